What follows belongs to an exercise in optimizing a design on an open flow for small area, a short achievable clock period and few clock cycles per item; a production flow would make more cautious choices. RTL that was checked went through simulation tests only; none was proved equivalent to the original. Order is by start time. A run may have started before the one above it ended, and the first run may already hold edits. Not every run is shown, and edits may drop behaviour that the tests do not exercise. For runs 2, 5, 10 to 12, 16, 18, 21, 22, 26, 27, 31, 32, 36 and 37, only the layout was checked, not whether the RTL still works. No activity file was given, so power comes from the tool's default toggle rates.

File: flow/config.mk
export PLATFORM = sky130hd
export DESIGN_NAME = xillybus_wrapper
export DESIGN_NICKNAME = xillybus_wrapper
export VERILOG_FILES = /design/flow/design.v
export SDC_FILE = /design/flow/constraint.sdc
export NUM_CORES = 4
export LEC_CHECK = 0
export CAP_MARGIN = 20
export CORE_MARGIN = 2
export CORE_UTILIZATION = 40
export SLEW_MARGIN = 20
File: flow/constraint.sdc
create_clock -name core_clock -period 7.0 [get_ports {ap_clk}]
set_input_delay 1.4000 -clock core_clock [delete_from_list [all_inputs] [get_ports {ap_clk}]]
set_output_delay 1.4000 -clock core_clock [all_outputs]
set_load 0.01 [all_outputs]
File: flow/design.v
`timescale 1 ns / 1 ps 
(* CORE_GENERATION_INFO="xillybus_wrapper,hls_ip_2014_4,{HLS_INPUT_TYPE=c,HLS_INPUT_FLOAT=0,HLS_INPUT_FIXED=0,HLS_INPUT_PART=xc7z020clg400-1,HLS_INPUT_CLOCK=10.000000,HLS_INPUT_ARCH=others,HLS_SYN_CLOCK=6.380000,HLS_SYN_LAT=2,HLS_SYN_TPT=none,HLS_SYN_MEM=0,HLS_SYN_DSP=1,HLS_SYN_FF=30,HLS_SYN_LUT=10}" *)
module xillybus_wrapper (
        ap_clk,
        ap_rst,
        in_r_dout,
        in_r_empty_n,
        in_r_read,
        out_r_din,
        out_r_full_n,
        out_r_write
);
parameter    ap_const_logic_1 = 1'b1;
parameter    ap_const_logic_0 = 1'b0;
parameter    ap_ST_st1_fsm_0 = 3'b1;
parameter    ap_ST_st2_fsm_1 = 3'b10;
parameter    ap_ST_st3_fsm_2 = 3'b100;
parameter    ap_const_lv32_0 = 32'b00000000000000000000000000000000;
parameter    ap_const_lv1_1 = 1'b1;
parameter    ap_const_lv32_1 = 32'b1;
parameter    ap_const_lv32_2 = 32'b10;
parameter    ap_const_lv32_10 = 32'b10000;
parameter    ap_const_lv32_17 = 32'b10111;
parameter    ap_const_lv32_8 = 32'b1000;
parameter    ap_const_lv32_F = 32'b1111;
parameter    ap_const_lv22_556 = 22'b10101010110;
parameter    ap_const_lv32_C = 32'b1100;
parameter    ap_const_lv32_15 = 32'b10101;
parameter    ap_true = 1'b1;
input   ap_clk;
input   ap_rst;
input  [31:0] in_r_dout;
input   in_r_empty_n;
output   in_r_read;
output  [31:0] out_r_din;
input   out_r_full_n;
output   out_r_write;
reg in_r_read;
reg out_r_write;
reg   [7:0] r_reg_130;
(* fsm_encoding = "none" *) reg   [2:0] ap_CS_fsm;
reg    ap_sig_cseq_ST_st1_fsm_0;
reg    ap_sig_bdd_26;
wire   [8:0] tmp1_fu_88_p2;
reg   [8:0] tmp1_reg_135;
reg   [9:0] y_reg_140;
reg    ap_sig_cseq_ST_st2_fsm_1;
reg    ap_sig_bdd_41;
reg    ap_sig_cseq_ST_st3_fsm_2;
reg    ap_sig_bdd_51;
wire   [7:0] g_fu_70_p4;
wire   [7:0] b_fu_56_p1;
wire   [8:0] b_cast_fu_84_p1;
wire   [8:0] g_cast_fu_80_p1;
wire   [9:0] tmp1_cast_fu_97_p1;
wire   [9:0] r_cast_fu_94_p1;
wire   [9:0] tmp_3_fu_100_p2;
wire   [9:0] mul_fu_110_p0;
wire   [21:0] mul_fu_110_p2;
reg   [2:0] ap_NS_fsm;
wire   [21:0] mul_fu_110_p00;
always @ (posedge ap_clk)
begin : ap_ret_ap_CS_fsm
    if (ap_rst == 1'b1) begin
        ap_CS_fsm <= ap_ST_st1_fsm_0;
    end else begin
        ap_CS_fsm <= ap_NS_fsm;
    end
end
always @(posedge ap_clk)
begin
    if (((ap_const_logic_1 == ap_sig_cseq_ST_st1_fsm_0) & ~(in_r_empty_n == ap_const_logic_0))) begin
        r_reg_130 <= {{in_r_dout[ap_const_lv32_17 : ap_const_lv32_10]}};
        tmp1_reg_135 <= tmp1_fu_88_p2;
    end
end
always @(posedge ap_clk)
begin
    if ((ap_const_logic_1 == ap_sig_cseq_ST_st2_fsm_1)) begin
        y_reg_140 <= {{mul_fu_110_p2[ap_const_lv32_15 : ap_const_lv32_C]}};
    end
end
always @ (ap_sig_bdd_26)
begin
    if (ap_sig_bdd_26) begin
        ap_sig_cseq_ST_st1_fsm_0 = ap_const_logic_1;
    end else begin
        ap_sig_cseq_ST_st1_fsm_0 = ap_const_logic_0;
    end
end
always @ (ap_sig_bdd_41)
begin
    if (ap_sig_bdd_41) begin
        ap_sig_cseq_ST_st2_fsm_1 = ap_const_logic_1;
    end else begin
        ap_sig_cseq_ST_st2_fsm_1 = ap_const_logic_0;
    end
end
always @ (ap_sig_bdd_51)
begin
    if (ap_sig_bdd_51) begin
        ap_sig_cseq_ST_st3_fsm_2 = ap_const_logic_1;
    end else begin
        ap_sig_cseq_ST_st3_fsm_2 = ap_const_logic_0;
    end
end
always @ (in_r_empty_n or ap_sig_cseq_ST_st1_fsm_0)
begin
    if (((ap_const_logic_1 == ap_sig_cseq_ST_st1_fsm_0) & ~(in_r_empty_n == ap_const_logic_0))) begin
        in_r_read = ap_const_logic_1;
    end else begin
        in_r_read = ap_const_logic_0;
    end
end
always @ (out_r_full_n or ap_sig_cseq_ST_st3_fsm_2)
begin
    if (((ap_const_logic_1 == ap_sig_cseq_ST_st3_fsm_2) & ~(out_r_full_n == ap_const_logic_0))) begin
        out_r_write = ap_const_logic_1;
    end else begin
        out_r_write = ap_const_logic_0;
    end
end
always @ (in_r_empty_n or out_r_full_n or ap_CS_fsm)
begin
    case (ap_CS_fsm)
        ap_ST_st1_fsm_0 : 
        begin
            if (~(in_r_empty_n == ap_const_logic_0)) begin
                ap_NS_fsm = ap_ST_st2_fsm_1;
            end else begin
                ap_NS_fsm = ap_ST_st1_fsm_0;
            end
        end
        ap_ST_st2_fsm_1 : 
        begin
            ap_NS_fsm = ap_ST_st3_fsm_2;
        end
        ap_ST_st3_fsm_2 : 
        begin
            if (~(out_r_full_n == ap_const_logic_0)) begin
                ap_NS_fsm = ap_ST_st1_fsm_0;
            end else begin
                ap_NS_fsm = ap_ST_st3_fsm_2;
            end
        end
        default : 
        begin
            ap_NS_fsm = 'bx;
        end
    endcase
end
always @ (ap_CS_fsm)
begin
    ap_sig_bdd_26 = (ap_CS_fsm[ap_const_lv32_0] == ap_const_lv1_1);
end
always @ (ap_CS_fsm)
begin
    ap_sig_bdd_41 = (ap_const_lv1_1 == ap_CS_fsm[ap_const_lv32_1]);
end
always @ (ap_CS_fsm)
begin
    ap_sig_bdd_51 = (ap_const_lv1_1 == ap_CS_fsm[ap_const_lv32_2]);
end
assign b_cast_fu_84_p1 = b_fu_56_p1;
assign b_fu_56_p1 = in_r_dout[7:0];
assign g_cast_fu_80_p1 = g_fu_70_p4;
assign g_fu_70_p4 = {{in_r_dout[ap_const_lv32_F : ap_const_lv32_8]}};
assign mul_fu_110_p0 = mul_fu_110_p00;
assign mul_fu_110_p00 = tmp_3_fu_100_p2;
assign mul_fu_110_p2 = (mul_fu_110_p0 * $signed('h556));
assign out_r_din = y_reg_140;
assign r_cast_fu_94_p1 = r_reg_130;
assign tmp1_cast_fu_97_p1 = tmp1_reg_135;
assign tmp1_fu_88_p2 = (b_cast_fu_84_p1 + g_cast_fu_80_p1);
assign tmp_3_fu_100_p2 = (tmp1_cast_fu_97_p1 + r_cast_fu_94_p1);
endmodule  
File: flow/run.sh
#!/bin/bash
# synth_recipe.tcl (not shown) runs the flow's synth.tcl, then flattens the netlist and writes it again
# the make line also repeats each setting of config.mk as NAME=value (left out here)
make -C /OpenROAD-flow-scripts/flow DESIGN_CONFIG=/design/flow/config.mk WORK_HOME=/design/flow/orfs CLKGATE_MAP_FILE= SYNTH_SCRIPT=/design/flow/synth_recipe.tcl finish
==> impl_metrics.csv, run 1 <==
group,metric,value,unit
final_layout,drive_above_1_share,3.88,%
worst_setup_path,crit_required,7.03,ns
placement,io_buffers,38,
final_layout,antenna-diode-count,0,
cts,worst_skew_pair.late_latency,0.27,ns
timing,worstMarginPinSlew,0.783,ns
global_routing,grt_max_degree,19,
timing,min_period,6.03,ns
floorplanning,die_h,98.1,µm
timing,fmax,0.166,GHz
global_routing,grt_pass1_wl,10600,µm
synthesis,yosysWarnings,1,
final_layout,final_util,46.8,%
route,dr.pass1.iters,4,
synthesis,seq_area_frac_synth,23.7,%
timing,worst_slack,0.971,ns
timing,fin_hold_ws,0.499,ns
worst_setup_path,cp-end-kind,"register",
worst_setup_path,r2r-end,"y_reg_140[7]$_DFFE_PP_",
global_routing,grt_overflow,0,
floorplanning,die_x,98.1,µm
floorplanning,core,8640,µm²
route,wl_per_cell,12.0,µm
timing,rsz0062_at_grt,"false",
route,drt_iter0_drc,55,
cts,cts_hold_buf,0,
synthesis,ys_types,42,
timing,max_slew_margin,47.8,%
cts,htreeDepth,2,
timing,report.final.slew_viol_count,0,
job,drv_cap,0,
worst_setup_path,cp.arrival,6.05,ns
cts,postCtsSetupRepairBufs,0,
cts,ctsResizeCount,0,
worst_setup_path,endpoint,"y_reg_140[7]$_DFFE_PP_",
worst_setup_path,critPathLaunch,"tmp1_reg_135[0]$_DFFE_PP_",
synthesis,ys_ff_latch,29,
placement,pre_cts_ws,0.972,ns
worst_setup_path,path_class,"register to register",
timing,setup_viol,0,
cts,cts_sinks,29,
worst_hold_path,hp-class,"register to register",
cts,cts-buffers-inserted,5,
timing,fin_setup_tns,0,ns
cts,root_buffer,"clkbuf_8",
global_routing,grt_usage,13.5,%
final_layout,synthToLayoutAreaGrowth,14.1,%
route,via_count,2376,
floorplanning,start_util,41.0,%
route,wl,5940,µm
timing,finClkSkew,0.00540,ns
worst_setup_path,critPathMaxFanout,3,
floorplanning,std_cell_rows,34,
timing,hold_viol_final,0,
route,remaining_drc_errors,0,
placement,routabilityCongestion,0.812,
synthesis,synth_edf_count,26,
final_layout,nets,520,
synthesis,syn_inst,344,
floorplanning,dieArea,9630,µm²
placement,dpl.hpwl,5190,µm
floorplanning,io_pins,70,
synthesis,synth_flop_cell,"edfxtp_1",
route,viasPerCell,4.80,
worst_setup_path,r2r-start,"tmp1_reg_135[0]$_DFFE_PP_",
outcome,status,"finished clean",
timing,min_period_over_period,86.1,%
global_routing,grt_pass1_vias,2440,
worst_setup_path,r2r_slack,0.97,ns
synthesis,syn_avg_cell_area,10.3,µm²
final_layout,fill_cells,826,
worst_setup_path,reg2reg_depth,22,
route,postRouteAntennaNets,0,
cts,cts_max_path_buffers,2,
synthesis,synth_area,3540,µm²
cts,cts_tree,"done",
worst_setup_path,cp-start-kind,"register",
cts,clkTransAtPathRegs,0.06,ns
synthesis,async_reset_ff_share,0,%
global_routing,antenna_found_initial,0,
registers in the layout (all words and copies together), names as in the netlist:
signal        flops
r_reg_130         8
ap_CS_fsm         3
y_reg_140         9
tmp1_reg_135      9
logic make-up (layout without fill, tap and decap cells):
| logic type | count (synthesis) | count (layout) | synth area share, % |
|---|---|---|---|
| AO/OA/AOI/OAI | 65 | 65 | 12.2 |
| XOR/XNOR | 30 | 30 | 7.62 |
| adder cells (fa/ha/maj) | 98 | 98 | 39.3 |
| buffers and inverters | 71 | 92 | 9.95 |
| flip-flops | 29 | 29 | 23.7 |
| other | 1 | 23 | 0.106 |
| AND/OR/NAND/NOR | 50 | 50 | 7.10 |
how the worst min path moves through the flow:
stage,startpoint,end,cells past startpoint
floorplan,ap_CS_fsm[0]$_SDFF_PP1_,ap_CS_fsm[2]$_SDFF_PP0_,1
global placement,ap_CS_fsm[0]$_SDFF_PP1_,ap_CS_fsm[2]$_SDFF_PP0_,1
detailed placement,ap_CS_fsm[0]$_SDFF_PP1_,ap_CS_fsm[2]$_SDFF_PP0_,1
CTS,ap_CS_fsm[0]$_SDFF_PP1_,ap_CS_fsm[2]$_SDFF_PP0_,1
global route,ap_CS_fsm[0]$_SDFF_PP1_,ap_CS_fsm[2]$_SDFF_PP0_,1
finish,ap_CS_fsm[0]$_SDFF_PP1_,ap_CS_fsm[2]$_SDFF_PP0_,1
worst max-delay path: stages, from the launching register on:
cell and delay, ns:
edfxtp_1 0.36, ha_1 0.24, fa_1 0.41, a21o_1 0.21, a21oi_2 0.17, nor2_1 0.06
o21a_1 0.20, o41ai_4 0.28, xnor2_1 0.20, ha_1 0.27, ha_1 0.33, fa_1 0.52
fa_1 0.53, inv_1 0.05, fa_1 0.49, inv_1 0.04, ha_1 0.31, a21oi_1 0.25
o211ai_1 0.17, o211ai_2 0.23, and4bb_1 0.24, nor3_2 0.05, xor2_1 0.14
synthesized netlist by cell type, types with 4 or more instances:
cell	n	area (µm²)
o211ai_1	4	30.0
buf_4	23	173
nand2_1	13	48.8
nor2_1	13	48.8
fa_1	22	440
xnor2_1	15	131
inv_1	46	173
xor2_1	14	123
nor3_1	5	25.0
edfxtp_1	26	781
ha_1	76	951
o21ai_0	14	70.1
a21o_1	8	60.1
a21oi_1	22	110
metrics by stage:
stage	std cells	instance area, µm²
finish	495	4050
global route	495	4050
CTS	495	4050
detailed placement	487	3960
global placement	487	3960
floorplan	366	3630
cell type report:
type / count / area [µm²] / share of cell area [%]
Sequential cell: 29 / 841 / 20.8
Clock inverter: 2 / 10.0 / 0.247
Timing Repair Buffer: 38 / 380 / 9.40
Tap cell: 108 / 135 / 3.34
Inverter: 46 / 173 / 4.27
Clock buffer: 6 / 72.6 / 1.79
Multi-Input combinational cell: 266 / 2430 / 60.2
layout by cell type (no fill, tap or decap), types with 2 or more instances in the layout:
master	n
nor2_1	13
xor2_1	14
conb_1	23
nand2b_1	3
o21ai_1	2
dfxtp_1	3
xnor2_1	15
edfxtp_1	26
nand2_1	13
a21o_1	8
nor3_1	5
o21ai_0	14
a21oi_2	2
ha_1	76
clkbuf_8	5
nor2b_1	2
o21a_1	3
clkdlybuf4s50_1	38
o211ai_1	4
a21oi_1	22
fa_1	22
and3_1	2
inv_1	46
and2_1	3
clkinv_2	2
nand4_1	3
layer usage:
layer / track usage [%] / routed length, µm / up-vias
met5: 0 / 0 / -
met2: 22.9 / 2940 / 51
met1: 17.7 / 2730 / 1091
li1: - / - / 1232
met4: 3.48 / 52 / 0
met3: 2.58 / 216 / 2
Testbench counts, summed over its fixed seeds: cycles 24,000, items 8,000.
Power of run 1 is left out: the tool's default activity adds up to more than one toggle a clock period on the data nets, which glitch-free logic cannot reach.
==> run 2, diff against run 1 <==
==> flow/design.v (replaced) <==
module xillybus_wrapper (
    input         ap_clk,
    input         ap_rst,
    input  [31:0] in_r_dout,
    input         in_r_empty_n,
    output        in_r_read,
    output [31:0] out_r_din,
    input         out_r_full_n,
    output        out_r_write
);
    wire [9:0]  sum  = in_r_dout[23:16] + in_r_dout[15:8] + in_r_dout[7:0];
    wire [20:0] prod = sum * 11'd683;    
    reg        vld;
    reg  [7:0] y;
    wire ready = ~vld | out_r_full_n;
    assign in_r_read   = in_r_empty_n & ready;
    assign out_r_write = vld & out_r_full_n;
    assign out_r_din   = {24'd0, y};
    always @(posedge ap_clk) begin
        if (ap_rst) vld <= 1'b0;
        else if (ready) vld <= in_r_empty_n;
        if (ready) y <= prod[18:11];
    end
endmodule
==> impl_metrics.csv, run 2 <==
group,metric,value,unit
outcome,status,"finished clean",
synthesis,synth_area,2710,µm²
final_layout,synthToLayoutAreaGrowth,46.9,%
floorplanning,core,6460,µm²
final_layout,final_common_cell,"buf_4",
cts,cts_tree,"done",
worst_setup_path,crit_family,"adder cells",
worst_setup_path,slowest_stage,"fa_1",
floorplanning,start_util,41.9,%
synthesis,syn_inst,274,
synthesis,synth.area.top_cells,"ha_1 (30%), fa_1 (22%), edfxtp_1 (8.9%)",
synthesis,synth_top_area_share,30.0,%
worst_setup_path,cp-end-kind,"register",
synthesis,synth_flop_cell,"edfxtp_1",
final_layout,multi_input_area,2540,µm²
final_layout,antenna-diode-count,0,
global_routing,grt_pass1_wl,9320,µm
timing,min_period_over_period,97.2,%
global_routing,grt_overflow,0,
synthesis,ys_ff_latch,9,
route,dr.pass1.iters,5,
route,drt-met1-wl,2650,µm
final_layout,largestRegisters,"y (8), vld (1)",
worst_setup_path,crit_required,7.09,ns
route,postRouteAntennaNets,0,
final_layout,final_cell_mix,"buf_4 (65), ha_1 (44), inv_1 (42)",
route,wl_met2,2620,µm
route,highest_layer,"met4",
worst_setup_path,worst_path_largest_cell_delay,0.52,ns
timing,hold_viol_final,0,
floorplanning,io_pins,70,
cts,cts-buffers-inserted,3,
route,wl_met3,133,µm
worst_setup_path,endpoint,"y[4]$_DFFE_PN_",
route,wl_per_cell,12.0,µm
worst_setup_path,cp-start-kind,"primary input",
cts,clkTransAtPathRegs,0.04,ns
timing,min_period,6.80,ns
route,wl,5480,µm
floorplanning,std_cell_rows,29,
worst_setup_path,r2r_slack,6.04,ns
cts,cts_sinks,9,
synthesis,ys_types,40,
timing,finClkSkew,0.00123,ns
global_routing,grt_pass1_vias,2153,
final_layout,drive_above_1_share,31.6,%
global_routing,grt_max_degree,11,
timing,setup_viol,0,
cts,root_buffer,"clkbuf_8",
synthesis,synth_edf_count,8,
timing,worst_slack,0.196,ns
placement,pre_cts_ws,-0.615,ns
final_layout,final_area,3980,µm²
placement,post_dp_cell_area,3500,µm²
final_layout,fill_cells,530,
synthesis,yosysWarnings,1,
global_routing,antenna_found_initial,0,
worst_setup_path,reg2reg_depth,1,
worst_setup_path,critPathLaunch,"in_r_dout[1]",
route,drt_iter0_drc,71,
final_layout,final-seq-area,260,µm²
synthesis,yosysMostFrequentCell,"ha_1",
worst_setup_path,path_cells,"clkdlybuf4s50_1 > inv_1 > fa_1 > inv_2 > ha_4 > fa_2 > a21oi_4 > o21ai_2 > o21a_1 > nor2_4 > xnor2_2 > ha_4 > ha_4 > fa_1 > fa_1 > inv_1 > fa_1 > inv_2 > ha_4 > o21a_1 > o211ai_2 > o2bb2ai_2 > or4_1 > nand4_1",
final_layout,stdcell_count,457,
synthesis,ys_top_cells_by_count,"ha_1 (65), inv_1 (45), fa_1 (30), buf_4 (24)",
worst_setup_path,path_depth,24,
worst_setup_path,cp_num_buf_inv,5,
placement,io_buffers,37,
final_layout,largest_register_ffs,8,
worst_setup_path,critPathMaxFanout,3,
synthesis,async_reset_ff_share,0,%
worst_setup_path,r2r-end,"y[0]$_DFFE_PN_",
worst_hold_path,hold_depth,2,
worst_setup_path,r2r-start,"vld$_SDFFE_PP0N_",
route,via_count,2178,
route,remaining_drc_errors,0,
timing,fmax,0.147,GHz
floorplanning,die_h,86.3,µm
placement,dp_cells,442,
synthesis,synth_largest_area_cell,"ha_1",
synthesis,syn_avg_cell_area,9.88,µm²
cts,cts_hold_buf,0,
placement,dpl.hpwl,4490,µm
cts,htreeDepth,1,
synthesis,seq_area_frac_synth,9.61,%
floorplanning,dieArea,7440,µm²
route,viasPerCell,4.77,
job,drv_cap,0,
timing,report.final.slew_viol_count,0,
cts,worst_skew_pair.late_latency,0.23,ns
worst_setup_path,path_class,"primary input to register",
final_layout,nets,512,
worst_setup_path,cp.arrival,6.89,ns
cts,cts_max_path_buffers,2,
global_routing,grt_usage,15.2,%
final_layout,largest_register,"y",
floorplanning,die_x,86.3,µm
placement,routabilityCongestion,0.838,
worst_hold_path,hp-class,"register to register",
## run 2: changes by cell type in the layout (fill, tap and decap cells not counted), sizes merged, moves of 4 or more
cell / delta
nor2: -6
xor2: -8
ha: -11
fa: +8
o21ai: -7
a21oi: -10
a21o: -7
edfxtp: -18
buf: +66
nand2: -6
xnor2: -4
nor3: -4
## run 2: final cells by class
cell class | instances | share of cell area, %
timing repair buffer | 103 | 21.9
tap | 77 | 2.42
inverter | 45 | 4.25
sequential | 9 | 6.54
multi-input combinational | 219 | 63.8
clock buffer | 4 | 1.13
## run 2: kinds of logic after synthesis
logic type	synth area share [%]
XOR/XNOR	5.82
AO/OA/AOI/OAI	11.6
AND/OR/NAND/NOR	7.72
flip-flops	9.61
other	0.138
buffers and inverters	12.9
adder cells (fa/ha/maj)	52.2
## run 2: tightest hold or removal path, cell delays in order, from the launching register on
cell,delay (ns)
dfxtp_1,0.30
nand2b_1,0.31
a21oi_1,0.12
## run 2: metal layers
metal | global-route usage (%) | vias to the layer above
met1 | 23.2 | 1019
met3 | 0.857 | 6
met5 | 0 | -
met2 | 24.3 | 43
met4 | 2.56 | 0
li1 | - | 1110
## run 2: worst min-delay path by stage
stage                          start               end  slack (ns)
floorplan           vld$_SDFFE_PP0N_  vld$_SDFFE_PP0N_        0.68
global placement    vld$_SDFFE_PP0N_  vld$_SDFFE_PP0N_        0.78
detailed placement  vld$_SDFFE_PP0N_  vld$_SDFFE_PP0N_        0.79
CTS                 vld$_SDFFE_PP0N_  vld$_SDFFE_PP0N_        0.79
global route        vld$_SDFFE_PP0N_  vld$_SDFFE_PP0N_        0.87
finish              vld$_SDFFE_PP0N_  vld$_SDFFE_PP0N_        0.77
## run 2: through the flow
stage | setup TNS, ns | hold WS (ns) | util, %
after global routing | -0.105 | 0.870 | 61.6
final | 0 | 0.775 | 61.6
after CTS | 0 | 0.794 | 58.8
after detailed placement | -3.92 | 0.786 | 54.1
after global placement | -3.74 | 0.778 | 54.1
after floorplan | 0 | 0.684 | -
## run 2: timing repair
action / 4_1_cts / 5_1_grt
resized for setup: 36 / 21
pin swaps: 38 / 34
setup buffers: 7 / 4
endpoints found under the setup margin: 8 / 8
Power of run 2 is left out for the same reason.
==> run 3, diff against run 2 <==
==> flow/design.v (replaced) <==
module xillybus_wrapper (
    input         ap_clk,
    input         ap_rst,
    input  [31:0] in_r_dout,
    input         in_r_empty_n,
    output        in_r_read,
    output [31:0] out_r_din,
    input         out_r_full_n,
    output        out_r_write
);
    function [1:0] step3(input [1:0] m, input b);
        case ({m, b})
            3'b000: step3 = 2'd0;
            3'b001: step3 = 2'd1;
            3'b010: step3 = 2'd2;
            3'b011: step3 = 2'd0;
            3'b100: step3 = 2'd1;
            3'b101: step3 = 2'd2;
            default: step3 = 2'bxx;
        endcase
    endfunction
    wire [7:0] R = in_r_dout[23:16];
    wire [7:0] G = in_r_dout[15:8];
    wire [7:0] B = in_r_dout[7:0];
    reg        vld;
    reg  [9:0] s;
    wire ready = ~vld | out_r_full_n;
    assign in_r_read   = in_r_empty_n & ready;
    assign out_r_write = vld & out_r_full_n;
    always @(posedge ap_clk) begin
        if (ap_rst) vld <= 1'b0;
        else if (ready) vld <= in_r_empty_n;
        if (ready) s <= R + G + B;
    end
    reg [1:0] m [0:10];
    reg [7:0] q;
    integer i;
    always @* begin
        m[10] = 2'd0;
        for (i = 9; i >= 0; i = i - 1) m[i] = step3(m[i+1], s[i]);
        for (i = 0; i < 8; i = i + 1) q[i] = m[i+1][1] | (m[i+1][0] & s[i]);
    end
    assign out_r_din = {24'd0, q};
endmodule
--- a/flow/config.mk
+++ b/flow/config.mk
@@ -6,6 +6,8 @@
 export NUM_CORES = 4
 export LEC_CHECK = 0
+export ABC_CLOCK_PERIOD_IN_PS = 3400
 export CAP_MARGIN = 20
 export CORE_MARGIN = 2
 export CORE_UTILIZATION = 40
+export SETUP_SLACK_MARGIN = 3.6
 export SLEW_MARGIN = 20
==> impl_metrics.csv, run 3 <==
group,metric,value,unit
global_routing,grt_pass1_wl,6710,µm
final_layout,final_common_cell,"buf_4",
timing,fin_setup_tns,0,ns
synthesis,synth_area,1690,µm²
synthesis,ys_types,49,
worst_setup_path,r2r_slack,6.07,ns
power,powerDensity,379,nW/µm²
route,postRouteAntennaNets,0,
global_routing,grt_max_degree,12,
worst_setup_path,critPathLaunch,"s[6]$_DFFE_PN_",
timing,rsz0062_at_grt,"true",
worst_setup_path,r2r-start,"vld$_SDFFE_PP0N_",
synthesis,synth_largest_area_cell,"edfxtp_1",
floorplanning,start_util,42.0,%
cts,cts_max_path_buffers,2,
floorplanning,core,4030,µm²
timing,report.final.slew_viol_count,0,
power,vdd_ir_drop_max,120,µV
cts,cts_hold_buf,0,
worst_setup_path,crit_required,5.60,ns
cts,cts-buffers-inserted,3,
worst_setup_path,cp-start-kind,"register",
synthesis,yosysWarnings,2,
timing,setup_viol,0,
worst_setup_path,endpoint,"out_r_din[0]",
final_layout,stdcell_count,323,
synthesis,synth_top_area_share,17.7,%
synthesis,ys_top_cells_by_count,"buf_4 (26), inv_1 (18), a21oi_1 (14), nor2_1 (12), o21ai_0 (12)",
placement,dp_cells,276,
synthesis,ys_ff_latch,11,
final_layout,final_cell_mix,"buf_4 (37), conb_1 (24), clkdlybuf4s50_1 (14)",
worst_setup_path,cp.arrival,2.47,ns
route,wl,4240,µm
global_routing,grt_overflow,0,
route,remaining_drc_errors,0,
synthesis,seq_area_frac_synth,18.9,%
cts,cts_sinks,11,
cts,htreeDepth,1,
timing,min_period,3.87,ns
power,p_leak,1.11,nW
synthesis,synth_flop_cell,"edfxtp_1",
worst_setup_path,r2r-end,"s[9]$_DFFE_PN_",
worst_hold_path,hp-class,"register to register",
final_layout,final_util,61.1,%
floorplanning,std_cell_rows,23,
timing,fin_hold_ws,0.745,ns
route,wl_per_cell,13.1,µm
final_layout,largest_register_ffs,10,
synthesis,synth.area.top_cells,"edfxtp_1 (18%), buf_4 (12%), fa_1 (11%)",
global_routing,grt_usage,16.7,%
final_layout,synthToLayoutAreaGrowth,45.3,%
floorplanning,die_h,69.1,µm
worst_setup_path,path_class,"register to primary output",
timing,fmax,0.259,GHz
global_routing,antenna_found_initial,0,
route,drt_iter0_drc,141,
worst_setup_path,critPathMaxFanout,5,
outcome,status,"finished clean",
final_layout,drive_above_1_share,33.0,%
final_layout,largest_register,"s",
timing,min_period_over_period,55.2,%
synthesis,synth_edf_count,10,
synthesis,syn_avg_cell_area,8.38,µm²
cts,cts_tree,"done",
route,viasPerCell,5.15,
cts,clkTransAtPathRegs,0.05,ns
synthesis,syn_inst,202,
cts,worst_skew_pair.late_latency,0.23,ns
placement,routabilityCongestion,0.833,
timing,finClkSkew,0.00804,ns
placement,dpl.hpwl,2480,µm
synthesis,async_reset_ff_share,0,%
final_layout,largestRegisters,"s (10), vld (1)",
global_routing,grt_pass1_vias,1541,
floorplanning,io_pins,70,
job,drv_cap,0,
route,via_count,1664,
timing,hold_viol_final,0,
route,dr.pass1.iters,4,
worst_setup_path,cp-end-kind,"primary output",
floorplanning,die_x,69.1,µm
worst_setup_path,reg2reg_depth,2,
final_layout,nets,326,
final_layout,antenna-diode-count,0,
floorplanning,dieArea,4770,µm²
synthesis,yosysMostFrequentCell,"buf_4",
placement,io_buffers,37,
cts,root_buffer,"clkbuf_8",
==> run 3: per-stage QoR <==
step / power [mW] / instance area (µm²) / setup WS [ns]
after global routing: 1.01 / 2460 / 3.02
final: 0.931 / 2460 / 3.13
after CTS: 0.855 / 2360 / 3.17
after floorplan: 0.504 / 1790 / 3.60
after global placement: 0.631 / 1970 / 2.54
after detailed placement: 0.632 / 1970 / 2.53
==> run 3: worst min path at each step <==
stage | from | end | slack (ns) | cells after the start
CTS | vld$_SDFFE_PP0N_ | vld$_SDFFE_PP0N_ | 0.74 | 3
global route | vld$_SDFFE_PP0N_ | s[0]$_DFFE_PN_ | 0.79 | 2
global placement | vld$_SDFFE_PP0N_ | vld$_SDFFE_PP0N_ | 0.89 | 2
detailed placement | vld$_SDFFE_PP0N_ | vld$_SDFFE_PP0N_ | 0.89 | 2
finish | vld$_SDFFE_PP0N_ | vld$_SDFFE_PP0N_ | 0.75 | 3
floorplan | vld$_SDFFE_PP0N_ | vld$_SDFFE_PP0N_ | 0.73 | 2
==> run 3: cell families (layout without fill, tap and decap cells) <==
kind of cell,Yosys count,in the layout,synth area share (%)
XOR/XNOR,9,9,4.66
AND/OR/NAND/NOR,52,52,17.7
flip-flops,11,11,18.9
buffers and inverters,54,102,18.8
AO/OA/AOI/OAI,59,59,23.9
adder cells (fa/ha/maj),16,16,15.8
other,1,24,0.222
==> run 3: critical path, cell delays in order, from the launching register on <==
cell	delay (ns)
edfxtp_1	0.39
buf_6	0.15
nor3b_4	0.15
or3_1	0.36
a32oi_2	0.24
nand2_2	0.13
buf_6	0.14
a211o_1	0.24
o211a_1	0.14
a32oi_2	0.15
buf_2	0.15
==> run 3: layout make-up <==
type / count / area (µm²)
Timing Repair Buffer: 80 / 664
Tap cell: 50 / 62.6
Fill cell: 373 / 1570
Clock buffer: 4 / 45.0
Multi-Input combinational cell: 160 / 1300
Sequential cell: 11 / 320
Inverter: 18 / 71.3
==> run 3: power breakdown <==
group | leakage, nW | internal (mW) | switching, mW
combinational | 0.977 | 0.383 | 0.358
clock | 0.0228 | 0.0398 | 0.0219
sequential | 0.113 | 0.0989 | 0.0303
==> run 3: per-layer routing <==
| metal | global-route usage [%] | up-vias | share of wire [%] |
|---|---|---|---|
| met3 | 1.02 | 6 | 4.6 |
| met5 | 0 | - | 0 |
| li1 | - | 799 | - |
| met2 | 29.4 | 69 | 53 |
| met1 | 21.4 | 790 | 41 |
| met4 | 5.88 | 0 | 1.3 |
==> run 3: what timing repair did <==
action,4_1_cts,5_1_grt
resized for setup,79,26
setup buffers,37,6
pin swaps,21,20
endpoints found under the setup margin,14,13
cloned,0,0
Testbench counts for the RTL of run 3, summed over its fixed seeds: cycles 8,008, items 8,000.
==> run 4, diff against run 3 <==
==> flow/flow/run.sh (new file) <==
#!/bin/bash
# Standard ORFS layout with two changes: every port buffer starts as a
# sky130_fd_sc_hd__buf_1 (the resizer may still resize it), and the constant
# outputs share the one tie cell synthesis made instead of one tie cell each.
set -euo pipefail
bash standard.sh SKIP_REPAIR_TIE_FANOUT=1 \
  "BUFFER_PORTS_ARGS=-buffer_cell sky130_fd_sc_hd__buf_1" finish > standard_flow.log 2>&1
==> flow/standard.sh (new file) <==
#!/bin/bash
# synth_recipe.tcl (not shown) runs the flow's synth.tcl, then flattens the netlist and writes it again
# the make line also repeats each setting of config.mk as NAME=value (left out here)
make -C /OpenROAD-flow-scripts/flow DESIGN_CONFIG=/design/flow/config.mk WORK_HOME=/design/flow/orfs CLKGATE_MAP_FILE= SYNTH_SCRIPT=/design/flow/synth_recipe.tcl "${@:-finish}"
--- a/flow/config.mk
+++ b/flow/config.mk
@@ -6,8 +6,7 @@
 export NUM_CORES = 4
 export LEC_CHECK = 0
-export ABC_CLOCK_PERIOD_IN_PS = 3400
 export CAP_MARGIN = 20
 export CORE_MARGIN = 2
-export CORE_UTILIZATION = 40
+export CORE_UTILIZATION = 60
 export SETUP_SLACK_MARGIN = 3.6
 export SLEW_MARGIN = 20
removed: flow/run.sh
==> impl_metrics.csv, run 4 <==
group,metric,value,unit
outcome,status,"finished clean",
cts,cts-buffers-inserted,3,
floorplanning,die_h,57.1,µm
worst_setup_path,cp-end-kind,"primary output",
route,viasPerCell,5.94,
route,wl_per_cell,15.3,µm
synthesis,ys_types,49,
worst_setup_path,critPathMaxFanout,7,
worst_setup_path,cp.arrival,2.54,ns
timing,rsz0062_at_grt,"true",
power,vdd_ir_drop_max,344,µV
final_layout,antenna-diode-count,0,
cts,htreeDepth,1,
worst_setup_path,crit_required,5.60,ns
worst_setup_path,cp-start-kind,"register",
global_routing,grt_max_degree,25,
synthesis,syn_inst,202,
final_layout,synthToLayoutAreaGrowth,18.4,%
global_routing,grt_pass1_wl,6530,µm
floorplanning,start_util,62.5,%
cts,clkTransAtPathRegs,0.06,ns
job,drv_cap,0,
final_layout,nets,290,
route,highest_layer,"met4",
synthesis,synth_edf_count,10,
floorplanning,std_cell_rows,19,
placement,dpl.hpwl,2500,µm
synthesis,syn_avg_cell_area,8.38,µm²
final_layout,largest_register,"s",
timing,fmax,0.254,GHz
cts,cts_sinks,11,
synthesis,seq_area_frac_synth,18.9,%
synthesis,yosysWarnings,2,
timing,hold_viol_final,0,
final_layout,largestRegisters,"s (10), vld (1)",
power,powerDensity,405,nW/µm²
route,wl,4100,µm
global_routing,grt_overflow,0,
worst_hold_path,hp-class,"register to register",
cts,cts_max_path_buffers,2,
timing,setup_viol,0,
final_layout,final_cell_mix,"buf_1 (33), buf_4 (25), inv_1 (17)",
synthesis,yosysMostFrequentCell,"buf_4",
final_layout,largest_register_ffs,10,
timing,finClkSkew,0.000672,ns
placement,routabilityCongestion,0.779,
power,p_leak,0.854,nW
cts,cts_hold_buf,0,
floorplanning,dieArea,3260,µm²
global_routing,grt_pass1_vias,1586,
synthesis,ys_top_cells_by_count,"buf_4 (26), inv_1 (18), a21oi_1 (14), nor2_1 (12), o21ai_0 (12)",
synthesis,async_reset_ff_share,0,%
route,remaining_drc_errors,0,
synthesis,synth.area.top_cells,"edfxtp_1 (18%), buf_4 (12%), fa_1 (11%)",
floorplanning,die_x,57.1,µm
route,wl_met2,2200,µm
cts,cts_tree,"done",
synthesis,synth_flop_cell,"edfxtp_1",
timing,fin_hold_ws,0.705,ns
worst_setup_path,path_class,"register to primary output",
route,wl_met3,286,µm
synthesis,synth_largest_area_cell,"edfxtp_1",
global_routing,antenna_found_initial,0,
timing,fin_setup_tns,0,ns
global_routing,grt_usage,25.6,%
route,via_count,1591,
placement,io_buffers,37,
cts,worst_skew_pair.late_latency,0.26,ns
synthesis,ys_ff_latch,11,
route,drt_iter0_drc,219,
final_layout,drive_above_1_share,26.6,%
floorplanning,io_pins,70,
final_layout,final_common_cell,"buf_1",
timing,min_period,3.94,ns
route,drt-met1-wl,1540,µm
cts,root_buffer,"clkbuf_4",
floorplanning,core,2710,µm²
timing,min_period_over_period,56.3,%
route,dr.pass1.iters,5,
timing,report.final.slew_viol_count,0,
synthesis,synth_top_area_share,17.7,%
route,postRouteAntennaNets,0,
synthesis,synth_area,1690,µm²
-- run 4: changes by cell type in the layout (fill, tap and decap cells not counted), sizes merged --
cell	before	now
conb	24	1
buf	49	65
clkdlybuf4s50	14	0
dlygate4sd2	9	0
clkbuf	8	5
clkdlybuf4s15	3	0
dlymetal6s2s	1	0
o21bai	1	2
-- run 4: what timing repair did --
action / CTS / global route
hold endpoints to repair: 0 / 0
gates cloned: 1 / 0
pin swaps: 10 / 5
gates resized for setup: 18 / 18
endpoints found under the setup margin: 7 / 9
setup buffers: 26 / 3
-- run 4: stage by stage --
step / utilization (%) / power, mW / instances / area, µm² / setup slack [ns]
floorplan: - / 0.504 / 202 / 1700 / 3.60
global placement: 60.0 / 0.547 / 234 / 1630 / 3.02
detailed placement: 60.0 / 0.567 / 234 / 1630 / 2.84
CTS: 71.0 / 0.745 / 265 / 1920 / 3.15
global route: 74.0 / 0.865 / 268 / 2000 / 2.96
finish: 74.0 / 0.812 / 268 / 2000 / 3.06
-- run 4: final timing paths --
check	start	endpoint	slack [ns]	cells after the start
setup reg to reg	vld$_SDFFE_PP0N_	s[9]$_DFFE_PN_	6.13	2
setup / recovery	s[7]$_DFFE_PN_	out_r_din[1]	3.06	9
hold / removal	vld$_SDFFE_PP0N_	vld$_SDFFE_PP0N_	0.70	3
hold reg to reg	vld$_SDFFE_PP0N_	vld$_SDFFE_PP0N_	0.70	3
-- run 4: report_power, final --
part / internal, mW / switching (mW) / total (mW) / leakage (nW)
clock network: 0.0220 / 0.0197 / 0.0418 / 0.0150
registers: 0.0987 / 0.0303 / 0.129 / 0.113
logic: 0.300 / 0.341 / 0.641 / 0.726
total: 0.421 / 0.391 / 0.812 / 0.854
-- run 4: layout make-up --
type	instances	area, µm²
inverters	18	71.3
repair buffers	66	370
fillers	202	706
flip-flops and latches	11	320
well taps	31	38.8
multi-input cells	138	1180
clock buffers	4	26.3
-- run 4: logic make-up (layout without fill, tap and decap cells) --
family,Yosys count,count (layout),synth area share [%]
DFF,11,11,18.9
buffers and inverters,54,88,18.8
AOI/OAI and AO/OA,59,60,23.9
xor gates and xnor gates,9,9,4.66
and+or+nand+nor,52,52,17.7
adders and majority gates,16,16,15.8
other,1,1,0.222
-- run 4: worst max-delay path, stage by stage, from the launching register on --
cell      delay [ns]
edfxtp_1        0.51
and3b_1         0.27
or3_1           0.32
a32oi_2         0.28
nand2_2         0.17
buf_6           0.16
nor2_2          0.07
o31ai_1         0.06
a221o_1         0.29
buf_2           0.14
-- run 4: metal layers --
layer | up-vias | track usage [%]
met3 | 12 | 3.63
met4 | 0 | 15.0
met1 | 740 | 26.8
li1 | 757 | -
met5 | - | 0
met2 | 82 | 48.1
==> run 5, diff against run 4 <==
--- a/flow/design.v
+++ b/flow/design.v
@@ -23,14 +23,11 @@
     wire [7:0] G = in_r_dout[15:8];
     wire [7:0] B = in_r_dout[7:0];
-    reg        vld;
+    reg        vld1, vld2;
     reg  [9:0] s;
-    wire ready = ~vld | out_r_full_n;
+    reg  [7:0] y;
+    wire ready = ~vld2 | out_r_full_n;
     assign in_r_read   = in_r_empty_n & ready;
-    assign out_r_write = vld & out_r_full_n;
-    always @(posedge ap_clk) begin
-        if (ap_rst) vld <= 1'b0;
-        else if (ready) vld <= in_r_empty_n;
-        if (ready) s <= R + G + B;
-    end
+    assign out_r_write = vld2 & out_r_full_n;
+    assign out_r_din   = {24'd0, y};
     reg [1:0] m [0:10];
     reg [7:0] q;
@@ -41,4 +38,16 @@
         for (i = 0; i < 8; i = i + 1) q[i] = m[i+1][1] | (m[i+1][0] & s[i]);
     end
-    assign out_r_din = {24'd0, q};
+    always @(posedge ap_clk) begin
+        if (ap_rst) begin
+            vld1 <= 1'b0;
+            vld2 <= 1'b0;
+        end else if (ready) begin
+            vld1 <= in_r_empty_n;
+            vld2 <= vld1;
+        end
+        if (ready) begin
+            s <= R + G + B;
+            y <= q;
+        end
+    end
 endmodule
--- a/flow/config.mk
+++ b/flow/config.mk
@@ -6,7 +6,8 @@
 export NUM_CORES = 4
 export LEC_CHECK = 0
+export ABC_AREA = 1
 export CAP_MARGIN = 20
 export CORE_MARGIN = 2
 export CORE_UTILIZATION = 60
-export SETUP_SLACK_MARGIN = 3.6
+export SETUP_SLACK_MARGIN = 3.7
 export SLEW_MARGIN = 20
==> impl_metrics.csv, run 5 <==
group,metric,value,unit
synthesis,syn_avg_cell_area,9.46,µm²
cts,cts-buffers-inserted,3,
floorplanning,die_x,55.9,µm
cts,cts_tree,"done",
cts,worst_skew_pair.late_latency,0.30,ns
timing,fin_setup_tns,0,ns
global_routing,antenna_found_initial,0,
final_layout,antenna-diode-count,0,
route,dr.pass1.iters,6,
timing,worst_slack,3.70,ns
route,wl_per_cell,11.5,µm
synthesis,synth_top_area_share,33.4,%
final_layout,final_util,68.9,%
worst_setup_path,path_class,"primary input to primary output",
worst_setup_path,r2r-start,"s[8]$_DFFE_PN_",
floorplanning,io_pins,70,
synthesis,synthAdderAreaFrac,16.6,%
worst_setup_path,crit_required,5.60,ns
synthesis,ys_top_cells_by_count,"inv_1 (27), nand2_1 (25), buf_4 (24), edfxtp_1 (18), nand3_1 (18)",
synthesis,synth.area.top_cells,"edfxtp_1 (33%), fa_1 (11%), buf_4 (11%)",
synthesis,yosys.area_share.simple,22.5,%
worst_setup_path,path_cells,"buf_6 > nor2_4 > inv_8 > nand2_4 > inv_2 > buf_6",
worst_setup_path,cp-start-kind,"primary input",
worst_setup_path,critPathMaxFanout,2,
placement,io_buffers,37,
global_routing,grt_usage,17.5,%
route,drt_iter0_drc,14,
final_layout,largest_register,"s",
cts,cts_max_path_buffers,2,
worst_hold_path,worstHoldStart,"vld1$_SDFFE_PP0N_",
cts,htreeDepth,1,
final_layout,final_common_cell,"buf_1",
route,wl,2540,µm
cts,clkTransAtPathRegs,0.11,ns
final_layout,largestRegisters,"s (10), y (8)",
route,via_count,1134,
global_routing,grt_max_degree,25,
synthesis,synth_flop_cell,"edfxtp_1",
synthesis,synth_top_family_by_area,"simple AND/OR/NAND/NOR gates",
global_routing,grt_busiest_layer,"met2",
timing,min_period_over_period,47.2,%
cts,root_buffer,"clkbuf_4",
global_routing,grt_pass1_vias,1102,
synthesis,ys_types,22,
worst_setup_path,slowest_stage,"nor2_4",
global_routing,use_met2,34.7,%
synthesis,synthXorXnorAreaFrac,3.25,%
worst_setup_path,critPathMostFrequentCell,"buf_6",
timing,min_period,3.30,ns
worst_setup_path,critPathLaunch,"out_r_full_n",
route,remaining_drc_errors,0,
synthesis,synth_largest_area_cell,"edfxtp_1",
power,vdd_ir_drop_max,274,µV
final_layout,drive_above_1_share,16.3,%
placement,pre_cts_ws,3.33,ns
power,p_leak,0.820,nW
route,viasPerCell,5.15,
floorplanning,start_util,64.1,%
floorplanning,die_h,55.9,µm
final_layout,final_cell_mix,"buf_1 (35), inv_1 (25), nand2_1 (24)",
worst_setup_path,cp.arrival,1.90,ns
route,postRouteAntennaNets,0,
timing,fmax,0.303,GHz
timing,hold_viol_final,0,
global_routing,met1_usage,17.6,%
final_layout,synthToLayoutAreaGrowth,7.50,%
synthesis,synth_edf_count,18,
placement,dpl.hpwl,2100,µm
job,drv_cap,0,
floorplanning,core,2520,µm²
power,powerDensity,400,nW/µm²
synthesis,synth_compound_area_share,4.18,%
worst_setup_path,cp-end-kind,"primary output",
worst_hold_path,hp-class,"register to register",
power,total_power,696,µW
synthesis,ys_ff_latch,20,
floorplanning,dieArea,3130,µm²
cts,cts_hold_buf,0,
cts,cts_sinks,20,
timing,finClkSkew,0.00612,ns
synthesis,synth_area,1620,µm²
worst_setup_path,worst_path_largest_cell_delay,0.17,ns
synthesis,async_reset_ff_share,0,%
synthesis,seq_area_frac_synth,35.9,%
global_routing,grt_overflow,0,
final_layout,largest_register_ffs,10,
global_routing,grt_pass1_wl,4330,µm
global_routing,grt_util_met3,3.26,%
final_layout,nets,243,
timing,setup_viol,0,
placement,routabilityCongestion,0.755,
outcome,status,"finished clean",
timing,rsz0062_at_grt,"true",
timing,report.final.slew_viol_count,0,
floorplanning,std_cell_rows,18,
synthesis,yosysMostFrequentCell,"inv_1",
synthesis,synthMuxAreaShare,0,%
synthesis,syn_inst,171,
synthesis,yosysWarnings,2,
[run 5: critical path, delay by kind of cell]
kind / cells / cell delay, ns
buf+inv: 4 / 0.28
simple gates: 2 / 0.22
[run 5: report_power, final]
part           leakage, nW  internal, mW  switching, mW  total, mW
clock network       0.0279        0.0578         0.0360     0.0939
registers            0.208         0.201         0.0259      0.227
logic                0.584         0.139          0.237      0.375
total                0.820         0.397          0.299      0.696
[run 5: layout make-up]
cell class	instances	area (µm²)
Timing Repair Buffer	39	169
Tap cell	30	37.5
Clock buffer	3	22.5
Multi-Input combinational cell	100	791
Inverter	27	109
Clock inverter	1	30.0
Fill cell	203	783
Sequential cell	20	581
[run 5: worst paths after layout]
path	to	slack [ns]	cells after the start
hold reg to reg	vld1$_SDFFE_PP0N_	0.49	2
hold / removal	vld1$_SDFFE_PP0N_	0.49	2
setup / recovery	in_r_read	3.70	6
setup reg to reg	y[0]$_DFFE_PN_	4.98	14
[run 5: cells by family after synthesis]
family / Yosys count
xor+xnor: 6
flops: 20
compound gates: 12
fa+ha+maj: 16
buf+inv: 51
other cells: 1
simple gates: 65
[run 5: what timing repair did]
action / in CTS / in global routing
endpoints found under the setup margin: 1 / 2
pin swaps: 1 / 1
resized for setup: 9 / 3
buffers inserted: 2 / 0
[run 5: per-stage QoR]
stage	cell area, µm²	hold WS [ns]	std cells
after global routing	1740	0.531	220
after CTS	1730	0.480	220
after global placement	1640	0.449	214
after floorplan	1640	0.438	171
final	1740	0.485	220
after detailed placement	1640	0.464	214
[run 5: metal layers]
metal  wire (µm)  part of all wire [%]  vias to the layer above
met5           0                     0                        -
met4          29                   1.1                        0
met3         156                   6.2                        4
met2        1340                    53                       39
met1        1000                    40                      522
li1            -                     -                      569
==> run 6, diff against run 5 <==
--- a/flow/design.v
+++ b/flow/design.v
@@ -23,11 +23,14 @@
     wire [7:0] G = in_r_dout[15:8];
     wire [7:0] B = in_r_dout[7:0];
-    reg        vld1, vld2;
+    reg        vld;
     reg  [9:0] s;
-    reg  [7:0] y;
-    wire ready = ~vld2 | out_r_full_n;
+    wire ready = ~vld | out_r_full_n;
     assign in_r_read   = in_r_empty_n & ready;
-    assign out_r_write = vld2 & out_r_full_n;
-    assign out_r_din   = {24'd0, y};
+    assign out_r_write = vld & out_r_full_n;
+    always @(posedge ap_clk) begin
+        if (ap_rst) vld <= 1'b0;
+        else if (ready) vld <= in_r_empty_n;
+        if (ready) s <= R + G + B;
+    end
     reg [1:0] m [0:10];
     reg [7:0] q;
@@ -38,16 +41,4 @@
         for (i = 0; i < 8; i = i + 1) q[i] = m[i+1][1] | (m[i+1][0] & s[i]);
     end
-    always @(posedge ap_clk) begin
-        if (ap_rst) begin
-            vld1 <= 1'b0;
-            vld2 <= 1'b0;
-        end else if (ready) begin
-            vld1 <= in_r_empty_n;
-            vld2 <= vld1;
-        end
-        if (ready) begin
-            s <= R + G + B;
-            y <= q;
-        end
-    end
+    assign out_r_din = {24'd0, q};
 endmodule
==> impl_metrics.csv, run 6 <==
group,metric,value,unit
synthesis,syn_inst,158,
synthesis,ys_types,22,
floorplanning,io_pins,70,
global_routing,grt_max_degree,25,
worst_setup_path,r2r-start,"vld$_SDFFE_PP0N_",
cts,clkTransAtPathRegs,0.07,ns
placement,post_dp_cell_area,1360,µm²
cts,cts-buffers-inserted,3,
floorplanning,std_cell_rows,17,
synthesis,synth_area,1340,µm²
synthesis,synth_flop_cell,"edfxtp_1",
power,power.switching,354,µW
final_layout,largest_register_ffs,10,
synthesis,async_reset_ff_share,0,%
global_routing,antenna_found_initial,0,
timing,hold_viol_final,0,
route,wl_per_cell,10.3,µm
timing,fin_setup_tns,0,ns
final_layout,drive_above_1_share,29.1,%
worst_hold_path,worstHoldStart,"vld$_SDFFE_PP0N_",
floorplanning,dieArea,2630,µm²
worst_setup_path,critPathLaunch,"s[9]$_DFFE_PN_",
route,remaining_drc_errors,0,
power,seqPwrFrac,18.5,%
final_layout,final_area,1560,µm²
route,via_count,1050,
synthesis,synth.area.top_cells,"edfxtp_1 (22%), fa_1 (13%), buf_4 (13%)",
worst_hold_path,hp-class,"register to register",
global_routing,grt_pass1_vias,937,
placement,routabilityCongestion,0.703,
cts,worst_skew_pair.late_latency,0.27,ns
final_layout,final_common_cell,"buf_1",
worst_setup_path,path_class,"register to primary output",
worst_setup_path,cp.arrival,2.15,ns
synthesis,seq_area_frac_synth,23.8,%
power,vdd_ir_drop_max,224,µV
power,pwr-share-comb,75.3,%
power,powerDensity,435,nW/µm²
placement,dpl.hpwl,1770,µm
synthesis,yosysWarnings,2,
worst_setup_path,critPathMaxFanout,5,
final_layout,largest_register,"s",
placement,io_buffers,37,
route,drt_iter0_drc,16,
synthesis,ys_top_cells_by_count,"inv_1 (26), buf_4 (24), nand2_1 (24), nand3_1 (18), edfxtp_1 (10)",
final_layout,nets,232,
timing,finClkSkew,0.00532,ns
floorplanning,die_h,51.3,µm
final_layout,synthToLayoutAreaGrowth,16.2,%
cts,cts_tree,"done",
cts,cts_sinks,11,
timing,min_period_over_period,50.7,%
cts,htreeDepth,1,
worst_setup_path,cp-end-kind,"primary output",
cts,cts_max_path_buffers,2,
job,drv_cap,0,
timing,fmax,0.282,GHz
final_layout,antenna-diode-count,0,
timing,setup_viol,0,
synthesis,syn_avg_cell_area,8.50,µm²
final_layout,final_cell_mix,"buf_1 (34), inv_1 (24), nand2_1 (16)",
timing,rsz0062_at_grt,"true",
route,wl,2140,µm
global_routing,grt_overflow,0,
power,p_leak,0.750,nW
synthesis,synth_largest_area_cell,"edfxtp_1",
final_layout,stdcell_count,207,
floorplanning,core,2170,µm²
synthesis,synth_edf_count,10,
final_layout,largestRegisters,"s (10), vld (1)",
synthesis,yosysMostFrequentCell,"inv_1",
outcome,status,"finished clean",
route,dr.pass1.iters,4,
placement,dp_cells,199,
worst_setup_path,crit_required,5.60,ns
power,intPower,325,µW
timing,min_period,3.55,ns
power,pwr-share-clk,6.2,%
synthesis,ys_ff_latch,11,
floorplanning,start_util,61.9,%
worst_setup_path,cp-start-kind,"register",
route,postRouteAntennaNets,0,
floorplanning,die_x,51.3,µm
cts,cts_hold_buf,0,
synthesis,synth_top_area_share,22.3,%
cts,root_buffer,"clkbuf_4",
route,viasPerCell,5.07,
global_routing,grt_pass1_wl,3460,µm
global_routing,grt_usage,17.2,%
power,switching_share,52.2,%
timing,report.final.slew_viol_count,0,
==> run 6: cell count changes in the layout (fill, tap and decap cells not counted), moves of 8 or more <==
cell / before / now
nand3_2: 3 / 11
edfxtp_1: 18 / 10
nand3_1: 18 / 8
nand2_1: 24 / 16
==> run 6: final timing paths <==
check | endpoint | slack [ns] | cells after the start
worst max-delay path | out_r_din[0] | 3.45 | 16
worst min-delay path | vld$_SDFFE_PP0N_ | 0.80 | 2
worst max register to register | s[1]$_DFFE_PN_ | 6.01 | 1
worst min register to register | vld$_SDFFE_PP0N_ | 0.80 | 2
==> run 6: logic make-up after synthesis <==
kind of cell / after synthesis / share of synthesized area [%]
XOR/XNOR: 6 / 3.91
AO/OA/AOI/OAI: 13 / 5.40
other: 1 / 0.279
AND/OR/NAND/NOR: 61 / 26.0
adder cells (fa/ha/maj): 16 / 19.9
flip-flops: 11 / 23.8
buffers and inverters: 50 / 20.7
==> run 6: layout make-up <==
cell class | count | area [µm²]
clock inverter | 1 | 5.00
fill | 171 | 608
sequential | 11 | 320
inverter | 26 | 97.6
tap | 28 | 35.0
timing repair buffer | 41 | 173
clock buffer | 3 | 22.5
multi-input combinational | 97 | 908
==> run 6: stage by stage <==
stage	hold slack, ns	setup slack (ns)	power (mW)	util [%]
3_3_place_gp	0.778	3.46	0.495	62.6
2_1_floorplan	0.708	3.70	0.433	-
4_1_cts	0.808	3.46	0.639	69.4
3_5_place_dp	0.799	3.44	0.510	62.6
5_1_grt	0.844	3.29	0.735	72.0
6_report	0.797	3.45	0.679	72.0
==> run 6: routing by layer <==
layer / track usage [%] / up-vias / wire length [µm]
met5: 0 / - / 0
met4: 10.5 / 0 / 27
met3: 0.877 / 2 / 108
met2: 31.8 / 36 / 1060
met1: 19.2 / 483 / 946
li1: - / 529 / -
==> run 6: power groups by stage <==
| stage | clock, mW | combinational (mW) | sequential, mW |
|---|---|---|---|
| final | 0.0420 | 0.511 | 0.126 |
| after global routing | 0.0456 | 0.560 | 0.129 |
| after CTS | 0.0436 | 0.472 | 0.124 |
| after detailed placement | 0 | 0.390 | 0.120 |
| after global placement | 0 | 0.376 | 0.118 |
| after floorplan | 0 | 0.318 | 0.115 |
==> run 6: timing repair <==
item / CTS / global route
gates resized for setup: 27 / 9
setup endpoints to repair: 3 / 6
pin swaps: 5 / 10
buffers inserted: 1 / 3
==> run 6: worst max-delay path: stages (launching register included) <==
cell	delay, ns
edfxtp_1	0.42
inv_1	0.09
nand2_2	0.07
nand2_2	0.11
nand3_4	0.14
nand2_4	0.13
nand2_8	0.07
nand2_4	0.07
nand2_4	0.07
nand2_4	0.07
nand3b_4	0.09
nand2_2	0.09
nand2_4	0.06
buf_4	0.14
nand4_1	0.07
nand2_1	0.05
buf_2	0.13
Testbench counts for the RTL of run 6, summed over its fixed seeds: cycles 8,008, items 8,000.
==> run 7, diff against run 6 <==
--- a/flow/config.mk
+++ b/flow/config.mk
@@ -8,6 +8,6 @@
 export ABC_AREA = 1
 export CAP_MARGIN = 20
-export CORE_MARGIN = 2
-export CORE_UTILIZATION = 60
-export SETUP_SLACK_MARGIN = 3.7
+export CORE_AREA = 2.3 2.72 61.64 61.2
+export DIE_AREA = 0 0 64 64
+export SETUP_SLACK_MARGIN = 3.4
 export SLEW_MARGIN = 20
==> impl_metrics.csv, run 7 <==
group,metric,value,unit
worst_setup_path,critPathMaxFanout,5,
global_routing,grt_pass1_wl,3300,µm
final_layout,synthToLayoutAreaGrowth,15.9,%
timing,fmax,0.284,GHz
placement,pre_cts_ws,3.33,ns
final_layout,final_common_cell,"buf_1",
timing,worst_slack,3.48,ns
power,powerDensity,429,nW/µm²
timing,fin_hold_ws,0.780,ns
timing,min_period,3.52,ns
route,via_count,999,
timing,fin_setup_tns,0,ns
route,dr.pass1.iters,4,
cts,worst_skew_pair.late_latency,0.26,ns
global_routing,grt_overflow,0,
final_layout,fill_cells,323,
final_layout,antenna-diode-count,0,
synthesis,ys_types,22,
cts,cts_hold_buf,0,
floorplanning,start_util,39.6,%
synthesis,synth_area,1340,µm²
synthesis,synth_flop_cell,"edfxtp_1",
timing,min_period_over_period,50.3,%
final_layout,largest_register,"s",
final_layout,final_cell_mix,"buf_1 (36), inv_1 (25), nand2_1 (14)",
power,total_power,668,µW
cts,cts_sinks,11,
placement,dpl.hpwl,1660,µm
cts,clkTransAtPathRegs,0.06,ns
cts,cts_max_path_buffers,2,
worst_setup_path,path_class,"register to primary output",
timing,setup_viol,0,
timing,report.final.slew_viol_count,0,
floorplanning,io_pins,70,
cts,root_buffer,"clkbuf_4",
synthesis,ys_ff_latch,11,
worst_setup_path,crit_required,5.60,ns
floorplanning,core,3390,µm²
placement,io_buffers,37,
final_layout,nets,231,
final_layout,drive_above_1_share,25.8,%
route,wl,1990,µm
synthesis,yosysWarnings,2,
route,drt_iter0_drc,18,
worst_setup_path,cp-end-kind,"primary output",
synthesis,syn_avg_cell_area,8.50,µm²
synthesis,seq_area_frac_synth,23.8,%
synthesis,synth_top_area_share,22.3,%
cts,cts_tree,"done",
global_routing,antenna_found_initial,0,
job,drv_cap,0,
floorplanning,std_cell_rows,21,
timing,hold_viol_final,0,
cts,cts-buffers-inserted,3,
worst_setup_path,cp-start-kind,"register",
cts,htreeDepth,1,
final_layout,largestRegisters,"s (10), vld (1)",
worst_setup_path,cp.arrival,2.12,ns
floorplanning,die_h,64,µm
timing,finClkSkew,0.00251,ns
floorplanning,die_x,64,µm
route,viasPerCell,4.46,
worst_setup_path,reg2reg_depth,1,
final_layout,largest_register_ffs,10,
synthesis,syn_inst,158,
global_routing,grt_usage,9.87,%
synthesis,synth.area.top_cells,"edfxtp_1 (22%), fa_1 (13%), buf_4 (13%)",
route,remaining_drc_errors,0,
floorplanning,dieArea,4100,µm²
synthesis,yosysMostFrequentCell,"inv_1",
outcome,status,"finished clean",
synthesis,async_reset_ff_share,0,%
global_routing,grt_max_degree,25,
placement,routabilityCongestion,0.735,
synthesis,synth_largest_area_cell,"edfxtp_1",
route,wl_per_cell,8.88,µm
synthesis,ys_top_cells_by_count,"inv_1 (26), buf_4 (24), nand2_1 (24), nand3_1 (18), edfxtp_1 (10)",
synthesis,synth_edf_count,10,
route,postRouteAntennaNets,0,
worst_hold_path,hp-class,"register to register",
global_routing,grt_pass1_vias,885,
worst_hold_path,hold_depth,2,
power,vdd_ir_drop_max,127,µV
power,p_leak,0.742,nW
timing,rsz0062_at_grt,"true",
## run 7: changes by cell type in the layout (fill, tap and decap cells not counted), sizes merged
cell,previous run,this run
buf,41,40
## run 7: worst max-delay path, stage by stage (launching register included)
cell	delay, ns
edfxtp_1	0.42
inv_1	0.09
nand2_2	0.07
nand2_2	0.11
nand3_4	0.13
nand2_4	0.12
nand2_8	0.07
nand2_4	0.07
nand2_4	0.08
nand2_4	0.08
nand3b_4	0.09
nand2_2	0.08
nand2_4	0.07
nand2_2	0.07
nand2_2	0.05
nand2_2	0.07
nand2_2	0.04
nand2_1	0.04
buf_2	0.12
## run 7: cell type report
class                           count  area [µm²]  share of cell area (%)
Clock inverter                      1        5.00                   0.321
Inverter                           26        97.6                    6.27
Sequential cell                    11         320                    20.6
Timing Repair Buffer               40         163                    10.4
Clock buffer                        3        22.5                    1.45
Multi-Input combinational cell     97         892                    57.3
Tap cell                           46        57.6                    3.69
## run 7: metrics by stage
stage	instance area (µm²)	util (%)	cells
CTS	1390	40.9	221
global route	1560	46.0	224
finish	1560	46.0	224
global placement	1360	40.1	217
detailed placement	1360	40.1	217
floorplan	1340	-	158
## run 7: path summary, 6_finish.rpt
path	start	end	slack, ns
min reg2reg	vld$_SDFFE_PP0N_	vld$_SDFFE_PP0N_	0.78
max reg2reg	vld$_SDFFE_PP0N_	s[4]$_DFFE_PN_	6.03
max	s[9]$_DFFE_PN_	out_r_din[0]	3.48
min	vld$_SDFFE_PP0N_	vld$_SDFFE_PP0N_	0.78
## run 7: what timing repair did
item                       in CTS  in global routing
resized for setup               0                 35
setup buffers                   0                  3
setup endpoints to repair       0                  3
## run 7: logic make-up after synthesis
kind of cell	count (synthesis)	share of synthesized area, %
AO/OA/AOI/OAI	13	5.40
buffers and inverters	50	20.7
XOR/XNOR	6	3.91
adder cells (fa/ha/maj)	16	19.9
AND/OR/NAND/NOR	61	26.0
other	1	0.279
flip-flops	11	23.8
## run 7: report_power, final
| part | switching (mW) | leakage [nW] | internal, mW | total (mW) |
|---|---|---|---|---|
| Sequential | 0.0261 | 0.113 | 0.0995 | 0.126 |
| Combinational | 0.306 | 0.611 | 0.196 | 0.502 |
| Clock | 0.0195 | 0.0177 | 0.0211 | 0.0406 |
| Total | 0.352 | 0.742 | 0.316 | 0.668 |
## run 7: layer usage
layer	GRT usage (%)	share of wire, %	up-vias
met4	5.71	2.4	0
met2	17.4	51	24
met1	11.5	42	442
li1	-	-	529
met3	1.06	5.0	4
met5	0	0	-
==> run 8, diff against run 7 <==
--- a/flow/config.mk
+++ b/flow/config.mk
@@ -10,4 +10,4 @@
 export CORE_AREA = 2.3 2.72 61.64 61.2
 export DIE_AREA = 0 0 64 64
-export SETUP_SLACK_MARGIN = 3.4
+export SETUP_SLACK_MARGIN = 3.6
 export SLEW_MARGIN = 20
==> impl_metrics.csv, run 8 <==
group,metric,value,unit
outcome,status,"finished clean",
global_routing,grt_max_degree,25,
final_layout,final_cell_mix,"buf_1 (34), inv_1 (25), nand2_1 (17)",
timing,fin_setup_tns,0,ns
final_layout,drive_above_1_share,23.7,%
placement,dpl.hpwl,1660,µm
global_routing,grt_usage,10.5,%
cts,clkTransAtPathRegs,0.06,ns
global_routing,grt_overflow,0,
timing,min_period,3.50,ns
cts,cts_sinks,11,
route,viasPerCell,4.51,
synthesis,synth_edf_count,10,
synthesis,async_reset_ff_share,0,%
cts,root_buffer,"clkbuf_4",
worst_setup_path,cp-start-kind,"register",
timing,hold_viol_final,0,
worst_hold_path,hold_depth,2,
route,wl,2020,µm
global_routing,antenna_found_initial,0,
final_layout,antenna-diode-count,0,
route,remaining_drc_errors,0,
placement,io_buffers,37,
timing,setup_viol,0,
floorplanning,std_cell_rows,21,
final_layout,largest_register,"s",
worst_setup_path,cp-end-kind,"primary output",
final_layout,nets,230,
route,drt_iter0_drc,14,
floorplanning,dieArea,4100,µm²
synthesis,ys_types,22,
final_layout,largestRegisters,"s (10), vld (1)",
power,vdd_ir_drop_max,117,µV
synthesis,seq_area_frac_synth,23.8,%
global_routing,grt_pass1_wl,3490,µm
power,p_leak,0.720,nW
route,dr.pass1.iters,2,
final_layout,final_common_cell,"buf_1",
floorplanning,io_pins,70,
timing,finClkSkew,0.00130,ns
synthesis,yosysMostFrequentCell,"inv_1",
synthesis,syn_avg_cell_area,8.50,µm²
global_routing,grt_pass1_vias,920,
synthesis,synth_largest_area_cell,"edfxtp_1",
timing,fmax,0.286,GHz
route,postRouteAntennaNets,0,
cts,cts_tree,"done",
floorplanning,die_x,64,µm
worst_setup_path,r2r-start,"vld$_SDFFE_PP0N_",
route,wl_per_cell,9.04,µm
worst_setup_path,cp.arrival,2.10,ns
route,via_count,1006,
timing,rsz0062_at_grt,"true",
cts,cts_hold_buf,0,
floorplanning,die_h,64,µm
synthesis,syn_inst,158,
worst_hold_path,worstHoldStart,"vld$_SDFFE_PP0N_",
final_layout,final_area,1520,µm²
timing,min_period_over_period,50.0,%
worst_setup_path,r2r-end,"s[4]$_DFFE_PN_",
cts,htreeDepth,1,
cts,cts_max_path_buffers,2,
synthesis,synth_flop_cell,"edfxtp_1",
floorplanning,core,3390,µm²
synthesis,ys_ff_latch,11,
cts,worst_skew_pair.late_latency,0.26,ns
final_layout,synthToLayoutAreaGrowth,12.8,%
synthesis,synth_area,1340,µm²
worst_setup_path,r2r_slack,6.03,ns
worst_setup_path,critPathMaxFanout,5,
synthesis,ys_top_cells_by_count,"inv_1 (26), buf_4 (24), nand2_1 (24), nand3_1 (18), edfxtp_1 (10)",
final_layout,largest_register_ffs,10,
power,powerDensity,413,nW/µm²
timing,report.final.slew_viol_count,0,
worst_hold_path,hp-class,"register to register",
cts,cts-buffers-inserted,3,
synthesis,synth_top_area_share,22.3,%
job,drv_cap,0,
worst_setup_path,path_class,"register to primary output",
worst_setup_path,crit_required,5.60,ns
worst_setup_path,reg2reg_depth,1,
placement,post_dp_cell_area,1360,µm²
placement,routabilityCongestion,0.735,
synthesis,synth.area.top_cells,"edfxtp_1 (22%), fa_1 (13%), buf_4 (13%)",
synthesis,yosysWarnings,2,
worst_hold_path,holdPathEnd,"vld$_SDFFE_PP0N_",
floorplanning,start_util,39.6,%
-- run 8: how the worst max path moves through the flow --
stage | startpoint | end | slack, ns
3_3_place_gp | in_r_dout[1] | s[9]$_DFFE_PN_ | 3.35
5_1_grt | s[9]$_DFFE_PN_ | out_r_din[0] | 3.29
4_1_cts | s[9]$_DFFE_PN_ | out_r_din[0] | 3.50
6_report | s[8]$_DFFE_PN_ | out_r_din[0] | 3.50
3_5_place_dp | in_r_dout[1] | s[9]$_DFFE_PN_ | 3.33
2_1_floorplan | in_r_dout[3] | s[8]$_DFFE_PN_ | 3.61
-- run 8: critical path: stages, from the launching register on --
cell      delay (ns)
edfxtp_1        0.41
inv_2           0.08
nand2_2         0.07
nand2_2         0.11
nand3_4         0.13
nand2_4         0.10
nand2_4         0.07
nand2_2         0.08
nand2_4         0.07
nand2_4         0.07
nand3b_4        0.08
nand2_2         0.07
nand2_2         0.07
nand2_1         0.08
nand2_1         0.05
nand2_1         0.06
nand2_1         0.05
nand2_1         0.05
buf_2           0.12
-- run 8: timing repair --
| action | 4_1_cts | 5_1_grt |
|---|---|---|
| endpoints found under the setup margin | 2 | 6 |
| resized for setup | 18 | 11 |
| pin swaps | 10 | 6 |
| setup buffers | 2 | 0 |
-- run 8: metal layers --
| layer | track usage, % | vias up | routed length, µm |
|---|---|---|---|
| li1 | - | 523 | - |
| met4 | 5.71 | 0 | 48 |
| met2 | 18.8 | 24 | 1040 |
| met3 | 1.06 | 4 | 101 |
| met1 | 12.1 | 455 | 824 |
| met5 | 0 | - | 0 |
-- run 8: cell families after synthesis --
kind of cell,count (synthesis),share of synthesized area (%)
xor+xnor,6,3.91
buf+inv,50,20.7
compound gates,13,5.40
flops,11,23.8
fa+ha+maj,16,19.9
other cells,1,0.279
simple gates,61,26.0
-- run 8: report_power, final --
group	internal, mW	switching, mW
logic	0.180	0.283
registers	0.0994	0.0231
clock network	0.0211	0.0198
total	0.301	0.326
-- run 8: area by class of cell --
class	count	area, µm²
clock buffers	3	22.5
clock inverters	1	5.00
fillers	333	1870
inverters	26	97.6
multi-input cells	97	855
flip-flops and latches	11	320
well taps	46	57.6
repair buffers	39	158
-- run 8: metrics by stage --
stage | setup WS, ns | power [mW] | util, % | hold slack, ns | cells
after floorplan | 3.61 | 0.428 | - | 0.708 | 158
after global placement | 3.35 | 0.499 | 40.1 | 0.795 | 217
after detailed placement | 3.33 | 0.505 | 40.1 | 0.791 | 217
after CTS | 3.50 | 0.611 | 43.7 | 0.800 | 223
after global routing | 3.29 | 0.690 | 44.7 | 0.882 | 223
final | 3.50 | 0.627 | 44.7 | 0.780 | 223
==> run 9, diff against run 8 <==
--- a/flow/config.mk
+++ b/flow/config.mk
@@ -9,4 +9,6 @@
 export CAP_MARGIN = 20
 export CORE_AREA = 2.3 2.72 61.64 61.2
+export CTS_CLUSTER_DIAMETER = 100
+export CTS_CLUSTER_SIZE = 30
 export DIE_AREA = 0 0 64 64
 export SETUP_SLACK_MARGIN = 3.6
==> impl_metrics.csv, run 9 <==
group,metric,value,unit
final_layout,antenna-diode-count,0,
global_routing,grt_pass1_wl,3490,µm
placement,dpl.hpwl,1660,µm
synthesis,synth_largest_area_cell,"edfxtp_1",
placement,post_dp_cell_area,1360,µm²
worst_hold_path,worstHoldStart,"vld$_SDFFE_PP0N_",
cts,clkTransAtPathRegs,0.06,ns
timing,worst_slack,3.50,ns
synthesis,async_reset_ff_share,0,%
synthesis,yosysMostFrequentCell,"inv_1",
synthesis,ys_top_cells_by_count,"inv_1 (26), buf_4 (24), nand2_1 (24), nand3_1 (18), edfxtp_1 (10)",
route,remaining_drc_errors,0,
route,wl,2020,µm
cts,cts-buffers-inserted,3,
worst_setup_path,critPathLaunch,"s[8]$_DFFE_PN_",
synthesis,synth_flop_cell,"edfxtp_1",
timing,rsz0062_at_grt,"true",
power,pwr-share-comb,73.9,%
synthesis,ys_ff_latch,11,
power,power.switching,326,µW
synthesis,synth_edf_count,10,
final_layout,largestRegisters,"s (10), vld (1)",
placement,io_buffers,37,
global_routing,grt_usage,10.5,%
cts,worst_skew_pair.late_latency,0.26,ns
route,wl_per_cell,9.04,µm
worst_setup_path,cp-start-kind,"register",
floorplanning,die_h,64,µm
route,viasPerCell,4.51,
timing,min_period,3.50,ns
synthesis,syn_avg_cell_area,8.50,µm²
final_layout,nets,230,
worst_setup_path,cp.arrival,2.10,ns
synthesis,synth_area,1340,µm²
timing,hold_viol_final,0,
cts,htreeDepth,1,
cts,cts_tree,"done",
timing,fin_setup_tns,0,ns
global_routing,grt_overflow,0,
floorplanning,start_util,39.6,%
final_layout,largest_register,"s",
synthesis,yosysWarnings,2,
power,pwr-share-clk,6.5,%
worst_setup_path,r2r_slack,6.03,ns
synthesis,synth.area.top_cells,"edfxtp_1 (22%), fa_1 (13%), buf_4 (13%)",
placement,pre_cts_ws,3.33,ns
power,vdd_ir_drop_max,117,µV
floorplanning,io_pins,70,
worst_setup_path,crit_required,5.60,ns
power,powerDensity,413,nW/µm²
floorplanning,dieArea,4100,µm²
power,intPower,301,µW
cts,cts_max_path_buffers,2,
floorplanning,core,3390,µm²
global_routing,antenna_found_initial,0,
timing,fmax,0.286,GHz
route,via_count,1006,
timing,min_period_over_period,50.0,%
cts,cts_sinks,11,
power,total_power,627,µW
synthesis,seq_area_frac_synth,23.8,%
cts,cts_hold_buf,0,
synthesis,ys_types,22,
final_layout,synthToLayoutAreaGrowth,12.8,%
final_layout,largest_register_ffs,10,
outcome,status,"finished clean",
placement,routabilityCongestion,0.735,
timing,setup_viol,0,
job,drv_cap,0,
synthesis,syn_inst,158,
global_routing,grt_pass1_vias,920,
timing,report.final.slew_viol_count,0,
route,drt_iter0_drc,14,
final_layout,final_util,44.7,%
worst_setup_path,cp-end-kind,"primary output",
route,dr.pass1.iters,2,
power,switching_share,52.0,%
final_layout,final_area,1520,µm²
cts,root_buffer,"clkbuf_4",
power,seqPwrFrac,19.5,%
worst_setup_path,r2r-start,"vld$_SDFFE_PP0N_",
floorplanning,die_x,64,µm
final_layout,final_cell_mix,"buf_1 (34), inv_1 (25), nand2_1 (17)",
power,p_leak,0.720,nW
timing,finClkSkew,0.00130,ns
global_routing,grt_max_degree,25,
worst_hold_path,hp-class,"register to register",
synthesis,synth_top_area_share,22.3,%
final_layout,final_common_cell,"buf_1",
worst_setup_path,reg2reg_depth,1,
floorplanning,std_cell_rows,21,
final_layout,drive_above_1_share,23.7,%
worst_setup_path,path_class,"register to primary output",
worst_setup_path,critPathMaxFanout,5,
worst_hold_path,hold_depth,2,
route,postRouteAntennaNets,0,
[run 9: routing by layer]
| metal | routed length (µm) | global-route usage, % |
|---|---|---|
| met3 | 101 | 1.06 |
| met4 | 48 | 5.71 |
| met1 | 824 | 12.1 |
| met5 | 0 | 0 |
| met2 | 1040 | 18.8 |
[run 9: cells by family after synthesis]
logic type                 synth area share [%]
AOI/OAI and AO/OA                          5.40
xor gates and xnor gates                   3.91
adders and majority gates                  19.9
buffers and inverters                      20.7
DFF                                        23.8
other                                     0.279
and+or+nand+nor                            26.0
[run 9: through the flow]
step,hold slack [ns],instances
floorplan,0.708,158
global placement,0.795,217
detailed placement,0.791,217
CTS,0.800,223
global route,0.882,223
finish,0.780,223
[run 9: repair_timing]
action / 4_1_cts / 5_1_grt
setup endpoints to repair: 2 / 6
pin swaps: 10 / 6
resized for setup: 18 / 11
setup buffers: 2 / 0
[run 9: worst paths after layout]
| check | to |
|---|---|
| worst max-delay path | out_r_din[0] |
| worst min-delay path | vld$_SDFFE_PP0N_ |
| worst max register to register | s[4]$_DFFE_PN_ |
| worst min register to register | vld$_SDFFE_PP0N_ |
[run 9: worst max-delay path, cell delays in order (launching register included)]
cell      delay, ns
edfxtp_1       0.41
inv_2          0.08
nand2_2        0.07
nand2_2        0.11
nand3_4        0.13
nand2_4        0.10
nand2_4        0.07
nand2_2        0.08
nand2_4        0.07
nand2_4        0.07
nand3b_4       0.08
nand2_2        0.07
nand2_2        0.07
nand2_1        0.08
nand2_1        0.05
nand2_1        0.06
nand2_1        0.05
nand2_1        0.05
buf_2          0.12
[run 9: final cells by class]
type	count	area, µm²
inverter	26	97.6
clock buffer	3	22.5
clock inverter	1	5.00
sequential	11	320
multi-input combinational	97	855
tap	46	57.6
timing repair buffer	39	158
fill	333	1870
[run 9: power by group through the flow]
stage | registers, mW | clock network, mW | logic (mW)
2_1_floorplan | 0.115 | 0 | 0.313
3_3_place_gp | 0.119 | 0 | 0.381
3_5_place_dp | 0.120 | 0 | 0.385
4_1_cts | 0.122 | 0.0422 | 0.447
5_1_grt | 0.125 | 0.0451 | 0.519
6_report | 0.122 | 0.0409 | 0.463
==> run 10, diff against run 9 <==
--- a/flow/design.v
+++ b/flow/design.v
@@ -9,4 +9,5 @@
     output        out_r_write
 );
+    localparam K = 7;
     function [1:0] step3(input [1:0] m, input b);
         case ({m, b})
@@ -23,6 +24,17 @@
     wire [7:0] G = in_r_dout[15:8];
     wire [7:0] B = in_r_dout[7:0];
-    reg        vld;
-    reg  [9:0] s;
+    wire [9:0] sum = R + G + B;
+    reg [1:0] mt [K:10];
+    reg [7:K] qt;
+    integer i;
+    always @* begin
+        mt[10] = 2'd0;
+        for (i = 9; i >= K; i = i - 1) mt[i] = step3(mt[i+1], sum[i]);
+        for (i = K; i < 8; i = i + 1) qt[i] = mt[i+1][1] | (mt[i+1][0] & sum[i]);
+    end
+    reg          vld;
+    reg  [7:K]   qh;      
+    reg  [1:0]   mh;      
+    reg  [K-1:0] sl;      
     wire ready = ~vld | out_r_full_n;
     assign in_r_read   = in_r_empty_n & ready;
@@ -31,14 +43,17 @@
         if (ap_rst) vld <= 1'b0;
         else if (ready) vld <= in_r_empty_n;
-        if (ready) s <= R + G + B;
+        if (ready) begin
+            qh <= qt;
+            mh <= mt[K];
+            sl <= sum[K-1:0];
+        end
     end
-    reg [1:0] m [0:10];
-    reg [7:0] q;
-    integer i;
+    reg [1:0] m [0:K];
+    reg [K-1:0] ql;
     always @* begin
-        m[10] = 2'd0;
-        for (i = 9; i >= 0; i = i - 1) m[i] = step3(m[i+1], s[i]);
-        for (i = 0; i < 8; i = i + 1) q[i] = m[i+1][1] | (m[i+1][0] & s[i]);
+        m[K] = mh;
+        for (i = K - 1; i >= 0; i = i - 1) m[i] = step3(m[i+1], sl[i]);
+        for (i = 0; i < K; i = i + 1) ql[i] = m[i+1][1] | (m[i+1][0] & sl[i]);
     end
-    assign out_r_din = {24'd0, q};
+    assign out_r_din = {24'd0, qh, ql};
 endmodule
--- a/flow/config.mk
+++ b/flow/config.mk
@@ -9,6 +9,4 @@
 export CAP_MARGIN = 20
 export CORE_AREA = 2.3 2.72 61.64 61.2
-export CTS_CLUSTER_DIAMETER = 100
-export CTS_CLUSTER_SIZE = 30
 export DIE_AREA = 0 0 64 64
 export SETUP_SLACK_MARGIN = 3.6
==> impl_metrics.csv, run 10 <==
group,metric,value,unit
worst_setup_path,path_depth,13,
worst_setup_path,cp-start-kind,"primary input",
synthesis,synth_largest_area_cell,"edfxtp_1",
floorplanning,die_x,64,µm
floorplanning,io_pins,70,
synthesis,syn_avg_cell_area,8.20,µm²
synthesis,yosysMostFrequentCell,"nand2_1",
worst_setup_path,cp_num_buf_inv,3,
global_routing,grt_usage,9.76,%
global_routing,grt_max_degree,25,
worst_setup_path,cp.arrival,3.46,ns
outcome,status,"finished clean",
route,viasPerCell,4.41,
placement,io_buffers,37,
worst_setup_path,critPathLaunch,"in_r_dout[1]",
global_routing,grt_pass1_vias,875,
synthesis,ys_types,25,
final_layout,synthToLayoutAreaGrowth,16.7,%
cts,cts-buffers-inserted,3,
global_routing,grt_overflow,0,
job,drv_cap,0,
final_layout,largestRegisters,"sl (7), mh (2)",
route,drt_iter0_drc,24,
synthesis,syn_inst,163,
worst_setup_path,crit_family,"adder cells",
global_routing,grt_pass1_wl,3300,µm
floorplanning,core,3390,µm²
synthesis,synth.area.top_cells,"edfxtp_1 (22%), buf_4 (14%), fa_1 (13%)",
synthesis,async_reset_ff_share,0,%
worst_setup_path,slowest_stage,"fa_1",
timing,min_period,3.44,ns
worst_hold_path,hp-class,"register to register",
worst_setup_path,worst_path_largest_cell_delay,0.53,ns
cts,clkTransAtPathRegs,0.07,ns
floorplanning,die_h,64,µm
final_layout,drive_above_1_share,28.3,%
synthesis,ys_top_cells_by_count,"nand2_1 (26), buf_4 (25), inv_1 (25), nand3_1 (14), a21oi_1 (11)",
final_layout,final_cell_mix,"buf_1 (34), inv_1 (21), nand2_1 (18)",
timing,setup_viol,0,
route,via_count,1027,
timing,fmax,0.291,GHz
floorplanning,dieArea,4100,µm²
timing,min_period_over_period,49.1,%
worst_setup_path,path_cells,"buf_6 > fa_1 > ha_2 > inv_2 > fa_2 > o21ai_2 > a21oi_1 > o21bai_1 > buf_4 > xnor2_4 > nor2_2 > nand2_1 > nand2_1",
route,wl,2050,µm
route,postRouteAntennaNets,0,
worst_setup_path,r2r_slack,6.00,ns
worst_setup_path,critPathMostFrequentCell,"nand2_1",
route,wl_per_cell,8.81,µm
cts,cts_tree,"done",
synthesis,synth_top_area_share,22.5,%
synthesis,synth_area,1340,µm²
placement,routabilityCongestion,0.787,
final_layout,nets,240,
placement,dpl.hpwl,1620,µm
timing,fin_setup_tns,0,ns
worst_setup_path,crit_required,7.02,ns
worst_setup_path,path_class,"primary input to register",
timing,hold_viol_final,0,
worst_setup_path,r2r-start,"vld$_SDFFE_PP0N_",
floorplanning,std_cell_rows,21,
synthesis,yosysWarnings,3,
worst_setup_path,cp-end-kind,"register",
cts,root_buffer,"clkbuf_4",
final_layout,antenna-diode-count,0,
synthesis,synth_edf_count,10,
synthesis,seq_area_frac_synth,24.0,%
power,total_power,628,µW
power,vdd_ir_drop_max,97.3,µV
cts,cts_max_path_buffers,2,
worst_setup_path,endpoint,"mh[0]$_DFFE_PN_",
final_layout,largest_register_ffs,7,
cts,worst_skew_pair.late_latency,0.26,ns
timing,report.final.slew_viol_count,0,
synthesis,synth_flop_cell,"edfxtp_1",
cts,cts_sinks,11,
route,remaining_drc_errors,0,
worst_setup_path,reg2reg_depth,1,
route,dr.pass1.iters,4,
cts,htreeDepth,1,
floorplanning,start_util,39.4,%
power,powerDensity,403,nW/µm²
global_routing,antenna_found_initial,0,
synthesis,ys_ff_latch,11,
cts,cts_hold_buf,0,
final_layout,largest_register,"sl",
power,p_leak,0.723,nW
worst_setup_path,r2r-end,"sl[1]$_DFFE_PN_",
timing,finClkSkew,0.00460,ns
worst_setup_path,critPathMaxFanout,4,
worst_hold_path,hold_depth,2,
final_layout,final_common_cell,"buf_1",
timing,rsz0062_at_grt,"true",
## run 10: power breakdown
part           switching [mW]  internal, mW  total [mW]
Combinational           0.275         0.189       0.463
Clock                  0.0188        0.0211      0.0399
Sequential             0.0211         0.103       0.124
Total                   0.315         0.313       0.628
## run 10: cell families after synthesis
group | share of synthesized area, %
other | 0.281
buffers and inverters | 21.3
adders and majority gates | 20.0
xor gates and xnor gates | 3.93
DFF | 24.0
AOI/OAI and AO/OA | 7.02
and+or+nand+nor | 23.4
## run 10: repair_timing
action / in CTS / in global routing
pin swaps: 5 / 13
setup endpoints to repair: 3 / 6
buffers inserted: 3 / 5
gates resized for setup: 5 / 31
## run 10: final cells by class
cell class,instances,area [µm²]
multi-input cells,101,847
repair buffers,45,209
clock buffers,3,22.5
fillers,340,1830
well taps,46,57.6
clock inverters,1,5.00
inverters,26,97.6
flip-flops and latches,11,320
## run 10: metal layers
metal	wire length, µm	vias to the layer above	GRT usage (%)
met5	0	-	0
met1	937	446	13.8
met3	117	2	0.704
met2	969	30	14.5
met4	27	0	5.98
li1	-	549	-
## run 10: how the worst min path moves through the flow
stage | startpoint | to | slack, ns
2_1_floorplan | vld$_SDFFE_PP0N_ | vld$_SDFFE_PP0N_ | 0.71
3_3_place_gp | vld$_SDFFE_PP0N_ | vld$_SDFFE_PP0N_ | 0.80
3_5_place_dp | vld$_SDFFE_PP0N_ | vld$_SDFFE_PP0N_ | 0.80
4_1_cts | vld$_SDFFE_PP0N_ | vld$_SDFFE_PP0N_ | 0.81
5_1_grt | vld$_SDFFE_PP0N_ | vld$_SDFFE_PP0N_ | 0.90
6_report | vld$_SDFFE_PP0N_ | vld$_SDFFE_PP0N_ | 0.80
## run 10: through the flow
step	setup WS [ns]	hold WS [ns]	util (%)	cell area (µm²)	std cells
global placement	3.22	0.804	39.8	1350	221
finish	3.56	0.797	46.0	1560	233
detailed placement	3.19	0.804	39.8	1350	221
CTS	3.53	0.814	41.6	1410	228
floorplan	3.45	0.708	-	1340	163
global route	3.43	0.902	46.0	1560	233
==> run 11, diff against run 10 <==
--- a/flow/config.mk
+++ b/flow/config.mk
@@ -10,4 +10,4 @@
 export CORE_AREA = 2.3 2.72 61.64 61.2
 export DIE_AREA = 0 0 64 64
-export SETUP_SLACK_MARGIN = 3.6
+export SETUP_SLACK_MARGIN = 3.3
 export SLEW_MARGIN = 20
==> impl_metrics.csv, run 11 <==
group,metric,value,unit
outcome,status,"finished clean",
placement,routabilityCongestion,0.771,
power,switching_share,49.9,%
global_routing,grt_usage,9.72,%
final_layout,drive_above_1_share,12.8,%
global_routing,grt_pass1_wl,3260,µm
cts,cts_tree,"done",
synthesis,ys_top_cells_by_count,"nand2_1 (26), buf_4 (25), inv_1 (25), nand3_1 (14), a21oi_1 (11)",
global_routing,grt_max_degree,25,
timing,fmax,0.287,GHz
worst_setup_path,crit_required,7.02,ns
worst_hold_path,hp-class,"register to register",
cts,root_buffer,"clkbuf_4",
synthesis,synth_top_area_share,22.5,%
final_layout,synthToLayoutAreaGrowth,4.68,%
timing,min_period_over_period,49.9,%
global_routing,grt_pass1_vias,829,
synthesis,synthXorXnorAreaFrac,3.93,%
global_routing,grt_overflow,0,
final_layout,stdcell_count,226,
route,remaining_drc_errors,0,
route,wl_met2,755,µm
floorplanning,dieArea,4100,µm²
final_layout,largestRegisters,"sl (7), mh (2)",
final_layout,nets,233,
placement,dp_cells,221,
cts,htreeDepth,1,
power,pwr-share-clk,7.8,%
final_layout,final_common_cell,"buf_1",
floorplanning,die_x,64,µm
synthesis,yosys.area_share.simple,23.4,%
timing,fin_setup_tns,0,ns
synthesis,synth_area,1340,µm²
route,drt-met1-wl,927,µm
synthesis,yosysMostFrequentCell,"nand2_1",
synthesis,synthAdderAreaFrac,20.0,%
final_layout,largest_register_ffs,7,
power,powerDensity,372,nW/µm²
timing,fin_hold_ws,0.792,ns
route,viasPerCell,4.41,
worst_setup_path,cp-end-kind,"register",
synthesis,seq_area_frac_synth,24.0,%
cts,cts-buffers-inserted,3,
synthesis,syn_inst,163,
route,wl_met3,119,µm
timing,hold_viol_final,0,
route,wl_per_cell,8.12,µm
placement,io_buffers,37,
floorplanning,io_pins,70,
placement,pre_cts_ws,3.13,ns
worst_setup_path,cp-start-kind,"primary input",
power,pwr-share-comb,68.9,%
synthesis,synth_compound_area_share,7.02,%
cts,cts_max_path_buffers,2,
route,highest_layer,"met4",
timing,rsz0062_at_grt,"false",
placement,dpl.hpwl,1590,µm
final_layout,final_cell_mix,"buf_1 (37), inv_1 (25), nand2_1 (25)",
cts,clkTransAtPathRegs,0.06,ns
synthesis,synth.area.top_cells,"edfxtp_1 (22%), buf_4 (14%), fa_1 (13%)",
timing,setup_viol,0,
synthesis,synth_largest_area_cell,"edfxtp_1",
route,wl,1840,µm
synthesis,syn_avg_cell_area,8.20,µm²
synthesis,yosysWarnings,3,
worst_setup_path,critPathMaxFanout,2,
power,p_leak,0.654,nW
route,dr.pass1.iters,4,
worst_setup_path,path_class,"primary input to register",
route,drt_iter0_drc,39,
cts,worst_skew_pair.late_latency,0.26,ns
floorplanning,std_cell_rows,21,
timing,worst_slack,3.51,ns
cts,cts_sinks,11,
synthesis,synth_top_family_by_area,"simple AND/OR/NAND/NOR gates",
power,seqPwrFrac,23.3,%
synthesis,synth_edf_count,10,
final_layout,largest_register,"sl",
synthesis,ys_ff_latch,11,
power,intPower,261,µW
worst_setup_path,cp.arrival,3.51,ns
route,via_count,996,
timing,finClkSkew,0.00204,ns
timing,min_period,3.49,ns
synthesis,synth_flop_cell,"edfxtp_1",
final_layout,antenna-diode-count,0,
floorplanning,die_h,64,µm
job,drv_cap,0,
global_routing,antenna_found_initial,0,
timing,report.final.slew_viol_count,0,
power,vdd_ir_drop_max,82.3,µV
power,power.switching,260,µW
synthesis,ys_types,25,
floorplanning,core,3390,µm²
floorplanning,start_util,39.4,%
synthesis,async_reset_ff_share,0,%
synthesis,synthMuxAreaShare,0,%
route,postRouteAntennaNets,0,
-- run 11: changes by cell type in the layout (fill, tap and decap cells not counted), moves of 2 or more --
cell / previous run / this run
inv_1: 21 / 25
nand3_4: 3 / 1
buf_4: 8 / 1
nand2_2: 10 / 6
nand3_2: 7 / 4
nand2_4: 3 / 0
inv_2: 5 / 1
nor2_1: 2 / 4
nor2_2: 2 / 0
nand3_1: 8 / 13
nand2_1: 18 / 25
buf_1: 34 / 37
-- run 11: cell families after synthesis --
logic type / count (synthesis)
AO/OA/AOI/OAI: 17
XOR/XNOR: 6
adder cells (fa/ha/maj): 16
buffers and inverters: 51
flip-flops: 11
other: 1
AND/OR/NAND/NOR: 61
-- run 11: worst max-delay path, stage by stage --
cell,delay (ns)
buf_1,0.09
fa_1,0.54
ha_2,0.17
inv_1,0.05
fa_2,0.36
o21ai_2,0.17
a21oi_2,0.08
o21bai_2,0.17
nand2_1,0.08
nand2_2,0.08
nand3_2,0.06
inv_1,0.08
nor2_1,0.05
nand2_1,0.06
nand2_1,0.05
-- run 11: final cells by class --
type / count / area, µm²
clock buffer: 4 / 26.3
fill: 357 / 1990
inverter: 26 / 97.6
multi-input combinational: 101 / 751
sequential: 11 / 320
tap: 46 / 57.6
timing repair buffer: 38 / 146
-- run 11: metal layers --
layer	vias up	GRT usage [%]
met5	-	0
met1	427	13.8
li1	535	-
met2	32	13.7
met3	2	1.23
met4	0	6.52
-- run 11: power by group through the flow --
| stage | combinational, mW | clock (mW) | sequential [mW] |
|---|---|---|---|
| 6_report | 0.358 | 0.0404 | 0.121 |
| 5_1_grt | 0.417 | 0.0471 | 0.125 |
| 4_1_cts | 0.356 | 0.0421 | 0.121 |
| 3_5_place_dp | 0.355 | 0 | 0.123 |
| 3_3_place_gp | 0.352 | 0 | 0.123 |
| 2_1_floorplan | 0.291 | 0 | 0.119 |
-- run 11: timing repair --
action | CTS | global route
buffers inserted | 0 | 1
setup endpoints to repair | 0 | 2
hold buffers | 0 | 0
gates resized for setup | 0 | 6
-- run 11: worst paths after layout --
kind | slack (ns) | endpoint | depth (start not counted) | startpoint
min | 0.79 | vld$_SDFFE_PP0N_ | 2 | vld$_SDFFE_PP0N_
max | 3.51 | mh[0]$_DFFE_PN_ | 15 | in_r_dout[1]
min reg2reg | 0.79 | vld$_SDFFE_PP0N_ | 2 | vld$_SDFFE_PP0N_
max reg2reg | 6.01 | sl[5]$_DFFE_PN_ | 1 | vld$_SDFFE_PP0N_
-- run 11: per-stage QoR --
step	cell area, µm²	total power [mW]	utilization (%)
5_1_grt	1400	0.589	41.3
6_report	1400	0.520	41.3
2_1_floorplan	1340	0.410	-
3_3_place_gp	1350	0.474	39.7
4_1_cts	1370	0.519	40.5
3_5_place_dp	1350	0.478	39.7
==> run 12, diff against run 11 <==
--- a/flow/config.mk
+++ b/flow/config.mk
@@ -10,4 +10,4 @@
 export CORE_AREA = 2.3 2.72 61.64 61.2
 export DIE_AREA = 0 0 64 64
-export SETUP_SLACK_MARGIN = 3.3
+export SETUP_SLACK_MARGIN = 2.5
 export SLEW_MARGIN = 20
==> impl_metrics.csv, run 12 <==
group,metric,value,unit
worst_setup_path,r2r_slack,6.01,ns
placement,pre_cts_ws,3.13,ns
synthesis,synth.area.top_cells,"edfxtp_1 (22%), buf_4 (14%), fa_1 (13%)",
final_layout,antenna-diode-count,0,
timing,min_period,3.57,ns
route,drt_iter0_drc,42,
timing,hold_viol_final,0,
power,vdd_ir_drop_max,82.4,µV
synthesis,ys_types,25,
synthesis,seq_area_frac_synth,24.0,%
cts,htreeDepth,1,
synthesis,synth_edf_count,10,
global_routing,antenna_found_initial,0,
final_layout,final_common_cell,"buf_1",
floorplanning,std_cell_rows,21,
global_routing,grt_max_degree,25,
cts,cts-buffers-inserted,3,
global_routing,use_met2,13.7,%
global_routing,grt_pass1_wl,3260,µm
final_layout,drive_above_1_share,8.94,%
synthesis,synth_top_area_share,22.5,%
timing,finClkSkew,0.00245,ns
route,wl_per_cell,7.97,µm
power,p_leak,0.647,nW
placement,routabilityCongestion,0.771,
floorplanning,io_pins,70,
timing,min_period_over_period,51.0,%
job,drv_cap,0,
cts,ctsResizeCount,0,
floorplanning,die_h,64,µm
final_layout,fill_cells,357,
cts,postCtsSetupRepairBufs,0,
final_layout,largest_register,"sl",
cts,worst_skew_pair.late_latency,0.26,ns
floorplanning,dieArea,4100,µm²
worst_hold_path,worstHoldStart,"vld$_SDFFE_PP0N_",
synthesis,yosysMostFrequentCell,"nand2_1",
worst_hold_path,hp-class,"register to register",
worst_setup_path,r2r-start,"vld$_SDFFE_PP0N_",
worst_setup_path,cp.arrival,3.59,ns
cts,cts_hold_buf,0,
route,viasPerCell,4.38,
global_routing,grt_usage,9.72,%
final_layout,synthToLayoutAreaGrowth,2.62,%
route,dr.pass1.iters,4,
outcome,status,"finished clean",
cts,cts_sinks,11,
global_routing,met1_usage,13.8,%
floorplanning,die_x,64,µm
synthesis,synth_area,1340,µm²
global_routing,grt_util_met3,1.23,%
timing,setup_viol,0,
global_routing,grt_busiest_layer,"met1",
synthesis,syn_inst,163,
route,remaining_drc_errors,0,
floorplanning,start_util,39.4,%
cts,root_buffer,"clkbuf_4",
final_layout,final_util,40.5,%
synthesis,synth_largest_area_cell,"edfxtp_1",
synthesis,ys_ff_latch,11,
final_layout,multi_input_area,731,µm²
synthesis,synth_flop_cell,"edfxtp_1",
global_routing,grt_overflow,0,
worst_setup_path,r2r-end,"sl[5]$_DFFE_PN_",
power,powerDensity,375,nW/µm²
route,via_count,985,
worst_hold_path,holdPathEnd,"vld$_SDFFE_PP0N_",
synthesis,ys_top_cells_by_count,"nand2_1 (26), buf_4 (25), inv_1 (25), nand3_1 (14), a21oi_1 (11)",
placement,io_buffers,37,
cts,cts_tree,"done",
synthesis,async_reset_ff_share,0,%
cts,clkTransAtPathRegs,0.06,ns
worst_setup_path,cp-start-kind,"primary input",
timing,report.final.slew_viol_count,0,
worst_setup_path,critPathMaxFanout,2,
cts,cts_max_path_buffers,2,
final_layout,final-seq-area,320,µm²
placement,dpl.hpwl,1590,µm
floorplanning,core,3390,µm²
worst_setup_path,reg2reg_depth,1,
worst_setup_path,path_class,"primary input to register",
final_layout,nets,232,
route,wl,1790,µm
global_routing,grt_pass1_vias,829,
synthesis,yosysWarnings,3,
final_layout,largest_register_ffs,7,
timing,worst_slack,3.43,ns
route,postRouteAntennaNets,0,
final_layout,largestRegisters,"sl (7), mh (2)",
worst_setup_path,cp-end-kind,"register",
timing,rsz0062_at_grt,"false",
synthesis,syn_avg_cell_area,8.20,µm²
worst_setup_path,crit_required,7.02,ns
timing,fin_setup_tns,0,ns
timing,fmax,0.280,GHz
final_layout,final_cell_mix,"buf_1 (37), nand2_1 (26), inv_1 (25)",
worst_hold_path,hold_depth,2,
-- run 12: cell counts after synthesis --
Identical to the previous run, type by type.
-- run 12: cells by family (layout without fill, tap and decap cells) --
family	after synthesis	after routing	share of synthesized area [%]
buffers and inverters	51	67	21.3
other	1	1	0.281
DFF	11	11	24.0
and+or+nand+nor	61	61	23.4
AOI/OAI and AO/OA	17	17	7.02
xor gates and xnor gates	6	6	3.93
adders and majority gates	16	16	20.0
-- run 12: cell type report --
| type | instances | area share (%) |
|---|---|---|
| Tap cell | 46 | 4.20 |
| Clock buffer | 4 | 1.92 |
| Multi-Input combinational cell | 101 | 53.3 |
| Sequential cell | 11 | 23.4 |
| Timing Repair Buffer | 37 | 10.1 |
| Inverter | 26 | 7.12 |
-- run 12: per-stage QoR --
step / hold WS [ns] / power [mW] / instances / instance area, µm²
floorplan: 0.708 / 0.410 / 163 / 1340
global placement: 0.797 / 0.474 / 221 / 1350
detailed placement: 0.803 / 0.478 / 221 / 1350
CTS: 0.811 / 0.519 / 225 / 1370
global route: 0.874 / 0.584 / 225 / 1370
finish: 0.792 / 0.515 / 225 / 1370
-- run 12: worst max-delay path by stage --
stage | cells after the start | end | from
3_5_place_dp | 15 | mh[0]$_DFFE_PN_ | in_r_dout[1]
3_3_place_gp | 15 | mh[0]$_DFFE_PN_ | in_r_dout[1]
5_1_grt | 15 | mh[0]$_DFFE_PN_ | in_r_dout[1]
4_1_cts | 15 | mh[0]$_DFFE_PN_ | in_r_dout[1]
6_report | 15 | mh[0]$_DFFE_PN_ | in_r_dout[1]
2_1_floorplan | 14 | mh[0]$_DFFE_PN_ | in_r_dout[1]
-- run 12: metal layers --
layer | wire, µm | share of wire [%] | vias to the layer above
met5 | 0 | 0 | -
met4 | 33 | 1.8 | 0
met3 | 113 | 6.3 | 2
met2 | 730 | 41 | 30
met1 | 917 | 51 | 419
li1 | - | - | 534
-- run 12: worst max-delay path, stage by stage --
cell and delay, ns:
buf_1 0.09, fa_1 0.53, ha_1 0.16, inv_1 0.05
fa_1 0.41, o21ai_2 0.19, a21oi_1 0.08, o21bai_1 0.19
nand2_1 0.07, nand2_1 0.08, nand3_1 0.09, inv_1 0.09
nor2_1 0.05, nand2_1 0.06, nand2_1 0.05
-- run 12: power breakdown --
part	internal, mW	switching, mW	leakage, nW
registers	0.103	0.0183	0.114
clock network	0.0220	0.0185	0.0150
logic	0.132	0.221	0.518
==> run 13, diff against run 12 <==
--- a/flow/design.v
+++ b/flow/design.v
@@ -9,5 +9,5 @@
     output        out_r_write
 );
-    localparam K = 7;
+    localparam K = 6;
     function [1:0] step3(input [1:0] m, input b);
         case ({m, b})
--- a/flow/config.mk
+++ b/flow/config.mk
@@ -10,4 +10,4 @@
 export CORE_AREA = 2.3 2.72 61.64 61.2
 export DIE_AREA = 0 0 64 64
-export SETUP_SLACK_MARGIN = 2.5
+export SETUP_SLACK_MARGIN = 3.6
 export SLEW_MARGIN = 20
==> impl_metrics.csv, run 13 <==
group,metric,value,unit
power,p_leak,0.739,nW
final_layout,synthToLayoutAreaGrowth,8.49,%
global_routing,grt_pass1_vias,948,
route,dr.pass1.iters,4,
floorplanning,core,3390,µm²
timing,finClkSkew,0.00397,ns
synthesis,async_reset_ff_share,0,%
floorplanning,dieArea,4100,µm²
worst_setup_path,path_cells,"buf_6 > fa_1 > ha_2 > fa_2 > nand3_2 > nand2_2 > nand2_1 > o211ai_1 > inv_1 > nand3_2 > nand2_2 > inv_2 > nand3_2 > nand2_1",
floorplanning,io_pins,70,
synthesis,ys_types,22,
final_layout,antenna-diode-count,0,
synthesis,yosysWarnings,3,
power,powerDensity,338,nW/µm²
timing,report.final.slew_viol_count,0,
synthesis,seq_area_frac_synth,23.4,%
final_layout,final_cell_mix,"nand2_1 (43), buf_1 (36), inv_1 (26)",
synthesis,yosysMostFrequentCell,"nand2_1",
placement,io_buffers,37,
final_layout,final_common_cell,"nand2_1",
cts,worst_skew_pair.late_latency,0.26,ns
global_routing,grt_pass1_wl,3550,µm
synthesis,ys_top_cells_by_count,"nand2_1 (45), inv_1 (27), buf_4 (24), nand3_1 (19), edfxtp_1 (10)",
worst_hold_path,hp-class,"register to register",
worst_setup_path,cp.arrival,3.35,ns
timing,rsz0062_at_grt,"true",
cts,cts_tree,"done",
worst_setup_path,critPathMostFrequentCell,"nand3_2",
power,vdd_ir_drop_max,89.3,µV
route,via_count,1086,
global_routing,grt_max_degree,25,
global_routing,antenna_found_initial,0,
worst_setup_path,critPathMaxFanout,3,
synthesis,synth.area.top_cells,"edfxtp_1 (22%), fa_1 (13%), buf_4 (13%)",
placement,pre_cts_ws,3.36,ns
final_layout,final_util,43.9,%
timing,worst_slack,3.67,ns
worst_setup_path,path_class,"primary input to register",
synthesis,synth_top_area_share,21.9,%
synthesis,synth_edf_count,10,
synthesis,syn_inst,178,
final_layout,largest_register_ffs,6,
timing,min_period,3.33,ns
synthesis,synth_area,1370,µm²
synthesis,ys_ff_latch,11,
cts,cts-buffers-inserted,3,
cts,root_buffer,"clkbuf_4",
final_layout,nets,251,
outcome,status,"finished clean",
job,drv_cap,0,
floorplanning,std_cell_rows,21,
cts,cts_sinks,11,
timing,setup_viol,0,
timing,fin_setup_tns,0,ns
synthesis,syn_avg_cell_area,7.70,µm²
placement,dpl.hpwl,1730,µm
cts,cts_max_path_buffers,2,
worst_setup_path,worst_path_largest_cell_delay,0.48,ns
final_layout,drive_above_1_share,15.7,%
final_layout,largestRegisters,"sl (6), mh (2), qh (2)",
synthesis,synth_largest_area_cell,"edfxtp_1",
placement,routabilityCongestion,0.758,
timing,hold_viol_final,0,
route,viasPerCell,4.45,
floorplanning,die_h,64,µm
floorplanning,start_util,40.5,%
cts,htreeDepth,1,
route,wl,2040,µm
cts,clkTransAtPathRegs,0.06,ns
route,drt_iter0_drc,27,
floorplanning,die_x,64,µm
worst_setup_path,cp-end-kind,"register",
route,remaining_drc_errors,0,
timing,fmax,0.300,GHz
worst_setup_path,slowest_stage,"fa_1",
synthesis,synth_flop_cell,"edfxtp_1",
global_routing,grt_overflow,0,
timing,min_period_over_period,47.6,%
route,wl_per_cell,8.36,µm
route,postRouteAntennaNets,0,
worst_setup_path,cp-start-kind,"primary input",
global_routing,grt_usage,10.6,%
worst_setup_path,crit_required,7.02,ns
final_layout,largest_register,"sl",
power,total_power,502,µW
run 13: cell count changes in the layout (fill, tap and decap cells not counted), sizes merged, moves of 3 or more:
cell   previous run  this run
buf              37        40
a21oi            11         6
inv              26        29
nand2            31        53
nor2              4         1
nand3            18        21
run 13: path summary, 6_finish.rpt:
kind,from,end,slack [ns],cells after the start
setup / recovery,in_r_dout[17],mh[0]$_DFFE_PN_,3.67,14
hold / removal,vld$_SDFFE_PP0N_,vld$_SDFFE_PP0N_,0.80,2
setup reg to reg,vld$_SDFFE_PP0N_,mh[0]$_DFFE_PN_,6.02,1
hold reg to reg,vld$_SDFFE_PP0N_,vld$_SDFFE_PP0N_,0.80,2
run 13: cells by family (layout without fill, tap and decap cells):
logic type	Yosys count	after routing	synth area share (%)
compound gates	12	12	4.56
xor+xnor	4	4	2.55
fa+ha+maj	16	16	19.5
buf+inv	53	73	21.1
flops	11	11	23.4
other cells	1	1	0.273
simple gates	81	81	28.6
run 13: power breakdown:
part           internal [mW]  switching [mW]  total [mW]
logic                  0.127           0.216       0.343
registers              0.103          0.0161       0.119
clock network         0.0211          0.0195      0.0407
run 13: metrics by stage:
| stage | hold WS, ns | cells | cell area, µm² |
|---|---|---|---|
| floorplan | 0.709 | 178 | 1380 |
| global placement | 0.804 | 237 | 1390 |
| detailed placement | 0.808 | 237 | 1390 |
| CTS | 0.822 | 241 | 1420 |
| global route | 0.899 | 244 | 1490 |
| finish | 0.797 | 244 | 1490 |
run 13: cell type report:
class                           instances  area, µm²
Clock buffer                            3       22.5
Inverter                               29        109
Tap cell                               46       57.6
Fill cell                             346       1900
Sequential cell                        11        320
Timing Repair Buffer                   40        169
Clock inverter                          1       5.00
Multi-Input combinational cell        114        805
run 13: critical path: cells and delay by family:
kind | cells | cell delay, ns
fa+ha+maj | 3 | 1.08
simple gates | 7 | 0.47
buf+inv | 3 | 0.25
compound gates | 1 | 0.14
run 13: metal layers:
| metal | global-route usage, % | up-vias | wire (µm) |
|---|---|---|---|
| met4 | 6.52 | 0 | 37 |
| met1 | 13.2 | 468 | 871 |
| li1 | - | 586 | - |
| met5 | 0 | - | 0 |
| met2 | 17.2 | 28 | 1000 |
| met3 | 1.58 | 4 | 129 |
run 13: what timing repair did:
item,4_1_cts,5_1_grt
setup buffers,0,3
endpoints found under the setup margin,0,3
hold buffers,0,0
gates resized for setup,0,10
Testbench counts for the RTL of run 13, summed over its fixed seeds: cycles 8,008, items 8,000.
==> run 14, diff against run 13 <==
--- a/flow/config.mk
+++ b/flow/config.mk
@@ -10,4 +10,4 @@
 export CORE_AREA = 2.3 2.72 61.64 61.2
 export DIE_AREA = 0 0 64 64
-export SETUP_SLACK_MARGIN = 3.6
+export SETUP_SLACK_MARGIN = 3.0
 export SLEW_MARGIN = 20
==> impl_metrics.csv, run 14 <==
group,metric,value,unit
outcome,status,"finished clean",
worst_setup_path,path_class,"primary input to register",
synthesis,yosysMostFrequentCell,"nand2_1",
floorplanning,core,3390,µm²
cts,cts_max_path_buffers,2,
worst_setup_path,critPathMaxFanout,3,
final_layout,final_area,1410,µm²
job,drv_cap,0,
cts,ctsResizeCount,0,
synthesis,async_reset_ff_share,0,%
global_routing,grt_overflow,0,
floorplanning,io_pins,70,
timing,min_period,3.46,ns
global_routing,grt_usage,10.4,%
synthesis,ys_ff_latch,11,
final_layout,final_util,41.7,%
cts,cts_hold_buf,0,
route,postRouteAntennaNets,0,
power,powerDensity,341,nW/µm²
route,remaining_drc_errors,0,
power,p_leak,0.715,nW
global_routing,grt_max_degree,25,
global_routing,antenna_found_initial,0,
floorplanning,dieArea,4100,µm²
final_layout,antenna-diode-count,0,
timing,min_period_over_period,49.4,%
final_layout,final_cell_mix,"nand2_1 (45), buf_1 (37), inv_1 (27)",
synthesis,syn_inst,178,
route,wl,1910,µm
placement,post_dp_cell_area,1390,µm²
final_layout,largest_register,"sl",
cts,clkTransAtPathRegs,0.06,ns
global_routing,grt_pass1_wl,3450,µm
cts,root_buffer,"clkbuf_4",
timing,worst_slack,3.54,ns
synthesis,ys_top_cells_by_count,"nand2_1 (45), inv_1 (27), buf_4 (24), nand3_1 (19), edfxtp_1 (10)",
timing,fmax,0.289,GHz
floorplanning,std_cell_rows,21,
final_layout,final_common_cell,"nand2_1",
synthesis,seq_area_frac_synth,23.4,%
timing,fin_setup_tns,0,ns
worst_hold_path,hp-class,"register to register",
floorplanning,die_h,64,µm
worst_setup_path,crit_required,7.02,ns
timing,rsz0062_at_grt,"false",
synthesis,syn_avg_cell_area,7.70,µm²
route,dr.pass1.iters,4,
timing,setup_viol,0,
final_layout,largestRegisters,"sl (6), mh (2), qh (2)",
synthesis,synth_flop_cell,"edfxtp_1",
placement,routabilityCongestion,0.806,
timing,finClkSkew,0.00266,ns
worst_setup_path,cp-end-kind,"register",
floorplanning,die_x,64,µm
final_layout,fill_cells,362,
cts,htreeDepth,1,
floorplanning,start_util,40.5,%
final_layout,nets,248,
cts,cts_sinks,11,
final_layout,drive_above_1_share,8.21,%
placement,pre_cts_ws,3.25,ns
cts,worst_skew_pair.late_latency,0.26,ns
global_routing,grt_pass1_vias,909,
final_layout,largest_register_ffs,6,
route,via_count,1062,
synthesis,ys_types,22,
route,viasPerCell,4.41,
cts,postCtsSetupRepairBufs,0,
timing,hold_viol_final,0,
worst_setup_path,cp.arrival,3.48,ns
synthesis,synth.area.top_cells,"edfxtp_1 (22%), fa_1 (13%), buf_4 (13%)",
synthesis,synth_area,1370,µm²
synthesis,synth_top_area_share,21.9,%
timing,report.final.slew_viol_count,0,
final_layout,synthToLayoutAreaGrowth,3.10,%
synthesis,synth_edf_count,10,
cts,cts_tree,"done",
synthesis,yosysWarnings,3,
placement,io_buffers,37,
route,wl_per_cell,7.92,µm
power,vdd_ir_drop_max,84.1,µV
route,drt_iter0_drc,49,
synthesis,synth_largest_area_cell,"edfxtp_1",
worst_setup_path,cp-start-kind,"primary input",
placement,dpl.hpwl,1740,µm
cts,cts-buffers-inserted,3,
==> run 14: cell types whose count changed in the layout (fill, tap and decap cells not counted), sizes merged <==
cell and delta:
clkinv -1, buf -3, clkbuf +1
==> run 14: metrics by stage <==
stage               hold WS (ns)  total power, mW  std cells
floorplan                  0.709            0.384        178
global placement           0.804            0.446        237
detailed placement         0.808            0.448        237
CTS                        0.818            0.489        241
global route               0.890            0.542        241
finish                     0.797            0.482        241
==> run 14: cell type report <==
type,instances,area [µm²],share of cell area (%)
repair buffers,37,139,9.82
inverters,29,109,7.70
well taps,46,57.6,4.07
multi-input cells,114,762,53.9
flip-flops and latches,11,320,22.7
clock buffers,4,26.3,1.86
==> run 14: power breakdown <==
| part | leakage, nW | total, mW | switching, mW | internal (mW) |
|---|---|---|---|---|
| Sequential | 0.115 | 0.119 | 0.0158 | 0.103 |
| Clock | 0.0150 | 0.0405 | 0.0185 | 0.0220 |
| Combinational | 0.585 | 0.322 | 0.207 | 0.115 |
==> run 14: routing by layer <==
metal | vias to the layer above | track usage [%] | share of wire (%)
li1 | 581 | - | -
met1 | 451 | 12.7 | 45
met2 | 26 | 17.3 | 48
met3 | 4 | 1.23 | 5.5
met4 | 0 | 6.52 | 1.7
met5 | - | 0 | 0
==> run 14: cells by family (layout without fill, tap and decap cells) <==
group,count (synthesis),after routing,synth area share [%]
other,1,1,0.273
DFF,11,11,23.4
adders and majority gates,16,16,19.5
AOI/OAI and AO/OA,12,12,4.56
and+or+nand+nor,81,81,28.6
buffers and inverters,53,70,21.1
xor gates and xnor gates,4,4,2.55
==> run 14: worst max-delay path, cell delays in order <==
cell and delay, ns:
buf_1 0.09, fa_1 0.49, ha_1 0.25, fa_1 0.40
nand3_1 0.11, nand2_2 0.08, nand2_1 0.08, nand2_1 0.05
nand2_1 0.06, nand2_1 0.06, inv_1 0.08, nand3_1 0.09
nand2_2 0.09, inv_2 0.04, nand3_1 0.05, nand2_1 0.05
==> run 14: path summary, 6_finish.rpt <==
check                                        end  slack, ns  depth (start not counted)              from
worst min register to register  vld$_SDFFE_PP0N_       0.80                          2  vld$_SDFFE_PP0N_
worst max-delay path             mh[0]$_DFFE_PN_       3.54                         16      in_r_dout[1]
worst min-delay path            vld$_SDFFE_PP0N_       0.80                          2  vld$_SDFFE_PP0N_
worst max register to register   sl[2]$_DFFE_PN_       6.01                          1  vld$_SDFFE_PP0N_
==> run 15, diff against run 14 <==
--- a/flow/config.mk
+++ b/flow/config.mk
@@ -10,4 +10,4 @@
 export CORE_AREA = 2.3 2.72 61.64 61.2
 export DIE_AREA = 0 0 64 64
-export SETUP_SLACK_MARGIN = 3.0
+export SETUP_SLACK_MARGIN = 3.3
 export SLEW_MARGIN = 20
==> impl_metrics.csv, run 15 <==
group,metric,value,unit
synthesis,syn_avg_cell_area,7.70,µm²
cts,cts_sinks,11,
cts,cts_tree,"done",
timing,hold_viol_final,0,
synthesis,yosysMostFrequentCell,"nand2_1",
worst_hold_path,worstHoldStart,"vld$_SDFFE_PP0N_",
synthesis,synth_top_area_share,21.9,%
cts,worst_skew_pair.late_latency,0.26,ns
route,drt_iter0_drc,49,
worst_hold_path,hp-class,"register to register",
worst_setup_path,r2r_slack,6.01,ns
power,power.switching,241,µW
synthesis,synth.area.top_cells,"edfxtp_1 (22%), fa_1 (13%), buf_4 (13%)",
worst_setup_path,critPathMaxFanout,3,
worst_setup_path,cp-end-kind,"register",
power,switching_share,50.1,%
route,wl_per_cell,7.92,µm
synthesis,async_reset_ff_share,0,%
power,vdd_ir_drop_max,84.1,µV
cts,postCtsSetupRepairBufs,0,
cts,clkTransAtPathRegs,0.06,ns
synthesis,yosysWarnings,3,
worst_setup_path,r2r-start,"vld$_SDFFE_PP0N_",
power,pwr-share-clk,8.4,%
placement,io_buffers,37,
job,drv_cap,0,
timing,fin_hold_ws,0.797,ns
worst_setup_path,path_class,"primary input to register",
cts,ctsResizeCount,0,
final_layout,stdcell_count,241,
synthesis,synth_largest_area_cell,"edfxtp_1",
timing,min_period_over_period,49.4,%
cts,htreeDepth,1,
timing,rsz0062_at_grt,"false",
floorplanning,io_pins,70,
final_layout,drive_above_1_share,8.21,%
power,intPower,240,µW
worst_setup_path,cp-start-kind,"primary input",
route,postRouteAntennaNets,0,
cts,cts_max_path_buffers,2,
power,seqPwrFrac,24.7,%
route,viasPerCell,4.41,
synthesis,seq_area_frac_synth,23.4,%
final_layout,synthToLayoutAreaGrowth,3.10,%
floorplanning,die_x,64,µm
final_layout,largest_register,"sl",
cts,cts-buffers-inserted,3,
floorplanning,dieArea,4100,µm²
route,dr.pass1.iters,4,
route,wl,1910,µm
timing,report.final.slew_viol_count,0,
global_routing,grt_pass1_vias,909,
final_layout,final_util,41.7,%
global_routing,grt_usage,10.4,%
synthesis,synth_area,1370,µm²
timing,min_period,3.46,ns
outcome,status,"finished clean",
synthesis,syn_inst,178,
timing,finClkSkew,0.00266,ns
placement,dpl.hpwl,1740,µm
synthesis,synth_edf_count,10,
route,remaining_drc_errors,0,
worst_setup_path,reg2reg_depth,1,
final_layout,final_cell_mix,"nand2_1 (45), buf_1 (37), inv_1 (27)",
placement,routabilityCongestion,0.806,
final_layout,largest_register_ffs,6,
power,p_leak,0.715,nW
power,powerDensity,341,nW/µm²
floorplanning,core,3390,µm²
power,pwr-share-comb,66.9,%
placement,pre_cts_ws,3.25,ns
synthesis,ys_top_cells_by_count,"nand2_1 (45), inv_1 (27), buf_4 (24), nand3_1 (19), edfxtp_1 (10)",
timing,fin_setup_tns,0,ns
synthesis,synth_flop_cell,"edfxtp_1",
final_layout,final_area,1410,µm²
worst_setup_path,crit_required,7.02,ns
final_layout,largestRegisters,"sl (6), mh (2), qh (2)",
global_routing,grt_max_degree,25,
placement,post_dp_cell_area,1390,µm²
timing,fmax,0.289,GHz
final_layout,antenna-diode-count,0,
final_layout,nets,248,
timing,worst_slack,3.54,ns
worst_hold_path,holdPathEnd,"vld$_SDFFE_PP0N_",
global_routing,grt_overflow,0,
route,via_count,1062,
synthesis,ys_types,22,
final_layout,fill_cells,362,
final_layout,final_common_cell,"nand2_1",
floorplanning,std_cell_rows,21,
synthesis,ys_ff_latch,11,
floorplanning,start_util,40.5,%
cts,cts_hold_buf,0,
floorplanning,die_h,64,µm
global_routing,antenna_found_initial,0,
placement,dp_cells,237,
worst_hold_path,hold_depth,2,
timing,setup_viol,0,
worst_setup_path,cp.arrival,3.48,ns
power,total_power,482,µW
cts,root_buffer,"clkbuf_4",
global_routing,grt_pass1_wl,3450,µm
worst_setup_path,r2r-end,"sl[2]$_DFFE_PN_",
run 15: power by group through the flow:
stage	sequential, mW	combinational [mW]	clock [mW]
2_1_floorplan	0.121	0.263	0
3_3_place_gp	0.121	0.325	0
3_5_place_dp	0.121	0.327	0
4_1_cts	0.119	0.328	0.0425
5_1_grt	0.122	0.375	0.0454
6_report	0.119	0.322	0.0405
run 15: worst max-delay path: stages:
cell	delay, ns
buf_1	0.09
fa_1	0.49
ha_1	0.25
fa_1	0.40
nand3_1	0.11
nand2_2	0.08
nand2_1	0.08
nand2_1	0.05
nand2_1	0.06
nand2_1	0.06
inv_1	0.08
nand3_1	0.09
nand2_2	0.09
inv_2	0.04
nand3_1	0.05
nand2_1	0.05
run 15: cell type report:
cell class,instances,area (µm²),share of cell area [%]
Multi-Input combinational cell,114,762,53.9
Sequential cell,11,320,22.7
Timing Repair Buffer,37,139,9.82
Inverter,29,109,7.70
Tap cell,46,57.6,4.07
Clock buffer,4,26.3,1.86
run 15: routing by layer:
layer / GRT usage [%] / vias up / share of wire [%]
met5: 0 / - / 0
met4: 6.52 / 0 / 1.7
met3: 1.23 / 4 / 5.5
met2: 17.3 / 26 / 48
met1: 12.7 / 451 / 45
li1: - / 581 / -
run 15: how the worst max path moves through the flow:
stage	startpoint	end	slack [ns]	depth (start not counted)
finish	in_r_dout[1]	mh[0]$_DFFE_PN_	3.54	16
global route	in_r_dout[1]	mh[0]$_DFFE_PN_	3.33	14
CTS	in_r_dout[1]	mh[0]$_DFFE_PN_	3.52	16
detailed placement	in_r_dout[1]	mh[0]$_DFFE_PN_	3.25	16
global placement	in_r_dout[1]	mh[0]$_DFFE_PN_	3.28	16
floorplan	in_r_dout[1]	mh[0]$_DFFE_PN_	3.52	15
run 15: kinds of logic after synthesis:
logic type | share of synthesized area [%]
buf+inv | 21.1
xor+xnor | 2.55
flops | 23.4
simple gates | 28.6
fa+ha+maj | 19.5
other cells | 0.273
compound gates | 4.56
==> run 16, diff against run 15 <==
--- a/flow/design.v
+++ b/flow/design.v
@@ -9,5 +9,5 @@
     output        out_r_write
 );
-    localparam K = 6;
+    localparam K = 7;
     function [1:0] step3(input [1:0] m, input b);
         case ({m, b})
@@ -21,16 +21,28 @@
         endcase
     endfunction
+    function [9-K:0] divtop(input [9-K:0] x);
+        reg [1:0] m;
+        reg [7:K] q;
+        integer j;
+        begin
+            m = 2'd0;
+            for (j = 9 - K; j >= 0; j = j - 1) begin
+                if (j + K <= 7) q[j + K] = m[1] | (m[0] & x[j]);
+                m = step3(m, x[j]);
+            end
+            divtop = {q, m};
+        end
+    endfunction
     wire [7:0] R = in_r_dout[23:16];
     wire [7:0] G = in_r_dout[15:8];
     wire [7:0] B = in_r_dout[7:0];
-    wire [9:0] sum = R + G + B;
-    reg [1:0] mt [K:10];
-    reg [7:K] qt;
-    integer i;
-    always @* begin
-        mt[10] = 2'd0;
-        for (i = 9; i >= K; i = i - 1) mt[i] = step3(mt[i+1], sum[i]);
-        for (i = K; i < 8; i = i + 1) qt[i] = mt[i+1][1] | (mt[i+1][0] & sum[i]);
-    end
+    wire [7:0] a = R ^ G ^ B;
+    wire [7:0] c = (R & G) | (R & B) | (G & B);
+    wire [K:0]   lo = {1'b0, a[K-1:0]} + {1'b0, c[K-2:0], 1'b0};
+    wire [9-K:0] hi0 = {2'b00, a[7:K]} + {1'b0, c[7:K-1]};
+    wire [9-K:0] hi1 = {2'b00, a[7:K]} + {1'b0, c[7:K-1]} + 1'b1;
+    wire [9-K:0] d0 = divtop(hi0);
+    wire [9-K:0] d1 = divtop(hi1);
+    wire [9-K:0] dt = lo[K] ? d1 : d0;
     reg          vld;
     reg  [7:K]   qh;      
@@ -44,11 +56,12 @@
         else if (ready) vld <= in_r_empty_n;
         if (ready) begin
-            qh <= qt;
-            mh <= mt[K];
-            sl <= sum[K-1:0];
+            qh <= dt[9-K:2];
+            mh <= dt[1:0];
+            sl <= lo[K-1:0];
         end
     end
     reg [1:0] m [0:K];
     reg [K-1:0] ql;
+    integer i;
     always @* begin
         m[K] = mh;
==> impl_metrics.csv, run 16 <==
group,metric,value,unit
cts,cts_tree,"done",
synthesis,synth_flop_cell,"edfxtp_1",
placement,dpl.hpwl,1600,µm
route,viasPerCell,4.32,
timing,hold_viol_final,0,
worst_setup_path,path_class,"primary input to register",
worst_hold_path,holdPathEnd,"vld$_SDFFE_PP0N_",
floorplanning,die_x,64,µm
cts,cts_max_path_buffers,2,
final_layout,final_cell_mix,"buf_1 (37), inv_1 (27), nand2_1 (22)",
cts,htreeDepth,1,
floorplanning,die_h,64,µm
global_routing,grt_usage,10.3,%
synthesis,synth_top_family_by_area,"simple AND/OR/NAND/NOR gates",
final_layout,largest_register,"sl",
final_layout,multi_input_area,783,µm²
synthesis,synth_edf_count,10,
placement,pre_cts_ws,3.26,ns
cts,postCtsSetupRepairBufs,0,
global_routing,grt_overflow,0,
synthesis,synth_compound_area_share,6.99,%
synthesis,synthAdderAreaFrac,22.9,%
timing,worst_slack,3.56,ns
final_layout,nets,238,
floorplanning,io_pins,70,
final_layout,fill_cells,353,
route,wl_per_cell,7.69,µm
power,p_leak,0.678,nW
final_layout,antenna-diode-count,0,
worst_setup_path,cp-start-kind,"primary input",
cts,clkTransAtPathRegs,0.06,ns
route,remaining_drc_errors,0,
timing,min_period_over_period,49.2,%
route,drt_iter0_drc,31,
timing,min_period,3.44,ns
worst_setup_path,cp-end-kind,"register",
timing,rsz0062_at_grt,"false",
route,via_count,986,
floorplanning,core,3390,µm²
worst_setup_path,r2r-start,"vld$_SDFFE_PP0N_",
power,total_power,501,µW
worst_hold_path,worstHoldStart,"vld$_SDFFE_PP0N_",
route,wl,1750,µm
route,dr.pass1.iters,5,
cts,cts-buffers-inserted,3,
final_layout,largest_register_ffs,7,
synthesis,yosys.area_share.simple,23.4,%
synthesis,synth_area,1400,µm²
worst_hold_path,hold_depth,2,
floorplanning,dieArea,4100,µm²
final_layout,final-seq-area,320,µm²
job,drv_cap,0,
synthesis,synth_largest_area_cell,"edfxtp_1",
route,postRouteAntennaNets,0,
final_layout,final_common_cell,"buf_1",
synthesis,async_reset_ff_share,0,%
timing,report.final.slew_viol_count,0,
synthesis,synthXorXnorAreaFrac,2.51,%
placement,io_buffers,37,
global_routing,grt_pass1_vias,948,
power,powerDensity,350,nW/µm²
floorplanning,start_util,41.2,%
outcome,status,"finished clean",
synthesis,synth_top_area_share,21.5,%
worst_setup_path,critPathMaxFanout,6,
cts,worst_skew_pair.late_latency,0.25,ns
placement,routabilityCongestion,0.752,
cts,cts_sinks,11,
worst_hold_path,hp-class,"register to register",
global_routing,grt_max_degree,25,
cts,root_buffer,"clkbuf_4",
power,vdd_ir_drop_max,84.4,µV
synthesis,syn_avg_cell_area,8.41,µm²
final_layout,synthToLayoutAreaGrowth,2.51,%
timing,fmax,0.291,GHz
worst_setup_path,r2r_slack,6.01,ns
final_layout,drive_above_1_share,10.4,%
timing,finClkSkew,0.000108,ns
final_layout,largestRegisters,"sl (7), mh (2)",
synthesis,synthMuxAreaShare,0,%
synthesis,ys_top_cells_by_count,"inv_1 (27), buf_4 (25), nand2_1 (22), nand3_1 (12), fa_1 (11)",
synthesis,syn_inst,166,
worst_setup_path,reg2reg_depth,1,
synthesis,seq_area_frac_synth,22.9,%
floorplanning,std_cell_rows,21,
worst_setup_path,r2r-end,"sl[0]$_DFFE_PN_",
synthesis,synth.area.top_cells,"edfxtp_1 (22%), fa_1 (16%), buf_4 (13%)",
synthesis,yosysMostFrequentCell,"inv_1",
worst_setup_path,crit_required,7.01,ns
timing,fin_setup_tns,0,ns
synthesis,ys_ff_latch,11,
worst_setup_path,cp.arrival,3.45,ns
cts,cts_hold_buf,0,
timing,setup_viol,0,
synthesis,yosysWarnings,2,
global_routing,antenna_found_initial,0,
global_routing,grt_pass1_wl,3480,µm
synthesis,ys_types,29,
cts,ctsResizeCount,0,
run 16: changes by cell type after synthesis, sizes merged, moves of 2 or more:
cell / before / now
nor2: 1 / 8
fa: 9 / 11
nand2: 53 / 29
a211oi: 0 / 2
nand3: 21 / 17
or2: 0 / 2
run 16: cell type report:
cell class / instances / share of cell area [%]
Tap cell: 46 / 4.02
Inverter: 28 / 7.34
Multi-Input combinational cell: 102 / 54.7
Sequential cell: 11 / 22.4
Timing Repair Buffer: 37 / 9.70
Clock buffer: 4 / 1.84
run 16: kinds of logic (layout without fill, tap and decap cells):
kind of cell / after synthesis / count (layout)
buffers and inverters: 53 / 69
adders and majority gates: 19 / 19
and+or+nand+nor: 61 / 61
xor gates and xnor gates: 4 / 4
DFF: 11 / 11
other: 1 / 1
AOI/OAI and AO/OA: 17 / 17
run 16: power by group:
part           switching, mW  leakage [nW]  internal, mW
logic                  0.212         0.550         0.131
clock network         0.0177        0.0150        0.0219
registers             0.0176         0.113         0.101
run 16: worst max path at each step:
stage	startpoint	to	slack, ns	cells past startpoint
global placement	in_r_dout[7]	mh[0]$_DFFE_PN_	3.30	11
floorplan	in_r_dout[7]	mh[0]$_DFFE_PN_	3.49	10
detailed placement	in_r_dout[7]	mh[0]$_DFFE_PN_	3.26	11
global route	in_r_dout[7]	mh[0]$_DFFE_PN_	3.33	11
CTS	in_r_dout[7]	mh[0]$_DFFE_PN_	3.55	11
finish	in_r_dout[7]	mh[0]$_DFFE_PN_	3.56	11
run 16: worst max-delay path: stages:
cell and delay, ns:
buf_1 0.09, fa_1 0.47, ha_1 0.41, fa_1 0.56, inv_1 0.05, nor2_1 0.16, nor2_1 0.06, inv_1 0.07
o22ai_1 0.06, nand2_1 0.07, o31ai_1 0.06
run 16: routing by layer:
layer / vias up / GRT usage (%) / wire length, µm
met5: - / 0 / 0
met4: 0 / 5.71 / 27
met3: 2 / 0.704 / 130
met2: 28 / 17.3 / 775
met1: 413 / 13.0 / 819
li1: 543 / - / -
run 16: metrics by stage:
stage                     cell area (µm²)  instances  hold slack (ns)  util (%)
after floorplan                      1400        166            0.709         -
after global placement               1410        224            0.812      41.5
after detailed placement             1410        224            0.811      41.5
after CTS                            1430        228            0.821      42.2
after global routing                 1430        228            0.907      42.2
final                                1430        228            0.796      42.2
==> run 17, diff against run 16 <==
==> flow/design.v (replaced) <==
module xillybus_wrapper (
    input         ap_clk,
    input         ap_rst,
    input  [31:0] in_r_dout,
    input         in_r_empty_n,
    output        in_r_read,
    output [31:0] out_r_din,
    input         out_r_full_n,
    output        out_r_write
);
    function [1:0] step3(input [1:0] m, input b);
        case ({m, b})
            3'b000: step3 = 2'd0;
            3'b001: step3 = 2'd1;
            3'b010: step3 = 2'd2;
            3'b011: step3 = 2'd0;
            3'b100: step3 = 2'd1;
            3'b101: step3 = 2'd2;
            default: step3 = 2'bxx;
        endcase
    endfunction
    wire [7:0] R = in_r_dout[23:16];
    wire [7:0] G = in_r_dout[15:8];
    wire [7:0] B = in_r_dout[7:0];
    reg        vld;
    reg  [9:0] s;
    wire ready = ~vld | out_r_full_n;
    assign in_r_read   = in_r_empty_n & ready;
    assign out_r_write = vld & out_r_full_n;
    always @(posedge ap_clk) begin
        if (ap_rst) vld <= 1'b0;
        else if (ready) vld <= in_r_empty_n;
        if (ready) s <= R + G + B;
    end
    reg [1:0] m [0:10];
    reg [7:0] q;
    integer i;
    always @* begin
        m[10] = 2'd0;
        for (i = 9; i >= 0; i = i - 1) m[i] = step3(m[i+1], s[i]);
        for (i = 0; i < 8; i = i + 1) q[i] = m[i+1][1] | (m[i+1][0] & s[i]);
    end
    assign out_r_din = {24'd0, q};
endmodule
--- a/flow/config.mk
+++ b/flow/config.mk
@@ -10,4 +10,4 @@
 export CORE_AREA = 2.3 2.72 61.64 61.2
 export DIE_AREA = 0 0 64 64
-export SETUP_SLACK_MARGIN = 3.3
+export SETUP_SLACK_MARGIN = 3.0
 export SLEW_MARGIN = 20
==> impl_metrics.csv, run 17 <==
group,metric,value,unit
outcome,status,"finished clean",
worst_setup_path,worst_path_largest_cell_delay,0.38,ns
synthesis,syn_avg_cell_area,8.50,µm²
final_layout,drive_above_1_share,11.4,%
worst_setup_path,r2r-start,"vld$_SDFFE_PP0N_",
floorplanning,die_h,64,µm
worst_setup_path,cp-start-kind,"register",
job,drv_cap,0,
worst_setup_path,r2r_slack,6.03,ns
cts,cts_max_path_buffers,2,
final_layout,synthToLayoutAreaGrowth,3.26,%
final_layout,final_area,1390,µm²
final_layout,final_common_cell,"buf_1",
synthesis,synthAdderAreaFrac,19.9,%
worst_setup_path,path_cells,"inv_1 > nand2_1 > nand2_1 > nand3_2 > nand2_4 > nand2_4 > nand2_2 > nand2_4 > nand2_2 > nand3b_4 > nand2_2 > nand2_2 > nand2_1 > nand2_1 > nand2_1 > nand2_1 > nand2_1 > buf_1",
synthesis,synth_top_family_by_area,"simple AND/OR/NAND/NOR gates",
cts,postCtsSetupRepairBufs,0,
cts,worst_skew_pair.late_latency,0.26,ns
cts,ctsResizeCount,0,
synthesis,synth_flop_cell,"edfxtp_1",
final_layout,largest_register,"s",
route,wl,1820,µm
worst_setup_path,critPathLaunch,"s[8]$_DFFE_PN_",
synthesis,synth_compound_area_share,5.40,%
timing,finClkSkew,0.00247,ns
timing,fmax,0.283,GHz
final_layout,antenna-diode-count,0,
timing,setup_viol,0,
synthesis,synth_largest_area_cell,"edfxtp_1",
synthesis,yosysMostFrequentCell,"inv_1",
synthesis,yosysWarnings,2,
worst_setup_path,critPathMostFrequentCell,"nand2_1",
worst_setup_path,endpoint,"out_r_din[0]",
floorplanning,io_pins,70,
synthesis,yosys.area_share.simple,26.0,%
synthesis,ys_top_cells_by_count,"inv_1 (26), buf_4 (24), nand2_1 (24), nand3_1 (18), edfxtp_1 (10)",
power,vdd_ir_drop_max,107,µV
placement,io_buffers,37,
global_routing,antenna_found_initial,0,
worst_setup_path,crit_required,5.60,ns
route,viasPerCell,4.36,
cts,clkTransAtPathRegs,0.06,ns
timing,fin_setup_tns,0,ns
placement,post_dp_cell_area,1360,µm²
route,postRouteAntennaNets,0,
worst_setup_path,cp.arrival,2.13,ns
route,via_count,964,
synthesis,synthXorXnorAreaFrac,3.91,%
synthesis,synthMuxAreaShare,0,%
global_routing,grt_pass1_vias,885,
final_layout,largest_register_ffs,10,
synthesis,synth_edf_count,10,
cts,cts_tree,"done",
worst_setup_path,critPathMaxFanout,5,
floorplanning,std_cell_rows,21,
floorplanning,start_util,39.6,%
synthesis,synth.area.top_cells,"edfxtp_1 (22%), fa_1 (13%), buf_4 (13%)",
global_routing,grt_overflow,0,
cts,cts_sinks,11,
cts,cts-buffers-inserted,3,
timing,report.final.slew_viol_count,0,
worst_setup_path,cp-end-kind,"primary output",
placement,routabilityCongestion,0.735,
placement,dpl.hpwl,1660,µm
global_routing,grt_max_degree,25,
synthesis,ys_ff_latch,11,
worst_setup_path,reg2reg_depth,1,
floorplanning,core,3390,µm²
route,remaining_drc_errors,0,
final_layout,nets,228,
worst_hold_path,hp-class,"register to register",
route,dr.pass1.iters,4,
timing,min_period,3.53,ns
synthesis,syn_inst,158,
timing,rsz0062_at_grt,"false",
synthesis,ys_types,22,
synthesis,synth_top_area_share,22.3,%
global_routing,grt_pass1_wl,3300,µm
worst_setup_path,path_class,"register to primary output",
synthesis,async_reset_ff_share,0,%
floorplanning,die_x,64,µm
global_routing,grt_usage,9.87,%
worst_setup_path,r2r-end,"s[4]$_DFFE_PN_",
cts,cts_hold_buf,0,
final_layout,final_cell_mix,"buf_1 (37), inv_1 (26), nand2_1 (24)",
final_layout,fill_cells,342,
cts,root_buffer,"clkbuf_4",
power,powerDensity,390,nW/µm²
timing,hold_viol_final,0,
route,wl_per_cell,8.25,µm
placement,dp_cells,217,
timing,min_period_over_period,50.4,%
power,p_leak,0.685,nW
final_layout,stdcell_count,221,
final_layout,largestRegisters,"s (10), vld (1)",
worst_setup_path,slowest_stage,"edfxtp_1",
synthesis,synth_area,1340,µm²
route,drt_iter0_drc,11,
cts,htreeDepth,1,
floorplanning,dieArea,4100,µm²
synthesis,seq_area_frac_synth,23.8,%
==> run 17: cells by family (layout without fill, tap and decap cells) <==
kind of cell    count (synthesis)  count (layout)
simple gates                   61              61
buf+inv                        50              67
fa+ha+maj                      16              16
compound gates                 13              13
flops                          11              11
xor+xnor                        6               6
other cells                     1               1
==> run 17: worst min-delay path by stage <==
stage	from	endpoint	slack, ns	depth (start not counted)
after floorplan	vld$_SDFFE_PP0N_	vld$_SDFFE_PP0N_	0.71	2
after global placement	vld$_SDFFE_PP0N_	vld$_SDFFE_PP0N_	0.80	2
after detailed placement	vld$_SDFFE_PP0N_	vld$_SDFFE_PP0N_	0.79	2
after CTS	vld$_SDFFE_PP0N_	vld$_SDFFE_PP0N_	0.80	2
after global routing	vld$_SDFFE_PP0N_	vld$_SDFFE_PP0N_	0.88	2
final	vld$_SDFFE_PP0N_	vld$_SDFFE_PP0N_	0.78	2
==> run 17: critical path, delay by kind of cell (launching register included) <==
kind	cells	cell delay [ns]
buf+inv	2	0.23
flops	1	0.38
simple gates	16	1.27
==> run 17: per-stage QoR <==
stage | setup slack (ns) | hold WS (ns) | utilization, % | power (mW)
6_report | 3.47 | 0.780 | 40.9 | 0.541
3_3_place_gp | 3.35 | 0.795 | 40.1 | 0.499
2_1_floorplan | 3.61 | 0.708 | - | 0.428
4_1_cts | 3.45 | 0.800 | 40.9 | 0.547
3_5_place_dp | 3.33 | 0.791 | 40.1 | 0.505
5_1_grt | 3.18 | 0.882 | 40.9 | 0.604
==> run 17: cell type report <==
type / count / area, µm² / share of cell area [%]
clock buffer: 3 / 22.5 / 1.62
clock inverter: 1 / 5.00 / 0.361
inverter: 26 / 97.6 / 7.03
multi-input combinational: 97 / 746 / 53.7
sequential: 11 / 320 / 23.1
tap: 46 / 57.6 / 4.15
timing repair buffer: 37 / 139 / 10.0
==> run 17: metal layers <==
metal  global-route usage (%)  routed length [µm]  vias to the layer above  part of all wire (%)
met1                     11.5                 793                      415                    43
met4                     5.71                  47                        0                   2.6
met3                     1.06                 100                        4                   5.5
li1                         -                   -                      521                     -
met5                        0                   0                        -                     0
met2                     17.4                 881                       24                    48
==> run 17: where the power goes <==
part	switching, mW	total [mW]	internal, mW
registers	0.0189	0.118	0.0992
clock network	0.0195	0.0406	0.0211
logic	0.242	0.382	0.140
Testbench counts for the RTL of run 17, summed over its fixed seeds: cycles 8,008, items 8,000.
==> run 18, diff against run 17 <==
--- a/flow/design.v
+++ b/flow/design.v
@@ -9,4 +9,5 @@
     output        out_r_write
 );
+    localparam K = 7;
     function [1:0] step3(input [1:0] m, input b);
         case ({m, b})
@@ -23,6 +24,17 @@
     wire [7:0] G = in_r_dout[15:8];
     wire [7:0] B = in_r_dout[7:0];
-    reg        vld;
-    reg  [9:0] s;
+    wire [9:0] sum = R + G + B;
+    reg [1:0] mt [K:10];
+    reg [7:K] qt;
+    integer i;
+    always @* begin
+        mt[10] = 2'd0;
+        for (i = 9; i >= K; i = i - 1) mt[i] = step3(mt[i+1], sum[i]);
+        for (i = K; i < 8; i = i + 1) qt[i] = mt[i+1][1] | (mt[i+1][0] & sum[i]);
+    end
+    reg          vld;
+    reg  [7:K]   qh;      
+    reg  [1:0]   mh;      
+    reg  [K-1:0] sl;      
     wire ready = ~vld | out_r_full_n;
     assign in_r_read   = in_r_empty_n & ready;
@@ -31,14 +43,17 @@
         if (ap_rst) vld <= 1'b0;
         else if (ready) vld <= in_r_empty_n;
-        if (ready) s <= R + G + B;
+        if (ready) begin
+            qh <= qt;
+            mh <= mt[K];
+            sl <= sum[K-1:0];
+        end
     end
-    reg [1:0] m [0:10];
-    reg [7:0] q;
-    integer i;
+    reg [1:0] m [0:K];
+    reg [K-1:0] ql;
     always @* begin
-        m[10] = 2'd0;
-        for (i = 9; i >= 0; i = i - 1) m[i] = step3(m[i+1], s[i]);
-        for (i = 0; i < 8; i = i + 1) q[i] = m[i+1][1] | (m[i+1][0] & s[i]);
+        m[K] = mh;
+        for (i = K - 1; i >= 0; i = i - 1) m[i] = step3(m[i+1], sl[i]);
+        for (i = 0; i < K; i = i + 1) ql[i] = m[i+1][1] | (m[i+1][0] & sl[i]);
     end
-    assign out_r_din = {24'd0, q};
+    assign out_r_din = {24'd0, qh, ql};
 endmodule
==> impl_metrics.csv, run 18 <==
group,metric,value,unit
outcome,status,"finished clean",
timing,min_period_over_period,51.0,%
synthesis,ys_top_cells_by_count,"nand2_1 (26), buf_4 (25), inv_1 (25), nand3_1 (14), a21oi_1 (11)",
worst_setup_path,path_class,"primary input to register",
route,wl,1790,µm
synthesis,ys_ff_latch,11,
worst_setup_path,critPathMaxFanout,2,
power,p_leak,0.647,nW
timing,fmax,0.280,GHz
final_layout,synthToLayoutAreaGrowth,2.62,%
floorplanning,core,3390,µm²
worst_hold_path,hp-class,"register to register",
synthesis,yosysMostFrequentCell,"nand2_1",
route,wl_per_cell,7.97,µm
route,via_count,985,
global_routing,antenna_found_initial,0,
global_routing,grt_max_degree,25,
worst_setup_path,r2r-end,"sl[5]$_DFFE_PN_",
worst_hold_path,holdPathEnd,"vld$_SDFFE_PP0N_",
timing,report.final.slew_viol_count,0,
synthesis,synthXorXnorAreaFrac,3.93,%
cts,cts_max_path_buffers,2,
worst_setup_path,crit_required,7.02,ns
synthesis,synth_largest_area_cell,"edfxtp_1",
timing,finClkSkew,0.00245,ns
synthesis,synth.area.top_cells,"edfxtp_1 (22%), buf_4 (14%), fa_1 (13%)",
timing,hold_viol_final,0,
timing,rsz0062_at_grt,"false",
worst_setup_path,cp-start-kind,"primary input",
floorplanning,dieArea,4100,µm²
placement,dpl.hpwl,1590,µm
synthesis,synth_area,1340,µm²
placement,io_buffers,37,
cts,cts_sinks,11,
global_routing,grt_usage,9.72,%
synthesis,synth_edf_count,10,
final_layout,largest_register,"sl",
synthesis,yosys.area_share.simple,23.4,%
cts,clkTransAtPathRegs,0.06,ns
global_routing,grt_pass1_wl,3260,µm
power,total_power,515,µW
final_layout,antenna-diode-count,0,
final_layout,drive_above_1_share,8.94,%
worst_setup_path,critPathMostFrequentCell,"nand2_1",
cts,postCtsSetupRepairBufs,0,
synthesis,synth_top_family_by_area,"simple AND/OR/NAND/NOR gates",
synthesis,synth_top_area_share,22.5,%
timing,min_period,3.57,ns
synthesis,synthAdderAreaFrac,20.0,%
timing,fin_hold_ws,0.792,ns
worst_setup_path,cp_num_buf_inv,3,
synthesis,seq_area_frac_synth,24.0,%
synthesis,syn_inst,163,
final_layout,nets,232,
cts,root_buffer,"clkbuf_4",
synthesis,syn_avg_cell_area,8.20,µm²
worst_setup_path,cp.arrival,3.59,ns
worst_setup_path,path_cells,"buf_1 > fa_1 > ha_1 > inv_1 > fa_1 > o21ai_2 > a21oi_1 > o21bai_1 > nand2_1 > nand2_1 > nand3_1 > inv_1 > nor2_1 > nand2_1 > nand2_1",
final_layout,largest_register_ffs,7,
worst_hold_path,hold_depth,2,
worst_setup_path,r2r-start,"vld$_SDFFE_PP0N_",
global_routing,grt_pass1_vias,829,
global_routing,grt_overflow,0,
synthesis,synthMuxAreaShare,0,%
floorplanning,io_pins,70,
route,remaining_drc_errors,0,
cts,ctsResizeCount,0,
worst_setup_path,r2r_slack,6.01,ns
worst_setup_path,reg2reg_depth,1,
synthesis,ys_types,25,
route,drt_iter0_drc,42,
cts,cts-buffers-inserted,3,
floorplanning,die_h,64,µm
worst_setup_path,crit_family,"adder cells",
final_layout,final_common_cell,"buf_1",
synthesis,synth_compound_area_share,7.02,%
cts,worst_skew_pair.late_latency,0.26,ns
route,dr.pass1.iters,4,
cts,htreeDepth,1,
worst_setup_path,cp-end-kind,"register",
route,postRouteAntennaNets,0,
job,drv_cap,0,
worst_setup_path,slowest_stage,"fa_1",
synthesis,yosysWarnings,3,
power,powerDensity,375,nW/µm²
final_layout,final_cell_mix,"buf_1 (37), nand2_1 (26), inv_1 (25)",
cts,cts_tree,"done",
worst_hold_path,worstHoldStart,"vld$_SDFFE_PP0N_",
power,vdd_ir_drop_max,82.4,µV
floorplanning,die_x,64,µm
floorplanning,start_util,39.4,%
cts,cts_hold_buf,0,
route,viasPerCell,4.38,
floorplanning,std_cell_rows,21,
worst_setup_path,worst_path_largest_cell_delay,0.53,ns
timing,setup_viol,0,
synthesis,synth_flop_cell,"edfxtp_1",
final_layout,largestRegisters,"sl (7), mh (2)",
timing,fin_setup_tns,0,ns
synthesis,async_reset_ff_share,0,%
placement,routabilityCongestion,0.771,
[run 18: cell type report]
| cell class | instances | area (µm²) |
|---|---|---|
| inverters | 26 | 97.6 |
| fillers | 357 | 2020 |
| well taps | 46 | 57.6 |
| clock buffers | 4 | 26.3 |
| multi-input cells | 101 | 731 |
| repair buffers | 37 | 139 |
| flip-flops and latches | 11 | 320 |
[run 18: power breakdown]
part	total, mW	leakage [nW]	switching (mW)	internal (mW)
Sequential	0.122	0.114	0.0183	0.103
Clock	0.0405	0.0150	0.0185	0.0220
Combinational	0.353	0.518	0.221	0.132
Total	0.515	0.647	0.258	0.257
[run 18: through the flow]
| stage | utilization, % | cells | area, µm² | setup WS (ns) |
|---|---|---|---|---|
| after floorplan | - | 163 | 1340 | 3.38 |
| after global placement | 39.7 | 221 | 1350 | 3.15 |
| after detailed placement | 39.7 | 221 | 1350 | 3.13 |
| after CTS | 40.5 | 225 | 1370 | 3.41 |
| after global routing | 40.5 | 225 | 1370 | 3.21 |
| final | 40.5 | 225 | 1370 | 3.43 |
[run 18: metal layers]
metal | up-vias | routed length (µm) | track usage (%) | share of wire [%]
met2 | 30 | 730 | 13.7 | 41
met3 | 2 | 113 | 1.23 | 6.3
met5 | - | 0 | 0 | 0
met4 | 0 | 33 | 6.52 | 1.8
li1 | 534 | - | - | -
met1 | 419 | 917 | 13.8 | 51
[run 18: kinds of logic (layout without fill, tap and decap cells)]
logic type / count (synthesis) / count (layout)
compound gates: 17 / 17
other cells: 1 / 1
flops: 11 / 11
fa+ha+maj: 16 / 16
buf+inv: 51 / 67
simple gates: 61 / 61
xor+xnor: 6 / 6
[run 18: how the worst max path moves through the flow]
stage / startpoint / end / slack (ns) / cells after the start
finish: in_r_dout[1] / mh[0]$_DFFE_PN_ / 3.43 / 15
detailed placement: in_r_dout[1] / mh[0]$_DFFE_PN_ / 3.13 / 15
CTS: in_r_dout[1] / mh[0]$_DFFE_PN_ / 3.41 / 15
floorplan: in_r_dout[1] / mh[0]$_DFFE_PN_ / 3.38 / 14
global placement: in_r_dout[1] / mh[0]$_DFFE_PN_ / 3.15 / 15
global route: in_r_dout[1] / mh[0]$_DFFE_PN_ / 3.21 / 15
==> run 19, diff against run 18 <==
--- a/flow/design.v
+++ b/flow/design.v
@@ -9,5 +9,5 @@
     output        out_r_write
 );
-    localparam K = 7;
+    localparam K = 6;
     function [1:0] step3(input [1:0] m, input b);
         case ({m, b})
--- a/flow/config.mk
+++ b/flow/config.mk
@@ -6,8 +6,8 @@
 export NUM_CORES = 4
 export LEC_CHECK = 0
-export ABC_AREA = 1
+export ABC_AREA = 0
 export CAP_MARGIN = 20
 export CORE_AREA = 2.3 2.72 61.64 61.2
 export DIE_AREA = 0 0 64 64
-export SETUP_SLACK_MARGIN = 3.0
+export SETUP_SLACK_MARGIN = 2.5
 export SLEW_MARGIN = 20
==> impl_metrics.csv, run 19 <==
group,metric,value,unit
outcome,status,"finished clean",
global_routing,grt_pass1_vias,1371,
synthesis,synth_area,1780,µm²
worst_setup_path,cp-start-kind,"primary input",
floorplanning,dieArea,4100,µm²
cts,htreeDepth,1,
timing,worst_slack,3.05,ns
placement,pre_cts_ws,2.76,ns
final_layout,drive_above_1_share,8.74,%
synthesis,ys_top_cells_by_count,"buf_4 (26), inv_1 (13), nand2_1 (13), a21oi_1 (12), edfxtp_1 (10)",
placement,dpl.hpwl,2550,µm
synthesis,ys_ff_latch,11,
floorplanning,die_x,64,µm
route,drt_iter0_drc,125,
timing,min_period_over_period,56.5,%
placement,io_buffers,37,
global_routing,grt_usage,16.6,%
global_routing,grt_pass1_wl,5600,µm
route,dr.pass1.iters,5,
timing,min_period,3.95,ns
worst_setup_path,critPathMostFrequentCell,"fa_1",
final_layout,largest_register,"sl",
placement,post_dp_cell_area,1720,µm²
floorplanning,std_cell_rows,21,
worst_hold_path,worstHoldStart,"vld$_SDFFE_PP0N_",
power,total_power,606,µW
worst_setup_path,reg2reg_depth,1,
worst_setup_path,cp-end-kind,"register",
cts,ctsResizeCount,0,
route,wl_per_cell,12.3,µm
worst_setup_path,slowest_stage,"fa_1",
synthesis,synth_edf_count,10,
placement,dp_cells,248,
worst_setup_path,r2r-start,"vld$_SDFFE_PP0N_",
worst_setup_path,worst_path_largest_cell_delay,0.47,ns
route,wl,3110,µm
cts,postCtsSetupRepairBufs,0,
placement,routabilityCongestion,0.869,
synthesis,yosysWarnings,3,
final_layout,final_area,1740,µm²
final_layout,antenna-diode-count,0,
synthesis,synth.area.top_cells,"edfxtp_1 (17%), buf_4 (11%), fa_1 (10%)",
worst_setup_path,r2r_slack,5.98,ns
timing,report.final.slew_viol_count,0,
global_routing,antenna_found_initial,0,
floorplanning,die_h,64,µm
synthesis,syn_inst,200,
cts,cts_hold_buf,0,
route,remaining_drc_errors,0,
cts,cts_sinks,11,
final_layout,final_util,51.4,%
final_layout,final_cell_mix,"buf_1 (37), inv_1 (13), nand2_1 (13)",
synthesis,synth_largest_area_cell,"edfxtp_1",
global_routing,grt_max_degree,25,
final_layout,final_common_cell,"buf_1",
power,vdd_ir_drop_max,152,µV
worst_setup_path,path_class,"primary input to register",
cts,clkTransAtPathRegs,0.06,ns
worst_hold_path,hp-class,"register to register",
synthesis,syn_avg_cell_area,8.88,µm²
power,powerDensity,348,nW/µm²
worst_hold_path,hold_depth,2,
final_layout,synthToLayoutAreaGrowth,-1.90,%
timing,max_slew_margin,62.8,%
floorplanning,start_util,52.4,%
floorplanning,core,3390,µm²
timing,fin_setup_tns,0,ns
synthesis,ys_types,62,
timing,setup_viol,0,
synthesis,synth_top_area_share,16.9,%
timing,worstMarginPinSlew,0.558,ns
worst_setup_path,crit_required,7.01,ns
final_layout,largestRegisters,"sl (6), mh (2), qh (2)",
final_layout,stdcell_count,252,
route,via_count,1388,
final_layout,largest_register_ffs,6,
worst_hold_path,holdPathEnd,"vld$_SDFFE_PP0N_",
power,p_leak,0.664,nW
timing,fmax,0.253,GHz
timing,fin_hold_ws,0.829,ns
timing,hold_viol_final,0,
cts,cts_tree,"done",
synthesis,yosysMostFrequentCell,"buf_4",
job,drv_cap,0,
cts,cts_max_path_buffers,2,
timing,finClkSkew,0.00219,ns
cts,cts-buffers-inserted,3,
final_layout,nets,259,
global_routing,grt_overflow,0,
synthesis,seq_area_frac_synth,18.0,%
synthesis,async_reset_ff_share,0,%
cts,worst_skew_pair.late_latency,0.26,ns
route,viasPerCell,5.51,
timing,rsz0062_at_grt,"false",
route,postRouteAntennaNets,0,
worst_setup_path,critPathMaxFanout,3,
cts,root_buffer,"clkbuf_4",
worst_setup_path,path_cells,"buf_1 > fa_1 > ha_1 > fa_1 > a211o_1 > a21o_1 > a21oi_4 > xor2_1 > o22ai_1 > a221o_1",
floorplanning,io_pins,70,
worst_setup_path,r2r-end,"sl[2]$_DFFE_PN_",
synthesis,synth_flop_cell,"edfxtp_1",
worst_setup_path,cp.arrival,3.97,ns
[run 19: area by class of cell]
| class | count | area (µm²) |
|---|---|---|
| Fill cell | 329 | 1650 |
| Tap cell | 46 | 57.6 |
| Clock buffer | 4 | 26.3 |
| Multi-Input combinational cell | 140 | 1150 |
| Timing Repair Buffer | 37 | 139 |
| Sequential cell | 11 | 320 |
| Inverter | 14 | 52.6 |
[run 19: power breakdown]
group,switching [mW],internal (mW)
registers,0.0610,0.103
clock network,0.0187,0.0220
logic,0.216,0.185
total,0.296,0.310
[run 19: how the worst max path moves through the flow]
stage,slack (ns),start,cells past startpoint,to
after CTS,3.04,in_r_dout[1],10,mh[0]$_DFFE_PN_
after detailed placement,2.76,in_r_dout[1],10,mh[0]$_DFFE_PN_
final,3.05,in_r_dout[1],10,mh[0]$_DFFE_PN_
after global placement,2.79,in_r_dout[1],10,mh[0]$_DFFE_PN_
after floorplan,2.99,in_r_dout[1],9,mh[0]$_DFFE_PN_
after global routing,2.89,in_r_dout[1],10,mh[1]$_DFFE_PN_
[run 19: logic make-up (layout without fill, tap and decap cells)]
kind of cell	Yosys count	count (layout)	share of synthesized area (%)
buffers and inverters	49	55	17.4
other	1	1	0.211
DFF	11	11	18.0
muxes	3	3	1.76
AOI/OAI and AO/OA	61	61	26.8
adders and majority gates	17	17	15.7
and+or+nand+nor	46	46	13.1
xor gates and xnor gates	12	12	6.98
[run 19: per-layer routing]
metal  share of wire, %  vias to the layer above  wire [µm]  GRT usage [%]
met5                  0                        -          0              0
met4               0.87                        0         27           7.61
met3                5.8                        2        181           1.23
met2                 51                       41       1580           29.7
met1                 42                      640       1310           20.2
li1                   -                      705          -              -
[run 19: worst max-delay path, delay by kind of cell]
| family | cells | cell delay (ns) |
|---|---|---|
| buffers and inverters | 1 | 0.09 |
| adders and majority gates | 3 | 1.16 |
| xor gates and xnor gates | 1 | 0.16 |
| AOI/OAI and AO/OA | 5 | 1.17 |
Testbench counts for the RTL of run 19, summed over its fixed seeds: cycles 8,008, items 8,000.
==> run 20, diff against run 19 <==
--- a/flow/config.mk
+++ b/flow/config.mk
@@ -10,4 +10,4 @@
 export CORE_AREA = 2.3 2.72 61.64 61.2
 export DIE_AREA = 0 0 64 64
-export SETUP_SLACK_MARGIN = 2.5
+export SETUP_SLACK_MARGIN = 3.2
 export SLEW_MARGIN = 20
==> impl_metrics.csv, run 20 <==
group,metric,value,unit
floorplanning,die_x,64,µm
timing,setup_viol,0,
final_layout,nets,269,
worst_setup_path,cp-start-kind,"primary input",
final_layout,largestRegisters,"sl (6), mh (2), qh (2)",
synthesis,synth_flop_cell,"edfxtp_1",
timing,fin_hold_ws,0.677,ns
synthesis,ys_top_cells_by_count,"buf_4 (26), inv_1 (13), nand2_1 (13), a21oi_1 (12), edfxtp_1 (10)",
timing,min_period,3.81,ns
cts,htreeDepth,1,
timing,rsz0062_at_grt,"true",
power,powerDensity,356,nW/µm²
outcome,status,"finished clean",
synthesis,ys_ff_latch,11,
route,dr.pass1.iters,4,
power,p_leak,0.711,nW
global_routing,antenna_found_initial,0,
worst_setup_path,cp.arrival,3.91,ns
worst_setup_path,cp_num_buf_inv,1,
global_routing,grt_overflow,0,
worst_setup_path,slowest_stage,"fa_1",
synthesis,synth_largest_area_cell,"edfxtp_1",
final_layout,antenna-diode-count,0,
route,wl,3310,µm
route,wl_per_cell,12.6,µm
timing,report.final.slew_viol_count,0,
global_routing,grt_pass1_wl,5350,µm
worst_setup_path,path_class,"primary input to register",
synthesis,ys_types,62,
cts,root_buffer,"clkbuf_4",
synthesis,synth_compound_area_share,26.8,%
job,drv_cap,0,
final_layout,largest_register,"sl",
worst_setup_path,critPathMostFrequentCell,"a211o_1",
timing,fmax,0.263,GHz
final_layout,final_common_cell,"buf_1",
cts,cts_hold_buf,0,
final_layout,largest_register_ffs,6,
cts,cts_tree,"done",
synthesis,yosysWarnings,3,
synthesis,synth_top_family_by_area,"compound AO/OA/AOI/OAI gates",
worst_hold_path,hp-class,"register to register",
worst_setup_path,crit_family,"adder cells",
route,via_count,1449,
floorplanning,core,3390,µm²
cts,clkTransAtPathRegs,0.06,ns
route,drt_iter0_drc,84,
floorplanning,die_h,64,µm
synthesis,synthAdderAreaFrac,15.7,%
final_layout,fill_cells,327,
placement,dpl.hpwl,2560,µm
route,viasPerCell,5.53,
synthesis,syn_inst,200,
route,postRouteAntennaNets,0,
final_layout,drive_above_1_share,14.8,%
floorplanning,dieArea,4100,µm²
synthesis,yosysMostFrequentCell,"buf_4",
synthesis,synth_top_area_share,16.9,%
global_routing,grt_pass1_vias,1287,
cts,cts_max_path_buffers,2,
timing,min_period_over_period,54.4,%
floorplanning,start_util,52.4,%
cts,worst_skew_pair.late_latency,0.26,ns
synthesis,seq_area_frac_synth,18.0,%
synthesis,synth_area,1780,µm²
synthesis,synthXorXnorAreaFrac,6.98,%
timing,fin_setup_tns,0,ns
worst_setup_path,critPathMaxFanout,3,
floorplanning,std_cell_rows,21,
route,remaining_drc_errors,0,
cts,cts_sinks,11,
worst_setup_path,cp-end-kind,"register",
final_layout,final_cell_mix,"buf_1 (37), inv_1 (13), nand2_1 (13)",
cts,cts-buffers-inserted,3,
synthesis,synth_edf_count,10,
timing,finClkSkew,0.00195,ns
synthesis,synth.area.top_cells,"edfxtp_1 (17%), buf_4 (11%), fa_1 (10%)",
synthesis,synthMuxAreaShare,1.76,%
final_layout,synthToLayoutAreaGrowth,3.03,%
worst_setup_path,worst_path_largest_cell_delay,0.48,ns
placement,routabilityCongestion,0.865,
power,vdd_ir_drop_max,146,µV
floorplanning,io_pins,70,
worst_setup_path,crit_required,7.10,ns
timing,hold_viol_final,0,
synthesis,syn_avg_cell_area,8.88,µm²
power,total_power,651,µW
synthesis,yosys.area_share.simple,13.1,%
synthesis,async_reset_ff_share,0,%
worst_setup_path,path_cells,"buf_1 > fa_1 > ha_2 > fa_2 > a211o_1 > a211o_1 > xnor2_1 > a22oi_2 > or2_0 > a32oi_1",
global_routing,grt_usage,15.8,%
global_routing,grt_max_degree,25,
placement,io_buffers,37,
[run 20: changes by cell type in the layout (fill, tap and decap cells not counted), sizes merged]
cell  previous run  this run
buf             37        47
[run 20: path summary, 6_finish.rpt]
check | cells past startpoint | slack [ns] | endpoint | startpoint
worst max-delay path | 10 | 3.19 | mh[1]$_DFFE_PN_ | in_r_dout[1]
worst min-delay path | 2 | 0.68 | vld$_SDFFE_PP0N_ | vld$_SDFFE_PP0N_
worst max register to register | 1 | 6.16 | qh[6]$_DFFE_PN_ | vld$_SDFFE_PP0N_
worst min register to register | 2 | 0.68 | vld$_SDFFE_PP0N_ | vld$_SDFFE_PP0N_
[run 20: cells by family after synthesis]
logic type | after synthesis
other | 1
AOI/OAI and AO/OA | 61
and+or+nand+nor | 46
muxes | 3
buffers and inverters | 49
DFF | 11
adders and majority gates | 17
xor gates and xnor gates | 12
[run 20: what timing repair did]
item | CTS | global route
endpoints found under the setup margin | 3 | 5
gates cloned | 0 | 0
pin swaps | 2 | 0
resized for setup | 0 | 2
setup buffers | 0 | 10
[run 20: report_power, final]
group          total (mW)  internal, mW  switching (mW)  leakage [nW]
sequential          0.150         0.103          0.0473         0.114
combinational       0.460         0.217           0.244         0.582
clock              0.0400        0.0220          0.0180        0.0150
total               0.651         0.342           0.309         0.711
[run 20: per-layer routing]
layer	track usage [%]	part of all wire, %	vias to the layer above
li1	-	-	727
met2	27.3	50	58
met5	0	0	-
met1	20.0	43	660
met4	6.52	1.2	0
met3	1.76	6.1	4
[run 20: layout make-up]
class / count / area, µm² / share of cell area (%)
well taps: 46 / 57.6 / 3.15
clock buffers: 4 / 26.3 / 1.44
repair buffers: 47 / 214 / 11.7
inverters: 14 / 52.6 / 2.87
multi-input cells: 140 / 1160 / 63.3
flip-flops and latches: 11 / 320 / 17.5
[run 20: stage by stage]
step	cell area [µm²]	util (%)	std cells	worst slack [ns]
2_1_floorplan	1780	-	200	3.14
3_3_place_gp	1720	50.8	248	2.94
3_5_place_dp	1720	50.8	248	2.90
4_1_cts	1750	51.5	252	3.20
5_1_grt	1830	54.0	262	3.11
6_report	1830	54.0	262	3.19
==> run 21, diff against run 20 <==
--- a/flow/design.v
+++ b/flow/design.v
@@ -9,5 +9,5 @@
     output        out_r_write
 );
-    localparam K = 6;
+    localparam K = 7;
     function [1:0] step3(input [1:0] m, input b);
         case ({m, b})
--- a/flow/config.mk
+++ b/flow/config.mk
@@ -6,8 +6,8 @@
 export NUM_CORES = 4
 export LEC_CHECK = 0
-export ABC_AREA = 0
+export ABC_AREA = 1
 export CAP_MARGIN = 20
-export CORE_AREA = 2.3 2.72 61.64 61.2
-export DIE_AREA = 0 0 64 64
-export SETUP_SLACK_MARGIN = 3.2
+export CORE_AREA = 2.3 2.72 58.42 59.84
+export DIE_AREA = 0 0 60.5 62.2
+export SETUP_SLACK_MARGIN = 3.3
 export SLEW_MARGIN = 20
==> impl_metrics.csv, run 21 <==
group,metric,value,unit
global_routing,grt_pass1_wl,3930,µm
power,intPower,258,µW
worst_setup_path,cp-start-kind,"primary input",
global_routing,grt_busiest_layer,"met2",
floorplanning,start_util,41.7,%
final_layout,nets,232,
final_layout,final-seq-area,320,µm²
timing,finClkSkew,0.00571,ns
worst_setup_path,r2r-end,"sl[6]$_DFFE_PN_",
worst_setup_path,r2r-start,"vld$_SDFFE_PP0N_",
timing,min_period,3.54,ns
placement,dpl.hpwl,1930,µm
global_routing,grt_max_degree,25,
synthesis,synth_top_family_by_area,"simple AND/OR/NAND/NOR gates",
floorplanning,io_pins,70,
worst_setup_path,reg2reg_depth,1,
final_layout,drive_above_1_share,10.1,%
final_layout,largest_register_ffs,7,
cts,clkTransAtPathRegs,0.07,ns
synthesis,ys_types,25,
power,powerDensity,386,nW/µm²
final_layout,synthToLayoutAreaGrowth,3.18,%
timing,hold_viol_final,0,
power,switching_share,51.5,%
global_routing,grt_usage,13.2,%
cts,root_buffer,"clkbuf_4",
power,p_leak,0.647,nW
placement,routabilityCongestion,0.771,
global_routing,grt_pass1_vias,1024,
outcome,status,"finished clean",
final_layout,final_area,1380,µm²
global_routing,use_met2,23.8,%
cts,cts_tree,"done",
final_layout,final_common_cell,"buf_1",
cts,worst_skew_pair.late_latency,0.26,ns
floorplanning,die_x,60.5,µm
worst_setup_path,path_class,"primary input to register",
floorplanning,dieArea,3760,µm²
timing,fin_setup_tns,0,ns
global_routing,grt_overflow,0,
synthesis,ys_ff_latch,11,
cts,cts-buffers-inserted,3,
global_routing,antenna_found_initial,0,
route,viasPerCell,4.66,
synthesis,yosysMostFrequentCell,"nand2_1",
power,pwr-share-comb,69.0,%
synthesis,synth_flop_cell,"edfxtp_1",
timing,fmax,0.282,GHz
worst_setup_path,critPathMaxFanout,2,
power,pwr-share-clk,8.0,%
job,drv_cap,0,
final_layout,largest_register,"sl",
worst_setup_path,endpoint,"mh[0]$_DFFE_PN_",
synthesis,yosysWarnings,3,
synthesis,async_reset_ff_share,0,%
power,total_power,533,µW
worst_setup_path,crit_required,7.02,ns
timing,rsz0062_at_grt,"false",
final_layout,largestRegisters,"sl (7), mh (2)",
placement,post_dp_cell_area,1350,µm²
placement,io_buffers,37,
synthesis,synth_area,1340,µm²
worst_setup_path,critPathLaunch,"in_r_dout[1]",
global_routing,grt_util_met3,1.25,%
route,wl,2240,µm
power,seqPwrFrac,23.0,%
synthesis,syn_avg_cell_area,8.20,µm²
synthesis,synthXorXnorAreaFrac,3.93,%
route,wl_per_cell,9.94,µm
worst_hold_path,hp-class,"register to register",
cts,htreeDepth,1,
cts,cts_max_path_buffers,2,
synthesis,syn_inst,163,
synthesis,ys_top_cells_by_count,"nand2_1 (26), buf_4 (25), inv_1 (25), nand3_1 (14), a21oi_1 (11)",
synthesis,synth_top_area_share,22.5,%
route,postRouteAntennaNets,0,
floorplanning,die_h,62.2,µm
final_layout,fill_cells,349,
final_layout,multi_input_area,738,µm²
cts,postCtsSetupRepairBufs,0,
final_layout,final_cell_mix,"buf_1 (37), nand2_1 (26), inv_1 (25)",
synthesis,yosys.area_share.simple,23.4,%
floorplanning,std_cell_rows,21,
route,dr.pass1.iters,4,
power,vdd_ir_drop_max,92.6,µV
synthesis,synthAdderAreaFrac,20.0,%
synthesis,synth_edf_count,10,
floorplanning,core,3210,µm²
final_layout,antenna-diode-count,0,
timing,setup_viol,0,
route,drt_iter0_drc,49,
route,via_count,1048,
worst_setup_path,cp-end-kind,"register",
worst_setup_path,cp.arrival,3.56,ns
synthesis,synth_largest_area_cell,"edfxtp_1",
synthesis,synth.area.top_cells,"edfxtp_1 (22%), buf_4 (14%), fa_1 (13%)",
worst_setup_path,r2r_slack,5.98,ns
global_routing,met1_usage,14.7,%
synthesis,synthMuxAreaShare,0,%
route,remaining_drc_errors,0,
synthesis,seq_area_frac_synth,24.0,%
cts,cts_sinks,11,
power,power.switching,274,µW
synthesis,synth_compound_area_share,7.02,%
timing,report.final.slew_viol_count,0,
timing,min_period_over_period,50.6,%
final_layout,final_util,43.0,%
## run 21: cell types whose count changed after synthesis, sizes merged, moves of 4 or more
cell / before / now
nand2: 13 / 31
nand3: 4 / 18
o21ai: 9 / 4
buf: 33 / 25
nand4: 0 / 5
nand2b: 4 / 0
a21o: 5 / 0
inv: 13 / 26
nor3: 7 / 0
xnor2: 9 / 2
nor2: 9 / 4
## run 21: worst min path at each step
stage	from	endpoint	slack, ns	cells after the start
final	vld$_SDFFE_PP0N_	vld$_SDFFE_PP0N_	0.82	2
after global routing	vld$_SDFFE_PP0N_	vld$_SDFFE_PP0N_	0.93	2
after CTS	vld$_SDFFE_PP0N_	vld$_SDFFE_PP0N_	0.84	2
after detailed placement	vld$_SDFFE_PP0N_	vld$_SDFFE_PP0N_	0.83	2
after global placement	vld$_SDFFE_PP0N_	vld$_SDFFE_PP0N_	0.79	2
after floorplan	vld$_SDFFE_PP0N_	vld$_SDFFE_PP0N_	0.71	2
## run 21: repair_timing
item	in CTS	in global routing
endpoints found under the setup margin	0	1
gates resized for setup	0	2
hold buffers	0	0
## run 21: critical path, cell delays in order
cell      delay [ns]
buf_1           0.09
fa_1            0.54
ha_1            0.17
inv_1           0.06
fa_2            0.36
o21ai_2         0.15
a21oi_1         0.08
o21bai_1        0.22
nand2_1         0.08
nand2_1         0.10
nand3_2         0.07
inv_1           0.08
nor2_1          0.05
nand2_1         0.07
nand2_1         0.05
## run 21: cells by family after synthesis
kind of cell	Yosys count
AO/OA/AOI/OAI	17
XOR/XNOR	6
adder cells (fa/ha/maj)	16
buffers and inverters	51
flip-flops	11
other	1
AND/OR/NAND/NOR	61
## run 21: through the flow
stage | hold WS (ns) | instances | setup WS [ns]
global placement | 0.793 | 221 | 3.16
floorplan | 0.708 | 163 | 3.38
global route | 0.929 | 225 | 3.30
detailed placement | 0.833 | 221 | 3.10
finish | 0.822 | 225 | 3.46
CTS | 0.841 | 225 | 3.38
## run 21: layout make-up
cell class | count | area share (%)
Clock buffer | 4 | 1.91
Multi-Input combinational cell | 101 | 53.5
Timing Repair Buffer | 37 | 10.1
Sequential cell | 11 | 23.2
Tap cell | 46 | 4.17
Inverter | 26 | 7.08
## run 21: per-layer routing
metal	up-vias	share of wire [%]
met1	482	40
met5	-	0
met3	2	5.5
met4	0	1.2
met2	31	53
li1	533	-
## run 21: power by group through the flow
stage / clock [mW] / sequential, mW / combinational [mW]
2_1_floorplan: 0 / 0.119 / 0.291
3_3_place_gp: 0 / 0.122 / 0.344
3_5_place_dp: 0 / 0.124 / 0.364
4_1_cts: 0.0430 / 0.122 / 0.365
5_1_grt: 0.0479 / 0.125 / 0.422
6_report: 0.0426 / 0.122 / 0.368
==> run 22, diff against run 21 <==
--- a/flow/design.v
+++ b/flow/design.v
@@ -21,16 +21,28 @@
         endcase
     endfunction
+    function [9-K:0] divtop(input [9-K:0] x);
+        reg [1:0] m;
+        reg [7:K] q;
+        integer j;
+        begin
+            m = 2'd0;
+            for (j = 9 - K; j >= 0; j = j - 1) begin
+                if (j + K <= 7) q[j + K] = m[1] | (m[0] & x[j]);
+                m = step3(m, x[j]);
+            end
+            divtop = {q, m};
+        end
+    endfunction
     wire [7:0] R = in_r_dout[23:16];
     wire [7:0] G = in_r_dout[15:8];
     wire [7:0] B = in_r_dout[7:0];
-    wire [9:0] sum = R + G + B;
-    reg [1:0] mt [K:10];
-    reg [7:K] qt;
-    integer i;
-    always @* begin
-        mt[10] = 2'd0;
-        for (i = 9; i >= K; i = i - 1) mt[i] = step3(mt[i+1], sum[i]);
-        for (i = K; i < 8; i = i + 1) qt[i] = mt[i+1][1] | (mt[i+1][0] & sum[i]);
-    end
+    wire [7:0] a = R ^ G ^ B;
+    wire [7:0] c = (R & G) | (R & B) | (G & B);
+    wire [K:0]   lo = {1'b0, a[K-1:0]} + {1'b0, c[K-2:0], 1'b0};
+    wire [9-K:0] hi0 = {2'b00, a[7:K]} + {1'b0, c[7:K-1]};
+    wire [9-K:0] hi1 = {2'b00, a[7:K]} + {1'b0, c[7:K-1]} + 1'b1;
+    wire [9-K:0] d0 = divtop(hi0);
+    wire [9-K:0] d1 = divtop(hi1);
+    wire [9-K:0] dt = lo[K] ? d1 : d0;
     reg          vld;
     reg  [7:K]   qh;      
@@ -44,11 +56,12 @@
         else if (ready) vld <= in_r_empty_n;
         if (ready) begin
-            qh <= qt;
-            mh <= mt[K];
-            sl <= sum[K-1:0];
+            qh <= dt[9-K:2];
+            mh <= dt[1:0];
+            sl <= lo[K-1:0];
         end
     end
     reg [1:0] m [0:K];
     reg [K-1:0] ql;
+    integer i;
     always @* begin
         m[K] = mh;
==> impl_metrics.csv, run 22 <==
group,metric,value,unit
outcome,status,"finished clean",
synthesis,ys_ff_latch,11,
route,dr.pass1.iters,4,
timing,min_period,3.45,ns
timing,hold_viol_final,0,
floorplanning,std_cell_rows,21,
worst_setup_path,cp-end-kind,"register",
timing,min_period_over_period,49.2,%
synthesis,synth.area.top_cells,"edfxtp_1 (22%), fa_1 (16%), buf_4 (13%)",
floorplanning,die_x,60.5,µm
synthesis,seq_area_frac_synth,22.9,%
job,drv_cap,0,
placement,routabilityCongestion,0.749,
power,p_leak,0.678,nW
placement,io_buffers,37,
synthesis,syn_avg_cell_area,8.41,µm²
final_layout,largestRegisters,"sl (7), mh (2)",
final_layout,final_common_cell,"buf_1",
final_layout,antenna-diode-count,0,
timing,fin_setup_tns,0,ns
route,remaining_drc_errors,0,
route,wl_per_cell,8.99,µm
synthesis,async_reset_ff_share,0,%
cts,postCtsSetupRepairBufs,0,
worst_setup_path,path_class,"primary input to register",
timing,report.final.slew_viol_count,0,
cts,clkTransAtPathRegs,0.06,ns
cts,ctsResizeCount,0,
worst_setup_path,critPathLaunch,"in_r_dout[7]",
timing,setup_viol,0,
final_layout,largest_register_ffs,7,
worst_setup_path,endpoint,"mh[0]$_DFFE_PN_",
final_layout,final_cell_mix,"buf_1 (37), inv_1 (27), nand2_1 (22)",
worst_setup_path,crit_required,7.01,ns
cts,root_buffer,"clkbuf_4",
synthesis,synth_largest_area_cell,"edfxtp_1",
cts,cts_sinks,11,
floorplanning,dieArea,3760,µm²
final_layout,final_area,1430,µm²
route,wl,2050,µm
worst_setup_path,r2r-start,"vld$_SDFFE_PP0N_",
synthesis,yosysWarnings,2,
floorplanning,core,3210,µm²
floorplanning,io_pins,70,
cts,cts_tree,"done",
synthesis,synth_area,1400,µm²
route,via_count,1010,
cts,cts_hold_buf,0,
cts,htreeDepth,1,
worst_setup_path,cp.arrival,3.45,ns
route,postRouteAntennaNets,0,
global_routing,grt_usage,12.0,%
final_layout,fill_cells,343,
global_routing,grt_max_degree,25,
cts,worst_skew_pair.late_latency,0.25,ns
timing,fmax,0.290,GHz
final_layout,nets,238,
route,drt_iter0_drc,64,
final_layout,largest_register,"sl",
timing,finClkSkew,0.000667,ns
route,viasPerCell,4.43,
worst_setup_path,cp-start-kind,"primary input",
synthesis,syn_inst,166,
floorplanning,die_h,62.2,µm
final_layout,drive_above_1_share,10.4,%
timing,rsz0062_at_grt,"false",
worst_hold_path,hp-class,"register to register",
final_layout,multi_input_area,783,µm²
global_routing,antenna_found_initial,0,
worst_setup_path,r2r_slack,6.02,ns
final_layout,synthToLayoutAreaGrowth,2.51,%
global_routing,grt_overflow,0,
global_routing,grt_pass1_vias,953,
power,vdd_ir_drop_max,101,µV
synthesis,synth_top_area_share,21.5,%
cts,cts-buffers-inserted,3,
cts,cts_max_path_buffers,2,
worst_setup_path,reg2reg_depth,1,
power,powerDensity,354,nW/µm²
placement,dpl.hpwl,1850,µm
synthesis,synth_edf_count,10,
worst_setup_path,r2r-end,"qh$_DFFE_PN_",
global_routing,grt_pass1_wl,3550,µm
placement,post_dp_cell_area,1410,µm²
synthesis,yosysMostFrequentCell,"inv_1",
synthesis,synth_flop_cell,"edfxtp_1",
worst_setup_path,critPathMaxFanout,6,
floorplanning,start_util,43.6,%
synthesis,ys_types,29,
synthesis,ys_top_cells_by_count,"inv_1 (27), buf_4 (25), nand2_1 (22), nand3_1 (12), fa_1 (11)",
final_layout,final-seq-area,320,µm²
run 22: changes by cell type in the layout (fill, tap and decap cells not counted), sizes merged, moves of 2 or more:
| cell | previous run | this run |
|---|---|---|
| a211oi | 0 | 2 |
| nand2 | 31 | 29 |
| o21ai | 4 | 6 |
| fa | 9 | 11 |
| nor2 | 4 | 8 |
| a21oi | 11 | 5 |
| inv | 26 | 28 |
run 22: layer usage:
metal	vias to the layer above	track usage [%]	share of wire, %
li1	546	-	-
met1	436	13.7	43
met2	26	21.2	50
met3	2	0.833	5.5
met4	0	6.52	1.3
met5	-	0	0
run 22: how the worst min path moves through the flow:
stage,from,to,slack (ns),depth (start not counted)
2_1_floorplan,vld$_SDFFE_PP0N_,vld$_SDFFE_PP0N_,0.71,2
3_3_place_gp,vld$_SDFFE_PP0N_,vld$_SDFFE_PP0N_,0.78,2
3_5_place_dp,vld$_SDFFE_PP0N_,vld$_SDFFE_PP0N_,0.80,2
4_1_cts,vld$_SDFFE_PP0N_,vld$_SDFFE_PP0N_,0.81,2
5_1_grt,vld$_SDFFE_PP0N_,vld$_SDFFE_PP0N_,0.85,2
6_report,vld$_SDFFE_PP0N_,vld$_SDFFE_PP0N_,0.80,2
run 22: kinds of logic (layout without fill, tap and decap cells):
group | after synthesis | count (layout) | share of synthesized area (%)
xor+xnor | 4 | 4 | 2.51
buf+inv | 53 | 69 | 21.0
compound gates | 17 | 17 | 6.99
flops | 11 | 11 | 22.9
other cells | 1 | 1 | 0.269
simple gates | 61 | 61 | 23.4
fa+ha+maj | 19 | 19 | 22.9
run 22: power breakdown:
group / leakage, nW / internal [mW] / switching (mW)
sequential: 0.113 / 0.101 / 0.0185
clock: 0.0150 / 0.0220 / 0.0178
combinational: 0.550 / 0.131 / 0.216
run 22: through the flow:
step	instances	util, %	setup slack [ns]	hold WS, ns	power [mW]
floorplan	166	-	3.49	0.709	0.404
global placement	224	43.8	3.31	0.776	0.460
detailed placement	224	43.8	3.26	0.800	0.472
CTS	228	44.7	3.55	0.810	0.513
global route	228	44.7	3.36	0.853	0.562
finish	228	44.7	3.55	0.799	0.507
run 22: final cells by class:
cell class,instances,share of cell area [%]
Clock buffer,4,1.84
Multi-Input combinational cell,102,54.7
Inverter,28,7.34
Tap cell,46,4.02
Sequential cell,11,22.4
Timing Repair Buffer,37,9.70
run 22: critical path, cell delays in order:
cell	delay [ns]
buf_1	0.09
fa_1	0.47
ha_1	0.42
fa_1	0.56
inv_1	0.05
nor2_1	0.15
nor2_1	0.06
inv_1	0.07
o22ai_1	0.06
nand2_1	0.07
o31ai_1	0.06
==> run 23, diff against run 22 <==
==> flow/design.v (replaced) <==
module xillybus_wrapper (
    input         ap_clk,
    input         ap_rst,
    input  [31:0] in_r_dout,
    input         in_r_empty_n,
    output        in_r_read,
    output [31:0] out_r_din,
    input         out_r_full_n,
    output        out_r_write
);
    localparam K = 6;
    function [1:0] step3(input [1:0] m, input b);
        case ({m, b})
            3'b000: step3 = 2'd0;
            3'b001: step3 = 2'd1;
            3'b010: step3 = 2'd2;
            3'b011: step3 = 2'd0;
            3'b100: step3 = 2'd1;
            3'b101: step3 = 2'd2;
            default: step3 = 2'bxx;
        endcase
    endfunction
    wire [7:0] R = in_r_dout[23:16];
    wire [7:0] G = in_r_dout[15:8];
    wire [7:0] B = in_r_dout[7:0];
    wire [9:0] sum = R + G + B;
    reg [1:0] mt [K:10];
    reg [7:K] qt;
    integer i;
    always @* begin
        mt[10] = 2'd0;
        for (i = 9; i >= K; i = i - 1) mt[i] = step3(mt[i+1], sum[i]);
        for (i = K; i < 8; i = i + 1) qt[i] = mt[i+1][1] | (mt[i+1][0] & sum[i]);
    end
    reg          vld;
    reg  [7:K]   qh;      
    reg  [1:0]   mh;      
    reg  [K-1:0] sl;      
    wire ready = ~vld | out_r_full_n;
    assign in_r_read   = in_r_empty_n & ready;
    assign out_r_write = vld & out_r_full_n;
    always @(posedge ap_clk) begin
        if (ap_rst) vld <= 1'b0;
        else if (ready) vld <= in_r_empty_n;
        if (ready) begin
            qh <= qt;
            mh <= mt[K];
            sl <= sum[K-1:0];
        end
    end
    reg [1:0] m [0:K];
    reg [K-1:0] ql;
    always @* begin
        m[K] = mh;
        for (i = K - 1; i >= 0; i = i - 1) m[i] = step3(m[i+1], sl[i]);
        for (i = 0; i < K; i = i + 1) ql[i] = m[i+1][1] | (m[i+1][0] & sl[i]);
    end
    assign out_r_din = {24'd0, qh, ql};
endmodule
==> impl_metrics.csv, run 23 <==
group,metric,value,unit
placement,dp_cells,237,
timing,min_period_over_period,48.8,%
worst_setup_path,r2r_slack,6.01,ns
worst_hold_path,worstHoldStart,"vld$_SDFFE_PP0N_",
final_layout,antenna-diode-count,0,
global_routing,grt_max_degree,25,
placement,routabilityCongestion,0.792,
timing,finClkSkew,0.000645,ns
cts,ctsResizeCount,0,
cts,postCtsSetupRepairBufs,0,
route,viasPerCell,4.45,
worst_setup_path,cp-start-kind,"primary input",
worst_setup_path,reg2reg_depth,1,
power,vdd_ir_drop_max,93.4,µV
cts,cts-buffers-inserted,3,
cts,cts_sinks,11,
global_routing,grt_pass1_wl,3380,µm
route,remaining_drc_errors,0,
timing,min_period,3.42,ns
global_routing,grt_pass1_vias,925,
route,via_count,1072,
cts,htreeDepth,1,
timing,hold_viol_final,0,
power,powerDensity,340,nW/µm²
final_layout,largestRegisters,"sl (6), mh (2), qh (2)",
cts,clkTransAtPathRegs,0.06,ns
synthesis,ys_ff_latch,11,
global_routing,antenna_found_initial,0,
worst_setup_path,r2r-start,"vld$_SDFFE_PP0N_",
final_layout,nets,248,
cts,root_buffer,"clkbuf_4",
global_routing,grt_util_met3,1.67,%
synthesis,seq_area_frac_synth,23.4,%
final_layout,largest_register,"sl",
final_layout,stdcell_count,241,
outcome,status,"finished clean",
placement,pre_cts_ws,3.28,ns
worst_setup_path,r2r-end,"sl[0]$_DFFE_PN_",
route,wl_per_cell,7.61,µm
route,postRouteAntennaNets,0,
timing,fin_hold_ws,0.802,ns
worst_hold_path,hp-class,"register to register",
timing,worst_slack,3.58,ns
synthesis,syn_avg_cell_area,7.70,µm²
placement,io_buffers,37,
synthesis,syn_inst,178,
timing,fmax,0.293,GHz
timing,fin_setup_tns,0,ns
synthesis,yosysMostFrequentCell,"nand2_1",
global_routing,met1_usage,13.5,%
final_layout,final_cell_mix,"nand2_1 (45), buf_1 (37), inv_1 (27)",
cts,worst_skew_pair.late_latency,0.26,ns
route,dr.pass1.iters,4,
timing,setup_viol,0,
floorplanning,std_cell_rows,21,
timing,rsz0062_at_grt,"false",
synthesis,synth_area,1370,µm²
cts,cts_max_path_buffers,2,
placement,dpl.hpwl,1660,µm
timing,report.final.slew_viol_count,0,
floorplanning,die_x,60.5,µm
final_layout,drive_above_1_share,8.21,%
worst_hold_path,hold_depth,2,
final_layout,final_common_cell,"nand2_1",
synthesis,synth.area.top_cells,"edfxtp_1 (22%), fa_1 (13%), buf_4 (13%)",
synthesis,synth_top_area_share,21.9,%
synthesis,ys_types,22,
final_layout,synthToLayoutAreaGrowth,3.10,%
worst_setup_path,crit_required,7.02,ns
floorplanning,core,3210,µm²
worst_setup_path,critPathMaxFanout,3,
floorplanning,io_pins,70,
floorplanning,dieArea,3760,µm²
floorplanning,die_h,62.2,µm
cts,cts_hold_buf,0,
synthesis,yosysWarnings,3,
worst_setup_path,cp.arrival,3.44,ns
route,drt_iter0_drc,40,
synthesis,synth_largest_area_cell,"edfxtp_1",
route,wl,1840,µm
synthesis,async_reset_ff_share,0,%
worst_setup_path,path_class,"primary input to register",
global_routing,use_met2,18.6,%
global_routing,grt_busiest_layer,"met2",
synthesis,synth_edf_count,10,
synthesis,ys_top_cells_by_count,"nand2_1 (45), inv_1 (27), buf_4 (24), nand3_1 (19), edfxtp_1 (10)",
cts,cts_tree,"done",
final_layout,largest_register_ffs,6,
power,p_leak,0.715,nW
global_routing,grt_usage,11.3,%
synthesis,synth_flop_cell,"edfxtp_1",
floorplanning,start_util,42.8,%
global_routing,grt_overflow,0,
worst_setup_path,cp-end-kind,"register",
job,drv_cap,0,
worst_hold_path,holdPathEnd,"vld$_SDFFE_PP0N_",
run 23: how the worst max path moves through the flow:
stage	from	to	slack (ns)	depth (start not counted)
final	in_r_dout[1]	mh[0]$_DFFE_PN_	3.58	16
after global routing	in_r_dout[1]	mh[0]$_DFFE_PN_	3.35	16
after CTS	in_r_dout[1]	mh[0]$_DFFE_PN_	3.57	16
after detailed placement	in_r_dout[1]	mh[0]$_DFFE_PN_	3.28	16
after global placement	in_r_dout[1]	mh[0]$_DFFE_PN_	3.28	14
after floorplan	in_r_dout[1]	mh[0]$_DFFE_PN_	3.52	15
run 23: cell families (layout without fill, tap and decap cells):
family,after synthesis,count (layout),share of synthesized area [%]
buf+inv,53,70,21.1
fa+ha+maj,16,16,19.5
xor+xnor,4,4,2.55
other cells,1,1,0.273
flops,11,11,23.4
compound gates,12,12,4.56
simple gates,81,81,28.6
run 23: where the power goes:
group	leakage (nW)	switching [mW]	internal [mW]	total, mW
clock network	0.0150	0.0191	0.0220	0.0412
logic	0.585	0.206	0.115	0.321
registers	0.115	0.0158	0.103	0.119
run 23: per-stage QoR:
step                util (%)  instance area, µm²  total power, mW
finish                  44.1                1410            0.481
global route            44.1                1410            0.546
CTS                     44.1                1410            0.489
detailed placement      43.3                1390            0.446
global placement        43.3                1390            0.446
floorplan                  -                1370            0.384
run 23: worst max-delay path, stage by stage:
cell and delay (ns):
buf_1 0.09, fa_1 0.47, ha_1 0.24, fa_1 0.40, nand3_1 0.11, nand2_2 0.08, nand2_1 0.08, nand2_1 0.05
nand2_1 0.06, nand2_1 0.06, inv_1 0.08, nand3_1 0.09, nand2_2 0.09, inv_2 0.04, nand3_1 0.06, nand2_1 0.05
run 23: cell type report:
class	count	area, µm²
Inverter	29	109
Fill cell	332	1790
Sequential cell	11	320
Multi-Input combinational cell	114	762
Clock buffer	4	26.3
Tap cell	46	57.6
Timing Repair Buffer	37	139
run 23: metal layers:
layer	vias to the layer above	part of all wire, %
met1	463	45
li1	579	-
met2	26	45
met4	0	2.4
met5	-	0
met3	4	8.0
Testbench counts for the RTL of run 23, summed over its fixed seeds: cycles 8,008, items 8,000.
==> run 24, diff against run 23 <==
==> flow/design.v (replaced) <==
module xillybus_wrapper (
    input         ap_clk,
    input         ap_rst,
    input  [31:0] in_r_dout,
    input         in_r_empty_n,
    output        in_r_read,
    output [31:0] out_r_din,
    input         out_r_full_n,
    output        out_r_write
);
    function [1:0] step3(input [1:0] m, input b);
        case ({m, b})
            3'b000: step3 = 2'd0;
            3'b001: step3 = 2'd1;
            3'b010: step3 = 2'd2;
            3'b011: step3 = 2'd0;
            3'b100: step3 = 2'd1;
            3'b101: step3 = 2'd2;
            default: step3 = 2'bxx;
        endcase
    endfunction
    wire [7:0] R = in_r_dout[23:16];
    wire [7:0] G = in_r_dout[15:8];
    wire [7:0] B = in_r_dout[7:0];
    reg        vld;
    reg  [9:0] s;
    wire ready = ~vld | out_r_full_n;
    assign in_r_read   = in_r_empty_n & ready;
    assign out_r_write = vld & out_r_full_n;
    always @(posedge ap_clk) begin
        if (ap_rst) vld <= 1'b0;
        else if (ready) vld <= in_r_empty_n;
        if (ready) s <= R + G + B;
    end
    reg [1:0] m [0:10];
    reg [7:0] q;
    integer i;
    always @* begin
        m[10] = 2'd0;
        for (i = 9; i >= 0; i = i - 1) m[i] = step3(m[i+1], s[i]);
        for (i = 0; i < 8; i = i + 1) q[i] = m[i+1][1] | (m[i+1][0] & s[i]);
    end
    assign out_r_din = {24'd0, q};
endmodule
==> impl_metrics.csv, run 24 <==
group,metric,value,unit
synthesis,syn_avg_cell_area,8.50,µm²
power,pwr-share-clk,6.1,%
final_layout,largestRegisters,"s (10), vld (1)",
synthesis,ys_ff_latch,11,
floorplanning,std_cell_rows,21,
power,seqPwrFrac,19.3,%
synthesis,synth_edf_count,10,
route,postRouteAntennaNets,0,
timing,finClkSkew,0.000588,ns
synthesis,ys_types,22,
synthesis,synth_flop_cell,"edfxtp_1",
cts,cts_sinks,11,
worst_setup_path,reg2reg_depth,1,
route,wl_per_cell,9.92,µm
timing,hold_viol_final,0,
worst_setup_path,cp-start-kind,"register",
timing,min_period_over_period,50.8,%
route,viasPerCell,4.61,
route,wl,2200,µm
timing,rsz0062_at_grt,"true",
final_layout,drive_above_1_share,21.0,%
timing,fin_hold_ws,0.785,ns
global_routing,grt_pass1_wl,3710,µm
worst_setup_path,cp-end-kind,"primary output",
timing,fmax,0.281,GHz
cts,cts_hold_buf,0,
floorplanning,core,3210,µm²
job,drv_cap,0,
worst_setup_path,cp.arrival,2.15,ns
synthesis,synth_top_area_share,22.3,%
timing,fin_setup_tns,0,ns
timing,worst_slack,3.45,ns
placement,routabilityCongestion,0.770,
synthesis,synth.area.top_cells,"edfxtp_1 (22%), fa_1 (13%), buf_4 (13%)",
global_routing,antenna_found_initial,0,
final_layout,antenna-diode-count,0,
final_layout,largest_register_ffs,10,
final_layout,final_cell_mix,"buf_1 (36), inv_1 (25), nand2_1 (17)",
cts,cts-buffers-inserted,3,
final_layout,synthToLayoutAreaGrowth,14.0,%
cts,htreeDepth,1,
synthesis,syn_inst,158,
power,power.switching,353,µW
final_layout,final_util,47.8,%
synthesis,ys_top_cells_by_count,"inv_1 (26), buf_4 (24), nand2_1 (24), nand3_1 (18), edfxtp_1 (10)",
final_layout,nets,229,
synthesis,yosysWarnings,2,
final_layout,stdcell_count,222,
timing,min_period,3.55,ns
floorplanning,die_x,60.5,µm
final_layout,final_common_cell,"buf_1",
cts,worst_skew_pair.late_latency,0.25,ns
cts,clkTransAtPathRegs,0.06,ns
global_routing,grt_max_degree,25,
floorplanning,io_pins,70,
route,drt_iter0_drc,26,
synthesis,synth_largest_area_cell,"edfxtp_1",
floorplanning,dieArea,3760,µm²
floorplanning,start_util,41.9,%
cts,cts_tree,"done",
placement,dp_cells,217,
cts,root_buffer,"clkbuf_4",
route,remaining_drc_errors,0,
final_layout,largest_register,"s",
power,vdd_ir_drop_max,107,µV
worst_setup_path,crit_required,5.60,ns
cts,cts_max_path_buffers,2,
worst_setup_path,path_class,"register to primary output",
synthesis,yosysMostFrequentCell,"inv_1",
outcome,status,"finished clean",
power,switching_share,54.0,%
placement,dpl.hpwl,1770,µm
route,via_count,1024,
placement,pre_cts_ws,3.33,ns
synthesis,async_reset_ff_share,0,%
global_routing,grt_pass1_vias,1006,
worst_setup_path,critPathMaxFanout,3,
power,intPower,301,µW
route,dr.pass1.iters,4,
floorplanning,die_h,62.2,µm
synthesis,synth_area,1340,µm²
worst_hold_path,hold_depth,2,
global_routing,grt_overflow,0,
timing,report.final.slew_viol_count,0,
worst_hold_path,hp-class,"register to register",
placement,io_buffers,37,
timing,setup_viol,0,
power,powerDensity,427,nW/µm²
power,p_leak,0.726,nW
power,pwr-share-comb,74.6,%
global_routing,grt_usage,12.1,%
synthesis,seq_area_frac_synth,23.8,%
[run 24: per-stage QoR]
stage                     instance area [µm²]  total power [mW]
after global placement                   1360             0.492
after CTS                                1390             0.549
after floorplan                          1340             0.428
after global routing                     1530             0.712
after detailed placement                 1360             0.508
final                                    1530             0.654
[run 24: worst max-delay path, stage by stage, from the launching register on]
cell	delay, ns
edfxtp_1	0.38
inv_1	0.14
nand3_1	0.14
nand3_2	0.12
nand2_4	0.08
nand2_1	0.07
nand2_1	0.10
nand3_2	0.12
nand3_1	0.12
nand2_2	0.12
nand3_2	0.10
nand3_2	0.09
nand2_1	0.05
inv_1	0.05
nand2_1	0.04
nand2_1	0.05
clkbuf_2	0.12
[run 24: final cells by class]
| class | count | area (µm²) |
|---|---|---|
| inverters | 26 | 97.6 |
| flip-flops and latches | 11 | 320 |
| repair buffers | 38 | 148 |
| clock buffers | 4 | 26.3 |
| fillers | 324 | 1670 |
| multi-input cells | 97 | 882 |
| well taps | 46 | 57.6 |
[run 24: power groups by stage]
stage	sequential, mW	clock, mW	combinational, mW
after CTS	0.119	0.0416	0.389
after global routing	0.131	0.0436	0.538
after global placement	0.119	0	0.373
after floorplan	0.115	0	0.313
after detailed placement	0.120	0	0.388
final	0.126	0.0399	0.487
[run 24: timing repair]
| action | in CTS | in global routing |
|---|---|---|
| setup buffers | 0 | 1 |
| resized for setup | 0 | 29 |
| endpoints found under the setup margin | 0 | 2 |
[run 24: worst paths after layout]
| path | from | endpoint | slack [ns] |
|---|---|---|---|
| worst min register to register | vld$_SDFFE_PP0N_ | vld$_SDFFE_PP0N_ | 0.78 |
| worst max register to register | vld$_SDFFE_PP0N_ | s[6]$_DFFE_PN_ | 6.03 |
| worst max-delay path | s[7]$_DFFE_PN_ | out_r_din[0] | 3.45 |
| worst min-delay path | vld$_SDFFE_PP0N_ | vld$_SDFFE_PP0N_ | 0.78 |
[run 24: logic make-up (layout without fill, tap and decap cells)]
| group | count (synthesis) | count (layout) | share of synthesized area (%) |
|---|---|---|---|
| and+or+nand+nor | 61 | 61 | 26.0 |
| buffers and inverters | 50 | 68 | 20.7 |
| adders and majority gates | 16 | 16 | 19.9 |
| AOI/OAI and AO/OA | 13 | 13 | 5.40 |
| DFF | 11 | 11 | 23.8 |
| xor gates and xnor gates | 6 | 6 | 3.91 |
| other | 1 | 1 | 0.279 |
[run 24: per-layer routing]
metal	vias up	global-route usage, %	wire length, µm
met4	0	5.71	45
li1	519	-	-
met3	4	0.208	117
met5	-	0	0
met2	37	23.8	1230
met1	464	12.5	812
Testbench counts for the RTL of run 24, summed over its fixed seeds: cycles 8,008, items 8,000.
==> run 25, diff against run 24 <==
--- a/flow/design.v
+++ b/flow/design.v
@@ -9,4 +9,5 @@
     output        out_r_write
 );
+    localparam K = 6;
     function [1:0] step3(input [1:0] m, input b);
         case ({m, b})
@@ -23,6 +24,17 @@
     wire [7:0] G = in_r_dout[15:8];
     wire [7:0] B = in_r_dout[7:0];
-    reg        vld;
-    reg  [9:0] s;
+    wire [9:0] sum = R + G + B;
+    reg [1:0] mt [K:10];
+    reg [7:K] qt;
+    integer i;
+    always @* begin
+        mt[10] = 2'd0;
+        for (i = 9; i >= K; i = i - 1) mt[i] = step3(mt[i+1], sum[i]);
+        for (i = K; i < 8; i = i + 1) qt[i] = mt[i+1][1] | (mt[i+1][0] & sum[i]);
+    end
+    reg          vld;
+    reg  [7:K]   qh;      
+    reg  [1:0]   mh;      
+    reg  [K-1:0] sl;      
     wire ready = ~vld | out_r_full_n;
     assign in_r_read   = in_r_empty_n & ready;
@@ -31,14 +43,17 @@
         if (ap_rst) vld <= 1'b0;
         else if (ready) vld <= in_r_empty_n;
-        if (ready) s <= R + G + B;
+        if (ready) begin
+            qh <= qt;
+            mh <= mt[K];
+            sl <= sum[K-1:0];
+        end
     end
-    reg [1:0] m [0:10];
-    reg [7:0] q;
-    integer i;
+    reg [1:0] m [0:K];
+    reg [K-1:0] ql;
     always @* begin
-        m[10] = 2'd0;
-        for (i = 9; i >= 0; i = i - 1) m[i] = step3(m[i+1], s[i]);
-        for (i = 0; i < 8; i = i + 1) q[i] = m[i+1][1] | (m[i+1][0] & s[i]);
+        m[K] = mh;
+        for (i = K - 1; i >= 0; i = i - 1) m[i] = step3(m[i+1], sl[i]);
+        for (i = 0; i < K; i = i + 1) ql[i] = m[i+1][1] | (m[i+1][0] & sl[i]);
     end
-    assign out_r_din = {24'd0, q};
+    assign out_r_din = {24'd0, qh, ql};
 endmodule
--- a/flow/config.mk
+++ b/flow/config.mk
@@ -10,4 +10,5 @@
 export CORE_AREA = 2.3 2.72 58.42 59.84
 export DIE_AREA = 0 0 60.5 62.2
+export PLACE_DENSITY = 0.8
 export SETUP_SLACK_MARGIN = 3.3
 export SLEW_MARGIN = 20
==> impl_metrics.csv, run 25 <==
group,metric,value,unit
final_layout,final_util,44.1,%
final_layout,final_cell_mix,"nand2_1 (45), buf_1 (37), inv_1 (27)",
synthesis,syn_inst,178,
synthesis,synth_flop_cell,"edfxtp_1",
global_routing,grt_pass1_vias,1017,
final_layout,stdcell_count,241,
synthesis,synth_largest_area_cell,"edfxtp_1",
cts,cts_max_path_buffers,2,
final_layout,largest_register,"sl",
final_layout,antenna-diode-count,0,
timing,min_period_over_period,49.1,%
floorplanning,core,3210,µm²
placement,pre_cts_ws,3.27,ns
floorplanning,die_x,60.5,µm
global_routing,grt_pass1_wl,3800,µm
timing,report.final.slew_viol_count,0,
route,viasPerCell,4.47,
synthesis,synth_area,1370,µm²
cts,ctsResizeCount,0,
route,drt_iter0_drc,25,
cts,cts-buffers-inserted,3,
placement,post_dp_cell_area,1390,µm²
route,postRouteAntennaNets,0,
worst_setup_path,critPathMaxFanout,3,
final_layout,largest_register_ffs,6,
job,drv_cap,0,
final_layout,final_area,1410,µm²
route,via_count,1078,
worst_setup_path,path_cells,"buf_1 > fa_1 > ha_1 > fa_1 > nand3_1 > nand2_2 > nand2_1 > nand2_1 > nand2_1 > nand2_1 > inv_1 > nand3_1 > nand2_2 > inv_2 > nand3_1 > nand2_1",
cts,cts_sinks,11,
synthesis,synth.area.top_cells,"edfxtp_1 (22%), fa_1 (13%), buf_4 (13%)",
synthesis,ys_ff_latch,11,
floorplanning,die_h,62.2,µm
worst_setup_path,slowest_stage,"fa_1",
worst_setup_path,reg2reg_depth,1,
cts,postCtsSetupRepairBufs,0,
synthesis,seq_area_frac_synth,23.4,%
global_routing,antenna_found_initial,0,
outcome,status,"finished clean",
global_routing,grt_overflow,0,
final_layout,final_common_cell,"nand2_1",
route,wl_per_cell,8.70,µm
cts,cts_hold_buf,0,
synthesis,async_reset_ff_share,0,%
synthesis,ys_types,22,
worst_setup_path,cp-start-kind,"primary input",
final_layout,drive_above_1_share,8.21,%
power,powerDensity,344,nW/µm²
worst_setup_path,cp.arrival,3.46,ns
placement,dpl.hpwl,1890,µm
floorplanning,io_pins,70,
timing,hold_viol_final,0,
worst_hold_path,hp-class,"register to register",
cts,clkTransAtPathRegs,0.06,ns
timing,rsz0062_at_grt,"false",
timing,setup_viol,0,
worst_setup_path,critPathMostFrequentCell,"nand2_1",
synthesis,synth_top_area_share,21.9,%
worst_setup_path,path_class,"primary input to register",
synthesis,ys_top_cells_by_count,"nand2_1 (45), inv_1 (27), buf_4 (24), nand3_1 (19), edfxtp_1 (10)",
route,dr.pass1.iters,4,
synthesis,synth_edf_count,10,
power,p_leak,0.715,nW
timing,fin_hold_ws,0.814,ns
timing,fin_setup_tns,0,ns
floorplanning,std_cell_rows,21,
floorplanning,dieArea,3760,µm²
floorplanning,start_util,42.8,%
final_layout,fill_cells,356,
worst_hold_path,hold_depth,2,
cts,root_buffer,"clkbuf_4",
final_layout,nets,248,
placement,routabilityCongestion,0.814,
timing,fmax,0.291,GHz
cts,worst_skew_pair.late_latency,0.26,ns
final_layout,synthToLayoutAreaGrowth,3.10,%
route,remaining_drc_errors,0,
timing,finClkSkew,0.00307,ns
route,wl,2100,µm
timing,min_period,3.44,ns
cts,htreeDepth,1,
cts,cts_tree,"done",
synthesis,yosysMostFrequentCell,"nand2_1",
final_layout,largestRegisters,"sl (6), mh (2), qh (2)",
worst_setup_path,worst_path_largest_cell_delay,0.47,ns
power,total_power,486,µW
worst_setup_path,cp-end-kind,"register",
placement,io_buffers,37,
worst_setup_path,crit_required,7.02,ns
synthesis,yosysWarnings,3,
synthesis,syn_avg_cell_area,7.70,µm²
placement,dp_cells,237,
timing,worst_slack,3.56,ns
global_routing,grt_max_degree,25,
power,vdd_ir_drop_max,88.5,µV
global_routing,grt_usage,12.7,%
-- run 25: layer usage --
metal,wire [µm],share of wire [%],track usage (%)
met1,879,42,14.9
met2,1130,54,22.0
met3,83,4.0,1.25
met4,0,0,6.52
met5,0,0,0
-- run 25: worst paths after layout --
path | start | endpoint | slack, ns
worst min-delay path | vld$_SDFFE_PP0N_ | vld$_SDFFE_PP0N_ | 0.81
worst max-delay path | in_r_dout[1] | mh[0]$_DFFE_PN_ | 3.56
worst min register to register | vld$_SDFFE_PP0N_ | vld$_SDFFE_PP0N_ | 0.81
worst max register to register | vld$_SDFFE_PP0N_ | sl[0]$_DFFE_PN_ | 5.99
-- run 25: where the power goes --
| part | switching (mW) | internal (mW) |
|---|---|---|
| Clock | 0.0189 | 0.0220 |
| Sequential | 0.0167 | 0.103 |
| Combinational | 0.209 | 0.116 |
-- run 25: area by class of cell --
| cell class | instances | area [µm²] | area share (%) |
|---|---|---|---|
| Multi-Input combinational cell | 114 | 762 | 53.9 |
| Sequential cell | 11 | 320 | 22.7 |
| Timing Repair Buffer | 37 | 139 | 9.82 |
| Inverter | 29 | 109 | 7.70 |
| Tap cell | 46 | 57.6 | 4.07 |
| Clock buffer | 4 | 26.3 | 1.86 |
-- run 25: kinds of logic (layout without fill, tap and decap cells) --
| logic type | Yosys count | count (layout) | share of synthesized area [%] |
|---|---|---|---|
| XOR/XNOR | 4 | 4 | 2.55 |
| buffers and inverters | 53 | 70 | 21.1 |
| AND/OR/NAND/NOR | 81 | 81 | 28.6 |
| flip-flops | 11 | 11 | 23.4 |
| other | 1 | 1 | 0.273 |
| adder cells (fa/ha/maj) | 16 | 16 | 19.5 |
| AO/OA/AOI/OAI | 12 | 12 | 4.56 |
-- run 25: critical path: cells and delay by family --
kind                       cells  cell delay [ns]
adders and majority gates      3             1.12
buffers and inverters          3             0.21
and+or+nand+nor               10             0.72
Testbench counts for the RTL of run 25, summed over its fixed seeds: cycles 8,008, items 8,000.
==> run 26, diff against run 25 <==
--- a/flow/design.v
+++ b/flow/design.v
@@ -9,5 +9,5 @@
     output        out_r_write
 );
-    localparam K = 6;
+    localparam K = 5;
     function [1:0] step3(input [1:0] m, input b);
         case ({m, b})
--- a/flow/config.mk
+++ b/flow/config.mk
@@ -10,5 +10,4 @@
 export CORE_AREA = 2.3 2.72 58.42 59.84
 export DIE_AREA = 0 0 60.5 62.2
-export PLACE_DENSITY = 0.8
 export SETUP_SLACK_MARGIN = 3.3
 export SLEW_MARGIN = 20
==> impl_metrics.csv, run 26 <==
group,metric,value,unit
outcome,status,"finished clean",
synthesis,ys_ff_latch,11,
synthesis,synth.area.top_cells,"edfxtp_1 (22%), fa_1 (13%), buf_4 (13%)",
global_routing,grt_pass1_wl,3510,µm
worst_hold_path,holdPathEnd,"vld$_SDFFE_PP0N_",
timing,finClkSkew,0.00290,ns
power,vdd_ir_drop_max,77.9,µV
floorplanning,core,3210,µm²
timing,setup_viol,0,
worst_hold_path,worstHoldStart,"vld$_SDFFE_PP0N_",
timing,report.final.slew_viol_count,0,
power,switching_share,47.9,%
synthesis,ys_top_cells_by_count,"nand2_1 (47), inv_1 (26), buf_4 (24), nand3_1 (12)",
worst_setup_path,cp.arrival,3.55,ns
power,p_leak,0.728,nW
power,power.switching,210,µW
synthesis,synth_top_area_share,21.5,%
synthesis,synth_flop_cell,"edfxtp_1",
power,pwr-share-comb,64.5,%
final_layout,nets,256,
synthesis,seq_area_frac_synth,23.0,%
cts,cts_hold_buf,0,
floorplanning,std_cell_rows,21,
route,remaining_drc_errors,0,
worst_hold_path,hold_depth,2,
route,postRouteAntennaNets,0,
cts,htreeDepth,1,
placement,io_buffers,37,
final_layout,final_cell_mix,"nand2_1 (45), buf_1 (37), inv_1 (26)",
power,pwr-share-clk,9.2,%
route,viasPerCell,4.48,
final_layout,drive_above_1_share,13.8,%
worst_setup_path,crit_required,7.01,ns
job,drv_cap,0,
global_routing,grt_pass1_vias,932,
cts,clkTransAtPathRegs,0.06,ns
timing,hold_viol_final,0,
final_layout,largestRegisters,"sl (5), qh (3), mh (2)",
timing,rsz0062_at_grt,"false",
final_layout,final_common_cell,"nand2_1",
route,wl_per_cell,8.28,µm
cts,root_buffer,"clkbuf_4",
timing,min_period_over_period,50.4,%
floorplanning,die_x,60.5,µm
synthesis,async_reset_ff_share,0,%
route,via_count,1116,
synthesis,synth_largest_area_cell,"edfxtp_1",
final_layout,antenna-diode-count,0,
floorplanning,start_util,43.5,%
final_layout,fill_cells,347,
worst_setup_path,cp-start-kind,"primary input",
cts,cts-buffers-inserted,3,
global_routing,grt_max_degree,25,
synthesis,ys_types,24,
global_routing,grt_usage,11.9,%
timing,fmax,0.283,GHz
placement,routabilityCongestion,0.752,
floorplanning,dieArea,3760,µm²
synthesis,syn_avg_cell_area,7.54,µm²
route,wl,2060,µm
synthesis,synth_area,1400,µm²
final_layout,largest_register,"sl",
power,powerDensity,300,nW/µm²
worst_hold_path,hp-class,"register to register",
power,total_power,438,µW
timing,fin_setup_tns,0,ns
floorplanning,io_pins,70,
cts,cts_sinks,11,
global_routing,antenna_found_initial,0,
cts,cts_max_path_buffers,2,
final_layout,largest_register_ffs,5,
final_layout,synthToLayoutAreaGrowth,4.75,%
worst_setup_path,critPathMaxFanout,4,
power,seqPwrFrac,26.2,%
final_layout,final-seq-area,320,µm²
synthesis,synth_edf_count,10,
worst_setup_path,reg2reg_depth,1,
floorplanning,die_h,62.2,µm
timing,min_period,3.53,ns
cts,cts_tree,"done",
global_routing,grt_overflow,0,
worst_setup_path,path_class,"primary input to register",
final_layout,multi_input_area,802,µm²
synthesis,syn_inst,185,
worst_setup_path,r2r_slack,5.99,ns
power,intPower,228,µW
synthesis,yosysMostFrequentCell,"nand2_1",
worst_setup_path,r2r-end,"sl[4]$_DFFE_PN_",
route,drt_iter0_drc,19,
route,dr.pass1.iters,4,
cts,worst_skew_pair.late_latency,0.26,ns
worst_setup_path,r2r-start,"vld$_SDFFE_PP0N_",
placement,dpl.hpwl,1790,µm
synthesis,yosysWarnings,3,
worst_setup_path,cp-end-kind,"register",
run 26: cell count changes after synthesis, moves of 2 or more:
cell	previous run	this run
a21oi_1	6	4
nand2_4	2	0
nand2_1	45	47
nor2_1	1	9
o21ai_1	2	4
nand3_1	19	12
or2_1	0	2
nand2_2	6	10
run 26: how the worst max path moves through the flow:
stage / cells past startpoint / endpoint / slack [ns] / start
after floorplan: 13 / mh[1]$_DFFE_PN_ / 3.35 / in_r_dout[1]
after global placement: 14 / qh[5]$_DFFE_PN_ / 3.05 / in_r_dout[1]
after detailed placement: 14 / mh[1]$_DFFE_PN_ / 3.07 / in_r_dout[1]
after CTS: 14 / mh[1]$_DFFE_PN_ / 3.34 / in_r_dout[1]
after global routing: 16 / mh[0]$_DFFE_PN_ / 3.30 / in_r_dout[1]
final: 16 / mh[1]$_DFFE_PN_ / 3.47 / in_r_dout[1]
run 26: cell families after synthesis:
family / after synthesis / synth area share, %
adders and majority gates: 16 / 19.2
other: 1 / 0.269
xor gates and xnor gates: 3 / 1.88
buffers and inverters: 53 / 20.7
AOI/OAI and AO/OA: 12 / 4.66
and+or+nand+nor: 89 / 30.3
DFF: 11 / 23.0
run 26: worst max-delay path: stages:
cell and delay (ns):
buf_1 0.09, fa_1 0.47, ha_1 0.24, fa_2 0.35, nand3_1 0.10, nand3_2 0.12, nand2_2 0.10, nand2_1 0.07
nand2_1 0.06, nand2_1 0.10, nand3_4 0.09, nand2_2 0.07, nand2_2 0.09, nand2_1 0.07, nand2_1 0.06, nand2_1 0.04
run 26: layout make-up:
cell class	count	share of cell area, %
Clock buffer	4	1.80
Tap cell	46	3.94
Sequential cell	11	21.9
Timing Repair Buffer	38	10.0
Inverter	29	7.45
Multi-Input combinational cell	121	54.9
run 26: per-stage QoR:
| step | setup slack, ns | util, % | std cells | hold WS, ns | instance area, µm² |
|---|---|---|---|---|---|
| 6_report | 3.47 | 45.6 | 249 | 0.812 | 1460 |
| 5_1_grt | 3.30 | 45.6 | 249 | 0.932 | 1460 |
| 4_1_cts | 3.34 | 44.8 | 248 | 0.840 | 1440 |
| 3_5_place_dp | 3.07 | 44.0 | 244 | 0.833 | 1410 |
| 3_3_place_gp | 3.05 | 44.0 | 244 | 0.811 | 1410 |
| 2_1_floorplan | 3.35 | - | 185 | 0.709 | 1400 |
run 26: per-layer routing:
layer | wire length, µm | GRT usage (%)
met1 | 893 | 13.6
met2 | 1020 | 21.2
met3 | 124 | 1.88
met4 | 23 | 4.89
met5 | 0 | 0
run 26: repair_timing:
item | in CTS | in global routing
gates resized for setup | 0 | 5
setup buffers | 0 | 1
endpoints found under the setup margin | 0 | 3
run 26: power groups by stage:
| stage | sequential (mW) | clock (mW) | combinational (mW) |
|---|---|---|---|
| final | 0.115 | 0.0405 | 0.282 |
| after global routing | 0.118 | 0.0457 | 0.329 |
| after CTS | 0.115 | 0.0426 | 0.280 |
| after detailed placement | 0.116 | 0 | 0.279 |
| after global placement | 0.116 | 0 | 0.276 |
| after floorplan | 0.119 | 0 | 0.222 |
==> run 27, diff against run 26 <==
--- a/flow/design.v
+++ b/flow/design.v
@@ -9,5 +9,5 @@
     output        out_r_write
 );
-    localparam K = 5;
+    localparam K = 7;
     function [1:0] step3(input [1:0] m, input b);
         case ({m, b})
--- a/flow/config.mk
+++ b/flow/config.mk
@@ -10,4 +10,5 @@
 export CORE_AREA = 2.3 2.72 58.42 59.84
 export DIE_AREA = 0 0 60.5 62.2
+export PLACE_DENSITY = 0.8
 export SETUP_SLACK_MARGIN = 3.3
 export SLEW_MARGIN = 20
==> impl_metrics.csv, run 27 <==
group,metric,value,unit
floorplanning,start_util,41.7,%
floorplanning,io_pins,70,
cts,cts-buffers-inserted,3,
timing,finClkSkew,0.00444,ns
global_routing,grt_busiest_layer,"met2",
route,remaining_drc_errors,0,
timing,min_period_over_period,50.7,%
synthesis,yosysWarnings,3,
synthesis,yosysMostFrequentCell,"nand2_1",
worst_setup_path,path_class,"primary input to register",
final_layout,final_common_cell,"buf_1",
synthesis,syn_avg_cell_area,8.20,µm²
timing,hold_viol_final,0,
route,wl_per_cell,8.55,µm
worst_setup_path,cp-start-kind,"primary input",
final_layout,final_cell_mix,"buf_1 (37), nand2_1 (26), inv_1 (25)",
global_routing,grt_max_degree,25,
cts,worst_skew_pair.late_latency,0.26,ns
final_layout,antenna-diode-count,0,
cts,cts_sinks,11,
synthesis,ys_top_cells_by_count,"nand2_1 (26), buf_4 (25), inv_1 (25), nand3_1 (14), a21oi_1 (11)",
final_layout,fill_cells,342,
outcome,status,"finished clean",
cts,clkTransAtPathRegs,0.06,ns
synthesis,ys_ff_latch,11,
floorplanning,die_x,60.5,µm
timing,setup_viol,0,
power,vdd_ir_drop_max,108,µV
synthesis,syn_inst,163,
route,drt_iter0_drc,15,
final_layout,largest_register,"sl",
synthesis,synth.area.top_cells,"edfxtp_1 (22%), buf_4 (14%), fa_1 (13%)",
route,postRouteAntennaNets,0,
synthesis,seq_area_frac_synth,24.0,%
final_layout,final_util,42.9,%
synthesis,synth_largest_area_cell,"edfxtp_1",
cts,postCtsSetupRepairBufs,0,
global_routing,antenna_found_initial,0,
synthesis,ys_types,25,
job,drv_cap,0,
floorplanning,core,3210,µm²
global_routing,grt_util_met3,1.25,%
cts,cts_tree,"done",
global_routing,grt_pass1_vias,960,
synthesis,synth_flop_cell,"edfxtp_1",
global_routing,grt_usage,11.5,%
global_routing,use_met2,20.7,%
timing,rsz0062_at_grt,"false",
timing,report.final.slew_viol_count,0,
global_routing,grt_overflow,0,
power,powerDensity,379,nW/µm²
global_routing,grt_pass1_wl,3440,µm
final_layout,largestRegisters,"sl (7), mh (2)",
route,dr.pass1.iters,4,
worst_hold_path,hp-class,"register to register",
floorplanning,dieArea,3760,µm²
synthesis,async_reset_ff_share,0,%
cts,htreeDepth,1,
synthesis,synth_top_area_share,22.5,%
timing,fin_setup_tns,0,ns
global_routing,met1_usage,12.1,%
final_layout,synthToLayoutAreaGrowth,2.81,%
final_layout,largest_register_ffs,7,
floorplanning,std_cell_rows,21,
timing,min_period,3.55,ns
power,p_leak,0.647,nW
route,viasPerCell,4.66,
floorplanning,die_h,62.2,µm
worst_setup_path,critPathMaxFanout,2,
placement,dpl.hpwl,1720,µm
cts,root_buffer,"clkbuf_4",
route,via_count,1048,
route,wl,1920,µm
placement,io_buffers,37,
synthesis,synth_edf_count,10,
placement,routabilityCongestion,0.710,
cts,cts_max_path_buffers,2,
timing,fmax,0.282,GHz
final_layout,nets,232,
worst_setup_path,crit_required,7.02,ns
worst_setup_path,cp-end-kind,"register",
final_layout,drive_above_1_share,9.50,%
worst_setup_path,cp.arrival,3.57,ns
synthesis,synth_area,1340,µm²
## run 27: changes by cell type after synthesis, moves of 2 or more
| cell | before | now |
|---|---|---|
| o21ai_1 | 4 | 0 |
| nand2_2 | 10 | 5 |
| a21oi_1 | 4 | 11 |
| nand3_1 | 12 | 14 |
| nor2_1 | 9 | 4 |
| nand2_1 | 47 | 26 |
| inv_2 | 3 | 1 |
| xnor2_1 | 0 | 2 |
## run 27: worst paths after layout
kind	from	end	slack (ns)	cells past startpoint
worst min-delay path	vld$_SDFFE_PP0N_	vld$_SDFFE_PP0N_	0.78	2
worst min register to register	vld$_SDFFE_PP0N_	vld$_SDFFE_PP0N_	0.78	2
worst max-delay path	in_r_dout[1]	mh[0]$_DFFE_PN_	3.45	15
worst max register to register	vld$_SDFFE_PP0N_	sl[6]$_DFFE_PN_	6.03	1
## run 27: layout make-up
class                           count  area (µm²)  area share (%)
Tap cell                           46        57.6            4.19
Clock buffer                        4        26.3            1.91
Multi-Input combinational cell    101         733            53.4
Timing Repair Buffer               37         139            10.1
Inverter                           26        97.6            7.10
Sequential cell                    11         320            23.3
## run 27: repair_timing
item,in CTS,in global routing
resized for setup,0,1
hold endpoints to repair,0,0
hold buffers,0,0
setup endpoints to repair,0,2
## run 27: stage by stage
| stage | total power, mW | worst slack [ns] | std cells | instance area [µm²] | hold slack, ns |
|---|---|---|---|---|---|
| final | 0.520 | 3.45 | 225 | 1370 | 0.783 |
| after global routing | 0.577 | 3.31 | 225 | 1370 | 0.870 |
| after CTS | 0.524 | 3.39 | 225 | 1370 | 0.796 |
| after detailed placement | 0.482 | 3.11 | 221 | 1350 | 0.788 |
| after global placement | 0.471 | 3.17 | 221 | 1350 | 0.777 |
| after floorplan | 0.410 | 3.38 | 163 | 1340 | 0.708 |
## run 27: cells by family (layout without fill, tap and decap cells)
group | after synthesis | after routing | share of synthesized area (%)
flops | 11 | 11 | 24.0
compound gates | 17 | 17 | 7.02
xor+xnor | 6 | 6 | 3.93
simple gates | 61 | 61 | 23.4
other cells | 1 | 1 | 0.281
fa+ha+maj | 16 | 16 | 20.0
buf+inv | 51 | 67 | 21.3
## run 27: report_power, final
group | internal [mW] | switching (mW) | leakage (nW) | total (mW)
logic | 0.133 | 0.225 | 0.518 | 0.357
registers | 0.103 | 0.0186 | 0.114 | 0.122
clock network | 0.0220 | 0.0187 | 0.0150 | 0.0407
## run 27: per-layer routing
| layer | share of wire (%) | vias to the layer above |
|---|---|---|
| met3 | 7.0 | 4 |
| met5 | 0 | - |
| met2 | 53 | 46 |
| met4 | 2.9 | 0 |
| li1 | - | 537 |
| met1 | 37 | 461 |
## run 27: critical path, stage by stage
cell	delay [ns]
buf_1	0.09
fa_1	0.54
ha_1	0.17
inv_1	0.06
fa_2	0.36
o21ai_2	0.16
a21oi_1	0.08
o21bai_1	0.21
nand2_1	0.08
nand2_1	0.08
nand3_1	0.09
inv_1	0.09
nor2_1	0.05
nand2_1	0.07
nand2_1	0.04
==> run 28, diff against run 27 <==
--- a/flow/design.v
+++ b/flow/design.v
@@ -9,5 +9,5 @@
     output        out_r_write
 );
-    localparam K = 7;
+    localparam K = 6;
     function [1:0] step3(input [1:0] m, input b);
         case ({m, b})
--- a/flow/config.mk
+++ b/flow/config.mk
@@ -10,5 +10,4 @@
 export CORE_AREA = 2.3 2.72 58.42 59.84
 export DIE_AREA = 0 0 60.5 62.2
-export PLACE_DENSITY = 0.8
-export SETUP_SLACK_MARGIN = 3.3
+export SETUP_SLACK_MARGIN = 3.5
 export SLEW_MARGIN = 20
==> impl_metrics.csv, run 28 <==
group,metric,value,unit
worst_setup_path,path_cells,"buf_1 > fa_1 > ha_2 > fa_2 > nand3_1 > nand2_2 > nand2_1 > o211ai_1 > inv_1 > nand3_1 > nand2_2 > inv_2 > nand3_1 > nand2_1",
global_routing,grt_max_degree,25,
synthesis,yosysMostFrequentCell,"nand2_1",
synthesis,yosysWarnings,3,
power,pwr-share-comb,67.1,%
cts,cts_sinks,11,
cts,worst_skew_pair.late_latency,0.26,ns
worst_hold_path,hp-class,"register to register",
timing,min_period,3.30,ns
floorplanning,die_x,60.5,µm
placement,post_dp_cell_area,1390,µm²
final_layout,largest_register_ffs,6,
final_layout,final_util,44.8,%
worst_setup_path,crit_family,"adder cells",
route,remaining_drc_errors,0,
final_layout,largestRegisters,"sl (6), mh (2), qh (2)",
power,total_power,486,µW
global_routing,grt_pass1_vias,925,
outcome,status,"finished clean",
final_layout,synthToLayoutAreaGrowth,4.74,%
global_routing,antenna_found_initial,0,
cts,cts_max_path_buffers,2,
power,seqPwrFrac,24.5,%
final_layout,drive_above_1_share,11.7,%
route,dr.pass1.iters,4,
synthesis,ys_types,22,
synthesis,async_reset_ff_share,0,%
synthesis,synth_edf_count,10,
floorplanning,die_h,62.2,µm
route,wl,1860,µm
synthesis,syn_avg_cell_area,7.70,µm²
synthesis,ys_ff_latch,11,
final_layout,final_common_cell,"nand2_1",
placement,routabilityCongestion,0.792,
placement,dpl.hpwl,1660,µm
timing,report.final.slew_viol_count,0,
worst_setup_path,cp-end-kind,"register",
worst_setup_path,worst_path_largest_cell_delay,0.47,ns
worst_setup_path,slowest_stage,"fa_1",
synthesis,synth_area,1370,µm²
timing,fin_setup_tns,0,ns
power,intPower,243,µW
cts,root_buffer,"clkbuf_4",
timing,setup_viol,0,
power,pwr-share-clk,8.4,%
floorplanning,start_util,42.8,%
floorplanning,dieArea,3760,µm²
timing,fmax,0.303,GHz
synthesis,synth_largest_area_cell,"edfxtp_1",
worst_setup_path,crit_required,7.02,ns
worst_setup_path,path_class,"primary input to register",
route,viasPerCell,4.45,
worst_setup_path,r2r_slack,6.01,ns
synthesis,synth.area.top_cells,"edfxtp_1 (22%), fa_1 (13%), buf_4 (13%)",
synthesis,seq_area_frac_synth,23.4,%
worst_setup_path,cp.arrival,3.33,ns
synthesis,synth_top_area_share,21.9,%
cts,clkTransAtPathRegs,0.06,ns
final_layout,antenna-diode-count,0,
floorplanning,std_cell_rows,21,
final_layout,nets,249,
cts,htreeDepth,1,
power,p_leak,0.717,nW
route,drt_iter0_drc,54,
worst_setup_path,critPathMaxFanout,3,
cts,cts-buffers-inserted,3,
power,switching_share,50.1,%
power,vdd_ir_drop_max,93.4,µV
worst_setup_path,critPathMostFrequentCell,"nand3_1",
global_routing,grt_pass1_wl,3380,µm
job,drv_cap,0,
final_layout,final-seq-area,320,µm²
route,postRouteAntennaNets,0,
synthesis,synth_flop_cell,"edfxtp_1",
timing,hold_viol_final,0,
global_routing,grt_overflow,0,
cts,cts_tree,"done",
route,wl_per_cell,7.69,µm
worst_setup_path,cp_num_buf_inv,3,
global_routing,grt_usage,11.3,%
power,powerDensity,339,nW/µm²
synthesis,syn_inst,178,
final_layout,largest_register,"sl",
route,via_count,1076,
final_layout,final_area,1440,µm²
final_layout,multi_input_area,777,µm²
timing,rsz0062_at_grt,"false",
placement,io_buffers,37,
power,power.switching,244,µW
floorplanning,core,3210,µm²
timing,finClkSkew,0.00118,ns
floorplanning,io_pins,70,
timing,min_period_over_period,47.2,%
final_layout,final_cell_mix,"nand2_1 (43), buf_1 (37), inv_1 (26)",
synthesis,ys_top_cells_by_count,"nand2_1 (45), inv_1 (27), buf_4 (24), nand3_1 (19), edfxtp_1 (10)",
worst_setup_path,cp-start-kind,"primary input",
final_layout,fill_cells,329,
==> run 28: layer usage <==
layer	GRT usage [%]	vias up	routed length (µm)
met1	13.5	464	836
met5	0	-	0
met2	18.6	26	833
met3	1.67	4	146
li1	-	582	-
met4	6.52	0	44
==> run 28: area by class of cell <==
cell class | instances | share of cell area (%)
Tap cell | 46 | 4.01
Inverter | 29 | 7.58
Clock buffer | 4 | 1.83
Multi-Input combinational cell | 114 | 54.1
Sequential cell | 11 | 22.3
Timing Repair Buffer | 38 | 10.2
==> run 28: worst paths after layout <==
path,start,to,depth (start not counted)
setup reg to reg,vld$_SDFFE_PP0N_,sl[0]$_DFFE_PN_,1
hold reg to reg,vld$_SDFFE_PP0N_,vld$_SDFFE_PP0N_,2
hold / removal,vld$_SDFFE_PP0N_,vld$_SDFFE_PP0N_,2
setup / recovery,in_r_dout[1],mh[0]$_DFFE_PN_,14
==> run 28: per-stage QoR <==
stage | hold WS, ns | cells | setup slack [ns]
final | 0.800 | 242 | 3.70
after global routing | 0.898 | 242 | 3.50
after CTS | 0.822 | 241 | 3.57
after detailed placement | 0.817 | 237 | 3.28
after global placement | 0.802 | 237 | 3.28
after floorplan | 0.709 | 178 | 3.52
==> run 28: repair_timing <==
item | CTS | global route
buffers inserted | 0 | 1
hold buffers | 0 | 0
setup endpoints to repair | 0 | 3
gates resized for setup | 0 | 6
==> run 28: logic make-up after synthesis <==
logic type                 count (synthesis)  share of synthesized area [%]
DFF                                       11                           23.4
other                                      1                          0.273
xor gates and xnor gates                   4                           2.55
buffers and inverters                     53                           21.1
and+or+nand+nor                           81                           28.6
adders and majority gates                 16                           19.5
AOI/OAI and AO/OA                         12                           4.56
==> run 28: power groups by stage <==
| stage | clock (mW) | combinational (mW) | sequential, mW |
|---|---|---|---|
| 2_1_floorplan | 0 | 0.263 | 0.121 |
| 3_5_place_dp | 0 | 0.325 | 0.121 |
| 3_3_place_gp | 0 | 0.325 | 0.121 |
| 5_1_grt | 0.0448 | 0.383 | 0.123 |
| 6_report | 0.0411 | 0.326 | 0.119 |
| 4_1_cts | 0.0431 | 0.326 | 0.119 |
==> run 28: tightest hold or removal path, stage by stage, from the launching register on <==
cell	delay [ns]
dfxtp_1	0.32
nand2_1	0.33
a21oi_1	0.11
Testbench counts for the RTL of run 28, summed over its fixed seeds: cycles 8,008, items 8,000.
==> run 29, diff against run 28 <==
--- a/flow/config.mk
+++ b/flow/config.mk
@@ -10,4 +10,4 @@
 export CORE_AREA = 2.3 2.72 58.42 59.84
 export DIE_AREA = 0 0 60.5 62.2
-export SETUP_SLACK_MARGIN = 3.5
+export SETUP_SLACK_MARGIN = 3.4
 export SLEW_MARGIN = 20
==> impl_metrics.csv, run 29 <==
group,metric,value,unit
synthesis,synth_edf_count,10,
route,wl_per_cell,7.63,µm
cts,root_buffer,"clkbuf_4",
floorplanning,std_cell_rows,21,
outcome,status,"finished clean",
timing,report.final.slew_viol_count,0,
synthesis,ys_types,22,
synthesis,synthAdderAreaFrac,19.5,%
placement,routabilityCongestion,0.792,
synthesis,yosysWarnings,3,
final_layout,fill_cells,333,
cts,htreeDepth,1,
worst_setup_path,crit_required,7.02,ns
floorplanning,start_util,42.8,%
final_layout,final_cell_mix,"nand2_1 (45), buf_1 (37), inv_1 (27)",
route,remaining_drc_errors,0,
global_routing,grt_overflow,0,
cts,cts-buffers-inserted,3,
timing,hold_viol_final,0,
global_routing,grt_max_degree,25,
cts,postCtsSetupRepairBufs,0,
floorplanning,dieArea,3760,µm²
power,powerDensity,340,nW/µm²
power,p_leak,0.714,nW
route,drt_iter0_drc,40,
route,wl,1840,µm
worst_setup_path,path_cells,"buf_1 > fa_1 > ha_1 > fa_2 > nand3_1 > nand2_2 > nand2_1 > nand2_1 > nand2_1 > nand2_1 > inv_1 > nand3_1 > nand2_2 > inv_2 > nand3_1 > nand2_1",
synthesis,synthMuxAreaShare,0,%
floorplanning,die_h,62.2,µm
final_layout,drive_above_1_share,8.72,%
timing,fin_hold_ws,0.802,ns
route,postRouteAntennaNets,0,
final_layout,final_common_cell,"nand2_1",
synthesis,synth.area.top_cells,"edfxtp_1 (22%), fa_1 (13%), buf_4 (13%)",
final_layout,antenna-diode-count,0,
global_routing,grt_usage,11.3,%
timing,fmax,0.297,GHz
final_layout,largestRegisters,"sl (6), mh (2), qh (2)",
placement,io_buffers,37,
final_layout,synthToLayoutAreaGrowth,3.28,%
synthesis,syn_avg_cell_area,7.70,µm²
synthesis,synth_flop_cell,"edfxtp_1",
worst_setup_path,cp-end-kind,"register",
synthesis,syn_inst,178,
floorplanning,io_pins,70,
route,viasPerCell,4.45,
synthesis,seq_area_frac_synth,23.4,%
synthesis,synth_top_family_by_area,"simple AND/OR/NAND/NOR gates",
cts,clkTransAtPathRegs,0.06,ns
cts,cts_max_path_buffers,2,
cts,worst_skew_pair.late_latency,0.26,ns
global_routing,grt_pass1_wl,3380,µm
timing,fin_setup_tns,0,ns
cts,cts_sinks,11,
synthesis,yosys.area_share.simple,28.6,%
power,vdd_ir_drop_max,93.4,µV
route,dr.pass1.iters,4,
synthesis,synth_compound_area_share,4.56,%
worst_setup_path,path_class,"primary input to register",
cts,cts_tree,"done",
worst_setup_path,slowest_stage,"fa_1",
timing,min_period_over_period,48.1,%
power,total_power,481,µW
route,via_count,1073,
synthesis,ys_ff_latch,11,
global_routing,grt_pass1_vias,925,
global_routing,antenna_found_initial,0,
final_layout,largest_register,"sl",
worst_setup_path,worst_path_largest_cell_delay,0.47,ns
synthesis,synth_top_area_share,21.9,%
timing,finClkSkew,0.000645,ns
worst_setup_path,cp-start-kind,"primary input",
synthesis,yosysMostFrequentCell,"nand2_1",
worst_hold_path,hp-class,"register to register",
placement,dpl.hpwl,1660,µm
synthesis,ys_top_cells_by_count,"nand2_1 (45), inv_1 (27), buf_4 (24), nand3_1 (19), edfxtp_1 (10)",
floorplanning,die_x,60.5,µm
job,drv_cap,0,
timing,setup_viol,0,
timing,rsz0062_at_grt,"false",
worst_setup_path,cp.arrival,3.39,ns
synthesis,synth_largest_area_cell,"edfxtp_1",
worst_setup_path,critPathMostFrequentCell,"nand2_1",
worst_setup_path,critPathMaxFanout,3,
final_layout,largest_register_ffs,6,
synthesis,synth_area,1370,µm²
timing,min_period,3.37,ns
final_layout,nets,248,
floorplanning,core,3210,µm²
synthesis,async_reset_ff_share,0,%
synthesis,synthXorXnorAreaFrac,2.55,%
[run 29: worst paths after layout]
kind / startpoint / endpoint / slack, ns / depth (start not counted)
worst min register to register: vld$_SDFFE_PP0N_ / vld$_SDFFE_PP0N_ / 0.80 / 2
worst max register to register: vld$_SDFFE_PP0N_ / sl[0]$_DFFE_PN_ / 6.01 / 1
worst max-delay path: in_r_dout[1] / mh[0]$_DFFE_PN_ / 3.63 / 16
worst min-delay path: vld$_SDFFE_PP0N_ / vld$_SDFFE_PP0N_ / 0.80 / 2
[run 29: area by class of cell]
class / count / area [µm²] / area share, %
Inverter: 29 / 109 / 7.69
Tap cell: 46 / 57.6 / 4.06
Clock buffer: 4 / 26.3 / 1.86
Multi-Input combinational cell: 114 / 764 / 54.0
Timing Repair Buffer: 37 / 139 / 9.81
Sequential cell: 11 / 320 / 22.6
[run 29: repair_timing]
| action | CTS | global route |
|---|---|---|
| resized for setup | 0 | 1 |
| hold buffers | 0 | 0 |
| endpoints found under the setup margin | 0 | 1 |
[run 29: kinds of logic after synthesis]
family,count (synthesis)
simple gates,81
compound gates,12
flops,11
xor+xnor,4
fa+ha+maj,16
buf+inv,53
other cells,1
[run 29: stage by stage]
step	utilization (%)	instance area (µm²)	std cells	setup slack, ns
floorplan	-	1370	178	3.52
global placement	43.3	1390	237	3.28
detailed placement	43.3	1390	237	3.28
CTS	44.1	1410	241	3.57
global route	44.2	1420	241	3.41
finish	44.2	1420	241	3.63
[run 29: worst max-delay path: cells and delay by family]
kind | cells | cell delay [ns]
fa+ha+maj | 3 | 1.06
buf+inv | 3 | 0.21
simple gates | 10 | 0.72
[run 29: layer usage]
layer,global-route usage (%),up-vias,share of wire [%]
met4,6.52,0,2.4
met3,1.67,4,7.9
li1,-,579,-
met2,18.6,26,45
met1,13.5,464,45
met5,0,-,0
[run 29: power breakdown]
part	leakage, nW	internal (mW)	switching (mW)
combinational	0.584	0.115	0.206
clock	0.0150	0.0220	0.0191
sequential	0.115	0.103	0.0158
==> run 30, diff against run 29 <==
--- a/flow/config.mk
+++ b/flow/config.mk
@@ -10,4 +10,4 @@
 export CORE_AREA = 2.3 2.72 58.42 59.84
 export DIE_AREA = 0 0 60.5 62.2
-export SETUP_SLACK_MARGIN = 3.4
+export SETUP_SLACK_MARGIN = 3.55
 export SLEW_MARGIN = 20
==> impl_metrics.csv, run 30 <==
group,metric,value,unit
outcome,status,"finished clean",
worst_setup_path,cp.arrival,3.31,ns
final_layout,largest_register_ffs,6,
synthesis,synth_largest_area_cell,"edfxtp_1",
route,wl,2010,µm
worst_setup_path,worst_path_largest_cell_delay,0.48,ns
timing,setup_viol,0,
final_layout,largestRegisters,"sl (6), mh (2), qh (2)",
global_routing,grt_pass1_wl,3390,µm
job,drv_cap,0,
synthesis,synth.area.top_cells,"edfxtp_1 (22%), fa_1 (13%), buf_4 (13%)",
final_layout,final_common_cell,"nand2_1",
worst_setup_path,cp-end-kind,"register",
route,postRouteAntennaNets,0,
floorplanning,start_util,42.8,%
synthesis,synth_area,1370,µm²
worst_setup_path,r2r_slack,6.01,ns
cts,cts_max_path_buffers,2,
power,p_leak,0.726,nW
worst_hold_path,worstHoldStart,"vld$_SDFFE_PP0N_",
route,remaining_drc_errors,0,
global_routing,grt_usage,11.3,%
synthesis,syn_inst,178,
worst_setup_path,crit_required,7.02,ns
synthesis,ys_top_cells_by_count,"nand2_1 (45), inv_1 (27), buf_4 (24), nand3_1 (19), edfxtp_1 (10)",
final_layout,final_util,45.3,%
floorplanning,std_cell_rows,21,
power,vdd_ir_drop_max,95.6,µV
synthesis,synth_top_area_share,21.9,%
route,wl_per_cell,8.27,µm
synthesis,ys_ff_latch,11,
timing,fmax,0.304,GHz
worst_hold_path,holdPathEnd,"vld$_SDFFE_PP0N_",
worst_setup_path,slowest_stage,"fa_1",
cts,worst_skew_pair.late_latency,0.26,ns
worst_setup_path,cp-start-kind,"primary input",
final_layout,synthToLayoutAreaGrowth,5.93,%
route,via_count,1082,
worst_setup_path,critPathMostFrequentCell,"nand2_2",
timing,min_period_over_period,47.0,%
final_layout,largest_register,"sl",
synthesis,ys_types,22,
final_layout,antenna-diode-count,0,
worst_setup_path,path_class,"primary input to register",
global_routing,grt_max_degree,25,
placement,routabilityCongestion,0.791,
power,powerDensity,339,nW/µm²
global_routing,grt_pass1_vias,914,
timing,report.final.slew_viol_count,0,
placement,pre_cts_ws,3.33,ns
synthesis,yosysWarnings,3,
synthesis,yosysMostFrequentCell,"nand2_1",
placement,io_buffers,37,
final_layout,drive_above_1_share,13.7,%
synthesis,synth_edf_count,10,
route,drt_iter0_drc,36,
synthesis,seq_area_frac_synth,23.4,%
floorplanning,io_pins,70,
synthesis,syn_avg_cell_area,7.70,µm²
worst_setup_path,path_cells,"buf_1 > fa_1 > ha_2 > fa_2 > nand3_2 > nand2_2 > nand2_2 > o211ai_1 > inv_1 > nand3_1 > nand2_2 > inv_2 > nand3_1 > nand2_1",
cts,cts_sinks,11,
worst_setup_path,critPathMaxFanout,3,
timing,rsz0062_at_grt,"false",
cts,htreeDepth,1,
floorplanning,core,3210,µm²
placement,post_dp_cell_area,1390,µm²
cts,cts_hold_buf,0,
route,dr.pass1.iters,4,
worst_hold_path,hold_depth,2,
worst_setup_path,r2r-start,"vld$_SDFFE_PP0N_",
final_layout,final_area,1450,µm²
timing,worst_slack,3.71,ns
timing,finClkSkew,0.00236,ns
timing,hold_viol_final,0,
timing,min_period,3.29,ns
route,viasPerCell,4.45,
synthesis,async_reset_ff_share,0,%
worst_setup_path,r2r-end,"mh[1]$_DFFE_PN_",
floorplanning,dieArea,3760,µm²
worst_setup_path,cp_num_buf_inv,3,
cts,cts_tree,"done",
floorplanning,die_h,62.2,µm
final_layout,final_cell_mix,"nand2_1 (42), buf_1 (37), inv_1 (26)",
worst_setup_path,crit_family,"adder cells",
timing,fin_setup_tns,0,ns
global_routing,grt_overflow,0,
cts,clkTransAtPathRegs,0.07,ns
worst_hold_path,hp-class,"register to register",
worst_setup_path,reg2reg_depth,1,
cts,cts-buffers-inserted,3,
synthesis,synth_flop_cell,"edfxtp_1",
final_layout,nets,250,
floorplanning,die_x,60.5,µm
placement,dpl.hpwl,1760,µm
cts,root_buffer,"clkbuf_4",
power,total_power,493,µW
global_routing,antenna_found_initial,0,
run 30: cell counts after synthesis:
No cell type changed its count.
run 30: cell type report:
cell class              instances  area, µm²
flip-flops and latches         11        320
clock inverters                 1       5.00
multi-input cells             114        785
well taps                      46       57.6
clock buffers                   3       22.5
inverters                      29        109
repair buffers                 39        154
fillers                       352       1750
run 30: per-stage QoR:
| stage | hold WS (ns) | cells |
|---|---|---|
| 2_1_floorplan | 0.709 | 178 |
| 3_3_place_gp | 0.805 | 237 |
| 3_5_place_dp | 0.812 | 237 |
| 4_1_cts | 0.822 | 241 |
| 5_1_grt | 0.894 | 243 |
| 6_report | 0.802 | 243 |
run 30: tightest hold or removal path, cell delays in order, from the launching register on:
cell and delay [ns]:
dfxtp_1 0.32, nand2_1 0.33, a21oi_1 0.11
run 30: kinds of logic (layout without fill, tap and decap cells):
family	after synthesis	in the layout	share of synthesized area (%)
buf+inv	53	72	21.1
simple gates	81	81	28.6
xor+xnor	4	4	2.55
flops	11	11	23.4
compound gates	12	12	4.56
fa+ha+maj	16	16	19.5
other cells	1	1	0.273
run 30: layer usage:
metal  up-vias  routed length, µm  track usage (%)
met5         -                  0                0
met4         0                 27             4.89
met3         2                 93             1.25
met2        26               1020             19.7
met1       472                869             13.5
li1        582                  -                -
run 30: power breakdown:
part           switching [mW]  total, mW  leakage, nW  internal, mW
Sequential             0.0165      0.120        0.115         0.103
Combinational           0.213      0.332        0.594         0.120
Clock                  0.0198     0.0409       0.0177        0.0211
run 30: worst max path at each step:
| stage | from | end | cells after the start | slack (ns) |
|---|---|---|---|---|
| 6_report | in_r_dout[1] | mh[0]$_DFFE_PN_ | 14 | 3.71 |
| 3_3_place_gp | in_r_dout[1] | mh[0]$_DFFE_PN_ | 14 | 3.34 |
| 3_5_place_dp | in_r_dout[1] | mh[0]$_DFFE_PN_ | 16 | 3.33 |
| 2_1_floorplan | in_r_dout[1] | mh[0]$_DFFE_PN_ | 15 | 3.57 |
| 5_1_grt | in_r_dout[1] | mh[0]$_DFFE_PN_ | 14 | 3.56 |
| 4_1_cts | in_r_dout[1] | mh[0]$_DFFE_PN_ | 14 | 3.61 |
run 30: what timing repair did:
action	CTS	global route
gates resized for setup	0	7
endpoints found under the setup margin	0	3
buffers inserted	0	2
==> run 31, diff against run 30 <==
--- a/flow/design.v
+++ b/flow/design.v
@@ -9,5 +9,5 @@
     output        out_r_write
 );
-    localparam K = 6;
+    localparam K = 7;
     function [1:0] step3(input [1:0] m, input b);
         case ({m, b})
@@ -21,16 +21,28 @@
         endcase
     endfunction
+    function [9-K:0] divtop(input [9-K:0] x);
+        reg [1:0] m;
+        reg [7:K] q;
+        integer j;
+        begin
+            m = 2'd0;
+            for (j = 9 - K; j >= 0; j = j - 1) begin
+                if (j + K <= 7) q[j + K] = m[1] | (m[0] & x[j]);
+                m = step3(m, x[j]);
+            end
+            divtop = {q, m};
+        end
+    endfunction
     wire [7:0] R = in_r_dout[23:16];
     wire [7:0] G = in_r_dout[15:8];
     wire [7:0] B = in_r_dout[7:0];
-    wire [9:0] sum = R + G + B;
-    reg [1:0] mt [K:10];
-    reg [7:K] qt;
-    integer i;
-    always @* begin
-        mt[10] = 2'd0;
-        for (i = 9; i >= K; i = i - 1) mt[i] = step3(mt[i+1], sum[i]);
-        for (i = K; i < 8; i = i + 1) qt[i] = mt[i+1][1] | (mt[i+1][0] & sum[i]);
-    end
+    wire [7:0] a = R ^ G ^ B;
+    wire [7:0] c = (R & G) | (R & B) | (G & B);
+    wire [K:0]   lo = {1'b0, a[K-1:0]} + {1'b0, c[K-2:0], 1'b0};
+    wire [9-K:0] hi0 = {2'b00, a[7:K]} + {1'b0, c[7:K-1]};
+    wire [9-K:0] hi1 = {2'b00, a[7:K]} + {1'b0, c[7:K-1]} + 1'b1;
+    wire [9-K:0] d0 = divtop(hi0);
+    wire [9-K:0] d1 = divtop(hi1);
+    wire [9-K:0] dt = lo[K] ? d1 : d0;
     reg          vld;
     reg  [7:K]   qh;      
@@ -44,11 +56,12 @@
         else if (ready) vld <= in_r_empty_n;
         if (ready) begin
-            qh <= qt;
-            mh <= mt[K];
-            sl <= sum[K-1:0];
+            qh <= dt[9-K:2];
+            mh <= dt[1:0];
+            sl <= lo[K-1:0];
         end
     end
     reg [1:0] m [0:K];
     reg [K-1:0] ql;
+    integer i;
     always @* begin
         m[K] = mh;
--- a/flow/config.mk
+++ b/flow/config.mk
@@ -10,4 +10,4 @@
 export CORE_AREA = 2.3 2.72 58.42 59.84
 export DIE_AREA = 0 0 60.5 62.2
-export SETUP_SLACK_MARGIN = 3.55
+export SETUP_SLACK_MARGIN = 3.5
 export SLEW_MARGIN = 20
==> impl_metrics.csv, run 31 <==
group,metric,value,unit
global_routing,grt_pass1_vias,982,
worst_setup_path,slowest_stage,"edfxtp_1",
final_layout,largestRegisters,"sl (7), mh (2)",
power,pwr-share-clk,7.4,%
synthesis,seq_area_frac_synth,22.9,%
timing,setup_viol,0,
worst_setup_path,path_class,"register to primary output",
worst_setup_path,cp-end-kind,"primary output",
floorplanning,core,3210,µm²
floorplanning,die_x,60.5,µm
cts,cts_max_path_buffers,2,
placement,dpl.hpwl,1870,µm
timing,hold_viol_final,0,
worst_setup_path,path_cells,"inv_2 > nand2_2 > nand4_1 > nand2_2 > nand2_4 > nand4_1 > nand3_2 > nand2_2 > nand2_1 > nor2_2 > or2_1 > clkbuf_2",
power,powerDensity,365,nW/µm²
synthesis,syn_avg_cell_area,8.41,µm²
final_layout,final_cell_mix,"buf_1 (35), inv_1 (25), nand2_1 (21)",
power,intPower,270,µW
synthesis,synth_largest_area_cell,"edfxtp_1",
worst_setup_path,critPathMostFrequentCell,"nand2_2",
timing,finClkSkew,0.00328,ns
power,seqPwrFrac,22.2,%
route,via_count,1013,
cts,cts_hold_buf,0,
route,postRouteAntennaNets,0,
synthesis,yosysWarnings,2,
timing,rsz0062_at_grt,"true",
placement,pre_cts_ws,3.31,ns
worst_hold_path,hp-class,"register to register",
cts,cts_sinks,11,
placement,routabilityCongestion,0.736,
timing,report.final.slew_viol_count,0,
floorplanning,io_pins,70,
synthesis,syn_inst,166,
cts,worst_skew_pair.late_latency,0.26,ns
timing,fin_setup_tns,0,ns
power,p_leak,0.694,nW
final_layout,fill_cells,338,
route,wl_per_cell,9.32,µm
global_routing,antenna_found_initial,0,
cts,cts_tree,"done",
route,dr.pass1.iters,2,
worst_hold_path,worstHoldStart,"vld$_SDFFE_PP0N_",
worst_setup_path,critPathLaunch,"sl[6]$_DFFE_PN_",
worst_setup_path,critPathMaxFanout,5,
synthesis,yosysMostFrequentCell,"inv_1",
power,total_power,539,µW
power,power.switching,270,µW
timing,worst_slack,3.63,ns
cts,clkTransAtPathRegs,0.06,ns
global_routing,grt_usage,12.4,%
power,vdd_ir_drop_max,99.7,µV
cts,htreeDepth,1,
cts,root_buffer,"clkbuf_4",
worst_setup_path,cp-start-kind,"register",
final_layout,drive_above_1_share,16.9,%
synthesis,synth_edf_count,10,
synthesis,synth_top_area_share,21.5,%
placement,io_buffers,37,
outcome,status,"finished clean",
synthesis,synth_flop_cell,"edfxtp_1",
synthesis,ys_types,29,
synthesis,ys_top_cells_by_count,"inv_1 (27), buf_4 (25), nand2_1 (22), nand3_1 (12), fa_1 (11)",
final_layout,largest_register_ffs,7,
worst_setup_path,cp.arrival,1.97,ns
final_layout,largest_register,"sl",
floorplanning,std_cell_rows,21,
power,pwr-share-comb,70.4,%
global_routing,grt_max_degree,25,
timing,min_period_over_period,48.2,%
final_layout,synthToLayoutAreaGrowth,5.74,%
worst_setup_path,worst_path_largest_cell_delay,0.44,ns
synthesis,ys_ff_latch,11,
timing,fmax,0.296,GHz
synthesis,async_reset_ff_share,0,%
route,viasPerCell,4.42,
timing,min_period,3.37,ns
route,wl,2140,µm
final_layout,final_common_cell,"buf_1",
job,drv_cap,0,
final_layout,antenna-diode-count,0,
floorplanning,start_util,43.6,%
synthesis,synth.area.top_cells,"edfxtp_1 (22%), fa_1 (16%), buf_4 (13%)",
floorplanning,die_h,62.2,µm
floorplanning,dieArea,3760,µm²
global_routing,grt_pass1_wl,3700,µm
synthesis,synth_area,1400,µm²
worst_setup_path,r2r-start,"vld$_SDFFE_PP0N_",
route,drt_iter0_drc,44,
global_routing,grt_overflow,0,
power,switching_share,50.0,%
worst_setup_path,crit_required,5.60,ns
cts,cts-buffers-inserted,3,
route,remaining_drc_errors,0,
final_layout,nets,239,
==> run 31: cell types whose count changed after synthesis, moves of 3 or more <==
| cell | previous run | this run |
|---|---|---|
| nand2_1 | 45 | 22 |
| nand3_1 | 19 | 12 |
| nor2_1 | 1 | 7 |
| o21ai_0 | 3 | 6 |
==> run 31: final timing paths <==
kind	cells past startpoint	endpoint	slack [ns]
setup / recovery	12	out_r_din[1]	3.63
setup reg to reg	1	qh$_DFFE_PN_	6.02
hold reg to reg	2	vld$_SDFFE_PP0N_	0.79
hold / removal	2	vld$_SDFFE_PP0N_	0.79
==> run 31: through the flow <==
stage                     hold WS (ns)  cell area [µm²]  std cells  utilization, %
after floorplan                  0.709             1400        166               -
after global placement           0.774             1410        224            43.9
after detailed placement         0.790             1410        224            43.9
after CTS                        0.801             1430        228            44.7
after global routing             0.844             1480        229            46.1
final                            0.794             1480        229            46.1
==> run 31: final cells by class <==
| type | instances | area (µm²) | share of cell area [%] |
|---|---|---|---|
| tap | 46 | 57.6 | 3.90 |
| inverter | 28 | 105 | 7.12 |
| multi-input combinational | 102 | 818 | 55.4 |
| timing repair buffer | 38 | 149 | 10.1 |
| clock buffer | 4 | 26.3 | 1.78 |
| sequential | 11 | 320 | 21.7 |
==> run 31: power groups by stage <==
stage / logic [mW] / registers, mW / clock network, mW
floorplan: 0.287 / 0.117 / 0
global placement: 0.340 / 0.120 / 0
global route: 0.429 / 0.124 / 0.0428
finish: 0.380 / 0.120 / 0.0400
CTS: 0.352 / 0.120 / 0.0415
detailed placement: 0.351 / 0.122 / 0
==> run 31: per-layer routing <==
layer	part of all wire [%]	up-vias	global-route usage (%)
met4	1.9	0	7.61
met1	43	438	15.2
met3	4.3	4	0.833
met5	0	-	0
met2	50	28	20.7
li1	-	543	-
==> run 31: kinds of logic (layout without fill, tap and decap cells) <==
kind of cell	count (synthesis)	after routing	share of synthesized area, %
AND/OR/NAND/NOR	61	61	23.4
buffers and inverters	53	70	21.0
adder cells (fa/ha/maj)	19	19	22.9
AO/OA/AOI/OAI	17	17	6.99
flip-flops	11	11	22.9
XOR/XNOR	4	4	2.51
other	1	1	0.269
==> run 31: timing repair <==
item	in CTS	in global routing
gates resized for setup	0	12
buffers inserted	0	1
endpoints found under the setup margin	0	4
endpoints found under the hold margin	0	0
==> run 31: worst max-delay path: cells and delay by family (launching register included) <==
family | cells | cell delay (ns)
buffers and inverters | 2 | 0.22
DFF | 1 | 0.44
and+or+nand+nor | 10 | 1.05
==> run 32, diff against run 31 <==
--- a/flow/design.v
+++ b/flow/design.v
@@ -9,5 +9,5 @@
     output        out_r_write
 );
-    localparam K = 7;
+    localparam K = 6;
     function [1:0] step3(input [1:0] m, input b);
         case ({m, b})
==> impl_metrics.csv, run 32 <==
group,metric,value,unit
outcome,status,"finished clean",
final_layout,synthToLayoutAreaGrowth,8.78,%
synthesis,yosysMostFrequentCell,"nand2_1",
cts,worst_skew_pair.late_latency,0.26,ns
global_routing,antenna_found_initial,0,
final_layout,stdcell_count,267,
final_layout,largestRegisters,"sl (6), mh (2), qh (2)",
worst_setup_path,r2r-start,"vld$_SDFFE_PP0N_",
timing,report.final.slew_viol_count,0,
placement,dp_cells,259,
worst_setup_path,cp.arrival,3.66,ns
worst_setup_path,cp-end-kind,"register",
placement,post_dp_cell_area,1550,µm²
timing,hold_viol_final,0,
floorplanning,start_util,47.1,%
placement,io_buffers,37,
timing,min_period,3.64,ns
cts,cts_tree,"done",
cts,cts_max_path_buffers,2,
placement,routabilityCongestion,0.705,
final_layout,final_common_cell,"nand2_1",
timing,worst_slack,3.36,ns
floorplanning,core,3210,µm²
global_routing,grt_max_degree,25,
placement,pre_cts_ws,2.86,ns
floorplanning,die_x,60.5,µm
route,wl,2260,µm
worst_setup_path,reg2reg_depth,1,
timing,rsz0062_at_grt,"true",
route,drt_iter0_drc,39,
worst_hold_path,hp-class,"register to register",
cts,htreeDepth,1,
final_layout,final_area,1640,µm²
synthesis,synth_top_area_share,19.9,%
timing,fmax,0.275,GHz
timing,setup_viol,0,
synthesis,syn_avg_cell_area,7.55,µm²
timing,finClkSkew,0.00294,ns
final_layout,final_cell_mix,"nand2_1 (48), buf_1 (35), inv_1 (32)",
synthesis,seq_area_frac_synth,21.2,%
cts,cts_hold_buf,0,
floorplanning,dieArea,3760,µm²
final_layout,drive_above_1_share,15.8,%
final_layout,fill_cells,334,
cts,root_buffer,"clkbuf_4",
route,via_count,1220,
synthesis,ys_ff_latch,11,
timing,fin_setup_tns,0,ns
global_routing,grt_usage,14.7,%
timing,min_period_over_period,52.0,%
power,total_power,567,µW
global_routing,grt_pass1_wl,4380,µm
worst_setup_path,path_class,"primary input to register",
final_layout,antenna-diode-count,0,
worst_setup_path,r2r_slack,6.02,ns
placement,dpl.hpwl,1960,µm
worst_setup_path,critPathMaxFanout,3,
final_layout,largest_register_ffs,6,
synthesis,synth_flop_cell,"edfxtp_1",
cts,cts-buffers-inserted,3,
worst_setup_path,crit_required,7.02,ns
synthesis,synth_area,1510,µm²
route,viasPerCell,4.57,
route,dr.pass1.iters,4,
synthesis,ys_top_cells_by_count,"nand2_1 (51), inv_1 (34), buf_4 (24), nand3_1 (14)",
worst_setup_path,cp-start-kind,"primary input",
route,remaining_drc_errors,0,
global_routing,grt_overflow,0,
synthesis,async_reset_ff_share,0,%
power,vdd_ir_drop_max,163,µV
worst_hold_path,hold_depth,2,
floorplanning,std_cell_rows,21,
worst_hold_path,worstHoldStart,"vld$_SDFFE_PP0N_",
power,p_leak,0.810,nW
power,powerDensity,345,nW/µm²
cts,clkTransAtPathRegs,0.06,ns
final_layout,nets,276,
global_routing,grt_pass1_vias,1199,
synthesis,ys_types,26,
final_layout,largest_register,"sl",
synthesis,syn_inst,200,
worst_setup_path,r2r-end,"qh[7]$_DFFE_PN_",
cts,cts_sinks,11,
floorplanning,io_pins,70,
route,wl_per_cell,8.45,µm
synthesis,yosysWarnings,2,
synthesis,synth.area.top_cells,"edfxtp_1 (20%), fa_1 (13%), nand2_1 (13%)",
floorplanning,die_h,62.2,µm
worst_hold_path,holdPathEnd,"vld$_SDFFE_PP0N_",
job,drv_cap,0,
route,postRouteAntennaNets,0,
synthesis,synth_largest_area_cell,"edfxtp_1",
synthesis,synth_edf_count,10,
==> run 32: stage by stage <==
| stage | hold WS (ns) | util [%] |
|---|---|---|
| finish | 0.787 | 51.2 |
| global placement | 0.799 | 48.4 |
| floorplan | 0.709 | - |
| global route | 0.886 | 51.2 |
| CTS | 0.807 | 50.3 |
| detailed placement | 0.798 | 48.4 |
==> run 32: how the worst max path moves through the flow <==
stage                      start  slack [ns]         endpoint
floorplan           in_r_dout[6]        3.23  mh[0]$_DFFE_PN_
global placement    in_r_dout[6]        2.87  mh[0]$_DFFE_PN_
detailed placement  in_r_dout[6]        2.86  mh[1]$_DFFE_PN_
CTS                 in_r_dout[6]        3.37  mh[1]$_DFFE_PN_
global route        in_r_dout[6]        3.25  mh[1]$_DFFE_PN_
finish              in_r_dout[6]        3.36  mh[0]$_DFFE_PN_
==> run 32: cell type report <==
type / instances / area [µm²] / area share [%]
Timing Repair Buffer: 41 / 181 / 11.0
Multi-Input combinational cell: 129 / 915 / 55.7
Inverter: 36 / 143 / 8.68
Clock buffer: 4 / 26.3 / 1.60
Tap cell: 46 / 57.6 / 3.50
Sequential cell: 11 / 320 / 19.5
==> run 32: worst max-delay path, stage by stage <==
cell and delay, ns:
buf_8 0.08, inv_8 0.02, fa_1 0.52, inv_1 0.04, ha_2 0.19, fa_2 0.59
ha_4 0.16, xor2_2 0.15, nand3_2 0.13, nand2_2 0.08, nand2_2 0.06, nor2_2 0.09
nor2_1 0.05, nand2_1 0.05, nand2_1 0.05
==> run 32: layer usage <==
| metal | up-vias | global-route usage [%] | wire [µm] |
|---|---|---|---|
| li1 | 646 | - | - |
| met1 | 537 | 15.5 | 883 |
| met2 | 32 | 27.7 | 1220 |
| met3 | 5 | 1.67 | 104 |
| met4 | 0 | 6.52 | 52 |
| met5 | - | 0 | 0 |
==> run 32: logic make-up after synthesis <==
family                     Yosys count  synth area share [%]
AOI/OAI and AO/OA                   16                  7.04
other                                1                 0.248
and+or+nand+nor                     88                  26.3
xor gates and xnor gates             6                  4.47
buffers and inverters               60                  20.9
DFF                                 11                  21.2
adders and majority gates           18                  19.9
==> run 32: timing repair <==
| action | CTS | global route |
|---|---|---|
| buffers inserted | 2 | 2 |
| setup endpoints to repair | 4 | 4 |
| pin swaps | 5 | 7 |
| gates resized for setup | 6 | 6 |
==> run 32: power breakdown <==
group          leakage (nW)  switching [mW]  internal [mW]  total [mW]
sequential            0.113          0.0133          0.104       0.118
clock                0.0150          0.0184         0.0220      0.0404
combinational         0.682           0.253          0.156       0.409
==> run 33, diff against run 32 <==
--- a/flow/design.v
+++ b/flow/design.v
@@ -21,28 +21,16 @@
         endcase
     endfunction
-    function [9-K:0] divtop(input [9-K:0] x);
-        reg [1:0] m;
-        reg [7:K] q;
-        integer j;
-        begin
-            m = 2'd0;
-            for (j = 9 - K; j >= 0; j = j - 1) begin
-                if (j + K <= 7) q[j + K] = m[1] | (m[0] & x[j]);
-                m = step3(m, x[j]);
-            end
-            divtop = {q, m};
-        end
-    endfunction
     wire [7:0] R = in_r_dout[23:16];
     wire [7:0] G = in_r_dout[15:8];
     wire [7:0] B = in_r_dout[7:0];
-    wire [7:0] a = R ^ G ^ B;
-    wire [7:0] c = (R & G) | (R & B) | (G & B);
-    wire [K:0]   lo = {1'b0, a[K-1:0]} + {1'b0, c[K-2:0], 1'b0};
-    wire [9-K:0] hi0 = {2'b00, a[7:K]} + {1'b0, c[7:K-1]};
-    wire [9-K:0] hi1 = {2'b00, a[7:K]} + {1'b0, c[7:K-1]} + 1'b1;
-    wire [9-K:0] d0 = divtop(hi0);
-    wire [9-K:0] d1 = divtop(hi1);
-    wire [9-K:0] dt = lo[K] ? d1 : d0;
+    wire [9:0] sum = R + G + B;
+    reg [1:0] mt [K:10];
+    reg [7:K] qt;
+    integer i;
+    always @* begin
+        mt[10] = 2'd0;
+        for (i = 9; i >= K; i = i - 1) mt[i] = step3(mt[i+1], sum[i]);
+        for (i = K; i < 8; i = i + 1) qt[i] = mt[i+1][1] | (mt[i+1][0] & sum[i]);
+    end
     reg          vld;
     reg  [7:K]   qh;      
@@ -56,12 +44,11 @@
         else if (ready) vld <= in_r_empty_n;
         if (ready) begin
-            qh <= dt[9-K:2];
-            mh <= dt[1:0];
-            sl <= lo[K-1:0];
+            qh <= qt;
+            mh <= mt[K];
+            sl <= sum[K-1:0];
         end
     end
     reg [1:0] m [0:K];
     reg [K-1:0] ql;
-    integer i;
     always @* begin
         m[K] = mh;
--- a/flow/config.mk
+++ b/flow/config.mk
@@ -7,7 +7,7 @@
 export LEC_CHECK = 0
 export ABC_AREA = 1
-export CAP_MARGIN = 20
+export CAP_MARGIN = 0
 export CORE_AREA = 2.3 2.72 58.42 59.84
 export DIE_AREA = 0 0 60.5 62.2
 export SETUP_SLACK_MARGIN = 3.5
-export SLEW_MARGIN = 20
+export SLEW_MARGIN = 0
==> impl_metrics.csv, run 33 <==
group,metric,value,unit
worst_setup_path,path_depth,14,
worst_setup_path,crit_family,"adder cells",
floorplanning,start_util,42.8,%
route,wl_per_cell,7.69,µm
cts,worst_skew_pair.late_latency,0.26,ns
worst_setup_path,r2r-end,"sl[0]$_DFFE_PN_",
cts,cts_hold_buf,0,
worst_hold_path,hp-class,"register to register",
final_layout,drive_above_1_share,11.7,%
timing,worst_slack,3.70,ns
timing,fin_setup_tns,0,ns
global_routing,grt_pass1_vias,925,
worst_setup_path,critPathMaxFanout,3,
worst_setup_path,slowest_stage,"fa_1",
worst_setup_path,worst_path_largest_cell_delay,0.47,ns
final_layout,final_area,1440,µm²
final_layout,antenna-diode-count,0,
global_routing,grt_max_degree,25,
synthesis,yosysWarnings,3,
worst_setup_path,cp-start-kind,"primary input",
floorplanning,std_cell_rows,21,
placement,routabilityCongestion,0.792,
timing,hold_viol_final,0,
timing,fmax,0.303,GHz
timing,setup_viol,0,
job,drv_cap,0,
outcome,status,"finished clean",
final_layout,largestRegisters,"sl (6), mh (2), qh (2)",
synthesis,synth_top_area_share,21.9,%
worst_setup_path,crit_required,7.02,ns
floorplanning,die_h,62.2,µm
placement,post_dp_cell_area,1390,µm²
worst_setup_path,critPathMostFrequentCell,"nand3_1",
placement,io_buffers,37,
floorplanning,core,3210,µm²
worst_setup_path,reg2reg_depth,1,
final_layout,largest_register,"sl",
synthesis,seq_area_frac_synth,23.4,%
power,vdd_ir_drop_max,93.4,µV
synthesis,ys_types,22,
route,postRouteAntennaNets,0,
cts,htreeDepth,1,
route,viasPerCell,4.45,
cts,root_buffer,"clkbuf_4",
synthesis,yosysMostFrequentCell,"nand2_1",
worst_setup_path,cp-end-kind,"register",
timing,min_period,3.30,ns
final_layout,final_cell_mix,"nand2_1 (43), buf_1 (37), inv_1 (26)",
route,drt_iter0_drc,54,
final_layout,final_common_cell,"nand2_1",
power,p_leak,0.717,nW
worst_setup_path,path_class,"primary input to register",
cts,cts_max_path_buffers,2,
worst_setup_path,cp.arrival,3.33,ns
cts,cts_sinks,11,
global_routing,grt_usage,11.3,%
cts,cts-buffers-inserted,3,
synthesis,synth_area,1370,µm²
timing,finClkSkew,0.00118,ns
worst_setup_path,endpoint,"mh[0]$_DFFE_PN_",
route,dr.pass1.iters,4,
power,powerDensity,339,nW/µm²
synthesis,synth.area.top_cells,"edfxtp_1 (22%), fa_1 (13%), buf_4 (13%)",
synthesis,syn_avg_cell_area,7.70,µm²
worst_setup_path,cp_num_buf_inv,3,
placement,dpl.hpwl,1660,µm
synthesis,ys_ff_latch,11,
final_layout,synthToLayoutAreaGrowth,4.74,%
route,via_count,1076,
floorplanning,dieArea,3760,µm²
global_routing,antenna_found_initial,0,
synthesis,ys_top_cells_by_count,"nand2_1 (45), inv_1 (27), buf_4 (24), nand3_1 (19), edfxtp_1 (10)",
timing,rsz0062_at_grt,"false",
worst_setup_path,r2r_slack,6.01,ns
worst_setup_path,critPathLaunch,"in_r_dout[1]",
final_layout,nets,249,
synthesis,synth_flop_cell,"edfxtp_1",
placement,pre_cts_ws,3.28,ns
worst_setup_path,r2r-start,"vld$_SDFFE_PP0N_",
timing,report.final.slew_viol_count,0,
worst_setup_path,path_cells,"buf_1 > fa_1 > ha_2 > fa_2 > nand3_1 > nand2_2 > nand2_1 > o211ai_1 > inv_1 > nand3_1 > nand2_2 > inv_2 > nand3_1 > nand2_1",
timing,min_period_over_period,47.2,%
floorplanning,io_pins,70,
route,wl,1860,µm
synthesis,async_reset_ff_share,0,%
synthesis,synth_edf_count,10,
global_routing,grt_pass1_wl,3380,µm
synthesis,synth_largest_area_cell,"edfxtp_1",
cts,cts_tree,"done",
cts,clkTransAtPathRegs,0.06,ns
floorplanning,die_x,60.5,µm
route,remaining_drc_errors,0,
synthesis,syn_inst,178,
global_routing,grt_overflow,0,
final_layout,largest_register_ffs,6,
[run 33: cell count changes after synthesis, sizes merged, moves of 2 or more]
cell   before  now
nor2        8    1
inv        35   29
nand2      58   53
nand3      16   21
a21oi       8    6
xnor2       2    0
[run 33: routing by layer]
layer	global-route usage (%)	routed length (µm)
met1	13.5	836
met2	18.6	833
met3	1.67	146
met4	6.52	44
met5	0	0
[run 33: logic make-up (layout without fill, tap and decap cells)]
group	after synthesis	after routing	share of synthesized area, %
flip-flops	11	11	23.4
adder cells (fa/ha/maj)	16	16	19.5
buffers and inverters	53	71	21.1
AO/OA/AOI/OAI	12	12	4.56
other	1	1	0.273
XOR/XNOR	4	4	2.55
AND/OR/NAND/NOR	81	81	28.6
[run 33: layout make-up]
| type | count | area [µm²] |
|---|---|---|
| inverter | 29 | 109 |
| clock buffer | 4 | 26.3 |
| fill | 329 | 1770 |
| tap | 46 | 57.6 |
| multi-input combinational | 114 | 777 |
| timing repair buffer | 38 | 146 |
| sequential | 11 | 320 |
[run 33: what timing repair did]
action                                 CTS  global route
resized for setup                        0             6
setup endpoints to repair                0             3
endpoints found under the hold margin    0             0
setup buffers                            0             1
[run 33: through the flow]
stage	hold WS, ns	power, mW	std cells	util, %
detailed placement	0.817	0.446	237	43.3
global placement	0.802	0.446	237	43.3
CTS	0.822	0.489	241	44.1
finish	0.800	0.486	242	44.8
floorplan	0.709	0.384	178	-
global route	0.898	0.551	242	44.8
[run 33: power breakdown]
part           leakage, nW  switching (mW)  internal (mW)
clock network       0.0150          0.0190         0.0220
registers            0.115          0.0158          0.103
logic                0.588           0.209          0.117
total                0.717           0.244          0.243
[run 33: worst min path at each step]
stage               depth (start not counted)        startpoint  slack (ns)          endpoint
finish                                      2  vld$_SDFFE_PP0N_        0.80  vld$_SDFFE_PP0N_
global route                                2  vld$_SDFFE_PP0N_        0.90  vld$_SDFFE_PP0N_
CTS                                         2  vld$_SDFFE_PP0N_        0.82  vld$_SDFFE_PP0N_
detailed placement                          2  vld$_SDFFE_PP0N_        0.82  vld$_SDFFE_PP0N_
global placement                            2  vld$_SDFFE_PP0N_        0.80  vld$_SDFFE_PP0N_
floorplan                                   2  vld$_SDFFE_PP0N_        0.71  vld$_SDFFE_PP0N_
[run 33: worst min-delay path, delay by kind of cell, from the launching register on]
kind	cells	cell delay, ns
AOI/OAI and AO/OA	1	0.11
DFF	1	0.32
and+or+nand+nor	1	0.33
Testbench counts for the RTL of run 33, summed over its fixed seeds: cycles 8,008, items 8,000.
==> run 34, diff against run 33 <==
--- a/flow/config.mk
+++ b/flow/config.mk
@@ -7,7 +7,8 @@
 export LEC_CHECK = 0
 export ABC_AREA = 1
-export CAP_MARGIN = 0
+export CAP_MARGIN = 20
 export CORE_AREA = 2.3 2.72 58.42 59.84
 export DIE_AREA = 0 0 60.5 62.2
+export GPL_TIMING_DRIVEN = 0
 export SETUP_SLACK_MARGIN = 3.5
-export SLEW_MARGIN = 0
+export SLEW_MARGIN = 20
==> impl_metrics.csv, run 34 <==
group,metric,value,unit
timing,setup_viol,0,
worst_setup_path,path_class,"primary input to register",
final_layout,drive_above_1_share,19.6,%
cts,htreeDepth,1,
route,wl_per_cell,8.28,µm
synthesis,synth_top_area_share,21.9,%
final_layout,largest_register,"sl",
placement,dpl.hpwl,1960,µm
global_routing,grt_max_degree,25,
global_routing,grt_overflow,0,
synthesis,syn_inst,178,
final_layout,synthToLayoutAreaGrowth,16.8,%
final_layout,final_util,50.0,%
route,wl,2190,µm
route,via_count,1149,
power,total_power,495,µW
floorplanning,die_h,62.2,µm
global_routing,grt_util_met3,1.25,%
cts,worst_skew_pair.late_latency,0.26,ns
floorplanning,start_util,42.8,%
cts,root_buffer,"clkbuf_4",
worst_setup_path,cp-end-kind,"register",
worst_setup_path,critPathMaxFanout,3,
worst_setup_path,slowest_stage,"fa_1",
power,powerDensity,309,nW/µm²
synthesis,ys_ff_latch,11,
route,dr.pass1.iters,4,
global_routing,grt_pass1_vias,982,
synthesis,ys_types,22,
timing,report.final.slew_viol_count,0,
worst_setup_path,cp-start-kind,"primary input",
power,p_leak,0.844,nW
floorplanning,dieArea,3760,µm²
route,viasPerCell,4.34,
worst_setup_path,cp.arrival,3.38,ns
worst_setup_path,worst_path_largest_cell_delay,0.48,ns
global_routing,grt_busiest_layer,"met2",
synthesis,synth_area,1370,µm²
global_routing,antenna_found_initial,0,
cts,cts_sinks,11,
floorplanning,io_pins,70,
final_layout,final_common_cell,"nand2_1",
global_routing,met1_usage,15.9,%
timing,hold_viol_final,0,
synthesis,yosysWarnings,3,
cts,cts-buffers-inserted,3,
final_layout,largest_register_ffs,6,
placement,pre_cts_ws,3.27,ns
final_layout,final_cell_mix,"nand2_1 (44), buf_1 (37), inv_1 (27)",
cts,cts_max_path_buffers,2,
synthesis,synth_flop_cell,"edfxtp_1",
synthesis,seq_area_frac_synth,23.4,%
cts,postCtsSetupRepairBufs,0,
worst_hold_path,hp-class,"register to register",
global_routing,use_met2,20.8,%
synthesis,synth_largest_area_cell,"edfxtp_1",
synthesis,async_reset_ff_share,0,%
worst_setup_path,path_cells,"buf_1 > fa_1 > ha_2 > fa_2 > nand3_1 > nand2_2 > nand2_2 > nand2_1 > nand2_1 > nand2_1 > inv_1 > nand3_1 > nand2_2 > inv_2 > nand3_1 > nand2_1",
synthesis,ys_top_cells_by_count,"nand2_1 (45), inv_1 (27), buf_4 (24), nand3_1 (19), edfxtp_1 (10)",
synthesis,synth.area.top_cells,"edfxtp_1 (22%), fa_1 (13%), buf_4 (13%)",
route,postRouteAntennaNets,0,
job,drv_cap,0,
global_routing,grt_pass1_wl,3750,µm
placement,io_buffers,37,
synthesis,syn_avg_cell_area,7.70,µm²
timing,min_period,3.36,ns
timing,min_period_over_period,48.0,%
global_routing,grt_usage,12.4,%
power,vdd_ir_drop_max,90.2,µV
route,drt_iter0_drc,37,
synthesis,synth_edf_count,10,
floorplanning,core,3210,µm²
worst_setup_path,critPathMostFrequentCell,"nand2_1",
floorplanning,die_x,60.5,µm
placement,routabilityCongestion,0.784,
timing,fmax,0.297,GHz
timing,rsz0062_at_grt,"false",
timing,worst_slack,3.64,ns
final_layout,antenna-diode-count,0,
timing,fin_setup_tns,0,ns
cts,clkTransAtPathRegs,0.06,ns
timing,fin_hold_ws,0.827,ns
floorplanning,std_cell_rows,21,
final_layout,largestRegisters,"sl (6), mh (2), qh (2)",
cts,cts_tree,"done",
final_layout,nets,272,
timing,finClkSkew,0.00260,ns
worst_setup_path,crit_required,7.02,ns
outcome,status,"finished clean",
route,remaining_drc_errors,0,
synthesis,yosysMostFrequentCell,"nand2_1",
==> run 34: timing repair <==
action / CTS / global route
hold buffers: 0 / 0
setup endpoints to repair: 0 / 3
resized for setup: 0 / 3
==> run 34: where the power goes <==
group / total (mW) / switching [mW] / internal (mW)
combinational: 0.336 / 0.211 / 0.125
sequential: 0.119 / 0.0161 / 0.103
clock: 0.0403 / 0.0183 / 0.0220
total: 0.495 / 0.246 / 0.250
==> run 34: final cells by class <==
type | instances | area, µm²
Buffer | 24 | 180
Clock buffer | 4 | 26.3
Fill cell | 335 | 1600
Inverter | 29 | 109
Multi-Input combinational cell | 114 | 769
Sequential cell | 11 | 320
Tap cell | 46 | 57.6
Timing Repair Buffer | 37 | 139
==> run 34: final timing paths <==
kind | startpoint | to | slack [ns] | depth (start not counted)
max | in_r_dout[1] | mh[0]$_DFFE_PN_ | 3.64 | 16
min | vld$_SDFFE_PP0N_ | vld$_SDFFE_PP0N_ | 0.83 | 2
max reg2reg | vld$_SDFFE_PP0N_ | mh[1]$_DFFE_PN_ | 6.00 | 1
min reg2reg | vld$_SDFFE_PP0N_ | vld$_SDFFE_PP0N_ | 0.83 | 2
==> run 34: kinds of logic (layout without fill, tap and decap cells) <==
kind of cell | count (synthesis) | after routing | synth area share [%]
simple gates | 81 | 81 | 28.6
flops | 11 | 11 | 23.4
xor+xnor | 4 | 4 | 2.55
buf+inv | 53 | 94 | 21.1
other cells | 1 | 1 | 0.273
fa+ha+maj | 16 | 16 | 19.5
compound gates | 12 | 12 | 4.56
==> run 34: worst max-delay path: cells and delay by family <==
family / cells / cell delay [ns]
adders and majority gates: 3 / 1.05
buffers and inverters: 3 / 0.21
and+or+nand+nor: 10 / 0.71
==> run 34: per-stage QoR <==
| step | std cells | instance area (µm²) |
|---|---|---|
| 2_1_floorplan | 178 | 1370 |
| 3_3_place_gp | 261 | 1570 |
| 3_5_place_dp | 261 | 1570 |
| 4_1_cts | 265 | 1590 |
| 5_1_grt | 265 | 1600 |
| 6_report | 265 | 1600 |
==> run 34: routing by layer <==
| metal | wire, µm | share of wire (%) |
|---|---|---|
| met1 | 955 | 44 |
| met2 | 1040 | 47 |
| met3 | 161 | 7.3 |
| met4 | 37 | 1.7 |
| met5 | 0 | 0 |
==> run 35, diff against run 34 <==
--- a/flow/config.mk
+++ b/flow/config.mk
@@ -10,5 +10,5 @@
 export CORE_AREA = 2.3 2.72 58.42 59.84
 export DIE_AREA = 0 0 60.5 62.2
-export GPL_TIMING_DRIVEN = 0
 export SETUP_SLACK_MARGIN = 3.5
 export SLEW_MARGIN = 20
+export TNS_END_PERCENT = 0
==> impl_metrics.csv, run 35 <==
group,metric,value,unit
outcome,status,"finished clean",
final_layout,drive_above_1_share,11.7,%
placement,dpl.hpwl,1660,µm
worst_setup_path,crit_family,"adder cells",
worst_setup_path,critPathMaxFanout,3,
synthesis,synthAdderAreaFrac,19.5,%
final_layout,antenna-diode-count,0,
worst_setup_path,cp-start-kind,"primary input",
synthesis,yosysMostFrequentCell,"nand2_1",
power,vdd_ir_drop_max,93.4,µV
route,via_count,1076,
synthesis,ys_types,22,
worst_setup_path,path_class,"primary input to register",
synthesis,syn_avg_cell_area,7.70,µm²
worst_setup_path,critPathMostFrequentCell,"nand3_1",
synthesis,seq_area_frac_synth,23.4,%
worst_setup_path,r2r_slack,6.01,ns
final_layout,final_cell_mix,"nand2_1 (43), buf_1 (37), inv_1 (26)",
power,powerDensity,339,nW/µm²
synthesis,synth_top_area_share,21.9,%
global_routing,grt_pass1_vias,925,
synthesis,synth.area.top_cells,"edfxtp_1 (22%), fa_1 (13%), buf_4 (13%)",
timing,hold_viol_final,0,
cts,root_buffer,"clkbuf_4",
route,drt_iter0_drc,54,
cts,clkTransAtPathRegs,0.06,ns
route,wl,1860,µm
worst_setup_path,worst_path_largest_cell_delay,0.47,ns
floorplanning,io_pins,70,
route,remaining_drc_errors,0,
worst_setup_path,cp_num_buf_inv,3,
power,p_leak,0.717,nW
cts,cts_max_path_buffers,2,
worst_setup_path,endpoint,"mh[0]$_DFFE_PN_",
floorplanning,core,3210,µm²
timing,report.final.slew_viol_count,0,
route,viasPerCell,4.45,
final_layout,nets,249,
route,dr.pass1.iters,4,
synthesis,ys_top_cells_by_count,"nand2_1 (45), inv_1 (27), buf_4 (24), nand3_1 (19), edfxtp_1 (10)",
timing,min_period,3.30,ns
synthesis,synth_compound_area_share,4.56,%
worst_setup_path,r2r-end,"sl[0]$_DFFE_PN_",
final_layout,final_common_cell,"nand2_1",
floorplanning,std_cell_rows,21,
timing,min_period_over_period,47.2,%
worst_setup_path,cp.arrival,3.33,ns
global_routing,grt_max_degree,25,
cts,cts-buffers-inserted,3,
cts,worst_skew_pair.late_latency,0.26,ns
final_layout,final_util,44.8,%
synthesis,ys_ff_latch,11,
synthesis,synth_flop_cell,"edfxtp_1",
synthesis,yosys.area_share.simple,28.6,%
route,wl_per_cell,7.69,µm
placement,routabilityCongestion,0.792,
floorplanning,start_util,42.8,%
timing,finClkSkew,0.00118,ns
synthesis,synth_largest_area_cell,"edfxtp_1",
timing,fin_setup_tns,0,ns
worst_setup_path,path_depth,14,
worst_hold_path,hp-class,"register to register",
worst_setup_path,r2r-start,"vld$_SDFFE_PP0N_",
timing,fmax,0.303,GHz
final_layout,synthToLayoutAreaGrowth,4.74,%
job,drv_cap,0,
synthesis,yosysWarnings,3,
cts,cts_tree,"done",
cts,htreeDepth,1,
synthesis,synth_top_family_by_area,"simple AND/OR/NAND/NOR gates",
floorplanning,die_x,60.5,µm
worst_setup_path,critPathLaunch,"in_r_dout[1]",
synthesis,synthXorXnorAreaFrac,2.55,%
synthesis,synth_area,1370,µm²
global_routing,antenna_found_initial,0,
final_layout,largest_register,"sl",
final_layout,largest_register_ffs,6,
worst_setup_path,slowest_stage,"fa_1",
placement,io_buffers,37,
cts,cts_sinks,11,
final_layout,largestRegisters,"sl (6), mh (2), qh (2)",
synthesis,syn_inst,178,
worst_setup_path,path_cells,"buf_1 > fa_1 > ha_2 > fa_2 > nand3_1 > nand2_2 > nand2_1 > o211ai_1 > inv_1 > nand3_1 > nand2_2 > inv_2 > nand3_1 > nand2_1",
worst_setup_path,reg2reg_depth,1,
synthesis,async_reset_ff_share,0,%
floorplanning,die_h,62.2,µm
floorplanning,dieArea,3760,µm²
timing,setup_viol,0,
route,postRouteAntennaNets,0,
global_routing,grt_overflow,0,
global_routing,grt_pass1_wl,3380,µm
global_routing,grt_usage,11.3,%
timing,rsz0062_at_grt,"false",
worst_setup_path,cp-end-kind,"register",
synthesis,synthMuxAreaShare,0,%
synthesis,synth_edf_count,10,
worst_hold_path,hold_depth,2,
worst_setup_path,crit_required,7.02,ns
## run 35: logic make-up (layout without fill, tap and decap cells)
logic type,count (synthesis),in the layout
fa+ha+maj,16,16
xor+xnor,4,4
compound gates,12,12
other cells,1,1
buf+inv,53,71
flops,11,11
simple gates,81,81
## run 35: final cells by class
class | count | area, µm²
inverter | 29 | 109
tap | 46 | 57.6
sequential | 11 | 320
timing repair buffer | 38 | 146
fill | 329 | 1770
multi-input combinational | 114 | 777
clock buffer | 4 | 26.3
## run 35: repair_timing
| action | in CTS | in global routing |
|---|---|---|
| setup buffers | 0 | 1 |
| hold buffers | 0 | 0 |
| endpoints found under the setup margin | 0 | 3 |
| gates resized for setup | 0 | 6 |
## run 35: worst min path at each step
stage	startpoint	end	slack [ns]
after CTS	vld$_SDFFE_PP0N_	vld$_SDFFE_PP0N_	0.82
after global placement	vld$_SDFFE_PP0N_	vld$_SDFFE_PP0N_	0.80
final	vld$_SDFFE_PP0N_	vld$_SDFFE_PP0N_	0.80
after floorplan	vld$_SDFFE_PP0N_	vld$_SDFFE_PP0N_	0.71
after detailed placement	vld$_SDFFE_PP0N_	vld$_SDFFE_PP0N_	0.82
after global routing	vld$_SDFFE_PP0N_	vld$_SDFFE_PP0N_	0.90
## run 35: report_power, final
part | total (mW) | internal (mW) | leakage [nW] | switching, mW
combinational | 0.326 | 0.117 | 0.588 | 0.209
clock | 0.0411 | 0.0220 | 0.0150 | 0.0190
sequential | 0.119 | 0.103 | 0.115 | 0.0158
total | 0.486 | 0.243 | 0.717 | 0.244
## run 35: layer usage
layer,share of wire (%),vias up,GRT usage (%)
met5,0,-,0
met4,2.4,0,6.52
met3,7.8,4,1.67
met2,45,26,18.6
met1,45,464,13.5
li1,-,582,-
## run 35: through the flow
stage	setup slack [ns]	hold WS [ns]	instance area, µm²	total power, mW	std cells
after floorplan	3.52	0.709	1370	0.384	178
after global placement	3.28	0.802	1390	0.446	237
after detailed placement	3.28	0.817	1390	0.446	237
after CTS	3.57	0.822	1410	0.489	241
after global routing	3.50	0.898	1440	0.551	242
final	3.70	0.800	1440	0.486	242
==> run 36, diff against run 35 <==
--- a/flow/design.v
+++ b/flow/design.v
@@ -21,11 +21,30 @@
         endcase
     endfunction
+    integer i;
     wire [7:0] R = in_r_dout[23:16];
     wire [7:0] G = in_r_dout[15:8];
     wire [7:0] B = in_r_dout[7:0];
-    wire [9:0] sum = R + G + B;
+    wire [7:0] a = R ^ G ^ B;
+    wire [7:0] c = (R & G) | (R & B) | (G & B);
+    wire [8:1] x = {1'b0, a[7:1]};
+    wire [8:1] y = c[7:0];
+    wire [8:1] p = x ^ y;
+    reg  [9:1] cy;         
+    reg        t;
+    integer j, k;
+    always @* begin
+        cy[1] = 1'b0;
+        for (j = 1; j <= 8; j = j + 1) begin
+            cy[j+1] = 1'b0;
+            for (k = 1; k <= j; k = k + 1) begin
+                t = 1'b1;
+                for (i = j; i > k; i = i - 1) t = t & p[i];
+                cy[j+1] = cy[j+1] | (t & x[k] & y[k]);
+            end
+        end
+    end
+    wire [9:0] sum = {cy[9], p ^ cy[8:1], a[0]};
     reg [1:0] mt [K:10];
     reg [7:K] qt;
-    integer i;
     always @* begin
         mt[10] = 2'd0;
--- a/flow/config.mk
+++ b/flow/config.mk
@@ -12,3 +12,2 @@
 export SETUP_SLACK_MARGIN = 3.5
 export SLEW_MARGIN = 20
-export TNS_END_PERCENT = 0
==> impl_metrics.csv, run 36 <==
group,metric,value,unit
placement,io_buffers,37,
floorplanning,dieArea,3760,µm²
route,via_count,1186,
global_routing,grt_pass1_vias,1016,
timing,min_period,3.45,ns
route,postRouteAntennaNets,0,
global_routing,grt_pass1_wl,3760,µm
global_routing,antenna_found_initial,0,
final_layout,largest_register_ffs,6,
synthesis,synth_top_area_share,20.2,%
worst_setup_path,reg2reg_depth,1,
route,wl,2120,µm
cts,worst_skew_pair.late_latency,0.26,ns
placement,post_dp_cell_area,1520,µm²
final_layout,drive_above_1_share,21.3,%
floorplanning,start_util,46.4,%
final_layout,final_common_cell,"inv_1",
floorplanning,std_cell_rows,21,
worst_setup_path,cp_num_buf_inv,4,
power,vdd_ir_drop_max,78.1,µV
cts,cts-buffers-inserted,3,
placement,dpl.hpwl,1790,µm
route,dr.pass1.iters,4,
synthesis,ys_ff_latch,11,
timing,fmax,0.290,GHz
route,viasPerCell,4.30,
final_layout,largest_register,"sl",
worst_setup_path,cp.arrival,3.47,ns
timing,rsz0062_at_grt,"true",
floorplanning,core,3210,µm²
worst_setup_path,worst_path_largest_cell_delay,0.59,ns
synthesis,synth.area.top_cells,"edfxtp_1 (20%), inv_1 (14%), buf_4 (12%)",
timing,report.final.slew_viol_count,0,
synthesis,synth_edf_count,10,
worst_setup_path,crit_family,"simple AND/OR/NAND/NOR gates",
final_layout,largestRegisters,"sl (6), mh (2), qh (2)",
timing,fin_hold_ws,0.792,ns
route,drt_iter0_drc,41,
cts,cts_max_path_buffers,2,
worst_hold_path,hp-class,"register to register",
floorplanning,die_h,62.2,µm
worst_setup_path,r2r_slack,6.01,ns
timing,worst_slack,3.55,ns
route,remaining_drc_errors,0,
final_layout,final_cell_mix,"inv_1 (45), nand2_1 (37), buf_1 (36)",
global_routing,grt_overflow,0,
synthesis,synth_area,1490,µm²
timing,min_period_over_period,49.3,%
outcome,status,"finished clean",
final_layout,final_area,1670,µm²
synthesis,async_reset_ff_share,0,%
worst_setup_path,crit_required,7.02,ns
worst_setup_path,critPathMostFrequentCell,"nand2_2",
cts,root_buffer,"clkbuf_4",
synthesis,syn_avg_cell_area,7.09,µm²
synthesis,yosysWarnings,3,
cts,cts_hold_buf,0,
placement,pre_cts_ws,3.26,ns
job,drv_cap,0,
timing,finClkSkew,0.00431,ns
worst_setup_path,path_depth,16,
final_layout,nets,282,
worst_setup_path,slowest_stage,"fa_1",
cts,htreeDepth,1,
synthesis,syn_inst,210,
placement,routabilityCongestion,0.808,
worst_setup_path,cp-start-kind,"primary input",
cts,cts_tree,"done",
worst_setup_path,critPathMaxFanout,5,
power,powerDensity,313,nW/µm²
cts,clkTransAtPathRegs,0.06,ns
synthesis,seq_area_frac_synth,21.5,%
synthesis,synth_largest_area_cell,"edfxtp_1",
power,p_leak,0.857,nW
route,wl_per_cell,7.66,µm
synthesis,ys_top_cells_by_count,"inv_1 (55), nand2_1 (45), buf_4 (24), nand3_1 (15), edfxtp_1 (10)",
timing,setup_viol,0,
worst_hold_path,hold_depth,2,
synthesis,ys_types,26,
final_layout,antenna-diode-count,0,
synthesis,yosysMostFrequentCell,"inv_1",
timing,hold_viol_final,0,
final_layout,final_util,52.0,%
worst_setup_path,path_class,"primary input to register",
global_routing,grt_max_degree,25,
floorplanning,io_pins,70,
final_layout,synthToLayoutAreaGrowth,11.8,%
cts,cts_sinks,11,
worst_setup_path,path_cells,"buf_1 > inv_1 > fa_1 > inv_2 > ha_4 > inv_2 > nor3_2 > nand4_1 > nand3_1 > nand2_2 > nor2_4 > nand2_2 > nand2_2 > nand2_2 > nand2_1 > nor2_1",
floorplanning,die_x,60.5,µm
worst_setup_path,cp-end-kind,"register",
global_routing,grt_usage,12.5,%
timing,fin_setup_tns,0,ns
synthesis,synth_flop_cell,"edfxtp_1",
[run 36: worst paths after layout]
path                         start                to
setup reg to reg  vld$_SDFFE_PP0N_   sl[0]$_DFFE_PN_
hold / removal    vld$_SDFFE_PP0N_  vld$_SDFFE_PP0N_
setup / recovery     in_r_dout[22]   mh[1]$_DFFE_PN_
hold reg to reg   vld$_SDFFE_PP0N_  vld$_SDFFE_PP0N_
[run 36: metal layers]
| metal | global-route usage (%) | vias up | part of all wire, % |
|---|---|---|---|
| li1 | - | 661 | - |
| met1 | 16.0 | 498 | 45 |
| met2 | 20.4 | 25 | 49 |
| met3 | 1.25 | 2 | 4.8 |
| met4 | 6.52 | 0 | 1.3 |
| met5 | 0 | - | 0 |
[run 36: report_power, final]
group          switching, mW  internal (mW)
sequential            0.0169          0.103
combinational          0.221          0.140
clock                 0.0187         0.0220
total                  0.257          0.265
[run 36: final cells by class]
class	count	area, µm²
Fill cell	344	1540
Multi-Input combinational cell	120	892
Sequential cell	11	320
Inverter	55	206
Timing Repair Buffer	40	163
Tap cell	46	57.6
Clock buffer	4	26.3
[run 36: cell families after synthesis]
family,count (synthesis),synth area share (%)
xor gates and xnor gates,4,2.35
buffers and inverters,79,26.0
adders and majority gates,15,16.6
and+or+nand+nor,85,26.8
other,1,0.252
DFF,11,21.5
AOI/OAI and AO/OA,15,6.47
[run 36: timing repair]
item | CTS | global route
resized for setup | 0 | 34
setup buffers | 0 | 3
setup endpoints to repair | 0 | 4
[run 36: per-stage QoR]
step / cells / power (mW)
2_1_floorplan: 210 / 0.382
3_3_place_gp: 269 / 0.442
3_5_place_dp: 269 / 0.444
4_1_cts: 273 / 0.486
5_1_grt: 276 / 0.587
6_report: 276 / 0.522
==> run 37, diff against run 36 <==
--- a/flow/design.v
+++ b/flow/design.v
@@ -18,33 +18,14 @@
             3'b100: step3 = 2'd1;
             3'b101: step3 = 2'd2;
-            default: step3 = 2'bxx;
+            default: step3 = 2'd0;
         endcase
     endfunction
-    integer i;
     wire [7:0] R = in_r_dout[23:16];
     wire [7:0] G = in_r_dout[15:8];
     wire [7:0] B = in_r_dout[7:0];
-    wire [7:0] a = R ^ G ^ B;
-    wire [7:0] c = (R & G) | (R & B) | (G & B);
-    wire [8:1] x = {1'b0, a[7:1]};
-    wire [8:1] y = c[7:0];
-    wire [8:1] p = x ^ y;
-    reg  [9:1] cy;         
-    reg        t;
-    integer j, k;
-    always @* begin
-        cy[1] = 1'b0;
-        for (j = 1; j <= 8; j = j + 1) begin
-            cy[j+1] = 1'b0;
-            for (k = 1; k <= j; k = k + 1) begin
-                t = 1'b1;
-                for (i = j; i > k; i = i - 1) t = t & p[i];
-                cy[j+1] = cy[j+1] | (t & x[k] & y[k]);
-            end
-        end
-    end
-    wire [9:0] sum = {cy[9], p ^ cy[8:1], a[0]};
+    wire [9:0] sum = R + G + B;
     reg [1:0] mt [K:10];
     reg [7:K] qt;
+    integer i;
     always @* begin
         mt[10] = 2'd0;
==> impl_metrics.csv, run 37 <==
group,metric,value,unit
synthesis,synth_compound_area_share,4.56,%
synthesis,ys_types,22,
global_routing,grt_pass1_vias,937,
global_routing,grt_usage,11.7,%
timing,setup_viol,0,
final_layout,antenna-diode-count,0,
route,wl_per_cell,8.21,µm
final_layout,final_cell_mix,"nand2_1 (43), buf_1 (37), inv_1 (26)",
floorplanning,std_cell_rows,21,
worst_setup_path,slowest_stage,"fa_1",
power,intPower,245,µW
synthesis,synth_largest_area_cell,"edfxtp_1",
worst_setup_path,r2r-start,"vld$_SDFFE_PP0N_",
floorplanning,die_h,62.2,µm
cts,htreeDepth,1,
power,switching_share,50.4,%
worst_setup_path,cp-end-kind,"register",
worst_hold_path,hp-class,"register to register",
global_routing,grt_busiest_layer,"met2",
global_routing,grt_util_met3,1.46,%
worst_setup_path,critPathMaxFanout,3,
cts,cts-buffers-inserted,3,
route,wl,2000,µm
synthesis,ys_top_cells_by_count,"nand2_1 (45), inv_1 (27), buf_4 (24), nand3_1 (19), edfxtp_1 (10)",
synthesis,synthXorXnorAreaFrac,2.55,%
global_routing,grt_max_degree,25,
synthesis,synthAdderAreaFrac,19.5,%
worst_setup_path,path_class,"primary input to register",
synthesis,yosys.area_share.simple,28.6,%
route,remaining_drc_errors,0,
route,viasPerCell,4.42,
global_routing,grt_overflow,0,
worst_setup_path,cp_num_buf_inv,2,
worst_setup_path,cp.arrival,3.36,ns
final_layout,largest_register,"sl",
synthesis,synth_top_family_by_area,"simple AND/OR/NAND/NOR gates",
timing,rsz0062_at_grt,"false",
placement,io_buffers,37,
synthesis,async_reset_ff_share,0,%
outcome,status,"finished clean",
cts,cts_tree,"done",
worst_setup_path,crit_family,"adder cells",
final_layout,drive_above_1_share,12.7,%
route,via_count,1073,
power,seqPwrFrac,24.2,%
synthesis,synth_edf_count,10,
timing,report.final.slew_viol_count,0,
synthesis,yosysMostFrequentCell,"nand2_1",
synthesis,synthMuxAreaShare,0,%
worst_setup_path,critPathLaunch,"in_r_dout[17]",
final_layout,synthToLayoutAreaGrowth,6.02,%
synthesis,synth_area,1370,µm²
floorplanning,dieArea,3760,µm²
worst_setup_path,worst_path_largest_cell_delay,0.48,ns
timing,min_period_over_period,47.7,%
timing,fmax,0.299,GHz
timing,hold_viol_final,0,
synthesis,syn_avg_cell_area,7.70,µm²
cts,cts_sinks,11,
final_layout,final_common_cell,"nand2_1",
synthesis,synth_top_area_share,21.9,%
route,dr.pass1.iters,4,
cts,cts_max_path_buffers,2,
timing,min_period,3.34,ns
timing,finClkSkew,0.00162,ns
power,vdd_ir_drop_max,79.8,µV
synthesis,synth_flop_cell,"edfxtp_1",
floorplanning,die_x,60.5,µm
placement,routabilityCongestion,0.792,
floorplanning,start_util,42.8,%
global_routing,antenna_found_initial,0,
placement,post_dp_cell_area,1390,µm²
worst_setup_path,crit_required,7.02,ns
synthesis,syn_inst,178,
cts,worst_skew_pair.late_latency,0.26,ns
cts,clkTransAtPathRegs,0.06,ns
power,p_leak,0.725,nW
power,powerDensity,339,nW/µm²
power,power.switching,248,µW
final_layout,largest_register_ffs,6,
floorplanning,io_pins,70,
synthesis,synth.area.top_cells,"edfxtp_1 (22%), fa_1 (13%), buf_4 (13%)",
placement,dpl.hpwl,1720,µm
global_routing,met1_usage,14.6,%
final_layout,largestRegisters,"sl (6), mh (2), qh (2)",
final_layout,final_area,1450,µm²
power,pwr-share-comb,67.5,%
synthesis,ys_ff_latch,11,
job,drv_cap,0,
timing,fin_setup_tns,0,ns
worst_setup_path,path_cells,"buf_1 > fa_1 > ha_2 > fa_2 > nand3_2 > nand2_4 > nand2_2 > nand3_1 > nand2_2 > nand3_1 > nand2_2 > inv_2 > nand3_1 > nand2_1",
power,pwr-share-clk,8.4,%
synthesis,yosysWarnings,3,
route,drt_iter0_drc,39,
worst_setup_path,cp-start-kind,"primary input",
worst_hold_path,worstHoldStart,"vld$_SDFFE_PP0N_",
global_routing,use_met2,20.0,%
floorplanning,core,3210,µm²
route,postRouteAntennaNets,0,
cts,root_buffer,"clkbuf_4",
final_layout,nets,250,
synthesis,seq_area_frac_synth,23.4,%
global_routing,grt_pass1_wl,3550,µm
-- run 37: power groups by stage --
stage	clock network, mW	registers [mW]	logic (mW)
global route	0.0430	0.123	0.392
detailed placement	0	0.121	0.326
global placement	0	0.120	0.325
CTS	0.0417	0.120	0.327
finish	0.0413	0.119	0.333
floorplan	0	0.121	0.263
-- run 37: cell families after synthesis --
group / count (synthesis)
XOR/XNOR: 4
AND/OR/NAND/NOR: 81
flip-flops: 11
buffers and inverters: 53
adder cells (fa/ha/maj): 16
other: 1
AO/OA/AOI/OAI: 12
-- run 37: repair_timing --
| action | CTS | global route |
|---|---|---|
| endpoints found under the setup margin | 0 | 3 |
| hold buffers | 0 | 0 |
| setup buffers | 0 | 2 |
| gates resized for setup | 0 | 8 |
-- run 37: per-stage QoR --
stage	utilization, %	hold WS (ns)	worst slack (ns)	total power, mW	instances
3_3_place_gp	43.3	0.803	3.28	0.445	237
2_1_floorplan	-	0.708	3.52	0.384	178
6_report	45.4	0.807	3.66	0.493	243
5_1_grt	45.4	0.901	3.46	0.558	243
4_1_cts	44.1	0.829	3.54	0.488	241
3_5_place_dp	43.3	0.820	3.27	0.447	237
-- run 37: area by class of cell --
class                           instances  area (µm²)
Clock buffer                            4        26.3
Fill cell                             365        1750
Inverter                               29         109
Multi-Input combinational cell        114         787
Sequential cell                        11         320
Tap cell                               46        57.6
Timing Repair Buffer                   39         154
-- run 37: path summary, 6_finish.rpt --
path                                    endpoint  slack, ns  cells past startpoint
worst min-delay path            vld$_SDFFE_PP0N_       0.81                      2
worst max-delay path             mh[0]$_DFFE_PN_       3.66                     14
worst max register to register   sl[0]$_DFFE_PN_       6.00                      1
worst min register to register  vld$_SDFFE_PP0N_       0.81                      2
-- run 37: metal layers --
layer | routed length [µm] | part of all wire, %
met1 | 851 | 43
met5 | 0 | 0
met4 | 38 | 1.9
met3 | 105 | 5.3
met2 | 999 | 50
==> run 38, diff against run 37 <==
--- a/flow/design.v
+++ b/flow/design.v
@@ -18,5 +18,5 @@
             3'b100: step3 = 2'd1;
             3'b101: step3 = 2'd2;
-            default: step3 = 2'd0;
+            default: step3 = 2'bxx;
         endcase
     endfunction
==> flow/flow/run.sh (replaced) <==
#!/bin/bash
# Standard ORFS layout with three changes: every port buffer starts as a
# sky130_fd_sc_hd__buf_1 (the resizer may still resize it), the constant
# outputs share the one tie cell synthesis made instead of one tie cell each,
# and setup repair only resizes and swaps gates (no new buffers).
set -euo pipefail
bash standard.sh SKIP_REPAIR_TIE_FANOUT=1 \
  "BUFFER_PORTS_ARGS=-buffer_cell sky130_fd_sc_hd__buf_1" \
  "SETUP_MOVE_SEQUENCE=unbuffer,sizeup,swap" finish > standard_flow.log 2>&1
--- a/flow/config.mk
+++ b/flow/config.mk
@@ -10,4 +10,4 @@
 export CORE_AREA = 2.3 2.72 58.42 59.84
 export DIE_AREA = 0 0 60.5 62.2
-export SETUP_SLACK_MARGIN = 3.5
+export SETUP_SLACK_MARGIN = 3.6
 export SLEW_MARGIN = 20
==> impl_metrics.csv, run 38 <==
group,metric,value,unit
outcome,status,"finished clean",
final_layout,nets,248,
synthesis,seq_area_frac_synth,23.4,%
floorplanning,std_cell_rows,21,
timing,fmax,0.301,GHz
route,dr.pass1.iters,4,
route,viasPerCell,4.48,
cts,cts_max_path_buffers,2,
job,drv_cap,0,
worst_setup_path,cp-end-kind,"register",
synthesis,yosysMostFrequentCell,"nand2_1",
route,postRouteAntennaNets,0,
final_layout,antenna-diode-count,0,
route,drt_iter0_drc,46,
synthesis,yosysWarnings,3,
final_layout,largest_register,"sl",
route,wl_per_cell,8.19,µm
power,powerDensity,334,nW/µm²
final_layout,final-seq-area,320,µm²
floorplanning,io_pins,70,
cts,postCtsSetupRepairBufs,0,
final_layout,final_cell_mix,"nand2_1 (41), buf_1 (36), inv_1 (26)",
global_routing,grt_pass1_vias,946,
worst_setup_path,crit_required,7.02,ns
worst_setup_path,cp.arrival,3.35,ns
floorplanning,die_x,60.5,µm
final_layout,largestRegisters,"sl (6), mh (2), qh (2)",
cts,htreeDepth,1,
route,remaining_drc_errors,0,
floorplanning,die_h,62.2,µm
worst_setup_path,cp_num_buf_inv,3,
synthesis,synth.area.top_cells,"edfxtp_1 (22%), fa_1 (13%), buf_4 (13%)",
synthesis,syn_inst,178,
final_layout,stdcell_count,241,
placement,routabilityCongestion,0.791,
placement,dpl.hpwl,1670,µm
floorplanning,core,3210,µm²
placement,io_buffers,37,
worst_setup_path,slowest_stage,"fa_1",
floorplanning,start_util,42.8,%
route,wl,1970,µm
cts,clkTransAtPathRegs,0.06,ns
worst_setup_path,cp-start-kind,"primary input",
timing,min_period,3.33,ns
floorplanning,dieArea,3760,µm²
worst_setup_path,path_class,"primary input to register",
timing,finClkSkew,0.00419,ns
cts,cts_sinks,11,
synthesis,synth_largest_area_cell,"edfxtp_1",
worst_setup_path,critPathMaxFanout,3,
synthesis,synth_flop_cell,"edfxtp_1",
synthesis,ys_types,22,
synthesis,syn_avg_cell_area,7.70,µm²
final_layout,synthToLayoutAreaGrowth,10.7,%
synthesis,async_reset_ff_share,0,%
placement,dp_cells,237,
worst_setup_path,critPathMostFrequentCell,"nand3_2",
cts,cts-buffers-inserted,3,
synthesis,synth_area,1370,µm²
timing,min_period_over_period,47.5,%
final_layout,final_common_cell,"nand2_1",
worst_setup_path,worst_path_largest_cell_delay,0.47,ns
power,p_leak,0.724,nW
final_layout,fill_cells,330,
final_layout,largest_register_ffs,6,
cts,ctsResizeCount,0,
synthesis,ys_ff_latch,11,
timing,report.final.slew_viol_count,0,
timing,fin_setup_tns,0,ns
cts,worst_skew_pair.late_latency,0.26,ns
synthesis,ys_top_cells_by_count,"nand2_1 (45), inv_1 (27), buf_4 (24), nand3_1 (19), edfxtp_1 (10)",
timing,hold_viol_final,0,
global_routing,grt_usage,11.7,%
global_routing,grt_max_degree,25,
cts,root_buffer,"clkbuf_4",
global_routing,grt_overflow,0,
timing,rsz0062_at_grt,"true",
worst_setup_path,crit_family,"adder cells",
final_layout,multi_input_area,858,µm²
global_routing,antenna_found_initial,0,
timing,setup_viol,0,
cts,cts_hold_buf,0,
route,via_count,1080,
synthesis,synth_edf_count,10,
global_routing,grt_pass1_wl,3480,µm
worst_setup_path,path_cells,"buf_6 > fa_1 > ha_2 > fa_2 > nand3_2 > nand2_4 > nand2_2 > o211ai_1 > inv_1 > nand3_2 > nand2_2 > inv_2 > nand3_2 > nand2_1",
cts,cts_tree,"done",
worst_hold_path,hp-class,"register to register",
power,vdd_ir_drop_max,105,µV
synthesis,synth_top_area_share,21.9,%
final_layout,drive_above_1_share,17.9,%
## run 38: cell counts after synthesis
Identical to the previous run, type by type.
## run 38: kinds of logic (layout without fill, tap and decap cells)
| kind of cell | count (synthesis) | in the layout | share of synthesized area (%) |
|---|---|---|---|
| and+or+nand+nor | 81 | 81 | 28.6 |
| buffers and inverters | 53 | 70 | 21.1 |
| adders and majority gates | 16 | 16 | 19.5 |
| AOI/OAI and AO/OA | 12 | 12 | 4.56 |
| DFF | 11 | 11 | 23.4 |
| xor gates and xnor gates | 4 | 4 | 2.55 |
| other | 1 | 1 | 0.273 |
## run 38: report_power, final
part	total, mW	leakage, nW	internal (mW)	switching [mW]
clock	0.0409	0.0150	0.0220	0.0189
sequential	0.119	0.115	0.103	0.0162
combinational	0.346	0.594	0.128	0.218
## run 38: layout make-up
| cell class | count | share of cell area, % |
|---|---|---|
| multi-input cells | 114 | 56.6 |
| clock buffers | 4 | 1.73 |
| inverters | 29 | 7.17 |
| flip-flops and latches | 11 | 21.1 |
| well taps | 46 | 3.79 |
| repair buffers | 37 | 9.65 |
## run 38: path summary, 6_finish.rpt
path	startpoint	endpoint	slack, ns	cells past startpoint
max	in_r_dout[17]	mh[0]$_DFFE_PN_	3.67	14
min	vld$_SDFFE_PP0N_	vld$_SDFFE_PP0N_	0.79	2
max reg2reg	vld$_SDFFE_PP0N_	sl[0]$_DFFE_PN_	6.01	1
min reg2reg	vld$_SDFFE_PP0N_	vld$_SDFFE_PP0N_	0.79	2
## run 38: through the flow
stage | util (%) | area, µm² | hold WS (ns) | worst slack, ns | power, mW
finish | 47.3 | 1520 | 0.793 | 3.67 | 0.507
global placement | 43.4 | 1390 | 0.814 | 3.39 | 0.446
CTS | 44.3 | 1420 | 0.817 | 3.67 | 0.490
floorplan | - | 1380 | 0.709 | 3.61 | 0.384
detailed placement | 43.4 | 1390 | 0.806 | 3.39 | 0.447
global route | 47.3 | 1520 | 0.877 | 3.54 | 0.572
## run 38: routing by layer
metal / part of all wire [%] / global-route usage, % / wire length [µm]
met1: 42 / 13.6 / 824
met2: 52 / 20.0 / 1030
met3: 4.7 / 1.46 / 93
met4: 1.4 / 6.52 / 27
met5: 0 / 0 / 0
Testbench counts for the RTL of run 38, summed over its fixed seeds: cycles 8,008, items 8,000.
==> run 39, diff against run 38 <==
--- a/flow/config.mk
+++ b/flow/config.mk
@@ -10,4 +10,4 @@
 export CORE_AREA = 2.3 2.72 58.42 59.84
 export DIE_AREA = 0 0 60.5 62.2
-export SETUP_SLACK_MARGIN = 3.6
+export SETUP_SLACK_MARGIN = 3.8
 export SLEW_MARGIN = 20
==> impl_metrics.csv, run 39 <==
group,metric,value,unit
outcome,status,"finished clean",
global_routing,grt_pass1_vias,966,
final_layout,nets,248,
power,p_leak,0.746,nW
route,drt_iter0_drc,25,
cts,cts_hold_buf,0,
worst_setup_path,cp-end-kind,"register",
final_layout,largest_register,"sl",
worst_setup_path,cp_num_buf_inv,3,
synthesis,ys_types,22,
final_layout,final_cell_mix,"nand2_1 (35), buf_1 (32), inv_1 (22)",
global_routing,grt_max_degree,25,
synthesis,yosysMostFrequentCell,"nand2_1",
route,postRouteAntennaNets,0,
synthesis,syn_avg_cell_area,7.70,µm²
worst_setup_path,cp-start-kind,"primary input",
placement,io_buffers,37,
worst_setup_path,worst_path_largest_cell_delay,0.47,ns
timing,rsz0062_at_grt,"true",
final_layout,fill_cells,329,
final_layout,final_common_cell,"nand2_1",
synthesis,synth.area.top_cells,"edfxtp_1 (22%), fa_1 (13%), buf_4 (13%)",
cts,htreeDepth,1,
route,viasPerCell,4.49,
global_routing,grt_pass1_wl,3640,µm
timing,min_period,3.29,ns
floorplanning,dieArea,3760,µm²
timing,fin_setup_tns,0,ns
timing,finClkSkew,0.00630,ns
floorplanning,core,3210,µm²
final_layout,synthToLayoutAreaGrowth,15.0,%
synthesis,synth_top_area_share,21.9,%
global_routing,grt_usage,12.0,%
cts,root_buffer,"clkbuf_4",
synthesis,ys_top_cells_by_count,"nand2_1 (45), inv_1 (27), buf_4 (24), nand3_1 (19), edfxtp_1 (10)",
cts,cts_max_path_buffers,2,
worst_hold_path,hp-class,"register to register",
final_layout,final_util,49.2,%
cts,postCtsSetupRepairBufs,0,
floorplanning,die_x,60.5,µm
power,vdd_ir_drop_max,97.1,µV
final_layout,largest_register_ffs,6,
worst_setup_path,slowest_stage,"fa_1",
cts,cts-buffers-inserted,3,
worst_setup_path,critPathMaxFanout,3,
floorplanning,std_cell_rows,21,
cts,worst_skew_pair.late_latency,0.26,ns
power,powerDensity,358,nW/µm²
synthesis,syn_inst,178,
timing,hold_viol_final,0,
synthesis,synth_edf_count,10,
timing,min_period_over_period,47.0,%
route,wl_per_cell,8.60,µm
global_routing,grt_overflow,0,
final_layout,drive_above_1_share,26.7,%
cts,cts_tree,"done",
floorplanning,die_h,62.2,µm
final_layout,largestRegisters,"sl (6), mh (2), qh (2)",
worst_setup_path,cp.arrival,3.31,ns
cts,cts_sinks,11,
timing,setup_viol,0,
route,dr.pass1.iters,4,
timing,fmax,0.304,GHz
floorplanning,start_util,42.8,%
synthesis,ys_ff_latch,11,
synthesis,synth_largest_area_cell,"edfxtp_1",
floorplanning,io_pins,70,
route,wl,2070,µm
synthesis,synth_flop_cell,"edfxtp_1",
placement,routabilityCongestion,0.800,
final_layout,antenna-diode-count,0,
worst_setup_path,crit_required,7.02,ns
synthesis,async_reset_ff_share,0,%
timing,report.final.slew_viol_count,0,
synthesis,synth_area,1370,µm²
placement,dpl.hpwl,1750,µm
synthesis,yosysWarnings,3,
cts,clkTransAtPathRegs,0.07,ns
synthesis,seq_area_frac_synth,23.4,%
worst_setup_path,crit_family,"adder cells",
route,via_count,1083,
global_routing,antenna_found_initial,0,
route,remaining_drc_errors,0,
worst_setup_path,path_cells,"buf_6 > fa_1 > ha_2 > fa_2 > nand3_2 > nand2_4 > nand2_2 > o211ai_1 > inv_1 > nand3_2 > nand2_2 > inv_2 > nand3_2 > nand2_2",
job,drv_cap,0,
worst_setup_path,path_class,"primary input to register",
-- run 39: cell counts after synthesis --
Identical to the previous run, type by type.
-- run 39: power by group --
group / internal, mW / switching, mW
sequential: 0.104 / 0.0218
combinational: 0.150 / 0.248
clock: 0.0219 / 0.0182
total: 0.275 / 0.288
-- run 39: worst paths after layout --
check	startpoint	end	slack, ns	depth (start not counted)
hold reg to reg	vld$_SDFFE_PP0N_	vld$_SDFFE_PP0N_	0.81	2
setup reg to reg	vld$_SDFFE_PP0N_	sl[0]$_DFFE_PN_	5.99	1
hold / removal	vld$_SDFFE_PP0N_	vld$_SDFFE_PP0N_	0.81	2
setup / recovery	in_r_dout[1]	mh[0]$_DFFE_PN_	3.71	14
-- run 39: cell families (layout without fill, tap and decap cells) --
| family | count (synthesis) | in the layout | share of synthesized area (%) |
|---|---|---|---|
| AO/OA/AOI/OAI | 12 | 12 | 4.56 |
| XOR/XNOR | 4 | 4 | 2.55 |
| adder cells (fa/ha/maj) | 16 | 16 | 19.5 |
| buffers and inverters | 53 | 70 | 21.1 |
| flip-flops | 11 | 11 | 23.4 |
| other | 1 | 1 | 0.273 |
| AND/OR/NAND/NOR | 81 | 81 | 28.6 |
-- run 39: final cells by class --
cell class | instances | area, µm² | share of cell area [%]
clock buffer | 4 | 26.3 | 1.67
multi-input combinational | 114 | 906 | 57.5
inverter | 29 | 109 | 6.90
timing repair buffer | 37 | 158 | 10.0
sequential | 11 | 320 | 20.3
tap | 46 | 57.6 | 3.65
-- run 39: through the flow --
| stage | instance area [µm²] | instances | total power [mW] | hold WS, ns | setup slack, ns |
|---|---|---|---|---|---|
| 4_1_cts | 1450 | 241 | 0.498 | 0.815 | 3.67 |
| 6_report | 1580 | 241 | 0.564 | 0.809 | 3.71 |
| 3_3_place_gp | 1400 | 237 | 0.447 | 0.800 | 3.40 |
| 3_5_place_dp | 1400 | 237 | 0.450 | 0.806 | 3.39 |
| 5_1_grt | 1580 | 241 | 0.629 | 0.901 | 3.56 |
| 2_1_floorplan | 1380 | 178 | 0.385 | 0.709 | 3.62 |
-- run 39: routing by layer --
| layer | GRT usage (%) | routed length [µm] | vias to the layer above |
|---|---|---|---|
| met5 | 0 | 0 | - |
| met2 | 20.4 | 1030 | 24 |
| li1 | - | - | 577 |
| met1 | 14.6 | 885 | 480 |
| met4 | 5.71 | 27 | 0 |
| met3 | 1.46 | 126 | 2 |
-- run 39: timing repair --
item / in CTS / in global routing
gates cloned: 0 / 0
gates resized for setup: 7 / 36
endpoints found under the hold margin: 0 / 0
pin swaps: 9 / 17
endpoints found under the setup margin: 4 / 7
-- run 39: worst min-delay path: cells and delay by family, from the launching register on --
kind,cells,cell delay (ns)
flip-flops,1,0.33
AND/OR/NAND/NOR,1,0.33
AO/OA/AOI/OAI,1,0.11

[static timing again, ports no longer ideal]
The results above use ideal ports. As a check the final layouts listed here were re-extracted and re-timed, cells and wires unchanged.
Step 1 (the two cells are an assumption about what drives the block):
set clk [get_ports {ap_clk}]
set_driving_cell -lib_cell sky130_fd_sc_hd__clkbuf_16 $clk
set_driving_cell -lib_cell sky130_fd_sc_hd__buf_2 [delete_from_list [all_inputs] $clk]
Step 2 adds t to the input delays and takes it off the output delays; t is the mean of the earliest and latest rising clock arrival at the registers after step 1. Input paths then give back, and output paths get back, about the clock's delay inside the block.
Three values: no drivers, after step 1, after step 2; two values: the first two.
run | t (ns) | slack for setup (ns) | clock arrival spread, ns | slew at the worst register clock pin (ns) | cell pins on the clock port's net
run 1 | 0.299 | 0.971 / 0.971 / 0.971 | 0.005 / 0.005 | 0.06 / 0.06 | 1
run 2 | 0.251 | 0.196 / 0.190 / -0.060 | 0.001 / 0.001 | 0.04 / 0.04 | 1
run 3 | 0.254 | 3.134 / 3.110 / 3.364 | 0.008 / 0.008 | 0.05 / 0.05 | 1
run 4 | 0.283 | 3.060 / 3.039 / 3.323 | 0.001 / 0.001 | 0.06 / 0.06 | 1
run 5 | 0.317 | 3.698 / 3.667 / 3.483 | 0.006 / 0.007 | 0.12 / 0.12 | 1
run 6 | 0.286 | 3.452 / 3.431 / 3.443 | 0.005 / 0.006 | 0.07 / 0.07 | 1
run 7 | 0.280 | 3.481 / 3.460 / 3.376 | 0.003 / 0.002 | 0.07 / 0.07 | 1
run 8 | 0.281 | 3.503 / 3.483 / 3.477 | 0.002 / 0.001 | 0.07 / 0.07 | 1
run 9 | 0.281 | 3.503 / 3.483 / 3.477 | 0.002 / 0.001 | 0.07 / 0.07 | 1
run 10 | 0.277 | 3.560 / 3.550 / 3.274 | 0.005 / 0.005 | 0.07 / 0.07 | 1
run 11 | 0.279 | 3.510 / 3.505 / 3.227 | 0.002 / 0.003 | 0.06 / 0.06 | 1
run 12 | 0.279 | 3.429 / 3.424 / 3.146 | 0.003 / 0.003 | 0.06 / 0.06 | 1
run 13 | 0.281 | 3.669 / 3.655 / 3.374 | 0.004 / 0.004 | 0.07 / 0.07 | 1
run 14 | 0.277 | 3.541 / 3.541 / 3.264 | 0.003 / 0.002 | 0.06 / 0.06 | 1
run 15 | 0.277 | 3.541 / 3.541 / 3.264 | 0.003 / 0.002 | 0.06 / 0.06 | 1
run 16 | 0.274 | 3.559 / 3.559 / 3.285 | 0.000 / 0.000 | 0.06 / 0.06 | 1
run 17 | 0.280 | 3.471 / 3.450 / 3.340 | 0.003 / 0.002 | 0.07 / 0.07 | 1
run 18 | 0.279 | 3.429 / 3.424 / 3.146 | 0.003 / 0.003 | 0.06 / 0.06 | 1
run 19 | 0.277 | 3.046 / 3.046 / 2.769 | 0.002 / 0.002 | 0.06 / 0.06 | 1
run 20 | 0.274 | 3.192 / 3.192 / 2.918 | 0.002 / 0.002 | 0.06 / 0.06 | 1
run 21 | 0.281 | 3.459 / 3.457 / 3.176 | 0.006 / 0.006 | 0.07 / 0.07 | 1
run 22 | 0.273 | 3.554 / 3.552 / 3.280 | 0.001 / 0.001 | 0.06 / 0.06 | 1
run 23 | 0.282 | 3.582 / 3.580 / 3.297 | 0.000 / 0.001 | 0.06 / 0.06 | 1
run 24 | 0.274 | 3.445 / 3.425 / 3.336 | 0.001 / 0.001 | 0.06 / 0.06 | 1
run 25 | 0.278 | 3.560 / 3.560 / 3.282 | 0.003 / 0.003 | 0.06 / 0.06 | 1
run 26 | 0.277 | 3.470 / 3.471 / 3.195 | 0.003 / 0.003 | 0.06 / 0.06 | 1
run 27 | 0.280 | 3.449 / 3.448 / 3.167 | 0.005 / 0.005 | 0.06 / 0.06 | 1
run 28 | 0.282 | 3.697 / 3.694 / 3.412 | 0.001 / 0.002 | 0.06 / 0.06 | 1
run 29 | 0.282 | 3.635 / 3.632 / 3.350 | 0.000 / 0.001 | 0.06 / 0.06 | 1
run 30 | 0.280 | 3.708 / 3.708 / 3.428 | 0.003 / 0.002 | 0.07 / 0.07 | 1
run 31 | 0.275 | 3.626 / 3.607 / 3.361 | 0.004 / 0.003 | 0.06 / 0.06 | 1
run 32 | 0.280 | 3.358 / 3.326 / 3.046 | 0.003 / 0.003 | 0.06 / 0.06 | 1
run 33 | 0.282 | 3.697 / 3.694 / 3.412 | 0.001 / 0.002 | 0.06 / 0.06 | 1
run 34 | 0.279 | 3.638 / 3.638 / 3.359 | 0.003 / 0.002 | 0.06 / 0.06 | 1
run 35 | 0.282 | 3.697 / 3.694 / 3.412 | 0.001 / 0.002 | 0.06 / 0.06 | 1
run 36 | 0.278 | 3.549 / 3.547 / 3.270 | 0.005 / 0.005 | 0.06 / 0.06 | 1
run 37 | 0.280 | 3.660 / 3.660 / 3.381 | 0.002 / 0.001 | 0.06 / 0.06 | 1
run 38 | 0.279 | 3.674 / 3.662 / 3.383 | 0.004 / 0.005 | 0.06 / 0.06 | 1
run 39 | 0.277 | 3.711 / 3.701 / 3.424 | 0.007 / 0.006 | 0.07 / 0.07 | 1
With both steps, setup timing fails in run 2, where it was met with ideal ports. For run 32, which loses most, drivers alone change the setup slack by -0.032 ns; drivers and shift together by -0.312 ns.
